Source: an optimization exercise on an open RTL-to-GDS flow (aim: small area). Production flows keep margins and buffers that such runs may drop. Where RTL was checked, it was by simulation tests only, not by an equivalence proof against the original. The runs stand in the order in which they began. Some may have run side by side, so a run need not build on the results above it, and the first need not be the original design. The series may have gaps, and a smaller design here may also do less where the tests do not look. The RTL of runs 2, 3, 18, 28, 29, 36, 41 to 44 and 47 was laid out without a check of its function.

**design/flow/design.v**
```verilog
`timescale 1ns / 1ps
module cordic_single_stage #(parameter m = 6, parameter n = 10, parameter iter_length = 4)(clk, x_in, y_in, z_in, i, atan, x_out, y_out, z_out);
	input clk;
	input signed [m + n - 1:0] x_in, y_in, z_in;
	input signed [m + n - 1:0] atan;
	input [iter_length - 1:0] i;
	output reg [m + n - 1:0] x_out, y_out, z_out;
	reg signed [1:0] d;	
	always @(posedge clk) begin
		d = z_in[m + n - 1] == 1'b0 ? 1 : -1;
		x_out <= x_in - d * (y_in >>> i);
		y_out <= y_in + d * (x_in >>> i);
		z_out <= z_in - d * atan;
	end
endmodule
`timescale 1ns / 1ps
module cordic_pipeline(clk, x0, y0, z0, out_x, out_y, out_z);
	parameter M = 6;
	parameter N = 10;
	parameter ITER_BIT = 4;
	parameter ITER_COUNT = 11;
	input clk;
	input signed [M + N - 1:0] x0;
	input signed [M + N - 1:0] y0;
	input signed [M + N - 1:0] z0;
	output signed [M + N - 1:0] out_x;
	output signed [M + N - 1:0] out_y;
	output signed [M + N - 1:0] out_z;
	reg signed [M + N - 1:0] atan_lut [ITER_COUNT:0];
	initial begin
		atan_lut[0] = 16'b0000001100100100;
		atan_lut[1] = 16'b0000000111011010;
		atan_lut[2] = 16'b0000000011111010;
		atan_lut[3] = 16'b0000000001111111;
		atan_lut[4] = 16'b0000000000111111;
		atan_lut[5] = 16'b0000000000011111;
		atan_lut[6] = 16'b0000000000001111;
		atan_lut[7] = 16'b0000000000000111;
		atan_lut[8] = 16'b0000000000000011;
		atan_lut[9] = 16'b0000000000000001;
		atan_lut[10] = 16'b0000000000000000;
		atan_lut[11] = 16'b0000000000000000;
	end
	wire signed [M + N - 1:0] x_values [ITER_COUNT:0];
	wire signed [M + N - 1:0] y_values [ITER_COUNT:0];
	wire signed [M + N - 1:0] z_values [ITER_COUNT:0];
	assign x_values[0] = x0;
	assign y_values[0] = y0;
	assign z_values[0] = z0;
	genvar i;
	generate
		for (i = 0; i < ITER_COUNT; i = i + 1)
			begin
				cordic_single_stage #(.m(M), .n(N), .iter_length(ITER_BIT)) stage (
					 .clk(clk), 
					 .x_in(x_values[i]), 
					 .y_in(y_values[i]), 
					 .z_in(z_values[i]), 
					 .i(i), 
					 .atan(atan_lut[i]), 
					 .x_out(x_values[i + 1]), 
					 .y_out(y_values[i + 1]), 
					 .z_out(z_values[i + 1])
				);
			end
	endgenerate
	assign out_x = x_values[ITER_COUNT];
	assign out_y = y_values[ITER_COUNT];
	assign out_z = z_values[ITER_COUNT];
endmodule
```
**design/flow/run.sh**
```bash
#!/bin/bash
# synth_recipe.tcl (not shown) runs the flow's synth.tcl, then flattens the netlist and writes it again
# the make line also repeats each setting of config.mk as NAME=value (left out here)
make -C /OpenROAD-flow-scripts/flow DESIGN_CONFIG=/design/flow/config.mk WORK_HOME=/design/flow/orfs CLKGATE_MAP_FILE= SYNTH_SCRIPT=/design/flow/synth_recipe.tcl finish
```
**design/flow/config.mk**
```make
export PLATFORM = sky130hd
export DESIGN_NAME = cordic_pipeline
export DESIGN_NICKNAME = cordic_pipeline
export VERILOG_FILES = /design/flow/design.v
export SDC_FILE = /design/flow/constraint.sdc
export NUM_CORES = 4
export LEC_CHECK = 0
export CAP_MARGIN = 20
export CORE_MARGIN = 2
export CORE_UTILIZATION = 40
export SLEW_MARGIN = 20
```
**design/flow/constraint.sdc**
```tcl
create_clock -name core_clock -period 4.0 [get_ports {clk}]
set_input_delay 0.8000 -clock core_clock [delete_from_list [all_inputs] [get_ports {clk}]]
set_output_delay 0.8000 -clock core_clock [all_outputs]
set_load 0.01 [all_outputs]
```
==> results of run 1 <==
stage by stage:
stage	std cells	utilization	worst slack, ns	cell area, um2
3_3_place_gp	6585	0.4307	-0.3434	47530
2_1_floorplan	4996	-	0.004909	44380
5_1_grt	6702	0.4514	0.01327	49820
3_5_place_dp	6585	0.4307	-0.3726	47530
6_report	6702	0.4514	0.2531	49820
4_1_cts	6702	0.4513	0.2637	49810
cells by family after synthesis:
| family | after synthesis | share of synthesized area |
|---|---|---|
| buffers and inverters | 907 | 0.07672 |
| flip-flops | 528 | 0.2382 |
| adder cells (fa/ha/maj) | 1023 | 0.3284 |
| AO/OA/AOI/OAI | 1038 | 0.1491 |
| XOR/XNOR | 481 | 0.09493 |
| AND/OR/NAND/NOR | 993 | 0.1064 |
| multiplexers | 26 | 0.006344 |
synth_stat cells, types with 6 or more instances:
library cell    n  area share
nand2b_1       78       0.011
o21ai_1         9      0.0010
a211o_1         6      0.0012
xor2_1        135       0.027
o41ai_1         7      0.0014
o21a_1         76       0.013
o31a_1          8      0.0016
o21bai_1       57      0.0096
and2_1         16      0.0023
nor2b_1        72       0.010
buf_1           7     0.00059
ha_1          787        0.22
or3_1          15      0.0021
mux2_2         13      0.0033
nor3b_1         7      0.0012
clkbuf_1       64      0.0054
a2111oi_0      10      0.0020
o211ai_1        9      0.0015
and3_1         24      0.0034
nand4_1        26      0.0037
xnor2_1       346       0.068
nor2_1        416       0.035
a211oi_1       31      0.0052
a31oi_1        28      0.0039
nand2_1       137       0.012
a21o_1        139       0.024
o31ai_1        15      0.0025
o311ai_0        6      0.0012
fa_1          236        0.11
mux2i_1        12      0.0027
nor3_1         71      0.0080
nand3b_1        6      0.0010
a21oi_1       348       0.039
dfxtp_1       528        0.24
o21ai_0       189       0.021
a41oi_1         7      0.0014
nand3_1        53      0.0060
inv_1         832       0.070
a21boi_0       17      0.0029
a31o_2          8      0.0016
or2_2          57      0.0080
a311oi_1        6      0.0012
registers in the layout, summed over array words and instances (netlist names):
| signal | flops |
|---|---|
| genblk1.stage.z_out | 176 |
| genblk1.stage.x_out | 176 |
| genblk1.stage.y_out | 176 |
path summary, 6_finish.rpt:
check,start,endpoint,slack (ns),cells after the start
worst max-delay path,z0[15],genblk1[0].stage.x_out[14],0.25,15
worst min-delay path,genblk1[0].stage.z_out[0],genblk1[1].stage.z_out[0],0.33,0
worst max register to register,genblk1[2].stage.z_out[15],genblk1[3].stage.x_out[12],0.29,15
worst min register to register,genblk1[0].stage.z_out[0],genblk1[1].stage.z_out[0],0.33,0
routing by layer:
| layer | up-vias | GRT usage | wire [um] |
|---|---|---|---|
| met5 | - | 0 | 10 |
| met4 | 2 | 0.04711 | 2211 |
| met3 | 122 | 0.02168 | 2801 |
| met2 | 385 | 0.2917 | 42590 |
| met1 | 15139 | 0.2101 | 42960 |
| li1 | 16991 | - | - |
what timing repair did:
action / CTS / global route
gates resized for setup: 0 / 2
endpoints found under the hold margin: 0 / 0
endpoints found under the setup margin: 0 / 2
final cells by class:
type / instances / share of cell area
Multi-Input combinational cell: 3561 / 0.6104
Tap cell: 1488 / 0.03737
Clock buffer: 92 / 0.03898
Timing Repair Buffer: 172 / 0.03125
Clock inverter: 25 / 0.006807
Inverter: 836 / 0.06299
Sequential cell: 528 / 0.2122
worst max-delay path, delay by kind of cell:
kind / cells / cell delay, ns
fa+ha+maj: 3 / 1.04
simple gates: 3 / 0.56
compound gates: 4 / 0.94
xor+xnor: 1 / 0.14
buf+inv: 4 / 0.80
==> notes.md, run 1 <==
- Syn Inst Count: between 4k and 5k
- Htree depth: 3
- Pre-antenna DRT Iters: 5
- Largest net degree at the start of global routing: 28
- Post-synth EDFFs: 0
- Row count: roughly 120
- Hold buffers post-CTS: 0
- Area grow syn2layout: 12.26%
- Critical-path top delay cell: clkdlybuf4s50_1
- Warnings, synthesis: 13
- Die Area: ~110000 um2
- Total grt overflow: 0
- Share of layout cells above drive strength 1: 0.05351
- Antenna violations before repair: 2
- Ports: 97
- Clock slew at reported path FFs: roughly 0.060 ns
- Later-pin clock latency in the skew report: between 0.6 and 0.7 ns
- Crit path cell chain: clkdlybuf4s50_1 > inv_1 > buf_4 > nor2_1 > ha_1 > fa_1 > inv_1 > ha_1 > a21oi_2 > o21bai_1 > a2111o_1 > and3_4 > or2_4 > a221oi_2 > xnor2_1
- Period utilization: 0.9367
- Launching element type of the critical path: input port
- Via/cell ratio: around 5
- Post-route minimum period: ~3.7 ns
- Avg Synthesized Cell Area: 8.882 um2
- Post-Syn Area: between 40000 and 50000 um2
- Postcts setup bufs: 0
- RSZ-0062 raised after global routing: false
- Main synth FF type: dfxtp_1
- Number of routed nets with antenna violations: 0
- Routed len/inst: approximately 14 um
- Reg area: around 11000 um2
- Core Footprint: about 110000 um2
- Vias in the first global route: 32.78k
- Relative slew slack: 0.5724
- Post-synth net total: about 6.1k
- Crit. End Element: register
- Vias post-DR: around 33k
- Starting DRT DRC Count: roughly 1.2k
- CTS Buf Count: 67
- Ant. Diodes: 0
- WS Path Type: in -> reg
- Worst Max-Slew Pin Slew: approximately 0.63 ns
- Final hold slack: between 0.3 and 0.4 ns
- Post-synthesis async set-or-reset flop share: 0
- Commonest non-fill, non-tap cells in the layout: inv_1 (832), ha_1 (787), dfxtp_1 (528)
- Die height: approximately 340 um
- Worst min path class: reg -> reg
- Status: finished clean
- Slowest stage delay, CP: approximately 0.48 ns
- Critical Path RT: 4.56 ns
- GPL Wtd Cong: about 0.86
- FILL cells: 10.77k
- TNS Setup: 0 ns
- CTS tree: done
- Area of the multi-input gates: slightly above 30000 um2
- Clock sink count: approximately 530
- Starting Density: 0.4021
- Unique masters post-synth: between 70 and 80
- Register area share after synthesis: 0.2382
- Clock skew: around 0.047 ns
- Max_cap viols: 0
- Root Driver: clkbuf_16
- Fmax: roughly 270 MHz
- DP HPWL: 75.73 mm
- Max-slew violations: 0
- Global-route wire length before repair: about 160 mm
- Buffers on Ports: 96
- Final WL: roughly 91 mm
- # DRC: 0
- Post-layout net count: 6238
- Final hold vios: 0
- Gr usage total: 0.1655
- Post-synthesis register bit count: ~530
- Peak fanout along the critical path: 4
- Final setup fails: 0
- WP data arrival: about 4.3 ns
- Die extent in x: around 340 um
- Commonest non-fill, non-tap cell in the layout: inv_1
- Clk buf depth: 3
Power of run 1 is not shown: default switching activity piles up to over one toggle a cycle in this logic, so the estimate is an artifact.
==> inputs of run 2 (changes only) <==
==> design/flow/design.v (replaced) <==
module cordic_single_stage #(parameter K = 0, parameter signed [15:0] A = 16'sd0) (
	input clk,
	input [15:0] x_in, y_in, z_in,
	output reg [15:0] x_out, y_out, z_out
);
	wire D = ~z_in[15];                       
	wire [15:0] sx = $signed(x_in) >>> K;
	wire [15:0] sy = $signed(y_in) >>> K;
	localparam [15:0] AP = A;
	localparam [15:0] AN = -A;
	wire [15:0] bx = sy ^ {16{D}};
	wire [15:0] by = sx ^ {16{~D}};
	wire [16:0] cx, cy;
	assign cx[0] = D;
	assign cy[0] = ~D;
	genvar j;
	generate for (j = 0; j < 16; j = j + 1) begin : rc
		assign cx[j+1] = (x_in[j] & bx[j]) | (cx[j] & (x_in[j] ^ bx[j]));
		assign cy[j+1] = (y_in[j] & by[j]) | (cy[j] & (y_in[j] ^ by[j]));
	end endgenerate
	always @(posedge clk) begin
		x_out <= x_in ^ bx ^ cx[15:0];
		y_out <= y_in ^ by ^ cy[15:0];
		z_out <= z_in + (D ? AN : AP);
	end
endmodule
module cordic_pipeline(clk, x0, y0, z0, out_x, out_y, out_z);
	input clk;
	input [15:0] x0, y0, z0;
	output [15:0] out_x, out_y, out_z;
	wire [15:0] xv [0:11];
	wire [15:0] yv [0:11];
	wire [15:0] zv [0:11];
	assign xv[0] = x0;
	assign yv[0] = y0;
	assign zv[0] = z0;
	localparam [16*11-1:0] ATAN = {16'd0, 16'd1, 16'd3, 16'd7, 16'd15, 16'd31,
	                               16'd63, 16'd127, 16'd250, 16'd474, 16'd804};
	genvar i;
	generate
		for (i = 0; i < 11; i = i + 1) begin : stage
			cordic_single_stage #(.K(i), .A(ATAN[16*i +: 16])) st (
				.clk(clk), .x_in(xv[i]), .y_in(yv[i]), .z_in(zv[i]),
				.x_out(xv[i+1]), .y_out(yv[i+1]), .z_out(zv[i+1]));
		end
	endgenerate
	assign out_x = xv[11];
	assign out_y = yv[11];
	assign out_z = zv[11];
endmodule
==> notes.md, run 2 <==
- Ant. Diodes: 0 (unchanged)
- Critical-path top delay cell: fa_2
- Post-synthesis async set-or-reset flop share: 0 (unchanged)
- Clk buf depth: 3 (unchanged)
- Max-slew violations: 0 (unchanged)
- Fmax: 163.3 MHz (-39%)
- CTS tree: done
- Clock slew at reported path FFs: 0.06 ns (about the same)
- Area grow syn2layout: 21.72%
- Commonest non-fill, non-tap cell in the layout: inv_1
- Gr usage total: 0.1251 (-0.04034)
- GRT met3 Usage: 0.02333 (+0.001650)
- Ports: 97 (unchanged)
- Post-synth EDFFs: 0 (unchanged)
- Root Driver: clkbuf_16
- Commonest non-fill, non-tap cells in the layout: inv_1 (614), dfxtp_1 (511), fa_2 (294)
- Share of layout cells above drive strength 1: 0.2394 (+0.1859)
- Starting DRT DRC Count: 454 (-62%)
- Post-Syn Area: 28220 um2 (-36%)
- Final setup fails: 154 (+154)
- Launching element type of the critical path: register
- Grt peak-use layer: met2
- RSZ-0062 raised after global routing: true
- Crit-path most repeated cell: fa_2
- Warnings, synthesis: 12 (-1)
- Later-pin clock latency in the skew report: 0.62 ns (-0.02 ns)
- Avg Synthesized Cell Area: 10.65 um2 (+20%)
- Register area share after synthesis: 0.3746 (+0.1364)
- Via/cell ratio: 4.242 (-13%)
- Dpl cell area: 31960 um2 (-33%)
- Clock skew: 0.02882 ns (-0.01832 ns)
- Crit path cell chain: buf_6 > xor2_1 > fa_2 > fa_2 > fa_2 > fa_2 > fa_2 > fa_2 > fa_2 > fa_2 > fa_2 > fa_2 > fa_2 > inv_2 > fa_1 > inv_1 > fa_2 > fa_2 > xnor2_2
- WS Path Type: reg -> reg
- Largest net degree at the start of global routing: 31 (+11%)
- Die height: 269.6 um (-20%)
- Starting Density: 0.4037 (+0.001598)
- Post-route minimum period: 6.123 ns (+2.376 ns)
- Die Area: 72690 um2 (-36%)
- Post-synthesis register bit count: 528 (unchanged)
- Unique masters post-synth: 76 (-3.8%)
- Clock sink count: 528 (unchanged)
- Status: failed layout checks
- Final Non-Filler Cells: 3877 (-42%)
- Post-synth net total: 3152 (-48%)
- Violated Checks: setup timing
- Worst min path class: reg -> reg
- Core Footprint: 69910 um2 (-37%)
- Met1 GRT Util: 0.1287 (-0.08143)
- Total grt overflow: 0 (unchanged)
- Vias post-DR: 16.45k (-50%)
- Top cells by count, synth: inv_1 (691), dfxtp_1 (528), fa_1 (318)
- Main synth FF type: dfxtp_1
- GPL Wtd Cong: 0.8105 (-6.0%)
- Max_cap viols: 0 (unchanged)
- Post-layout net count: 3393 (-46%)
- Crit. End Element: register
- Slowest stage delay, CP: 0.40 ns (-0.08 ns)
- Row count: 97 (-20%)
- Vias in the first global route: 17.74k (-46%)
- Global-route wire length before repair: 77.56 mm (-50%)
- Final hold vios: 0 (unchanged)
- WP data arrival: 6.61 ns (+2.30 ns)
- Pre-antenna DRT Iters: 4 (-1)
- TNS Setup: -194.45 ns (-194.45 ns)
- Routed len/inst: 11.31 um (-16%)
- Htree depth: 2 (-1)
- Antenna violations before repair: 0 (-2)
- Cells after DPL: 3758 (-43%)
- Die extent in x: 269.6 um (-20%)
- Fin area: 34350 um2 (-31%)
- DP HPWL: 35.72 mm (-53%)
- Area leader, netlist: dfxtp_1
- Worst Max-Slew Pin Slew: 0.5533 ns (-0.08003 ns)
- Yosys top cell area share: 0.3746 (+0.1364)
- Setup WS post-layout: -2.123 ns (-2.376 ns)
- Critical Path RT: 4.48 ns (-0.08 ns)
- CTS Buf Count: 58 (-13%)
- # DRC: 0 (unchanged)
- Top cells by area, synth: dfxtp_1 (37%), fa_1 (23%), inv_1 (9.2%), xnor2_1 (6.2%), ha_1 (6.0%)
- Peak fanout along the critical path: 5 (+1)
- Syn Inst Count: 2649 (-47%)
- Most common cell in the netlist: inv_1
- Crit path buf inv count: 3 (-1)
- Biggest regs: stage.st.x_out: 176 flops, stage.st.y_out: 176 flops, stage.st.z_out: 176 flops
- Buffers on Ports: 96 (unchanged)
- M2 GR Usage: 0.2531 (-0.03859)
- Relative slew slack: 0.6299 (+0.05746)
- Final WL: 43.87 mm (-52%)
- Period utilization: 1.531 (+0.5940)
- Delay-heaviest family, CP: adder cells
- Number of routed nets with antenna violations: 0 (unchanged)
## run 2: changes by cell type after synthesis, moves of 82 or more
cell / previous run / this run
o21ai_0: 189 / 44
inv_1: 832 / 691
ha_1: 787 / 136
a21o_1: 139 / 42
a21oi_1: 348 / 105
nor2_1: 416 / 70
nand2_1: 137 / 47
fa_1: 236 / 318
xnor2_1: 346 / 199
## run 2: final timing paths
path / start / to / slack [ns] / depth (start not counted)
setup / recovery: stage[4].st.z_out[15] / stage[5].st.x_out[15] / -2.12 / 19
setup reg to reg: stage[4].st.z_out[15] / stage[5].st.x_out[15] / -2.12 / 19
hold / removal: stage[9].st.z_out[2] / stage[10].st.z_out[2] / 0.32 / 0
hold reg to reg: stage[9].st.z_out[2] / stage[10].st.z_out[2] / 0.32 / 0
## run 2: what timing repair did
action / CTS / global route
endpoints found under the setup margin: 166 / 160
gates resized for setup: 66 / 70
cloned: 0 / 0
setup buffers: 7 / 5
pin swaps: 23 / 9
hold buffers: 0 / 0
## run 2: worst reg2reg max path, cell delays in order, from the launching register on
cell     delay [ns]
dfxtp_4        0.38
buf_6          0.13
xor2_1         0.17
fa_2           0.35
fa_2           0.37
fa_2           0.37
fa_2           0.38
fa_2           0.40
fa_2           0.38
fa_2           0.37
fa_2           0.37
fa_2           0.39
fa_2           0.39
fa_2           0.37
inv_2          0.06
fa_1           0.16
inv_1          0.05
fa_2           0.36
fa_2           0.40
xnor2_2        0.14
## run 2: logic make-up after synthesis
kind of cell / after synthesis / synth area share
multiplexers: 15 / 0.005320
flip-flops: 528 / 0.3746
AO/OA/AOI/OAI: 328 / 0.08078
AND/OR/NAND/NOR: 214 / 0.03698
XOR/XNOR: 383 / 0.1189
adder cells (fa/ha/maj): 454 / 0.2859
buffers and inverters: 727 / 0.09763
## run 2: area by class of cell
type                    count  area (um2)
inverters                 691        2594
clock buffers              83        1687
repair buffers            217        1924
fillers                  6289       35560
well taps                 940        1176
flip-flops and latches    528       10620
clock inverters            24       332.8
multi-input cells        1394       16020
## run 2: stage by stage
stage / hold WS, ns / util / worst slack, ns
after global placement: 0.3125 / 0.4572 / -2.988
final: 0.3243 / 0.4914 / -2.123
after global routing: 0.3300 / 0.4914 / -2.292
after CTS: 0.3257 / 0.4887 / -2.189
after detailed placement: 0.3121 / 0.4572 / -3.050
after floorplan: 0.3096 / - / -2.531
## run 2: metal layers
layer,part of all wire,up-vias
met4,0.026,0
met5,0,-
met3,0.034,82
met2,0.56,215
li1,-,8490
met1,0.38,7660
Power of run 2 is left out for the same reason.
==> inputs of run 3 (changes only) <==
--- a/design/flow/design.v
+++ b/design/flow/design.v
@@ -9,17 +9,7 @@
 	localparam [15:0] AP = A;
 	localparam [15:0] AN = -A;
-	wire [15:0] bx = sy ^ {16{D}};
-	wire [15:0] by = sx ^ {16{~D}};
-	wire [16:0] cx, cy;
-	assign cx[0] = D;
-	assign cy[0] = ~D;
-	genvar j;
-	generate for (j = 0; j < 16; j = j + 1) begin : rc
-		assign cx[j+1] = (x_in[j] & bx[j]) | (cx[j] & (x_in[j] ^ bx[j]));
-		assign cy[j+1] = (y_in[j] & by[j]) | (cy[j] & (y_in[j] ^ by[j]));
-	end endgenerate
 	always @(posedge clk) begin
-		x_out <= x_in ^ bx ^ cx[15:0];
-		y_out <= y_in ^ by ^ cy[15:0];
+		x_out <= x_in + (sy ^ {16{D}}) + {15'd0, D};
+		y_out <= y_in + (sx ^ {16{~D}}) + {15'd0, ~D};
 		z_out <= z_in + (D ? AN : AP);
 	end
==> notes.md, run 3 <==
- Status: finished clean
- Post-synth EDFFs: 0 (unchanged)
- Die extent in x: 287.9 um (+6.8%)
- Commonest non-fill, non-tap cells in the layout: dfxtp_1 (526), ha_1 (466), xnor2_1 (386)
- Total grt overflow: 0 (unchanged)
- Warnings, synthesis: 12 (unchanged)
- Vias post-DR: 22.78k (+39%)
- Max-slew violations: 0 (unchanged)
- Final WL: 61.38 mm (+40%)
- Row count: 104 (+7.2%)
- Top cells by count, synth: dfxtp_1 (528), ha_1 (466), xnor2_1 (386)
- Launching element type of the critical path: register
- Area of the multi-input gates: 21190 um2 (+32%)
- Core Footprint: 80160 um2 (+15%)
- Fmax: 296.9 MHz (+82%)
- Clock skew: 0.02777 ns (-0.001055 ns)
- Syn Inst Count: 3335 (+26%)
- RSZ-0062 raised after global routing: false
- Htree depth: 2 (unchanged)
- Final hold vios: 0 (unchanged)
- Root Driver: clkbuf_16
- Crit-path most repeated cell: a31oi_1
- Pre-antenna DRT Iters: 7 (+3)
- Die height: 287.9 um (+6.8%)
- Max_cap viols: 0 (unchanged)
- Number of routed nets with antenna violations: 0 (unchanged)
- Post-route minimum period: 3.369 ns (-2.754 ns)
- Share of layout cells above drive strength 1: 0.05055 (-0.1888)
- Die Area: 82860 um2 (+14%)
- Period utilization: 0.8421 (-0.6886)
- Top cells by area, synth: dfxtp_1 (33%), ha_1 (18%), xnor2_1 (10%), xor2_1 (7.3%), a21oi_1 (4.7%)
- Global-route wire length before repair: 104.3 mm (+34%)
- Later-pin clock latency in the skew report: 0.63 ns (about the same)
- Worst min path class: reg -> reg
- Via/cell ratio: 4.952 (+17%)
- # DRC: 0 (unchanged)
- Vias in the first global route: 22.11k (+25%)
- Clk buf depth: 3 (unchanged)
- Post-layout net count: 4039 (+19%)
- Area grow syn2layout: 14.27%
- Clock slew at reported path FFs: 0.06 ns (about the same)
- Peak fanout along the critical path: 15 (+10)
- Avg Synthesized Cell Area: 9.664 um2 (-9.3%)
- Ports: 97 (unchanged)
- Yosys top cell area share: 0.3280 (-0.04660)
- Crit. End Element: register
- Hold buffers post-CTS: 0 (unchanged)
- Final setup fails: 0 (-100%)
- FILL cells: 7729 (+23%)
- Delay-heaviest family, CP: compound AO/OA/AOI/OAI gates
- Post-synthesis async set-or-reset flop share: 0 (unchanged)
- Post-CTS resize count: 0 (-100%)
- Routed len/inst: 13.34 um (+18%)
- GPL Wtd Cong: 0.8440 (+4.1%)
- Clock sink count: 528 (unchanged)
- Critical-path top delay cell: dfxtp_1
- Worst Max-Slew Pin Slew: 0.9481 ns (+0.3948 ns)
- Ant. Diodes: 0 (unchanged)
- Critical Path RT: 4.56 ns (+0.08 ns)
- Biggest regs: stage.st.x_out: 176 flops, stage.st.y_out: 176 flops, stage.st.z_out: 176 flops
- WP data arrival: 3.93 ns (-2.68 ns)
- Postcts setup bufs: 0 (-7)
- Crit path cell chain: buf_4 > mux2_2 > fa_1 > a21o_1 > a31oi_1 > o21ai_0 > a211oi_1 > nor2_1 > or4_1 > a31oi_1 > xnor2_1
- Slowest stage delay, CP: 0.56 ns (+0.16 ns)
- Post-Syn Area: 32230 um2 (+14%)
- Area leader, netlist: dfxtp_1
- TNS Setup: 0 ns (+194.45 ns)
- CTS Buf Count: 61 (+5.2%)
- Crit path buf inv count: 1 (-2)
- Post-synth net total: 3882 (+23%)
- Unique masters post-synth: 66 (-13%)
- Commonest non-fill, non-tap cell in the layout: dfxtp_1
- CTS tree: done
- Starting DRT DRC Count: 785 (+73%)
- WS Path Type: reg -> reg
- Relative slew slack: 0.3634 (-0.2665)
- Largest net degree at the start of global routing: 32 (+3.2%)
- Gr usage total: 0.1488 (+0.02368)
- Reg area: 10570 um2 (-0.41%)
- Most common cell in the netlist: dfxtp_1
- Main synth FF type: dfxtp_1
- Register area share after synthesis: 0.3280 (-0.04660)
- Buffers on Ports: 96 (unchanged)
- DP HPWL: 49.33 mm (+38%)
- Post-synthesis register bit count: 528 (unchanged)
- Antenna violations before repair: 0 (unchanged)
- Starting Density: 0.4021 (-0.001593)
==> run 3: per-layer routing <==
layer / vias up / track usage / routed length, um / share of wire
met4: 0 / 0.04624 / 1623 / 0.026
met2: 248 / 0.2721 / 29990 / 0.49
met3: 103 / 0.02211 / 1843 / 0.030
li1: 12193 / - / - / -
met1: 10239 / 0.1780 / 27920 / 0.45
met5: - / 0 / 0 / 0
==> run 3: cells by family after synthesis <==
| logic type | after synthesis | share of synthesized area |
|---|---|---|
| xor gates and xnor gates | 655 | 0.1780 |
| DFF | 528 | 0.3280 |
| and+or+nand+nor | 599 | 0.08948 |
| adders and majority gates | 498 | 0.2008 |
| muxes | 11 | 0.003727 |
| AOI/OAI and AO/OA | 920 | 0.1855 |
| buffers and inverters | 124 | 0.01460 |
==> run 3: cell type report <==
| cell class | instances | share of cell area |
|---|---|---|
| Multi-Input combinational cell | 2683 | 0.5754 |
| Sequential cell | 528 | 0.2871 |
| Clock buffer | 79 | 0.04603 |
| Tap cell | 1060 | 0.03601 |
| Timing Repair Buffer | 122 | 0.03126 |
| Clock inverter | 33 | 0.01447 |
| Inverter | 96 | 0.009784 |
==> run 3: path summary, 6_finish.rpt <==
kind / from / endpoint / slack [ns] / cells past startpoint
max: stage[5].st.z_out[15] / stage[6].st.y_out[14] / 0.63 / 11
min: stage[9].st.z_out[8] / stage[10].st.z_out[8] / 0.32 / 0
max reg2reg: stage[5].st.z_out[15] / stage[6].st.y_out[14] / 0.63 / 11
min reg2reg: stage[9].st.z_out[8] / stage[10].st.z_out[8] / 0.32 / 0
==> run 3: worst register-to-register path, cell delays in order, from the launching register on <==
cell and delay (ns):
dfxtp_1 0.56, buf_4 0.30, mux2_2 0.29, fa_1 0.43, a21o_1 0.21, a31oi_1 0.24
o21ai_0 0.16, a211oi_1 0.26, nor2_1 0.11, or4_1 0.41, a31oi_1 0.20, xnor2_1 0.13
==> run 3: metrics by stage <==
stage / cell area (um2) / worst slack, ns / hold WS [ns] / util / instances
after detailed placement: 34600 / 0.1201 / 0.3121 / 0.4317 / 4489
after floorplan: 32230 / 0.1743 / 0.3096 / - / 3335
after global placement: 34600 / 0.1951 / 0.3110 / 0.4317 / 4489
final: 36830 / 0.6315 / 0.3249 / 0.4595 / 4601
after CTS: 36830 / 0.6091 / 0.3253 / 0.4595 / 4601
after global routing: 36830 / 0.4249 / 0.3278 / 0.4595 / 4601
Power of run 3 is left out for the same reason.
==> inputs of run 4 (changes only) <==
--- a/design/flow/design.v
+++ b/design/flow/design.v
@@ -5,6 +5,8 @@
 );
 	wire D = ~z_in[15];                       
-	wire [15:0] sx = $signed(x_in) >>> K;
-	wire [15:0] sy = $signed(y_in) >>> K;
+	wire signed [15:0] xs = x_in;
+	wire signed [15:0] ys = y_in;
+	wire [15:0] sx = xs >>> K;
+	wire [15:0] sy = ys >>> K;
 	localparam [15:0] AP = A;
 	localparam [15:0] AN = -A;
==> notes.md, run 4 <==
- Register area share after synthesis: 0.3274 (-0.0005719)
- Post-layout net count: 4066 (+0.67%)
- Min-delay src: stage[9].st.z_out[9]
- Post-synth net total: 3912 (+0.77%)
- Clk buf depth: 3 (unchanged)
- Final WL: 61.85 mm (+0.77%)
- WS Path Type: reg -> reg
- Largest net degree at the start of global routing: 26 (-19%)
- Htree depth: 2 (unchanged)
- Routed len/inst: 13.38 um (+0.31%)
- Post-Syn Area: 32290 um2 (+0.17%)
- Period utilization: 0.8427 (about the same)
- Main synth FF type: dfxtp_1
- Relative slew slack: 0.3766 (+0.01317)
- Postcts setup bufs: 0 (unchanged)
- FILL cells: 7779 (+0.65%)
- Number of routed nets with antenna violations: 0 (unchanged)
- Slowest stage delay, CP: 0.51 ns (-0.05 ns)
- Worst min path class: reg -> reg
- Syn Inst Count: 3365 (+0.90%)
- Post-synth EDFFs: 0 (unchanged)
- Share of layout cells above drive strength 1: 0.04576 (-0.004790)
- Fmax: 296.7 MHz (about the same)
- Reg area: 10570 um2 (unchanged)
- Max_cap viols: 0 (unchanged)
- Unique masters post-synth: 63 (-4.5%)
- Top cells by count, synth: dfxtp_1 (528), ha_1 (466), xnor2_1 (388)
- Area of the multi-input gates: 21210 um2 (+0.11%)
- CTS Buf Count: 60 (-1.6%)
- TNS Setup: 0 ns (unchanged)
- Clock slew at reported path FFs: 0.06 ns (about the same)
- Area grow syn2layout: 13.65%
- Vias in the first global route: 22.50k (+1.8%)
- Final hold vios: 0 (unchanged)
- Starting DRT DRC Count: 913 (+16%)
- Most common cell in the netlist: dfxtp_1
- Core Footprint: 80160 um2 (unchanged)
- Post-synthesis register bit count: 528 (unchanged)
- Final setup fails: 0 (unchanged)
- Biggest regs: stage.st.x_out: 176 flops, stage.st.y_out: 176 flops, stage.st.z_out: 176 flops
- Warnings, synthesis: 12 (unchanged)
- Gr usage total: 0.1503 (+0.001478)
- Pre-antenna DRT Iters: 5 (-2)
- Root Driver: clkbuf_16
- Status: finished clean
- CP startpoint: stage[6].st.z_out[15]
- Via/cell ratio: 4.950 (about the same)
- Vias post-DR: 22.88k (+0.42%)
- Critical-path top delay cell: dfxtp_1
- Ports: 97 (unchanged)
- Buffers on Ports: 96 (unchanged)
- Antenna violations before repair: 0 (unchanged)
- Avg Synthesized Cell Area: 9.595 um2 (-0.72%)
- Die height: 288.1 um (about the same)
- Critical Path RT: 4.54 ns (-0.02 ns)
- Worst Max-Slew Pin Slew: 0.9285 ns (-0.01961 ns)
- Final Util: 0.4578 (-0.001670)
- Later-pin clock latency in the skew report: 0.61 ns (-0.02 ns)
- Max-slew violations: 0 (unchanged)
- Post-CTS resize count: 0 (unchanged)
- Commonest non-fill, non-tap cell in the layout: dfxtp_1
- Die Area: 83010 um2 (+0.17%)
- Crit. End Element: register
- GPL Wtd Cong: 0.8739 (+3.5%)
- CTS tree: done
- Area leader, netlist: dfxtp_1
- Clock sink count: 528 (unchanged)
- Row count: 104 (unchanged)
- Crit-path most repeated cell: a21oi_2
- Post-route minimum period: 3.371 ns (+0.002153 ns)
- Peak fanout along the critical path: 16 (+1)
- RSZ-0062 raised after global routing: false
- Top cells by area, synth: dfxtp_1 (33%), ha_1 (18%), xnor2_1 (11%), xor2_1 (7.4%), a21oi_1 (4.8%)
- Ant. Diodes: 0 (unchanged)
- Yosys top cell area share: 0.3274 (-0.0005719)
- Clock skew: 0.01644 ns (-0.01133 ns)
- WP data arrival: 3.92 ns (about the same)
- Reg2reg start: stage[6].st.z_out[15]
- Global-route wire length before repair: 105.1 mm (+0.84%)
- # DRC: 0 (unchanged)
- Post-synthesis async set-or-reset flop share: 0 (unchanged)
- Starting Density: 0.4028 (+0.0007024)
- Total grt overflow: 0 (unchanged)
- DP HPWL: 49.90 mm (+1.2%)
- Launching element type of the critical path: register
- Hold buffers post-CTS: 0 (unchanged)
- Crit path cell chain: buf_4 > xor2_1 > ha_1 > a21o_1 > a21oi_2 > o21bai_1 > a221o_1 > or4_1 > a41o_1 > a21oi_2 > xnor2_1
- Commonest non-fill, non-tap cells in the layout: dfxtp_1 (526), ha_1 (466), xnor2_1 (388)
- Die extent in x: 288.1 um (about the same)
==> run 4: cell count changes after synthesis, moves of 6 or more <==
cell,delta
nor2b_1,+11
o21ai_0,+7
a211oi_1,+8
inv_1,+8
a21oi_1,+9
a211o_1,-6
nand2b_1,-6
nor2_1,+8
o21a_1,-10
==> run 4: logic make-up after synthesis <==
logic type / after synthesis / share of synthesized area
muxes: 11 / 0.003720
AOI/OAI and AO/OA: 921 / 0.1829
DFF: 528 / 0.3274
xor gates and xnor gates: 659 / 0.1788
buffers and inverters: 133 / 0.01558
and+or+nand+nor: 615 / 0.09126
adders and majority gates: 498 / 0.2004
==> run 4: stage by stage <==
stage                     area, um2  setup WS (ns)  hold slack, ns  std cells
after floorplan               32290         0.2036          0.3096       3365
after global placement        34660         0.4100          0.3102       4517
after detailed placement      34660         0.4013          0.3121       4517
after CTS                     36700         0.6140          0.3257       4622
after global routing          36700         0.4155          0.3294       4622
final                         36700         0.6293          0.3252       4622
==> run 4: layout make-up <==
type	instances	area share
sequential	528	0.2881
clock buffer	83	0.04712
multi-input combinational	2704	0.5781
tap	1060	0.03614
clock inverter	22	0.008354
timing repair buffer	121	0.03151
inverter	104	0.01064
==> run 4: metal layers <==
metal / part of all wire / wire, um / track usage / vias to the layer above
met5: 0 / 0 / 0 / -
met4: 0.030 / 1885 / 0.04935 / 0
met3: 0.026 / 1605 / 0.01870 / 112
met2: 0.50 / 30880 / 0.2822 / 251
met1: 0.44 / 27480 / 0.1752 / 10244
li1: - / - / - / 12272
==> run 4: worst max-delay path: cells and delay by family (launching register included) <==
kind	cells	cell delay, ns
buffers and inverters	1	0.33
xor gates and xnor gates	2	0.29
adders and majority gates	1	0.30
DFF	1	0.51
and+or+nand+nor	1	0.50
AOI/OAI and AO/OA	6	1.35
==> run 4: path summary, 6_finish.rpt <==
path / end / slack (ns) / cells after the start
max: stage[7].st.y_out[14] / 0.63 / 11
min: stage[10].st.z_out[9] / 0.33 / 0
max reg2reg: stage[7].st.y_out[14] / 0.63 / 11
min reg2reg: stage[10].st.z_out[9] / 0.33 / 0
Power of run 4 is left out for the same reason.
--- run 5: outline of the changes from run 4 ---
design/flow/design.v: 42 -> 4425 lines; modules unchanged: 0
  cordic_pipeline: edited, 24 -> 4425 lines, not shown
  removed: cordic_single_stage
==> notes.md, run 5 <==
- Commonest non-fill, non-tap cells in the layout: dfxtp_1 (595), inv_1 (337), xnor2_1 (274)
- Starting DRT DRC Count: 345 (-62%)
- Peak fanout along the critical path: 5 (-11)
- Avg Synthesized Cell Area: 11.62 um2 (+21%)
- Final setup fails: 0 (unchanged)
- Crit path cell chain: ha_1 > nand2b_1 > or4_1 > nor3_2 > nor4b_2 > a31oi_1 > xnor2_1 > clkdlybuf4s50_1
- Post-synth net total: 2761 (-29%)
- Gr usage total: 0.1276 (-0.02271)
- DP HPWL: 34.71 mm (-30%)
- Htree depth: 2 (unchanged)
- Clock skew: 0.02515 ns (+0.008711 ns)
- Fin area: 31120 um2 (-15%)
- Post-layout net count: 2855 (-30%)
- # DRC: 0 (unchanged)
- Share of layout cells above drive strength 1: 0.06396 (+0.01820)
- Ant. Diodes: 0 (unchanged)
- CP startpoint: x10_b_1482_r1
- Area leader, netlist: dfxtp_1
- Pre-antenna DRT Iters: 5 (unchanged)
- Syn Inst Count: 2341 (-30%)
- Dpl cell area: 28900 um2 (-17%)
- RSZ-0062 raised after global routing: false
- Yosys top cell area share: 0.4380 (+0.1107)
- Core Footprint: 67280 um2 (-16%)
- Antenna violations before repair: 0 (unchanged)
- Reg area: 11910 um2 (+13%)
- Crit. End Element: output pin
- Die height: 264.7 um (-8.1%)
- Max_cap viols: 0 (unchanged)
- Launching element type of the critical path: register
- Worst Max-Slew Pin Slew: 0.7519 ns (-0.1766 ns)
- Buffers on Ports: 96 (unchanged)
- Warnings, synthesis: 1 (-11)
- Largest net degree at the start of global routing: 17 (-35%)
- Reg2reg start: nS_1143_r1
- Postcts setup bufs: 0 (unchanged)
- Top cells by count, synth: dfxtp_1 (595), inv_1 (337), xnor2_1 (274)
- GPL Wtd Cong: 0.8320 (-4.8%)
- Global-route wire length before repair: 73.27 mm (-30%)
- Routed len/inst: 12.76 um (-4.7%)
- Die Area: 70080 um2 (-16%)
- Vias post-DR: 14.64k (-36%)
- Post-synth EDFFs: 0 (unchanged)
- Period utilization: 0.9266 (+0.08393)
- Status: finished clean
- CTS tree: done
- FILL cells: 6084 (-22%)
- WP data arrival: 2.91 ns (-1.01 ns)
- Register area share after synthesis: 0.4380 (+0.1107)
- WS Path Type: reg -> out
- Root Driver: clkbuf_16
- CTS Buf Count: 60 (unchanged)
- Critical Path RT: 3.20 ns (-1.34 ns)
- Total grt overflow: 0 (unchanged)
- Starting Density: 0.4042 (+0.001384)
- Clk buf depth: 3 (unchanged)
- Number of routed nets with antenna violations: 0 (unchanged)
- Relative slew slack: 0.4987 (+0.1221)
- Top cells by area, synth: dfxtp_1 (44%), fa_1 (16%), xnor2_1 (8.8%), xor2_1 (7.1%), ha_1 (7.0%)
- Area grow syn2layout: 14.44%
- Commonest non-fill, non-tap cell in the layout: dfxtp_1
- Critical-path top delay cell: clkdlybuf4s50_1
- Clock slew at reported path FFs: 0.07 ns (about the same)
- Post-route minimum period: 3.706 ns (+0.3357 ns)
- Via/cell ratio: 4.360 (-12%)
- Worst min path class: reg -> reg
- Die extent in x: 264.7 um (-8.1%)
- Vias in the first global route: 15.93k (-29%)
- Final WL: 42.85 mm (-31%)
- Main synth FF type: dfxtp_1
- Unique masters post-synth: 64 (+1.6%)
- TNS Setup: 0 ns (unchanged)
- Slowest stage delay, CP: 0.54 ns (+0.03 ns)
- Post-synthesis register bit count: 595 (+13%)
- Max-slew violations: 0 (unchanged)
- Post-synthesis async set-or-reset flop share: 0 (unchanged)
- Clock sink count: 595 (+13%)
- Final hold vios: 0 (unchanged)
- Area of the multi-input gates: 13530 um2 (-36%)
- Post-Syn Area: 27190 um2 (-16%)
- Row count: 95 (-8.7%)
- Ports: 97 (unchanged)
- Min-delay src: z1i_88_r1
- Later-pin clock latency in the skew report: 0.62 ns (about the same)
- Fmax: 269.8 MHz (-9.1%)
- Most common cell in the netlist: dfxtp_1
==> run 5: area by class of cell <==
| cell class | instances | share of cell area |
|---|---|---|
| timing repair buffer | 117 | 0.03594 |
| multi-input combinational | 1323 | 0.4347 |
| sequential | 595 | 0.3828 |
| clock inverter | 32 | 0.01572 |
| tap | 873 | 0.03510 |
| clock buffer | 81 | 0.05500 |
| inverter | 338 | 0.04077 |
==> run 5: through the flow <==
step / instances / setup WS [ns] / utilization / hold slack (ns)
4_1_cts: 3359 / 0.07858 / 0.4623 / 0.3227
2_1_floorplan: 2341 / 0.03386 / - / 0.3096
3_3_place_gp: 3246 / 0.3990 / 0.4296 / 0.3098
6_report: 3359 / 0.2936 / 0.4626 / 0.3210
3_5_place_dp: 3246 / 0.2060 / 0.4296 / 0.3121
5_1_grt: 3359 / 0.01269 / 0.4626 / 0.3273
==> run 5: worst max-delay path: cells and delay by family (launching register included) <==
kind	cells	cell delay [ns]
buf+inv	1	0.54
flops	1	0.36
fa+ha+maj	1	0.16
xor+xnor	1	0.15
simple gates	4	0.99
compound gates	1	0.08
==> run 5: logic make-up (layout without fill, tap and decap cells) <==
logic type	count (synthesis)	after routing	synth area share
multiplexers	39	39	0.01463
flip-flops	595	595	0.4380
AO/OA/AOI/OAI	134	134	0.03419
XOR/XNOR	496	496	0.1603
buffers and inverters	423	568	0.06538
AND/OR/NAND/NOR	283	283	0.05655
adder cells (fa/ha/maj)	371	371	0.2309
==> run 5: timing repair <==
item,CTS,global route
gates resized for setup,0,4
endpoints found under the setup margin,0,4
hold buffers,0,0
==> run 5: worst paths after layout <==
path / cells past startpoint / endpoint / slack (ns)
setup / recovery: 8 / out_x[15] / 0.29
hold / removal: 0 / z1i_88_r2 / 0.32
setup reg to reg: 14 / x7_q_1200_r1 / 0.33
hold reg to reg: 0 / z1i_88_r2 / 0.32
==> run 5: per-layer routing <==
layer,track usage,routed length [um]
met5,0,0
met4,0.05772,1672
met3,0.02025,1183
met2,0.2536,23170
met1,0.1290,16830
Power of run 5 is left out for the same reason.
==> inputs of run 6 (changes only) <==
--- a/design/flow/config.mk
+++ b/design/flow/config.mk
@@ -9,3 +9,5 @@
 export CORE_MARGIN = 2
 export CORE_UTILIZATION = 40
+export CTS_BUF_LIST = sky130_fd_sc_hd__clkbuf_8
+export CTS_CLUSTER_SIZE = 25
 export SLEW_MARGIN = 20
==> notes.md, run 6 <==
- Most common cell in the netlist: dfxtp_1
- Pre-antenna DRT Iters: 4 (-1)
- Later-pin clock latency in the skew report: 0.67 ns (+0.05 ns)
- Ports: 97 (unchanged)
- Met2 wire length: 23.23 mm (+0.28%)
- Crit path cell chain: ha_1 > nand2b_1 > or4_4 > nor3_2 > nor4b_2 > a31oi_1 > xnor2_1 > clkdlybuf4s50_1
- Commonest non-fill, non-tap cell in the layout: dfxtp_1
- Clk buf depth: 3 (unchanged)
- Critical Path RT: 3.20 ns (about the same)
- Starting Density: 0.4042 (unchanged)
- Worst min path class: reg -> reg
- Post-Syn Area: 27190 um2 (unchanged)
- Met1 WL: 16.90 mm (+0.39%)
- Slowest stage delay, CP: 0.54 ns (about the same)
- Main synth FF type: dfxtp_1
- Relative slew slack: 0.5009 (+0.002236)
- Clock slew at reported path FFs: 0.06 ns (about the same)
- CTS Buf Count: 96 (+60%)
- Die extent in x: 264.7 um (unchanged)
- Critical-path top delay cell: clkdlybuf4s50_1
- Root Driver: clkbuf_8
- Share of layout cells above drive strength 1: 0.07928 (+0.01532)
- Htree depth: 3 (+1)
- Dpl cell area: 28900 um2 (unchanged)
- Top Layer Used: met4
- Metal3 WL: 1.550 mm (+31%)
- Global-route wire length before repair: 74.28 mm (+1.4%)
- Register area share after synthesis: 0.4380 (unchanged)
- Antenna violations before repair: 1 (+1)
- Critical R2R Capture: y6_q_1139_r1
- Via/cell ratio: 4.363 (about the same)
- Launching element type of the critical path: register
- Max_cap viols: 0 (unchanged)
- Period utilization: 0.9285 (+0.001865)
- Post-synth EDFFs: 0 (unchanged)
- Post-synthesis async set-or-reset flop share: 0 (unchanged)
- GPL Wtd Cong: 0.8320 (unchanged)
- Cells after DPL: 3246 (unchanged)
- CP startpoint: x10_b_1482_r1
- Area leader, netlist: dfxtp_1
- Post-synthesis register bit count: 595 (unchanged)
- Max-slew violations: 0 (unchanged)
- Unique masters post-synth: 64 (unchanged)
- Post-layout net count: 2891 (+1.3%)
- Final Non-Filler Cells: 3422 (+1.9%)
- WP data arrival: 2.91 ns (about the same)
- Crit. End Element: output pin
- Starting DRT DRC Count: 379 (+9.9%)
- Status: finished clean
- Top cells by area, synth: dfxtp_1 (44%), fa_1 (16%), xnor2_1 (8.8%), xor2_1 (7.1%), ha_1 (7.0%)
- Total grt overflow: 0 (unchanged)
- # DRC: 0 (unchanged)
- RSZ-0062 raised after global routing: false
- Post-synth net total: 2761 (unchanged)
- Fin area: 30970 um2 (-0.49%)
- Final hold vios: 0 (unchanged)
- Commonest non-fill, non-tap cells in the layout: dfxtp_1 (595), inv_1 (366), xnor2_1 (274)
- Hold Crit Depth: 0 (unchanged)
- FF-to-FF path depth: 13 (-1)
- Yosys top cell area share: 0.4380 (unchanged)
- TNS Setup: 0 ns (unchanged)
- Row count: 95 (unchanged)
- WS Path Type: reg -> out
- Final setup fails: 0 (unchanged)
- Number of routed nets with antenna violations: 0 (unchanged)
- Final WL: 43.50 mm (+1.5%)
- Postcts setup bufs: 0 (unchanged)
- Avg Synthesized Cell Area: 11.62 um2 (unchanged)
- R2R setup slack: 0.34 ns (about the same)
- Clock sink count: 595 (unchanged)
- Largest net degree at the start of global routing: 17 (unchanged)
- Die height: 264.7 um (unchanged)
- Vias in the first global route: 16.32k (+2.4%)
- Post-route minimum period: 3.714 ns (+0.007460 ns)
- Syn Inst Count: 2341 (unchanged)
- Area grow syn2layout: 13.89%
- Die Area: 70080 um2 (unchanged)
- Buffers on Ports: 96 (unchanged)
- Gr usage total: 0.1300 (+0.002444)
- Top cells by count, synth: dfxtp_1 (595), inv_1 (337), xnor2_1 (274)
- Warnings, synthesis: 1 (unchanged)
- Setup WS post-layout: 0.2862 ns (-0.007460 ns)
- Worst Max-Slew Pin Slew: 0.7485 ns (-0.003353 ns)
- Reg2reg start: z5i_179_r1
- Crit path to: out_x[15]
- Fmax: 269.3 MHz (-0.20%)
- Core Footprint: 67280 um2 (unchanged)
- Vias post-DR: 14.93k (+2.0%)
- CTS tree: done
- Peak fanout along the critical path: 5 (unchanged)
- Pre-CTS setup slack: 0.2060 ns (unchanged)
- Clock skew: 0.03650 ns (+0.01135 ns)
- DP HPWL: 34.71 mm (unchanged)
- Routed len/inst: 12.71 um (-0.37%)
run 6: cell types whose count changed in the layout (fill, tap and decap cells not counted), moves of 2 or more:
cell	change
clkbuf_16	-61
inv_6	-2
clkbuf_8	+112
clkinv_2	+4
clkinvlp_4	-5
inv_1	+29
clkbuf_1	-9
bufinv_16	-7
run 6: worst min path at each step:
| stage | endpoint | from |
|---|---|---|
| 5_1_grt | z1i_88_r7 | z1i_88_r6 |
| 3_5_place_dp | z0i_49_r2 | z0i_49_r1 |
| 3_3_place_gp | z0i_59_r4 | z0i_59_r3 |
| 6_report | z0i_49_r6 | z0i_49_r5 |
| 4_1_cts | z0i_49_r6 | z0i_49_r5 |
| 2_1_floorplan | x9_i_1394_r2 | x9_i_1394_r1 |
run 6: final cells by class:
class | count | area [um2]
clock inverter | 52 | 350.3
timing repair buffer | 117 | 1119
fill | 6147 | 36310
inverter | 338 | 1269
clock buffer | 123 | 1693
sequential | 595 | 11910
antenna | 1 | 2.502
tap | 873 | 1092
multi-input combinational | 1323 | 13530
run 6: worst max-delay path, delay by kind of cell (launching register included):
| kind | cells | cell delay [ns] |
|---|---|---|
| fa+ha+maj | 1 | 0.16 |
| xor+xnor | 1 | 0.15 |
| buf+inv | 1 | 0.54 |
| compound gates | 1 | 0.08 |
| flops | 1 | 0.36 |
| simple gates | 4 | 0.93 |
run 6: cell families after synthesis:
| group | Yosys count | synth area share |
|---|---|---|
| AO/OA/AOI/OAI | 134 | 0.03419 |
| XOR/XNOR | 496 | 0.1603 |
| adder cells (fa/ha/maj) | 371 | 0.2309 |
| buffers and inverters | 423 | 0.06538 |
| flip-flops | 595 | 0.4380 |
| multiplexers | 39 | 0.01463 |
| AND/OR/NAND/NOR | 283 | 0.05655 |
run 6: what timing repair did:
item	in CTS	in global routing
hold buffers	0	0
pin swaps	0	0
endpoints found under the setup margin	1	5
hold endpoints to repair	0	0
gates resized for setup	1	4
run 6: per-stage QoR:
| stage | util | hold WS, ns |
|---|---|---|
| 6_report | 0.4603 | 0.3071 |
| 2_1_floorplan | - | 0.3096 |
| 4_1_cts | 0.4600 | 0.3112 |
| 5_1_grt | 0.4603 | 0.3179 |
| 3_5_place_dp | 0.4296 | 0.3121 |
| 3_3_place_gp | 0.4296 | 0.3098 |
run 6: metal layers:
metal | up-vias | global-route usage
met5 | - | 0
li1 | 7569 | -
met2 | 224 | 0.2531
met1 | 7024 | 0.1285
met3 | 113 | 0.02963
met4 | 0 | 0.06322
Power of run 6 is left out for the same reason.
==> inputs of run 7 (changes only) <==
--- a/design/flow/config.mk
+++ b/design/flow/config.mk
@@ -9,5 +9,6 @@
 export CORE_MARGIN = 2
 export CORE_UTILIZATION = 40
-export CTS_BUF_LIST = sky130_fd_sc_hd__clkbuf_8
-export CTS_CLUSTER_SIZE = 25
+export CTS_BUF_LIST = sky130_fd_sc_hd__clkbuf_8 sky130_fd_sc_hd__clkbuf_16
+export CTS_CLUSTER_DIAMETER = 60
+export CTS_CLUSTER_SIZE = 20
 export SLEW_MARGIN = 20
==> notes.md, run 7 <==
- FILL cells: 6166 (+0.31%)
- Via/cell ratio: 4.388 (+0.58%)
- Post-layout net count: 2838 (-1.8%)
- Setup WS post-layout: 0.3294 ns (+0.04321 ns)
- Final hold vios: 0 (unchanged)
- Critical R2R Capture: x7_q_1200_r1
- Routed len/inst: 12.77 um (+0.46%)
- Global-route wire length before repair: 72.64 mm (-2.2%)
- Register area share after synthesis: 0.4380 (unchanged)
- Hold buffers post-CTS: 0 (unchanged)
- Critical Path RT: 3.20 ns (about the same)
- Most common cell in the netlist: dfxtp_1
- Max-slew violations: 0 (unchanged)
- Crit path to: out_x[15]
- Core Footprint: 67280 um2 (unchanged)
- Post-synth net total: 2761 (unchanged)
- Final hold slack: 0.3221 ns (+0.01494 ns)
- Total grt overflow: 0 (unchanged)
- RSZ-0062 raised after global routing: false
- Crit path cell chain: ha_1 > nand2b_1 > or4_1 > nor3_2 > nor4b_2 > a31oi_1 > xnor2_1 > clkdlybuf4s50_1
- Clock slew at reported path FFs: 0.08 ns (+0.02 ns)
- R2R setup slack: 0.34 ns (about the same)
- Die extent in x: 264.7 um (unchanged)
- Avg Synthesized Cell Area: 11.62 um2 (unchanged)
- Largest net degree at the start of global routing: 21 (+4)
- Area grow syn2layout: 11.61%
- Final Non-Filler Cells: 3321 (-3.0%)
- Area of the multi-input gates: 13530 um2 (about the same)
- Slowest stage delay, CP: 0.54 ns (about the same)
- Post-synthesis register bit count: 595 (unchanged)
- Top cells by area, synth: dfxtp_1 (44%), fa_1 (16%), xnor2_1 (8.8%), xor2_1 (7.1%), ha_1 (7.0%)
- Main synth FF type: dfxtp_1
- Share of layout cells above drive strength 1: 0.05188 (-0.02740)
- Vias in the first global route: 15.75k (-3.5%)
- Max_cap viols: 0 (unchanged)
- Antenna violations before repair: 0 (-1)
- CTS tree: done
- Worst Max-Slew Pin Slew: 0.7469 ns (-0.001566 ns)
- Number of routed nets with antenna violations: 0 (unchanged)
- Pre-antenna DRT Iters: 4 (unchanged)
- # DRC: 0 (unchanged)
- TNS Setup: 0 ns (unchanged)
- Top cells by count, synth: dfxtp_1 (595), inv_1 (337), xnor2_1 (274)
- Relative slew slack: 0.5020 (+0.001044)
- Starting DRT DRC Count: 357 (-5.8%)
- Cells after DPL: 3246 (unchanged)
- Vias post-DR: 14.57k (-2.4%)
- Die Area: 70080 um2 (unchanged)
- Clock sink count: 595 (unchanged)
- Pre-CTS setup slack: 0.2060 ns (unchanged)
- Commonest non-fill, non-tap cell in the layout: dfxtp_1
- CTS Buf Count: 43 (-55%)
- Post-Syn Area: 27190 um2 (unchanged)
- Post-synth EDFFs: 0 (unchanged)
- Commonest non-fill, non-tap cells in the layout: dfxtp_1 (595), inv_1 (340), xnor2_1 (274)
- Final WL: 42.41 mm (-2.5%)
- Status: finished clean
- Yosys top cell area share: 0.4380 (unchanged)
- Area leader, netlist: dfxtp_1
- Clock skew: 0.01634 ns (-0.02016 ns)
- CP startpoint: x10_b_1482_r1
- FF-to-FF path depth: 14 (+1)
- Syn Inst Count: 2341 (unchanged)
- Post-route minimum period: 3.671 ns (-0.04321 ns)
- Clk buf depth: 3 (unchanged)
- Worst min path class: reg -> reg
- Ant. Diodes: 0 (-1)
- Warnings, synthesis: 1 (unchanged)
- Later-pin clock latency in the skew report: 0.58 ns (-0.09 ns)
- Htree depth: 2 (-1)
- WP data arrival: 2.87 ns (-0.04 ns)
- Root Driver: clkbuf_16
- Row count: 95 (unchanged)
- Final setup fails: 0 (unchanged)
- Post-synthesis async set-or-reset flop share: 0 (unchanged)
- Reg area: 11910 um2 (unchanged)
- Unique masters post-synth: 64 (unchanged)
- WS Path Type: reg -> out
- Launching element type of the critical path: register
- Gr usage total: 0.1266 (-0.003438)
- Crit. End Element: output pin
- GPL Wtd Cong: 0.8320 (unchanged)
- Reg2reg start: nS_1143_r1
- Fmax: 272.4 MHz (+1.2%)
- Starting Density: 0.4042 (unchanged)
- Buffers on Ports: 96 (unchanged)
- Period utilization: 0.9177 (-0.01080)
- Ports: 97 (unchanged)
- DP HPWL: 34.71 mm (unchanged)
- Die height: 264.7 um (unchanged)
- Peak fanout along the critical path: 5 (unchanged)
- Critical-path top delay cell: clkdlybuf4s50_1
## run 7: changes by cell type in the layout (fill, tap and decap cells not counted), moves of 2 or more
cell       delta
clkbuf_8    -117
clkbuf_16    +44
inv_1        -26
clkinv_2      -9
inv_6         +4
inv_8         +4
bufinv_16     -3
inv_12        +2
## run 7: layout make-up
type	instances	share of cell area
multi-input combinational	1323	0.4457
sequential	595	0.3925
inverter	338	0.04180
clock buffer	50	0.03900
timing repair buffer	117	0.03686
tap	873	0.03599
clock inverter	25	0.008163
## run 7: worst min path at each step
stage | startpoint | endpoint | slack (ns) | cells after the start
after floorplan | x9_i_1394_r1 | x9_i_1394_r2 | 0.31 | 0
after global placement | z0i_59_r3 | z0i_59_r4 | 0.31 | 0
after detailed placement | z0i_49_r1 | z0i_49_r2 | 0.31 | 0
after CTS | z1i_88_r1 | z1i_88_r2 | 0.33 | 0
after global routing | z0i_47_r5 | z0i_47_r6 | 0.33 | 0
final | z1i_88_r1 | z1i_88_r2 | 0.32 | 0
## run 7: kinds of logic after synthesis
logic type / after synthesis / share of synthesized area
AND/OR/NAND/NOR: 283 / 0.05655
multiplexers: 39 / 0.01463
XOR/XNOR: 496 / 0.1603
adder cells (fa/ha/maj): 371 / 0.2309
flip-flops: 595 / 0.4380
AO/OA/AOI/OAI: 134 / 0.03419
buffers and inverters: 423 / 0.06538
## run 7: metrics by stage
step	utilization	instance area (um2)
after floorplan	-	27190
after global placement	0.4296	28900
after detailed placement	0.4296	28900
after CTS	0.4509	30330
after global routing	0.4511	30350
final	0.4511	30350
## run 7: worst max-delay path, delay by kind of cell (launching register included)
| family | cells | cell delay [ns] |
|---|---|---|
| AND/OR/NAND/NOR | 4 | 0.99 |
| buffers and inverters | 1 | 0.54 |
| flip-flops | 1 | 0.37 |
| adder cells (fa/ha/maj) | 1 | 0.16 |
| AO/OA/AOI/OAI | 1 | 0.08 |
| XOR/XNOR | 1 | 0.15 |
## run 7: layer usage
metal	track usage	vias up	routed length [um]
met2	0.2514	173	22930
met1	0.1292	6876	16610
met4	0.05619	0	1658
met5	0	-	0
li1	-	7430	-
met3	0.01923	94	1212
## run 7: timing repair
action | CTS | global route
buffers inserted | 0 | 0
endpoints found under the hold margin | 0 | 0
resized for setup | 0 | 4
setup endpoints to repair | 0 | 4
Power of run 7 is left out for the same reason.
==> inputs of run 8 (changes only) <==
--- a/design/flow/config.mk
+++ b/design/flow/config.mk
@@ -9,6 +9,6 @@
 export CORE_MARGIN = 2
 export CORE_UTILIZATION = 40
-export CTS_BUF_LIST = sky130_fd_sc_hd__clkbuf_8 sky130_fd_sc_hd__clkbuf_16
-export CTS_CLUSTER_DIAMETER = 60
-export CTS_CLUSTER_SIZE = 20
+export CTS_BUF_LIST = sky130_fd_sc_hd__clkbuf_4 sky130_fd_sc_hd__clkbuf_8
+export CTS_CLUSTER_DIAMETER = 50
+export CTS_CLUSTER_SIZE = 16
 export SLEW_MARGIN = 20
==> notes.md, run 8 <==
- Post-synthesis async set-or-reset flop share: 0 (unchanged)
- WS Path Type: reg -> out
- Worst Max-Slew Pin Slew: 0.7462 ns (-0.0007560 ns)
- Unique masters post-synth: 64 (unchanged)
- Most common cell in the netlist: dfxtp_1
- Post-Syn Area: 27190 um2 (unchanged)
- Crit path cell chain: ha_1 > nand2b_1 > or4_4 > nor3_2 > nor4b_2 > a31oi_1 > xnor2_1 > clkdlybuf4s50_1
- Fmax: 269.7 MHz (-0.99%)
- Pre-CTS setup slack: 0.2060 ns (unchanged)
- Yosys top cell area share: 0.4380 (unchanged)
- Peak fanout along the critical path: 5 (unchanged)
- Htree depth: 2 (unchanged)
- Postcts setup bufs: 0 (unchanged)
- Share of layout cells above drive strength 1: 0.06346 (+0.01158)
- Number of routed nets with antenna violations: 0 (unchanged)
- Worst min path class: reg -> reg
- Via/cell ratio: 4.383 (-0.11%)
- Avg Synthesized Cell Area: 11.62 um2 (unchanged)
- Critical Path RT: 3.20 ns (about the same)
- DP HPWL: 34.71 mm (unchanged)
- Slowest stage delay, CP: 0.54 ns (about the same)
- Status: finished clean
- CTS tree: done
- Post-layout net count: 2852 (+0.49%)
- CP startpoint: x10_b_1482_r1
- Row count: 95 (unchanged)
- Syn Inst Count: 2341 (unchanged)
- Register area share after synthesis: 0.4380 (unchanged)
- FILL cells: 6230 (+1.0%)
- Core Footprint: 67280 um2 (unchanged)
- Final hold vios: 0 (unchanged)
- Launching element type of the critical path: register
- Hold Crit Depth: 0 (unchanged)
- Warnings, synthesis: 1 (unchanged)
- FF-to-FF path depth: 14 (unchanged)
- Die extent in x: 264.7 um (unchanged)
- Post-synth net total: 2761 (unchanged)
- Max_cap viols: 0 (unchanged)
- Antenna violations before repair: 1 (+1)
- Relative slew slack: 0.5025 (+0.0005040)
- Top cells by area, synth: dfxtp_1 (44%), fa_1 (16%), xnor2_1 (8.8%), xor2_1 (7.1%), ha_1 (7.0%)
- TNS Setup: 0 ns (unchanged)
- Area grow syn2layout: 10.97%
- Vias in the first global route: 15.92k (+1.1%)
- Post-route minimum period: 3.707 ns (+0.03686 ns)
- Clock slew at reported path FFs: 0.10 ns (+0.02 ns)
- Commonest non-fill, non-tap cells in the layout: dfxtp_1 (595), inv_1 (337), xnor2_1 (274)
- R2R setup slack: 0.35 ns (about the same)
- Root Driver: clkbuf_8
- Setup WS post-layout: 0.2925 ns (-0.03686 ns)
- Routed len/inst: 12.75 um (-0.15%)
- Crit. End Element: output pin
- Ports: 97 (unchanged)
- Later-pin clock latency in the skew report: 0.68 ns (+0.10 ns)
- Starting Density: 0.4042 (unchanged)
- Final hold slack: 0.3199 ns (-0.002171 ns)
- CTS Buf Count: 57 (+33%)
- Top cells by count, synth: dfxtp_1 (595), inv_1 (337), xnor2_1 (274)
- Final WL: 42.69 mm (+0.66%)
- WP data arrival: 2.91 ns (+0.04 ns)
- Clk buf depth: 3 (unchanged)
- Global-route wire length before repair: 73.24 mm (+0.83%)
- Crit path to: out_x[15]
- Die Area: 70080 um2 (unchanged)
- Gr usage total: 0.1277 (+0.001112)
- Critical R2R Capture: x7_q_1200_r1
- Main synth FF type: dfxtp_1
- Area leader, netlist: dfxtp_1
- Pre-antenna DRT Iters: 4 (unchanged)
- Buffers on Ports: 96 (unchanged)
- RSZ-0062 raised after global routing: false
- # DRC: 0 (unchanged)
- Hold buffers post-CTS: 0 (unchanged)
- Post-synth EDFFs: 0 (unchanged)
- Die height: 264.7 um (unchanged)
- Final Util: 0.4485 (-0.002604)
- Commonest non-fill, non-tap cell in the layout: dfxtp_1
- Clock sink count: 595 (unchanged)
- Period utilization: 0.9269 (+0.009216)
- Max-slew violations: 0 (unchanged)
- Total grt overflow: 0 (unchanged)
- Critical-path top delay cell: clkdlybuf4s50_1
- Starting DRT DRC Count: 380 (+6.4%)
- GPL Wtd Cong: 0.8320 (unchanged)
- Clock skew: 0.03785 ns (+0.02151 ns)
- Reg2reg start: nS_1143_r1
- Vias post-DR: 14.68k (+0.70%)
- Final setup fails: 0 (unchanged)
- Post-synthesis register bit count: 595 (unchanged)
- Largest net degree at the start of global routing: 17 (-19%)
- Post-CTS resize count: 1 (+1)
[run 8: routing by layer]
| layer | up-vias | routed length, um | track usage |
|---|---|---|---|
| li1 | 7466 | - | - |
| met1 | 6910 | 16540 | 0.1293 |
| met2 | 191 | 23120 | 0.2532 |
| met3 | 108 | 1236 | 0.02025 |
| met4 | 0 | 1794 | 0.05894 |
| met5 | - | 0 | 0 |
[run 8: final cells by class]
| type | instances | area [um2] | share of cell area |
|---|---|---|---|
| well taps | 873 | 1092 | 0.03620 |
| repair buffers | 117 | 1119 | 0.03707 |
| clock inverters | 32 | 337.8 | 0.01120 |
| multi-input cells | 1323 | 13530 | 0.4484 |
| flip-flops and latches | 595 | 11910 | 0.3947 |
| inverters | 338 | 1269 | 0.04205 |
| diodes | 1 | 2.502 | 0.00008293 |
| clock buffers | 69 | 912.1 | 0.03023 |
[run 8: how the worst min path moves through the flow]
stage                       from      endpoint
finish              y8_i_1343_r1  y8_i_1343_r2
global route        y8_i_1343_r1  y8_i_1343_r2
CTS                    z1i_88_r1     z1i_88_r2
detailed placement     z0i_49_r1     z0i_49_r2
global placement       z0i_59_r3     z0i_59_r4
floorplan           x9_i_1394_r1  x9_i_1394_r2
[run 8: cells by family after synthesis]
logic type	after synthesis	synth area share
muxes	39	0.01463
AOI/OAI and AO/OA	134	0.03419
xor gates and xnor gates	496	0.1603
DFF	595	0.4380
buffers and inverters	423	0.06538
adders and majority gates	371	0.2309
and+or+nand+nor	283	0.05655
[run 8: worst max-delay path, delay by kind of cell, from the launching register on]
kind | cells | cell delay, ns
AO/OA/AOI/OAI | 1 | 0.08
buffers and inverters | 1 | 0.54
XOR/XNOR | 1 | 0.15
AND/OR/NAND/NOR | 4 | 0.93
flip-flops | 1 | 0.37
adder cells (fa/ha/maj) | 1 | 0.16
[run 8: metrics by stage]
step	instance area, um2	std cells
after global routing	30180	3348
after detailed placement	28900	3246
after CTS	30160	3347
after global placement	28900	3246
final	30180	3348
after floorplan	27190	2341
Power of run 8 is left out for the same reason.
==> inputs of run 9 (changes only) <==
--- a/design/flow/config.mk
+++ b/design/flow/config.mk
@@ -9,6 +9,6 @@
 export CORE_MARGIN = 2
 export CORE_UTILIZATION = 40
-export CTS_BUF_LIST = sky130_fd_sc_hd__clkbuf_4 sky130_fd_sc_hd__clkbuf_8
-export CTS_CLUSTER_DIAMETER = 50
-export CTS_CLUSTER_SIZE = 16
+export CTS_BUF_LIST = sky130_fd_sc_hd__clkbuf_16
+export CTS_CLUSTER_DIAMETER = 80
+export CTS_CLUSTER_SIZE = 40
 export SLEW_MARGIN = 20
==> notes.md, run 9 <==
- Commonest non-fill, non-tap cells in the layout: dfxtp_1 (595), inv_1 (338), xnor2_1 (274)
- Crit path cell chain: ha_1 > nand2b_1 > or4_1 > nor3_2 > nor4b_2 > a31oi_1 > xnor2_1 > clkdlybuf4s50_1
- Clk buf depth: 3 (unchanged)
- GPL Wtd Cong: 0.8320 (unchanged)
- WS Path Type: reg -> out
- Fmax: 268.9 MHz (-0.31%)
- Slowest stage delay, CP: 0.54 ns (about the same)
- M2 GR Usage: 0.2533 (about the same)
- Routed len/inst: 12.78 um (+0.25%)
- Post-layout net count: 2825 (-0.95%)
- Gr usage total: 0.1250 (-0.002722)
- Ports: 97 (unchanged)
- Hold buffers post-CTS: 0 (unchanged)
- Antenna violations before repair: 0 (-1)
- Register area share after synthesis: 0.4380 (unchanged)
- Most common cell in the netlist: dfxtp_1
- Warnings, synthesis: 1 (unchanged)
- CTS tree: done
- GRT met3 Usage: 0.01533 (-0.004923)
- Vias in the first global route: 15.66k (-1.6%)
- Critical Path RT: 3.20 ns (about the same)
- Ant. Diodes: 0 (-1)
- Final WL: 42.20 mm (-1.2%)
- Die Area: 70080 um2 (unchanged)
- Post-route minimum period: 3.719 ns (+0.01139 ns)
- DP HPWL: 34.71 mm (unchanged)
- TNS Setup: 0 ns (unchanged)
- Final setup fails: 0 (unchanged)
- Worst min path class: reg -> reg
- Main synth FF type: dfxtp_1
- Post-synth net total: 2761 (unchanged)
- Worst Max-Slew Pin Slew: 0.7464 ns (+0.0002077 ns)
- Vias post-DR: 14.45k (-1.5%)
- Launching element type of the critical path: register
- Root Driver: clkbuf_16
- Global-route wire length before repair: 72.49 mm (-1.0%)
- Unique masters post-synth: 64 (unchanged)
- Post-synthesis register bit count: 595 (unchanged)
- Area grow syn2layout: 10.69%
- Post-Syn Area: 27190 um2 (unchanged)
- Status: finished clean
- Starting Density: 0.4042 (unchanged)
- Clock skew: 0.03757 ns (-0.0002828 ns)
- Met1 GRT Util: 0.1303 (+0.001083)
- Period utilization: 0.9297 (+0.002849)
- Pre-antenna DRT Iters: 4 (unchanged)
- Max_cap viols: 0 (unchanged)
- Relative slew slack: 0.5023 (about the same)
- Later-pin clock latency in the skew report: 0.62 ns (-0.06 ns)
- Crit path buf inv count: 1 (unchanged)
- Avg Synthesized Cell Area: 11.62 um2 (unchanged)
- Starting DRT DRC Count: 329 (-13%)
- Grt peak-use layer: met2
- CTS Buf Count: 30 (-47%)
- Clock slew at reported path FFs: 0.12 ns (+0.02 ns)
- Total grt overflow: 0 (unchanged)
- Peak fanout along the critical path: 5 (unchanged)
- Largest net degree at the start of global routing: 41 (+24)
- Post-CTS resize count: 0 (-1)
- Postcts setup bufs: 0 (unchanged)
- # DRC: 0 (unchanged)
- RSZ-0062 raised after global routing: false
- Critical-path top delay cell: clkdlybuf4s50_1
- Final hold vios: 0 (unchanged)
- Max-slew violations: 0 (unchanged)
- Via/cell ratio: 4.378 (-0.12%)
- Post-synth EDFFs: 0 (unchanged)
- Buffers on Ports: 96 (unchanged)
- Die extent in x: 264.7 um (unchanged)
- Top cells by count, synth: dfxtp_1 (595), inv_1 (337), xnor2_1 (274)
- Htree depth: 1 (-1)
- Clock sink count: 595 (unchanged)
- WP data arrival: 2.92 ns (about the same)
- Core Footprint: 67280 um2 (unchanged)
- Commonest non-fill, non-tap cell in the layout: dfxtp_1
- Area leader, netlist: dfxtp_1
- Post-synthesis async set-or-reset flop share: 0 (unchanged)
- Final Util: 0.4474 (-0.001115)
- Yosys top cell area share: 0.4380 (unchanged)
- Die height: 264.7 um (unchanged)
- Syn Inst Count: 2341 (unchanged)
- Crit. End Element: output pin
- Delay-heaviest family, CP: simple AND/OR/NAND/NOR gates
- Number of routed nets with antenna violations: 0 (unchanged)
- Row count: 95 (unchanged)
- Top cells by area, synth: dfxtp_1 (44%), fa_1 (16%), xnor2_1 (8.8%), xor2_1 (7.1%), ha_1 (7.0%)
- Share of layout cells above drive strength 1: 0.04530 (-0.01816)
-- run 9: metal layers --
metal	vias up	routed length (um)
met5	-	0
met4	0	1563
met3	71	870
met2	143	23050
met1	6854	16710
li1	7384	-
-- run 9: worst paths after layout --
path	from	to	slack, ns	depth (start not counted)
setup / recovery	x10_b_1482_r1	out_x[15]	0.28	8
hold / removal	y8_i_1343_r1	y8_i_1343_r2	0.33	0
setup reg to reg	zs_218_r1	x9_q_1422_r1	0.32	14
hold reg to reg	y8_i_1343_r1	y8_i_1343_r2	0.33	0
-- run 9: kinds of logic after synthesis --
family	share of synthesized area
compound gates	0.03419
xor+xnor	0.1603
simple gates	0.05655
fa+ha+maj	0.2309
buf+inv	0.06538
flops	0.4380
mux	0.01463
-- run 9: cell type report --
type                       instances  area [um2]
sequential                       595       11910
timing repair buffer             117        1119
multi-input combinational       1323       13530
clock inverter                    24       400.4
fill                            6186       37180
tap                              873        1092
inverter                         338        1269
clock buffer                      31       775.7
-- run 9: per-stage QoR --
stage | hold WS (ns) | setup slack (ns) | area (um2) | instances
final | 0.3262 | 0.2811 | 30100 | 3301
after global routing | 0.3330 | 0.02559 | 30100 | 3301
after CTS | 0.3305 | 0.06837 | 30080 | 3301
after detailed placement | 0.3121 | 0.2060 | 28900 | 3246
after global placement | 0.3098 | 0.3990 | 28900 | 3246
after floorplan | 0.3096 | 0.03386 | 27190 | 2341
Power of run 9 is left out for the same reason.
==> inputs of run 10 (changes only) <==
--- a/design/flow/config.mk
+++ b/design/flow/config.mk
@@ -9,6 +9,6 @@
 export CORE_MARGIN = 2
 export CORE_UTILIZATION = 40
-export CTS_BUF_LIST = sky130_fd_sc_hd__clkbuf_16
-export CTS_CLUSTER_DIAMETER = 80
-export CTS_CLUSTER_SIZE = 40
+export CTS_BUF_LIST = sky130_fd_sc_hd__clkbuf_8
+export CTS_CLUSTER_DIAMETER = 45
+export CTS_CLUSTER_SIZE = 22
 export SLEW_MARGIN = 20
==> notes.md, run 10 <==
- # DRC: 0 (unchanged)
- Clock slew at reported path FFs: 0.11 ns (about the same)
- Total grt overflow: 0 (unchanged)
- Commonest non-fill, non-tap cells in the layout: dfxtp_1 (595), inv_1 (344), xnor2_1 (274)
- Post-synthesis async set-or-reset flop share: 0 (unchanged)
- Cells after DPL: 3246 (unchanged)
- Later-pin clock latency in the skew report: 0.66 ns (+0.04 ns)
- Post-route minimum period: 3.708 ns (-0.01122 ns)
- Met2 wire length: 23.03 mm (about the same)
- Vias in the first global route: 15.90k (+1.5%)
- Gr usage total: 0.1286 (+0.003663)
- Area leader, netlist: dfxtp_1
- Die extent in x: 264.7 um (unchanged)
- Period utilization: 0.9269 (-0.002804)
- Reg2reg start: nS_1143_r1
- Top cells by count, synth: dfxtp_1 (595), inv_1 (337), xnor2_1 (274)
- Buffers on Ports: 96 (unchanged)
- Post-synth EDFFs: 0 (unchanged)
- Share of layout cells above drive strength 1: 0.06667 (+0.02136)
- GPL Wtd Cong: 0.8320 (unchanged)
- Top cells by area, synth: dfxtp_1 (44%), fa_1 (16%), xnor2_1 (8.8%), xor2_1 (7.1%), ha_1 (7.0%)
- Post-Syn Area: 27190 um2 (unchanged)
- Ports: 97 (unchanged)
- Vias post-DR: 14.73k (+1.9%)
- Area grow syn2layout: 11.92%
- Largest net degree at the start of global routing: 23 (-44%)
- Final hold vios: 0 (unchanged)
- Worst min path class: reg -> reg
- Starting DRT DRC Count: 390 (+19%)
- Global-route wire length before repair: 73.20 mm (+0.98%)
- Worst Max-Slew Pin Slew: 0.7487 ns (+0.002321 ns)
- Most common cell in the netlist: dfxtp_1
- Core Footprint: 67280 um2 (unchanged)
- Via/cell ratio: 4.377 (about the same)
- Hold buffers post-CTS: 0 (unchanged)
- Root Driver: clkbuf_8
- Syn Inst Count: 2341 (unchanged)
- Pre-antenna DRT Iters: 5 (+1)
- Launching element type of the critical path: register
- Clock skew: 0.05582 ns (+0.01825 ns)
- Metal3 WL: 1.313 mm (+51%)
- Starting Density: 0.4042 (unchanged)
- Final Non-Filler Cells: 3365 (+1.9%)
- WS Path Type: reg -> reg
- Final setup fails: 0 (unchanged)
- Clock sink count: 595 (unchanged)
- Register area share after synthesis: 0.4380 (unchanged)
- Routed len/inst: 12.74 um (-0.32%)
- WP data arrival: 4.26 ns (+1.34 ns)
- CTS tree: done
- Delay-heaviest family, CP: adder cells
- Antenna violations before repair: 1 (+1)
- Crit-path most repeated cell: fa_1
- RSZ-0062 raised after global routing: false
- Post-synth net total: 2761 (unchanged)
- Die Area: 70080 um2 (unchanged)
- Critical Path RT: 4.55 ns (+1.35 ns)
- Final WL: 42.88 mm (+1.6%)
- Crit path cell chain: buf_4 > xor2_1 > fa_1 > fa_1 > inv_1 > fa_1 > o21a_1 > fa_1 > inv_1 > ha_1 > and4_1 > and3_1 > mux2i_1 > xnor2_1
- Fin area: 30430 um2 (+1.1%)
- Post-synthesis register bit count: 595 (unchanged)
- Die height: 264.7 um (unchanged)
- Critical-path top delay cell: fa_1
- Commonest non-fill, non-tap cell in the layout: dfxtp_1
- Avg Synthesized Cell Area: 11.62 um2 (unchanged)
- DP HPWL: 34.71 mm (unchanged)
- Max_cap viols: 0 (unchanged)
- Crit path buf inv count: 3 (+2)
- Main synth FF type: dfxtp_1
- Yosys top cell area share: 0.4380 (unchanged)
- Crit. End Element: register
- Clk buf depth: 3 (unchanged)
- Unique masters post-synth: 64 (unchanged)
- Fmax: 269.7 MHz (+0.30%)
- Max-slew violations: 0 (unchanged)
- Row count: 95 (unchanged)
- Min-delay src: zm_1580_r1
- Post-layout net count: 2861 (+1.3%)
- TNS Setup: 0 ns (unchanged)
- Relative slew slack: 0.5008 (-0.001548)
- Status: finished clean
- Met1 WL: 16.66 mm (-0.35%)
- Number of routed nets with antenna violations: 0 (unchanged)
- Peak fanout along the critical path: 6 (+1)
- Warnings, synthesis: 1 (unchanged)
- Final Util: 0.4524 (+0.004947)
- Top Layer Used: met4
- CP startpoint: nS_1143_r1
- Htree depth: 3 (+2)
- Dpl cell area: 28900 um2 (unchanged)
- Slowest stage delay, CP: 0.45 ns (-0.09 ns)
- CTS Buf Count: 66 (+120%)
run 10: cell count changes in the layout (fill, tap and decap cells not counted), moves of 3 or more:
cell        previous run  this run
clkinv_8               3         7
clkinv_2               0         5
inv_6                  4         7
clkinv_16              4         0
inv_12                 5         0
clkbuf_8               0        71
bufinv_16              0         6
clkinv_4               1         4
inv_1                338       344
inv_16                 4         0
clkbuf_16             31         0
clkinvlp_4             0         7
run 10: layout make-up:
| type | count | area, um2 |
|---|---|---|
| clock buffer | 71 | 977.2 |
| fill | 6193 | 36840 |
| antenna | 2 | 5.005 |
| timing repair buffer | 117 | 1119 |
| inverter | 338 | 1269 |
| multi-input combinational | 1323 | 13530 |
| clock inverter | 46 | 528.0 |
| sequential | 595 | 11910 |
| tap | 873 | 1092 |
run 10: final timing paths:
check / slack, ns / cells after the start / to
worst max-delay path: 0.29 / 14 / x7_q_1200_r1
worst min register to register: 0.31 / 0 / zm_1580_r2
worst max register to register: 0.29 / 14 / x7_q_1200_r1
worst min-delay path: 0.31 / 0 / zm_1580_r2
run 10: logic make-up after synthesis:
family                   synth area share
buffers and inverters             0.06538
adder cells (fa/ha/maj)            0.2309
flip-flops                         0.4380
AO/OA/AOI/OAI                     0.03419
AND/OR/NAND/NOR                   0.05655
XOR/XNOR                           0.1603
multiplexers                      0.01463
run 10: repair_timing:
action | CTS | global route
setup buffers | 0 | 0
setup endpoints to repair | 0 | 5
gates resized for setup | 0 | 5
run 10: worst register-to-register path, delay by kind of cell (launching register included):
| family | cells | cell delay [ns] |
|---|---|---|
| fa+ha+maj | 5 | 1.81 |
| simple gates | 2 | 0.42 |
| flops | 1 | 0.38 |
| buf+inv | 3 | 0.35 |
| xor+xnor | 2 | 0.32 |
| compound gates | 1 | 0.25 |
| mux | 1 | 0.09 |
run 10: per-layer routing:
metal	GRT usage	vias up
li1	-	7486
met1	0.1285	6929
met2	0.2524	198
met3	0.02750	116
met4	0.05772	0
met5	0	-
run 10: per-stage QoR:
step	hold slack, ns	worst slack (ns)
floorplan	0.3096	0.03386
global placement	0.3098	0.3990
detailed placement	0.3121	0.2060
CTS	0.3092	0.04888
global route	0.3094	0.006708
finish	0.3128	0.2923
Power of run 10 is left out for the same reason.
==> inputs of run 11 (changes only) <==
--- a/design/flow/config.mk
+++ b/design/flow/config.mk
@@ -10,5 +10,5 @@
 export CORE_UTILIZATION = 40
 export CTS_BUF_LIST = sky130_fd_sc_hd__clkbuf_8
-export CTS_CLUSTER_DIAMETER = 45
-export CTS_CLUSTER_SIZE = 22
+export CTS_CLUSTER_DIAMETER = 60
+export CTS_CLUSTER_SIZE = 20
 export SLEW_MARGIN = 20
==> notes.md, run 11 <==
- Main synth FF type: dfxtp_1
- Ports: 97 (unchanged)
- Later-pin clock latency in the skew report: 0.65 ns (about the same)
- Reg2reg start: nS_1143_r1
- Worst Max-Slew Pin Slew: 0.7461 ns (-0.002606 ns)
- Routed len/inst: 12.71 um (-0.26%)
- Post-Syn Area: 27190 um2 (unchanged)
- CTS tree: done
- RSZ-0062 raised after global routing: false
- Hold Path End: z1i_88_r2
- Top cells by count, synth: dfxtp_1 (595), inv_1 (337), xnor2_1 (274)
- CTS Buf Count: 43 (-35%)
- Avg Synthesized Cell Area: 11.62 um2 (unchanged)
- Warnings, synthesis: 1 (unchanged)
- Fmax: 270.9 MHz (+0.43%)
- Die Area: 70080 um2 (unchanged)
- DP HPWL: 34.71 mm (unchanged)
- Final hold vios: 0 (unchanged)
- Relative slew slack: 0.5025 (+0.001738)
- Final WL: 42.22 mm (-1.5%)
- Commonest non-fill, non-tap cells in the layout: dfxtp_1 (595), inv_1 (340), xnor2_1 (274)
- Max-slew violations: 0 (unchanged)
- Clock skew: 0.03714 ns (-0.01867 ns)
- Gr usage total: 0.1260 (-0.002656)
- FF-to-FF path depth: 14 (unchanged)
- Post-synth EDFFs: 0 (unchanged)
- Met1 WL: 16.57 mm (-0.49%)
- Htree depth: 2 (-1)
- Post-synth net total: 2761 (unchanged)
- Post-synthesis async set-or-reset flop share: 0 (unchanged)
- Final hold slack: 0.3246 ns (+0.01178 ns)
- Share of layout cells above drive strength 1: 0.05229 (-0.01438)
- Die extent in x: 264.7 um (unchanged)
- Yosys top cell area share: 0.4380 (unchanged)
- Worst min path class: reg -> reg
- R2R setup slack: 0.35 ns (+0.06 ns)
- Hold buffers post-CTS: 0 (unchanged)
- Total grt overflow: 0 (unchanged)
- Top cells by area, synth: dfxtp_1 (44%), fa_1 (16%), xnor2_1 (8.8%), xor2_1 (7.1%), ha_1 (7.0%)
- Commonest non-fill, non-tap cell in the layout: dfxtp_1
- Buffers on Ports: 96 (unchanged)
- GPL Wtd Cong: 0.8320 (unchanged)
- Starting DRT DRC Count: 382 (-2.1%)
- Row count: 95 (unchanged)
- Clock sink count: 595 (unchanged)
- Unique masters post-synth: 64 (unchanged)
- Hold Crit Depth: 0 (unchanged)
- Area leader, netlist: dfxtp_1
- Top Layer Used: met4
- Starting Density: 0.4042 (unchanged)
- Pre-antenna DRT Iters: 5 (unchanged)
- # DRC: 0 (unchanged)
- Status: finished clean
- Min-delay src: z1i_88_r1
- Largest net degree at the start of global routing: 21 (-8.7%)
- Crit. End Element: output pin
- Post-layout net count: 2838 (-0.80%)
- Most common cell in the netlist: dfxtp_1
- Global-route wire length before repair: 72.35 mm (-1.2%)
- WP data arrival: 2.89 ns (-1.37 ns)
- Final setup fails: 0 (unchanged)
- Peak fanout along the critical path: 5 (-1)
- CP startpoint: x10_b_1482_r1
- Register area share after synthesis: 0.4380 (unchanged)
- Antenna violations before repair: 1 (unchanged)
- Critical R2R Capture: x7_q_1200_r1
- Period utilization: 0.9229 (-0.004014)
- Clk buf depth: 3 (unchanged)
- Number of routed nets with antenna violations: 0 (unchanged)
- Core Footprint: 67280 um2 (unchanged)
- Syn Inst Count: 2341 (unchanged)
- TNS Setup: 0 ns (unchanged)
- Post-synthesis register bit count: 595 (unchanged)
- Launching element type of the critical path: register
- Postcts setup bufs: 0 (unchanged)
- Vias in the first global route: 15.73k (-1.1%)
- Via/cell ratio: 4.383 (+0.14%)
- Vias post-DR: 14.56k (-1.1%)
- Max_cap viols: 0 (unchanged)
- Clock slew at reported path FFs: 0.11 ns (about the same)
- WS Path Type: reg -> out
- Area grow syn2layout: 9.782%
- Metal3 WL: 1.060 mm (-19%)
- Met2 wire length: 22.81 mm (-0.97%)
- Root Driver: clkbuf_8
- Critical Path RT: 3.20 ns (-1.35 ns)
- Die height: 264.7 um (unchanged)
- Post-route minimum period: 3.692 ns (-0.01606 ns)
## run 11: cell counts after synthesis
No cell type changed its count.
## run 11: logic make-up (layout without fill, tap and decap cells)
kind of cell,Yosys count,after routing,share of synthesized area
other,0,1,0
buffers and inverters,423,530,0.06538
multiplexers,39,39,0.01463
adder cells (fa/ha/maj),371,371,0.2309
AO/OA/AOI/OAI,134,134,0.03419
XOR/XNOR,496,496,0.1603
flip-flops,595,595,0.4380
AND/OR/NAND/NOR,283,283,0.05655
## run 11: final cells by class
cell class | instances | area [um2]
Clock buffer | 50 | 688.2
Multi-Input combinational cell | 1323 | 13530
Inverter | 338 | 1269
Timing Repair Buffer | 117 | 1119
Tap cell | 873 | 1092
Sequential cell | 595 | 11910
Fill cell | 6238 | 37420
Antenna cell | 1 | 2.502
Clock inverter | 25 | 239.0
## run 11: worst max path at each step
stage,end,slack (ns),cells past startpoint
floorplan,y8_q_1368_r1,0.03,17
global placement,y6_q_1142_r1,0.40,14
detailed placement,y6_q_1139_r1,0.21,13
CTS,out_x[15],0.06,8
global route,y8_q_1368_r1,0.03,14
finish,out_x[15],0.31,8
## run 11: layer usage
layer | track usage | up-vias
li1 | - | 7417
met1 | 0.1289 | 6865
met2 | 0.2500 | 180
met3 | 0.01849 | 99
met4 | 0.05665 | 0
met5 | 0 | -
## run 11: repair_timing
item,4_1_cts,5_1_grt
resized for setup,1,4
endpoints found under the setup margin,1,4
cloned,0,0
hold endpoints to repair,0,0
pin swaps,0,0
## run 11: worst max-delay path: stages, from the launching register on
cell,delay [ns]
dfxtp_1,0.38
ha_1,0.16
nand2b_1,0.10
or4_4,0.47
nor3_2,0.15
nor4b_2,0.21
a31oi_1,0.08
xnor2_1,0.15
clkdlybuf4s50_1,0.54
## run 11: per-stage QoR
stage	instances	util	cell area, um2	worst slack (ns)
2_1_floorplan	2341	-	27190	0.03386
3_3_place_gp	3246	0.4296	28900	0.3990
3_5_place_dp	3246	0.4296	28900	0.2060
4_1_cts	3321	0.4434	29830	0.05965
5_1_grt	3322	0.4437	29850	0.03359
6_report	3322	0.4437	29850	0.3084
Power of run 11 is left out for the same reason.
==> inputs of run 12 (changes only) <==
==> design/flow/flow/run.sh (new file) <==
#!/bin/bash
# Own layout flow: the standard synthesis, then a netlist clean-up that pushes inverters
# through full adders and xor/xnor cells (flow/invopt.py; registers and ports untouched),
# then the standard layout with smaller port buffers.
set -euo pipefail
R=orfs/results/${FLOW_PLATFORM}/cordic_pipeline/base
bash standard.sh synth > synth.log 2>&1
cp $R/1_2_yosys.v synth_netlist.v
python3 flow/invopt.py synth_netlist.v $R/1_2_yosys.v > invopt.log 2>&1
rm -f $R/1_synth.odb $R/1_synth.sdc
bash standard.sh BUFFER_PORTS_ARGS="-buffer_cell sky130_fd_sc_hd__buf_2" finish > layout.log 2>&1
==> design/flow/flow/invopt.py (new file) <==
#!/usr/bin/env python3
"""Push inverters through full adders (a full adder is self-dual: inverting all three inputs
inverts both outputs) to remove inverters that synthesis left around sky130 fa cells.
Registers, ports and every other cell are kept as they are. usage: invopt.py IN.v OUT.v"""
import re, sys, random, collections

src = open(sys.argv[1]).read()
m = re.search(r'\bmodule\b.*?;\n', src, re.S)
cell_re = re.compile(r'\n  (sky130_fd_sc_hd__\w+)\s+(\S+)\s*\((.*?)\);', re.S)
OUTPINS = {'X', 'Y', 'Q', 'Q_N', 'SUM', 'COUT', 'HI', 'LO'}
cells = []
for mm in cell_re.finditer(src):
    typ, name, body = mm.group(1), mm.group(2), mm.group(3)
    pins = [(p, n.strip()) for p, n in re.findall(r'\.(\w+)\(([^()]*)\)', body)]
    cells.append([typ, name, pins, mm.start(), mm.end()])
ports_in = set(); ports_out = set()
for kind, rng, names in re.findall(r'\n  (input|output)\s+(\[\d+:\d+\])?\s*([^;]+);', src):
    for nm in names.split(','):
        nm = nm.strip()
        if rng:
            hi, lo = map(int, rng[1:-1].split(':'))
            for i in range(min(hi, lo), max(hi, lo) + 1):
                (ports_in if kind == 'input' else ports_out).add('%s[%d]' % (nm, i))
        else:
            (ports_in if kind == 'input' else ports_out).add(nm)

def is_inv(t): return re.fullmatch(r'sky130_fd_sc_hd__inv_\d+', t) is not None
def is_fa(t): return re.fullmatch(r'sky130_fd_sc_hd__fa_\d+', t) is not None
def is_xor(t): return re.fullmatch(r'sky130_fd_sc_hd__x(n)?or2_\d+', t) is not None

drv = {}
loads = collections.defaultdict(list)   # net -> [(cell idx, pin)]
for ci, (typ, name, pins, a, b) in enumerate(cells):
    for p, n in pins:
        if p in OUTPINS: drv[n] = (ci, p)
        else: loads[n].append((ci, p))

def root(n):
    """(root net, polarity) following inverters back to a non-inverter driver."""
    pol = 0
    seen = 0
    while n in drv and is_inv(cells[drv[n][0]][0]) and seen < 50:
        ci = drv[n][0]
        n = dict(cells[ci][2])['A']; pol ^= 1; seen += 1
    return n, pol

# nets touching ports are left alone
frozen_roots = set()
for ci, c in enumerate(cells):
    if is_inv(c[0]):
        pins = dict(c[2])
        if pins['A'] in ports_in or pins['Y'] in ports_out:
            frozen_roots.add(root(pins['A'])[0])
for p in ports_out:
    frozen_roots.add(root(p)[0])

import os
MODE = os.environ.get('INVOPT', 'fx')
fas = [ci for ci, c in enumerate(cells) if (is_fa(c[0]) and 'f' in MODE) or (is_xor(c[0]) and 'x' in MODE)]
fa_index = {ci: i for i, ci in enumerate(fas)}
# consumers per root: list of (cell idx, pin, needed polarity relative to root)
cons = collections.defaultdict(list)
for ci, c in enumerate(cells):
    if is_inv(c[0]): continue
    for p, n in c[2]:
        if p in OUTPINS: continue
        if n in ('1\'h0', '1\'h1') or n.startswith("1'"): continue
        r, pol = root(n)
        if is_xor(c[0]): continue          # xor/xnor inputs take either polarity
        cons[r].append((ci, p, pol))
for p in ports_out:
    r, pol = root(p)
    cons[r].append((-1, p, pol))
producer = {}
for ci, c in enumerate(cells):
    if is_inv(c[0]): continue
    for p, n in c[2]:
        if p in OUTPINS: producer[n] = ci
flip = [0] * len(cells)

def sig_cost(r):
    if r in frozen_roots: return 0
    pi = flip[producer[r]] if r in producer else 0
    for ci, p, pol in cons[r]:
        need = pol ^ (flip[ci] if ci >= 0 else 0)
        if need != pi: return 1
    return 0

def fa_sigs(ci):
    s = set()
    for p, n in cells[ci][2]:
        if is_xor(cells[ci][0]) and p not in OUTPINS: continue
        s.add(root(n)[0])
    return s

cache_sigs = {ci: fa_sigs(ci) for ci in fas}
movable = [ci for ci in fas if not (cache_sigs[ci] & frozen_roots)]
allroots = set(cons) | set(producer)
before = sum(sig_cost(r) for r in allroots)
random.seed(1)
improved = True; rounds = 0
while improved and rounds < 50:
    improved = False; rounds += 1
    order = movable[:]; random.shuffle(order)
    for ci in order:
        sigs = cache_sigs[ci]
        c0 = sum(sig_cost(r) for r in sigs)
        flip[ci] ^= 1
        c1 = sum(sig_cost(r) for r in sigs)
        if c1 < c0: improved = True
        else: flip[ci] ^= 1
after = sum(sig_cost(r) for r in allroots)
print('inverters needed: before %d after %d (flipped %d of %d adders)' % (before, after, sum(flip), len(fas)),
      file=sys.stderr)

# ---- rewrite: every root gets its producer net (polarity pi) and, if needed, one inverter
newcells = []
newwires = []
net_for = {}   # (root, polarity) -> net name
cnt = 0
def get_net(r, pol):
    global cnt
    pi = flip[producer[r]] if r in producer else 0
    if pol == pi: return r
    key = (r, pol)
    if key not in net_for:
        cnt += 1
        nn = 'invopt_n%d' % cnt
        newwires.append(nn)
        newcells.append('  sky130_fd_sc_hd__inv_1 invopt_i%d (\n    .A(%s),\n    .Y(%s)\n  );' % (cnt, r, nn))
        net_for[key] = nn
    return net_for[key]

out = []
pos = 0
keep_inv = set()
# inverters feeding ports or fed by ports, or on frozen roots, are kept
for ci, c in enumerate(cells):
    if is_inv(c[0]):
        pins = dict(c[2])
        if root(pins['A'])[0] in frozen_roots: keep_inv.add(ci)
for ci, c in enumerate(cells):
    typ, name, pins, a, b = c
    out.append(src[pos:a]); pos = b
    if is_inv(typ) and ci not in keep_inv:
        continue
    if is_inv(typ):
        out.append(src[a:b]); continue
    fl = flip[ci]
    newpins = []
    if is_xor(typ):
        par = fl
        for p, n in pins:
            if p in OUTPINS or n.startswith("1'") or root(n)[0] in frozen_roots:
                newpins.append((p, n)); continue
            r, pol = root(n)
            pi = flip[producer[r]] if r in producer else 0
            newpins.append((p, get_net(r, pi)))
            par ^= pi ^ pol
        if par:
            if 'xnor2' in typ:
                typ = typ.replace('xnor2', 'xor2')
                newpins = [('X' if p == 'Y' else p, n) for p, n in newpins]
            else:
                typ = typ.replace('xor2', 'xnor2')
                newpins = [('Y' if p == 'X' else p, n) for p, n in newpins]
    else:
      for p, n in pins:
        if p in OUTPINS or n.startswith("1'") or root(n)[0] in frozen_roots:
            newpins.append((p, n)); continue
        r, pol = root(n)
        newpins.append((p, get_net(r, pol ^ fl)))
    body = ',\n'.join('    .%s(%s)' % (p, n) for p, n in newpins)
    out.append('\n  %s %s (\n%s\n  );' % (typ, name, body))
out.append(src[pos:])
res = ''.join(out)
decl = ''.join('  wire %s;\n' % w for w in newwires)
ins = res.index(';\n', res.index('module')) + 2
res = res[:ins] + decl + res[ins:]
endm = res.rindex('endmodule')
res = res[:endm] + '\n'.join(newcells) + '\n' + res[endm:]
open(sys.argv[2], 'w').write(res)
==> design/flow/standard.sh (new file) <==
#!/bin/bash
# synth_recipe.tcl (not shown) runs the flow's synth.tcl, then flattens the netlist and writes it again
# the make line also repeats each setting of config.mk as NAME=value (left out here)
make -C /OpenROAD-flow-scripts/flow DESIGN_CONFIG=/design/flow/config.mk WORK_HOME=/design/flow/orfs CLKGATE_MAP_FILE= SYNTH_SCRIPT=/design/flow/synth_recipe.tcl "${@:-finish}"
removed: design/flow/run.sh
==> notes.md, run 12 <==
- Post-route minimum period: 3.772 ns (+0.08058 ns)
- Launching element type of the critical path: register
- Reg2reg start: z5i_179_r1
- R2R setup slack: 0.23 ns (-0.12 ns)
- Starting DRT DRC Count: 374 (-2.1%)
- Slowest stage delay, CP: 0.45 ns (-0.09 ns)
- CTS tree: done
- Post-layout net count: 2680 (-5.6%)
- Fmax: 265.1 MHz (-2.1%)
- Commonest non-fill, non-tap cells in the layout: dfxtp_1 (595), xor2_1 (254), xnor2_1 (240)
- Crit path cell chain: buf_4 > mux2i_1 > inv_1 > fa_1 > fa_1 > fa_1 > and3_1 > nand2_1 > o21ai_0 > a31oi_1 > inv_1 > ha_1 > nor4b_2 > nand3_1 > o21ai_0 > xor2_1
- Avg Synthesized Cell Area: 12.17 um2 (+4.8%)
- Post-Syn Area: 26610 um2 (-2.1%)
- Syn Inst Count: 2186 (-6.6%)
- Warnings, synthesis: 1 (unchanged)
- Clock sink count: 595 (unchanged)
- CTS Buf Count: 41 (-4.7%)
- Gr usage total: 0.1247 (-0.001294)
- WS Path Type: reg -> reg
- Commonest non-fill, non-tap cell in the layout: dfxtp_1
- Global-route wire length before repair: 69.43 mm (-4.0%)
- Via/cell ratio: 4.436 (+1.2%)
- Antenna violations before repair: 1 (unchanged)
- Critical Path RT: 4.52 ns (+1.32 ns)
- Final WL: 41.05 mm (-2.8%)
- Critical-path top delay cell: dfxtp_1
- Largest net degree at the start of global routing: 21 (unchanged)
- Clock skew: 0.03773 ns (+0.0005831 ns)
- Ports: 97 (unchanged)
- Clock slew at reported path FFs: 0.11 ns (about the same)
- Postcts setup bufs: 0 (unchanged)
- Die extent in x: 261.9 um (-1.1%)
- Later-pin clock latency in the skew report: 0.64 ns (about the same)
- DP HPWL: 33.54 mm (-3.4%)
- Peak fanout along the critical path: 9 (+4)
- Share of layout cells above drive strength 1: 0.09461 (+0.04232)
- GPL Wtd Cong: 0.8237 (-1.0%)
- FF-to-FF path depth: 16 (+2)
- Critical R2R Capture: y6_q_1142_r1
- Final hold vios: 0 (unchanged)
- Vias post-DR: 13.97k (-4.1%)
- Row count: 94 (-1.1%)
- Hold Crit Depth: 1 (+1)
- TNS Setup: 0 ns (unchanged)
- Post-synth net total: 2606 (-5.6%)
- # DRC: 0 (unchanged)
- Cells after DPL: 3081 (-5.1%)
- Status: finished clean
- Clk buf depth: 3 (unchanged)
- Area grow syn2layout: 8.219%
- Max-slew violations: 0 (unchanged)
- Final setup fails: 0 (unchanged)
- Min-delay src: y0[10]
- Buffers on Ports: 96 (unchanged)
- Core Footprint: 65860 um2 (-2.1%)
- Relative slew slack: 0.4497 (-0.05282)
- Final Non-Filler Cells: 3148 (-5.2%)
- Worst min path class: in -> reg
- Die Area: 68600 um2 (-2.1%)
- Hold Path End: y0_10_r1
- Root Driver: clkbuf_8
- Vias in the first global route: 14.88k (-5.4%)
- Period utilization: 0.9430 (+0.02014)
- Total grt overflow: 0 (unchanged)
- Htree depth: 2 (unchanged)
- Worst Max-Slew Pin Slew: 0.8254 ns (+0.07932 ns)
- Routed len/inst: 13.04 um (+2.6%)
- Die height: 261.9 um (-1.1%)
- Starting Density: 0.4040 (about the same)
- WP data arrival: 4.30 ns (+1.41 ns)
- Max_cap viols: 0 (unchanged)
- Number of routed nets with antenna violations: 0 (unchanged)
- Crit-path most repeated cell: fa_1
- Crit. End Element: register
- Pre-antenna DRT Iters: 4 (-1)
-- run 12: how the worst max path moves through the flow --
stage,start,end
finish,z5i_179_r1,y6_q_1142_r1
global route,x9_q_1407_r1,y10_q_1578_r1
CTS,x9_q_1407_r1,y10_q_1578_r1
detailed placement,x9_q_1407_r1,y10_q_1578_r1
global placement,x9_q_1407_r1,y10_q_1578_r1
floorplan,zs_208_r1,y8_q_1368_r1
-- run 12: final cells by class --
| type | instances | area, um2 |
|---|---|---|
| Inverter | 183 | 686.9 |
| Clock inverter | 19 | 302.8 |
| Tap cell | 864 | 1081 |
| Antenna cell | 1 | 2.502 |
| Multi-Input combinational cell | 1323 | 13540 |
| Sequential cell | 595 | 11910 |
| Fill cell | 6135 | 37070 |
| Timing Repair Buffer | 116 | 630.6 |
| Clock buffer | 47 | 646.9 |
-- run 12: repair_timing --
action / in CTS / in global routing
setup endpoints to repair: 0 / 4
resized for setup: 0 / 4
hold buffers: 0 / 0
endpoints found under the hold margin: 0 / 0
-- run 12: metal layers --
metal / share of wire / vias up / GRT usage
li1: - / 7081 / -
met1: 0.40 / 6655 / 0.1309
met2: 0.54 / 157 / 0.2469
met3: 0.028 / 72 / 0.01890
met4: 0.033 / 0 / 0.04739
met5: 0 / - / 0
-- run 12: stage by stage --
step / area [um2] / utilization / setup WS [ns] / hold slack, ns
5_1_grt: 28800 / 0.4372 / -0.005218 / 0.1933
2_1_floorplan: 26610 / - / 0.04954 / 0.3096
6_report: 28800 / 0.4372 / 0.2278 / 0.2505
3_3_place_gp: 27820 / 0.4224 / 0.2276 / 0.3100
3_5_place_dp: 27820 / 0.4224 / 0.1723 / 0.3121
4_1_cts: 28770 / 0.4368 / 0.1604 / 0.1811
-- run 12: critical path, delay by kind of cell, from the launching register on --
family | cells | cell delay, ns
AO/OA/AOI/OAI | 3 | 0.52
adder cells (fa/ha/maj) | 4 | 1.46
AND/OR/NAND/NOR | 4 | 0.58
buffers and inverters | 3 | 0.39
XOR/XNOR | 1 | 0.16
multiplexers | 1 | 0.13
flip-flops | 1 | 0.45
Power of run 12 is left out for the same reason.
==> inputs of run 13 (changes only) <==
--- a/design/flow/flow/invopt.py
+++ b/design/flow/flow/invopt.py
@@ -110,4 +110,41 @@
         if c1 < c0: improved = True
         else: flip[ci] ^= 1
+# group moves: runs of adders joined by their carries
+carry_next = {}
+for ci in movable:
+    if not is_fa(cells[ci][0]): continue
+    co = dict(cells[ci][2]).get('COUT')
+    if co is None: continue
+    for cj in movable:
+        pass
+fa_by_cin_root = collections.defaultdict(list)
+for ci in movable:
+    if is_fa(cells[ci][0]):
+        fa_by_cin_root[root(dict(cells[ci][2])['CIN'])[0]].append(ci)
+for ci in movable:
+    if is_fa(cells[ci][0]):
+        co = dict(cells[ci][2])['COUT']
+        nx = fa_by_cin_root.get(co, [])
+        if len(nx) == 1: carry_next[ci] = nx[0]
+def try_group(g):
+    sigs = set()
+    for ci in g: sigs |= cache_sigs[ci]
+    c0 = sum(sig_cost(r) for r in sigs)
+    for ci in g: flip[ci] ^= 1
+    c1 = sum(sig_cost(r) for r in sigs)
+    if c1 < c0: return True
+    for ci in g: flip[ci] ^= 1
+    return False
+for it in range(20):
+    changed = False
+    for ci in movable:
+        g = [ci]
+        while g[-1] in carry_next and len(g) < 16:
+            g.append(carry_next[g[-1]])
+            if try_group(g): changed = True
+    order = movable[:]; random.shuffle(order)
+    for ci in order:
+        if try_group([ci]): changed = True
+    if not changed: break
 after = sum(sig_cost(r) for r in allroots)
 print('inverters needed: before %d after %d (flipped %d of %d adders)' % (before, after, sum(flip), len(fas)),
==> notes.md, run 13 <==
- Fin area: 28750 um2 (-0.16%)
- Core Footprint: 65750 um2 (-0.18%)
- Die extent in x: 261.7 um (about the same)
- Via/cell ratio: 4.421 (-0.35%)
- R2R setup slack: 0.25 ns (+0.02 ns)
- Final WL: 41.16 mm (+0.27%)
- Peak fanout along the critical path: 5 (-4)
- Buffers on Ports: 96 (unchanged)
- WP data arrival: 4.27 ns (-0.03 ns)
- Gr usage total: 0.1262 (+0.001514)
- Post-route minimum period: 3.750 ns (-0.02265 ns)
- Die Area: 68510 um2 (-0.14%)
- Hold buffers post-CTS: 0 (unchanged)
- Fmax: 266.7 MHz (+0.60%)
- Max-slew violations: 0 (unchanged)
- Share of layout cells above drive strength 1: 0.09582 (+0.001212)
- Hold Crit Depth: 1 (unchanged)
- Critical R2R Capture: x9_q_1422_r1
- Commonest non-fill, non-tap cell in the layout: dfxtp_1
- Vias in the first global route: 15.04k (+1.1%)
- Starting DRT DRC Count: 411 (+9.9%)
- Global-route wire length before repair: 70.61 mm (+1.7%)
- Status: finished clean
- Post-synth net total: 2596 (-0.38%)
- Area of the multi-input gates: 13540 um2 (unchanged)
- Total grt overflow: 0 (unchanged)
- Avg Synthesized Cell Area: 12.21 um2 (+0.32%)
- Postcts setup bufs: 0 (unchanged)
- Max_cap viols: 0 (unchanged)
- Clk buf depth: 3 (unchanged)
- Clock slew at reported path FFs: 0.12 ns (about the same)
- FF-to-FF path depth: 16 (unchanged)
- Vias post-DR: 13.89k (-0.57%)
- Die height: 261.7 um (about the same)
- Pre-antenna DRT Iters: 6 (+2)
- Relative slew slack: 0.5150 (+0.06529)
- GPL Wtd Cong: 0.8185 (-0.63%)
- Later-pin clock latency in the skew report: 0.64 ns (about the same)
- Reg area: 11910 um2 (about the same)
- Htree depth: 2 (unchanged)
- Hold Path End: x0_8_r1
- Area grow syn2layout: 8.197% (about the same)
- DP HPWL: 33.49 mm (-0.14%)
- Warnings, synthesis: 1 (unchanged)
- Clock skew: 0.02809 ns (-0.009640 ns)
- CTS Buf Count: 42 (+2.4%)
- Starting Density: 0.4042 (about the same)
- Post-layout net count: 2670 (-0.37%)
- Worst min path class: in -> reg
- Period utilization: 0.9374 (-0.005664)
- Commonest non-fill, non-tap cells in the layout: dfxtp_1 (594), xor2_1 (250), xnor2_1 (244)
- Min-delay src: x0[8]
- Antenna violations before repair: 1 (unchanged)
- Clock sink count: 595 (unchanged)
- RSZ-0062 raised after global routing: false
- Ports: 97 (unchanged)
- Root Driver: clkbuf_8
- FILL cells: 6034 (-1.6%)
- Syn Inst Count: 2176 (-0.46%)
- TNS Setup: 0 ns (unchanged)
- Final hold vios: 0 (unchanged)
- Crit. End Element: register
- Worst Max-Slew Pin Slew: 0.7275 ns (-0.09794 ns)
- Final setup fails: 0 (unchanged)
- Largest net degree at the start of global routing: 21 (unchanged)
- # DRC: 0 (unchanged)
- Reg2reg start: zs_218_r1
- Post-Syn Area: 26570 um2 (-0.14%)
- Routed len/inst: 13.11 um (+0.50%)
- Number of routed nets with antenna violations: 0 (unchanged)
- Critical Path RT: 4.52 ns (about the same)
- Row count: 94 (unchanged)
- Dpl cell area: 27780 um2 (-0.16%)
- CTS tree: done
- Launching element type of the critical path: register
- WS Path Type: reg -> reg
## run 13: final cells by class
type                       count  area share
tap                          864     0.03760
multi-input combinational   1323      0.4708
clock buffer                  44     0.02106
sequential                   595      0.4143
antenna                        2   0.0001741
timing repair buffer         115     0.02167
clock inverter                25     0.01179
inverter                     173     0.02259
## run 13: per-layer routing
metal / track usage / vias to the layer above / routed length [um]
met1: 0.1313 / 6600 / 16170
met5: 0 / - / 0
met2: 0.2519 / 146 / 22590
met4: 0.04688 / 0 / 1291
met3: 0.01881 / 73 / 1116
li1: - / 7066 / -
## run 13: repair_timing
| action | in CTS | in global routing |
|---|---|---|
| endpoints found under the hold margin | 0 | 0 |
| resized for setup | 0 | 5 |
| setup endpoints to repair | 0 | 6 |
## run 13: through the flow
| stage | worst slack (ns) | utilization | std cells | hold slack, ns |
|---|---|---|---|---|
| global placement | 0.2446 | 0.4225 | 3070 | 0.3100 |
| CTS | 0.08533 | 0.4368 | 3139 | 0.1780 |
| detailed placement | 0.1043 | 0.4225 | 3070 | 0.3121 |
| finish | 0.2505 | 0.4373 | 3141 | 0.2531 |
| global route | 0.01374 | 0.4373 | 3141 | 0.1991 |
| floorplan | 0.04954 | - | 2176 | 0.3096 |
## run 13: how the worst max path moves through the flow
stage                    end         start  slack [ns]  cells after the start
2_1_floorplan   y8_q_1368_r1     zs_208_r1        0.05                     15
3_3_place_gp   y10_q_1578_r1  x9_q_1407_r1        0.24                     12
3_5_place_dp   y10_q_1578_r1  x9_q_1407_r1        0.10                     12
4_1_cts        y10_q_1578_r1  x9_q_1407_r1        0.09                     12
5_1_grt        y10_q_1578_r1  x9_q_1407_r1        0.01                     12
6_report        x9_q_1422_r1     zs_218_r1        0.25                     16
## run 13: critical path: stages, from the launching register on
cell,delay [ns]
dfxtp_1,0.41
nor2_1,0.07
a21oi_1,0.12
inv_1,0.07
fa_1,0.39
fa_1,0.39
fa_1,0.40
inv_1,0.07
nor2_1,0.04
nand2_1,0.11
o21a_1,0.15
ha_1,0.15
nor3b_1,0.41
o211ai_1,0.24
nor4_1,0.33
mux2i_1,0.15
xnor2_1,0.15
Power of run 13 is left out for the same reason.
==> inputs of run 14 (changes only) <==
--- a/design/flow/config.mk
+++ b/design/flow/config.mk
@@ -8,7 +8,8 @@
 export CAP_MARGIN = 20
 export CORE_MARGIN = 2
-export CORE_UTILIZATION = 40
+export CORE_UTILIZATION = 70
 export CTS_BUF_LIST = sky130_fd_sc_hd__clkbuf_8
 export CTS_CLUSTER_DIAMETER = 60
 export CTS_CLUSTER_SIZE = 20
+export PLACE_DENSITY = 0.8
 export SLEW_MARGIN = 20
==> notes.md, run 14 <==
- Status: finished clean
- Critical Path RT: 4.51 ns (about the same)
- Syn Inst Count: 2176 (unchanged)
- Post-Syn Area: 26570 um2 (unchanged)
- Vias in the first global route: 15.16k (+0.76%)
- CTS tree: done
- CTS Buf Count: 39 (-7.1%)
- Die Area: 39540 um2 (-42%)
- Final hold vios: 0 (unchanged)
- TNS Setup: 0 ns (unchanged)
- FF-to-FF path depth: 14 (-2)
- Min-delay src: y0[8]
- Hold buffers post-CTS: 0 (unchanged)
- Later-pin clock latency in the skew report: 0.65 ns (about the same)
- Warnings, synthesis: 1 (unchanged)
- Clock slew at reported path FFs: 0.11 ns (about the same)
- Worst min path class: in -> reg
- Max-slew violations: 0 (unchanged)
- Buffers on Ports: 96 (unchanged)
- Commonest non-fill, non-tap cells in the layout: dfxtp_1 (593), xor2_1 (250), xnor2_1 (244)
- Final WL: 41.45 mm (+0.70%)
- Hold Crit Depth: 1 (unchanged)
- Die height: 198.8 um (-24%)
- Final setup fails: 0 (unchanged)
- Core Footprint: 37490 um2 (-43%)
- Period utilization: 0.9493 (+0.01192)
- Hold Path End: y0_8_r1
- Ports: 97 (unchanged)
- Worst Max-Slew Pin Slew: 0.8710 ns (+0.1435 ns)
- Crit. End Element: register
- R2R setup slack: 0.20 ns (-0.05 ns)
- Post-layout net count: 2664 (-0.22%)
- Area grow syn2layout: 5.636%
- Clock sink count: 595 (unchanged)
- WP data arrival: 4.31 ns (+0.04 ns)
- WS Path Type: reg -> reg
- Starting DRT DRC Count: 459 (+12%)
- Ant. Diodes: 0 (-2)
- Row count: 71 (-24%)
- Root Driver: clkbuf_8
- Critical R2R Capture: x7_q_1200_r1
- Post-synth net total: 2596 (unchanged)
- Number of routed nets with antenna violations: 0 (unchanged)
- Via/cell ratio: 5.083 (+15%)
- CP startpoint: nS_1143_r1
- Pre-antenna DRT Iters: 6 (unchanged)
- RSZ-0062 raised after global routing: false
- Global-route wire length before repair: 70.73 mm (+0.18%)
- Launching element type of the critical path: register
- Avg Synthesized Cell Area: 12.21 um2 (unchanged)
- Commonest non-fill, non-tap cell in the layout: dfxtp_1
- Post-route minimum period: 3.797 ns (+0.04770 ns)
- GPL Wtd Cong: 0.8311 (+1.5%)
- Share of layout cells above drive strength 1: 0.09067 (-0.005156)
- Vias post-DR: 14.09k (+1.5%)
- Relative slew slack: 0.4194 (-0.09564)
- Clock skew: 0.02129 ns (-0.006798 ns)
- Peak fanout along the critical path: 9 (+4)
- Starting Density: 0.7088 (+0.3047)
- Max_cap viols: 0 (unchanged)
- Largest net degree at the start of global routing: 30 (+43%)
- # DRC: 0 (unchanged)
- Routed len/inst: 14.95 um (+14%)
- Post-CTS resize count: 0 (unchanged)
- Postcts setup bufs: 0 (unchanged)
- Clk buf depth: 3 (unchanged)
- Fmax: 263.4 MHz (-1.3%)
- Gr usage total: 0.2256 (+0.09944)
- Die extent in x: 198.8 um (-24%)
- Reg2reg start: nS_1143_r1
- DP HPWL: 33.38 mm (-0.34%)
- Total grt overflow: 0 (unchanged)
- Antenna violations before repair: 0 (-1)
- FILL cells: 2531 (-58%)
- Htree depth: 2 (unchanged)
[run 14: changes by cell type in the layout (fill, tap and decap cells not counted), moves of 2 or more]
cell / before / now
inv_6: 1 / 6
clkinv_4: 4 / 0
buf_4: 19 / 16
a31oi_2: 2 / 0
a31oi_1: 15 / 17
diode_2: 2 / 0
clkbuf_8: 44 / 40
bufinv_16: 5 / 2
[run 14: area by class of cell]
class,instances,area [um2],area share
Inverter,173,649.4,0.02313
Tap cell,511,639.4,0.02278
Timing Repair Buffer,112,600.6,0.02140
Sequential cell,595,11910,0.4244
Clock inverter,18,190.2,0.006775
Multi-Input combinational cell,1323,13530,0.4819
Clock buffer,40,550.5,0.01961
[run 14: metrics by stage]
stage	hold WS (ns)	area, um2	setup slack [ns]	cells	util
after floorplan	0.3096	26570	0.04954	2176	-
after global placement	0.3097	27310	0.2759	2714	0.7285
after detailed placement	0.3121	27310	0.1249	2714	0.7285
after CTS	0.1961	28050	0.07393	2772	0.7483
after global routing	0.2055	28070	0.002947	2772	0.7488
final	0.2519	28070	0.2028	2772	0.7488
[run 14: worst max path at each step]
stage / end / depth (start not counted)
final: x7_q_1200_r1 / 14
after global routing: x9_q_1422_r1 / 16
after CTS: y8_q_1368_r1 / 13
after detailed placement: y8_q_1368_r1 / 13
after global placement: y10_q_1578_r1 / 12
after floorplan: y8_q_1368_r1 / 15
[run 14: metal layers]
layer  track usage  up-vias  part of all wire
li1              -     7046                 -
met1        0.2622     6788              0.42
met2        0.4242      177              0.52
met3       0.03204       78             0.029
met4       0.07739        0             0.028
met5             0        -                 0
[run 14: worst max-delay path, cell delays in order, from the launching register on]
cell and delay (ns):
dfxtp_1 0.60, xor2_1 0.16, fa_1 0.43, fa_1 0.39, fa_1 0.43, nand4_1 0.14
o21a_1 0.13, inv_1 0.05, fa_1 0.39, inv_1 0.08, ha_1 0.16, nand2_1 0.09
nor4_1 0.33, mux2i_1 0.15, xnor2_1 0.14
Power of run 14 is left out for the same reason.
==> inputs of run 15 (changes only) <==
--- a/design/flow/config.mk
+++ b/design/flow/config.mk
@@ -8,8 +8,8 @@
 export CAP_MARGIN = 20
 export CORE_MARGIN = 2
-export CORE_UTILIZATION = 70
+export CORE_UTILIZATION = 60
 export CTS_BUF_LIST = sky130_fd_sc_hd__clkbuf_8
 export CTS_CLUSTER_DIAMETER = 60
 export CTS_CLUSTER_SIZE = 20
-export PLACE_DENSITY = 0.8
+export PLACE_DENSITY = 0.7
 export SLEW_MARGIN = 20
==> notes.md, run 15 <==
- Die Area: 45990 um2 (+16%)
- Peak fanout along the critical path: 4 (-5)
- Slowest stage delay, CP: 0.47 ns (-0.13 ns)
- Commonest non-fill, non-tap cells in the layout: dfxtp_1 (594), xor2_1 (250), xnor2_1 (244)
- Clock sink count: 595 (unchanged)
- Critical-path top delay cell: or3b_2
- Row count: 77 (+8.5%)
- Fmax: 263.2 MHz (about the same)
- Crit-path most repeated cell: fa_1
- Htree depth: 2 (unchanged)
- Launching element type of the critical path: register
- Starting DRT DRC Count: 554 (+21%)
- # DRC: 0 (unchanged)
- Vias in the first global route: 14.89k (-1.7%)
- RSZ-0062 raised after global routing: false
- Worst min path class: in -> reg
- Met1 GRT Util: 0.2233 (-0.03884)
- Status: finished clean
- Clk buf depth: 3 (unchanged)
- WP data arrival: 4.35 ns (+0.04 ns)
- Ports: 97 (unchanged)
- Worst Max-Slew Pin Slew: 0.8593 ns (-0.01161 ns)
- CTS Buf Count: 42 (+7.7%)
- Via/cell ratio: 4.924 (-3.1%)
- Vias post-DR: 14.11k (+0.13%)
- Final hold slack: 0.2449 ns (-0.007002 ns)
- Starting Density: 0.6049 (-0.1040)
- Crit path buf inv count: 1 (-1)
- Die height: 214.4 um (+7.9%)
- Final Non-Filler Cells: 2865 (+3.4%)
- M2 GR Usage: 0.3536 (-0.07067)
- Gr usage total: 0.1904 (-0.03523)
- Later-pin clock latency in the skew report: 0.66 ns (about the same)
- Clock skew: 0.03848 ns (+0.01719 ns)
- CTS tree: done
- FILL cells: 3454 (+36%)
- Crit path cell chain: mux2i_1 > inv_1 > fa_1 > fa_1 > fa_1 > a31oi_1 > ha_1 > or3b_2 > a211o_1 > nor4b_1 > mux2i_1 > xnor2_1
- Avg Synthesized Cell Area: 12.21 um2 (unchanged)
- Number of routed nets with antenna violations: 0 (unchanged)
- GPL Wtd Cong: 0.8326 (+0.18%)
- Routed len/inst: 14.57 um (-2.6%)
- Period utilization: 0.9498 (about the same)
- Critical Path RT: 4.55 ns (+0.04 ns)
- Crit. End Element: register
- WS Path Type: reg -> reg
- Commonest non-fill, non-tap cell in the layout: dfxtp_1
- Post-layout net count: 2668 (+0.15%)
- Max_cap viols: 0 (unchanged)
- Syn Inst Count: 2176 (unchanged)
- Max-slew violations: 0 (unchanged)
- Antenna violations before repair: 0 (unchanged)
- Post-route minimum period: 3.799 ns (+0.001838 ns)
- Post-synth net total: 2596 (unchanged)
- Final WL: 41.75 mm (+0.72%)
- Largest net degree at the start of global routing: 30 (unchanged)
- Ant. Diodes: 0 (unchanged)
- TNS Setup: 0 ns (unchanged)
- Root Driver: clkbuf_8
- Final hold vios: 0 (unchanged)
- Relative slew slack: 0.4271 (+0.007739)
- Area grow syn2layout: 6.912%
- Die extent in x: 214.4 um (+7.9%)
- Final Util: 0.6467 (-0.1021)
- Global-route wire length before repair: 71.26 mm (+0.75%)
- DP HPWL: 33.71 mm (+0.98%)
- Final setup fails: 0 (unchanged)
- Grt peak-use layer: met2
- Core Footprint: 43930 um2 (+17%)
- Buffers on Ports: 96 (unchanged)
- GRT met3 Usage: 0.03234 (+0.0002957)
- Total grt overflow: 0 (unchanged)
- Clock slew at reported path FFs: 0.11 ns (about the same)
- Pre-antenna DRT Iters: 4 (-2)
- Share of layout cells above drive strength 1: 0.09459 (+0.003921)
- Warnings, synthesis: 1 (unchanged)
- Delay-heaviest family, CP: adder cells
- Cells after DPL: 2796 (+3.0%)
- Post-Syn Area: 26570 um2 (unchanged)
run 15: changes by cell type in the layout (fill, tap and decap cells not counted), moves of 2 or more:
cell       delta
bufinv_16     +4
clkbuf_8      +5
clkinv_2      -2
clkinv_4      +2
inv_6         -3
inv_8         +2
run 15: routing by layer:
metal	vias to the layer above	routed length [um]
li1	7058	-
met1	6834	17440
met2	147	21970
met3	69	1198
met4	0	1138
met5	-	0
run 15: metrics by stage:
step	setup WS, ns	area (um2)
global route	0.004857	28410
CTS	0.1918	28390
finish	0.2009	28410
global placement	0.2332	27420
floorplan	0.04954	26570
detailed placement	0.1896	27420
run 15: timing repair:
item,4_1_cts,5_1_grt
hold buffers,0,0
gates resized for setup,0,4
setup endpoints to repair,0,5
setup buffers,0,0
run 15: final cells by class:
cell class | count | area (um2) | share of cell area
clock buffer | 45 | 619.3 | 0.02180
tap | 592 | 740.7 | 0.02607
inverter | 173 | 649.4 | 0.02286
clock inverter | 24 | 354.1 | 0.01246
multi-input combinational | 1323 | 13530 | 0.4761
timing repair buffer | 113 | 608.1 | 0.02140
sequential | 595 | 11910 | 0.4193
run 15: worst paths after layout:
path | slack (ns) | start | end | depth (start not counted)
min | 0.24 | y0[11] | y0_11_r1 | 1
max reg2reg | 0.20 | x9_q_1407_r1 | y10_q_1578_r1 | 12
max | 0.20 | x9_q_1407_r1 | y10_q_1578_r1 | 12
min reg2reg | 0.33 | z9s_223_r1 | z9s_223_r2 | 0
run 15: worst reg2reg max path, delay by kind of cell, from the launching register on:
kind / cells / cell delay (ns)
fa+ha+maj: 4 / 1.36
simple gates: 2 / 0.83
compound gates: 2 / 0.56
flops: 1 / 0.38
mux: 2 / 0.35
xor+xnor: 1 / 0.14
buf+inv: 1 / 0.07
Power of run 15 is left out for the same reason.
==> inputs of run 16 (changes only) <==
--- a/design/flow/config.mk
+++ b/design/flow/config.mk
@@ -8,8 +8,8 @@
 export CAP_MARGIN = 20
 export CORE_MARGIN = 2
-export CORE_UTILIZATION = 60
+export CORE_UTILIZATION = 80
 export CTS_BUF_LIST = sky130_fd_sc_hd__clkbuf_8
 export CTS_CLUSTER_DIAMETER = 60
 export CTS_CLUSTER_SIZE = 20
-export PLACE_DENSITY = 0.7
+export PLACE_DENSITY = 0.9
 export SLEW_MARGIN = 20
==> notes.md, run 16 <==
- Final setup fails: 0 (unchanged)
- Launching element type of the critical path: register
- Antenna violations before repair: 0 (unchanged)
- CTS Buf Count: 39 (-7.1%)
- Fmax: 262.7 MHz (-0.19%)
- Share of layout cells above drive strength 1: 0.08882 (-0.005768)
- Largest net degree at the start of global routing: 30 (unchanged)
- Status: finished clean
- Post-Syn Area: 26570 um2 (unchanged)
- Worst min path class: in -> reg
- Crit. End Element: register
- Core Footprint: 32620 um2 (-26%)
- Starting DRT DRC Count: 629 (+14%)
- Ports: 97 (unchanged)
- # DRC: 0 (unchanged)
- Avg Synthesized Cell Area: 12.21 um2 (unchanged)
- Max_cap viols: 0 (unchanged)
- Final WL: 46.26 mm (+11%)
- Clk buf depth: 3 (unchanged)
- M2 GR Usage: 0.5368 (+0.1832)
- Die Area: 34690 um2 (-25%)
- Critical-path top delay cell: or3b_2
- Vias post-DR: 14.72k (+4.4%)
- R2R setup slack: 0.19 ns (about the same)
- Post-route minimum period: 3.806 ns (+0.007385 ns)
- Grt peak-use layer: met2
- FF-to-FF path depth: 12 (unchanged)
- Ant. Diodes: 0 (unchanged)
- Total grt overflow: 0 (unchanged)
- Critical Path RT: 4.48 ns (-0.07 ns)
- Crit-path most repeated cell: fa_1
- Postcts setup bufs: 0 (unchanged)
- Post-synth net total: 2596 (unchanged)
- Final Non-Filler Cells: 2705 (-5.6%)
- Final hold slack: 0.3196 ns (+0.07470 ns)
- Warnings, synthesis: 1 (unchanged)
- Worst Max-Slew Pin Slew: 0.9286 ns (+0.06924 ns)
- Cells after DPL: 2645 (-5.4%)
- Commonest non-fill, non-tap cells in the layout: dfxtp_1 (595), xor2_1 (250), xnor2_1 (244)
- Global-route wire length before repair: 77.11 mm (+8.2%)
- Root Driver: clkbuf_8
- Critical R2R Capture: y10_q_1578_r1
- FILL cells: 1560 (-55%)
- Peak fanout along the critical path: 4 (unchanged)
- Period utilization: 0.9516 (+0.001846)
- Routed len/inst: 17.10 um (+17%)
- Clock skew: 0.02521 ns (-0.01327 ns)
- Clock slew at reported path FFs: 0.11 ns (about the same)
- WS Path Type: reg -> reg
- Met1 GRT Util: 0.3208 (+0.09744)
- DP HPWL: 35.31 mm (+4.7%)
- Crit path cell chain: mux2i_1 > inv_1 > fa_1 > fa_1 > fa_1 > a31oi_1 > ha_1 > or3b_2 > a211o_1 > nor4b_2 > mux2i_1 > xnor2_1
- Clock sink count: 595 (unchanged)
- Pre-antenna DRT Iters: 5 (+1)
- Vias in the first global route: 16.12k (+8.2%)
- Fin area: 28040 um2 (-1.3%)
- Dpl cell area: 27220 um2 (-0.71%)
- Buffers on Ports: 96 (unchanged)
- Post-layout net count: 2664 (-0.15%)
- Slowest stage delay, CP: 0.48 ns (about the same)
- Syn Inst Count: 2176 (unchanged)
- GPL Wtd Cong: 0.8662 (+4.0%)
- Max-slew violations: 0 (unchanged)
- CTS tree: done
- Reg2reg start: x9_q_1407_r1
- Die extent in x: 186.3 um (-13%)
- WP data arrival: 4.29 ns (-0.06 ns)
- Crit path to: y10_q_1578_r1
- Commonest non-fill, non-tap cell in the layout: dfxtp_1
- Htree depth: 2 (unchanged)
- Setup WS post-layout: 0.1936 ns (-0.007385 ns)
- CP startpoint: x9_q_1407_r1
- Die height: 186.3 um (-13%)
- Via/cell ratio: 5.443 (+11%)
- Final hold vios: 0 (unchanged)
- Row count: 66 (-14%)
- Area grow syn2layout: 5.514%
- Pre-CTS setup slack: 0.09920 ns (-0.09042 ns)
- Gr usage total: 0.2832 (+0.09278)
- Later-pin clock latency in the skew report: 0.59 ns (-0.07 ns)
- Relative slew slack: 0.3809 (-0.04616)
- Number of routed nets with antenna violations: 0 (unchanged)
- Starting Density: 0.8147 (+0.2098)
- GRT met3 Usage: 0.03914 (+0.006795)
run 16: area by class of cell:
class                           instances  area [um2]  area share
Clock buffer                           43       591.8     0.02111
Clock inverter                         17       209.0    0.007452
Inverter                              173       649.4     0.02316
Multi-Input combinational cell       1323       13520      0.4823
Sequential cell                       595       11910      0.4248
Tap cell                              442       553.0     0.01972
Timing Repair Buffer                  112       600.6     0.02142
run 16: worst max-delay path, delay by kind of cell, from the launching register on:
family,cells,cell delay [ns]
simple gates,2,0.75
flops,1,0.39
buf+inv,1,0.07
compound gates,2,0.58
xor+xnor,1,0.15
fa+ha+maj,4,1.41
mux,2,0.35
run 16: through the flow:
step | util | TNS (ns)
after CTS | 0.8592 | 0
after global routing | 0.8596 | -0.009907
after floorplan | - | 0
after detailed placement | 0.8346 | 0
after global placement | 0.8346 | 0
final | 0.8596 | 0
run 16: worst min-delay path by stage:
stage,to,slack (ns),cells after the start,from
2_1_floorplan,x9_i_1394_r2,0.31,0,x9_i_1394_r1
3_3_place_gp,zm_1581_r2,0.31,0,zm_1581_r1
3_5_place_dp,z1i_88_r2,0.31,0,z1i_88_r1
4_1_cts,y0_10_r1,0.30,1,y0[10]
5_1_grt,y0_10_r1,0.29,1,y0[10]
6_report,y0_10_r1,0.32,1,y0[10]
run 16: timing repair:
item | 4_1_cts | 5_1_grt
hold buffers | 0 | 0
gates resized for setup | 0 | 2
setup endpoints to repair | 0 | 4
run 16: routing by layer:
metal | vias up | wire length, um
li1 | 7047 | -
met1 | 7211 | 17880
met2 | 343 | 24920
met3 | 122 | 1722
met4 | 0 | 1734
met5 | - | 0
Power of run 16 is left out for the same reason.
## Run 17: large edit since run 16, in outline
design/flow/design.v: 4425 -> 4139 lines; modules unchanged: 0
  cordic_pipeline: edited, 4425 -> 4139 lines, not shown
--- a/design/flow/config.mk
+++ b/design/flow/config.mk
@@ -8,8 +8,8 @@
 export CAP_MARGIN = 20
 export CORE_MARGIN = 2
-export CORE_UTILIZATION = 80
+export CORE_UTILIZATION = 70
 export CTS_BUF_LIST = sky130_fd_sc_hd__clkbuf_8
 export CTS_CLUSTER_DIAMETER = 60
 export CTS_CLUSTER_SIZE = 20
-export PLACE_DENSITY = 0.9
+export PLACE_DENSITY = 0.8
 export SLEW_MARGIN = 20
==> notes.md, run 17 <==
- Global-route wire length before repair: 62.30 mm (-19%)
- Share of layout cells above drive strength 1: 0.1056 (+0.01674)
- Post-Syn Area: 25410 um2 (-4.4%)
- Number of routed nets with antenna violations: 0 (unchanged)
- RSZ-0062 raised after global routing: true
- Htree depth: 2 (unchanged)
- Ports: 97 (unchanged)
- Max-slew violations: 0 (unchanged)
- Ant. Diodes: 0 (unchanged)
- Crit. End Element: output pin
- Hold buffers post-CTS: 0 (unchanged)
- Gr usage total: 0.2038 (-0.07936)
- Die height: 194.5 um (+4.4%)
- WP data arrival: 3.11 ns (-1.18 ns)
- GPL Wtd Cong: 0.8598 (-0.74%)
- Core Footprint: 35660 um2 (+9.3%)
- Syn Inst Count: 2023 (-7.0%)
- Post-route minimum period: 3.906 ns (+0.09958 ns)
- FILL cells: 2315 (+48%)
- Post-synth net total: 2442 (-5.9%)
- Commonest non-fill, non-tap cell in the layout: dfxtp_1
- Starting Density: 0.7126 (-0.1020)
- Total grt overflow: 0 (unchanged)
- Slowest stage delay, CP: 0.48 ns (about the same)
- Root Driver: clkbuf_8
- Fmax: 256.0 MHz (-2.5%)
- Avg Synthesized Cell Area: 12.56 um2 (+2.9%)
- Post-layout net count: 2523 (-5.3%)
- # DRC: 0 (unchanged)
- Die extent in x: 194.5 um (+4.4%)
- Relative slew slack: 0.5055 (+0.1246)
- Vias in the first global route: 14.08k (-13%)
- Worst Max-Slew Pin Slew: 0.7364 ns (-0.1922 ns)
- Commonest non-fill, non-tap cells in the layout: dfxtp_1 (588), xor2_1 (247), fa_1 (244)
- Critical Path RT: 3.20 ns (-1.28 ns)
- Launching element type of the critical path: register
- Peak fanout along the critical path: 4 (unchanged)
- Warnings, synthesis: 1 (unchanged)
- Max_cap viols: 0 (unchanged)
- Pre-antenna DRT Iters: 6 (+1)
- WS Path Type: reg -> out
- Later-pin clock latency in the skew report: 0.59 ns (about the same)
- Final setup fails: 0 (unchanged)
- DP HPWL: 29.75 mm (-16%)
- Routed len/inst: 14.21 um (-17%)
- CTS tree: done
- Clock sink count: 592 (-0.50%)
- Clock slew at reported path FFs: 0.10 ns (about the same)
- Critical-path top delay cell: or4_4
- Vias post-DR: 12.85k (-13%)
- Die Area: 37840 um2 (+9.1%)
- Crit path cell chain: xor2_2 > fa_2 > inv_2 > ha_4 > or4b_4 > or4_4 > nor3_1 > a31oi_1 > xnor2_1 > buf_2
- Status: finished clean
- Clock skew: 0.01791 ns (-0.007302 ns)
- Period utilization: 0.9765 (+0.02489)
- Row count: 69 (+4.5%)
- Final WL: 36.71 mm (-21%)
- Worst min path class: in -> reg
- Final hold vios: 0 (unchanged)
- Starting DRT DRC Count: 279 (-56%)
- Via/cell ratio: 4.975 (-8.6%)
- Antenna violations before repair: 0 (unchanged)
- Largest net degree at the start of global routing: 24 (-20%)
- Clk buf depth: 3 (unchanged)
- Buffers on Ports: 96 (unchanged)
- Final Util: 0.7598 (-0.09974)
- Area grow syn2layout: 6.623%
- CTS Buf Count: 40 (+2.6%)
run 17: routing by layer:
metal	global-route usage	wire length (um)
met2	0.4281	21350
met1	0.1894	12690
met4	0.08860	1626
met3	0.02950	1049
met5	0	0
run 17: cell type report:
type                    count  area, um2  share of cell area
clock buffers              43      591.8             0.02184
clock inverters            17      210.2            0.007759
inverters                 177      664.4             0.02452
multi-input cells        1164      12460              0.4601
flip-flops and latches    592      11860              0.4376
well taps                 461      576.8             0.02129
repair buffers            129      728.2             0.02688
run 17: timing repair:
item / CTS / global route
resized for setup: 10 / 13
buffers inserted: 4 / 1
endpoints found under the setup margin: 7 / 11
endpoints found under the hold margin: 0 / 0
run 17: final timing paths:
path / startpoint / endpoint / slack, ns / cells after the start
min: y0[6] / y0_6_r1 / 0.30 / 1
min reg2reg: z1i_83_r5 / z1i_83_r6 / 0.33 / 0
max: x9_q_1287_r1 / out_y[14] / 0.09 / 10
max reg2reg: x0_5_r1 / y0_s_307_r1 / 0.15 / 9
run 17: through the flow:
step / TNS (ns) / cells / hold slack [ns] / setup WS [ns] / cell area (um2)
after floorplan: -0.05064 / 2023 / 0.3096 / -0.05064 / 25420
after global placement: -0.1926 / 2518 / 0.3104 / -0.1149 / 26160
after detailed placement: -0.3201 / 2518 / 0.3121 / -0.1686 / 26160
after CTS: 0 / 2582 / 0.2545 / 0.01162 / 27030
after global routing: -0.1937 / 2583 / 0.2662 / -0.09746 / 27090
final: 0 / 2583 / 0.3030 / 0.09398 / 27090
run 17: critical path: cells and delay by family (launching register included):
family          cells  cell delay, ns
compound gates      1            0.07
xor+xnor            2            0.33
fa+ha+maj           2            0.47
buf+inv             2            0.22
flops               1            0.35
simple gates        3            1.09
Power of run 17 is left out for the same reason.
## Run 18: large edit since run 17, in outline
design/flow/design.v: 4139 -> 3903 lines; modules unchanged: 0
  cordic_pipeline: edited, 4139 -> 3903 lines, not shown
changed, not shown: design/flow/flow/invopt.py
==> notes.md, run 18 <==
- Clock slew at reported path FFs: 0.11 ns (about the same)
- Final hold vios: 0 (unchanged)
- DP HPWL: 28.72 mm (-3.4%)
- Die extent in x: 191.8 um (-1.4%)
- Commonest non-fill, non-tap cell in the layout: dfxtp_1
- Min-delay src: y0[13]
- Hold Crit Depth: 1 (unchanged)
- Pre-antenna DRT Iters: 4 (-2)
- Post-layout net count: 2322 (-8.0%)
- Post-route minimum period: 4.500 ns (+0.5936 ns)
- Number of routed nets with antenna violations: 0 (unchanged)
- Critical Path RT: 3.20 ns (about the same)
- Via/cell ratio: 5.017 (+0.84%)
- Max_cap viols: 0 (unchanged)
- Warnings, synthesis: 1 (unchanged)
- Antenna violations before repair: 0 (unchanged)
- Avg Synthesized Cell Area: 13.24 um2 (+5.4%)
- Worst min path class: in -> reg
- Post-Syn Area: 24680 um2 (-2.9%)
- Relative slew slack: 0.6133 (+0.1077)
- Die height: 191.8 um (-1.4%)
- Setup WS post-layout: -0.4996 ns (-0.5936 ns)
- Starting Density: 0.7128 (about the same)
- Share of layout cells above drive strength 1: 0.1119 (+0.006342)
- Violated Checks: setup timing
- Htree depth: 2 (unchanged)
- Buffers on Ports: 96 (unchanged)
- Dpl cell area: 25430 um2 (-2.8%)
- Max-slew violations: 0 (unchanged)
- Root Driver: clkbuf_8
- Crit. End Element: output pin
- R2R setup slack: 0.13 ns (-0.02 ns)
- WP data arrival: 3.70 ns (+0.59 ns)
- Clock sink count: 607 (+2.5%)
- Ant. Diodes: 0 (unchanged)
- Status: failed layout checks
- Post-synth net total: 2238 (-8.4%)
- Final WL: 35.59 mm (-3.1%)
- Later-pin clock latency in the skew report: 0.59 ns (about the same)
- Fmax: 222.2 MHz (-13%)
- Row count: 68 (-1.4%)
- Vias in the first global route: 13.37k (-5.1%)
- Syn Inst Count: 1865 (-7.8%)
- RSZ-0062 raised after global routing: true
- Period utilization: 1.125 (+0.1484)
- Hold Path End: y0_13_r1
- Routed len/inst: 14.70 um (+3.4%)
- Launching element type of the critical path: register
- Clk buf depth: 3 (unchanged)
- Core Footprint: 34630 um2 (-2.9%)
- CTS tree: done
- Clock skew: 0.01483 ns (-0.003077 ns)
- Commonest non-fill, non-tap cells in the layout: dfxtp_1 (605), fa_1 (257), xor2_1 (255)
- Area grow syn2layout: 6.960%
- Reg2reg start: y3_s_562_r1
- Largest net degree at the start of global routing: 21 (-13%)
- Vias post-DR: 12.15k (-5.5%)
- Die Area: 36780 um2 (-2.8%)
- WS Path Type: reg -> out
- Starting DRT DRC Count: 302 (+8.2%)
- CTS Buf Count: 39 (-2.5%)
- Fin area: 26400 um2 (-2.5%)
- Peak fanout along the critical path: 2 (-2)
- Total grt overflow: 0 (unchanged)
- Global-route wire length before repair: 59.28 mm (-4.9%)
- Ports: 97 (unchanged)
- FF-to-FF path depth: 9 (unchanged)
- Critical R2R Capture: x4_s_615_r1
- Gr usage total: 0.2053 (+0.001488)
- Worst Max-Slew Pin Slew: 0.5793 ns (-0.1571 ns)
- GPL Wtd Cong: 0.8264 (-3.9%)
- Final setup fails: 9 (+9)
- # DRC: 0 (unchanged)
## run 18: metrics by stage
step,std cells,setup WS [ns],utilization,hold slack (ns),TNS [ns]
2_1_floorplan,1865,-0.06611,-,0.3096,-0.06611
3_3_place_gp,2355,-0.02169,0.7342,0.3100,-0.02169
3_5_place_dp,2355,-0.06789,0.7342,0.3121,-0.1081
4_1_cts,2419,-0.5497,0.7605,0.2623,-2.098
5_1_grt,2421,-0.6393,0.7624,0.2593,-3.634
6_report,2421,-0.4996,0.7624,0.2986,-2.037
## run 18: critical path, cell delays in order (launching register included)
cell	delay [ns]
dfxtp_2	0.34
xor2_1	0.17
fa_2	0.35
fa_2	0.35
inv_2	0.07
ha_4	0.13
or4b_4	0.46
or3_4	0.34
or4_4	0.45
mux2i_4	0.15
xor2_1	0.15
buf_2	0.15
## run 18: area by class of cell
class / count / area (um2)
multi-input cells: 1054 / 11710
clock buffers: 44 / 605.6
repair buffers: 131 / 758.2
inverters: 116 / 435.4
flip-flops and latches: 607 / 12150
fillers: 2154 / 8227
well taps: 455 / 569.3
clock inverters: 14 / 172.7
## run 18: timing repair
| item | CTS | global route |
|---|---|---|
| buffers inserted | 6 | 2 |
| pin swaps | 5 | 7 |
| gates resized for setup | 23 | 11 |
| setup endpoints to repair | 12 | 14 |
| hold buffers | 0 | 0 |
## run 18: worst max-delay path by stage
stage,cells past startpoint,endpoint,startpoint
after detailed placement,11,out_y[15],x9_q_1159_r1
after global routing,11,out_y[14],x9_q_1159_r1
after floorplan,10,x0_s_247_r1,zn_7_r1
after CTS,11,out_y[15],x9_q_1159_r1
after global placement,11,out_y[15],x9_q_1159_r1
final,11,out_y[15],x9_q_1159_r1
## run 18: metal layers
layer / routed length (um) / global-route usage / up-vias
met5: 0 / 0 / -
met3: 1065 / 0.02923 / 82
met2: 21370 / 0.4450 / 185
met1: 11710 / 0.1785 / 5903
li1: - / - / 5975
met4: 1448 / 0.08698 / 0
Power of run 18 is left out for the same reason.
==> inputs of run 19 (changes only) <==
==> design/flow/design.v: back to that of run 17 <==
==> notes.md, run 19 <==
- Max-slew violations: 0 (unchanged)
- Final setup fails: 0 (-9)
- Htree depth: 2 (unchanged)
- DP HPWL: 29.33 mm (+2.1%)
- Status: finished clean
- WP data arrival: 3.12 ns (-0.58 ns)
- Setup WS post-layout: 0.07929 ns (+0.5789 ns)
- Total grt overflow: 0 (unchanged)
- Avg Synthesized Cell Area: 12.63 um2 (-4.6%)
- Area grow syn2layout: 6.352%
- Peak fanout along the critical path: 4 (+2)
- Pre-CTS setup slack: -0.1945 ns (-0.1266 ns)
- Clock slew at reported path FFs: 0.11 ns (about the same)
- Fmax: 255.1 MHz (+15%)
- Final WL: 36.19 mm (+1.7%)
- CTS tree: done
- RSZ-0062 raised after global routing: true
- Core Footprint: 35660 um2 (+3.0%)
- Dpl cell area: 26090 um2 (+2.6%)
- Critical Path RT: 3.20 ns (about the same)
- Cells after DPL: 2501 (+6.2%)
- Period utilization: 0.9802 (-0.1447)
- Later-pin clock latency in the skew report: 0.60 ns (about the same)
- Gr usage total: 0.2030 (-0.002292)
- Starting Density: 0.7110 (-0.001798)
- Ant. Diodes: 0 (unchanged)
- Commonest non-fill, non-tap cell in the layout: dfxtp_1
- Ports: 97 (unchanged)
- Die extent in x: 194.3 um (+1.3%)
- Share of layout cells above drive strength 1: 0.1066 (-0.005286)
- Via/cell ratio: 4.986 (-0.62%)
- Global-route wire length before repair: 62.02 mm (+4.6%)
- Post-Syn Area: 25350 um2 (+2.7%)
- Fin area: 26960 um2 (+2.1%)
- Starting DRT DRC Count: 366 (+21%)
- # DRC: 0 (unchanged)
- Syn Inst Count: 2008 (+7.7%)
- Launching element type of the critical path: register
- Largest net degree at the start of global routing: 24 (+14%)
- Post-route minimum period: 3.921 ns (-0.5789 ns)
- Clock skew: 0.02094 ns (+0.006108 ns)
- GPL Wtd Cong: 0.8697 (+5.2%)
- Hold buffers post-CTS: 0 (unchanged)
- CTS Buf Count: 38 (-2.6%)
- Final hold vios: 0 (unchanged)
- Die Area: 37750 um2 (+2.7%)
- Root Driver: clkbuf_8
- Post-synth net total: 2427 (+8.4%)
- Clk buf depth: 3 (unchanged)
- Buffers on Ports: 96 (unchanged)
- Number of routed nets with antenna violations: 0 (unchanged)
- Worst Max-Slew Pin Slew: 0.7777 ns (+0.1983 ns)
- Commonest non-fill, non-tap cells in the layout: dfxtp_1 (586), xor2_1 (250), fa_1 (243)
- Max_cap viols: 0 (unchanged)
- Warnings, synthesis: 1 (unchanged)
- Pre-antenna DRT Iters: 23 (+19)
- WS Path Type: reg -> out
- Die height: 194.3 um (+1.3%)
- Row count: 69 (+1.5%)
- Routed len/inst: 14.12 um (-3.9%)
- Crit. End Element: output pin
- Vias in the first global route: 13.92k (+4.1%)
- Clock sink count: 592 (-2.5%)
- Antenna violations before repair: 0 (unchanged)
- Post-layout net count: 2503 (+7.8%)
- Worst min path class: in -> reg
- Final Util: 0.7562 (-0.006245)
- Relative slew slack: 0.4778 (-0.1354)
- Final Non-Filler Cells: 2562 (+5.8%)
- Vias post-DR: 12.77k (+5.2%)
## run 19: final cells by class
| class | instances | area (um2) |
|---|---|---|
| Multi-Input combinational cell | 1164 | 12490 |
| Sequential cell | 592 | 11860 |
| Fill cell | 2334 | 8693 |
| Timing Repair Buffer | 126 | 705.7 |
| Inverter | 162 | 608.1 |
| Clock buffer | 44 | 605.6 |
| Tap cell | 461 | 576.8 |
| Clock inverter | 13 | 113.9 |
## run 19: per-layer routing
metal / part of all wire / up-vias / track usage
met2: 0.58 / 193 / 0.4181
met4: 0.049 / 0 / 0.1023
met5: 0 / - / 0
met3: 0.026 / 103 / 0.02638
met1: 0.35 / 6092 / 0.1930
li1: - / 6385 / -
## run 19: through the flow
| stage | setup TNS (ns) | hold slack, ns |
|---|---|---|
| 2_1_floorplan | -0.05089 | 0.3096 |
| 3_3_place_gp | -0.1958 | 0.3100 |
| 3_5_place_dp | -0.3949 | 0.3121 |
| 4_1_cts | -0.001121 | 0.2509 |
| 5_1_grt | -0.2117 | 0.2577 |
| 6_report | 0 | 0.2880 |
## run 19: path summary, 6_finish.rpt
check                                 from           to  slack [ns]  cells after the start
worst max-delay path            z9i_218_r2    out_y[15]        0.08                     10
worst min-delay path                y0[10]     y0_10_r1        0.29                      1
worst max register to register     y0_5_r1  x0_s_260_r1        0.13                      9
worst min register to register   z1i_88_r4    z1i_88_r5        0.32                      0
## run 19: timing repair
item                                    in CTS  in global routing
setup buffers                                3                  1
gates resized for setup                     12                 20
endpoints found under the setup margin       8                 14
pin swaps                                    2                  2
## run 19: worst max-delay path, stage by stage, from the launching register on
cell and delay (ns):
dfxtp_2 0.35, xor2_2 0.18, fa_2 0.35, inv_2 0.07
ha_4 0.12, or4b_4 0.46, or4_4 0.47, nor4_4 0.16
a41oi_2 0.06, xnor2_1 0.15, buf_2 0.14
Power of run 19 is left out for the same reason.
==> inputs of run 20 (changes only) <==
--- a/design/flow/flow/run.sh
+++ b/design/flow/flow/run.sh
@@ -9,3 +9,3 @@
 python3 flow/invopt.py synth_netlist.v $R/1_2_yosys.v > invopt.log 2>&1
 rm -f $R/1_synth.odb $R/1_synth.sdc
-bash standard.sh BUFFER_PORTS_ARGS="-buffer_cell sky130_fd_sc_hd__buf_2" finish > layout.log 2>&1
+bash standard.sh BUFFER_PORTS_ARGS="-buffer_cell sky130_fd_sc_hd__buf_1" finish > layout.log 2>&1
==> notes.md, run 20 <==
- Commonest non-fill, non-tap cells in the layout: dfxtp_1 (586), xor2_1 (250), fa_1 (244)
- Clk buf depth: 3 (unchanged)
- Area grow syn2layout: 6.115%
- Final setup fails: 0 (unchanged)
- Core Footprint: 35660 um2 (unchanged)
- Critical Path RT: 3.20 ns (about the same)
- Warnings, synthesis: 1 (unchanged)
- Worst min path class: in -> reg
- Critical R2R Capture: y9_q_1338_r1
- Reg2reg start: zs_208_r1
- CTS tree: done
- Starting DRT DRC Count: 326 (-11%)
- Later-pin clock latency in the skew report: 0.61 ns (about the same)
- Crit. End Element: output pin
- Avg Synthesized Cell Area: 12.63 um2 (unchanged)
- Root Driver: clkbuf_8
- Period utilization: 0.9950 (+0.01483)
- Post-synth net total: 2427 (unchanged)
- Post-Syn Area: 25350 um2 (unchanged)
- Ports: 97 (unchanged)
- Syn Inst Count: 2008 (unchanged)
- Antenna violations before repair: 0 (unchanged)
- Die extent in x: 194.3 um (unchanged)
- GPL Wtd Cong: 0.9348 (+7.5%)
- Row count: 69 (unchanged)
- Routed len/inst: 14.12 um (about the same)
- Die Area: 37750 um2 (unchanged)
- Post-route minimum period: 3.980 ns (+0.05932 ns)
- Relative slew slack: 0.5335 (+0.05569)
- WS Path Type: reg -> out
- Total grt overflow: 0 (unchanged)
- Final WL: 36.21 mm (about the same)
- Vias post-DR: 12.88k (+0.80%)
- CTS Buf Count: 39 (+2.6%)
- Crit path to: out_y[15]
- TNS Setup: 0 ns (unchanged)
- Largest net degree at the start of global routing: 24 (unchanged)
- Htree depth: 2 (unchanged)
- Commonest non-fill, non-tap cell in the layout: dfxtp_1
- Gr usage total: 0.2022 (-0.0007705)
- Ant. Diodes: 0 (unchanged)
- Max-slew violations: 0 (unchanged)
- Pre-antenna DRT Iters: 23 (unchanged)
- Max_cap viols: 0 (unchanged)
- Buffers on Ports: 96 (unchanged)
- Share of layout cells above drive strength 1: 0.06226 (-0.04435)
- Final hold slack: 0.2675 ns (-0.02049 ns)
- Global-route wire length before repair: 61.31 mm (-1.2%)
- Clock sink count: 592 (unchanged)
- FF-to-FF path depth: 12 (+3)
- Starting Density: 0.7110 (unchanged)
- Launching element type of the critical path: register
- Post-layout net count: 2503 (unchanged)
- Clock slew at reported path FFs: 0.11 ns (about the same)
- DP HPWL: 29.40 mm (+0.24%)
- Number of routed nets with antenna violations: 0 (unchanged)
- RSZ-0062 raised after global routing: true
- Hold Crit Depth: 1 (unchanged)
- Clock skew: 0.02385 ns (+0.002906 ns)
- Vias in the first global route: 13.94k (+0.086%)
- Hold buffers post-CTS: 0 (unchanged)
- Final hold vios: 0 (unchanged)
- Die height: 194.3 um (unchanged)
- Worst Max-Slew Pin Slew: 0.6947 ns (-0.08294 ns)
- Status: finished clean
- CP startpoint: z9i_218_r2
- # DRC: 0 (unchanged)
- Fmax: 251.3 MHz (-1.5%)
- Via/cell ratio: 5.019 (+0.68%)
- Peak fanout along the critical path: 4 (unchanged)
- R2R setup slack: 0.17 ns (+0.04 ns)
- WP data arrival: 3.18 ns (+0.06 ns)
## run 20: through the flow
step / setup WS (ns) / area [um2] / util / instances
floorplan: -0.05089 / 25370 / - / 2008
global placement: -0.1115 / 25960 / 0.7282 / 2501
detailed placement: -0.1736 / 25960 / 0.7282 / 2501
CTS: -0.05894 / 26820 / 0.7523 / 2564
global route: -0.1832 / 26900 / 0.7545 / 2565
finish: 0.01998 / 26900 / 0.7545 / 2565
## run 20: cell type report
class / instances / area, um2
Clock inverter: 17 / 170.2
Sequential cell: 592 / 11860
Timing Repair Buffer: 125 / 583.1
Multi-Input combinational cell: 1164 / 12500
Inverter: 162 / 608.1
Tap cell: 461 / 576.8
Fill cell: 2325 / 8753
Clock buffer: 44 / 605.6
## run 20: routing by layer
layer | routed length, um | GRT usage
met5 | 0 | 0
met4 | 1623 | 0.09060
met3 | 1072 | 0.03540
met2 | 20990 | 0.4238
met1 | 12530 | 0.1842
## run 20: how the worst min path moves through the flow
stage | slack, ns | end | startpoint
2_1_floorplan | 0.31 | x0_13_r2 | x0_13_r1
3_3_place_gp | 0.31 | y0_15_r2 | y0_15_r1
3_5_place_dp | 0.31 | y9_q_1317_r2 | y9_q_1317_r1
4_1_cts | 0.20 | x0_5_r1 | x0[5]
5_1_grt | 0.21 | x0_5_r1 | x0[5]
6_report | 0.27 | x0_5_r1 | x0[5]
## run 20: critical path, cell delays in order (launching register included)
cell and delay [ns]:
dfxtp_2 0.37, xor2_4 0.19, fa_2 0.37, inv_2 0.08
ha_4 0.12, or4b_4 0.46, or4_4 0.48, nor4_4 0.14
a41oi_1 0.08, xnor2_1 0.16, buf_2 0.15
## run 20: what timing repair did
action	in CTS	in global routing
pin swaps	3	2
gates resized for setup	18	17
endpoints found under the setup margin	8	18
setup buffers	2	1
Power of run 20 is left out for the same reason.
--- run 21: outline of the changes from run 20 ---
design/flow/design.v: 4139 -> 4071 lines; modules unchanged: 0
  cordic_pipeline: edited, 4139 -> 4071 lines, not shown
--- a/design/flow/flow/run.sh
+++ b/design/flow/flow/run.sh
@@ -9,3 +9,3 @@
 python3 flow/invopt.py synth_netlist.v $R/1_2_yosys.v > invopt.log 2>&1
 rm -f $R/1_synth.odb $R/1_synth.sdc
-bash standard.sh BUFFER_PORTS_ARGS="-buffer_cell sky130_fd_sc_hd__buf_1" finish > layout.log 2>&1
+bash standard.sh BUFFER_PORTS_ARGS="-buffer_cell sky130_fd_sc_hd__buf_2" finish > layout.log 2>&1
==> notes.md, run 21 <==
- Fin area: 26940 um2 (+0.16%)
- Delay-heaviest family, CP: adder cells
- Crit path cell chain: buf_4 > xor2_1 > fa_1 > fa_1 > fa_1 > a31o_2 > inv_1 > ha_1 > or4b_4 > or3_4 > nor4_4 > a2bb2oi_1 > xnor2_1
- WS Path Type: reg -> reg
- Syn Inst Count: 1956 (-2.6%)
- Share of layout cells above drive strength 1: 0.1152 (+0.05295)
- Crit-path most repeated cell: fa_1
- Final WL: 37.35 mm (+3.2%)
- Worst min path class: in -> reg
- Vias post-DR: 12.68k (-1.5%)
- Die height: 194.0 um (-0.18%)
- Critical R2R Capture: y10_q_1410_r1
- Antenna violations before repair: 0 (unchanged)
- Reg2reg start: z9i_211_r1
- Final hold vios: 0 (unchanged)
- Commonest non-fill, non-tap cell in the layout: dfxtp_1
- Buffers on Ports: 96 (unchanged)
- Cell depth of the worst setup path: 13 (+3)
- Min-delay src: y0[7]
- Htree depth: 2 (unchanged)
- Avg Synthesized Cell Area: 12.91 um2 (+2.3%)
- Die Area: 37620 um2 (-0.35%)
- FF-to-FF path depth: 13 (+1)
- DP HPWL: 30.41 mm (+3.4%)
- Final Non-Filler Cells: 2518 (-1.8%)
- Total grt overflow: 0 (unchanged)
- Pre-antenna DRT Iters: 7 (-70%)
- Crit path buf inv count: 2 (unchanged)
- GPL Wtd Cong: 0.9101 (-2.6%)
- Number of routed nets with antenna violations: 0 (unchanged)
- CP startpoint: z9i_211_r1
- WP data arrival: 4.36 ns (+1.18 ns)
- Clock sink count: 585 (-1.2%)
- Starting DRT DRC Count: 243 (-25%)
- Ports: 97 (unchanged)
- Global-route wire length before repair: 61.59 mm (+0.46%)
- # DRC: 0 (unchanged)
- Pre-CTS setup slack: 0.02108 ns (+0.1947 ns)
- Period utilization: 0.9631 (-0.03193)
- Critical Path RT: 4.50 ns (+1.30 ns)
- RSZ-0062 raised after global routing: true
- Met2 wire length: 21.87 mm (+4.2%)
- Row count: 69 (unchanged)
- Via/cell ratio: 5.037 (+0.35%)
- Post-route minimum period: 3.852 ns (-0.1277 ns)
- Metal3 WL: 961 um (-10%)
- Dpl cell area: 26040 um2 (+0.29%)
- Clock slew at reported path FFs: 0.11 ns (about the same)
- Warnings, synthesis: 1 (unchanged)
- Root Driver: clkbuf_8
- Die extent in x: 194.0 um (-0.18%)
- Max-slew violations: 0 (unchanged)
- Routed len/inst: 14.83 um (+5.1%)
- Crit path to: y10_q_1410_r1
- Ant. Diodes: 0 (unchanged)
- Top Layer Used: met4
- Area grow syn2layout: 6.672%
- Starting Density: 0.7101 (-0.0008773)
- Fmax: 259.6 MHz (+3.3%)
- CTS tree: done
- Hold buffers post-CTS: 0 (unchanged)
- Post-Syn Area: 25260 um2 (-0.37%)
- Core Footprint: 35570 um2 (-0.24%)
- Critical-path top delay cell: or4b_4
- Relative slew slack: 0.4576 (-0.07588)
- Met1 WL: 12.52 mm (about the same)
- Slowest stage delay, CP: 0.49 ns (about the same)
- Commonest non-fill, non-tap cells in the layout: dfxtp_1 (578), fa_1 (260), xor2_1 (252)
- Gr usage total: 0.2045 (+0.002251)
- Max_cap viols: 0 (unchanged)
- R2R setup slack: 0.15 ns (-0.02 ns)
- Largest net degree at the start of global routing: 22 (-8.3%)
- Peak fanout along the critical path: 9 (+5)
- Cells after DPL: 2451 (-2.0%)
- Hold Crit Depth: 1 (unchanged)
- Later-pin clock latency in the skew report: 0.64 ns (+0.03 ns)
- Launching element type of the critical path: register
- Post-layout net count: 2460 (-1.7%)
- Final setup fails: 0 (unchanged)
- Vias in the first global route: 13.82k (-0.84%)
- Clk buf depth: 3 (unchanged)
- Clock skew: 0.03801 ns (+0.01416 ns)
- Crit. End Element: register
- Setup WS post-layout: 0.1477 ns (+0.1277 ns)
- Status: finished clean
- Worst Max-Slew Pin Slew: 0.8124 ns (+0.1177 ns)
- Post-synth net total: 2381 (-1.9%)
- CTS Buf Count: 40 (+2.6%)
==> run 21: worst min-delay path by stage <==
stage                      to  slack [ns]
CTS                  y0_14_r1        0.21
finish                y0_7_r1        0.26
global placement    z1i_62_r7        0.31
detailed placement  z1i_77_r2        0.31
global route          y0_8_r1        0.22
floorplan            x0_14_r2        0.31
==> run 21: metal layers <==
metal	global-route usage	up-vias
met1	0.1825	6140
met4	0.1159	0
met3	0.02696	103
met2	0.4260	209
met5	0	-
li1	-	6231
==> run 21: timing repair <==
action,in CTS,in global routing
pin swaps,0,2
resized for setup,1,21
setup buffers,0,3
setup endpoints to repair,1,16
==> run 21: area by class of cell <==
class | instances | area, um2
Clock inverter | 17 | 170.2
Tap cell | 461 | 576.8
Inverter | 160 | 600.6
Timing Repair Buffer | 138 | 795.8
Multi-Input combinational cell | 1110 | 12430
Fill cell | 2322 | 8625
Clock buffer | 47 | 646.9
Sequential cell | 585 | 11720
==> run 21: through the flow <==
| step | utilization | hold WS (ns) | TNS [ns] |
|---|---|---|---|
| after detailed placement | 0.7321 | 0.3121 | 0 |
| after floorplan | - | 0.3096 | 0 |
| after global placement | 0.7321 | 0.3095 | 0 |
| after CTS | 0.7551 | 0.2144 | 0 |
| final | 0.7575 | 0.2635 | 0 |
| after global routing | 0.7575 | 0.2208 | -0.04915 |
==> run 21: worst reg2reg max path, cell delays in order, from the launching register on <==
cell and delay (ns):
dfxtp_1 0.44, buf_4 0.24, xor2_1 0.11, fa_1 0.42
fa_1 0.40, fa_1 0.40, a31o_2 0.25, inv_1 0.06
ha_1 0.16, or4b_4 0.49, or3_4 0.39, nor4_4 0.17
a2bb2oi_1 0.12, xnor2_1 0.13
Power of run 21 is left out for the same reason.
==> inputs of run 22 (changes only) <==
--- a/design/flow/config.mk
+++ b/design/flow/config.mk
@@ -9,7 +9,7 @@
 export CORE_MARGIN = 2
 export CORE_UTILIZATION = 70
-export CTS_BUF_LIST = sky130_fd_sc_hd__clkbuf_8
-export CTS_CLUSTER_DIAMETER = 60
-export CTS_CLUSTER_SIZE = 20
+export CTS_BUF_LIST = sky130_fd_sc_hd__clkbuf_4
+export CTS_CLUSTER_DIAMETER = 40
+export CTS_CLUSTER_SIZE = 12
 export PLACE_DENSITY = 0.8
 export SLEW_MARGIN = 20
==> notes.md, run 22 <==
- Gr usage total: 0.2084 (+0.003923)
- Largest net degree at the start of global routing: 22 (unchanged)
- Core Footprint: 35570 um2 (unchanged)
- Syn Inst Count: 1956 (unchanged)
- Final hold vios: 0 (unchanged)
- Vias post-DR: 12.91k (+1.8%)
- Root Driver: clkbuf_4
- Final Util: 0.7618 (+0.004291)
- Later-pin clock latency in the skew report: 0.76 ns (+0.12 ns)
- R2R setup slack: 0.15 ns (about the same)
- Starting DRT DRC Count: 260 (+7.0%)
- Post-route minimum period: 3.851 ns (-0.001251 ns)
- Area grow syn2layout: 7.276%
- Pre-antenna DRT Iters: 6 (-1)
- Pre-CTS setup slack: 0.02108 ns (unchanged)
- Fin area: 27100 um2 (+0.57%)
- Buffers on Ports: 96 (unchanged)
- Clock skew: 0.05447 ns (+0.01646 ns)
- CTS Buf Count: 71 (+78%)
- Post-Syn Area: 25260 um2 (unchanged)
- Global-route wire length before repair: 62.67 mm (+1.7%)
- Slowest stage delay, CP: 0.50 ns (about the same)
- Worst min path class: in -> reg
- DP HPWL: 30.41 mm (unchanged)
- Row count: 69 (unchanged)
- Final WL: 38.08 mm (+1.9%)
- # DRC: 0 (unchanged)
- Ports: 97 (unchanged)
- Warnings, synthesis: 1 (unchanged)
- Routed len/inst: 14.81 um (-0.16%)
- Starting Density: 0.7101 (unchanged)
- Launching element type of the critical path: register
- Dpl cell area: 26040 um2 (unchanged)
- Status: finished clean
- Clock sink count: 585 (unchanged)
- Max_cap viols: 0 (unchanged)
- Avg Synthesized Cell Area: 12.91 um2 (unchanged)
- Total grt overflow: 0 (unchanged)
- Crit-path most repeated cell: fa_1
- Setup WS post-layout: 0.1490 ns (+0.001251 ns)
- GPL Wtd Cong: 0.9101 (unchanged)
- WS Path Type: reg -> reg
- Period utilization: 0.9628 (about the same)
- Relative slew slack: 0.4613 (+0.003696)
- Vias in the first global route: 14.13k (+2.2%)
- Clk buf depth: 3 (unchanged)
- Fmax: 259.7 MHz (about the same)
- Die height: 194.0 um (unchanged)
- Share of layout cells above drive strength 1: 0.1356 (+0.02039)
- CTS tree: done
- Crit. End Element: register
- Antenna violations before repair: 1 (+1)
- Worst Max-Slew Pin Slew: 0.8069 ns (-0.005537 ns)
- Via/cell ratio: 5.020 (-0.34%)
- Clock slew at reported path FFs: 0.11 ns (about the same)
- Max-slew violations: 0 (unchanged)
- Critical-path top delay cell: dfxtp_1
- Die Area: 37620 um2 (unchanged)
- Commonest non-fill, non-tap cell in the layout: dfxtp_1
- Final setup fails: 0 (unchanged)
- Critical Path RT: 4.62 ns (+0.12 ns)
- FILL cells: 2317 (-0.22%)
- Die extent in x: 194.0 um (unchanged)
- Peak fanout along the critical path: 7 (-2)
- Post-layout net count: 2492 (+1.3%)
- Crit path cell chain: mux2i_1 > inv_1 > fa_1 > fa_1 > fa_1 > a31o_2 > inv_1 > ha_1 > or4b_4 > or3_4 > nor4_4 > a2bb2oi_1 > xnor2_1
- Commonest non-fill, non-tap cells in the layout: dfxtp_1 (577), fa_1 (259), xor2_1 (252)
- Post-synth net total: 2381 (unchanged)
- Htree depth: 3 (+1)
- WP data arrival: 4.47 ns (+0.11 ns)
- Number of routed nets with antenna violations: 0 (unchanged)
## run 22: final cells by class
class | count | area (um2) | area share
Antenna cell | 1 | 2.502 | 0.00009235
Clock buffer | 79 | 593.1 | 0.02189
Clock inverter | 36 | 365.4 | 0.01348
Inverter | 160 | 600.6 | 0.02216
Multi-Input combinational cell | 1110 | 12430 | 0.4588
Sequential cell | 585 | 11720 | 0.4327
Tap cell | 461 | 576.8 | 0.02129
Timing Repair Buffer | 139 | 803.3 | 0.02964
## run 22: routing by layer
layer / wire length, um / global-route usage / share of wire / vias to the layer above
li1: - / - / - / 6350
met1: 12480 / 0.1815 / 0.33 / 6204
met5: 0 / 0 / 0 / -
met4: 1856 / 0.1190 / 0.049 / 0
met2: 22400 / 0.4325 / 0.59 / 238
met3: 1339 / 0.03566 / 0.035 / 114
## run 22: final timing paths
kind	start	depth (start not counted)	endpoint
hold reg to reg	z1i_62_r4	0	z1i_62_r5
hold / removal	y0[7]	1	y0_7_r1
setup reg to reg	x9_q_1239_r1	13	y10_q_1410_r1
setup / recovery	x9_q_1239_r1	13	y10_q_1410_r1
## run 22: critical path: cells and delay by family (launching register included)
| kind | cells | cell delay, ns |
|---|---|---|
| xor gates and xnor gates | 1 | 0.13 |
| AOI/OAI and AO/OA | 2 | 0.37 |
| buffers and inverters | 2 | 0.12 |
| adders and majority gates | 4 | 1.33 |
| muxes | 1 | 0.22 |
| and+or+nand+nor | 3 | 1.03 |
| DFF | 1 | 0.50 |
## run 22: per-stage QoR
stage | hold slack [ns] | std cells | TNS (ns)
final | 0.1513 | 2571 | 0
after global routing | 0.07039 | 2571 | -0.06222
after CTS | 0.05878 | 2566 | 0
after detailed placement | 0.3121 | 2451 | 0
after global placement | 0.3095 | 2451 | 0
after floorplan | 0.3096 | 1956 | 0
## run 22: timing repair
item	CTS	global route
buffers inserted	0	4
endpoints found under the setup margin	1	19
hold buffers	0	0
gates resized for setup	1	23
pin swaps	0	4
Power of run 22 is left out for the same reason.
==> inputs of run 23 (changes only) <==
--- a/design/flow/config.mk
+++ b/design/flow/config.mk
@@ -9,7 +9,7 @@
 export CORE_MARGIN = 2
 export CORE_UTILIZATION = 70
-export CTS_BUF_LIST = sky130_fd_sc_hd__clkbuf_4
-export CTS_CLUSTER_DIAMETER = 40
-export CTS_CLUSTER_SIZE = 12
+export CTS_BUF_LIST = sky130_fd_sc_hd__clkbuf_2 sky130_fd_sc_hd__clkbuf_4
+export CTS_CLUSTER_DIAMETER = 30
+export CTS_CLUSTER_SIZE = 8
 export PLACE_DENSITY = 0.8
 export SLEW_MARGIN = 20
==> notes.md, run 23 <==
- WS Path Type: reg -> reg
- Status: finished clean
- Root Driver: clkbuf_4
- Period utilization: 0.9618 (-0.0009837)
- CP startpoint: z0_15_r1
- Fin area: 27650 um2 (+2.0%)
- Later-pin clock latency in the skew report: 0.81 ns (+0.05 ns)
- Starting Density: 0.7101 (unchanged)
- Die height: 194.0 um (unchanged)
- Clock slew at reported path FFs: 0.09 ns (-0.02 ns)
- Critical R2R Capture: y0_s_302_r1
- Largest net degree at the start of global routing: 22 (unchanged)
- Max-slew violations: 0 (unchanged)
- Peak fanout along the critical path: 2 (-5)
- FF-to-FF path depth: 9 (-4)
- Die extent in x: 194.0 um (unchanged)
- CTS Buf Count: 106 (+49%)
- Final hold vios: 0 (unchanged)
- Fmax: 259.9 MHz (+0.10%)
- Htree depth: 3 (unchanged)
- Crit. End Element: register
- Starting DRT DRC Count: 268 (+3.1%)
- Warnings, synthesis: 1 (unchanged)
- Row count: 69 (unchanged)
- Final WL: 38.58 mm (+1.3%)
- Vias post-DR: 13.12k (+1.6%)
- Core Footprint: 35570 um2 (unchanged)
- Clk buf depth: 3 (unchanged)
- Ports: 97 (unchanged)
- Syn Inst Count: 1956 (unchanged)
- GPL Wtd Cong: 0.9101 (unchanged)
- Post-synth net total: 2381 (unchanged)
- CTS tree: done
- DP HPWL: 30.41 mm (unchanged)
- Final setup fails: 0 (unchanged)
- Post-route minimum period: 3.847 ns (-0.003935 ns)
- Reg2reg start: z0_15_r1
- Worst Max-Slew Pin Slew: 0.8166 ns (+0.009697 ns)
- Final hold slack: 0.1018 ns (-0.04948 ns)
- Post-Syn Area: 25260 um2 (unchanged)
- Clock sink count: 585 (unchanged)
- Cells after DPL: 2451 (unchanged)
- Vias in the first global route: 14.52k (+2.8%)
- # DRC: 0 (unchanged)
- Final Non-Filler Cells: 2633 (+2.4%)
- Die Area: 37620 um2 (unchanged)
- Global-route wire length before repair: 64.09 mm (+2.3%)
- Commonest non-fill, non-tap cells in the layout: dfxtp_1 (578), fa_1 (261), xor2_1 (252)
- Total grt overflow: 0 (unchanged)
- Critical Path RT: 4.66 ns (+0.04 ns)
- Avg Synthesized Cell Area: 12.91 um2 (unchanged)
- Area grow syn2layout: 9.471%
- Number of routed nets with antenna violations: 0 (unchanged)
- Dpl cell area: 26040 um2 (unchanged)
- Hold buffers post-CTS: 0 (unchanged)
- Gr usage total: 0.2131 (+0.004651)
- Commonest non-fill, non-tap cell in the layout: dfxtp_1
- Buffers on Ports: 96 (unchanged)
- R2R setup slack: 0.15 ns (about the same)
- Min-delay src: y0[13]
- FILL cells: 2239 (-3.4%)
- Reg area: 11720 um2 (about the same)
- WP data arrival: 4.51 ns (+0.04 ns)
- Routed len/inst: 14.65 um (-1.1%)
- Worst min path class: in -> reg
- Max_cap viols: 0 (unchanged)
- Antenna violations before repair: 2 (+1)
- Via/cell ratio: 4.981 (-0.77%)
- Clock skew: 0.04783 ns (-0.006649 ns)
- Post-layout net count: 2524 (+1.3%)
- Area of the multi-input gates: 12430 um2 (about the same)
- Launching element type of the critical path: register
- Share of layout cells above drive strength 1: 0.1544 (+0.01877)
- Hold Crit Depth: 1 (unchanged)
- Relative slew slack: 0.4549 (-0.006473)
- Hold Path End: y0_13_r1
- Pre-antenna DRT Iters: 4 (-2)
[run 23: area by class of cell]
type	count	share of cell area
well taps	461	0.02086
clock buffers	120	0.03258
repair buffers	136	0.02824
clock inverters	59	0.02299
flip-flops and latches	585	0.4239
diodes	2	0.0001810
inverters	160	0.02172
multi-input cells	1110	0.4495
[run 23: worst max path at each step]
stage	slack [ns]	end	depth (start not counted)
floorplan	0.01	x9_q_1254_r1	18
global placement	0.15	y8_q_1200_r1	13
detailed placement	0.02	y7_i_1093_r1	13
CTS	0.02	y9_q_1304_r1	16
global route	-0.02	y7_i_1093_r1	14
finish	0.15	y0_s_302_r1	9
[run 23: metal layers]
metal / up-vias / wire [um] / GRT usage
met3: 112 / 1212 / 0.04366
li1: 6465 / - / -
met2: 240 / 22770 / 0.4369
met1: 6299 / 12730 / 0.1836
met5: - / 0 / 0
met4: 0 / 1874 / 0.1257
[run 23: through the flow]
| stage | TNS (ns) | worst slack [ns] | util |
|---|---|---|---|
| finish | 0 | 0.1529 | 0.7774 |
| global route | -0.02242 | -0.02242 | 0.7774 |
| CTS | 0 | 0.02099 | 0.7753 |
| detailed placement | 0 | 0.02108 | 0.7321 |
| global placement | 0 | 0.1457 | 0.7321 |
| floorplan | 0 | 0.01005 | - |
[run 23: critical path: stages, from the launching register on]
cell     delay (ns)
dfxtp_1        0.32
xor2_1         0.17
fa_1           0.38
fa_1           0.41
fa_1           0.40
fa_1           0.41
fa_1           0.40
fa_1           0.42
fa_1           0.40
fa_1           0.43
[run 23: what timing repair did]
action,4_1_cts,5_1_grt
pin swaps,0,1
buffers inserted,0,1
resized for setup,1,21
setup endpoints to repair,1,16
Power of run 23 is left out for the same reason.
==> inputs of run 24 (changes only) <==
--- a/design/flow/flow/run.sh
+++ b/design/flow/flow/run.sh
@@ -9,3 +9,3 @@
 python3 flow/invopt.py synth_netlist.v $R/1_2_yosys.v > invopt.log 2>&1
 rm -f $R/1_synth.odb $R/1_synth.sdc
-bash standard.sh BUFFER_PORTS_ARGS="-buffer_cell sky130_fd_sc_hd__buf_2" finish > layout.log 2>&1
+bash standard.sh BUFFER_PORTS_ARGS="-buffer_cell sky130_fd_sc_hd__buf_1" finish > layout.log 2>&1
--- a/design/flow/config.mk
+++ b/design/flow/config.mk
@@ -9,7 +9,7 @@
 export CORE_MARGIN = 2
 export CORE_UTILIZATION = 70
-export CTS_BUF_LIST = sky130_fd_sc_hd__clkbuf_2 sky130_fd_sc_hd__clkbuf_4
-export CTS_CLUSTER_DIAMETER = 30
-export CTS_CLUSTER_SIZE = 8
+export CTS_BUF_LIST = sky130_fd_sc_hd__clkbuf_8
+export CTS_CLUSTER_DIAMETER = 60
+export CTS_CLUSTER_SIZE = 20
 export PLACE_DENSITY = 0.8
 export SLEW_MARGIN = 20
==> notes.md, run 24 <==
- Status: finished clean
- Htree depth: 2 (-1)
- Ports: 97 (unchanged)
- Pre-antenna DRT Iters: 4 (unchanged)
- Post-layout net count: 2460 (-2.5%)
- Commonest non-fill, non-tap cell in the layout: dfxtp_1
- Starting Density: 0.7101 (unchanged)
- Total grt overflow: 0 (unchanged)
- Pre-CTS setup slack: 0.01567 ns (-0.005405 ns)
- Clock skew: 0.04142 ns (-0.006403 ns)
- Later-pin clock latency in the skew report: 0.64 ns (-0.17 ns)
- Critical Path RT: 4.53 ns (-0.13 ns)
- Gr usage total: 0.2060 (-0.007031)
- Number of routed nets with antenna violations: 0 (unchanged)
- WS Path Type: reg -> reg
- WP data arrival: 4.42 ns (-0.09 ns)
- FF-to-FF path depth: 13 (+4)
- Commonest non-fill, non-tap cells in the layout: dfxtp_1 (577), fa_1 (260), xor2_1 (252)
- Reg area: 11730 um2 (about the same)
- Max-slew violations: 0 (unchanged)
- Area grow syn2layout: 6.093%
- Clock sink count: 585 (unchanged)
- Global-route wire length before repair: 62.13 mm (-3.1%)
- Worst min path class: in -> reg
- Root Driver: clkbuf_8
- Max_cap viols: 0 (unchanged)
- Die height: 194.0 um (unchanged)
- FILL cells: 2304 (+2.9%)
- Period utilization: 0.9728 (+0.01103)
- Row count: 69 (unchanged)
- Peak fanout along the critical path: 9 (+7)
- Fmax: 257.0 MHz (-1.1%)
- Area of the multi-input gates: 12450 um2 (+0.18%)
- Avg Synthesized Cell Area: 12.91 um2 (unchanged)
- GPL Wtd Cong: 0.8997 (-1.1%)
- Vias post-DR: 12.62k (-3.8%)
- Post-Syn Area: 25260 um2 (unchanged)
- Die Area: 37620 um2 (unchanged)
- Clk buf depth: 3 (unchanged)
- Syn Inst Count: 1956 (unchanged)
- # DRC: 0 (unchanged)
- CTS Buf Count: 40 (-62%)
- Via/cell ratio: 5.013 (+0.63%)
- Setup WS post-layout: 0.1088 ns (-0.04414 ns)
- Ant. Diodes: 0 (-2)
- Share of layout cells above drive strength 1: 0.06907 (-0.08531)
- Hold Crit Depth: 1 (unchanged)
- Antenna violations before repair: 0 (-2)
- Buffers on Ports: 96 (unchanged)
- Vias in the first global route: 13.90k (-4.3%)
- Clock slew at reported path FFs: 0.11 ns (+0.02 ns)
- Final setup fails: 0 (unchanged)
- Post-synth net total: 2381 (unchanged)
- Post-route minimum period: 3.891 ns (+0.04414 ns)
- Relative slew slack: 0.4884 (+0.03353)
- Routed len/inst: 14.86 um (+1.4%)
- Die extent in x: 194.0 um (unchanged)
- CTS tree: done
- Starting DRT DRC Count: 276 (+3.0%)
- Largest net degree at the start of global routing: 22 (unchanged)
- Final WL: 37.41 mm (-3.0%)
- Warnings, synthesis: 1 (unchanged)
- Crit. End Element: register
- Core Footprint: 35570 um2 (unchanged)
- Launching element type of the critical path: register
- Final hold vios: 0 (unchanged)
- Worst Max-Slew Pin Slew: 0.7664 ns (-0.05023 ns)
- DP HPWL: 30.29 mm (-0.39%)
[run 24: stage by stage]
step                      TNS (ns)  std cells  area [um2]  hold WS, ns  utilization
after floorplan                  0       1956       25270       0.3096            -
after global placement           0       2451       25920       0.3098       0.7287
after detailed placement         0       2451       25920       0.3121       0.7287
after CTS                        0       2514       26690       0.2161       0.7505
after global routing      -0.06977       2517       26800       0.2059       0.7534
final                            0       2517       26800       0.2669       0.7534
[run 24: critical path, stage by stage, from the launching register on]
cell	delay, ns
dfxtp_2	0.37
buf_4	0.19
xor2_1	0.19
fa_1	0.42
fa_1	0.40
fa_1	0.43
a31o_2	0.26
inv_1	0.07
ha_1	0.18
or4b_4	0.49
or3_4	0.38
nor4_4	0.16
a2bb2oi_1	0.11
xnor2_1	0.14
[run 24: layout make-up]
type	instances	area share
well taps	461	0.02152
clock buffers	44	0.02260
repair buffers	138	0.02521
clock inverters	19	0.006023
flip-flops and latches	585	0.4376
multi-input cells	1110	0.4647
inverters	160	0.02241
[run 24: repair_timing]
action                     CTS  global route
buffers inserted             0             3
setup endpoints to repair    3            25
gates resized for setup      2            24
hold buffers                 0             0
pin swaps                    0             3
[run 24: worst paths after layout]
path | start | to | slack (ns)
setup reg to reg | z9i_211_r1 | y10_q_1410_r1 | 0.11
hold / removal | y0[15] | y0_15_r1 | 0.27
setup / recovery | z9i_211_r1 | y10_q_1410_r1 | 0.11
hold reg to reg | y8_s_1156_r1 | y8_s_1156_r2 | 0.33
[run 24: layer usage]
layer	wire [um]	global-route usage	up-vias
met5	0	0	-
met4	2137	0.1105	0
met3	1115	0.03566	109
met2	21680	0.4280	213
met1	12480	0.1818	6049
li1	-	-	6246
Power of run 24 is left out for the same reason.
==> inputs of run 25 (changes only) <==
--- a/design/flow/config.mk
+++ b/design/flow/config.mk
@@ -6,5 +6,5 @@
 export NUM_CORES = 4
 export LEC_CHECK = 0
-export CAP_MARGIN = 20
+export CAP_MARGIN = 0
 export CORE_MARGIN = 2
 export CORE_UTILIZATION = 70
@@ -13,3 +13,3 @@
 export CTS_CLUSTER_SIZE = 20
 export PLACE_DENSITY = 0.8
-export SLEW_MARGIN = 20
+export SLEW_MARGIN = 0
==> notes.md, run 25 <==
- Antenna violations before repair: 0 (unchanged)
- Period utilization: 0.9728 (unchanged)
- Max_cap viols: 0 (unchanged)
- Die height: 194.0 um (unchanged)
- Clk buf depth: 3 (unchanged)
- Pre-antenna DRT Iters: 4 (unchanged)
- Worst Max-Slew Pin Slew: 0.7664 ns (unchanged)
- CP startpoint: z9i_211_r1
- Commonest non-fill, non-tap cells in the layout: dfxtp_1 (577), fa_1 (260), xor2_1 (252)
- Delay-heaviest family, CP: adder cells
- Post-route minimum period: 3.891 ns (unchanged)
- Pre-CTS setup slack: 0.01567 ns (unchanged)
- Ports: 97 (unchanged)
- Final WL: 37.41 mm (unchanged)
- R2R setup slack: 0.11 ns (about the same)
- Critical R2R Capture: y10_q_1410_r1
- Final hold slack: 0.2669 ns (unchanged)
- Post-layout net count: 2460 (unchanged)
- Final Util: 0.7534 (unchanged)
- Critical-path top delay cell: or4b_4
- Crit. End Element: register
- Crit path buf inv count: 2 (unchanged)
- Number of routed nets with antenna violations: 0 (unchanged)
- Launching element type of the critical path: register
- Final setup fails: 0 (unchanged)
- Status: finished clean
- Post-synth net total: 2381 (unchanged)
- CTS Buf Count: 40 (unchanged)
- Gr usage total: 0.2060 (unchanged)
- Starting DRT DRC Count: 276 (unchanged)
- Via/cell ratio: 5.013 (unchanged)
- FILL cells: 2304 (unchanged)
- Vias in the first global route: 13.90k (unchanged)
- Clock skew: 0.04142 ns (unchanged)
- Routed len/inst: 14.86 um (unchanged)
- Die Area: 37620 um2 (unchanged)
- Share of layout cells above drive strength 1: 0.06907 (unchanged)
- Row count: 69 (unchanged)
- Reg2reg start: z9i_211_r1
- DP HPWL: 30.29 mm (unchanged)
- Root Driver: clkbuf_8
- Buffers on Ports: 96 (unchanged)
- Area of the multi-input gates: 12450 um2 (unchanged)
- Final hold vios: 0 (unchanged)
- GPL Wtd Cong: 0.8997 (unchanged)
- Post-Syn Area: 25260 um2 (unchanged)
- Global-route wire length before repair: 62.13 mm (unchanged)
- Core Footprint: 35570 um2 (unchanged)
- Ant. Diodes: 0 (unchanged)
- Clock slew at reported path FFs: 0.11 ns (about the same)
- Area grow syn2layout: 6.093% (unchanged)
- WP data arrival: 4.42 ns (about the same)
- Fmax: 257.0 MHz (unchanged)
- Total grt overflow: 0 (unchanged)
- Commonest non-fill, non-tap cell in the layout: dfxtp_1
- Hold buffers post-CTS: 0 (unchanged)
- Clock sink count: 585 (unchanged)
- Setup WS post-layout: 0.1088 ns (unchanged)
- Starting Density: 0.7101 (unchanged)
- FF-to-FF path depth: 13 (unchanged)
- # DRC: 0 (unchanged)
- WS Path Type: reg -> reg
- Slowest stage delay, CP: 0.49 ns (about the same)
- Crit-path most repeated cell: fa_1
- Later-pin clock latency in the skew report: 0.64 ns (about the same)
- Die extent in x: 194.0 um (unchanged)
- Worst min path class: in -> reg
- Crit path to: y10_q_1410_r1
- Largest net degree at the start of global routing: 22 (unchanged)
- Syn Inst Count: 1956 (unchanged)
- Avg Synthesized Cell Area: 12.91 um2 (unchanged)
- Relative slew slack: 0.4884 (unchanged)
- CTS tree: done
- Crit path cell chain: buf_4 > xor2_1 > fa_1 > fa_1 > fa_1 > a31o_2 > inv_1 > ha_1 > or4b_4 > or3_4 > nor4_4 > a2bb2oi_1 > xnor2_1
- Max-slew violations: 0 (unchanged)
- Htree depth: 2 (unchanged)
- Min-delay src: y0[15]
- Cell depth of the worst setup path: 13 (unchanged)
- Critical Path RT: 4.53 ns (about the same)
- Vias post-DR: 12.62k (unchanged)
- Peak fanout along the critical path: 9 (unchanged)
- Reg area: 11730 um2 (unchanged)
- Warnings, synthesis: 1 (unchanged)
## run 25: per-layer routing
metal  wire, um  up-vias  track usage
li1           -     6246            -
met3       1115      109      0.03566
met2      21680      213       0.4280
met5          0        -            0
met4       2137        0       0.1105
met1      12480     6049       0.1818
## run 25: worst min-delay path by stage
stage	to	slack (ns)	cells after the start
after global placement	z1i_62_r7	0.31	0
after detailed placement	x0_14_r2	0.31	0
after floorplan	x0_14_r2	0.31	0
after CTS	y0_11_r1	0.22	1
final	y0_15_r1	0.27	1
after global routing	x0_8_r1	0.21	1
## run 25: stage by stage
| stage | TNS, ns | std cells | area, um2 |
|---|---|---|---|
| 6_report | 0 | 2517 | 26800 |
| 5_1_grt | -0.06977 | 2517 | 26800 |
| 4_1_cts | 0 | 2514 | 26690 |
| 3_5_place_dp | 0 | 2451 | 25920 |
| 3_3_place_gp | 0 | 2451 | 25920 |
| 2_1_floorplan | 0 | 1956 | 25270 |
## run 25: repair_timing
item / 4_1_cts / 5_1_grt
endpoints found under the hold margin: 0 / 0
resized for setup: 2 / 24
setup buffers: 0 / 3
pin swaps: 0 / 3
endpoints found under the setup margin: 3 / 25
## run 25: layout make-up
class,count,area share
Clock inverter,19,0.006023
Clock buffer,44,0.02260
Tap cell,461,0.02152
Timing Repair Buffer,138,0.02521
Multi-Input combinational cell,1110,0.4647
Inverter,160,0.02241
Sequential cell,585,0.4376
Power of run 25 is left out for the same reason.
==> inputs of run 26 (changes only) <==
--- a/design/flow/config.mk
+++ b/design/flow/config.mk
@@ -6,5 +6,5 @@
 export NUM_CORES = 4
 export LEC_CHECK = 0
-export CAP_MARGIN = 0
+export CAP_MARGIN = 5
 export CORE_MARGIN = 2
 export CORE_UTILIZATION = 70
@@ -13,3 +13,3 @@
 export CTS_CLUSTER_SIZE = 20
 export PLACE_DENSITY = 0.8
-export SLEW_MARGIN = 0
+export SLEW_MARGIN = 5
==> notes.md, run 26 <==
- Post-Syn Area: 25260 um2 (unchanged)
- Status: finished clean
- Share of layout cells above drive strength 1: 0.06907 (unchanged)
- Peak fanout along the critical path: 9 (unchanged)
- Period utilization: 0.9728 (unchanged)
- Starting Density: 0.7101 (unchanged)
- Die height: 194.0 um (unchanged)
- Critical R2R Capture: y10_q_1410_r1
- Reg2reg start: z9i_211_r1
- Crit-path most repeated cell: fa_1
- Total grt overflow: 0 (unchanged)
- Min-delay src: y0[15]
- Starting DRT DRC Count: 276 (unchanged)
- Avg Synthesized Cell Area: 12.91 um2 (unchanged)
- FILL cells: 2304 (unchanged)
- Routed len/inst: 14.86 um (unchanged)
- Critical-path top delay cell: or4b_4
- Largest net degree at the start of global routing: 22 (unchanged)
- Area grow syn2layout: 6.093% (unchanged)
- Commonest non-fill, non-tap cell in the layout: dfxtp_1
- Clock slew at reported path FFs: 0.11 ns (about the same)
- Vias post-DR: 12.62k (unchanged)
- Clk buf depth: 3 (unchanged)
- Setup WS post-layout: 0.1088 ns (unchanged)
- Commonest non-fill, non-tap cells in the layout: dfxtp_1 (577), fa_1 (260), xor2_1 (252)
- Global-route wire length before repair: 62.13 mm (unchanged)
- WP data arrival: 4.42 ns (about the same)
- Die Area: 37620 um2 (unchanged)
- Gr usage total: 0.2060 (unchanged)
- Fmax: 257.0 MHz (unchanged)
- # DRC: 0 (unchanged)
- Post-synth net total: 2381 (unchanged)
- CTS Buf Count: 40 (unchanged)
- Final setup fails: 0 (unchanged)
- Core Footprint: 35570 um2 (unchanged)
- Worst min path class: in -> reg
- Post-layout net count: 2460 (unchanged)
- Max_cap viols: 0 (unchanged)
- Ant. Diodes: 0 (unchanged)
- WS Path Type: reg -> reg
- Die extent in x: 194.0 um (unchanged)
- Crit path cell chain: buf_4 > xor2_1 > fa_1 > fa_1 > fa_1 > a31o_2 > inv_1 > ha_1 > or4b_4 > or3_4 > nor4_4 > a2bb2oi_1 > xnor2_1
- Post-route minimum period: 3.891 ns (unchanged)
- Vias in the first global route: 13.90k (unchanged)
- Clock skew: 0.04142 ns (unchanged)
- Htree depth: 2 (unchanged)
- Crit. End Element: register
- Later-pin clock latency in the skew report: 0.64 ns (about the same)
- Worst Max-Slew Pin Slew: 0.7664 ns (unchanged)
- FF-to-FF path depth: 13 (unchanged)
- Final WL: 37.41 mm (unchanged)
- Slowest stage delay, CP: 0.49 ns (about the same)
- Antenna violations before repair: 0 (unchanged)
- Ports: 97 (unchanged)
- Critical Path RT: 4.53 ns (about the same)
- Relative slew slack: 0.4884 (unchanged)
- DP HPWL: 30.29 mm (unchanged)
- Row count: 69 (unchanged)
- Warnings, synthesis: 1 (unchanged)
- GPL Wtd Cong: 0.8997 (unchanged)
- Final hold vios: 0 (unchanged)
- Clock sink count: 585 (unchanged)
- Root Driver: clkbuf_8
- Pre-CTS setup slack: 0.01567 ns (unchanged)
- Via/cell ratio: 5.013 (unchanged)
- Hold Path End: y0_15_r1
- Syn Inst Count: 1956 (unchanged)
- R2R setup slack: 0.11 ns (about the same)
- Launching element type of the critical path: register
- Number of routed nets with antenna violations: 0 (unchanged)
- Buffers on Ports: 96 (unchanged)
- Pre-antenna DRT Iters: 4 (unchanged)
- Max-slew violations: 0 (unchanged)
- Hold Crit Depth: 1 (unchanged)
- CTS tree: done
run 26: how the worst max path moves through the flow:
stage,endpoint,start,cells past startpoint
after floorplan,x9_q_1254_r1,zs_201_r1,18
after global placement,y8_q_1200_r1,zs_190_r1,13
after detailed placement,y7_i_1093_r1,zs_177_r1,13
after CTS,x8_q_1147_r1,nS_1094_r1,14
after global routing,x8_q_1147_r1,nS_1094_r1,14
final,y10_q_1410_r1,z9i_211_r1,13
run 26: cell type report:
cell class / count / area, um2 / area share
clock buffers: 44 / 605.6 / 0.02260
clock inverters: 19 / 161.4 / 0.006023
inverters: 160 / 600.6 / 0.02241
multi-input cells: 1110 / 12450 / 0.4647
flip-flops and latches: 585 / 11730 / 0.4376
well taps: 461 / 576.8 / 0.02152
repair buffers: 138 / 675.6 / 0.02521
run 26: repair_timing:
action,4_1_cts,5_1_grt
hold buffers,0,0
buffers inserted,0,3
pin swaps,0,3
endpoints found under the setup margin,3,25
hold endpoints to repair,0,0
gates resized for setup,2,24
run 26: metal layers:
metal / routed length, um / share of wire / GRT usage / vias to the layer above
li1: - / - / - / 6246
met1: 12480 / 0.33 / 0.1818 / 6049
met2: 21680 / 0.58 / 0.4280 / 213
met3: 1115 / 0.030 / 0.03566 / 109
met4: 2137 / 0.057 / 0.1105 / 0
met5: 0 / 0 / 0 / -
run 26: critical path: cells and delay by family (launching register included):
family,cells,cell delay [ns]
flops,1,0.37
xor+xnor,2,0.33
fa+ha+maj,4,1.43
buf+inv,2,0.26
compound gates,2,0.37
simple gates,3,1.03
run 26: stage by stage:
| step | area (um2) | setup TNS (ns) | utilization | instances | hold WS, ns |
|---|---|---|---|---|---|
| floorplan | 25270 | 0 | - | 1956 | 0.3096 |
| global placement | 25920 | 0 | 0.7287 | 2451 | 0.3098 |
| detailed placement | 25920 | 0 | 0.7287 | 2451 | 0.3121 |
| CTS | 26690 | 0 | 0.7505 | 2514 | 0.2161 |
| global route | 26800 | -0.06977 | 0.7534 | 2517 | 0.2059 |
| finish | 26800 | 0 | 0.7534 | 2517 | 0.2669 |
Power of run 26 is left out for the same reason.
==> inputs of run 27 (changes only) <==
--- a/design/flow/design.v
+++ b/design/flow/design.v
@@ -1425,5 +1425,4 @@
 	wire zm_1421;
 	wire zm_1422;
-	reg x0_6_r1;
 	reg x0_7_r1;
 	reg x0_8_r1;
@@ -1434,8 +1433,6 @@
 	reg x0_13_r1;
 	reg x0_14_r1;
-	reg x0_14_r2;
 	reg x0_15_r1;
 	reg x0_15_r2;
-	reg y0_6_r1;
 	reg y0_7_r1;
 	reg y0_8_r1;
@@ -1446,5 +1443,4 @@
 	reg y0_13_r1;
 	reg y0_14_r1;
-	reg y0_14_r2;
 	reg y0_15_r1;
 	reg y0_15_r2;
@@ -1621,5 +1617,5 @@
 	reg z9i_211_r2;
 	reg nS_212_r1;
-	reg nS_212_r2;
+	reg x0_b_228_r1;
 	reg x0_s_229_r1;
 	reg x0_s_231_r1;
@@ -1628,5 +1624,6 @@
 	reg x0_s_237_r1;
 	reg x0_s_239_r1;
-	reg x0_c_240_r1;
+	reg x0_s_241_r1;
+	reg x0_c_242_r1;
 	reg x0_s_245_r1;
 	reg x0_s_247_r1;
@@ -1635,5 +1632,6 @@
 	reg x0_s_253_r1;
 	reg x0_s_255_r1;
-	reg x0_c_256_r1;
+	reg x0_s_257_r1;
+	reg x0_c_258_r1;
 	reg y0_s_276_r1;
 	reg y0_s_278_r1;
@@ -1642,5 +1640,6 @@
 	reg y0_s_284_r1;
 	reg y0_s_286_r1;
-	reg y0_c_287_r1;
+	reg y0_s_288_r1;
+	reg y0_c_289_r1;
 	reg y0_s_292_r1;
 	reg y0_s_294_r1;
@@ -1649,5 +1648,6 @@
 	reg y0_s_300_r1;
 	reg y0_s_302_r1;
-	reg y0_c_303_r1;
+	reg y0_s_304_r1;
+	reg y0_c_305_r1;
 	reg nS_307_r1;
 	reg nS_307_r2;
@@ -1698,5 +1698,4 @@
 	reg x2_s_433_r2;
 	reg x2_c_434_r1;
-	reg x2_s_439_r1;
 	reg x2_s_441_r1;
 	reg x2_s_443_r1;
@@ -1720,5 +1719,4 @@
 	reg y2_s_494_r1;
 	reg nS_495_r1;
-	reg x3_b_507_r1;
 	reg x3_s_509_r1;
 	reg x3_s_511_r1;
@@ -1731,10 +1729,10 @@
 	reg x3_s_525_r1;
 	reg x3_s_527_r1;
-	reg x3_c_528_r1;
+	reg x3_s_529_r1;
+	reg x3_c_530_r1;
 	reg x3_i_542_r1;
 	reg x3_q_547_r1;
 	reg x3_q_549_r1;
 	reg x3_q_552_r1;
-	reg y3_b_564_r1;
 	reg y3_s_566_r1;
 	reg y3_s_568_r1;
@@ -1819,5 +1817,4 @@
 	reg y5_s_849_r1;
 	reg nS_854_r1;
-	reg x6_b_855_r1;
 	reg x6_s_865_r1;
 	reg x6_s_867_r1;
@@ -1836,5 +1833,4 @@
 	reg x6_q_910_r1;
 	reg x6_q_913_r1;
-	reg y6_b_914_r1;
 	reg y6_s_924_r1;
 	reg y6_s_926_r1;
@@ -1854,5 +1850,5 @@
 	reg y6_q_972_r1;
 	reg nS_973_r1;
-	reg x7_b_974_r1;
+	reg x7_s_983_r1;
 	reg x7_s_985_r1;
 	reg x7_s_987_r1;
@@ -1870,5 +1866,4 @@
 	reg x7_i_1032_r1;
 	reg x7_i_1033_r1;
-	reg y7_b_1034_r1;
 	reg y7_s_1045_r1;
 	reg y7_s_1047_r1;
@@ -1887,7 +1882,6 @@
 	reg y7_i_1093_r1;
 	reg nS_1094_r1;
+	reg x8_b_1095_r1;
 	reg x8_s_1103_r1;
-	reg x8_s_1103_r2;
-	reg x8_c_1104_r1;
 	reg x8_s_1105_r1;
 	reg x8_s_1107_r1;
@@ -2229,5 +2223,5 @@
 	assign x0_b_217 = y0[4] ^ nS_212;
 	assign x0_b_218 = y0[5] ^ nS_212;
-	assign x0_b_219 = y0_6_r1 ^ nS_212_r1;
+	assign x0_b_219 = y0[6] ^ nS_212;
 	assign x0_b_220 = y0_7_r1 ^ nS_212_r1;
 	assign x0_b_221 = y0_8_r1 ^ nS_212_r1;
@@ -2237,6 +2231,6 @@
 	assign x0_b_225 = y0_12_r1 ^ nS_212_r1;
 	assign x0_b_226 = y0_13_r1 ^ nS_212_r1;
-	assign x0_b_227 = y0_14_r2 ^ nS_212_r2;
-	assign x0_b_228 = y0_15_r2 ^ nS_212_r2;
+	assign x0_b_227 = y0_14_r1 ^ nS_212_r1;
+	assign x0_b_228 = y0_15_r1 ^ nS_212_r1;
 	assign x0_s_229 = x0[0] ^ x0_b_213 ^ nS_212;
 	assign x0_c_230 = (x0[0] & x0_b_213) | (nS_212 & (x0[0] ^ x0_b_213));
@@ -2251,8 +2245,8 @@
 	assign x0_s_239 = x0[5] ^ x0_b_218 ^ x0_c_238;
 	assign x0_c_240 = (x0[5] & x0_b_218) | (x0_c_238 & (x0[5] ^ x0_b_218));
-	assign x0_s_241 = x0_6_r1 ^ x0_b_219 ^ x0_c_240_r1;
-	assign x0_c_242 = (x0_6_r1 & x0_b_219) | (x0_c_240_r1 & (x0_6_r1 ^ x0_b_219));
-	assign x0_s_243 = x0_7_r1 ^ x0_b_220 ^ x0_c_242;
-	assign x0_c_244 = (x0_7_r1 & x0_b_220) | (x0_c_242 & (x0_7_r1 ^ x0_b_220));
+	assign x0_s_241 = x0[6] ^ x0_b_219 ^ x0_c_240;
+	assign x0_c_242 = (x0[6] & x0_b_219) | (x0_c_240 & (x0[6] ^ x0_b_219));
+	assign x0_s_243 = x0_7_r1 ^ x0_b_220 ^ x0_c_242_r1;
+	assign x0_c_244 = (x0_7_r1 & x0_b_220) | (x0_c_242_r1 & (x0_7_r1 ^ x0_b_220));
 	assign x0_s_245 = x0_8_r1 ^ x0_b_221 ^ x0_c_244;
 	assign x0_c_246 = (x0_8_r1 & x0_b_221) | (x0_c_244 & (x0_8_r1 ^ x0_b_221));
@@ -2267,7 +2261,7 @@
 	assign x0_s_255 = x0_13_r1 ^ x0_b_226 ^ x0_c_254;
 	assign x0_c_256 = (x0_13_r1 & x0_b_226) | (x0_c_254 & (x0_13_r1 ^ x0_b_226));
-	assign x0_s_257 = x0_14_r2 ^ x0_b_227 ^ x0_c_256_r1;
-	assign x0_c_258 = (x0_14_r2 & x0_b_227) | (x0_c_256_r1 & (x0_14_r2 ^ x0_b_227));
-	assign x0_s_259 = x0_15_r2 ^ x0_b_228 ^ x0_c_258;
+	assign x0_s_257 = x0_14_r1 ^ x0_b_227 ^ x0_c_256;
+	assign x0_c_258 = (x0_14_r1 & x0_b_227) | (x0_c_256 & (x0_14_r1 ^ x0_b_227));
+	assign x0_s_259 = x0_15_r2 ^ x0_b_228_r1 ^ x0_c_258_r1;
 	assign y0_b_260 = x0[0] ^ z0[15];
 	assign y0_b_261 = x0[1] ^ z0[15];
@@ -2276,5 +2270,5 @@
 	assign y0_b_264 = x0[4] ^ z0[15];
 	assign y0_b_265 = x0[5] ^ z0[15];
-	assign y0_b_266 = x0_6_r1 ^ z0_15_r1;
+	assign y0_b_266 = x0[6] ^ z0[15];
 	assign y0_b_267 = x0_7_r1 ^ z0_15_r1;
 	assign y0_b_268 = x0_8_r1 ^ z0_15_r1;
@@ -2284,5 +2278,5 @@
 	assign y0_b_272 = x0_12_r1 ^ z0_15_r1;
 	assign y0_b_273 = x0_13_r1 ^ z0_15_r1;
-	assign y0_b_274 = x0_14_r2 ^ z0_15_r2;
+	assign y0_b_274 = x0_14_r1 ^ z0_15_r1;
 	assign y0_b_275 = x0_15_r2 ^ z0_15_r2;
 	assign y0_s_276 = y0[0] ^ y0_b_260 ^ z0[15];
@@ -2298,8 +2292,8 @@
 	assign y0_s_286 = y0[5] ^ y0_b_265 ^ y0_c_285;
 	assign y0_c_287 = (y0[5] & y0_b_265) | (y0_c_285 & (y0[5] ^ y0_b_265));
-	assign y0_s_288 = y0_6_r1 ^ y0_b_266 ^ y0_c_287_r1;
-	assign y0_c_289 = (y0_6_r1 & y0_b_266) | (y0_c_287_r1 & (y0_6_r1 ^ y0_b_266));
-	assign y0_s_290 = y0_7_r1 ^ y0_b_267 ^ y0_c_289;
-	assign y0_c_291 = (y0_7_r1 & y0_b_267) | (y0_c_289 & (y0_7_r1 ^ y0_b_267));
+	assign y0_s_288 = y0[6] ^ y0_b_266 ^ y0_c_287;
+	assign y0_c_289 = (y0[6] & y0_b_266) | (y0_c_287 & (y0[6] ^ y0_b_266));
+	assign y0_s_290 = y0_7_r1 ^ y0_b_267 ^ y0_c_289_r1;
+	assign y0_c_291 = (y0_7_r1 & y0_b_267) | (y0_c_289_r1 & (y0_7_r1 ^ y0_b_267));
 	assign y0_s_292 = y0_8_r1 ^ y0_b_268 ^ y0_c_291;
 	assign y0_c_293 = (y0_8_r1 & y0_b_268) | (y0_c_291 & (y0_8_r1 ^ y0_b_268));
@@ -2314,7 +2308,7 @@
 	assign y0_s_302 = y0_13_r1 ^ y0_b_273 ^ y0_c_301;
 	assign y0_c_303 = (y0_13_r1 & y0_b_273) | (y0_c_301 & (y0_13_r1 ^ y0_b_273));
-	assign y0_s_304 = y0_14_r2 ^ y0_b_274 ^ y0_c_303_r1;
-	assign y0_c_305 = (y0_14_r2 & y0_b_274) | (y0_c_303_r1 & (y0_14_r2 ^ y0_b_274));
-	assign y0_s_306 = y0_15_r2 ^ y0_b_275 ^ y0_c_305;
+	assign y0_s_304 = y0_14_r1 ^ y0_b_274 ^ y0_c_303;
+	assign y0_c_305 = (y0_14_r1 & y0_b_274) | (y0_c_303 & (y0_14_r1 ^ y0_b_274));
+	assign y0_s_306 = y0_15_r2 ^ y0_b_275 ^ y0_c_305_r1;
 	assign nS_307 = ~zs_6;
 	assign x1_b_308 = y0_s_278_r1 ^ nS_307_r1;
@@ -2323,5 +2317,5 @@
 	assign x1_b_311 = y0_s_284_r1 ^ nS_307_r1;
 	assign x1_b_312 = y0_s_286_r1 ^ nS_307_r1;
-	assign x1_b_313 = y0_s_288 ^ nS_307_r1;
+	assign x1_b_313 = y0_s_288_r1 ^ nS_307_r1;
 	assign x1_b_314 = y0_s_290 ^ nS_307_r1;
 	assign x1_b_315 = y0_s_292 ^ nS_307_r1;
@@ -2331,5 +2325,5 @@
 	assign x1_b_319 = y0_s_300_r1 ^ nS_307_r2;
 	assign x1_b_320 = y0_s_302_r1 ^ nS_307_r2;
-	assign x1_b_321 = y0_s_304 ^ nS_307_r2;
+	assign x1_b_321 = y0_s_304_r1 ^ nS_307_r2;
 	assign x1_b_322 = y0_s_306 ^ nS_307_r2;
 	assign x1_s_323 = x0_s_229_r1 ^ x1_b_308 ^ nS_307_r1;
@@ -2345,6 +2339,6 @@
 	assign x1_s_333 = x0_s_239_r1 ^ x1_b_313 ^ x1_c_332;
 	assign x1_c_334 = (x0_s_239_r1 & x1_b_313) | (x1_c_332 & (x0_s_239_r1 ^ x1_b_313));
-	assign x1_s_335 = x0_s_241 ^ x1_b_314 ^ x1_c_334;
-	assign x1_c_336 = (x0_s_241 & x1_b_314) | (x1_c_334 & (x0_s_241 ^ x1_b_314));
+	assign x1_s_335 = x0_s_241_r1 ^ x1_b_314 ^ x1_c_334;
+	assign x1_c_336 = (x0_s_241_r1 & x1_b_314) | (x1_c_334 & (x0_s_241_r1 ^ x1_b_314));
 	assign x1_s_337 = x0_s_243 ^ x1_b_315 ^ x1_c_336;
 	assign x1_c_338 = (x0_s_243 & x1_b_315) | (x1_c_336 & (x0_s_243 ^ x1_b_315));
@@ -2361,6 +2355,6 @@
 	assign x1_s_349 = x0_s_255_r1 ^ x1_b_321 ^ x1_c_348;
 	assign x1_c_350 = (x0_s_255_r1 & x1_b_321) | (x1_c_348 & (x0_s_255_r1 ^ x1_b_321));
-	assign x1_s_351 = x0_s_257 ^ x1_b_322 ^ x1_c_350;
-	assign x1_c_352 = (x0_s_257 & x1_b_322) | (x1_c_350 & (x0_s_257 ^ x1_b_322));
+	assign x1_s_351 = x0_s_257_r1 ^ x1_b_322 ^ x1_c_350;
+	assign x1_c_352 = (x0_s_257_r1 & x1_b_322) | (x1_c_350 & (x0_s_257_r1 ^ x1_b_322));
 	assign x1_u_353 = x1_c_352 & ~x1_b_322;
 	assign x1_v_354 = x1_b_322 & ~x1_c_352;
@@ -2371,5 +2365,5 @@
 	assign y1_b_359 = x0_s_237_r1 ^ zs_6_r1;
 	assign y1_b_360 = x0_s_239_r1 ^ zs_6_r1;
-	assign y1_b_361 = x0_s_241 ^ zs_6_r1;
+	assign y1_b_361 = x0_s_241_r1 ^ zs_6_r1;
 	assign y1_b_362 = x0_s_243 ^ zs_6_r1;
 	assign y1_b_363 = x0_s_245 ^ zs_6_r1;
@@ -2379,5 +2373,5 @@
 	assign y1_b_367 = x0_s_253_r1 ^ zs_6_r2;
 	assign y1_b_368 = x0_s_255_r1 ^ zs_6_r2;
-	assign y1_b_369 = x0_s_257 ^ zs_6_r2;
+	assign y1_b_369 = x0_s_257_r1 ^ zs_6_r2;
 	assign y1_b_370 = x0_s_259 ^ zs_6_r2;
 	assign y1_s_371 = y0_s_276_r1 ^ y1_b_356 ^ zs_6_r1;
@@ -2393,6 +2387,6 @@
 	assign y1_s_381 = y0_s_286_r1 ^ y1_b_361 ^ y1_c_380;
 	assign y1_c_382 = (y0_s_286_r1 & y1_b_361) | (y1_c_380 & (y0_s_286_r1 ^ y1_b_361));
-	assign y1_s_383 = y0_s_288 ^ y1_b_362 ^ y1_c_382;
-	assign y1_c_384 = (y0_s_288 & y1_b_362) | (y1_c_382 & (y0_s_288 ^ y1_b_362));
+	assign y1_s_383 = y0_s_288_r1 ^ y1_b_362 ^ y1_c_382;
+	assign y1_c_384 = (y0_s_288_r1 & y1_b_362) | (y1_c_382 & (y0_s_288_r1 ^ y1_b_362));
 	assign y1_s_385 = y0_s_290 ^ y1_b_363 ^ y1_c_384;
 	assign y1_c_386 = (y0_s_290 & y1_b_363) | (y1_c_384 & (y0_s_290 ^ y1_b_363));
@@ -2409,6 +2403,6 @@
 	assign y1_s_397 = y0_s_302_r1 ^ y1_b_369 ^ y1_c_396;
 	assign y1_c_398 = (y0_s_302_r1 & y1_b_369) | (y1_c_396 & (y0_s_302_r1 ^ y1_b_369));
-	assign y1_s_399 = y0_s_304 ^ y1_b_370 ^ y1_c_398;
-	assign y1_c_400 = (y0_s_304 & y1_b_370) | (y1_c_398 & (y0_s_304 ^ y1_b_370));
+	assign y1_s_399 = y0_s_304_r1 ^ y1_b_370 ^ y1_c_398;
+	assign y1_c_400 = (y0_s_304_r1 & y1_b_370) | (y1_c_398 & (y0_s_304_r1 ^ y1_b_370));
 	assign y1_u_401 = y1_c_400 & ~y1_b_370;
 	assign y1_v_402 = y1_b_370 & ~y1_c_400;
@@ -2516,6 +2510,6 @@
 	assign x3_b_504 = y2_s_486 ^ nS_495;
 	assign x3_b_505 = y2_s_488 ^ nS_495;
-	assign x3_b_506 = y2_s_490_r1 ^ nS_495_r1;
-	assign x3_b_507 = y2_s_492 ^ nS_495;
+	assign x3_b_506 = y2_s_490 ^ nS_495;
+	assign x3_b_507 = y2_s_492_r1 ^ nS_495_r1;
 	assign x3_b_508 = y2_s_494_r1 ^ nS_495_r1;
 	assign x3_s_509 = x2_s_419_r1 ^ x3_b_496 ^ nS_495;
@@ -2539,14 +2533,14 @@
 	assign x3_s_527 = x2_s_437 ^ x3_b_505 ^ x3_c_526;
 	assign x3_c_528 = (x2_s_437 & x3_b_505) | (x3_c_526 & (x2_s_437 ^ x3_b_505));
-	assign x3_s_529 = x2_s_439_r1 ^ x3_b_506 ^ x3_c_528_r1;
-	assign x3_c_530 = (x2_s_439_r1 & x3_b_506) | (x3_c_528_r1 & (x2_s_439_r1 ^ x3_b_506));
+	assign x3_s_529 = x2_s_439 ^ x3_b_506 ^ x3_c_528;
+	assign x3_c_530 = (x2_s_439 & x3_b_506) | (x3_c_528 & (x2_s_439 ^ x3_b_506));
 	assign x3_i_531 = x3_s_525_r1 ^ x3_c_524;
 	assign x3_i_532 = x3_s_527_r1 ^ (x3_c_524 & x3_s_525_r1);
 	assign x3_p_533 = x3_s_525_r1 & x3_s_527_r1;
-	assign x3_i_534 = x3_s_529 ^ (x3_c_524 & x3_p_533);
-	assign x3_p_535 = x3_p_533 & x3_s_529;
-	assign x3_k_536 = (x3_c_524 & x3_p_535) | x3_c_530;
-	assign x3_s_537 = x2_s_441_r1 ^ x3_b_507_r1 ^ 1'b0;
-	assign x3_c_538 = (x2_s_441_r1 & x3_b_507_r1) | (1'b0 & (x2_s_441_r1 ^ x3_b_507_r1));
+	assign x3_i_534 = x3_s_529_r1 ^ (x3_c_524 & x3_p_533);
+	assign x3_p_535 = x3_p_533 & x3_s_529_r1;
+	assign x3_k_536 = (x3_c_524 & x3_p_535) | x3_c_530_r1;
+	assign x3_s_537 = x2_s_441_r1 ^ x3_b_507 ^ 1'b0;
+	assign x3_c_538 = (x2_s_441_r1 & x3_b_507) | (1'b0 & (x2_s_441_r1 ^ x3_b_507));
 	assign x3_s_539 = x2_s_443_r1 ^ x3_b_508 ^ x3_c_538;
 	assign x3_c_540 = (x2_s_443_r1 & x3_b_508) | (x3_c_538 & (x2_s_443_r1 ^ x3_b_508));
@@ -2574,5 +2568,5 @@
 	assign y3_b_562 = x2_s_443 ^ zs_106_r1;
 	assign y3_b_563 = x2_s_445_r1 ^ zs_106_r2;
-	assign y3_b_564 = x2_s_447 ^ zs_106_r1;
+	assign y3_b_564 = x2_s_447_r1 ^ zs_106_r2;
 	assign y3_b_565 = x2_s_449_r1 ^ zs_106_r2;
 	assign y3_s_566 = y2_s_464_r1 ^ y3_b_553 ^ zs_106_r1;
@@ -2604,6 +2598,6 @@
 	assign y3_p_592 = y3_p_590 & y3_s_586;
 	assign y3_k_593 = (y3_c_581_r1 & y3_p_592) | y3_c_587;
-	assign y3_s_594 = y2_s_486_r1 ^ y3_b_564_r1 ^ 1'b0;
-	assign y3_c_595 = (y2_s_486_r1 & y3_b_564_r1) | (1'b0 & (y2_s_486_r1 ^ y3_b_564_r1));
+	assign y3_s_594 = y2_s_486_r1 ^ y3_b_564 ^ 1'b0;
+	assign y3_c_595 = (y2_s_486_r1 & y3_b_564) | (1'b0 & (y2_s_486_r1 ^ y3_b_564));
 	assign y3_s_596 = y2_s_488_r1 ^ y3_b_565 ^ y3_c_595;
 	assign y3_c_597 = (y2_s_488_r1 & y3_b_565) | (y3_c_595 & (y2_s_488_r1 ^ y3_b_565));
@@ -2865,5 +2859,5 @@
 	assign y5_i_853 = y5_s_849_r1 ^ (y5_k_844_r1 & y5_p_852);
 	assign nS_854 = ~z5i_162;
-	assign x6_b_855 = y5_i_818 ^ nS_854;
+	assign x6_b_855 = y5_i_818_r1 ^ nS_854_r1;
 	assign x6_b_856 = y5_i_827_r1 ^ nS_854_r1;
 	assign x6_b_857 = y5_i_828_r1 ^ nS_854_r1;
@@ -2875,6 +2869,6 @@
 	assign x6_b_863 = y5_i_851 ^ nS_854_r1;
 	assign x6_b_864 = y5_i_853 ^ nS_854_r1;
-	assign x6_s_865 = x5_s_737_r1 ^ x6_b_855_r1 ^ nS_854_r1;
-	assign x6_c_866 = (x5_s_737_r1 & x6_b_855_r1) | (nS_854_r1 & (x5_s_737_r1 ^ x6_b_855_r1));
+	assign x6_s_865 = x5_s_737_r1 ^ x6_b_855 ^ nS_854_r1;
+	assign x6_c_866 = (x5_s_737_r1 & x6_b_855) | (nS_854_r1 & (x5_s_737_r1 ^ x6_b_855));
 	assign x6_s_867 = x5_s_739_r1 ^ x6_b_856 ^ x6_c_866;
 	assign x6_c_868 = (x5_s_739_r1 & x6_b_856) | (x6_c_866 & (x5_s_739_r1 ^ x6_b_856));
@@ -2924,5 +2918,5 @@
 	assign x6_D_912 = x6_D_909 & ~x5_i_787;
 	assign x6_q_913 = x5_i_789 ^ ((x6_u_897 & x6_I_911) | (x6_v_898 & x6_D_912));
-	assign y6_b_914 = x5_i_754 ^ z5i_162;
+	assign y6_b_914 = x5_i_754_r1 ^ z5i_162_r1;
 	assign y6_b_915 = x5_i_763_r1 ^ z5i_162_r1;
 	assign y6_b_916 = x5_i_764_r1 ^ z5i_162_r1;
@@ -2934,6 +2928,6 @@
 	assign y6_b_922 = x5_i_787 ^ z5i_162_r1;
 	assign y6_b_923 = x5_i_789 ^ z5i_162_r1;
-	assign y6_s_924 = y5_s_801_r1 ^ y6_b_914_r1 ^ z5i_162_r1;
-	assign y6_c_925 = (y5_s_801_r1 & y6_b_914_r1) | (z5i_162_r1 & (y5_s_801_r1 ^ y6_b_914_r1));
+	assign y6_s_924 = y5_s_801_r1 ^ y6_b_914 ^ z5i_162_r1;
+	assign y6_c_925 = (y5_s_801_r1 & y6_b_914) | (z5i_162_r1 & (y5_s_801_r1 ^ y6_b_914));
 	assign y6_s_926 = y5_s_803_r1 ^ y6_b_915 ^ y6_c_925;
 	assign y6_c_927 = (y5_s_803_r1 & y6_b_915) | (y6_c_925 & (y5_s_803_r1 ^ y6_b_915));
@@ -2984,5 +2978,5 @@
 	assign y6_q_972 = y5_i_853 ^ ((y6_u_956 & y6_I_970) | (y6_v_957 & y6_D_971));
 	assign nS_973 = ~zs_177;
-	assign x7_b_974 = y6_i_950 ^ nS_973;
+	assign x7_b_974 = y6_i_950_r1 ^ nS_973_r1;
 	assign x7_b_975 = y6_i_951_r1 ^ nS_973_r1;
 	assign x7_b_976 = y6_i_953_r1 ^ nS_973_r1;
@@ -2993,6 +2987,6 @@
 	assign x7_b_981 = y6_q_969_r1 ^ nS_973_r1;
 	assign x7_b_982 = y6_q_972_r1 ^ nS_973_r1;
-	assign x7_s_983 = x6_s_865_r1 ^ x7_b_974_r1 ^ nS_973_r1;
-	assign x7_c_984 = (x6_s_865_r1 & x7_b_974_r1) | (nS_973_r1 & (x6_s_865_r1 ^ x7_b_974_r1));
+	assign x7_s_983 = x6_s_865_r1 ^ x7_b_974 ^ nS_973_r1;
+	assign x7_c_984 = (x6_s_865_r1 & x7_b_974) | (nS_973_r1 & (x6_s_865_r1 ^ x7_b_974));
 	assign x7_s_985 = x6_s_867_r1 ^ x7_b_975 ^ x7_c_984;
 	assign x7_c_986 = (x6_s_867_r1 & x7_b_975) | (x7_c_984 & (x6_s_867_r1 ^ x7_b_975));
@@ -3044,5 +3038,5 @@
 	assign x7_i_1032 = x7_s_1029 ^ x7_k_1028;
 	assign x7_i_1033 = x7_s_1031 ^ (x7_k_1028 & x7_s_1029);
-	assign y7_b_1034 = x6_i_891 ^ zs_177;
+	assign y7_b_1034 = x6_i_891_r1 ^ zs_177_r1;
 	assign y7_b_1035 = x6_i_892_r1 ^ zs_177_r1;
 	assign y7_b_1036 = x6_i_894_r1 ^ zs_177_r1;
@@ -3053,6 +3047,6 @@
 	assign y7_b_1041 = x6_q_910_r1 ^ zs_177_r1;
 	assign y7_b_1042 = x6_q_913_r1 ^ zs_177_r1;
-	assign y7_s_1043 = y6_s_924_r1 ^ y7_b_1034_r1 ^ zs_177_r1;
-	assign y7_c_1044 = (y6_s_924_r1 & y7_b_1034_r1) | (zs_177_r1 & (y6_s_924_r1 ^ y7_b_1034_r1));
+	assign y7_s_1043 = y6_s_924_r1 ^ y7_b_1034 ^ zs_177_r1;
+	assign y7_c_1044 = (y6_s_924_r1 & y7_b_1034) | (zs_177_r1 & (y6_s_924_r1 ^ y7_b_1034));
 	assign y7_s_1045 = y6_s_926_r1 ^ y7_b_1035 ^ y7_c_1044;
 	assign y7_c_1046 = (y6_s_926_r1 & y7_b_1035) | (y7_c_1044 & (y6_s_926_r1 ^ y7_b_1035));
@@ -3113,8 +3107,8 @@
 	assign x8_b_1101 = y7_i_1092_r1 ^ nS_1094_r1;
 	assign x8_b_1102 = y7_i_1093_r1 ^ nS_1094_r1;
-	assign x8_s_1103 = x7_s_983 ^ x8_b_1095 ^ nS_1094;
-	assign x8_c_1104 = (x7_s_983 & x8_b_1095) | (nS_1094 & (x7_s_983 ^ x8_b_1095));
-	assign x8_s_1105 = x7_s_985_r1 ^ x8_b_1096 ^ x8_c_1104_r1;
-	assign x8_c_1106 = (x7_s_985_r1 & x8_b_1096) | (x8_c_1104_r1 & (x7_s_985_r1 ^ x8_b_1096));
+	assign x8_s_1103 = x7_s_983_r1 ^ x8_b_1095_r1 ^ nS_1094_r1;
+	assign x8_c_1104 = (x7_s_983_r1 & x8_b_1095_r1) | (nS_1094_r1 & (x7_s_983_r1 ^ x8_b_1095_r1));
+	assign x8_s_1105 = x7_s_985_r1 ^ x8_b_1096 ^ x8_c_1104;
+	assign x8_c_1106 = (x7_s_985_r1 & x8_b_1096) | (x8_c_1104 & (x7_s_985_r1 ^ x8_b_1096));
 	assign x8_s_1107 = x7_s_987_r1 ^ x8_b_1097 ^ x8_c_1106;
 	assign x8_c_1108 = (x7_s_987_r1 & x8_b_1097) | (x8_c_1106 & (x7_s_987_r1 ^ x8_b_1097));
@@ -3219,6 +3213,6 @@
 	assign x9_b_1207 = y8_q_1197_r1 ^ nS_1201;
 	assign x9_b_1208 = y8_q_1200_r1 ^ nS_1201;
-	assign x9_s_1209 = x8_s_1103_r2 ^ x9_b_1202 ^ nS_1201;
-	assign x9_c_1210 = (x8_s_1103_r2 & x9_b_1202) | (nS_1201 & (x8_s_1103_r2 ^ x9_b_1202));
+	assign x9_s_1209 = x8_s_1103_r1 ^ x9_b_1202 ^ nS_1201;
+	assign x9_c_1210 = (x8_s_1103_r1 & x9_b_1202) | (nS_1201 & (x8_s_1103_r1 ^ x9_b_1202));
 	assign x9_s_1211 = x8_s_1105_r1 ^ x9_b_1203 ^ x9_c_1210;
 	assign x9_c_1212 = (x8_s_1105_r1 & x9_b_1203) | (x9_c_1210 & (x8_s_1105_r1 ^ x9_b_1203));
@@ -3482,5 +3476,4 @@
 	assign out_z[15] = z9i_211_r2;
 	always @(posedge clk) begin
-		x0_6_r1 <= x0[6];
 		x0_7_r1 <= x0[7];
 		x0_8_r1 <= x0[8];
@@ -3491,8 +3484,6 @@
 		x0_13_r1 <= x0[13];
 		x0_14_r1 <= x0[14];
-		x0_14_r2 <= x0_14_r1;
 		x0_15_r1 <= x0[15];
 		x0_15_r2 <= x0_15_r1;
-		y0_6_r1 <= y0[6];
 		y0_7_r1 <= y0[7];
 		y0_8_r1 <= y0[8];
@@ -3503,5 +3494,4 @@
 		y0_13_r1 <= y0[13];
 		y0_14_r1 <= y0[14];
-		y0_14_r2 <= y0_14_r1;
 		y0_15_r1 <= y0[15];
 		y0_15_r2 <= y0_15_r1;
@@ -3678,5 +3668,5 @@
 		z9i_211_r2 <= z9i_211_r1;
 		nS_212_r1 <= nS_212;
-		nS_212_r2 <= nS_212_r1;
+		x0_b_228_r1 <= x0_b_228;
 		x0_s_229_r1 <= x0_s_229;
 		x0_s_231_r1 <= x0_s_231;
@@ -3685,5 +3675,6 @@
 		x0_s_237_r1 <= x0_s_237;
 		x0_s_239_r1 <= x0_s_239;
-		x0_c_240_r1 <= x0_c_240;
+		x0_s_241_r1 <= x0_s_241;
+		x0_c_242_r1 <= x0_c_242;
 		x0_s_245_r1 <= x0_s_245;
 		x0_s_247_r1 <= x0_s_247;
@@ -3692,5 +3683,6 @@
 		x0_s_253_r1 <= x0_s_253;
 		x0_s_255_r1 <= x0_s_255;
-		x0_c_256_r1 <= x0_c_256;
+		x0_s_257_r1 <= x0_s_257;
+		x0_c_258_r1 <= x0_c_258;
 		y0_s_276_r1 <= y0_s_276;
 		y0_s_278_r1 <= y0_s_278;
@@ -3699,5 +3691,6 @@
 		y0_s_284_r1 <= y0_s_284;
 		y0_s_286_r1 <= y0_s_286;
-		y0_c_287_r1 <= y0_c_287;
+		y0_s_288_r1 <= y0_s_288;
+		y0_c_289_r1 <= y0_c_289;
 		y0_s_292_r1 <= y0_s_292;
 		y0_s_294_r1 <= y0_s_294;
@@ -3706,5 +3699,6 @@
 		y0_s_300_r1 <= y0_s_300;
 		y0_s_302_r1 <= y0_s_302;
-		y0_c_303_r1 <= y0_c_303;
+		y0_s_304_r1 <= y0_s_304;
+		y0_c_305_r1 <= y0_c_305;
 		nS_307_r1 <= nS_307;
 		nS_307_r2 <= nS_307_r1;
@@ -3755,5 +3749,4 @@
 		x2_s_433_r2 <= x2_s_433_r1;
 		x2_c_434_r1 <= x2_c_434;
-		x2_s_439_r1 <= x2_s_439;
 		x2_s_441_r1 <= x2_s_441;
 		x2_s_443_r1 <= x2_s_443;
@@ -3777,5 +3770,4 @@
 		y2_s_494_r1 <= y2_s_494;
 		nS_495_r1 <= nS_495;
-		x3_b_507_r1 <= x3_b_507;
 		x3_s_509_r1 <= x3_s_509;
 		x3_s_511_r1 <= x3_s_511;
@@ -3788,10 +3780,10 @@
 		x3_s_525_r1 <= x3_s_525;
 		x3_s_527_r1 <= x3_s_527;
-		x3_c_528_r1 <= x3_c_528;
+		x3_s_529_r1 <= x3_s_529;
+		x3_c_530_r1 <= x3_c_530;
 		x3_i_542_r1 <= x3_i_542;
 		x3_q_547_r1 <= x3_q_547;
 		x3_q_549_r1 <= x3_q_549;
 		x3_q_552_r1 <= x3_q_552;
-		y3_b_564_r1 <= y3_b_564;
 		y3_s_566_r1 <= y3_s_566;
 		y3_s_568_r1 <= y3_s_568;
@@ -3876,5 +3868,4 @@
 		y5_s_849_r1 <= y5_s_849;
 		nS_854_r1 <= nS_854;
-		x6_b_855_r1 <= x6_b_855;
 		x6_s_865_r1 <= x6_s_865;
 		x6_s_867_r1 <= x6_s_867;
@@ -3893,5 +3884,4 @@
 		x6_q_910_r1 <= x6_q_910;
 		x6_q_913_r1 <= x6_q_913;
-		y6_b_914_r1 <= y6_b_914;
 		y6_s_924_r1 <= y6_s_924;
 		y6_s_926_r1 <= y6_s_926;
@@ -3911,5 +3901,5 @@
 		y6_q_972_r1 <= y6_q_972;
 		nS_973_r1 <= nS_973;
-		x7_b_974_r1 <= x7_b_974;
+		x7_s_983_r1 <= x7_s_983;
 		x7_s_985_r1 <= x7_s_985;
 		x7_s_987_r1 <= x7_s_987;
@@ -3927,5 +3917,4 @@
 		x7_i_1032_r1 <= x7_i_1032;
 		x7_i_1033_r1 <= x7_i_1033;
-		y7_b_1034_r1 <= y7_b_1034;
 		y7_s_1045_r1 <= y7_s_1045;
 		y7_s_1047_r1 <= y7_s_1047;
@@ -3944,7 +3933,6 @@
 		y7_i_1093_r1 <= y7_i_1093;
 		nS_1094_r1 <= nS_1094;
+		x8_b_1095_r1 <= x8_b_1095;
 		x8_s_1103_r1 <= x8_s_1103;
-		x8_s_1103_r2 <= x8_s_1103_r1;
-		x8_c_1104_r1 <= x8_c_1104;
 		x8_s_1105_r1 <= x8_s_1105;
 		x8_s_1107_r1 <= x8_s_1107;
--- a/design/flow/config.mk
+++ b/design/flow/config.mk
@@ -6,5 +6,5 @@
 export NUM_CORES = 4
 export LEC_CHECK = 0
-export CAP_MARGIN = 5
+export CAP_MARGIN = 20
 export CORE_MARGIN = 2
 export CORE_UTILIZATION = 70
@@ -13,3 +13,3 @@
 export CTS_CLUSTER_SIZE = 20
 export PLACE_DENSITY = 0.8
-export SLEW_MARGIN = 5
+export SLEW_MARGIN = 20
==> notes.md, run 27 <==
- Status: finished clean
- CTS Buf Count: 39 (-2.5%)
- Post-layout net count: 2471 (+0.45%)
- GPL Wtd Cong: 0.8798 (-2.2%)
- Starting DRT DRC Count: 231 (-16%)
- Ports: 97 (unchanged)
- R2R setup slack: 0.14 ns (+0.03 ns)
- Vias post-DR: 12.67k (+0.39%)
- Global-route wire length before repair: 63.02 mm (+1.4%)
- WS Path Type: reg -> reg
- Area grow syn2layout: 6.062% (about the same)
- Delay-heaviest family, CP: adder cells
- Launching element type of the critical path: register
- # DRC: 0 (unchanged)
- Final WL: 37.34 mm (-0.21%)
- Core Footprint: 35480 um2 (-0.24%)
- Final setup fails: 0 (unchanged)
- Pre-antenna DRT Iters: 4 (unchanged)
- Buffers on Ports: 96 (unchanged)
- Post-route minimum period: 3.864 ns (-0.02731 ns)
- Worst min path class: in -> reg
- Metal3 WL: 1.063 mm (-4.7%)
- Relative slew slack: 0.4841 (-0.004304)
- Largest net degree at the start of global routing: 21 (-4.5%)
- Clock skew: 0.03009 ns (-0.01133 ns)
- Clock sink count: 579 (-1.0%)
- Commonest non-fill, non-tap cells in the layout: dfxtp_1 (571), xor2_1 (259), fa_1 (252)
- Min-delay src: y0[7]
- Met2 wire length: 22.15 mm (+2.2%)
- Gr usage total: 0.2100 (+0.003962)
- CTS tree: done
- Crit-path most repeated cell: fa_1
- Max_cap viols: 0 (unchanged)
- RSZ-0062 raised after global routing: false
- Via/cell ratio: 5.006 (-0.13%)
- Commonest non-fill, non-tap cell in the layout: dfxtp_1
- Max-slew violations: 0 (unchanged)
- Final hold vios: 0 (unchanged)
- Pre-CTS setup slack: -0.03483 ns (-0.05050 ns)
- Number of routed nets with antenna violations: 0 (unchanged)
- WP data arrival: 4.35 ns (-0.07 ns)
- Vias in the first global route: 13.67k (-1.7%)
- Crit path buf inv count: 0 (-2)
- Ant. Diodes: 0 (unchanged)
- Clk buf depth: 3 (unchanged)
- Htree depth: 2 (unchanged)
- Die Area: 37420 um2 (-0.55%)
- Top Layer Used: met4
- Met1 WL: 12.61 mm (+1.0%)
- Critical R2R Capture: x0_s_257_r1
- Hold Path End: y0_7_r1
- Later-pin clock latency in the skew report: 0.63 ns (about the same)
- Routed len/inst: 14.76 um (-0.72%)
- Root Driver: clkbuf_8
- Clock slew at reported path FFs: 0.11 ns (about the same)
- Share of layout cells above drive strength 1: 0.06283 (-0.006234)
- FF-to-FF path depth: 9 (-4)
- Worst Max-Slew Pin Slew: 0.7639 ns (-0.002489 ns)
- Final hold slack: 0.2740 ns (+0.007036 ns)
- Row count: 69 (unchanged)
- Period utilization: 0.9660 (-0.006827)
- Reg area: 11610 um2 (-1.0%)
- Slowest stage delay, CP: 0.46 ns (-0.03 ns)
- Post-Syn Area: 25120 um2 (-0.55%)
- Peak fanout along the critical path: 2 (-7)
- Die extent in x: 193.4 um (-0.27%)
- Hold buffers post-CTS: 0 (unchanged)
- Fmax: 258.8 MHz (+0.71%)
- Syn Inst Count: 1968 (+0.61%)
- Setup WS post-layout: 0.1361 ns (+0.02731 ns)
- Critical Path RT: 4.49 ns (-0.04 ns)
- Total grt overflow: 0 (unchanged)
- Reg2reg start: y0_7_r1
- Crit path cell chain: xor2_1 > fa_1 > fa_1 > fa_1 > fa_1 > fa_1 > fa_2 > fa_1 > fa_1
- Area of the multi-input gates: 12350 um2 (-0.84%)
- Crit. End Element: register
- Starting Density: 0.7079 (-0.002222)
- Warnings, synthesis: 1 (unchanged)
- Avg Synthesized Cell Area: 12.76 um2 (-1.2%)
- DP HPWL: 30.38 mm (+0.30%)
- Die height: 193.4 um (-0.27%)
- Post-synth net total: 2390 (+0.38%)
- Hold Crit Depth: 1 (unchanged)
- FILL cells: 2310 (+0.26%)
- Antenna violations before repair: 0 (unchanged)
- Critical-path top delay cell: fa_1
[run 27: layer usage]
layer | vias to the layer above | GRT usage
li1 | 6265 | -
met1 | 6113 | 0.1988
met2 | 192 | 0.4354
met3 | 96 | 0.03504
met4 | 0 | 0.08482
met5 | - | 0
[run 27: worst max-delay path by stage]
stage | startpoint | to | slack, ns | cells after the start
2_1_floorplan | zs_201_r1 | x9_q_1254_r1 | 0.0005 | 18
6_report | y0_7_r1 | x0_s_257_r1 | 0.14 | 9
5_1_grt | x8_q_1129_r1 | y9_q_1307_r1 | 0.008 | 14
4_1_cts | x7_s_983_r1 | x8_q_1144_r1 | 0.003 | 15
3_5_place_dp | z9i_211_r1 | x10_q_1356_r1 | -0.03 | 13
3_3_place_gp | z9i_211_r1 | x10_q_1359_r1 | 0.08 | 13
[run 27: area by class of cell]
class                      count  area share
tap                          461     0.02165
multi-input combinational   1109      0.4634
clock inverter                18    0.006199
clock buffer                  43     0.02221
timing repair buffer         137     0.02508
sequential                   579      0.4356
inverter                     183     0.02578
[run 27: what timing repair did]
action                                  CTS  global route
endpoints found under the setup margin    4            19
pin swaps                                 0             1
gates resized for setup                   2            23
buffers inserted                          0             0
[run 27: stage by stage]
step | instances | setup TNS (ns) | instance area, um2 | utilization
2_1_floorplan | 1968 | 0 | 25130 | -
3_3_place_gp | 2469 | 0 | 25820 | 0.7276
3_5_place_dp | 2469 | -0.05371 | 25820 | 0.7276
4_1_cts | 2530 | 0 | 26580 | 0.7491
5_1_grt | 2530 | 0 | 26640 | 0.7508
6_report | 2530 | 0 | 26640 | 0.7508
Power of run 27 is left out for the same reason.
--- run 28: outline of the changes from run 27 ---
design/flow/design.v: 4059 -> 4047 lines; modules unchanged: 0
  cordic_pipeline: edited, 4059 -> 4047 lines, not shown
==> design/flow/flow/run.sh (replaced) <==
#!/bin/bash
# Own layout flow: the standard synthesis, then a netlist clean-up that removes inverters
# (flow/invopt.py complements self-dual or De Morgan-dual cells such as full adders, xor/xnor,
# nand/nor and aoi/oai so fewer inverters are needed; registers, half adders and ports are
# untouched), then the standard layout with buf_1 port buffers. Each tool writes its own
# log here: synth.log, invopt.log, layout.log.
set -euo pipefail
R=orfs/results/${FLOW_PLATFORM}/cordic_pipeline/base
bash standard.sh synth > synth.log 2>&1
cp $R/1_2_yosys.v synth_netlist.v
if ! python3 flow/invopt.py synth_netlist.v $R/1_2_yosys.v > invopt.log 2>&1; then
  echo "invopt failed; keeping the standard netlist" >> invopt.log
  cp synth_netlist.v $R/1_2_yosys.v
fi
rm -f $R/1_synth.odb $R/1_synth.sdc
bash standard.sh BUFFER_PORTS_ARGS="-buffer_cell sky130_fd_sc_hd__buf_1" finish > layout.log 2>&1
==> notes.md, run 28 <==
- Status: finished clean
- WS Path Type: reg -> reg
- Routed len/inst: 14.93 um (+1.1%)
- Commonest non-fill, non-tap cells in the layout: dfxtp_1 (566), fa_1 (251), xor2_1 (247)
- Gr usage total: 0.2102 (+0.0002239)
- Cells after DPL: 2492 (+0.93%)
- Post-layout net count: 2494 (+0.93%)
- Global-route wire length before repair: 63.34 mm (+0.50%)
- Antenna violations before repair: 0 (unchanged)
- Setup WS post-layout: 0.1621 ns (+0.02607 ns)
- CTS Buf Count: 40 (+2.6%)
- Total grt overflow: 0 (unchanged)
- Worst min path class: in -> reg
- GPL Wtd Cong: 0.9126 (+3.7%)
- Clock skew: 0.02301 ns (-0.007083 ns)
- Slowest stage delay, CP: 0.44 ns (-0.02 ns)
- Ant. Diodes: 0 (unchanged)
- Buffers on Ports: 96 (unchanged)
- Starting DRT DRC Count: 296 (+28%)
- Final Util: 0.7562 (+0.005354)
- Largest net degree at the start of global routing: 21 (unchanged)
- # DRC: 0 (unchanged)
- M2 GR Usage: 0.4438 (+0.008333)
- Launching element type of the critical path: register
- Worst Max-Slew Pin Slew: 0.7884 ns (+0.02456 ns)
- CTS tree: done
- Relative slew slack: 0.4706 (-0.01349)
- Clock slew at reported path FFs: 0.11 ns (about the same)
- Fmax: 260.6 MHz (+0.68%)
- WP data arrival: 4.35 ns (about the same)
- Vias in the first global route: 14.10k (+3.2%)
- Crit path cell chain: fa_1 > fa_1 > fa_1 > fa_2 > fa_1 > fa_2 > fa_1 > fa_1 > xor2_1 > xnor2_1
- Ports: 97 (unchanged)
- Final hold vios: 0 (unchanged)
- Later-pin clock latency in the skew report: 0.62 ns (about the same)
- Clock sink count: 573 (-1.0%)
- Commonest non-fill, non-tap cell in the layout: dfxtp_1
- RSZ-0062 raised after global routing: true
- Max_cap viols: 0 (unchanged)
- Reg area: 11480 um2 (-1.1%)
- Die extent in x: 193.8 um (+0.20%)
- Peak fanout along the critical path: 1 (-1)
- Final Non-Filler Cells: 2553 (+0.91%)
- Core Footprint: 35570 um2 (+0.24%)
- GRT met3 Usage: 0.03374 (-0.001297)
- Warnings, synthesis: 1 (unchanged)
- Hold buffers post-CTS: 0 (unchanged)
- Via/cell ratio: 5.042 (+0.72%)
- Avg Synthesized Cell Area: 12.69 um2 (-0.60%)
- Final setup fails: 0 (unchanged)
- Pre-CTS setup slack: -0.1068 ns (-0.07194 ns)
- Root Driver: clkbuf_8
- Syn Inst Count: 1988 (+1.0%)
- Starting Density: 0.7091 (+0.001166)
- Vias post-DR: 12.87k (+1.6%)
- Max-slew violations: 0 (unchanged)
- Number of routed nets with antenna violations: 0 (unchanged)
- Post-route minimum period: 3.838 ns (-0.02607 ns)
- Crit. End Element: register
- Share of layout cells above drive strength 1: 0.07505 (+0.01222)
- Post-Syn Area: 25220 um2 (+0.41%)
- Area grow syn2layout: 6.642%
- Period utilization: 0.9595 (-0.006517)
- Grt peak-use layer: met2
- Final WL: 38.10 mm (+2.1%)
- Clk buf depth: 3 (unchanged)
- Die height: 193.8 um (+0.20%)
- Htree depth: 2 (unchanged)
- Die Area: 37570 um2 (+0.40%)
- Critical Path RT: 4.51 ns (+0.02 ns)
- FILL cells: 2343 (+1.4%)
- Row count: 69 (unchanged)
- Crit-path most repeated cell: fa_1
- Area of the multi-input gates: 12590 um2 (+1.9%)
- Met1 GRT Util: 0.1899 (-0.008863)
- Pre-antenna DRT Iters: 4 (unchanged)
- DP HPWL: 31.17 mm (+2.6%)
- Critical-path top delay cell: fa_1
- Post-synth net total: 2409 (+0.79%)
==> run 28: worst paths after layout <==
| path | from | to | slack [ns] | cells past startpoint |
|---|---|---|---|---|
| setup / recovery | x0_7_r1 | x0_s_259_r1 | 0.16 | 10 |
| hold reg to reg | z2i_104_r4 | z2i_104_r5 | 0.33 | 0 |
| setup reg to reg | x0_7_r1 | x0_s_259_r1 | 0.16 | 10 |
| hold / removal | x0[11] | x0_11_r1 | 0.27 | 1 |
==> run 28: metrics by stage <==
| stage | TNS [ns] | cell area (um2) | hold WS [ns] |
|---|---|---|---|
| 2_1_floorplan | -0.04155 | 25230 | 0.3096 |
| 3_3_place_gp | 0 | 25960 | 0.3106 |
| 3_5_place_dp | -0.2619 | 25960 | 0.3121 |
| 4_1_cts | -0.03062 | 26810 | 0.2206 |
| 5_1_grt | -0.03693 | 26900 | 0.2251 |
| 6_report | 0 | 26900 | 0.2662 |
==> run 28: critical path, delay by kind of cell (launching register included) <==
family                   cells  cell delay, ns
XOR/XNOR                     2            0.29
flip-flops                   1            0.34
adder cells (fa/ha/maj)      8            3.11
==> run 28: area by class of cell <==
cell class                      count  share of cell area
Multi-Input combinational cell   1127              0.4680
Sequential cell                   573              0.4268
Timing Repair Buffer              147             0.02763
Inverter                          184             0.02568
Clock buffer                       44             0.02251
Tap cell                          461             0.02144
Clock inverter                     17            0.007955
==> run 28: repair_timing <==
item	in CTS	in global routing
resized for setup	5	24
pin swaps	0	1
buffers inserted	0	0
hold endpoints to repair	0	0
setup endpoints to repair	8	23
==> run 28: routing by layer <==
| layer | vias up | wire length, um |
|---|---|---|
| met5 | - | 0 |
| li1 | 6352 | - |
| met4 | 0 | 1700 |
| met1 | 6212 | 12730 |
| met3 | 102 | 1055 |
| met2 | 207 | 22620 |
Power of run 28 is left out for the same reason.
## Run 29: large edit since run 28, in outline
design/flow/design.v: 4047 -> 4031 lines; modules unchanged: 0
  cordic_pipeline: edited, 4047 -> 4031 lines, not shown
==> notes.md, run 29 <==
- Gr usage total: 0.2121 (+0.001860)
- Crit-path most repeated cell: fa_1
- Core Footprint: 35310 um2 (-0.73%)
- Post-route minimum period: 3.878 ns (+0.03998 ns)
- Max-slew violations: 0 (unchanged)
- Crit path cell chain: xor2_1 > fa_1 > fa_1 > fa_1 > fa_1 > fa_1 > fa_2 > xor2_1 > fa_1
- RSZ-0062 raised after global routing: true
- GPL Wtd Cong: 0.8597 (-5.8%)
- Hold buffers post-CTS: 0 (unchanged)
- WS Path Type: reg -> reg
- Later-pin clock latency in the skew report: 0.59 ns (-0.03 ns)
- Critical Path RT: 4.47 ns (-0.04 ns)
- FF-to-FF path depth: 9 (-1)
- Via/cell ratio: 5.014 (-0.57%)
- Row count: 69 (unchanged)
- Post-synth net total: 2402 (-0.29%)
- Post-layout net count: 2490 (-0.16%)
- Vias post-DR: 12.78k (-0.72%)
- Final WL: 37.64 mm (-1.2%)
- TNS Setup: 0 ns (unchanged)
- # DRC: 0 (unchanged)
- Dpl cell area: 25760 um2 (-0.78%)
- Commonest non-fill, non-tap cell in the layout: dfxtp_1
- Fmax: 257.9 MHz (-1.0%)
- Avg Synthesized Cell Area: 12.60 um2 (-0.67%)
- Htree depth: 2 (unchanged)
- Critical-path top delay cell: fa_2
- DP HPWL: 30.04 mm (-3.6%)
- Commonest non-fill, non-tap cells in the layout: dfxtp_1 (553), fa_1 (237), xor2_1 (233)
- Clk buf depth: 3 (unchanged)
- Warnings, synthesis: 1 (unchanged)
- CTS Buf Count: 39 (-2.5%)
- Starting Density: 0.7070 (-0.002098)
- Share of layout cells above drive strength 1: 0.08716 (+0.01212)
- Global-route wire length before repair: 61.82 mm (-2.4%)
- Peak fanout along the critical path: 2 (+1)
- Number of routed nets with antenna violations: 0 (unchanged)
- Slowest stage delay, CP: 0.55 ns (+0.11 ns)
- Pre-antenna DRT Iters: 4 (unchanged)
- FILL cells: 2266 (-3.3%)
- Buffers on Ports: 96 (unchanged)
- Period utilization: 0.9695 (+0.009996)
- Ports: 97 (unchanged)
- Final setup fails: 0 (unchanged)
- Worst min path class: in -> reg
- WP data arrival: 4.35 ns (about the same)
- Critical R2R Capture: y3_s_586_r1
- Ant. Diodes: 0 (unchanged)
- Relative slew slack: 0.6339 (+0.1633)
- Largest net degree at the start of global routing: 24 (+14%)
- Min-delay src: y0[13]
- Hold Path End: y0_13_r1
- Clock sink count: 565 (-1.4%)
- Clock skew: 0.02842 ns (+0.005410 ns)
- Post-Syn Area: 24960 um2 (-1.0%)
- Antenna violations before repair: 0 (unchanged)
- Final hold slack: 0.2953 ns (+0.02911 ns)
- Die height: 192.8 um (-0.50%)
- Final hold vios: 0 (unchanged)
- Status: finished clean
- Worst Max-Slew Pin Slew: 0.5473 ns (-0.2411 ns)
- Launching element type of the critical path: register
- Vias in the first global route: 13.72k (-2.7%)
- Reg2reg start: y1_s_391_r1
- Starting DRT DRC Count: 287 (-3.0%)
- Crit. End Element: register
- Root Driver: clkbuf_8
- Clock slew at reported path FFs: 0.11 ns (about the same)
- Max_cap viols: 0 (unchanged)
- Die extent in x: 192.8 um (-0.50%)
- Die Area: 37190 um2 (-1.0%)
- Routed len/inst: 14.77 um (-1.1%)
- Syn Inst Count: 1981 (-0.35%)
- CTS tree: done
- Area grow syn2layout: 7.072%
- R2R setup slack: 0.12 ns (-0.04 ns)
- Total grt overflow: 0 (unchanged)
- Fin area: 26730 um2 (-0.62%)
- Hold Crit Depth: 1 (unchanged)
==> run 29: worst max-delay path by stage <==
| stage | slack [ns] | from | cells after the start | to |
|---|---|---|---|---|
| 3_3_place_gp | -0.04 | z0[15] | 10 | y0_s_290_r1 |
| 5_1_grt | -0.04 | zs_190_r1 | 18 | x8_q_1147_r1 |
| 4_1_cts | 0.02 | zs_129_r1 | 11 | y4_i_711_r1 |
| 3_5_place_dp | -0.14 | zs_190_r1 | 17 | y8_q_1200_r1 |
| 6_report | 0.12 | y1_s_391_r1 | 9 | y3_s_586_r1 |
| 2_1_floorplan | -0.16 | z0[15] | 11 | y0_s_290_r1 |
==> run 29: through the flow <==
| step | util | cells | setup slack (ns) |
|---|---|---|---|
| 3_3_place_gp | 0.7296 | 2487 | -0.03634 |
| 5_1_grt | 0.7570 | 2549 | -0.03942 |
| 3_5_place_dp | 0.7296 | 2487 | -0.1353 |
| 2_1_floorplan | - | 1981 | -0.1628 |
| 4_1_cts | 0.7523 | 2547 | 0.01871 |
| 6_report | 0.7570 | 2549 | 0.1221 |
==> run 29: final cells by class <==
class                           count  area, um2  share of cell area
Inverter                          189      711.9             0.02663
Clock buffer                       43      591.8             0.02214
Sequential cell                   565      11340              0.4243
Tap cell                          461      576.8             0.02158
Timing Repair Buffer              149      774.5             0.02898
Clock inverter                     17      196.4            0.007349
Multi-Input combinational cell   1125      12540              0.4690
==> run 29: critical path, delay by kind of cell (launching register included) <==
family	cells	cell delay, ns
xor+xnor	2	0.41
fa+ha+maj	7	2.99
flops	1	0.35
==> run 29: repair_timing <==
action	4_1_cts	5_1_grt
pin swaps	0	7
endpoints found under the setup margin	12	31
gates resized for setup	8	48
buffers inserted	0	2
==> run 29: per-layer routing <==
layer | wire length, um | GRT usage
met5 | 0 | 0
met4 | 1364 | 0.08573
met3 | 1013 | 0.02837
met2 | 22360 | 0.4490
met1 | 12900 | 0.1969
Power of run 29 is left out for the same reason.
==> inputs of run 30 (changes only) <==
==> design/flow/design.v: back to that of run 27 <==
==> notes.md, run 30 <==
- Vias in the first global route: 13.67k (-0.41%)
- Reg2reg start: y0_7_r1
- Antenna violations before repair: 0 (unchanged)
- Root Driver: clkbuf_8
- Die extent in x: 193.4 um (+0.30%)
- Status: finished clean
- Final hold vios: 0 (unchanged)
- GPL Wtd Cong: 0.8798 (+2.3%)
- Crit. End Element: register
- Number of routed nets with antenna violations: 0 (unchanged)
- Htree depth: 2 (unchanged)
- Avg Synthesized Cell Area: 12.76 um2 (+1.3%)
- Max-slew violations: 0 (unchanged)
- Vias post-DR: 12.67k (-0.89%)
- Final WL: 37.34 mm (-0.80%)
- Dpl cell area: 25820 um2 (+0.22%)
- TNS Setup: 0 ns (unchanged)
- Starting DRT DRC Count: 231 (-20%)
- Global-route wire length before repair: 63.02 mm (+1.9%)
- Share of layout cells above drive strength 1: 0.06283 (-0.02433)
- Worst min path class: in -> reg
- CTS tree: done
- Max_cap viols: 0 (unchanged)
- RSZ-0062 raised after global routing: false
- Syn Inst Count: 1968 (-0.66%)
- Post-route minimum period: 3.864 ns (-0.01392 ns)
- Commonest non-fill, non-tap cells in the layout: dfxtp_1 (571), xor2_1 (259), fa_1 (252)
- Clock skew: 0.03009 ns (+0.001673 ns)
- CTS Buf Count: 39 (unchanged)
- DP HPWL: 30.38 mm (+1.1%)
- Pre-antenna DRT Iters: 4 (unchanged)
- Warnings, synthesis: 1 (unchanged)
- Final setup fails: 0 (unchanged)
- Post-synth net total: 2390 (-0.50%)
- Gr usage total: 0.2100 (-0.002084)
- Hold buffers post-CTS: 0 (unchanged)
- Die height: 193.4 um (+0.30%)
- R2R setup slack: 0.14 ns (about the same)
- Post-layout net count: 2471 (-0.76%)
- Peak fanout along the critical path: 2 (unchanged)
- FILL cells: 2310 (+1.9%)
- Commonest non-fill, non-tap cell in the layout: dfxtp_1
- Fmax: 258.8 MHz (+0.36%)
- Worst Max-Slew Pin Slew: 0.7639 ns (+0.2165 ns)
- Row count: 69 (unchanged)
- Final hold slack: 0.2740 ns (-0.02135 ns)
- Clock slew at reported path FFs: 0.11 ns (about the same)
- Ant. Diodes: 0 (unchanged)
- Routed len/inst: 14.76 um (about the same)
- Die Area: 37420 um2 (+0.61%)
- Launching element type of the critical path: register
- Fin area: 26640 um2 (-0.33%)
- Area grow syn2layout: 6.062%
- Via/cell ratio: 5.006 (-0.15%)
- Critical R2R Capture: x0_s_257_r1
- Later-pin clock latency in the skew report: 0.63 ns (+0.04 ns)
- Critical Path RT: 4.49 ns (+0.02 ns)
- Ports: 97 (unchanged)
- Clock sink count: 579 (+2.5%)
- Largest net degree at the start of global routing: 21 (-13%)
- FF-to-FF path depth: 9 (unchanged)
- Total grt overflow: 0 (unchanged)
- Min-delay src: y0[7]
- WS Path Type: reg -> reg
- Clk buf depth: 3 (unchanged)
- Hold Crit Depth: 1 (unchanged)
- # DRC: 0 (unchanged)
- Relative slew slack: 0.4841 (-0.1498)
- Starting Density: 0.7079 (+0.0009322)
- Buffers on Ports: 96 (unchanged)
- Period utilization: 0.9660 (-0.003479)
- Post-Syn Area: 25120 um2 (+0.62%)
- WP data arrival: 4.35 ns (about the same)
- Core Footprint: 35480 um2 (+0.49%)
- Hold Path End: y0_7_r1
run 30: metal layers:
metal / vias to the layer above / global-route usage / routed length, um / part of all wire
met5: - / 0 / 0 / 0
met4: 0 / 0.08482 / 1506 / 0.040
met3: 96 / 0.03504 / 1063 / 0.028
met2: 192 / 0.4354 / 22150 / 0.59
met1: 6113 / 0.1988 / 12610 / 0.34
li1: 6265 / - / - / -
run 30: worst max-delay path, cell delays in order, from the launching register on:
cell and delay, ns:
dfxtp_1 0.36, xor2_1 0.16, fa_1 0.40, fa_1 0.39
fa_1 0.40, fa_1 0.39, fa_1 0.39, fa_2 0.37
fa_1 0.41, fa_1 0.46
run 30: area by class of cell:
type / instances / area (um2) / share of cell area
Clock buffer: 43 / 591.8 / 0.02221
Clock inverter: 18 / 165.2 / 0.006199
Inverter: 183 / 686.9 / 0.02578
Multi-Input combinational cell: 1109 / 12350 / 0.4634
Sequential cell: 579 / 11610 / 0.4356
Tap cell: 461 / 576.8 / 0.02165
Timing Repair Buffer: 137 / 668.1 / 0.02508
run 30: worst max path at each step:
stage	slack (ns)	endpoint	cells past startpoint	start
2_1_floorplan	0.0005	x9_q_1254_r1	18	zs_201_r1
3_3_place_gp	0.08	x10_q_1359_r1	13	z9i_211_r1
3_5_place_dp	-0.03	x10_q_1356_r1	13	z9i_211_r1
4_1_cts	0.003	x8_q_1144_r1	15	x7_s_983_r1
5_1_grt	0.008	y9_q_1307_r1	14	x8_q_1129_r1
6_report	0.14	x0_s_257_r1	9	y0_7_r1
run 30: through the flow:
step	utilization	cells	setup slack [ns]
final	0.7508	2530	0.1361
after global placement	0.7276	2469	0.07787
after floorplan	-	1968	0.0004579
after CTS	0.7491	2530	0.002796
after detailed placement	0.7276	2469	-0.03483
after global routing	0.7508	2530	0.007675
run 30: repair_timing:
item / 4_1_cts / 5_1_grt
pin swaps: 0 / 1
buffers inserted: 0 / 0
resized for setup: 2 / 23
endpoints found under the setup margin: 4 / 19
Power of run 30 is left out for the same reason.
==> inputs of run 31 (changes only) <==
--- a/design/flow/flow/run.sh
+++ b/design/flow/flow/run.sh
@@ -14,3 +14,3 @@
 fi
 rm -f $R/1_synth.odb $R/1_synth.sdc
-bash standard.sh BUFFER_PORTS_ARGS="-buffer_cell sky130_fd_sc_hd__buf_1" finish > layout.log 2>&1
+bash standard.sh BUFFER_PORTS_ARGS="-buffer_cell sky130_fd_sc_hd__buf_1" DONT_USE_CELLS="sky130_fd_sc_hd__probe_p_8 sky130_fd_sc_hd__probec_p_8 sky130_fd_sc_hd__lpflow_bleeder_1 sky130_fd_sc_hd__lpflow_clkbufkapwr_1 sky130_fd_sc_hd__lpflow_clkbufkapwr_16 sky130_fd_sc_hd__lpflow_clkbufkapwr_2 sky130_fd_sc_hd__lpflow_clkbufkapwr_4 sky130_fd_sc_hd__lpflow_clkbufkapwr_8 sky130_fd_sc_hd__lpflow_clkinvkapwr_1 sky130_fd_sc_hd__lpflow_clkinvkapwr_16 sky130_fd_sc_hd__lpflow_clkinvkapwr_2 sky130_fd_sc_hd__lpflow_clkinvkapwr_4 sky130_fd_sc_hd__lpflow_clkinvkapwr_8 sky130_fd_sc_hd__lpflow_decapkapwr_12 sky130_fd_sc_hd__lpflow_decapkapwr_3 sky130_fd_sc_hd__lpflow_decapkapwr_4 sky130_fd_sc_hd__lpflow_decapkapwr_6 sky130_fd_sc_hd__lpflow_decapkapwr_8 sky130_fd_sc_hd__lpflow_inputiso0n_1 sky130_fd_sc_hd__lpflow_inputiso0p_1 sky130_fd_sc_hd__lpflow_inputiso1n_1 sky130_fd_sc_hd__lpflow_inputiso1p_1 sky130_fd_sc_hd__lpflow_inputisolatch_1 sky130_fd_sc_hd__lpflow_isobufsrc_1 sky130_fd_sc_hd__lpflow_isobufsrc_16 sky130_fd_sc_hd__lpflow_isobufsrc_2 sky130_fd_sc_hd__lpflow_isobufsrc_4 sky130_fd_sc_hd__lpflow_isobufsrc_8 sky130_fd_sc_hd__lpflow_isobufsrckapwr_16 sky130_fd_sc_hd__lpflow_lsbuf_lh_hl_isowell_tap_1 sky130_fd_sc_hd__lpflow_lsbuf_lh_hl_isowell_tap_2 sky130_fd_sc_hd__lpflow_lsbuf_lh_hl_isowell_tap_4 sky130_fd_sc_hd__lpflow_lsbuf_lh_isowell_4 sky130_fd_sc_hd__lpflow_lsbuf_lh_isowell_tap_1 sky130_fd_sc_hd__lpflow_lsbuf_lh_isowell_tap_2 sky130_fd_sc_hd__lpflow_lsbuf_lh_isowell_tap_4 sky130_fd_sc_hd__buf_4 sky130_fd_sc_hd__buf_6 sky130_fd_sc_hd__buf_8 sky130_fd_sc_hd__buf_12 sky130_fd_sc_hd__buf_16" finish > layout.log 2>&1
==> notes.md, run 31 <==
- Launching element type of the critical path: register
- Area grow syn2layout: 6.899%
- Critical-path top delay cell: fa_1
- DP HPWL: 30.53 mm (+0.48%)
- R2R setup slack: 0.13 ns (about the same)
- FF-to-FF path depth: 10 (+1)
- Ports: 97 (unchanged)
- Pre-antenna DRT Iters: 4 (unchanged)
- Status: finished clean
- Reg area: 11600 um2 (about the same)
- Clock slew at reported path FFs: 0.11 ns (about the same)
- Syn Inst Count: 1968 (unchanged)
- CP startpoint: zs_86_r2
- Hold buffers post-CTS: 0 (unchanged)
- Post-route minimum period: 3.873 ns (+0.008667 ns)
- Final setup fails: 0 (unchanged)
- Clock sink count: 579 (unchanged)
- Post-synth net total: 2390 (unchanged)
- Relative slew slack: 0.4722 (-0.01194)
- Critical Path RT: 4.54 ns (+0.05 ns)
- Clock skew: 0.03567 ns (+0.005580 ns)
- Peak fanout along the critical path: 3 (+1)
- Max_cap viols: 0 (unchanged)
- Fmax: 258.2 MHz (-0.22%)
- Via/cell ratio: 5.055 (+0.97%)
- Total grt overflow: 0 (unchanged)
- Starting Density: 0.7079 (unchanged)
- Core Footprint: 35480 um2 (unchanged)
- Crit. End Element: register
- Worst Max-Slew Pin Slew: 0.7918 ns (+0.02790 ns)
- Reg2reg start: zs_86_r2
- CTS tree: done
- Warnings, synthesis: 1 (unchanged)
- CTS Buf Count: 39 (unchanged)
- Largest net degree at the start of global routing: 21 (unchanged)
- Max-slew violations: 0 (unchanged)
- Global-route wire length before repair: 61.68 mm (-2.1%)
- Vias post-DR: 12.84k (+1.4%)
- Die Area: 37420 um2 (unchanged)
- Routed len/inst: 14.67 um (-0.58%)
- Worst min path class: in -> reg
- Slowest stage delay, CP: 0.55 ns (+0.09 ns)
- Clk buf depth: 3 (unchanged)
- TNS Setup: 0 ns (unchanged)
- # DRC: 0 (unchanged)
- Row count: 69 (unchanged)
- GPL Wtd Cong: 0.9072 (+3.1%)
- WP data arrival: 4.41 ns (+0.06 ns)
- Htree depth: 2 (unchanged)
- Antenna violations before repair: 0 (unchanged)
- FILL cells: 2296 (-0.61%)
- Crit-path most repeated cell: fa_1
- Starting DRT DRC Count: 328 (+42%)
- Commonest non-fill, non-tap cell in the layout: dfxtp_1
- Post-Syn Area: 25120 um2 (unchanged)
- Final hold vios: 0 (unchanged)
- Later-pin clock latency in the skew report: 0.60 ns (-0.03 ns)
- Area of the multi-input gates: 12370 um2 (+0.19%)
- Gr usage total: 0.2047 (-0.005269)
- Root Driver: clkbuf_8
- Crit path to: x3_s_529_r1
- Crit path cell chain: xor2_1 > fa_2 > fa_1 > fa_1 > fa_1 > fa_1 > fa_1 > xor2_1 > fa_1 > inv_1
- Die height: 193.4 um (unchanged)
- Critical R2R Capture: x3_s_529_r1
- Number of routed nets with antenna violations: 0 (unchanged)
- Commonest non-fill, non-tap cells in the layout: dfxtp_1 (573), xor2_1 (259), fa_1 (254)
- Post-layout net count: 2484 (+0.53%)
- Buffers on Ports: 96 (unchanged)
- Period utilization: 0.9682 (+0.002167)
- Vias in the first global route: 13.94k (+2.0%)
- Avg Synthesized Cell Area: 12.76 um2 (unchanged)
- Ant. Diodes: 0 (unchanged)
- Final Util: 0.7568 (+0.005925)
- WS Path Type: reg -> reg
- Final WL: 37.27 mm (-0.18%)
- Die extent in x: 193.4 um (unchanged)
- Share of layout cells above drive strength 1: 0.04570 (-0.01714)
- Min-delay src: x0[11]
[run 31: routing by layer]
layer,GRT usage,up-vias,wire (um)
met5,0,-,0
met4,0.1074,0,1962
met3,0.02929,112,1087
met2,0.4299,220,21840
met1,0.1818,6236,12380
li1,-,6271,-
[run 31: worst max-delay path: cells and delay by family (launching register included)]
kind	cells	cell delay (ns)
flops	1	0.35
buf+inv	1	0.06
xor+xnor	2	0.43
fa+ha+maj	7	2.98
[run 31: worst min-delay path by stage]
stage | end | slack [ns] | cells after the start
after floorplan | x0_15_r2 | 0.31 | 0
after global placement | z1i_62_r6 | 0.31 | 0
after detailed placement | z1i_85_r7 | 0.31 | 0
after CTS | x0_11_r1 | 0.26 | 1
after global routing | x0_14_r1 | 0.25 | 1
final | x0_11_r1 | 0.29 | 1
[run 31: what timing repair did]
action                                  CTS  global route
resized for setup                         2            25
cloned                                    0             0
pin swaps                                 0             2
buffers inserted                          0             2
endpoints found under the setup margin    5            23
[run 31: layout make-up]
type | instances | area share
Clock buffer | 42 | 0.02153
Sequential cell | 579 | 0.4321
Multi-Input combinational cell | 1109 | 0.4607
Inverter | 183 | 0.02558
Clock inverter | 16 | 0.007129
Tap cell | 461 | 0.02148
Timing Repair Buffer | 150 | 0.03145
[run 31: through the flow]
step / hold slack (ns) / instances / cell area, um2 / setup WS (ns)
after floorplan: 0.3096 / 1968 / 25130 / 0.0004579
after global placement: 0.3102 / 2480 / 25980 / -0.08252
after detailed placement: 0.3121 / 2480 / 25980 / -0.2277
after CTS: 0.2560 / 2538 / 26750 / 0.007561
after global routing: 0.2549 / 2540 / 26850 / -0.01040
final: 0.2937 / 2540 / 26850 / 0.1274
Power of run 31 is left out for the same reason.
==> inputs of run 32 (changes only) <==
==> design/flow/flow/run.sh (replaced) <==
#!/bin/bash
# Own layout flow: the standard synthesis, then a netlist clean-up that removes inverters
# (flow/invopt.py complements self-dual or De Morgan-dual cells such as full adders, xor/xnor,
# nand/nor and aoi/oai so fewer inverters are needed; registers, half adders and ports are
# untouched), then the standard layout with buf_1 port buffers. Each tool writes its own
# log here: synth.log, invopt.log, layout.log.
set -euo pipefail
R=orfs/results/${FLOW_PLATFORM}/cordic_pipeline/base
bash standard.sh synth > synth.log 2>&1
cp $R/1_2_yosys.v synth_netlist.v
if ! python3 flow/invopt.py synth_netlist.v $R/1_2_yosys.v > invopt.log 2>&1; then
  echo "invopt failed; keeping the standard netlist" >> invopt.log
  cp synth_netlist.v $R/1_2_yosys.v
fi
rm -f $R/1_synth.odb $R/1_synth.sdc
bash standard.sh BUFFER_PORTS_ARGS="-buffer_cell sky130_fd_sc_hd__buf_1" finish > layout.log 2>&1
--- a/design/flow/config.mk
+++ b/design/flow/config.mk
@@ -8,8 +8,8 @@
 export CAP_MARGIN = 20
 export CORE_MARGIN = 2
-export CORE_UTILIZATION = 70
+export CORE_UTILIZATION = 75
 export CTS_BUF_LIST = sky130_fd_sc_hd__clkbuf_8
 export CTS_CLUSTER_DIAMETER = 60
 export CTS_CLUSTER_SIZE = 20
-export PLACE_DENSITY = 0.8
+export PLACE_DENSITY = 0.85
 export SLEW_MARGIN = 20
==> notes.md, run 32 <==
- Status: finished clean
- WS Path Type: reg -> reg
- Largest net degree at the start of global routing: 21 (unchanged)
- DP HPWL: 30.76 mm (+0.76%)
- Routed len/inst: 14.94 um (+1.8%)
- Antenna violations before repair: 0 (unchanged)
- Dpl cell area: 25790 um2 (-0.75%)
- Ant. Diodes: 0 (unchanged)
- Die height: 187.0 um (-3.3%)
- Total grt overflow: 0 (unchanged)
- Avg Synthesized Cell Area: 12.76 um2 (unchanged)
- Critical-path top delay cell: fa_1
- Crit path buf inv count: 1 (unchanged)
- Worst min path class: in -> reg
- M2 GR Usage: 0.4720 (+0.04208)
- Post-Syn Area: 25120 um2 (unchanged)
- GRT met3 Usage: 0.02889 (-0.0003956)
- Crit path cell chain: xor2_1 > fa_1 > fa_1 > fa_1 > fa_1 > fa_1 > fa_1 > xor2_2 > fa_1 > inv_1
- GPL Wtd Cong: 0.8766 (-3.4%)
- Commonest non-fill, non-tap cell in the layout: dfxtp_1
- Number of routed nets with antenna violations: 0 (unchanged)
- Commonest non-fill, non-tap cells in the layout: dfxtp_1 (572), xor2_1 (258), fa_1 (252)
- Delay-heaviest family, CP: adder cells
- Final setup fails: 0 (unchanged)
- WP data arrival: 4.37 ns (-0.04 ns)
- Ports: 97 (unchanged)
- Post-layout net count: 2470 (-0.56%)
- Final hold vios: 0 (unchanged)
- Area grow syn2layout: 6.211%
- Launching element type of the critical path: register
- Fmax: 257.1 MHz (-0.42%)
- Post-route minimum period: 3.889 ns (+0.01629 ns)
- Htree depth: 2 (unchanged)
- Row count: 67 (-2.9%)
- # DRC: 0 (unchanged)
- Clock skew: 0.03021 ns (-0.005464 ns)
- Crit. End Element: register
- Global-route wire length before repair: 63.42 mm (+2.8%)
- Met1 GRT Util: 0.2080 (+0.02618)
- Vias in the first global route: 14.23k (+2.1%)
- Starting Density: 0.7548 (+0.04684)
- Worst Max-Slew Pin Slew: 0.5967 ns (-0.1951 ns)
- CTS tree: done
- Share of layout cells above drive strength 1: 0.06780 (+0.02210)
- CTS Buf Count: 39 (unchanged)
- Clock slew at reported path FFs: 0.11 ns (about the same)
- Relative slew slack: 0.6016 (+0.1295)
- Pre-antenna DRT Iters: 4 (unchanged)
- TNS Setup: 0 ns (unchanged)
- Root Driver: clkbuf_8
- Later-pin clock latency in the skew report: 0.58 ns (-0.02 ns)
- Vias post-DR: 12.85k (+0.055%)
- Max-slew violations: 0 (unchanged)
- Warnings, synthesis: 1 (unchanged)
- Fin area: 26680 um2 (-0.64%)
- Post-synth net total: 2390 (unchanged)
- Syn Inst Count: 1968 (unchanged)
- RSZ-0062 raised after global routing: true
- Period utilization: 0.9722 (+0.004074)
- Slowest stage delay, CP: 0.51 ns (-0.04 ns)
- Buffers on Ports: 96 (unchanged)
- Starting DRT DRC Count: 435 (+33%)
- Crit-path most repeated cell: fa_1
- Clk buf depth: 3 (unchanged)
- Die Area: 34970 um2 (-6.5%)
- Critical Path RT: 4.48 ns (-0.06 ns)
- Max_cap viols: 0 (unchanged)
- Via/cell ratio: 5.112 (+1.1%)
- Gr usage total: 0.2251 (+0.02042)
- Clock sink count: 579 (unchanged)
- Grt peak-use layer: met2
- Die extent in x: 187.0 um (-3.3%)
- Final WL: 37.54 mm (+0.74%)
- Core Footprint: 33280 um2 (-6.2%)
- Peak fanout along the critical path: 2 (-1)
run 32: timing repair:
action	CTS	global route
setup endpoints to repair	3	24
gates resized for setup	2	32
hold buffers	0	0
buffers inserted	0	1
gates cloned	0	0
pin swaps	0	2
run 32: final timing paths:
path | from | depth (start not counted) | slack, ns | to
worst min register to register | z1i_62_r7 | 0 | 0.32 | z1i_62_r8
worst max-delay path | zs_86_r2 | 10 | 0.11 | x3_s_529_r1
worst max register to register | zs_86_r2 | 10 | 0.11 | x3_s_529_r1
worst min-delay path | x0[14] | 1 | 0.31 | x0_14_r1
run 32: cell type report:
class                      count  area [um2]
clock buffer                  43       591.8
clock inverter                15       168.9
fill                        1947        6601
inverter                     183       686.9
multi-input combinational   1109       12410
sequential                   579       11600
tap                          448       560.5
timing repair buffer         136       660.6
run 32: routing by layer:
metal / part of all wire / vias to the layer above
met4: 0.047 / 0
li1: - / 6242
met3: 0.028 / 113
met1: 0.33 / 6246
met5: 0 / -
met2: 0.59 / 245
run 32: metrics by stage:
step                      setup WS (ns)  cells  hold slack [ns]  utilization
after CTS                       0.01741   2512           0.2778       0.7979
after global routing           -0.02230   2513           0.2775       0.8016
after global placement           0.1188   2454           0.3104       0.7748
after detailed placement       -0.01677   2454           0.3121       0.7748
final                            0.1111   2513           0.3060       0.8016
after floorplan               0.0004579   1968           0.3096            -
Power of run 32 is left out for the same reason.
==> inputs of run 33 (changes only) <==
--- a/design/flow/flow/invopt.py
+++ b/design/flow/flow/invopt.py
@@ -66,5 +66,6 @@
 def is_inv(t): return re.fullmatch(PFX + r'(clk)?inv_\d+', t) is not None
 def is_xor(t): return re.fullmatch(PFX + r'x(n)?or2_\d+', t) is not None
-def flippable(t): return dual_type(t) is not None
+def is_ha(t): return re.fullmatch(PFX + r'ha_\d+', t) is not None
+def flippable(t): return dual_type(t) is not None or is_ha(t)
 
 drv = {}
@@ -84,5 +85,5 @@
     if is_inv(c[0]):
         pins = dict(c[2])
-        if pins['A'] in ports_in or pins['Y'] in ports_out:
+        if pins['Y'] in ports_out:
             frozen_roots.add(root(pins['A'])[0])
 for p in ports_out:
@@ -90,4 +91,5 @@
 
 def data_pin(ci, p):
+    if is_ha(cells[ci][0]): return False
     base = split(cells[ci][0])[0]
     if base in DATA_ONLY: return p in DATA_ONLY[base]
@@ -112,7 +114,13 @@
 flip = [0] * len(cells)
 
+def prod_pol(r):
+    if r not in producer: return 0
+    ci = producer[r]
+    if is_ha(cells[ci][0]) and dict(cells[ci][2]).get('COUT') != r: return 0
+    return flip[ci]
+
 def sig_cost(r):
     if r in frozen_roots: return 0
-    pi = flip[producer[r]] if r in producer else 0
+    pi = prod_pol(r)
     for ci, p, pol in cons[r]:
         need = pol
@@ -123,5 +131,5 @@
 def area_delta(ci):
     t = cells[ci][0]
-    if is_xor(t): return 0.0
+    if is_xor(t) or is_ha(t): return 0.0
     d = dual_type(t)
     return (AREA[d] - AREA[t]) / 3.75 if flip[ci] else 0.0
@@ -132,4 +140,5 @@
         if n.startswith("1'"): continue
         if is_xor(cells[ci][0]) and p not in OUTPINS: continue
+        if is_ha(cells[ci][0]) and p != 'COUT': continue
         s.add(root(n)[0])
     return s
@@ -177,5 +186,5 @@
 def get_net(r, pol):
     global cnt
-    pi = flip[producer[r]] if r in producer else 0
+    pi = prod_pol(r)
     if pol == pi: return r
     key = (r, pol)
@@ -207,5 +216,5 @@
                 newpins.append((p, n)); continue
             r, pol = root(n)
-            pi = flip[producer[r]] if r in producer else 0
+            pi = prod_pol(r)
             newpins.append((p, get_net(r, pi)))
             par ^= pi ^ pol
@@ -215,4 +224,14 @@
             else:
                 typ = typ.replace('xor2', 'xnor2'); newpins = [('Y' if p == 'X' else p, n) for p, n in newpins]
+    elif is_ha(typ) and fl:
+        pd = dict(pins)
+        def inp(n):
+            if n.startswith("1'") or root(n)[0] in frozen_roots: return n
+            r, pol = root(n)
+            return get_net(r, pol)
+        a_, b_ = inp(pd['A']), inp(pd['B'])
+        out.append('\n  sky130_fd_sc_hd__xor2_1 %s_hx (\n    .A(%s),\n    .B(%s),\n    .X(%s)\n  );' % (name.strip().lstrip('\\').replace('$', '_'), a_, b_, pd['SUM']))
+        out.append('\n  sky130_fd_sc_hd__nand2_1 %s_hn (\n    .A(%s),\n    .B(%s),\n    .Y(%s)\n  );' % (name.strip().lstrip('\\').replace('$', '_'), a_, b_, pd['COUT']))
+        continue
     else:
         for p, n in pins:
@@ -222,5 +241,5 @@
             inv = fl and data_pin(ci, p)
             newpins.append((p, get_net(r, pol ^ inv)))
-        if fl:
+        if fl and not is_ha(typ):
             typ = dual_type(typ)
     body = ',\n'.join('    .%s(%s)' % (p, n) for p, n in newpins)
--- a/design/flow/config.mk
+++ b/design/flow/config.mk
@@ -8,8 +8,8 @@
 export CAP_MARGIN = 20
 export CORE_MARGIN = 2
-export CORE_UTILIZATION = 75
+export CORE_UTILIZATION = 70
 export CTS_BUF_LIST = sky130_fd_sc_hd__clkbuf_8
 export CTS_CLUSTER_DIAMETER = 60
 export CTS_CLUSTER_SIZE = 20
-export PLACE_DENSITY = 0.85
+export PLACE_DENSITY = 0.8
 export SLEW_MARGIN = 20
==> notes.md, run 33 <==
- Row count: 69 (+3.0%)
- Clock sink count: 579 (unchanged)
- Largest net degree at the start of global routing: 21 (unchanged)
- Post-Syn Area: 24960 um2 (-0.64%)
- Commonest non-fill, non-tap cells in the layout: dfxtp_1 (569), xor2_1 (269), fa_1 (256)
- Clock slew at reported path FFs: 0.11 ns (about the same)
- Syn Inst Count: 1945 (-1.2%)
- Status: finished clean
- Post-synth net total: 2347 (-1.8%)
- Die extent in x: 192.8 um (+3.1%)
- Launching element type of the critical path: register
- Period utilization: 0.9678 (-0.004406)
- Crit-path most repeated cell: fa_1
- Critical Path RT: 4.51 ns (+0.03 ns)
- Antenna violations before repair: 0 (unchanged)
- TNS Setup: 0 ns (unchanged)
- Buffers on Ports: 96 (unchanged)
- GPL Wtd Cong: 0.8870 (+1.2%)
- Ports: 97 (unchanged)
- # DRC: 0 (unchanged)
- Warnings, synthesis: 1 (unchanged)
- Vias in the first global route: 13.68k (-3.9%)
- Post-route minimum period: 3.871 ns (-0.01762 ns)
- Relative slew slack: 0.4455 (-0.1561)
- Gr usage total: 0.2110 (-0.01417)
- Max_cap viols: 0 (unchanged)
- Pre-antenna DRT Iters: 4 (unchanged)
- Die height: 192.8 um (+3.1%)
- Crit. End Element: register
- Final setup fails: 0 (unchanged)
- Avg Synthesized Cell Area: 12.83 um2 (+0.53%)
- Global-route wire length before repair: 61.06 mm (-3.7%)
- DP HPWL: 29.96 mm (-2.6%)
- Later-pin clock latency in the skew report: 0.63 ns (+0.05 ns)
- Clk buf depth: 3 (unchanged)
- Via/cell ratio: 5.006 (-2.1%)
- Dpl cell area: 25620 um2 (-0.65%)
- Cells after DPL: 2441 (-0.53%)
- Final hold vios: 0 (unchanged)
- WP data arrival: 4.38 ns (about the same)
- Post-layout net count: 2424 (-1.9%)
- Max-slew violations: 0 (unchanged)
- Core Footprint: 35310 um2 (+6.1%)
- Die Area: 37180 um2 (+6.3%)
- Number of routed nets with antenna violations: 0 (unchanged)
- Starting Density: 0.7068 (-0.04795)
- Vias post-DR: 12.53k (-2.4%)
- Routed len/inst: 14.62 um (-2.1%)
- Final Non-Filler Cells: 2504 (-0.36%)
- Fmax: 258.3 MHz (+0.46%)
- Clock skew: 0.02988 ns (-0.0003327 ns)
- Area grow syn2layout: 6.136% (about the same)
- Commonest non-fill, non-tap cell in the layout: dfxtp_1
- Total grt overflow: 0 (unchanged)
- Share of layout cells above drive strength 1: 0.06363 (-0.004165)
- CTS tree: done
- Slowest stage delay, CP: 0.51 ns (about the same)
- Hold buffers post-CTS: 0 (unchanged)
- Fin area: 26490 um2 (-0.71%)
- Root Driver: clkbuf_8
- Final WL: 36.61 mm (-2.5%)
- Final Util: 0.7502 (-0.05146)
- Critical-path top delay cell: or4b_4
- Htree depth: 2 (unchanged)
- Starting DRT DRC Count: 211 (-51%)
- Crit path cell chain: nor2_1 > a21oi_1 > inv_1 > fa_1 > fa_1 > fa_1 > a31oi_2 > ha_1 > or4b_4 > or4_4 > nor3_1 > a31oi_1 > xnor2_1
- Worst min path class: in -> reg
- Worst Max-Slew Pin Slew: 0.8306 ns (+0.2338 ns)
- WS Path Type: reg -> reg
- CTS Buf Count: 39 (unchanged)
- Peak fanout along the critical path: 6 (+4)
- Ant. Diodes: 0 (unchanged)
run 33: path summary, 6_finish.rpt:
| kind | cells past startpoint | from | endpoint | slack (ns) |
|---|---|---|---|---|
| setup / recovery | 13 | z9i_211_r1 | x10_q_1356_r1 | 0.13 |
| hold / removal | 1 | y0[7] | y0_7_r1 | 0.27 |
| setup reg to reg | 13 | z9i_211_r1 | x10_q_1356_r1 | 0.13 |
| hold reg to reg | 0 | z5s_159_r3 | z5s_159_r4 | 0.33 |
run 33: area by class of cell:
cell class	count	area [um2]
fillers	2316	8821
clock buffers	44	605.6
inverters	140	525.5
flip-flops and latches	579	11610
repair buffers	133	638.1
multi-input cells	1129	12350
clock inverters	18	186.4
well taps	461	576.8
run 33: worst max-delay path: cells and delay by family (launching register included):
kind            cells  cell delay (ns)
fa+ha+maj           4             1.45
flops               1             0.42
buf+inv             1             0.07
compound gates      3             0.48
simple gates        4             1.19
xor+xnor            1             0.15
run 33: per-layer routing:
layer | part of all wire | GRT usage | vias up
met5 | 0 | 0 | -
met4 | 0.053 | 0.1113 | 0
met3 | 0.030 | 0.03746 | 109
met2 | 0.58 | 0.4389 | 212
met1 | 0.33 | 0.1854 | 6023
li1 | - | - | 6190
run 33: stage by stage:
stage          setup WS (ns)  hold WS (ns)
3_3_place_gp         0.08513        0.3103
2_1_floorplan        0.01148        0.3096
4_1_cts             0.006912        0.2162
3_5_place_dp        -0.03129        0.3121
5_1_grt             -0.02294        0.2141
6_report              0.1287        0.2658
run 33: timing repair:
action / CTS / global route
setup endpoints to repair: 2 / 23
gates resized for setup: 1 / 23
cloned: 0 / 0
pin swaps: 0 / 1
setup buffers: 0 / 1
Power of run 33 is left out for the same reason.
==> inputs of run 34 (changes only) <==
--- a/design/flow/flow/run.sh
+++ b/design/flow/flow/run.sh
@@ -2,6 +2,7 @@
 # Own layout flow: the standard synthesis, then a netlist clean-up that removes inverters
 # (flow/invopt.py complements self-dual or De Morgan-dual cells such as full adders, xor/xnor,
-# nand/nor and aoi/oai so fewer inverters are needed; registers, half adders and ports are
-# untouched), then the standard layout with buf_1 port buffers. Each tool writes its own
+# nand/nor and aoi/oai, and splits a half adder into xor2 + nand2 where its carry is wanted
+# inverted, so fewer inverters are needed; registers and output ports are untouched), then
+# the standard layout with buf_1 port buffers. Each tool writes its own
 # log here: synth.log, invopt.log, layout.log.
 set -euo pipefail
==> notes.md, run 34 <==
- Cells after DPL: 2441 (unchanged)
- WP data arrival: 4.38 ns (about the same)
- FILL cells: 2316 (unchanged)
- Relative slew slack: 0.4455 (unchanged)
- Ant. Diodes: 0 (unchanged)
- Vias post-DR: 12.53k (unchanged)
- Clock sink count: 579 (unchanged)
- TNS Setup: 0 ns (unchanged)
- Gr usage total: 0.2110 (unchanged)
- Buffers on Ports: 96 (unchanged)
- Status: finished clean
- Root Driver: clkbuf_8
- Later-pin clock latency in the skew report: 0.63 ns (about the same)
- Min-delay src: y0[7]
- Crit. End Element: register
- Share of layout cells above drive strength 1: 0.06363 (unchanged)
- Period utilization: 0.9678 (unchanged)
- Via/cell ratio: 5.006 (unchanged)
- Final hold slack: 0.2658 ns (unchanged)
- Hold Crit Depth: 1 (unchanged)
- Critical R2R Capture: x10_q_1356_r1
- Ports: 97 (unchanged)
- Max-slew violations: 0 (unchanged)
- FF-to-FF path depth: 13 (unchanged)
- Worst Max-Slew Pin Slew: 0.8306 ns (unchanged)
- Clock slew at reported path FFs: 0.11 ns (about the same)
- Critical Path RT: 4.51 ns (about the same)
- Clock skew: 0.02988 ns (unchanged)
- Fmax: 258.3 MHz (unchanged)
- Largest net degree at the start of global routing: 21 (unchanged)
- Avg Synthesized Cell Area: 12.83 um2 (unchanged)
- Routed len/inst: 14.62 um (unchanged)
- Final WL: 36.61 mm (unchanged)
- CTS Buf Count: 39 (unchanged)
- CP startpoint: z9i_211_r1
- Pre-antenna DRT Iters: 4 (unchanged)
- Row count: 69 (unchanged)
- Dpl cell area: 25620 um2 (unchanged)
- Antenna violations before repair: 0 (unchanged)
- Die height: 192.8 um (unchanged)
- Launching element type of the critical path: register
- Final hold vios: 0 (unchanged)
- Syn Inst Count: 1945 (unchanged)
- Core Footprint: 35310 um2 (unchanged)
- Peak fanout along the critical path: 6 (unchanged)
- Die extent in x: 192.8 um (unchanged)
- Critical-path top delay cell: or4b_4
- Slowest stage delay, CP: 0.51 ns (about the same)
- # DRC: 0 (unchanged)
- Fin area: 26490 um2 (unchanged)
- GPL Wtd Cong: 0.8870 (unchanged)
- Clk buf depth: 3 (unchanged)
- Warnings, synthesis: 1 (unchanged)
- Reg2reg start: z9i_211_r1
- Final Non-Filler Cells: 2504 (unchanged)
- Total grt overflow: 0 (unchanged)
- Area grow syn2layout: 6.136% (unchanged)
- Crit path cell chain: nor2_1 > a21oi_1 > inv_1 > fa_1 > fa_1 > fa_1 > a31oi_2 > ha_1 > or4b_4 > or4_4 > nor3_1 > a31oi_1 > xnor2_1
- Max_cap viols: 0 (unchanged)
- Final setup fails: 0 (unchanged)
- CTS tree: done
- Commonest non-fill, non-tap cells in the layout: dfxtp_1 (569), xor2_1 (269), fa_1 (256)
- Vias in the first global route: 13.68k (unchanged)
- Worst min path class: in -> reg
- Number of routed nets with antenna violations: 0 (unchanged)
- Starting Density: 0.7068 (unchanged)
- DP HPWL: 29.96 mm (unchanged)
- Commonest non-fill, non-tap cell in the layout: dfxtp_1
- Post-route minimum period: 3.871 ns (unchanged)
- Htree depth: 2 (unchanged)
- Die Area: 37180 um2 (unchanged)
- WS Path Type: reg -> reg
- Global-route wire length before repair: 61.06 mm (unchanged)
- R2R setup slack: 0.13 ns (about the same)
- Hold Path End: y0_7_r1
- Starting DRT DRC Count: 211 (unchanged)
- Crit-path most repeated cell: fa_1
- Post-layout net count: 2424 (unchanged)
- Post-Syn Area: 24960 um2 (unchanged)
- Post-synth net total: 2347 (unchanged)
==> run 34: area by class of cell <==
cell class / instances / area, um2 / area share
clock buffer: 44 / 605.6 / 0.02286
clock inverter: 18 / 186.4 / 0.007038
inverter: 140 / 525.5 / 0.01984
multi-input combinational: 1129 / 12350 / 0.4662
sequential: 579 / 11610 / 0.4382
tap: 461 / 576.8 / 0.02178
timing repair buffer: 133 / 638.1 / 0.02409
==> run 34: what timing repair did <==
item,CTS,global route
pin swaps,0,1
resized for setup,1,23
endpoints found under the setup margin,2,23
buffers inserted,0,1
hold buffers,0,0
hold endpoints to repair,0,0
==> run 34: through the flow <==
step / setup slack (ns) / utilization
2_1_floorplan: 0.01148 / -
3_3_place_gp: 0.08513 / 0.7255
3_5_place_dp: -0.03129 / 0.7255
4_1_cts: 0.006912 / 0.7480
5_1_grt: -0.02294 / 0.7502
6_report: 0.1287 / 0.7502
==> run 34: layer usage <==
| layer | track usage | part of all wire | routed length [um] |
|---|---|---|---|
| met1 | 0.1854 | 0.33 | 12210 |
| met3 | 0.03746 | 0.030 | 1111 |
| met4 | 0.1113 | 0.053 | 1944 |
| met2 | 0.4389 | 0.58 | 21340 |
| met5 | 0 | 0 | 0 |
==> run 34: worst max-delay path by stage <==
stage                          endpoint
after floorplan             y3_s_580_r1
after global placement     x9_q_1254_r1
after detailed placement   x9_q_1254_r1
after CTS                 x10_q_1356_r1
after global routing      x10_q_1356_r1
final                     x10_q_1356_r1
==> run 34: critical path: cells and delay by family, from the launching register on <==
| kind | cells | cell delay [ns] |
|---|---|---|
| AO/OA/AOI/OAI | 3 | 0.48 |
| XOR/XNOR | 1 | 0.15 |
| adder cells (fa/ha/maj) | 4 | 1.45 |
| buffers and inverters | 1 | 0.07 |
| flip-flops | 1 | 0.42 |
| AND/OR/NAND/NOR | 4 | 1.19 |
Power of run 34 is left out for the same reason.
==> inputs of run 35 (changes only) <==
--- a/design/flow/flow/invopt.py
+++ b/design/flow/flow/invopt.py
@@ -3,7 +3,9 @@
 self-dual and nand/nor, and/or, aoi/oai pairs are De Morgan duals, so complementing all
 (data) inputs and the output of such a cell keeps its function (the cell type changes to its
-dual). xor/xnor cells take either input polarity by swapping type. This pass chooses which
-cells to complement so that as few inverters as possible are needed; registers, half adders and
-ports are left as they are. usage: invopt2.py IN.v OUT.v"""
+dual). xor/xnor cells take either input polarity by swapping type; a cell with an inverting
+twin (nand2/and2, a21oi/a21o, mux2i/mux2, ...) can complement its output by swapping type; a
+half adder whose carry is wanted inverted becomes xor2 + nand2. This pass chooses these changes
+so that as few inverters (and as little area) as possible are needed. Registers and output
+ports are left as they are. usage: invopt.py IN.v OUT.v"""
 import re, sys, random, collections
 
@@ -28,5 +30,25 @@
 for s in ('fa', 'maj3', 'buf', 'mux2', 'mux2i'):
     DUAL[s] = s
+TWIN_PAIRS = [('nand2', 'and2'), ('nor2', 'or2'), ('nand3', 'and3'), ('nor3', 'or3'), ('nand4', 'and4'),
+              ('nor4', 'or4'), ('a21oi', 'a21o'), ('o21ai', 'o21a'), ('a31oi', 'a31o'), ('o31ai', 'o31a'),
+              ('a22oi', 'a22o'), ('o22ai', 'o22a'), ('a211oi', 'a211o'), ('o211ai', 'o211a'),
+              ('a41oi', 'a41o'), ('o41ai', 'o41a'), ('a32oi', 'a32o'), ('o32ai', 'o32a'),
+              ('a221oi', 'a221o'), ('o221ai', 'o221a'), ('a311oi', 'a311o'), ('o311ai', 'o311a'),
+              ('a2111oi', 'a2111o'), ('o2111ai', 'o2111a'), ('mux2i', 'mux2')]
+TWIN = {}
+for a, b in TWIN_PAIRS:
+    TWIN[a] = b; TWIN[b] = a
+INVERTING = set(a for a, b in TWIN_PAIRS)
 DATA_ONLY = {'mux2': {'A0', 'A1'}, 'mux2i': {'A0', 'A1'}}
+
+def twin_type(t):
+    base, drv = split(t)
+    if base not in TWIN: return None
+    d = TWIN[base]
+    cand = [c for c in AREA if split(c)[0] == d]
+    if not cand: return None
+    same = PFX + d + '_' + drv
+    if same in AREA: return same
+    return min(cand, key=lambda c: abs(AREA[c] - AREA[t]))
 
 def split(t):
@@ -113,4 +135,5 @@
         if p in OUTPINS: producer[n] = ci
 flip = [0] * len(cells)
+oflip = [0] * len(cells)
 
 def prod_pol(r):
@@ -118,5 +141,5 @@
     ci = producer[r]
     if is_ha(cells[ci][0]) and dict(cells[ci][2]).get('COUT') != r: return 0
-    return flip[ci]
+    return flip[ci] ^ oflip[ci]
 
 def sig_cost(r):
@@ -129,9 +152,16 @@
     return 0
 
+def final_type(ci):
+    t = cells[ci][0]
+    if flip[ci]: t = dual_type(t)
+    if oflip[ci]: t = twin_type(t)
+    return t
+
 def area_delta(ci):
     t = cells[ci][0]
     if is_xor(t) or is_ha(t): return 0.0
-    d = dual_type(t)
-    return (AREA[d] - AREA[t]) / 3.75 if flip[ci] else 0.0
+    ft = final_type(ci)
+    if ft is None: return 1e6
+    return (AREA[ft] - AREA[t]) / 3.75
 
 def cell_sigs(ci):
@@ -170,4 +200,17 @@
         for cj, p, pol in cons[r]:
             if cj in mset and cj != ci: nbr[ci].add(cj)
+def out_sigs(ci):
+    return set(root(n)[0] for p, n in cells[ci][2] if p in OUTPINS)
+twinable = [ci for ci in movable if not is_xor(cells[ci][0]) and not is_ha(cells[ci][0])
+            and twin_type(cells[ci][0]) is not None and (dual_type(cells[ci][0]) is None or twin_type(dual_type(cells[ci][0])) is not None)]
+osigs = {ci: out_sigs(ci) for ci in twinable}
+def try_oflip(ci):
+    ss = osigs[ci]
+    c0 = sum(sig_cost(r) for r in ss) + area_delta(ci)
+    oflip[ci] ^= 1
+    c1 = sum(sig_cost(r) for r in ss) + area_delta(ci)
+    if c1 < c0 - 1e-9: return True
+    oflip[ci] ^= 1
+    return False
 random.seed(1)
 for it in range(30):
@@ -176,4 +219,6 @@
     for ci in order:
         if try_group([ci]): changed = True
+    for ci in twinable:
+        if try_oflip(ci): changed = True
     for ci in order:
         for cj in nbr[ci]:
@@ -241,6 +286,11 @@
             inv = fl and data_pin(ci, p)
             newpins.append((p, get_net(r, pol ^ inv)))
-        if fl and not is_ha(typ):
-            typ = dual_type(typ)
+        if (fl or oflip[ci]) and not is_ha(typ):
+            nt = final_type(ci)
+            old_inv = split(typ)[0] in INVERTING
+            new_inv = split(nt)[0] in INVERTING
+            typ = nt
+            if old_inv != new_inv:
+                newpins = [(('X' if p == 'Y' else 'Y') if p in ('X', 'Y') else p, n) for p, n in newpins]
     body = ',\n'.join('    .%s(%s)' % (p, n) for p, n in newpins)
     out.append('\n  %s %s (\n%s\n  );' % (typ, name, body))
==> notes.md, run 35 <==
- Status: failed layout checks
- Violated Checks: setup timing
- Buffers on Ports: 96 (unchanged)
- Area grow syn2layout: 7.500%
- Total grt overflow: 0 (unchanged)
- Crit path buf inv count: 2 (+1)
- Critical Path RT: 4.51 ns (about the same)
- Max_cap viols: 0 (unchanged)
- Commonest non-fill, non-tap cells in the layout: dfxtp_1 (571), xor2_1 (272), fa_1 (249)
- # DRC: 0 (unchanged)
- Launching element type of the critical path: register
- Post-synth net total: 2320 (-1.2%)
- Routed len/inst: 14.76 um (+0.96%)
- Pre-CTS setup slack: -0.4170 ns (-0.3857 ns)
- Vias post-DR: 12.51k (-0.16%)
- Period utilization: 1.003 (+0.03494)
- Relative slew slack: 0.4755 (+0.03000)
- FF-to-FF path depth: 13 (unchanged)
- Starting Density: 0.7044 (-0.002410)
- Final hold slack: 0.2433 ns (-0.02252 ns)
- Reg2reg start: z9i_211_r1
- Clock sink count: 579 (unchanged)
- Die height: 192.5 um (-0.17%)
- Fmax: 249.3 MHz (-3.5%)
- Htree depth: 2 (unchanged)
- Vias in the first global route: 13.54k (-1.0%)
- Clock slew at reported path FFs: 0.11 ns (about the same)
- Avg Synthesized Cell Area: 12.97 um2 (+1.1%)
- Warnings, synthesis: 1 (unchanged)
- WS Path Type: reg -> reg
- Hold buffers post-CTS: 0 (unchanged)
- Final setup fails: 2 (+2)
- WP data arrival: 4.53 ns (+0.15 ns)
- CTS Buf Count: 41 (+5.1%)
- Crit path cell chain: buf_6 > mux2_4 > fa_2 > fa_2 > fa_2 > a31oi_4 > ha_2 > or4b_4 > or4_4 > or4_4 > inv_2 > a41oi_2 > xnor2_1
- Post-layout net count: 2414 (-0.41%)
- Via/cell ratio: 5.010 (about the same)
- Starting DRT DRC Count: 268 (+27%)
- R2R setup slack: -0.01 ns (-0.14 ns)
- Crit. End Element: register
- Post-route minimum period: 4.011 ns (+0.1398 ns)
- RSZ-0062 raised after global routing: true
- Global-route wire length before repair: 61.04 mm (about the same)
- Peak fanout along the critical path: 5 (-1)
- Die Area: 37060 um2 (-0.33%)
- Ant. Diodes: 0 (unchanged)
- GPL Wtd Cong: 0.8789 (-0.91%)
- Min-delay src: y0[14]
- Clock skew: 0.01815 ns (-0.01172 ns)
- Critical-path top delay cell: or4b_4
- Row count: 69 (unchanged)
- Antenna violations before repair: 0 (unchanged)
- Worst Max-Slew Pin Slew: 0.7856 ns (-0.04494 ns)
- Critical R2R Capture: y10_q_1410_r1
- Setup WS post-layout: -0.01104 ns (-0.1398 ns)
- Hold Path End: y0_14_r1
- CTS tree: done
- Share of layout cells above drive strength 1: 0.08297 (+0.01933)
- Clk buf depth: 3 (unchanged)
- Max-slew violations: 0 (unchanged)
- Ports: 97 (unchanged)
- Number of routed nets with antenna violations: 0 (unchanged)
- Final hold vios: 0 (unchanged)
- Hold Crit Depth: 1 (unchanged)
- Delay-heaviest family, CP: simple AND/OR/NAND/NOR gates
- Largest net degree at the start of global routing: 21 (unchanged)
- Root Driver: clkbuf_8
- Gr usage total: 0.2121 (+0.001105)
- Core Footprint: 35310 um2 (unchanged)
- FILL cells: 2300 (-0.69%)
- DP HPWL: 29.80 mm (-0.54%)
- Die extent in x: 192.5 um (-0.17%)
- Slowest stage delay, CP: 0.49 ns (-0.02 ns)
- Final WL: 36.87 mm (+0.72%)
- Worst min path class: in -> reg
- Reg area: 11610 um2 (about the same)
- Crit-path most repeated cell: fa_2
- Area of the multi-input gates: 12480 um2 (+1.0%)
- Cells after DPL: 2426 (-0.61%)
- Post-Syn Area: 24870 um2 (-0.34%)
- Syn Inst Count: 1918 (-1.4%)
- Commonest non-fill, non-tap cell in the layout: dfxtp_1
- Final Non-Filler Cells: 2498 (-0.24%)
- Pre-antenna DRT Iters: 6 (+2)
- Later-pin clock latency in the skew report: 0.64 ns (about the same)
==> run 35: layout make-up <==
type | count | area share
well taps | 461 | 0.02157
multi-input cells | 1129 | 0.4666
clock buffers | 45 | 0.02316
repair buffers | 148 | 0.02836
clock inverters | 23 | 0.01034
inverters | 113 | 0.01586
flip-flops and latches | 579 | 0.4341
==> run 35: worst reg2reg max path, delay by kind of cell (launching register included) <==
kind,cells,cell delay [ns]
adder cells (fa/ha/maj),4,1.31
multiplexers,1,0.27
XOR/XNOR,1,0.16
AND/OR/NAND/NOR,3,1.35
AO/OA/AOI/OAI,2,0.21
buffers and inverters,2,0.19
flip-flops,1,0.39
==> run 35: through the flow <==
step | utilization | setup TNS (ns) | cell area, um2
floorplan | - | -0.1080 | 24900
global placement | 0.7259 | -0.4544 | 25630
detailed placement | 0.7259 | -0.9645 | 25630
CTS | 0.7534 | -0.06835 | 26600
global route | 0.7572 | -0.2459 | 26740
finish | 0.7572 | -0.02035 | 26740
==> run 35: worst max path at each step <==
stage	start	end	slack, ns	cells after the start
floorplan	y9_q_1292_r1	x10_q_1359_r1	-0.11	14
global placement	z9i_211_r1	x10_q_1359_r1	-0.23	13
detailed placement	z9i_211_r1	x10_q_1359_r1	-0.42	13
CTS	z9i_211_r1	x10_q_1359_r1	-0.04	13
global route	z9i_211_r1	y10_q_1410_r1	-0.08	13
finish	z9i_211_r1	y10_q_1410_r1	-0.01	13
==> run 35: layer usage <==
| layer | part of all wire | vias up | global-route usage |
|---|---|---|---|
| met3 | 0.027 | 114 | 0.02964 |
| met1 | 0.34 | 6009 | 0.1925 |
| met4 | 0.057 | 0 | 0.1286 |
| met2 | 0.58 | 202 | 0.4335 |
| met5 | 0 | - | 0 |
| li1 | - | 6189 | - |
==> run 35: timing repair <==
action	CTS	global route
pin swaps	7	12
endpoints found under the setup margin	7	16
setup buffers	2	2
resized for setup	19	31
Power of run 35 is left out for the same reason.
## Run 36: large edit since run 35, in outline
design/flow/design.v: 4059 -> 3801 lines; modules unchanged: 0
  cordic_pipeline: edited, 4059 -> 3801 lines, not shown
==> notes.md, run 36 <==
- Total grt overflow: 0 (unchanged)
- Clock slew at reported path FFs: 0.11 ns (about the same)
- Ports: 97 (unchanged)
- Fin area: 26480 um2 (-0.96%)
- Max_cap viols: 0 (unchanged)
- Via/cell ratio: 4.938 (-1.4%)
- Delay-heaviest family, CP: adder cells
- Post-Syn Area: 24620 um2 (-1.0%)
- Global-route wire length before repair: 57.55 mm (-5.7%)
- Vias post-DR: 11.78k (-5.9%)
- Starting Density: 0.7110 (+0.006572)
- Clock sink count: 604 (+4.3%)
- Avg Synthesized Cell Area: 13.56 um2 (+4.5%)
- Crit path buf inv count: 2 (unchanged)
- Gr usage total: 0.1979 (-0.01421)
- Post-layout net count: 2289 (-5.2%)
- Worst Max-Slew Pin Slew: 0.9803 ns (+0.1947 ns)
- Min-delay src: x0[13]
- Hold Crit Depth: 1 (unchanged)
- GPL Wtd Cong: 0.8333 (-5.2%)
- Relative slew slack: 0.3277 (-0.1478)
- Die extent in x: 191.5 um (-0.50%)
- WS Path Type: reg -> reg
- DP HPWL: 27.56 mm (-7.5%)
- Number of routed nets with antenna violations: 0 (unchanged)
- Largest net degree at the start of global routing: 21 (unchanged)
- Commonest non-fill, non-tap cells in the layout: dfxtp_1 (597), xor2_1 (269), fa_1 (225)
- Ant. Diodes: 0 (unchanged)
- Clk buf depth: 3 (unchanged)
- Starting DRT DRC Count: 278 (+3.7%)
- Hold Path End: x0_13_r1
- WP data arrival: 4.55 ns (+0.02 ns)
- CTS Buf Count: 39 (-4.9%)
- Final WL: 34.43 mm (-6.6%)
- Max-slew violations: 0 (unchanged)
- Violated Checks: setup timing
- Antenna violations before repair: 0 (unchanged)
- Final setup fails: 8 (+6)
- Critical R2R Capture: x10_q_1203_r1
- CP startpoint: x9_s_1067_r1
- Share of layout cells above drive strength 1: 0.1233 (+0.04035)
- Clock skew: 0.02654 ns (+0.008390 ns)
- Die height: 191.5 um (-0.50%)
- Pre-CTS setup slack: -0.1439 ns (+0.2730 ns)
- Status: failed layout checks
- Dpl cell area: 25420 um2 (-0.83%)
- Post-synth net total: 2193 (-5.5%)
- Worst min path class: in -> reg
- Period utilization: 1.025 (+0.02256)
- Routed len/inst: 14.43 um (-2.2%)
- Warnings, synthesis: 1 (unchanged)
- Post-route minimum period: 4.101 ns (+0.09023 ns)
- Critical-path top delay cell: or4b_4
- Launching element type of the critical path: register
- Vias in the first global route: 12.86k (-5.1%)
- CTS tree: done
- Later-pin clock latency in the skew report: 0.58 ns (-0.06 ns)
- RSZ-0062 raised after global routing: true
- Htree depth: 2 (unchanged)
- Critical Path RT: 4.45 ns (-0.06 ns)
- Pre-antenna DRT Iters: 4 (-2)
- Peak fanout along the critical path: 4 (-1)
- # DRC: 0 (unchanged)
- FF-to-FF path depth: 13 (unchanged)
- Cell depth of the worst setup path: 13 (unchanged)
- Buffers on Ports: 96 (unchanged)
- Setup WS post-layout: -0.1013 ns (-0.09023 ns)
- Final hold vios: 0 (unchanged)
- Die Area: 36690 um2 (-0.99%)
- Crit-path most repeated cell: fa_2
- Root Driver: clkbuf_8
- Core Footprint: 34630 um2 (-1.9%)
- Crit. End Element: register
- Fmax: 243.8 MHz (-2.2%)
- Crit path cell chain: fa_2 > fa_2 > fa_2 > fa_2 > fa_2 > fa_2 > inv_2 > ha_4 > or4b_4 > or4_4 > inv_4 > mux2i_1 > xnor2_1
- Reg2reg start: x9_s_1067_r1
- Commonest non-fill, non-tap cell in the layout: dfxtp_1
- R2R setup slack: -0.10 ns (-0.09 ns)
- Syn Inst Count: 1816 (-5.3%)
- Slowest stage delay, CP: 0.48 ns (about the same)
- Area grow syn2layout: 7.562% (about the same)
- Row count: 68 (-1.4%)
==> run 36: cell type report <==
| cell class | count | area, um2 |
|---|---|---|
| clock buffers | 42 | 578.1 |
| flip-flops and latches | 604 | 12100 |
| fillers | 2198 | 8147 |
| repair buffers | 160 | 840.8 |
| inverters | 85 | 324.1 |
| clock inverters | 17 | 108.9 |
| well taps | 455 | 569.3 |
| multi-input cells | 1022 | 11960 |
==> run 36: metal layers <==
| metal | GRT usage | routed length, um |
|---|---|---|
| met1 | 0.1861 | 11850 |
| met2 | 0.4260 | 20790 |
| met3 | 0.02662 | 940 |
| met4 | 0.05799 | 852 |
| met5 | 0 | 0 |
==> run 36: stage by stage <==
step / util / instances / hold WS [ns] / setup TNS, ns
floorplan: - / 1816 / 0.3096 / -0.1406
finish: 0.7647 / 2385 / 0.2993 / -0.4649
detailed placement: 0.7340 / 2319 / 0.3121 / -1.668
global placement: 0.7340 / 2319 / 0.3097 / -0.4108
global route: 0.7647 / 2385 / 0.2710 / -1.169
CTS: 0.7583 / 2382 / 0.2674 / -0.5295
==> run 36: how the worst max path moves through the flow <==
| stage | to | slack (ns) |
|---|---|---|
| CTS | x7_q_900_r1 | -0.1 |
| global placement | y5_s_749_r1 | -0.09 |
| finish | x10_q_1203_r1 | -0.10 |
| detailed placement | y10_q_1253_r1 | -0.14 |
| global route | x10_q_1203_r1 | -0.17 |
| floorplan | x7_q_900_r1 | -0.04 |
==> run 36: what timing repair did <==
action                                  CTS  global route
pin swaps                                 7            15
hold buffers                              0             0
buffers inserted                          4             3
gates resized for setup                  32            57
endpoints found under the setup margin   26            50
Power of run 36 is left out for the same reason.
==> inputs of run 37 (changes only) <==
==> design/flow/design.v: back to that of run 27 <==
==> design/flow/flow/invopt.py: back to that of run 33 <==
--- a/design/flow/config.mk
+++ b/design/flow/config.mk
@@ -11,5 +11,5 @@
 export CTS_BUF_LIST = sky130_fd_sc_hd__clkbuf_8
 export CTS_CLUSTER_DIAMETER = 60
-export CTS_CLUSTER_SIZE = 20
+export CTS_CLUSTER_SIZE = 22
 export PLACE_DENSITY = 0.8
 export SLEW_MARGIN = 20
==> notes.md, run 37 <==
- Row count: 69 (+1.5%)
- Commonest non-fill, non-tap cell in the layout: dfxtp_1
- Post-Syn Area: 24960 um2 (+1.4%)
- Status: finished clean
- Period utilization: 0.9683 (-0.05699)
- Clock sink count: 579 (-4.1%)
- Relative slew slack: 0.4380 (+0.1102)
- Ports: 97 (unchanged)
- # DRC: 0 (unchanged)
- Max_cap viols: 0 (unchanged)
- Largest net degree at the start of global routing: 23 (+9.5%)
- Htree depth: 2 (unchanged)
- Final hold slack: 0.2567 ns (-0.04264 ns)
- Die Area: 37180 um2 (+1.3%)
- Critical Path RT: 4.51 ns (+0.06 ns)
- Commonest non-fill, non-tap cells in the layout: dfxtp_1 (569), xor2_1 (269), fa_1 (256)
- DP HPWL: 29.96 mm (+8.7%)
- Grt peak-use layer: met2
- Met1 GRT Util: 0.1879 (+0.001801)
- Pre-antenna DRT Iters: 4 (unchanged)
- Fmax: 258.2 MHz (+5.9%)
- Root Driver: clkbuf_8
- Buffers on Ports: 96 (unchanged)
- Final WL: 36.71 mm (+6.6%)
- Vias post-DR: 12.52k (+6.3%)
- Worst Max-Slew Pin Slew: 0.8419 ns (-0.1384 ns)
- CTS tree: done
- FILL cells: 2290 (+4.2%)
- Via/cell ratio: 4.999 (+1.2%)
- Syn Inst Count: 1945 (+7.1%)
- Clock skew: 0.02314 ns (-0.003402 ns)
- Final hold vios: 0 (unchanged)
- Clk buf depth: 3 (unchanged)
- GPL Wtd Cong: 0.8870 (+6.4%)
- Peak fanout along the critical path: 6 (+2)
- Global-route wire length before repair: 61.12 mm (+6.2%)
- Starting Density: 0.7068 (-0.004163)
- Vias in the first global route: 13.67k (+6.3%)
- Share of layout cells above drive strength 1: 0.06409 (-0.05923)
- Crit. End Element: register
- Worst min path class: in -> reg
- Avg Synthesized Cell Area: 12.83 um2 (-5.4%)
- CTS Buf Count: 38 (-2.6%)
- Post-synth net total: 2347 (+7.0%)
- Die extent in x: 192.8 um (+0.67%)
- M2 GR Usage: 0.4396 (+0.01363)
- Total grt overflow: 0 (unchanged)
- Final setup fails: 0 (-8)
- Antenna violations before repair: 0 (unchanged)
- Area grow syn2layout: 6.357%
- Starting DRT DRC Count: 234 (-16%)
- Later-pin clock latency in the skew report: 0.63 ns (+0.05 ns)
- Max-slew violations: 0 (unchanged)
- Post-route minimum period: 3.873 ns (-0.2280 ns)
- Post-layout net count: 2423 (+5.9%)
- Routed len/inst: 14.65 um (+1.5%)
- Launching element type of the critical path: register
- Core Footprint: 35310 um2 (+2.0%)
- WS Path Type: reg -> reg
- Gr usage total: 0.2115 (+0.01365)
- Warnings, synthesis: 1 (unchanged)
- Hold buffers post-CTS: 0 (unchanged)
- Clock slew at reported path FFs: 0.12 ns (about the same)
- GRT met3 Usage: 0.03510 (+0.008477)
- WP data arrival: 4.39 ns (-0.16 ns)
- Die height: 192.8 um (+0.67%)
- Ant. Diodes: 0 (unchanged)
- Number of routed nets with antenna violations: 0 (unchanged)
-- run 37: final timing paths --
check                           startpoint             to  slack (ns)  depth (start not counted)
worst max register to register  z9i_211_r1  x10_q_1356_r1        0.13                         13
worst max-delay path            z9i_211_r1  x10_q_1356_r1        0.13                         13
worst min-delay path                y0[15]       y0_15_r1        0.26                          1
worst min register to register  z9s_206_r1     z9s_206_r2        0.33                          0
-- run 37: critical path: stages, from the launching register on --
cell and delay, ns:
dfxtp_4 0.42, nor2_1 0.05, a21oi_1 0.12, inv_1 0.07, fa_1 0.39, fa_1 0.42
fa_1 0.43, a31oi_2 0.27, ha_1 0.22, or4b_4 0.51, or4_4 0.47, nor3_1 0.16
a31oi_1 0.08, xnor2_1 0.16
-- run 37: per-stage QoR --
stage	instances	utilization	setup slack (ns)	setup TNS (ns)	cell area, um2
after global routing	2505	0.7517	-0.02143	-0.02780	26540
after CTS	2504	0.7495	0.005032	0	26470
after detailed placement	2441	0.7255	-0.03129	-0.03129	25620
after floorplan	1945	-	0.01148	0	24970
final	2505	0.7517	0.1267	0	26540
after global placement	2441	0.7255	0.08513	0	25620
-- run 37: area by class of cell --
type	count	area, um2	area share
Clock buffer	42	578.1	0.02178
Timing Repair Buffer	133	638.1	0.02404
Multi-Input combinational cell	1129	12350	0.4652
Inverter	140	525.5	0.01980
Tap cell	461	576.8	0.02173
Sequential cell	579	11610	0.4373
Clock inverter	21	269.0	0.01013
-- run 37: per-layer routing --
layer  vias to the layer above  wire (um)  share of wire
li1                       6183          -              -
met1                      6009      12370           0.34
met2                       222      21350           0.58
met3                       109       1077          0.029
met4                         0       1912          0.052
met5                         -          0              0
-- run 37: timing repair --
| action | 4_1_cts | 5_1_grt |
|---|---|---|
| resized for setup | 1 | 23 |
| hold endpoints to repair | 0 | 0 |
| pin swaps | 0 | 3 |
| buffers inserted | 0 | 1 |
| endpoints found under the setup margin | 2 | 23 |
Power of run 37 is left out for the same reason.
==> inputs of run 38 (changes only) <==
--- a/design/flow/config.mk
+++ b/design/flow/config.mk
@@ -11,5 +11,6 @@
 export CTS_BUF_LIST = sky130_fd_sc_hd__clkbuf_8
 export CTS_CLUSTER_DIAMETER = 60
-export CTS_CLUSTER_SIZE = 22
+export CTS_CLUSTER_SIZE = 20
+export GPL_TIMING_DRIVEN = 0
 export PLACE_DENSITY = 0.8
 export SLEW_MARGIN = 20
==> notes.md, run 38 <==
- Global-route wire length before repair: 62.60 mm (+2.4%)
- Die Area: 37180 um2 (unchanged)
- Hold Path End: x0_8_r1
- Period utilization: 0.9834 (+0.01511)
- Commonest non-fill, non-tap cells in the layout: dfxtp_1 (562), xor2_1 (269), fa_1 (234)
- DP HPWL: 30.88 mm (+3.1%)
- Post-route minimum period: 3.934 ns (+0.06043 ns)
- Reg2reg start: nS_1094_r1
- Max_cap viols: 0 (unchanged)
- Routed len/inst: 15.04 um (+2.6%)
- Clock slew at reported path FFs: 0.11 ns (about the same)
- Worst Max-Slew Pin Slew: 0.9316 ns (+0.08969 ns)
- Clock sink count: 579 (unchanged)
- Root Driver: clkbuf_8
- Vias in the first global route: 13.93k (+1.9%)
- WS Path Type: reg -> reg
- Post-synth net total: 2347 (unchanged)
- Critical R2R Capture: x8_q_1147_r1
- Core Footprint: 35310 um2 (unchanged)
- Fmax: 254.2 MHz (-1.5%)
- Post-Syn Area: 24960 um2 (unchanged)
- Worst min path class: in -> reg
- Critical Path RT: 4.48 ns (-0.03 ns)
- Via/cell ratio: 5.048 (+0.97%)
- Starting DRT DRC Count: 208 (-11%)
- TNS Setup: 0 ns (unchanged)
- RSZ-0062 raised after global routing: true
- Die extent in x: 192.8 um (unchanged)
- Largest net degree at the start of global routing: 21 (-8.7%)
- Relative slew slack: 0.3745 (-0.06349)
- Hold Crit Depth: 1 (unchanged)
- Die height: 192.8 um (unchanged)
- Area grow syn2layout: 9.009%
- Clock skew: 0.02594 ns (+0.002802 ns)
- Post-layout net count: 2485 (+2.6%)
- Number of routed nets with antenna violations: 0 (unchanged)
- GPL Wtd Cong: 0.9301 (+4.9%)
- WP data arrival: 4.41 ns (+0.02 ns)
- Gr usage total: 0.2166 (+0.005109)
- Peak fanout along the critical path: 6 (unchanged)
- Commonest non-fill, non-tap cell in the layout: dfxtp_1
- Starting Density: 0.7068 (unchanged)
- Min-delay src: x0[8]
- Crit. End Element: register
- Final WL: 38.61 mm (+5.2%)
- Avg Synthesized Cell Area: 12.83 um2 (unchanged)
- Syn Inst Count: 1945 (unchanged)
- Status: finished clean
- Fin area: 27210 um2 (+2.5%)
- Final setup fails: 0 (unchanged)
- Share of layout cells above drive strength 1: 0.1073 (+0.04322)
- Buffers on Ports: 96 (unchanged)
- Launching element type of the critical path: register
- CTS Buf Count: 41 (+7.9%)
- Vias post-DR: 12.96k (+3.5%)
- Dpl cell area: 25900 um2 (+1.1%)
- Total grt overflow: 0 (unchanged)
- Row count: 69 (unchanged)
- Max-slew violations: 0 (unchanged)
- Later-pin clock latency in the skew report: 0.60 ns (-0.03 ns)
- # DRC: 0 (unchanged)
- R2R setup slack: 0.07 ns (-0.06 ns)
- Antenna violations before repair: 0 (unchanged)
- Final hold vios: 0 (unchanged)
- Clk buf depth: 3 (unchanged)
- Htree depth: 2 (unchanged)
- Final hold slack: 0.2861 ns (+0.02944 ns)
- FF-to-FF path depth: 15 (+2)
- Ports: 97 (unchanged)
- CTS tree: done
- Warnings, synthesis: 1 (unchanged)
- Ant. Diodes: 0 (unchanged)
- Pre-antenna DRT Iters: 4 (unchanged)
[run 38: through the flow]
| stage | util | std cells | setup WS [ns] |
|---|---|---|---|
| global route | 0.7705 | 2567 | -0.07094 |
| CTS | 0.7625 | 2556 | 0.0004627 |
| floorplan | - | 1945 | 0.01148 |
| detailed placement | 0.7336 | 2502 | -0.7491 |
| global placement | 0.7336 | 2502 | -0.6171 |
| finish | 0.7705 | 2567 | 0.06626 |
[run 38: final cells by class]
type	instances	area, um2
Tap cell	461	576.8
Fill cell	2251	8104
Inverter	140	525.5
Multi-Input combinational cell	1129	12520
Clock buffer	46	633.1
Sequential cell	579	11630
Buffer	81	565.5
Timing Repair Buffer	111	473.0
Clock inverter	20	284.0
[run 38: how the worst max path moves through the flow]
stage / startpoint / to
floorplan: zs_106_r1 / y3_s_580_r1
global placement: z9i_211_r1 / x10_q_1359_r1
detailed placement: z9i_211_r1 / x10_q_1356_r1
CTS: z5i_162_r1 / y6_q_972_r1
global route: nS_1094_r1 / x8_q_1147_r1
finish: nS_1094_r1 / x8_q_1147_r1
[run 38: repair_timing]
action / 4_1_cts / 5_1_grt
hold buffers: 0 / 0
buffers inserted: 2 / 13
setup endpoints to repair: 71 / 40
pin swaps: 0 / 7
gates resized for setup: 50 / 60
[run 38: routing by layer]
metal	track usage	vias up	wire length (um)
met2	0.4600	232	22960
met5	0	-	0
met4	0.1183	0	1993
li1	-	6333	-
met3	0.02746	107	1031
met1	0.1878	6286	12630
[run 38: critical path, cell delays in order (launching register included)]
cell	delay [ns]
dfxtp_4	0.39
fa_2	0.37
fa_2	0.35
fa_2	0.36
fa_2	0.42
fa_2	0.41
inv_2	0.06
nor2_2	0.04
nand2_2	0.08
o21a_1	0.18
ha_4	0.16
nand2b_4	0.06
or4_4	0.58
nor4_4	0.14
a31oi_1	0.08
xnor2_1	0.16
Power of run 38 is left out for the same reason.
==> inputs of run 39 (changes only) <==
--- a/design/flow/flow/run.sh
+++ b/design/flow/flow/run.sh
@@ -4,5 +4,5 @@
 # nand/nor and aoi/oai, and splits a half adder into xor2 + nand2 where its carry is wanted
 # inverted, so fewer inverters are needed; registers and output ports are untouched), then
-# the standard layout with buf_1 port buffers. Each tool writes its own
+# the standard layout with buf_1 port buffers and a clock tree without dummy loads. Each tool writes its own
 # log here: synth.log, invopt.log, layout.log.
 set -euo pipefail
@@ -15,3 +15,5 @@
 fi
 rm -f $R/1_synth.odb $R/1_synth.sdc
-bash standard.sh BUFFER_PORTS_ARGS="-buffer_cell sky130_fd_sc_hd__buf_1" finish > layout.log 2>&1
+bash standard.sh BUFFER_PORTS_ARGS="-buffer_cell sky130_fd_sc_hd__buf_1" \
+  CTS_ARGS="-sink_clustering_enable -repair_clock_nets -sink_clustering_size 20 -sink_clustering_max_diameter 60 -buf_list sky130_fd_sc_hd__clkbuf_8 -dont_use_dummy_load" \
+  finish > layout.log 2>&1
--- a/design/flow/config.mk
+++ b/design/flow/config.mk
@@ -12,5 +12,4 @@
 export CTS_CLUSTER_DIAMETER = 60
 export CTS_CLUSTER_SIZE = 20
-export GPL_TIMING_DRIVEN = 0
 export PLACE_DENSITY = 0.8
 export SLEW_MARGIN = 20
==> notes.md, run 39 <==
- CTS tree: done
- Post-layout net count: 2424 (-2.5%)
- Largest net degree at the start of global routing: 21 (unchanged)
- Pre-antenna DRT Iters: 4 (unchanged)
- Commonest non-fill, non-tap cells in the layout: dfxtp_1 (569), xor2_1 (269), fa_1 (256)
- Global-route wire length before repair: 61.01 mm (-2.5%)
- Syn Inst Count: 1945 (unchanged)
- Root Driver: clkbuf_8
- Final hold vios: 0 (unchanged)
- Share of layout cells above drive strength 1: 0.05545 (-0.05187)
- Die height: 192.8 um (unchanged)
- Worst Max-Slew Pin Slew: 0.8214 ns (-0.1102 ns)
- Ports: 97 (unchanged)
- Htree depth: 2 (unchanged)
- Buffers on Ports: 96 (unchanged)
- TNS Setup: 0 ns (unchanged)
- WP data arrival: 4.39 ns (-0.02 ns)
- Clock slew at reported path FFs: 0.10 ns (about the same)
- Final setup fails: 0 (unchanged)
- Max_cap viols: 0 (unchanged)
- Clock skew: 0.06741 ns (+0.04147 ns)
- DP HPWL: 29.96 mm (-3.0%)
- Gr usage total: 0.2109 (-0.005702)
- Ant. Diodes: 0 (unchanged)
- Clk buf depth: 3 (unchanged)
- Crit. End Element: register
- Commonest non-fill, non-tap cell in the layout: dfxtp_1
- Area grow syn2layout: 5.149%
- # DRC: 0 (unchanged)
- Starting DRT DRC Count: 230 (+11%)
- Cells after DPL: 2441 (-2.4%)
- Warnings, synthesis: 1 (unchanged)
- Worst min path class: in -> reg
- Relative slew slack: 0.4517 (+0.07720)
- CTS Buf Count: 39 (-4.9%)
- Min-delay src: y0[7]
- Routed len/inst: 14.71 um (-2.2%)
- Status: finished clean
- Hold Path End: y0_7_r1
- Launching element type of the critical path: register
- Max-slew violations: 0 (unchanged)
- Reg2reg start: z9i_211_r1
- Final Util: 0.7432 (-0.02729)
- Vias post-DR: 12.45k (-3.9%)
- Period utilization: 0.9740 (-0.009395)
- Avg Synthesized Cell Area: 12.83 um2 (unchanged)
- Later-pin clock latency in the skew report: 0.63 ns (+0.03 ns)
- Die Area: 37180 um2 (unchanged)
- Post-Syn Area: 24960 um2 (unchanged)
- Number of routed nets with antenna violations: 0 (unchanged)
- Fmax: 256.7 MHz (+0.96%)
- GPL Wtd Cong: 0.8870 (-4.6%)
- Antenna violations before repair: 0 (unchanged)
- Vias in the first global route: 13.67k (-1.8%)
- Critical Path RT: 4.49 ns (about the same)
- Final WL: 36.49 mm (-5.5%)
- Pre-CTS setup slack: -0.03129 ns (+0.7178 ns)
- Core Footprint: 35310 um2 (unchanged)
- Post-route minimum period: 3.896 ns (-0.03758 ns)
- Setup WS post-layout: 0.1038 ns (+0.03758 ns)
- Hold buffers post-CTS: 0 (unchanged)
- Row count: 69 (unchanged)
- R2R setup slack: 0.10 ns (+0.04 ns)
- FF-to-FF path depth: 13 (-2)
- Peak fanout along the critical path: 6 (unchanged)
- WS Path Type: reg -> reg
- Hold Crit Depth: 1 (unchanged)
- Final Non-Filler Cells: 2481 (-3.4%)
- Critical R2R Capture: x10_q_1356_r1
- Starting Density: 0.7068 (unchanged)
- Die extent in x: 192.8 um (unchanged)
- Clock sink count: 579 (unchanged)
- Via/cell ratio: 5.019 (-0.58%)
- Total grt overflow: 0 (unchanged)
- Post-synth net total: 2347 (unchanged)
run 39: per-layer routing:
metal	GRT usage	routed length [um]	up-vias
met4	0.1127	1932	0
met2	0.4385	21350	200
met5	0	0	-
met1	0.1859	12130	5983
met3	0.03619	1071	107
li1	-	-	6161
run 39: repair_timing:
action / 4_1_cts / 5_1_grt
setup buffers: 0 / 1
hold endpoints to repair: 0 / 0
resized for setup: 1 / 26
pin swaps: 0 / 3
endpoints found under the setup margin: 2 / 24
run 39: worst max-delay path by stage:
stage | cells past startpoint | to | slack (ns) | startpoint
global route | 13 | x10_q_1356_r1 | -0.02 | z9i_211_r1
global placement | 16 | x9_q_1254_r1 | 0.09 | zs_201_r1
detailed placement | 16 | x9_q_1254_r1 | -0.03 | zs_201_r1
CTS | 13 | x10_q_1356_r1 | 0.01 | z9i_211_r1
finish | 13 | x10_q_1356_r1 | 0.10 | z9i_211_r1
floorplan | 10 | y3_s_580_r1 | 0.01 | zs_106_r1
run 39: critical path, cell delays in order, from the launching register on:
cell and delay (ns):
dfxtp_4 0.41, nor2_1 0.05, a21oi_1 0.13, inv_1 0.07
fa_1 0.39, fa_1 0.42, fa_1 0.43, a31oi_2 0.27
ha_1 0.22, or4b_4 0.51, or4_4 0.47, nor3_1 0.18
a31oi_1 0.08, xnor2_1 0.15
run 39: layout make-up:
type	count	area [um2]
multi-input cells	1129	12350
well taps	461	576.8
flip-flops and latches	579	11610
inverters	140	525.5
clock buffers	39	536.8
repair buffers	133	638.1
fillers	2347	9067
run 39: through the flow:
stage	hold slack [ns]	cell area, um2
detailed placement	0.3121	25620
floorplan	0.3096	24970
finish	0.2742	26240
global placement	0.3103	25620
CTS	0.2216	26160
global route	0.2230	26240
Power of run 39 is left out for the same reason.
==> inputs of run 40 (changes only) <==
--- a/design/flow/flow/run.sh
+++ b/design/flow/flow/run.sh
@@ -16,4 +16,4 @@
 rm -f $R/1_synth.odb $R/1_synth.sdc
 bash standard.sh BUFFER_PORTS_ARGS="-buffer_cell sky130_fd_sc_hd__buf_1" \
-  CTS_ARGS="-sink_clustering_enable -repair_clock_nets -sink_clustering_size 20 -sink_clustering_max_diameter 60 -buf_list sky130_fd_sc_hd__clkbuf_8 -dont_use_dummy_load" \
+  CTS_ARGS="-sink_clustering_enable -repair_clock_nets -sink_clustering_size 24 -sink_clustering_max_diameter 50 -buf_list sky130_fd_sc_hd__clkbuf_8 -dont_use_dummy_load" \
   finish > layout.log 2>&1
--- a/design/flow/config.mk
+++ b/design/flow/config.mk
@@ -10,6 +10,6 @@
 export CORE_UTILIZATION = 70
 export CTS_BUF_LIST = sky130_fd_sc_hd__clkbuf_8
-export CTS_CLUSTER_DIAMETER = 60
-export CTS_CLUSTER_SIZE = 20
+export CTS_CLUSTER_DIAMETER = 50
+export CTS_CLUSTER_SIZE = 24
 export PLACE_DENSITY = 0.8
 export SLEW_MARGIN = 20
==> notes.md, run 40 <==
- Status: finished clean
- Peak fanout along the critical path: 6 (unchanged)
- CTS tree: done
- Post-Syn Area: 24960 um2 (unchanged)
- Die Area: 37180 um2 (unchanged)
- Clk buf depth: 3 (unchanged)
- Row count: 69 (unchanged)
- # DRC: 0 (unchanged)
- Post-layout net count: 2426 (+0.083%)
- Crit-path most repeated cell: fa_1
- Period utilization: 0.9832 (+0.009138)
- Hold buffers post-CTS: 0 (unchanged)
- Cell depth of the worst setup path: 13 (unchanged)
- Routed len/inst: 14.74 um (+0.23%)
- Warnings, synthesis: 1 (unchanged)
- Later-pin clock latency in the skew report: 0.64 ns (about the same)
- Final WL: 36.60 mm (+0.31%)
- Critical R2R Capture: x10_q_1356_r1
- Global-route wire length before repair: 60.93 mm (-0.12%)
- R2R setup slack: 0.07 ns (-0.04 ns)
- WP data arrival: 4.43 ns (+0.04 ns)
- Final hold slack: 0.2666 ns (-0.007593 ns)
- Antenna violations before repair: 0 (unchanged)
- Crit path buf inv count: 1 (unchanged)
- Root Driver: clkbuf_8
- Core Footprint: 35310 um2 (unchanged)
- Vias in the first global route: 13.66k (-0.066%)
- RSZ-0062 raised after global routing: true
- Starting Density: 0.7068 (unchanged)
- Largest net degree at the start of global routing: 25 (+19%)
- CTS Buf Count: 41 (+5.1%)
- WS Path Type: reg -> reg
- Fmax: 254.3 MHz (-0.93%)
- Buffers on Ports: 96 (unchanged)
- FF-to-FF path depth: 13 (unchanged)
- Gr usage total: 0.2113 (+0.0004090)
- Htree depth: 2 (unchanged)
- Vias post-DR: 12.51k (+0.47%)
- Min-delay src: y0[7]
- GPL Wtd Cong: 0.8870 (unchanged)
- Starting DRT DRC Count: 260 (+13%)
- Via/cell ratio: 5.038 (+0.39%)
- Worst min path class: in -> reg
- Crit. End Element: register
- DP HPWL: 29.96 mm (unchanged)
- Clock sink count: 579 (unchanged)
- Launching element type of the critical path: register
- Ports: 97 (unchanged)
- Slowest stage delay, CP: 0.51 ns (about the same)
- Relative slew slack: 0.4549 (+0.003177)
- Max_cap viols: 0 (unchanged)
- Syn Inst Count: 1945 (unchanged)
- Clock skew: 0.06342 ns (-0.003986 ns)
- Commonest non-fill, non-tap cell in the layout: dfxtp_1
- Final hold vios: 0 (unchanged)
- Die extent in x: 192.8 um (unchanged)
- Avg Synthesized Cell Area: 12.83 um2 (unchanged)
- Total grt overflow: 0 (unchanged)
- Clock slew at reported path FFs: 0.10 ns (about the same)
- Pre-antenna DRT Iters: 6 (+2)
- Final setup fails: 0 (unchanged)
- Hold Crit Depth: 1 (unchanged)
- Delay-heaviest family, CP: adder cells
- Hold Path End: y0_7_r1
- Worst Max-Slew Pin Slew: 0.8166 ns (-0.004759 ns)
- Share of layout cells above drive strength 1: 0.05638 (+0.0009343)
- Ant. Diodes: 0 (unchanged)
- Post-route minimum period: 3.933 ns (+0.03655 ns)
- Max-slew violations: 0 (unchanged)
- Die height: 192.8 um (unchanged)
- Reg2reg start: z9i_211_r1
- Commonest non-fill, non-tap cells in the layout: dfxtp_1 (570), xor2_1 (269), fa_1 (254)
- Critical-path top delay cell: or4b_4
- Crit path cell chain: nor2_1 > a21oi_1 > inv_1 > fa_1 > fa_1 > fa_1 > a31oi_2 > ha_1 > or4b_4 > or4_4 > nor3_1 > a31oi_1 > xnor2_1
- Post-synth net total: 2347 (unchanged)
- Critical Path RT: 4.49 ns (about the same)
- Number of routed nets with antenna violations: 0 (unchanged)
- Area grow syn2layout: 5.254% (about the same)
-- run 40: cell types whose count changed in the layout (fill, tap and decap cells not counted) --
cell      previous run  this run
clkbuf_8            39        41
nor3_2               1         0
fa_1               256       254
nor3_1              16        17
fa_2                 2         4
dfxtp_2              7         6
dfxtp_1            569       570
-- run 40: what timing repair did --
item,in CTS,in global routing
pin swaps,0,3
buffers inserted,0,1
endpoints found under the setup margin,3,22
resized for setup,2,25
-- run 40: how the worst max path moves through the flow --
stage,from,to,slack [ns]
finish,z9i_211_r1,x10_q_1356_r1,0.07
global route,z9i_211_r1,x10_q_1356_r1,-0.03
CTS,x8_q_1129_r1,y9_q_1307_r1,0.02
detailed placement,zs_201_r1,x9_q_1254_r1,-0.03
global placement,zs_201_r1,x9_q_1254_r1,0.09
floorplan,zs_106_r1,y3_s_580_r1,0.01
-- run 40: area by class of cell --
cell class / instances / area (um2)
tap: 461 / 576.8
timing repair buffer: 133 / 638.1
multi-input combinational: 1129 / 12350
sequential: 579 / 11610
fill: 2342 / 9041
clock buffer: 41 / 564.3
inverter: 140 / 525.5
-- run 40: layer usage --
metal  track usage  up-vias  share of wire
li1              -     6171              -
met1        0.1871     6018           0.34
met2        0.4382      206           0.58
met3       0.02946      115          0.027
met4        0.1245        0          0.057
met5             0        -              0
-- run 40: stage by stage --
| stage | cells | instance area, um2 | worst slack (ns) | setup TNS [ns] | utilization |
|---|---|---|---|---|---|
| after global routing | 2483 | 26270 | -0.03311 | -0.04820 | 0.7440 |
| after floorplan | 1945 | 24970 | 0.01148 | 0 | - |
| after global placement | 2441 | 25620 | 0.08513 | 0 | 0.7255 |
| after detailed placement | 2441 | 25620 | -0.03129 | -0.03129 | 0.7255 |
| final | 2483 | 26270 | 0.06729 | 0 | 0.7440 |
| after CTS | 2482 | 26190 | 0.01712 | 0 | 0.7416 |
Power of run 40 is left out for the same reason.
## Run 41: large edit since run 40, in outline
design/flow/design.v: 4059 -> 3865 lines; modules unchanged: 0
  cordic_pipeline: edited, 4059 -> 3865 lines, not shown
--- a/design/flow/flow/run.sh
+++ b/design/flow/flow/run.sh
@@ -16,4 +16,4 @@
 rm -f $R/1_synth.odb $R/1_synth.sdc
 bash standard.sh BUFFER_PORTS_ARGS="-buffer_cell sky130_fd_sc_hd__buf_1" \
-  CTS_ARGS="-sink_clustering_enable -repair_clock_nets -sink_clustering_size 24 -sink_clustering_max_diameter 50 -buf_list sky130_fd_sc_hd__clkbuf_8 -dont_use_dummy_load" \
+  CTS_ARGS="-sink_clustering_enable -repair_clock_nets -sink_clustering_size 20 -sink_clustering_max_diameter 60 -buf_list sky130_fd_sc_hd__clkbuf_8 -dont_use_dummy_load" \
   finish > layout.log 2>&1
--- a/design/flow/config.mk
+++ b/design/flow/config.mk
@@ -10,6 +10,6 @@
 export CORE_UTILIZATION = 70
 export CTS_BUF_LIST = sky130_fd_sc_hd__clkbuf_8
-export CTS_CLUSTER_DIAMETER = 50
-export CTS_CLUSTER_SIZE = 24
+export CTS_CLUSTER_DIAMETER = 60
+export CTS_CLUSTER_SIZE = 20
 export PLACE_DENSITY = 0.8
 export SLEW_MARGIN = 20
==> notes.md, run 41 <==
- Area grow syn2layout: 5.106%
- Clock sink count: 636 (+9.8%)
- Pre-antenna DRT Iters: 4 (-2)
- Syn Inst Count: 1827 (-6.1%)
- Via/cell ratio: 5.014 (-0.48%)
- Antenna violations before repair: 0 (unchanged)
- Die Area: 37630 um2 (+1.2%)
- Post-layout net count: 2281 (-6.0%)
- Clock skew: 0.06171 ns (-0.001709 ns)
- Commonest non-fill, non-tap cell in the layout: dfxtp_1
- Ports: 97 (unchanged)
- Worst min path class: in -> reg
- Crit path buf inv count: 0 (-1)
- CTS Buf Count: 40 (-2.4%)
- WP data arrival: 4.48 ns (+0.05 ns)
- Core Footprint: 35570 um2 (+0.73%)
- Launching element type of the critical path: register
- Crit-path most repeated cell: fa_1
- Post-Syn Area: 25260 um2 (+1.2%)
- Final hold slack: 0.2745 ns (+0.007907 ns)
- Share of layout cells above drive strength 1: 0.06799 (+0.01161)
- Vias in the first global route: 13.09k (-4.2%)
- Max_cap viols: 0 (unchanged)
- Delay-heaviest family, CP: adder cells
- Post-route minimum period: 3.960 ns (+0.02777 ns)
- Avg Synthesized Cell Area: 13.83 um2 (+7.8%)
- Final setup fails: 0 (unchanged)
- Worst Max-Slew Pin Slew: 0.8481 ns (+0.03152 ns)
- Fmax: 252.5 MHz (-0.70%)
- Max-slew violations: 0 (unchanged)
- Clock slew at reported path FFs: 0.11 ns (about the same)
- Critical Path RT: 4.51 ns (+0.02 ns)
- Relative slew slack: 0.4184 (-0.03644)
- Root Driver: clkbuf_8
- Largest net degree at the start of global routing: 21 (-16%)
- Die extent in x: 194.0 um (+0.60%)
- WS Path Type: reg -> reg
- Warnings, synthesis: 1 (unchanged)
- Later-pin clock latency in the skew report: 0.63 ns (about the same)
- Hold buffers post-CTS: 0 (unchanged)
- Crit. End Element: register
- Clk buf depth: 3 (unchanged)
- Gr usage total: 0.1982 (-0.01310)
- Routed len/inst: 14.83 um (+0.63%)
- Period utilization: 0.9901 (+0.006942)
- Starting DRT DRC Count: 328 (+26%)
- Die height: 194.0 um (+0.60%)
- Number of routed nets with antenna violations: 0 (unchanged)
- Critical-path top delay cell: fa_1
- # DRC: 0 (unchanged)
- Global-route wire length before repair: 59.57 mm (-2.2%)
- RSZ-0062 raised after global routing: true
- CTS tree: done
- Final hold vios: 0 (unchanged)
- GPL Wtd Cong: 0.8544 (-3.7%)
- Commonest non-fill, non-tap cells in the layout: dfxtp_1 (633), fa_1 (270), xor2_1 (251)
- DP HPWL: 28.42 mm (-5.2%)
- Vias post-DR: 11.90k (-4.9%)
- Buffers on Ports: 96 (unchanged)
- Peak fanout along the critical path: 2 (-4)
- Status: finished clean
- Post-synth net total: 2194 (-6.5%)
- Ant. Diodes: 0 (unchanged)
- Slowest stage delay, CP: 0.55 ns (+0.04 ns)
- Final WL: 35.20 mm (-3.8%)
- Row count: 69 (unchanged)
- Htree depth: 2 (unchanged)
- Starting Density: 0.7103 (+0.003436)
- Total grt overflow: 0 (unchanged)
- Crit path cell chain: fa_1 > fa_1 > fa_1 > fa_1 > fa_1 > xor2_2 > fa_2 > xnor2_2 > fa_1
[run 41: path summary, 6_finish.rpt]
kind | start | endpoint | slack, ns | cells past startpoint
hold reg to reg | x8_i_979_r1 | x8_i_979_r2 | 0.33 | 0
setup reg to reg | y4_s_658_r1 | y7_s_912_r1 | 0.04 | 9
setup / recovery | y4_s_658_r1 | y7_s_912_r1 | 0.04 | 9
hold / removal | y0[9] | y0_9_r1 | 0.27 | 1
[run 41: final cells by class]
class | count | area (um2)
Clock buffer | 40 | 550.5
Multi-Input combinational cell | 1008 | 11700
Tap cell | 461 | 576.8
Sequential cell | 636 | 12740
Inverter | 95 | 356.6
Fill cell | 2348 | 9016
Timing Repair Buffer | 133 | 638.1
[run 41: stage by stage]
step	utilization	TNS [ns]	setup slack (ns)	instance area [um2]	std cells
finish	0.7465	0	0.03952	26550	2373
detailed placement	0.7290	-0.1149	-0.06211	25930	2331
global placement	0.7290	0	0.02762	25930	2331
floorplan	-	-0.04379	-0.04379	25280	1827
global route	0.7465	-0.04848	-0.04848	26550	2373
CTS	0.7455	0	0.006033	26520	2372
[run 41: what timing repair did]
item	in CTS	in global routing
gates resized for setup	8	9
endpoints found under the setup margin	2	7
buffers inserted	1	1
pin swaps	2	7
[run 41: routing by layer]
layer | GRT usage | wire (um)
met5 | 0 | 0
met4 | 0.08838 | 1573
met3 | 0.03479 | 1073
met1 | 0.1847 | 11850
met2 | 0.4089 | 20700
Power of run 41 is left out for the same reason.
## Run 42: large edit since run 41, in outline
design/flow/design.v: 3865 -> 4183 lines; modules unchanged: 0
  cordic_pipeline: edited, 3865 -> 4183 lines, not shown
==> notes.md, run 42 <==
- Relative slew slack: 0.5358 (+0.1174)
- Critical Path RT: 4.44 ns (-0.07 ns)
- Antenna violations before repair: 0 (unchanged)
- Worst Max-Slew Pin Slew: 0.6946 ns (-0.1535 ns)
- Vias in the first global route: 13.56k (+3.6%)
- Ports: 97 (unchanged)
- FF-to-FF path depth: 15 (+6)
- Gr usage total: 0.2137 (+0.01548)
- Crit path buf inv count: 2 (+2)
- Final Non-Filler Cells: 2490 (+4.9%)
- Critical-path top delay cell: fa_2
- Hold Crit Depth: 1 (unchanged)
- Commonest non-fill, non-tap cell in the layout: dfxtp_1
- Routed len/inst: 14.96 um (+0.85%)
- M2 GR Usage: 0.4138 (+0.004950)
- Peak fanout along the critical path: 3 (+1)
- Period utilization: 0.9664 (-0.02369)
- Dpl cell area: 25450 um2 (-1.9%)
- Final WL: 37.25 mm (+5.8%)
- Max-slew violations: 0 (unchanged)
- Fin area: 26120 um2 (-1.6%)
- Area grow syn2layout: 5.180% (about the same)
- Ant. Diodes: 0 (unchanged)
- Die Area: 37000 um2 (-1.7%)
- Share of layout cells above drive strength 1: 0.05651 (-0.01148)
- GRT met3 Usage: 0.02782 (-0.006965)
- Crit-path most repeated cell: fa_2
- Hold Path End: x0_15_r1
- Delay-heaviest family, CP: adder cells
- GPL Wtd Cong: 0.8466 (-0.91%)
- Pre-antenna DRT Iters: 5 (+1)
- Die extent in x: 192.4 um (-0.84%)
- Post-Syn Area: 24830 um2 (-1.7%)
- Total grt overflow: 0 (unchanged)
- Reg2reg start: zs_190_r1
- Crit path cell chain: inv_1 > fa_2 > fa_2 > fa_2 > fa_2 > fa_2 > nand3_2 > inv_1 > a21o_1 > ha_1 > and4_1 > and3_1 > and3_1 > a31o_1 > xor2_1
- Clock sink count: 572 (-10%)
- Root Driver: clkbuf_8
- Syn Inst Count: 1956 (+7.1%)
- Number of routed nets with antenna violations: 0 (unchanged)
- Launching element type of the critical path: register
- Grt peak-use layer: met2
- # DRC: 0 (unchanged)
- Final hold vios: 0 (unchanged)
- Setup WS post-layout: 0.1343 ns (+0.09474 ns)
- Clk buf depth: 3 (unchanged)
- Final setup fails: 0 (unchanged)
- Hold buffers post-CTS: 0 (unchanged)
- Clock skew: 0.07329 ns (+0.01157 ns)
- Cells after DPL: 2449 (+5.1%)
- Worst min path class: in -> reg
- Die height: 192.4 um (-0.84%)
- Critical R2R Capture: x8_q_1193_r1
- Starting DRT DRC Count: 376 (+15%)
- WP data arrival: 4.31 ns (-0.17 ns)
- Largest net degree at the start of global routing: 22 (+4.8%)
- Later-pin clock latency in the skew report: 0.61 ns (-0.02 ns)
- CTS Buf Count: 39 (-2.5%)
- Core Footprint: 34710 um2 (-2.4%)
- Vias post-DR: 12.57k (+5.7%)
- Pre-CTS setup slack: -0.06839 ns (-0.006276 ns)
- TNS Setup: 0 ns (unchanged)
- Slowest stage delay, CP: 0.41 ns (-0.14 ns)
- Clock slew at reported path FFs: 0.12 ns (about the same)
- Via/cell ratio: 5.049 (+0.70%)
- Buffers on Ports: 96 (unchanged)
- Global-route wire length before repair: 62.58 mm (+5.1%)
- DP HPWL: 29.97 mm (+5.5%)
- Met1 GRT Util: 0.2466 (+0.06190)
- Fmax: 258.7 MHz (+2.5%)
- Post-layout net count: 2458 (+7.8%)
- Commonest non-fill, non-tap cells in the layout: dfxtp_1 (564), fa_1 (257), inv_1 (212)
- CTS tree: done
- Post-route minimum period: 3.866 ns (-0.09474 ns)
- Crit. End Element: register
- Avg Synthesized Cell Area: 12.70 um2 (-8.2%)
- Post-synth net total: 2377 (+8.3%)
- Min-delay src: x0[15]
- Status: finished clean
- FILL cells: 2253 (-4.0%)
- Htree depth: 2 (unchanged)
- Max_cap viols: 0 (unchanged)
- WS Path Type: reg -> reg
- Row count: 68 (-1.4%)
- Warnings, synthesis: 1 (unchanged)
- R2R setup slack: 0.13 ns (+0.09 ns)
- Starting Density: 0.7154 (+0.005111)
## run 42: cell type report
cell class                 count  area (um2)  area share
multi-input combinational   1092       12210      0.4676
sequential                   572       11460      0.4389
inverter                     212       795.8     0.03047
tap                          455       569.3     0.02180
timing repair buffer         120       540.5     0.02069
clock buffer                  39       536.8     0.02055
## run 42: worst max-delay path by stage
| stage | from | end | slack, ns | cells past startpoint |
|---|---|---|---|---|
| finish | zs_190_r1 | x8_q_1193_r1 | 0.13 | 15 |
| global route | zs_190_r1 | x8_q_1193_r1 | -0.005 | 16 |
| CTS | zs_190_r1 | x8_q_1193_r1 | 0.01 | 15 |
| detailed placement | zs_190_r1 | x8_q_1193_r1 | -0.07 | 16 |
| global placement | zs_190_r1 | x8_q_1193_r1 | 0.07 | 15 |
| floorplan | ye_1247_r1 | x9_q_1309_r1 | -0.02 | 17 |
## run 42: metrics by stage
| step | hold WS, ns | utilization |
|---|---|---|
| floorplan | 0.3096 | - |
| global placement | 0.3096 | 0.7331 |
| detailed placement | 0.3121 | 0.7331 |
| CTS | 0.2449 | 0.7490 |
| global route | 0.2454 | 0.7524 |
| finish | 0.2823 | 0.7524 |
## run 42: timing repair
| action | CTS | global route |
|---|---|---|
| pin swaps | 0 | 5 |
| buffers inserted | 0 | 2 |
| endpoints found under the setup margin | 6 | 27 |
| resized for setup | 5 | 29 |
| hold endpoints to repair | 0 | 0 |
## run 42: routing by layer
layer	wire length [um]	up-vias
li1	-	6160
met1	14640	6165
met2	20620	179
met3	1145	68
met4	840	0
met5	0	-
Power of run 42 is left out for the same reason.
--- run 43: outline of the changes from run 42 ---
design/flow/design.v: 4183 -> 4151 lines; modules unchanged: 0
  cordic_pipeline: edited, 4183 -> 4151 lines, not shown
==> notes.md, run 43 <==
- GRT met3 Usage: 0.03636 (+0.008537)
- Die Area: 36840 um2 (-0.43%)
- Share of layout cells above drive strength 1: 0.06336 (+0.006848)
- CTS Buf Count: 39 (unchanged)
- Pre-antenna DRT Iters: 5 (unchanged)
- Clock slew at reported path FFs: 0.11 ns (about the same)
- Clock skew: 0.05187 ns (-0.02142 ns)
- Post-synth net total: 2359 (-0.76%)
- Critical Path RT: 4.47 ns (+0.03 ns)
- Ports: 97 (unchanged)
- Fmax: 257.0 MHz (-0.67%)
- Clock sink count: 575 (+0.52%)
- Buffers on Ports: 96 (unchanged)
- Final WL: 36.93 mm (-0.85%)
- Pre-CTS setup slack: -0.03899 ns (+0.02940 ns)
- Syn Inst Count: 1942 (-0.72%)
- Antenna violations before repair: 0 (unchanged)
- Setup WS post-layout: 0.1083 ns (-0.02600 ns)
- CTS tree: done
- Later-pin clock latency in the skew report: 0.61 ns (about the same)
- Peak fanout along the critical path: 5 (+2)
- Core Footprint: 34630 um2 (-0.25%)
- Starting DRT DRC Count: 377 (+0.27%)
- Max-slew violations: 0 (unchanged)
- Post-route minimum period: 3.892 ns (+0.02600 ns)
- GPL Wtd Cong: 0.8953 (+5.8%)
- M2 GR Usage: 0.4574 (+0.04357)
- WS Path Type: reg -> reg
- Status: finished clean
- Avg Synthesized Cell Area: 12.73 um2 (+0.28%)
- Hold Crit Depth: 1 (unchanged)
- Ant. Diodes: 0 (unchanged)
- Row count: 68 (unchanged)
- # DRC: 0 (unchanged)
- Largest net degree at the start of global routing: 21 (-4.5%)
- Grt peak-use layer: met2
- Routed len/inst: 14.83 um (-0.89%)
- Vias post-DR: 12.51k (-0.49%)
- Total grt overflow: 0 (unchanged)
- Met1 GRT Util: 0.1861 (-0.06053)
- Via/cell ratio: 5.022 (-0.53%)
- Area grow syn2layout: 5.800%
- FF-to-FF path depth: 9 (-6)
- Clk buf depth: 3 (unchanged)
- Number of routed nets with antenna violations: 0 (unchanged)
- Worst Max-Slew Pin Slew: 0.6991 ns (+0.004531 ns)
- Commonest non-fill, non-tap cell in the layout: dfxtp_1
- Worst min path class: in -> reg
- Global-route wire length before repair: 60.66 mm (-3.1%)
- Final setup fails: 0 (unchanged)
- Hold buffers post-CTS: 0 (unchanged)
- Relative slew slack: 0.5323 (-0.003480)
- Root Driver: clkbuf_8
- Final hold vios: 0 (unchanged)
- Launching element type of the critical path: register
- Period utilization: 0.9729 (+0.006500)
- Warnings, synthesis: 1 (unchanged)
- Post-Syn Area: 24720 um2 (-0.44%)
- Post-layout net count: 2455 (-0.12%)
- WP data arrival: 4.36 ns (+0.05 ns)
- Commonest non-fill, non-tap cells in the layout: dfxtp_1 (567), fa_1 (258), xor2_1 (203)
- FILL cells: 2210 (-1.9%)
- Gr usage total: 0.2120 (-0.001700)
- R2R setup slack: 0.11 ns (-0.03 ns)
- Starting Density: 0.7140 (-0.001386)
- Crit. End Element: register
- Die extent in x: 191.9 um (-0.22%)
- Vias in the first global route: 13.46k (-0.75%)
- Die height: 191.9 um (-0.22%)
- Max_cap viols: 0 (unchanged)
- Htree depth: 2 (unchanged)
- DP HPWL: 30.00 mm (about the same)
## run 43: final cells by class
cell class	instances	area (um2)	area share
Clock buffer	39	536.8	0.02052
Multi-Input combinational cell	1089	12110	0.4628
Tap cell	455	569.3	0.02176
Inverter	194	728.2	0.02784
Timing Repair Buffer	139	690.7	0.02640
Sequential cell	575	11530	0.4406
## run 43: repair_timing
action	in CTS	in global routing
endpoints found under the hold margin	0	0
pin swaps	0	1
gates resized for setup	4	35
setup buffers	0	3
setup endpoints to repair	3	27
## run 43: metrics by stage
| step | cells | hold WS [ns] | setup TNS (ns) | util | instance area [um2] |
|---|---|---|---|---|---|
| after floorplan | 1942 | 0.3096 | -0.01406 | - | 24750 |
| after global placement | 2449 | 0.3099 | 0 | 0.7352 | 25460 |
| after detailed placement | 2449 | 0.3121 | -0.05074 | 0.7352 | 25460 |
| after CTS | 2488 | 0.2246 | 0 | 0.7511 | 26010 |
| after global routing | 2491 | 0.2362 | -0.04317 | 0.7554 | 26160 |
| final | 2491 | 0.2827 | 0 | 0.7554 | 26160 |
## run 43: path summary, 6_finish.rpt
kind | startpoint | endpoint
worst max-delay path | zs_6_r1 | x1_s_348_r1
worst min-delay path | x0[14] | x0_14_r1
worst max register to register | zs_6_r1 | x1_s_348_r1
worst min register to register | z1s_43_r1 | z1s_43_r2
## run 43: critical path: stages, from the launching register on
cell	delay, ns
dfxtp_2	0.38
inv_1	0.07
fa_1	0.43
fa_1	0.39
fa_1	0.42
fa_1	0.40
fa_1	0.40
fa_1	0.40
fa_1	0.42
fa_1	0.43
## run 43: per-layer routing
metal | part of all wire | vias up
met5 | 0 | -
met4 | 0.033 | 0
met3 | 0.030 | 86
met2 | 0.60 | 198
met1 | 0.33 | 6049
li1 | - | 6177
Power of run 43 is left out for the same reason.
## Run 44: large edit since run 43, in outline
design/flow/design.v: 4151 -> 4107 lines; modules unchanged: 0
  cordic_pipeline: edited, 4151 -> 4107 lines, not shown
==> notes.md, run 44 <==
- Ant. Diodes: 0 (unchanged)
- Htree depth: 2 (unchanged)
- Clock slew at reported path FFs: 0.11 ns (about the same)
- Commonest non-fill, non-tap cells in the layout: dfxtp_1 (564), fa_1 (258), xor2_1 (198), xnor2_1 (198), inv_1 (180)
- Area grow syn2layout: 4.619%
- Fmax: 259.4 MHz (+0.96%)
- Crit path cell chain: xor2_1 > fa_1 > fa_1 > fa_1 > fa_1 > fa_1 > fa_1 > fa_1 > ha_1 > xor2_1
- Ports: 97 (unchanged)
- Crit. End Element: register
- CTS Buf Count: 38 (-2.6%)
- Die Area: 37200 um2 (+0.99%)
- Buffers on Ports: 96 (unchanged)
- Launching element type of the critical path: register
- CTS tree: done
- Commonest non-fill, non-tap cell in the layout: dfxtp_1
- Critical Path RT: 4.51 ns (+0.04 ns)
- Slowest stage delay, CP: 0.42 ns (about the same)
- Largest net degree at the start of global routing: 21 (unchanged)
- TNS Setup: 0 ns (unchanged)
- Routed len/inst: 14.94 um (+0.79%)
- Share of layout cells above drive strength 1: 0.04995 (-0.01341)
- Relative slew slack: 0.3846 (-0.1478)
- WP data arrival: 4.37 ns (about the same)
- Clock sink count: 574 (-0.17%)
- Number of routed nets with antenna violations: 0 (unchanged)
- Max_cap viols: 0 (unchanged)
- Period utilization: 0.9637 (-0.009218)
- Antenna violations before repair: 0 (unchanged)
- Worst Max-Slew Pin Slew: 0.9165 ns (+0.2174 ns)
- Final setup fails: 0 (unchanged)
- Min-delay src: x0[12]
- Starting Density: 0.7073 (-0.006701)
- Core Footprint: 35310 um2 (+2.0%)
- Die height: 192.9 um (+0.49%)
- Vias in the first global route: 13.70k (+1.7%)
- DP HPWL: 30.15 mm (+0.51%)
- Total grt overflow: 0 (unchanged)
- GPL Wtd Cong: 0.9175 (+2.5%)
- Clk buf depth: 3 (unchanged)
- Final hold vios: 0 (unchanged)
- Post-synth net total: 2375 (+0.68%)
- Final Util: 0.7399 (-0.01544)
- # DRC: 0 (unchanged)
- Dpl cell area: 25540 um2 (+0.31%)
- CP startpoint: ye_626_r1
- Peak fanout along the critical path: 2 (-3)
- Reg2reg start: ye_626_r1
- Crit-path most repeated cell: fa_1
- Post-route minimum period: 3.855 ns (-0.03687 ns)
- Status: finished clean
- Post-layout net count: 2436 (-0.77%)
- Clock skew: 0.06137 ns (+0.009506 ns)
- Die extent in x: 192.9 um (+0.49%)
- Worst min path class: in -> reg
- Vias post-DR: 12.51k (+0.016%)
- Fin area: 26130 um2 (-0.11%)
- Max-slew violations: 0 (unchanged)
- Post-Syn Area: 24970 um2 (+1.0%)
- Root Driver: clkbuf_8
- Avg Synthesized Cell Area: 12.72 um2 (about the same)
- Critical-path top delay cell: fa_1
- Gr usage total: 0.2121 (about the same)
- Final hold slack: 0.2716 ns (-0.01110 ns)
- Row count: 69 (+1.5%)
- Starting DRT DRC Count: 376 (-0.27%)
- Warnings, synthesis: 1 (unchanged)
- Final WL: 37.11 mm (+0.47%)
- Pre-antenna DRT Iters: 4 (-1)
- Syn Inst Count: 1963 (+1.1%)
- Via/cell ratio: 5.039 (+0.34%)
- WS Path Type: reg -> reg
- Later-pin clock latency in the skew report: 0.62 ns (about the same)
- Global-route wire length before repair: 61.40 mm (+1.2%)
## run 44: routing by layer
layer  up-vias  global-route usage  wire [um]
met3        95             0.03637       1033
met4         0             0.09953       1707
met2       191              0.4433      21980
li1       6176                   -          -
met5         -                   0          0
met1      6050              0.1905      12380
## run 44: path summary, 6_finish.rpt
| kind | to | slack [ns] | cells after the start |
|---|---|---|---|
| hold / removal | x0_12_r1 | 0.27 | 1 |
| setup / recovery | x4_i_664_r1 | 0.15 | 10 |
| hold reg to reg | x8_s_1135_r2 | 0.33 | 0 |
| setup reg to reg | x4_i_664_r1 | 0.15 | 10 |
## run 44: critical path: cells and delay by family (launching register included)
kind | cells | cell delay (ns)
adders and majority gates | 8 | 3.09
DFF | 1 | 0.34
xor gates and xnor gates | 2 | 0.34
## run 44: stage by stage
stage / cells / worst slack (ns)
floorplan: 1963 / -0.02876
finish: 2483 / 0.1451
CTS: 2483 / 0.02509
detailed placement: 2445 / 0.02088
global route: 2483 / -0.002999
global placement: 2445 / 0.05095
## run 44: cell type report
class                      instances  area [um2]
timing repair buffer             120       541.8
clock buffer                      38       523.0
multi-input combinational       1110       12310
sequential                       574       11500
tap                              461       576.8
inverter                         180       675.6
fill                            2334        9183
## run 44: timing repair
action / CTS / global route
buffers inserted: 0 / 0
gates resized for setup: 1 / 21
pin swaps: 0 / 1
hold buffers: 0 / 0
setup endpoints to repair: 1 / 25
Power of run 44 is left out for the same reason.
## Run 45: large edit since run 44, in outline
design/flow/design.v: 4107 -> 4119 lines; modules unchanged: 0
  cordic_pipeline: edited, 4107 -> 4119 lines, not shown
==> notes.md, run 45 <==
- Antenna violations before repair: 0 (unchanged)
- Final hold slack: 0.2703 ns (-0.001328 ns)
- Clk buf depth: 3 (unchanged)
- Critical-path top delay cell: or4_1
- Fmax: 258.2 MHz (-0.46%)
- Hold Path End: x0_8_r1
- Root Driver: clkbuf_8
- Period utilization: 0.9681 (+0.004432)
- Syn Inst Count: 1964 (+0.051%)
- Area grow syn2layout: 5.037%
- Buffers on Ports: 96 (unchanged)
- Htree depth: 2 (unchanged)
- WP data arrival: 4.35 ns (-0.02 ns)
- Hold Crit Depth: 1 (unchanged)
- Max_cap viols: 0 (unchanged)
- Die height: 192.1 um (-0.41%)
- Post-Syn Area: 24770 um2 (-0.83%)
- Critical Path RT: 4.47 ns (-0.04 ns)
- FILL cells: 2297 (-1.6%)
- Worst Max-Slew Pin Slew: 0.8346 ns (-0.08198 ns)
- Min-delay src: x0[8]
- Final setup fails: 0 (unchanged)
- Via/cell ratio: 5.060 (+0.42%)
- RSZ-0062 raised after global routing: true
- Routed len/inst: 14.87 um (-0.47%)
- Largest net degree at the start of global routing: 21 (unchanged)
- Commonest non-fill, non-tap cell in the layout: dfxtp_1
- Number of routed nets with antenna violations: 0 (unchanged)
- WS Path Type: reg -> reg
- Starting DRT DRC Count: 327 (-13%)
- Post-synth net total: 2375 (unchanged)
- Starting Density: 0.7135 (+0.006213)
- FF-to-FF path depth: 12 (+2)
- Pre-antenna DRT Iters: 4 (unchanged)
- Row count: 68 (-1.4%)
- Launching element type of the critical path: register
- Ant. Diodes: 0 (unchanged)
- R2R setup slack: 0.13 ns (-0.02 ns)
- Die Area: 36900 um2 (-0.81%)
- Later-pin clock latency in the skew report: 0.61 ns (about the same)
- Avg Synthesized Cell Area: 12.61 um2 (-0.88%)
- Gr usage total: 0.2115 (-0.0005905)
- Total grt overflow: 0 (unchanged)
- CTS tree: done
- Max-slew violations: 0 (unchanged)
- Crit. End Element: register
- Vias in the first global route: 13.40k (-2.2%)
- Warnings, synthesis: 1 (unchanged)
- Post-layout net count: 2451 (+0.62%)
- Die extent in x: 192.1 um (-0.41%)
- Slowest stage delay, CP: 0.48 ns (+0.06 ns)
- Core Footprint: 34710 um2 (-1.7%)
- Hold buffers post-CTS: 0 (unchanged)
- Status: finished clean
- Final WL: 37.08 mm (about the same)
- Share of layout cells above drive strength 1: 0.05348 (+0.003533)
- Clock sink count: 574 (unchanged)
- Crit path cell chain: buf_4 > xor2_1 > fa_1 > fa_1 > fa_2 > a31oi_4 > ha_1 > or4b_1 > or4_1 > nor4_2 > a41oi_1 > xnor2_1
- Ports: 97 (unchanged)
- Clock slew at reported path FFs: 0.11 ns (about the same)
- Clock skew: 0.04925 ns (-0.01212 ns)
- Final hold vios: 0 (unchanged)
- Worst min path class: in -> reg
- DP HPWL: 29.90 mm (-0.84%)
- Relative slew slack: 0.4389 (+0.05429)
- CTS Buf Count: 38 (unchanged)
- Vias post-DR: 12.62k (+0.82%)
- Critical R2R Capture: y10_q_1446_r1
- # DRC: 0 (unchanged)
- Post-route minimum period: 3.873 ns (+0.01773 ns)
- Commonest non-fill, non-tap cells in the layout: dfxtp_1 (566), fa_1 (258), inv_1 (203)
- Reg2reg start: z9i_211_r1
- GPL Wtd Cong: 0.9277 (+1.1%)
- Global-route wire length before repair: 60.33 mm (-1.7%)
- Crit-path most repeated cell: fa_1
- Peak fanout along the critical path: 6 (+4)
run 45: metrics by stage:
stage                     utilization  worst slack [ns]   TNS, ns  instance area (um2)  instances
after detailed placement       0.7313          -0.06775  -0.06775                25390       2454
after floorplan                     -          -0.02825  -0.02825                24800       1964
after global routing           0.7494          -0.04936  -0.09274                26020       2493
after CTS                      0.7468           0.02784         0                25920       2492
after global placement         0.7313            0.1301         0                25390       2454
final                          0.7494            0.1274         0                26020       2493
run 45: repair_timing:
action,4_1_cts,5_1_grt
setup buffers,0,1
resized for setup,2,26
pin swaps,0,4
setup endpoints to repair,1,21
run 45: cell type report:
type	count	area (um2)	area share
clock buffers	38	523.0	0.02010
inverters	203	762.0	0.02929
multi-input cells	1096	12070	0.4638
flip-flops and latches	574	11500	0.4421
well taps	455	569.3	0.02188
repair buffers	127	593.1	0.02280
run 45: how the worst max path moves through the flow:
stage               startpoint            end  cells after the start
finish              z9i_211_r1  y10_q_1446_r1                     12
global route         zs_201_r1   y9_q_1344_r1                     16
global placement    z9i_211_r1  y10_q_1446_r1                     12
CTS                  zs_201_r1   x9_q_1291_r1                     15
floorplan            ye_415_r1    x2_s_446_r1                     11
detailed placement  z9i_211_r1  y10_q_1446_r1                     12
run 45: worst max-delay path: cells and delay by family, from the launching register on:
kind	cells	cell delay, ns
XOR/XNOR	2	0.35
flip-flops	1	0.35
AND/OR/NAND/NOR	3	1.14
buffers and inverters	1	0.16
adder cells (fa/ha/maj)	4	1.40
AO/OA/AOI/OAI	2	0.34
run 45: metal layers:
layer  vias up  track usage  part of all wire
met5         -            0                 0
met4         0       0.1063             0.049
met3        92      0.02978             0.028
met2       208       0.4485              0.59
met1      6143       0.1866              0.33
li1       6172            -                 -
Power of run 45 is left out for the same reason.
--- run 46: outline of the changes from run 45 ---
design/flow/design.v: 4119 -> 3989 lines; modules unchanged: 0
  cordic_pipeline: edited, 4119 -> 3989 lines, not shown
==> notes.md, run 46 <==
- FF-to-FF path depth: 10 (-2)
- Core Footprint: 34370 um2 (-0.98%)
- Row count: 68 (unchanged)
- CP startpoint: ye_395_r1
- RSZ-0062 raised after global routing: true
- CTS Buf Count: 39 (+2.6%)
- Max_cap viols: 0 (unchanged)
- Relative slew slack: 0.6132 (+0.1743)
- Critical R2R Capture: y2_s_473_r1
- Pre-antenna DRT Iters: 4 (unchanged)
- Syn Inst Count: 1867 (-4.9%)
- DP HPWL: 27.84 mm (-6.9%)
- Clock slew at reported path FFs: 0.11 ns (about the same)
- Fmax: 256.9 MHz (-0.49%)
- Area grow syn2layout: 5.141% (about the same)
- R2R setup slack: 0.11 ns (-0.02 ns)
- Clk buf depth: 3 (unchanged)
- Buffers on Ports: 96 (unchanged)
- Crit path to: y2_s_473_r1
- Avg Synthesized Cell Area: 13.04 um2 (+3.4%)
- Global-route wire length before repair: 57.94 mm (-4.0%)
- Hold Crit Depth: 1 (unchanged)
- Total grt overflow: 0 (unchanged)
- GPL Wtd Cong: 0.8660 (-6.7%)
- Share of layout cells above drive strength 1: 0.04985 (-0.003638)
- WS Path Type: reg -> reg
- Post-synth net total: 2265 (-4.6%)
- Reg2reg start: ye_395_r1
- Number of routed nets with antenna violations: 0 (unchanged)
- CTS tree: done
- Die height: 190.5 um (-0.85%)
- Post-route minimum period: 3.892 ns (+0.01923 ns)
- Status: finished clean
- Ports: 97 (unchanged)
- Starting DRT DRC Count: 302 (-7.6%)
- Root Driver: clkbuf_8
- Starting Density: 0.7080 (-0.005458)
- Die Area: 36280 um2 (-1.7%)
- Commonest non-fill, non-tap cells in the layout: dfxtp_1 (578), fa_1 (272), xor2_1 (204)
- Later-pin clock latency in the skew report: 0.58 ns (-0.03 ns)
- Final setup fails: 0 (unchanged)
- Period utilization: 0.9730 (+0.004807)
- Largest net degree at the start of global routing: 21 (unchanged)
- Die extent in x: 190.5 um (-0.85%)
- Routed len/inst: 14.14 um (-5.0%)
- Launching element type of the critical path: register
- Final hold slack: 0.3101 ns (+0.03974 ns)
- Peak fanout along the critical path: 15 (+9)
- Gr usage total: 0.2014 (-0.01007)
- Vias in the first global route: 13.05k (-2.6%)
- Htree depth: 2 (unchanged)
- Critical Path RT: 4.46 ns (about the same)
- Clock sink count: 583 (+1.6%)
- Clock skew: 0.05974 ns (+0.01049 ns)
- Max-slew violations: 0 (unchanged)
- Via/cell ratio: 4.925 (-2.7%)
- Post-Syn Area: 24340 um2 (-1.7%)
- Vias post-DR: 11.83k (-6.3%)
- Worst min path class: in -> reg
- WP data arrival: 4.36 ns (about the same)
- Final hold vios: 0 (unchanged)
- Final WL: 33.94 mm (-8.5%)
- Antenna violations before repair: 0 (unchanged)
- Crit. End Element: register
- Commonest non-fill, non-tap cell in the layout: dfxtp_1
- # DRC: 0 (unchanged)
- Ant. Diodes: 0 (unchanged)
- Post-layout net count: 2346 (-4.3%)
- Worst Max-Slew Pin Slew: 0.5782 ns (-0.2563 ns)
- Hold buffers post-CTS: 0 (unchanged)
- Warnings, synthesis: 1 (unchanged)
==> run 46: changes by cell type in the layout (fill, tap and decap cells not counted), sizes merged, moves of 7 or more <==
cell | previous run | this run
mux2i | 13 | 25
ha | 100 | 74
inv | 203 | 180
fa | 262 | 275
nand2 | 75 | 62
dfxtp | 574 | 583
xnor2 | 193 | 156
or3 | 1 | 8
==> run 46: area by class of cell <==
cell class | instances | area, um2
clock buffers | 39 | 536.8
fillers | 2289 | 8785
inverters | 180 | 675.6
multi-input cells | 1015 | 11510
flip-flops and latches | 583 | 11690
well taps | 455 | 569.3
repair buffers | 129 | 615.6
==> run 46: layer usage <==
metal | global-route usage | routed length [um] | up-vias
met1 | 0.1877 | 11410 | 5740
li1 | - | - | 5828
met2 | 0.4287 | 20320 | 178
met3 | 0.02595 | 919 | 80
met4 | 0.07692 | 1293 | 0
met5 | 0 | 0 | -
==> run 46: how the worst min path moves through the flow <==
stage               startpoint  slack, ns   endpoint
floorplan             x0_15_r1       0.31   x0_15_r2
global placement     z1s_59_r4       0.31  z1s_59_r5
detailed placement   z1s_47_r1       0.31  z1s_47_r2
CTS                      x0[9]       0.27    x0_9_r1
global route             x0[9]       0.27    x0_9_r1
finish                  x0[11]       0.31   x0_11_r1
==> run 46: through the flow <==
stage	setup slack [ns]	instance area [um2]	setup TNS, ns	utilization	instances
after floorplan	-0.04813	24360	-0.04813	-	1867
after global placement	0.08673	24990	0	0.7271	2362
after detailed placement	0.005698	24990	0	0.7271	2362
after CTS	0.01673	25530	0	0.7428	2401
after global routing	-0.06510	25590	-0.1802	0.7444	2401
final	0.1082	25590	0	0.7444	2401
==> run 46: timing repair <==
item / CTS / global route
resized for setup: 1 / 17
pin swaps: 0 / 1
setup endpoints to repair: 1 / 16
buffers inserted: 0 / 0
==> run 46: critical path, stage by stage (launching register included) <==
cell	delay (ns)
dfxtp_1	0.34
buf_4	0.21
xnor2_1	0.29
nand2_1	0.11
fa_1	0.41
fa_1	0.41
fa_1	0.40
fa_1	0.40
fa_1	0.40
fa_1	0.39
fa_1	0.42
Power of run 46 is left out for the same reason.
## Run 47: large edit since run 46, in outline
design/flow/design.v: 3989 -> 3955 lines; modules unchanged: 0
  cordic_pipeline: edited, 3989 -> 3955 lines, not shown
==> notes.md, run 47 <==
- Status: failed layout checks
- Violated Checks: setup timing
- Critical R2R Capture: x10_q_1307_r1
- Critical Path RT: 4.46 ns (about the same)
- Final WL: 35.19 mm (+3.7%)
- Clock slew at reported path FFs: 0.11 ns (about the same)
- Period utilization: 1.034 (+0.06086)
- Starting Density: 0.7048 (-0.003279)
- Gr usage total: 0.2070 (+0.005581)
- Worst min path class: in -> reg
- Via/cell ratio: 4.961 (+0.72%)
- Max-slew violations: 0 (unchanged)
- DP HPWL: 28.55 mm (+2.6%)
- Post-Syn Area: 24160 um2 (-0.71%)
- Die Area: 36020 um2 (-0.70%)
- Number of routed nets with antenna violations: 0 (unchanged)
- Area grow syn2layout: 7.927%
- Reg2reg start: y9_q_1243_r1
- Avg Synthesized Cell Area: 13.26 um2 (+1.7%)
- Post-route minimum period: 4.135 ns (+0.2434 ns)
- Commonest non-fill, non-tap cells in the layout: dfxtp_1 (571), fa_1 (220), xor2_1 (195)
- Min-delay src: x0[1]
- Row count: 68 (unchanged)
- Vias in the first global route: 13.23k (+1.4%)
- # DRC: 0 (unchanged)
- Crit. End Element: register
- Setup WS post-layout: -0.1353 ns (-0.2434 ns)
- Fin area: 26080 um2 (+1.9%)
- Antenna violations before repair: 0 (unchanged)
- CTS Buf Count: 39 (unchanged)
- WS Path Type: reg -> reg
- Routed len/inst: 14.66 um (+3.7%)
- Pre-antenna DRT Iters: 4 (unchanged)
- Peak fanout along the critical path: 4 (-11)
- Hold Path End: x0_1_r1
- Largest net degree at the start of global routing: 21 (unchanged)
- Top Layer Used: met4
- Share of layout cells above drive strength 1: 0.1213 (+0.07143)
- Starting DRT DRC Count: 369 (+22%)
- RSZ-0062 raised after global routing: true
- R2R setup slack: -0.14 ns (-0.24 ns)
- Warnings, synthesis: 1 (unchanged)
- Final hold vios: 0 (unchanged)
- GPL Wtd Cong: 0.8654 (about the same)
- Hold Crit Depth: 1 (unchanged)
- Worst Max-Slew Pin Slew: 0.7368 ns (+0.1586 ns)
- FF-to-FF path depth: 14 (+4)
- Htree depth: 2 (unchanged)
- Root Driver: clkbuf_8
- Global-route wire length before repair: 58.77 mm (+1.4%)
- Met1 WL: 11.25 mm (-1.4%)
- Syn Inst Count: 1823 (-2.4%)
- Fmax: 241.8 MHz (-5.9%)
- Die extent in x: 189.8 um (-0.35%)
- Ant. Diodes: 0 (unchanged)
- Buffers on Ports: 96 (unchanged)
- CTS tree: done
- Ports: 97 (unchanged)
- Post-synth net total: 2226 (-1.7%)
- Core Footprint: 34290 um2 (-0.25%)
- Die height: 189.8 um (-0.35%)
- Clock skew: 0.05073 ns (-0.009011 ns)
- Dpl cell area: 25130 um2 (+0.53%)
- Met2 wire length: 21.22 mm (+4.4%)
- Post-layout net count: 2351 (+0.21%)
- Launching element type of the critical path: register
- Clk buf depth: 3 (unchanged)
- Vias post-DR: 11.91k (+0.72%)
- Relative slew slack: 0.5071 (-0.1061)
- Commonest non-fill, non-tap cell in the layout: dfxtp_1
- Final setup fails: 7 (+7)
- Max_cap viols: 0 (unchanged)
- WP data arrival: 4.60 ns (+0.24 ns)
- Later-pin clock latency in the skew report: 0.56 ns (-0.02 ns)
- Metal3 WL: 952 um (+3.6%)
- Clock sink count: 581 (-0.34%)
- Total grt overflow: 0 (unchanged)
-- run 47: worst max path at each step --
stage | startpoint | endpoint | slack [ns]
floorplan | y9_q_1243_r1 | x10_q_1307_r1 | -0.06
global placement | y9_q_1243_r1 | x10_q_1307_r1 | -0.06
detailed placement | x0_s_237_r1 | x2_s_436_r1 | -0.18
CTS | x9_q_1192_r1 | y10_q_1356_r1 | -0.13
global route | x7_i_963_r1 | y8_q_1156_r1 | -0.31
finish | y9_q_1243_r1 | x10_q_1307_r1 | -0.14
-- run 47: what timing repair did --
action                                  in CTS  in global routing
hold buffers                                 0                  0
setup buffers                                3                  7
gates resized for setup                     35                 62
endpoints found under the setup margin      21                 35
gates cloned                                 0                  0
pin swaps                                    5                 10
-- run 47: through the flow --
| step | util | instances | hold slack [ns] | TNS (ns) | worst slack [ns] |
|---|---|---|---|---|---|
| finish | 0.7606 | 2401 | 0.3102 | -0.4452 | -0.1353 |
| global route | 0.7606 | 2401 | 0.2871 | -1.535 | -0.3135 |
| CTS | 0.7524 | 2394 | 0.2695 | -0.4474 | -0.1349 |
| detailed placement | 0.7328 | 2352 | 0.3121 | -1.387 | -0.1791 |
| global placement | 0.7328 | 2352 | 0.3102 | -0.1804 | -0.06425 |
| floorplan | - | 1823 | 0.3096 | -0.05620 | -0.05620 |
-- run 47: cell type report --
type | instances | area, um2
repair buffers | 172 | 938.4
multi-input cells | 989 | 11770
well taps | 455 | 569.3
inverters | 165 | 619.3
clock buffers | 39 | 536.8
flip-flops and latches | 581 | 11640
fillers | 2148 | 8208
-- run 47: worst max-delay path, stage by stage, from the launching register on --
cell,delay [ns]
dfxtp_2,0.35
mux2i_1,0.19
inv_1,0.07
fa_2,0.34
fa_2,0.34
fa_2,0.35
fa_2,0.36
fa_2,0.37
inv_2,0.08
ha_4,0.12
or4b_4,0.49
or4_4,0.50
nor4_2,0.23
a41oi_1,0.08
xnor2_1,0.17
-- run 47: routing by layer --
layer / up-vias / track usage
met5: - / 0
met4: 0 / 0.1029
met3: 109 / 0.02453
met2: 223 / 0.4442
met1: 5765 / 0.1821
li1: 5814 / -
Power of run 47 is left out for the same reason.

## static timing again, ports no longer ideal
The flow's constraints put no driver on any port. The routed layouts listed below were extracted and timed again, unchanged, in two steps.
Step 1, drivers: a clkbuf_16 drives clk and a buf_2 each remaining input, both assumed.
Step 2 adds t to the input delays and takes it off the output delays; t is the mean of the earliest and latest rising clock arrival at the registers after step 1. Input paths then give back, and output paths get back, about the clock's delay inside the block.
a / b / c = ideal ports / drivers / drivers and shift; a / b = the first two.
run | shift t [ns] | setup WS [ns] | hold WS [ns] | latest minus earliest clock arrival (ns) | slew at the worst register clock pin (ns)
run 1 | 0.677 | 0.253 / 0.285 / -0.393 | 0.328 / 0.328 / 0.328 | 0.048 / 0.047 | 0.06 / 0.06
run 2 | 0.663 | -2.123 / -2.123 / -2.598 | 0.324 / 0.324 / 0.324 | 0.029 / 0.029 | 0.06 / 0.06
run 3 | 0.680 | 0.631 / 0.631 / 0.135 | 0.325 / 0.325 / 0.325 | 0.030 / 0.030 | 0.07 / 0.07
run 4 | 0.668 | 0.629 / 0.629 / 0.401 | 0.325 / 0.325 / 0.325 | 0.021 / 0.020 | 0.06 / 0.06
run 5 | 0.663 | 0.294 / 0.235 / 0.332 | 0.321 / 0.321 / 0.321 | 0.026 / 0.026 | 0.07 / 0.07
run 6 | 0.714 | 0.286 / 0.230 / 0.345 | 0.307 / 0.307 / 0.307 | 0.046 / 0.046 | 0.07 / 0.07
run 7 | 0.631 | 0.329 / 0.271 / 0.343 | 0.322 / 0.322 / 0.322 | 0.018 / 0.018 | 0.08 / 0.08
run 8 | 0.709 | 0.293 / 0.236 / 0.349 | 0.320 / 0.320 / 0.320 | 0.046 / 0.046 | 0.10 / 0.10
run 9 | 0.667 | 0.281 / 0.221 / 0.321 | 0.326 / 0.326 / 0.326 | 0.041 / 0.042 | 0.13 / 0.13
run 10 | 0.691 | 0.292 / 0.286 / 0.292 | 0.313 / 0.313 / 0.313 | 0.058 / 0.058 | 0.11 / 0.11
run 11 | 0.689 | 0.308 / 0.251 / 0.347 | 0.325 / 0.325 / 0.325 | 0.039 / 0.039 | 0.12 / 0.12
run 12 | 0.676 | 0.228 / 0.228 / 0.228 | 0.250 / 0.215 / 0.329 | 0.038 / 0.038 | 0.12 / 0.12
run 13 | 0.681 | 0.250 / 0.250 / 0.250 | 0.253 / 0.219 / 0.332 | 0.032 / 0.032 | 0.12 / 0.12
run 14 | 0.685 | 0.203 / 0.203 / 0.203 | 0.252 / 0.222 / 0.331 | 0.030 / 0.031 | 0.12 / 0.12
run 15 | 0.690 | 0.201 / 0.201 / 0.201 | 0.245 / 0.217 / 0.335 | 0.042 / 0.043 | 0.12 / 0.12
run 16 | 0.625 | 0.194 / 0.194 / 0.194 | 0.320 / 0.294 / 0.335 | 0.026 / 0.026 | 0.11 / 0.11
run 17 | 0.631 | 0.094 / 0.043 / 0.148 | 0.303 / 0.273 / 0.332 | 0.022 / 0.022 | 0.11 / 0.11
run 18 | 0.631 | -0.500 / -0.547 / 0.084 | 0.299 / 0.271 / 0.333 | 0.022 / 0.022 | 0.11 / 0.11
run 19 | 0.641 | 0.079 / 0.030 / 0.135 | 0.288 / 0.259 / 0.316 | 0.028 / 0.027 | 0.11 / 0.11
run 20 | 0.649 | 0.020 / -0.028 / 0.170 | 0.268 / 0.241 / 0.334 | 0.029 / 0.029 | 0.11 / 0.11
run 21 | 0.669 | 0.148 / 0.148 / 0.148 | 0.263 / 0.232 / 0.326 | 0.038 / 0.038 | 0.11 / 0.11
run 22 | 0.784 | 0.149 / 0.149 / 0.149 | 0.151 / 0.124 / 0.327 | 0.057 / 0.058 | 0.12 / 0.12
run 23 | 0.831 | 0.153 / 0.153 / 0.153 | 0.102 / 0.074 / 0.307 | 0.050 / 0.050 | 0.09 / 0.09
run 24 | 0.665 | 0.109 / 0.109 / 0.109 | 0.267 / 0.240 / 0.330 | 0.042 / 0.041 | 0.12 / 0.12
run 25 | 0.665 | 0.109 / 0.109 / 0.109 | 0.267 / 0.240 / 0.330 | 0.042 / 0.041 | 0.12 / 0.12
run 26 | 0.665 | 0.109 / 0.109 / 0.109 | 0.267 / 0.240 / 0.330 | 0.042 / 0.041 | 0.12 / 0.12
run 27 | 0.659 | 0.136 / 0.136 / 0.136 | 0.274 / 0.248 / 0.313 | 0.036 / 0.036 | 0.11 / 0.11
run 28 | 0.658 | 0.162 / 0.162 / 0.080 | 0.266 / 0.234 / 0.333 | 0.026 / 0.026 | 0.11 / 0.11
run 29 | 0.631 | 0.122 / 0.122 / -0.102 | 0.295 / 0.265 / 0.325 | 0.029 / 0.029 | 0.12 / 0.12
run 30 | 0.659 | 0.136 / 0.136 / 0.136 | 0.274 / 0.248 / 0.313 | 0.036 / 0.036 | 0.11 / 0.11
run 31 | 0.629 | 0.127 / 0.127 / 0.119 | 0.294 / 0.267 / 0.311 | 0.045 / 0.046 | 0.11 / 0.11
run 32 | 0.613 | 0.111 / 0.111 / 0.100 | 0.306 / 0.283 / 0.321 | 0.032 / 0.031 | 0.11 / 0.11
run 33 | 0.666 | 0.129 / 0.129 / 0.129 | 0.266 / 0.236 / 0.332 | 0.032 / 0.032 | 0.11 / 0.11
run 34 | 0.666 | 0.129 / 0.129 / 0.129 | 0.266 / 0.236 / 0.332 | 0.032 / 0.032 | 0.11 / 0.11
run 35 | 0.677 | -0.011 / -0.011 / -0.011 | 0.243 / 0.216 / 0.335 | 0.025 / 0.025 | 0.11 / 0.11
run 36 | 0.617 | -0.101 / -0.101 / -0.101 | 0.299 / 0.270 / 0.332 | 0.034 / 0.034 | 0.12 / 0.12
run 37 | 0.665 | 0.127 / 0.127 / 0.127 | 0.257 / 0.226 / 0.330 | 0.028 / 0.028 | 0.12 / 0.12
run 38 | 0.637 | 0.066 / 0.066 / -0.360 | 0.286 / 0.260 / 0.334 | 0.031 / 0.031 | 0.11 / 0.11
run 39 | 0.644 | 0.104 / 0.104 / 0.104 | 0.274 / 0.249 / 0.323 | 0.072 / 0.072 | 0.11 / 0.11
run 40 | 0.662 | 0.067 / 0.067 / 0.067 | 0.267 / 0.237 / 0.311 | 0.068 / 0.069 | 0.12 / 0.12
run 41 | 0.645 | 0.040 / 0.040 / 0.040 | 0.275 / 0.247 / 0.327 | 0.063 / 0.063 | 0.12 / 0.12
run 42 | 0.625 | 0.134 / 0.134 / 0.099 | 0.282 / 0.253 / 0.320 | 0.085 / 0.085 | 0.12 / 0.12
run 43 | 0.636 | 0.108 / 0.108 / 0.051 | 0.283 / 0.259 / 0.317 | 0.058 / 0.058 | 0.11 / 0.11
run 44 | 0.635 | 0.145 / 0.145 / 0.127 | 0.272 / 0.246 / 0.327 | 0.069 / 0.069 | 0.12 / 0.12
run 45 | 0.637 | 0.127 / 0.127 / 0.127 | 0.270 / 0.242 / 0.314 | 0.049 / 0.049 | 0.12 / 0.12
run 46 | 0.599 | 0.108 / 0.108 / 0.060 | 0.310 / 0.281 / 0.313 | 0.060 / 0.060 | 0.11 / 0.11
run 47 | 0.593 | -0.135 / -0.135 / -0.135 | 0.310 / 0.282 / 0.332 | 0.063 / 0.063 | 0.11 / 0.11
With both steps, setup timing fails in run 1, run 29 and run 38, where it was met with ideal ports. For run 1, which loses most, drivers alone change the setup slack by +0.032 ns; drivers and shift together by -0.646 ns.
